Source: an optimization exercise on an open RTL-to-GDS flow (aim: small area, a short achievable clock period and few clock cycles per item). Production flows keep margins and buffers that such runs may drop.
RTL that was checked went through simulation tests only; none was proved equivalent to the original.
The runs stand in the order in which they began. Some may have run side by side, so a run need not build on the results above it, and the first need not be the original design.
The series may have gaps, and a smaller design here may also do less where the tests do not look.
For runs 2 to 9, 17 to 20, 22, 23 and 25 to 30, only the layout was checked, not whether the RTL still works.
Power and IR drop assume default switching activity.

===== design.v =====
`timescale 1ps / 1ps
module requant
#(
    parameter integer D_W = 8,
    parameter integer D_W_ACC = 32,
    parameter integer OUT_BITS = 8,
    parameter integer CLIP = 0
)
(
    input  wire           clk,
    input  wire           rst,
    input  wire signed [D_W_ACC-1:0] in_A_tdata,
    input  wire                      in_A_tlast,
    input  wire                      in_A_tvalid,
    output wire                      in_A_tready,
    input  wire signed [D_W_ACC-1:0] in_bias_tdata,
    input  wire                      in_bias_tlast,
    input  wire                      in_bias_tvalid,
    output wire                      in_bias_tready,
    input  wire signed [D_W_ACC-1:0] in_m_tdata,
    input  wire                      in_m_tlast,
    input  wire                      in_m_tvalid,
    output wire                      in_m_tready,
    input  wire signed [D_W-1:0]     in_e_tdata,
    input  wire                      in_e_tlast,
    input  wire                      in_e_tvalid,
    output wire                      in_e_tready,
    output wire signed [OUT_BITS-1:0] out_D_tdata,
    output wire                      out_D_tlast,
    output wire                      out_D_tvalid,
    input  wire                      out_D_tready
);
localparam signed [D_W_ACC-1:0] UPPER_BOUND = (1 << (OUT_BITS - 1)) - 1;
localparam signed [D_W_ACC-1:0] LOWER_BOUND = - UPPER_BOUND - 1;
localparam SHAMT_SZ  = $clog2(2*D_W_ACC);
localparam MAX_SHAMT = 1 << SHAMT_SZ;
reg signed [D_W_ACC-1:0]   in_tdata_r0;
reg signed [D_W_ACC-1:0]   in_tdata_bias_r0;
reg signed [D_W_ACC-1:0]   in_tdata_m_r[1:0];
reg signed [D_W-1:0]       in_tdata_e_r[2:0];
reg in_tvalid_r0;
reg in_tvalid_bias_r0;
reg in_tvalid_m_r0;
reg in_tvalid_e_r0;
reg in_tlast_r0;
reg in_tlast_bias_r0;
reg in_tlast_m_r0;
reg in_tlast_e_r0;
reg signed [4:0]           result_tvalid;
reg signed [4:0]           result_tlast;
reg signed [D_W_ACC-1:0]   result_add;
reg signed [2*D_W_ACC-1:0] result_mul;
reg signed [2*D_W_ACC-1:0] result_shift_int;
reg signed [2*D_W_ACC-1:0] result_shift_frac;
reg signed [D_W_ACC-1:0]   result;
wire in_tvalid_s0;
wire in_tlast_s0;
wire in_tready_s0;
wire in_tready_s1;
assign out_D_tvalid = result_tvalid[4];
assign out_D_tlast = result_tlast[4];
assign out_D_tdata = (CLIP && result < LOWER_BOUND) ? LOWER_BOUND :
                   (CLIP && result > UPPER_BOUND) ? UPPER_BOUND : result;
assign in_A_tready = in_tready_s0 | ~in_tvalid_r0;
assign in_bias_tready = in_tready_s0 | ~in_tvalid_bias_r0;
assign in_m_tready = in_tready_s0 | ~in_tvalid_m_r0;
assign in_e_tready = in_tready_s0 | ~in_tvalid_e_r0;
assign in_tvalid_s0 = in_tvalid_r0 & in_tvalid_bias_r0 & in_tvalid_m_r0 & in_tvalid_e_r0;
assign in_tlast_s0 = in_tlast_r0 & in_tlast_bias_r0 & in_tlast_m_r0 & in_tlast_e_r0;
assign in_tready_s0 = in_tready_s1 & in_tvalid_s0;
assign in_tready_s1 = out_D_tready | ~out_D_tvalid;
always @(posedge clk) begin
    if (rst) begin
        in_tdata_r0 <= 0;
        in_tlast_r0 <= 0;
        in_tvalid_r0 <= 0;
        in_tdata_bias_r0 <= 0;
        in_tlast_bias_r0 <= 0;
        in_tvalid_bias_r0 <= 0;
        in_tdata_m_r[0] <= 0;
        in_tlast_m_r0 <= 0;
        in_tvalid_m_r0 <= 0;
        in_tdata_e_r[0] <= 0;
        in_tlast_e_r0 <= 0;
        in_tvalid_e_r0 <= 0;
    end else begin
        if (in_A_tready) begin
            in_tdata_r0 <= in_A_tdata;
            in_tlast_r0 <= in_A_tlast;
            in_tvalid_r0 <= in_A_tvalid;
        end
        if (in_bias_tready) begin
            in_tdata_bias_r0 <= in_bias_tdata;
            in_tlast_bias_r0 <= in_bias_tlast;
            in_tvalid_bias_r0 <= in_bias_tvalid;
        end
        if (in_m_tready) begin
            in_tdata_m_r[0] <= in_m_tdata;
            in_tlast_m_r0 <= in_m_tlast;
            in_tvalid_m_r0 <= in_m_tvalid;
        end
        if (in_e_tready) begin
            in_tdata_e_r[0] <= in_e_tdata;
            in_tlast_e_r0 <= in_e_tlast;
            in_tvalid_e_r0 <= in_e_tvalid;
        end
    end
end
always @(posedge clk) begin
    if (rst) begin
        result_add <= 0;
        in_tdata_m_r[1] <= 0;
        in_tdata_e_r[1] <= 0;
        result_tvalid[1] <= 0;
        result_tlast[1] <= 0;
        result_mul <= 0;
        in_tdata_e_r[2] <= 0;
        result_tvalid[2] <= 0;
        result_tlast[2] <= 0;
        result_shift_int <= 0;
        result_shift_frac <= 0;
        result_tvalid[3] <= 0;
        result_tlast[3] <= 0;
        result <= 0;
        result_tvalid[4] <= 0;
        result_tlast[4] <= 0;
    end else begin
        if (in_tready_s1) begin
            result_add <= in_tdata_r0 + in_tdata_bias_r0;
            in_tdata_m_r[1] <= in_tdata_m_r[0];
            in_tdata_e_r[1] <= in_tdata_e_r[0];
            result_tvalid[1] <= in_tvalid_s0;
            result_tlast[1] <= in_tlast_s0;
            result_mul <= result_add * in_tdata_m_r[1];
            in_tdata_e_r[2] <= in_tdata_e_r[1];
            result_tvalid[2] <= result_tvalid[1];
            result_tlast[2] <= result_tlast[1];
            result_shift_int <= result_mul >>> in_tdata_e_r[2];
            result_shift_frac <= result_mul << (MAX_SHAMT - in_tdata_e_r[2]);
            result_tvalid[3] <= result_tvalid[2];
            result_tlast[3] <= result_tlast[2];
            result <= result_shift_int + result_shift_frac[2*D_W_ACC-1];
            result_tvalid[4] <= result_tvalid[3];
            result_tlast[4] <= result_tlast[3];
        end
    end
end
endmodule
`timescale 1ps / 1ps
module requant_top (
    input  wire        clk,
    input  wire        rst,
    input  wire [31:0] in_A_tdata,
    input  wire        in_A_tlast,
    input  wire        in_A_tvalid,
    output wire        in_A_tready,
    input  wire [31:0] in_bias_tdata,
    input  wire        in_bias_tlast,
    input  wire        in_bias_tvalid,
    output wire        in_bias_tready,
    input  wire [31:0] in_m_tdata,
    input  wire        in_m_tlast,
    input  wire        in_m_tvalid,
    output wire        in_m_tready,
    input  wire [7:0]  in_e_tdata,
    input  wire        in_e_tlast,
    input  wire        in_e_tvalid,
    output wire        in_e_tready,
    output wire [7:0]  out_D_tdata,
    output wire        out_D_tlast,
    output wire        out_D_tvalid,
    input  wire        out_D_tready
);
requant #(
    .D_W      (8),
    .D_W_ACC  (32),
    .OUT_BITS (8),
    .CLIP     (1)
) requant_QKV (
    .clk            (clk),
    .rst            (rst),
    .in_A_tdata     (in_A_tdata),
    .in_A_tlast     (in_A_tlast),
    .in_A_tvalid    (in_A_tvalid),
    .in_A_tready    (in_A_tready),
    .in_bias_tdata  (in_bias_tdata),
    .in_bias_tlast  (in_bias_tlast),
    .in_bias_tvalid (in_bias_tvalid),
    .in_bias_tready (in_bias_tready),
    .in_m_tdata     (in_m_tdata),
    .in_m_tlast     (in_m_tlast),
    .in_m_tvalid    (in_m_tvalid),
    .in_m_tready    (in_m_tready),
    .in_e_tdata     (in_e_tdata),
    .in_e_tlast     (in_e_tlast),
    .in_e_tvalid    (in_e_tvalid),
    .in_e_tready    (in_e_tready),
    .out_D_tdata    (out_D_tdata),
    .out_D_tlast    (out_D_tlast),
    .out_D_tvalid   (out_D_tvalid),
    .out_D_tready   (out_D_tready)
);
endmodule

===== run.sh =====
#!/bin/bash
# synth_recipe.tcl (not shown) runs the flow's synth.tcl, then flattens the netlist and writes it again
# the make line also repeats each setting of config.mk as NAME=value (left out here)
make -C /OpenROAD-flow-scripts/flow DESIGN_CONFIG=/design/flow/config.mk WORK_HOME=/design/flow/orfs CLKGATE_MAP_FILE= SYNTH_SCRIPT=/design/flow/synth_recipe.tcl finish

===== config.mk =====
export PLATFORM = sky130hd
export DESIGN_NAME = requant_top
export DESIGN_NICKNAME = requant_top
export VERILOG_FILES = /design/flow/design.v
export SDC_FILE = /design/flow/constraint.sdc
export NUM_CORES = 4
export LEC_CHECK = 0
export CAP_MARGIN = 20
export CORE_MARGIN = 2
export CORE_UTILIZATION = 40
export SLEW_MARGIN = 20

===== constraint.sdc =====
create_clock -name core_clock -period 9.0 [get_ports {clk}]
set_input_delay 1.8000 -clock core_clock [delete_from_list [all_inputs] [get_ports {clk}]]
set_output_delay 1.8000 -clock core_clock [all_outputs]
set_load 0.01 [all_outputs]

==> flow_summary_export.csv, run 1 <==
group,metric,value,unit
outcome,status,"complete, no violations",
synthesis,ys.warnings.count,3,
worst_setup_path,worstSetupStartpointType,"flip-flop",
worst_setup_path,critical-path-top-delay-family,"adder cells",
min_path,hold_start,"requant_QKV.in_tdata_m_r[0][22]$_SDFFE_PP0P_",
synthesis,async_reset_ff_share,0,%
cts,htree_num_levels,2,
synthesis,seq_area_frac_synth,12.24,%
min_path,hold_depth,2,
routing,dr_total_vias,40770,
timing,worst_slack,0.6048,ns
worst_setup_path,r2r_slack,0.60,ns
worst_setup_path,cp_cell_sequence,"buf_4 > buf_4 > nand2_1 > fa_1 > inv_1 > fa_1 > fa_1 > fa_1 > fa_1 > fa_1 > fa_1 > fa_1 > ha_1 > a21oi_1 > o21ai_0 > a41oi_1 > o21ai_0 > a31oi_1 > o21ai_2 > o21ai_2 > a211oi_1 > or4_1 > a32o_1",
timing,min_period_over_period,93.28,%
floorplanning,die_y,370.8,um
pwr,power.density,128.3,nW/um^2
global_routing,grt_pass1_vias,43570,
cts,cts.path.max_buffers,3,
cts,cts_num_sinks,329,
timing,max-slew-margin-rel,23.56,%
synthesis,netlist_instances,6082,
global_routing,antenna_found_initial,9,
placed_design,port_buffers,128,
synthesis,synth_top_area_share,40.29,%
synthesis,synth-seq-cells,329,
finish,layout-drive-gt1-share,5.929,%
routing,drtIter0Drc,2387,
placed_design,numPlacedInstances,7742,
placed_design,gp_congestion,0.8945,
timing,hold_viol_final,0,
floorplanning,initial_core_util,40.32,%
finish,area_delta_synth_final,8.403,%
cts,cts.repair.resized,0,
routing,viasPerCell,5.223,
cts,clkLatencyLatePin,0.58,ns
worst_setup_path,path_buf_inv,3,
synthesis,ys_types,86,
routing,dr.pass1.iters,5,
timing,finalSetupViolations,0,
pwr,cellLeakagePower,27.09,nW
global_routing,grt_max_degree,101,
global_routing,grt_first_pass_wirelength,243300,um
synthesis,syn_avg_cell_area,8.848,sq um
worst_setup_path,crit_slowest_cell,"dfxtp_1",
finish,nets,7428,
synthesis,synth_edf_count,0,
timing,tightest_slew,1.145,ns
synthesis,synthTopCellsByArea,"fa_1 40%, dfxtp_1 12%, nand2_1 7.3%",
worst_setup_path,r2r_cells,23,
worst_setup_path,critical_path.endpoint_type,"flip-flop",
floorplanning,core-area,133500,sq um
routing,wirelength,150700,um
finish,instances_no_fill,7806,
min_path,worstHoldEndpoint,"requant_QKV.in_tdata_m_r[1][22]$_SDFFE_PP0N_",
floorplanning,row_count,134,
placed_design,postPlaceCellArea,57030,sq um
floorplanning,die_x,370.8,um
timing,maxSlewViolCount,0,
placed_design,detailed_place_hpwl,120300,um
worst_setup_path,startpoint,"requant_QKV.result_add[10]$_SDFFE_PP0N_",
worst_setup_path,critical_path_arrival,8.87,ns
worst_setup_path,r2r_end,"requant_QKV.result_mul[61]$_SDFFE_PP0N_",
cts,post-cts-setup-buffers,0,
cts,cts_root_buf,"clkbuf_16",
placed_design,pre_cts_ws,0.6572,ns
synthesis,syn_nets,7498,
routing,ant_nets,0,
cts,cts-hold-fix-buffers,0,
worst_setup_path,max_stage_delay,0.91,ns
synthesis,yosysTopAreaCell,"fa_1",
finish,final_area,58340,sq um
finish,fillers,13430,
synthesis,syn_area,53810,sq um
worst_setup_path,crit_top_cell,"fa_1",
routing,drc,0,
run,maxCapViolCount,0,
floorplanning,io_pins,129,
worst_setup_path,r2r-start,"requant_QKV.result_add[10]$_SDFFE_PP0N_",
worst_setup_path,worst_ep_required_time,9.47,ns
pwr,ir_drop,133.2,uV
timing,setup_tns,0,ns
cts,clk_pin_slew,0.08,ns
routing,wl_per_cell,19.30,um
worst_setup_path,crit_fanout,16,
min_path,hp-class,"flip-flop to flip-flop",
timing,rsz0062_at_grt,"no",
cts,cts_buffers,36,
floorplanning,dieArea,137500,sq um
timing,finClkSkew,0.02366,ns
timing,holdWs,0.4369,ns
global_routing,groute.usage.overall,22.57,%
finish,antenna_cells,0,
global_routing,grt_overflow,0,
cts,cts_tree,"done",
timing,fin_crit,8.395,ns
timing,clock.fmax,119.1,MHz
synthesis,synth_ff_type,"dfxtp_1",
worst_setup_path,path_class,"flip-flop to flip-flop",
metrics by stage:
stage,total power [mW],util (%)
2_1_floorplan,4.466,-
3_3_place_gp,5.800,42.73
3_5_place_dp,5.816,42.73
4_1_cts,7.535,43.71
5_1_grt,8.052,43.71
6_report,7.485,43.71
logic make-up after synthesis:
logic type	count (synthesis)	synth area share [%]
AND/OR/NAND/NOR	1927	16.61
buffers and inverters	1359	9.523
adder cells (fa/ha/maj)	1301	45.36
AO/OA/AOI/OAI	801	8.998
flip-flops	329	12.24
multiplexers	253	5.450
XOR/XNOR	112	1.823
power breakdown:
| group | total, mW | leakage (nW) | switching, mW | internal (mW) |
|---|---|---|---|---|
| clock | 1.67 | 0.639 | 0.690 | 0.977 |
| sequential | 1.88 | 2.71 | 0.247 | 1.63 |
| combinational | 3.94 | 23.7 | 2.35 | 1.59 |
state kept, by name (all words and copies together), names as in the netlist, 4 cells and up:
signal / cells
requant_QKV.in_tdata_r0: 32
requant_QKV.in_tdata_bias_r0: 32
requant_QKV.in_tdata_e_r: 24
requant_QKV.result_tlast: 4
requant_QKV.result_shift_int: 32
requant_QKV.in_tdata_m_r: 64
requant_QKV.result: 32
requant_QKV.result_mul: 64
requant_QKV.result_tvalid: 4
requant_QKV.result_add: 32
cells in the final DEF (no fill, tap or decap), drive strengths merged, types with 45 or more instances in the layout:
master | synthesis | final
and2 | 512 | 512
mux2 | 90 | 90
nor2 | 179 | 179
mux2i | 140 | 140
xnor2 | 60 | 60
fa | 1083 | 1083
buf | 36 | 144
inv | 976 | 980
xor2 | 52 | 52
o21ai | 195 | 195
ha | 218 | 218
nand3 | 50 | 50
nand2 | 1045 | 1045
clkdlybuf4s50 | 0 | 127
dfxtp | 329 | 329
clkbuf | 343 | 45
a211oi | 47 | 47
a21oi | 345 | 345
synth_stat cells, types with 34 or more instances:
| master | n |
|---|---|
| a211oi_1 | 45 |
| nand2_1 | 1045 |
| dfxtp_1 | 329 |
| a21oi_1 | 344 |
| clkbuf_1 | 343 |
| and2_1 | 511 |
| nor2_1 | 179 |
| mux2_2 | 90 |
| xnor2_1 | 60 |
| o211ai_1 | 37 |
| fa_1 | 1083 |
| nand3_1 | 50 |
| inv_1 | 975 |
| ha_1 | 218 |
| xor2_1 | 52 |
| mux2i_1 | 140 |
| o21ai_0 | 192 |
| a21o_1 | 34 |
worst min-delay path, cell delays in order (launching register included):
cell	delay, ns
dfxtp_1	0.31
nand2_1	0.05
a21oi_1	0.05
layout make-up:
class,count,area (sq um),share of cell area (%)
Sequential cell,329,6601,11.32
Timing Repair Buffer,271,2422,4.152
Clock buffer,45,1005,1.722
Tap cell,1768,2212,3.792
Inverter,980,3679,6.306
Multi-Input combinational cell,4394,42120,72.20
Clock inverter,19,299.0,0.5126
how the worst max path moves through the flow:
| stage | cells after the start | to | slack, ns |
|---|---|---|---|
| after floorplan | 23 | requant_QKV.result_mul[61]$_SDFFE_PP0N_ | 1.45 |
| after global placement | 23 | requant_QKV.result_mul[60]$_SDFFE_PP0N_ | 0.68 |
| after detailed placement | 23 | requant_QKV.result_mul[60]$_SDFFE_PP0N_ | 0.66 |
| after CTS | 23 | requant_QKV.result_mul[60]$_SDFFE_PP0N_ | 0.63 |
| after global routing | 24 | requant_QKV.result_mul[60]$_SDFFE_PP0N_ | 0.24 |
| final | 23 | requant_QKV.result_mul[61]$_SDFFE_PP0N_ | 0.60 |
layer usage:
metal | vias to the layer above | wire (um) | track usage (%) | share of wire (%)
li1 | 18640 | - | - | -
met1 | 20870 | 65480 | 30.09 | 43
met2 | 1008 | 71720 | 38.01 | 48
met3 | 245 | 8128 | 3.004 | 5.4
met4 | 12 | 5286 | 7.124 | 3.5
met5 | - | 79 | 0 | 0.052
Testbench counts, summed over its fixed seeds: cycles 8,040, items 8,000.
--- run 2: outline of the changes from run 1 ---
design.v: 203 -> 3467 lines; modules unchanged: 1
  requant: edited, 147 -> 3411 lines, shown in part
==> module requant, changes in run 2, first 32 of 3536 lines <==
@@ -3,145 +3,3409 @@
     parameter integer D_W = 8,
     parameter integer D_W_ACC = 32,
     parameter integer OUT_BITS = 8,
-    parameter integer CLIP = 0
+    parameter integer CLIP = 1
 )
 (
     input  wire           clk,
     input  wire           rst,
-    input  wire signed [D_W_ACC-1:0] in_A_tdata,
-    input  wire                      in_A_tlast,
-    input  wire                      in_A_tvalid,
-    output wire                      in_A_tready,
-    input  wire signed [D_W_ACC-1:0] in_bias_tdata,
-    input  wire                      in_bias_tlast,
-    input  wire                      in_bias_tvalid,
-    output wire                      in_bias_tready,
-    input  wire signed [D_W_ACC-1:0] in_m_tdata,
-    input  wire                      in_m_tlast,
-    input  wire                      in_m_tvalid,
-    output wire                      in_m_tready,
-    input  wire signed [D_W-1:0]     in_e_tdata,
-    input  wire                      in_e_tlast,
-    input  wire                      in_e_tvalid,
-    output wire                      in_e_tready,
-    output wire signed [OUT_BITS-1:0] out_D_tdata,
-    output wire                      out_D_tlast,
-    output wire                      out_D_tvalid,
-    input  wire                      out_D_tready
+    input  wire [D_W_ACC-1:0] in_A_tdata,
+    input  wire          in_A_tlast,
==> flow_summary_export.csv, run 2 <==
group,metric,value,unit
cts,post-cts-setup-buffers,0,
floorplanning,die_y,333.6,um
global_routing,grt_pass1_vias,36530,
synthesis,synth_top_area_share,19.49,%
synthesis,synth_most_common_cell,"a22oi_1",
cts,cts_num_sinks,434,
routing,ant_nets,0,
cts,cts.repair.resized,0,
finish,mostFrequentLayoutCell,"a22oi_1",
routing,wirelength,147700,um
cts,htree_num_levels,2,
timing,finalSetupViolations,0,
routing,dr_total_vias,35960,
synthesis,synth_ff_type,"dfxtp_1",
synthesis,syn_area,43440,sq um
finish,largest_reg_flops,63,
synthesis,netlist_instances,4597,
timing,setup_tns,0,ns
cts,cts.path.max_buffers,3,
global_routing,groute.usage.overall,26.18,%
worst_setup_path,critical_path.endpoint_type,"flip-flop",
timing,rsz0062_at_grt,"no",
worst_setup_path,crit_fanout,31,
worst_setup_path,worst_ep_required_time,9.38,ns
synthesis,async_reset_ff_share,0,%
timing,tightest_slew,1.104,ns
timing,clock.fmax,194.5,MHz
timing,hold_viol_final,0,
global_routing,grt_overflow,0,
routing,wl_per_cell,24.99,um
routing,drtIter0Drc,3798,
placed_design,postPlaceCellArea,45590,sq um
routing,drc,0,
synthesis,syn_avg_cell_area,9.450,sq um
run,maxCapViolCount,0,
floorplanning,row_count,120,
timing,maxSlewViolCount,0,
synthesis,ys_types,118,
synthesis,synthTopCellsByArea,"fa_1 19%, dfxtp_1 13%, edfxtp_1 11%",
worst_setup_path,path_class,"flip-flop to flip-flop",
finish,area_delta_synth_final,8.701,%
floorplanning,die_x,333.6,um
floorplanning,core-area,107400,sq um
cts,cts_tree,"done",
synthesis,syn_nets,5288,
timing,min_period_over_period,57.13,%
cts,cts-hold-fix-buffers,0,
global_routing,grt_max_degree,66,
finish,multiInputGateArea,30010,sq um
synthesis,yosysTopAreaCell,"fa_1",
synthesis,synth-seq-cells,434,
finish,layout_common_cells,"511 x a22oi_1, 429 x inv_1, 423 x fa_1",
timing,finClkSkew,0.04997,ns
cts,clk_pin_slew,0.06,ns
placed_design,detailed_place_hpwl,100900,um
floorplanning,dieArea,111300,sq um
timing,max-slew-margin-rel,26.42,%
finish,nets,5156,
outcome,status,"complete, no violations",
min_path,hp-class,"flip-flop to flip-flop",
routing,viasPerCell,6.084,
floorplanning,initial_core_util,40.47,%
worst_setup_path,critical_path_arrival,5.53,ns
synthesis,netlist_top_cells_count,"511 x a22oi_1, 429 x inv_1, 423 x fa_1, 377 x xor2_1, 303 x clkbuf_1",
finish,layout-drive-gt1-share,7.346,%
floorplanning,io_pins,129,
finish,seq_area,10280,sq um
global_routing,antenna_found_initial,1,
synthesis,seq_area_frac_synth,23.52,%
global_routing,grt_first_pass_wirelength,224200,um
finish,fillers,10350,
finish,largest_register,"requant_QKV.S2",
worst_setup_path,worstSetupStartpointType,"flip-flop",
cts,clkLatencyLatePin,0.64,ns
cts,cts_root_buf,"clkbuf_16",
finish,final_area,47220,sq um
routing,dr.pass1.iters,6,
synthesis,synth_edf_count,153,
placed_design,port_buffers,128,
synthesis,ys.warnings.count,1,
timing,fin_crit,5.142,ns
cts,cts_buffers,51,
placed_design,gp_congestion,0.9618,
## run 2: changes by cell type after synthesis, moves of 51 or more
cell,delta
inv_1,-546
a22oi_1,+511
nand2_1,-826
and2_1,-488
xnor2_1,+204
a21oi_1,-172
mux2i_1,-89
edfxtp_1,+153
mux2_2,-51
xor2_1,+325
fa_1,-660
ha_1,-65
## run 2: per-layer routing
layer	part of all wire [%]	routed length (um)	track usage (%)	vias up
li1	-	-	-	15770
met1	39	57570	32.90	17630
met2	46	68000	42.42	2068
met3	9.3	13780	5.332	494
met4	5.7	8353	13.78	2
met5	0.0088	13	0	-
## run 2: cell type report
| class | count | share of cell area [%] |
|---|---|---|
| timing repair buffer | 212 | 4.049 |
| clock buffer | 67 | 2.851 |
| antenna | 1 | 0.005299 |
| inverter | 436 | 3.468 |
| multi-input combinational | 3330 | 63.54 |
| sequential | 434 | 21.77 |
| clock inverter | 27 | 0.5962 |
| tap | 1403 | 3.717 |
## run 2: path summary, 6_finish.rpt
path	start	to	slack [ns]	cells past startpoint
setup / recovery	requant_QKV.sh3[6]$_DFF_P_	requant_QKV.od[6]$_DFFE_PP_	3.86	16
hold / removal	requant_QKV.sh1[6]$_DFF_P_	requant_QKV.sh2[6]$_DFF_P_	0.32	0
setup reg to reg	requant_QKV.sh3[6]$_DFF_P_	requant_QKV.od[6]$_DFFE_PP_	3.86	16
hold reg to reg	requant_QKV.sh1[6]$_DFF_P_	requant_QKV.sh2[6]$_DFF_P_	0.32	0
## run 2: kinds of logic after synthesis
| group | share of synthesized area (%) |
|---|---|
| muxes | 3.102 |
| xor gates and xnor gates | 12.92 |
| and+or+nand+nor | 9.095 |
| DFF | 23.52 |
| adders and majority gates | 23.90 |
| AOI/OAI and AO/OA | 20.04 |
| buffers and inverters | 7.419 |
## run 2: critical path, stage by stage (launching register included)
cell and delay (ns):
dfxtp_1 0.30, buf_4 0.29, and2_1 0.58, a21oi_1 0.09, nor2_1 0.13, ha_1 0.29, ha_1 0.27, a21boi_1 0.45
and3_4 0.29, nand2_2 0.07, xor2_1 0.17, or4_1 0.55, nor4_2 0.17, o2111ai_1 0.15, o31a_1 0.44, mux2_4 0.39
mux2_2 0.27
## run 2: per-stage QoR
stage / cells / util, % / hold WS (ns) / setup WS [ns]
after floorplan: 4597 / - / 0.3096 / 4.529
after global placement: 5815 / 42.47 / 0.3121 / 3.987
after detailed placement: 5815 / 42.47 / 0.3135 / 3.919
after CTS: 5909 / 43.99 / 0.3273 / 3.895
after global routing: 5909 / 43.99 / 0.3352 / 3.476
final: 5910 / 43.99 / 0.3231 / 3.858
Power of run 2 is not shown: default switching activity piles up to over one toggle a cycle in this logic, so the estimate is an artifact.
==> inputs of run 3 (changes only) <==
--- a/design.v
+++ b/design.v
@@ -3114,70 +3114,70 @@
 wire        sgn = mul[63];
 wire [64:0] t6 = {mul, 1'b0};
 wire [63:0] t5;
-assign t5[0] = sh2[5] ? t6[32] : t6[0];
-assign t5[1] = sh2[5] ? t6[33] : t6[1];
-assign t5[2] = sh2[5] ? t6[34] : t6[2];
-assign t5[3] = sh2[5] ? t6[35] : t6[3];
-assign t5[4] = sh2[5] ? t6[36] : t6[4];
-assign t5[5] = sh2[5] ? t6[37] : t6[5];
-assign t5[6] = sh2[5] ? t6[38] : t6[6];
-assign t5[7] = sh2[5] ? t6[39] : t6[7];
-assign t5[8] = sh2[5] ? t6[40] : t6[8];
-assign t5[9] = sh2[5] ? t6[41] : t6[9];
-assign t5[10] = sh2[5] ? t6[42] : t6[10];
-assign t5[11] = sh2[5] ? t6[43] : t6[11];
-assign t5[12] = sh2[5] ? t6[44] : t6[12];
-assign t5[13] = sh2[5] ? t6[45] : t6[13];
-assign t5[14] = sh2[5] ? t6[46] : t6[14];
-assign t5[15] = sh2[5] ? t6[47] : t6[15];
-assign t5[16] = sh2[5] ? t6[48] : t6[16];
-assign t5[17] = sh2[5] ? t6[49] : t6[17];
-assign t5[18] = sh2[5] ? t6[50] : t6[18];
-assign t5[19] = sh2[5] ? t6[51] : t6[19];
-assign t5[20] = sh2[5] ? t6[52] : t6[20];
-assign t5[21] = sh2[5] ? t6[53] : t6[21];
-assign t5[22] = sh2[5] ? t6[54] : t6[22];
-assign t5[23] = sh2[5] ? t6[55] : t6[23];
-assign t5[24] = sh2[5] ? t6[56] : t6[24];
-assign t5[25] = sh2[5] ? t6[57] : t6[25];
-assign t5[26] = sh2[5] ? t6[58] : t6[26];
-assign t5[27] = sh2[5] ? t6[59] : t6[27];
-assign t5[28] = sh2[5] ? t6[60] : t6[28];
-assign t5[29] = sh2[5] ? t6[61] : t6[29];
-assign t5[30] = sh2[5] ? t6[62] : t6[30];
-assign t5[31] = sh2[5] ? t6[63] : t6[31];
-assign t5[32] = sh2[5] ? t6[64] : t6[32];
-assign t5[33] = sh2[5] ? sgn : t6[33];
-assign t5[34] = sh2[5] ? sgn : t6[34];
-assign t5[35] = sh2[5] ? sgn : t6[35];
-assign t5[36] = sh2[5] ? sgn : t6[36];
-assign t5[37] = sh2[5] ? sgn : t6[37];
-assign t5[38] = sh2[5] ? sgn : t6[38];
-assign t5[39] = sh2[5] ? sgn : t6[39];
-assign t5[40] = sh2[5] ? sgn : t6[40];
-assign t5[41] = sh2[5] ? sgn : t6[41];
-assign t5[42] = sh2[5] ? sgn : t6[42];
-assign t5[43] = sh2[5] ? sgn : t6[43];
-assign t5[44] = sh2[5] ? sgn : t6[44];
-assign t5[45] = sh2[5] ? sgn : t6[45];
-assign t5[46] = sh2[5] ? sgn : t6[46];
-assign t5[47] = sh2[5] ? sgn : t6[47];
-assign t5[48] = sh2[5] ? sgn : t6[48];
-assign t5[49] = sh2[5] ? sgn : t6[49];
-assign t5[50] = sh2[5] ? sgn : t6[50];
-assign t5[51] = sh2[5] ? sgn : t6[51];
-assign t5[52] = sh2[5] ? sgn : t6[52];
-assign t5[53] = sh2[5] ? sgn : t6[53];
-assign t5[54] = sh2[5] ? sgn : t6[54];
-assign t5[55] = sh2[5] ? sgn : t6[55];
-assign t5[56] = sh2[5] ? sgn : t6[56];
-assign t5[57] = sh2[5] ? sgn : t6[57];
-assign t5[58] = sh2[5] ? sgn : t6[58];
-assign t5[59] = sh2[5] ? sgn : t6[59];
-assign t5[60] = sh2[5] ? sgn : t6[60];
-assign t5[61] = sh2[5] ? sgn : t6[61];
-assign t5[62] = sh2[5] ? sgn : t6[62];
-assign t5[63] = sh2[5] ? sgn : t6[63];
+assign t5[0] = sh2[6] ? sgn : sh2[5] ? t6[32] : t6[0];
+assign t5[1] = sh2[6] ? sgn : sh2[5] ? t6[33] : t6[1];
+assign t5[2] = sh2[6] ? sgn : sh2[5] ? t6[34] : t6[2];
+assign t5[3] = sh2[6] ? sgn : sh2[5] ? t6[35] : t6[3];
+assign t5[4] = sh2[6] ? sgn : sh2[5] ? t6[36] : t6[4];
+assign t5[5] = sh2[6] ? sgn : sh2[5] ? t6[37] : t6[5];
+assign t5[6] = sh2[6] ? sgn : sh2[5] ? t6[38] : t6[6];
+assign t5[7] = sh2[6] ? sgn : sh2[5] ? t6[39] : t6[7];
+assign t5[8] = sh2[6] ? sgn : sh2[5] ? t6[40] : t6[8];
+assign t5[9] = sh2[6] ? sgn : sh2[5] ? t6[41] : t6[9];
+assign t5[10] = sh2[6] ? sgn : sh2[5] ? t6[42] : t6[10];
+assign t5[11] = sh2[6] ? sgn : sh2[5] ? t6[43] : t6[11];
+assign t5[12] = sh2[6] ? sgn : sh2[5] ? t6[44] : t6[12];
+assign t5[13] = sh2[6] ? sgn : sh2[5] ? t6[45] : t6[13];
+assign t5[14] = sh2[6] ? sgn : sh2[5] ? t6[46] : t6[14];
+assign t5[15] = sh2[6] ? sgn : sh2[5] ? t6[47] : t6[15];
+assign t5[16] = sh2[6] ? sgn : sh2[5] ? t6[48] : t6[16];
+assign t5[17] = sh2[6] ? sgn : sh2[5] ? t6[49] : t6[17];
+assign t5[18] = sh2[6] ? sgn : sh2[5] ? t6[50] : t6[18];
+assign t5[19] = sh2[6] ? sgn : sh2[5] ? t6[51] : t6[19];
+assign t5[20] = sh2[6] ? sgn : sh2[5] ? t6[52] : t6[20];
+assign t5[21] = sh2[6] ? sgn : sh2[5] ? t6[53] : t6[21];
+assign t5[22] = sh2[6] ? sgn : sh2[5] ? t6[54] : t6[22];
+assign t5[23] = sh2[6] ? sgn : sh2[5] ? t6[55] : t6[23];
+assign t5[24] = sh2[6] ? sgn : sh2[5] ? t6[56] : t6[24];
+assign t5[25] = sh2[6] ? sgn : sh2[5] ? t6[57] : t6[25];
+assign t5[26] = sh2[6] ? sgn : sh2[5] ? t6[58] : t6[26];
+assign t5[27] = sh2[6] ? sgn : sh2[5] ? t6[59] : t6[27];
+assign t5[28] = sh2[6] ? sgn : sh2[5] ? t6[60] : t6[28];
+assign t5[29] = sh2[6] ? sgn : sh2[5] ? t6[61] : t6[29];
+assign t5[30] = sh2[6] ? sgn : sh2[5] ? t6[62] : t6[30];
+assign t5[31] = sh2[6] ? sgn : sh2[5] ? t6[63] : t6[31];
+assign t5[32] = sh2[6] ? sgn : sh2[5] ? t6[64] : t6[32];
+assign t5[33] = sh2[6] ? sgn : sh2[5] ? sgn : t6[33];
+assign t5[34] = sh2[6] ? sgn : sh2[5] ? sgn : t6[34];
+assign t5[35] = sh2[6] ? sgn : sh2[5] ? sgn : t6[35];
+assign t5[36] = sh2[6] ? sgn : sh2[5] ? sgn : t6[36];
+assign t5[37] = sh2[6] ? sgn : sh2[5] ? sgn : t6[37];
+assign t5[38] = sh2[6] ? sgn : sh2[5] ? sgn : t6[38];
+assign t5[39] = sh2[6] ? sgn : sh2[5] ? sgn : t6[39];
+assign t5[40] = sh2[6] ? sgn : sh2[5] ? sgn : t6[40];
+assign t5[41] = sh2[6] ? sgn : sh2[5] ? sgn : t6[41];
+assign t5[42] = sh2[6] ? sgn : sh2[5] ? sgn : t6[42];
+assign t5[43] = sh2[6] ? sgn : sh2[5] ? sgn : t6[43];
+assign t5[44] = sh2[6] ? sgn : sh2[5] ? sgn : t6[44];
+assign t5[45] = sh2[6] ? sgn : sh2[5] ? sgn : t6[45];
+assign t5[46] = sh2[6] ? sgn : sh2[5] ? sgn : t6[46];
+assign t5[47] = sh2[6] ? sgn : sh2[5] ? sgn : t6[47];
+assign t5[48] = sh2[6] ? sgn : sh2[5] ? sgn : t6[48];
+assign t5[49] = sh2[6] ? sgn : sh2[5] ? sgn : t6[49];
+assign t5[50] = sh2[6] ? sgn : sh2[5] ? sgn : t6[50];
+assign t5[51] = sh2[6] ? sgn : sh2[5] ? sgn : t6[51];
+assign t5[52] = sh2[6] ? sgn : sh2[5] ? sgn : t6[52];
+assign t5[53] = sh2[6] ? sgn : sh2[5] ? sgn : t6[53];
+assign t5[54] = sh2[6] ? sgn : sh2[5] ? sgn : t6[54];
+assign t5[55] = sh2[6] ? sgn : sh2[5] ? sgn : t6[55];
+assign t5[56] = sh2[6] ? sgn : sh2[5] ? sgn : t6[56];
+assign t5[57] = sh2[6] ? sgn : sh2[5] ? sgn : t6[57];
+assign t5[58] = sh2[6] ? sgn : sh2[5] ? sgn : t6[58];
+assign t5[59] = sh2[6] ? sgn : sh2[5] ? sgn : t6[59];
+assign t5[60] = sh2[6] ? sgn : sh2[5] ? sgn : t6[60];
+assign t5[61] = sh2[6] ? sgn : sh2[5] ? sgn : t6[61];
+assign t5[62] = sh2[6] ? sgn : sh2[5] ? sgn : t6[62];
+assign t5[63] = sh2[6] ? sgn : sh2[5] ? sgn : t6[63];
 wire [47:0] t4;
 assign t4[0] = sh2[4] ? t5[16] : t5[0];
 assign t4[1] = sh2[4] ? t5[17] : t5[1];
@@ -3380,11 +3380,15 @@
 always @(posedge clk) begin
     T3 <= t0; sh3 <= sh2; nr3 <= nr2; sg3 <= sgn; l3 <= l2;
 end
-wire [31:0] U  = sh3[6] ? {32{sg3}} : T3[32:1];
-wire        rb = (sh3[6] ? sg3 : T3[0]) & ~nr3;
-wire [31:0] res = U + {31'd0, rb};
-wire        inr = (&res[31:7]) | ~(|res[31:7]);
-wire [7:0]  q = inr ? res[7:0] : (res[31] ? 8'h80 : 8'h7f);
+wire [31:0] U  = T3[32:1];
+wire        rb = T3[0] & ~nr3;
+wire        c7 = rb & (&U[6:0]);
+wire        h1 = &U[31:7];
+wire        h0 = ~(|U[31:7]);
+wire        inr = h1 | (h0 & ~c7);
+wire        neg_res = U[31] ^ (c7 & (&U[30:7]));
+wire [7:0]  r8 = U[7:0] + {7'd0, rb};
+wire [7:0]  q = inr ? r8 : (neg_res ? 8'h80 : 8'h7f);
 reg  [8:0] od;
 reg  [8:0] mem [0:3];
 reg  [1:0] rp, wp;
==> flow_summary_export.csv, run 3 <==
group,metric,value,unit
timing,rsz0062_at_grt,"no",
routing,wirelength,145700,um
cts,cts_num_sinks,432,
worst_setup_path,crit_fanout,23,
floorplanning,io_pins,129,
finish,nets,5013,
finish,layout-drive-gt1-share,6.534,%
timing,setup_tns,0,ns
synthesis,syn_area,42190,sq um
routing,drtIter0Drc,4196,
placed_design,port_buffers,128,
placed_design,detailed_place_hpwl,100000,um
global_routing,grt_pass1_vias,35640,
cts,clkLatencyLatePin,0.66,ns
worst_setup_path,cp_cell_sequence,"buf_4 > o21ai_0 > xnor2_1 > inv_1 > fa_1 > fa_1 > fa_1 > fa_1 > fa_1 > inv_1 > fa_1",
worst_setup_path,path_buf_inv,3,
floorplanning,die_x,328.8,um
finish,fillers,10210,
finish,antenna_cells,0,
cts,cts_root_buf,"clkbuf_16",
routing,wl_per_cell,25.33,um
synthesis,netlist_top_cells_count,"507 x a22oi_1, 423 x fa_1, 418 x inv_1, 372 x xor2_1, 298 x clkbuf_1",
worst_setup_path,crit_slowest_cell,"dfxtp_1",
routing,viasPerCell,6.126,
global_routing,grt_max_degree,49,
worst_setup_path,r2r-start,"requant_QKV.one[0]$_DFF_P_",
worst_setup_path,worst_ep_required_time,9.49,ns
global_routing,groute.usage.overall,26.59,%
cts,cts-hold-fix-buffers,0,
timing,min_period_over_period,57.01,%
routing,dr_total_vias,35240,
timing,max-slew-margin-rel,25.48,%
finish,layout_common_cells,"507 x a22oi_1, 423 x fa_1, 418 x inv_1",
min_path,hold_depth,0,
synthesis,synthTopCellsByArea,"fa_1 20%, dfxtp_1 13%, edfxtp_1 11%",
timing,fin_crit,5.131,ns
synthesis,synth_top_area_share,20.07,%
synthesis,syn_nets,5129,
cts,cts_tree,"done",
worst_setup_path,crit_top_cell,"fa_1",
finish,largest_reg_flops,63,
floorplanning,die_y,328.8,um
worst_setup_path,r2r_cells,11,
finish,seq_area,10220,sq um
worst_setup_path,worstSetupStartpointType,"flip-flop",
min_path,hold_start,"requant_QKV.sh1[2]$_SDFF_PP0_",
routing,ant_nets,0,
cts,htree_num_levels,2,
timing,maxSlewViolCount,0,
floorplanning,row_count,119,
floorplanning,core-area,105000,sq um
worst_setup_path,critical_path_arrival,5.62,ns
timing,finalSetupViolations,0,
min_path,worstHoldEndpoint,"requant_QKV.sh2[2]$_DFF_P_",
run,maxCapViolCount,0,
timing,tightest_slew,1.118,ns
worst_setup_path,path_class,"flip-flop to flip-flop",
routing,dr.pass1.iters,7,
cts,cts_buffers,49,
synthesis,seq_area_frac_synth,24.13,%
synthesis,async_reset_ff_share,0,%
finish,multiInputGateArea,28910,sq um
synthesis,yosysTopAreaCell,"fa_1",
floorplanning,dieArea,108100,sq um
finish,area_delta_synth_final,8.923,%
synthesis,ys_types,101,
finish,mostFrequentLayoutCell,"a22oi_1",
worst_setup_path,critical_path.endpoint_type,"flip-flop",
synthesis,syn_avg_cell_area,9.507,sq um
global_routing,antenna_found_initial,3,
worst_setup_path,critical-path-top-delay-family,"adder cells",
cts,cts.repair.resized,0,
worst_setup_path,max_stage_delay,1.00,ns
worst_setup_path,r2r_end,"requant_QKV.C2[35]$_DFF_P_",
cts,post-cts-setup-buffers,0,
synthesis,synth_ff_type,"dfxtp_1",
synthesis,netlist_instances,4438,
timing,finClkSkew,0.05474,ns
routing,drc,0,
global_routing,grt_overflow,0,
timing,hold_viol_final,0,
worst_setup_path,r2r_slack,3.87,ns
cts,clk_pin_slew,0.06,ns
timing,clock.fmax,194.9,MHz
synthesis,synth_most_common_cell,"a22oi_1",
finish,largest_register,"requant_QKV.S2",
global_routing,grt_first_pass_wirelength,219700,um
outcome,status,"complete, no violations",
cts,cts.path.max_buffers,3,
synthesis,synth_edf_count,153,
placed_design,gp_congestion,1.033,
floorplanning,initial_core_util,40.19,%
synthesis,ys.warnings.count,1,
synthesis,synth-seq-cells,432,
min_path,hp-class,"flip-flop to flip-flop",
[run 3: cell count changes in the layout (fill, tap and decap cells not counted), moves of 12 or more]
cell,before,now
o21ai_1,21,7
a21oi_1,172,157
xnor2_1,264,250
dfxtp_2,48,36
mux2i_1,51,37
nand3_1,76,55
[run 3: cell families (layout without fill, tap and decap cells)]
group / Yosys count / after routing / share of synthesized area [%]
xor+xnor: 622 / 622 / 12.91
mux: 78 / 78 / 2.319
simple gates: 740 / 740 / 8.585
buf+inv: 804 / 728 / 7.399
compound gates: 1186 / 1186 / 20.05
fa+ha+maj: 576 / 576 / 24.61
flops: 432 / 432 / 24.13
[run 3: through the flow]
| stage | cell area [sq um] | hold slack [ns] | utilization [%] | worst slack, ns | std cells |
|---|---|---|---|---|---|
| 2_1_floorplan | 42190 | 0.3096 | - | 4.792 | 4438 |
| 3_3_place_gp | 44390 | 0.3113 | 42.29 | 3.900 | 5662 |
| 3_5_place_dp | 44390 | 0.3121 | 42.29 | 3.892 | 5662 |
| 4_1_cts | 45960 | 0.3248 | 43.78 | 3.829 | 5753 |
| 5_1_grt | 45960 | 0.3284 | 43.78 | 3.584 | 5753 |
| 6_report | 45960 | 0.3243 | 43.78 | 3.869 | 5753 |
[run 3: layer usage]
metal	vias up	global-route usage [%]	share of wire, %
li1	15310	-	-
met1	17190	33.37	39
met2	2159	42.39	45
met3	580	5.813	9.9
met4	4	14.92	6.5
met5	-	0	0.021
[run 3: worst max path at each step]
stage / startpoint / to / depth (start not counted)
after global placement: requant_QKV.one[0]$_DFF_P_ / requant_QKV.C2[34]$_DFF_P_ / 11
after floorplan: requant_QKV.neg[7]$_DFF_P_ / requant_QKV.C2[32]$_DFF_P_ / 10
after global routing: requant_QKV.one[0]$_DFF_P_ / requant_QKV.C2[35]$_DFF_P_ / 11
after CTS: requant_QKV.one[0]$_DFF_P_ / requant_QKV.C2[35]$_DFF_P_ / 11
final: requant_QKV.one[0]$_DFF_P_ / requant_QKV.C2[35]$_DFF_P_ / 11
after detailed placement: requant_QKV.one[0]$_DFF_P_ / requant_QKV.C2[34]$_DFF_P_ / 11
[run 3: layout make-up]
type                            count  share of cell area, %
Multi-Input combinational cell   3202                  62.92
Clock inverter                     23                 0.5037
Sequential cell                   432                  22.25
Timing Repair Buffer              214                  4.193
Tap cell                         1391                  3.787
Clock buffer                       68                  2.897
Inverter                          423                  3.455
Power of run 3 is left out for the same reason.
==> inputs of run 4 (changes only) <==
--- a/config.mk
+++ b/config.mk
@@ -5,7 +5,9 @@
 export SDC_FILE = /design/flow/constraint.sdc
 export NUM_CORES = 4
 export LEC_CHECK = 0
+export ABC_CLOCK_PERIOD_IN_PS = 4000
 export CAP_MARGIN = 20
 export CORE_MARGIN = 2
 export CORE_UTILIZATION = 40
+export SETUP_SLACK_MARGIN = 5
 export SLEW_MARGIN = 20
==> flow_summary_export.csv, run 4 <==
group,metric,value,unit
floorplanning,row_count,119,
finish,final_area,52060,sq um
synthesis,seq_area_frac_synth,24.13,%
routing,dr.pass1.iters,6,
finish,instances_no_fill,5985,
synthesis,syn_area,42190,sq um
worst_setup_path,r2r_end,"requant_QKV.C2[39]$_DFF_P_",
floorplanning,die_x,328.8,um
cts,cts_buffers,48,
synthesis,synth-seq-cells,432,
worst_setup_path,max_stage_delay,0.63,ns
global_routing,groute.usage.overall,29.17,%
worst_setup_path,r2r_slack,4.89,ns
synthesis,ys.warnings.count,1,
global_routing,grt_first_pass_wirelength,237500,um
timing,tightest_slew,1.186,ns
finish,nets,5242,
floorplanning,dieArea,108100,sq um
timing,finClkSkew,0.05167,ns
worst_setup_path,path_class,"flip-flop to flip-flop",
min_path,hold_depth,0,
timing,rsz0062_at_grt,"yes",
worst_setup_path,path_buf_inv,3,
finish,largest_register,"requant_QKV.S2",
finish,area_delta_synth_final,23.40,%
synthesis,synth_edf_count,153,
timing,maxSlewViolCount,0,
synthesis,async_reset_ff_share,0,%
timing,max-slew-margin-rel,20.83,%
routing,drc,0,
global_routing,grt_overflow,0,
min_path,hp-class,"flip-flop to flip-flop",
cts,clk_pin_slew,0.06,ns
timing,min_period_over_period,45.64,%
timing,hold_viol_final,0,
finish,layout_common_cells,"431 x a22oi_1, 397 x inv_1, 363 x fa_1",
global_routing,grt_max_degree,49,
timing,setup_tns,0,ns
finish,mostFrequentLayoutCell,"a22oi_1",
synthesis,netlist_instances,4438,
routing,viasPerCell,6.271,
synthesis,syn_nets,5129,
timing,fin_crit,4.108,ns
cts,cts-hold-fix-buffers,0,
synthesis,synth_top_area_share,20.07,%
worst_setup_path,worstSetupStartpointType,"flip-flop",
worst_setup_path,cp_cell_sequence,"buf_4 > o21ai_2 > xnor2_2 > fa_1 > inv_1 > fa_1 > fa_2 > fa_2 > fa_1 > inv_1 > fa_2",
global_routing,grt_pass1_vias,37590,
cts,htree_num_levels,2,
floorplanning,initial_core_util,40.19,%
worst_setup_path,critical_path_arrival,4.68,ns
routing,dr_total_vias,37530,
cts,cts_num_sinks,432,
timing,finalSetupViolations,0,
worst_setup_path,crit_slowest_cell,"fa_2",
synthesis,ys_types,101,
floorplanning,core-area,105000,sq um
worst_setup_path,critical_path.endpoint_type,"flip-flop",
finish,layout-drive-gt1-share,21.26,%
min_path,worstHoldEndpoint,"requant_QKV.nr2$_DFF_P_",
synthesis,yosysTopAreaCell,"fa_1",
floorplanning,io_pins,129,
finish,utilization,49.60,%
synthesis,synth_most_common_cell,"a22oi_1",
synthesis,syn_avg_cell_area,9.507,sq um
run,maxCapViolCount,0,
routing,wirelength,165200,um
min_path,hold_start,"requant_QKV.nr1$_DFF_P_",
synthesis,synthTopCellsByArea,"fa_1 20%, dfxtp_1 13%, edfxtp_1 11%",
cts,cts_root_buf,"clkbuf_16",
worst_setup_path,r2r-start,"requant_QKV.X[31]$_DFF_P_",
placed_design,postPlaceCellArea,44450,sq um
placed_design,detailed_place_hpwl,100200,um
worst_setup_path,crit_fanout,6,
routing,drtIter0Drc,4526,
cts,cts.path.max_buffers,3,
synthesis,netlist_top_cells_count,"507 x a22oi_1, 423 x fa_1, 418 x inv_1, 372 x xor2_1, 298 x clkbuf_1",
synthesis,synth_ff_type,"dfxtp_1",
cts,cts_tree,"done",
finish,largest_reg_flops,63,
placed_design,numPlacedInstances,5670,
timing,clock.fmax,243.4,MHz
cts,clkLatencyLatePin,0.66,ns
placed_design,port_buffers,128,
outcome,status,"complete, no violations",
routing,wl_per_cell,27.61,um
finish,fillers,9563,
global_routing,antenna_found_initial,7,
worst_setup_path,r2r_cells,11,
routing,ant_nets,0,
worst_setup_path,critical-path-top-delay-family,"adder cells",
placed_design,gp_congestion,1.027,
worst_setup_path,worst_ep_required_time,9.58,ns
floorplanning,die_y,328.8,um
-- run 4: cell counts after synthesis --
Identical to the previous run, type by type.
-- run 4: how the worst max path moves through the flow --
stage,cells past startpoint,slack [ns],end,startpoint
after CTS,10,4.92,requant_QKV.C2[38]$_DFF_P_,requant_QKV.X[23]$_DFF_P_
after floorplan,11,5.00,requant_QKV.C2[29]$_DFF_P_,requant_QKV.neg[4]$_DFF_P_
after global routing,13,4.79,requant_QKV.T3[0]$_DFF_P_,requant_QKV.C2[14]$_DFF_P_
final,11,4.89,requant_QKV.C2[39]$_DFF_P_,requant_QKV.X[31]$_DFF_P_
after global placement,14,4.09,requant_QKV.T3[19]$_DFF_P_,requant_QKV.C2[22]$_DFF_P_
after detailed placement,10,4.13,requant_QKV.C2[38]$_DFF_P_,requant_QKV.neg[4]$_DFF_P_
-- run 4: timing repair --
action | CTS | global route
endpoints found under the setup margin | 92 | 80
cloned | 27 | 10
pin swaps | 82 | 163
resized for setup | 419 | 373
buffers inserted | 92 | 93
-- run 4: kinds of logic after synthesis --
logic type               after synthesis  share of synthesized area, %
AO/OA/AOI/OAI                       1186                         20.05
XOR/XNOR                             622                         12.91
adder cells (fa/ha/maj)              576                         24.61
buffers and inverters                804                         7.399
flip-flops                           432                         24.13
multiplexers                          78                         2.319
AND/OR/NAND/NOR                      740                         8.585
-- run 4: cell type report --
| cell class | count | area (sq um) | share of cell area, % |
|---|---|---|---|
| Sequential cell | 432 | 10350 | 19.89 |
| Clock buffer | 61 | 1333 | 2.559 |
| Timing Repair Buffer | 444 | 5388 | 10.35 |
| Antenna cell | 4 | 10.01 | 0.01923 |
| Tap cell | 1391 | 1740 | 3.343 |
| Multi-Input combinational cell | 3202 | 31340 | 60.20 |
| Clock inverter | 28 | 281.5 | 0.5407 |
| Inverter | 423 | 1614 | 3.100 |
-- run 4: stage by stage --
stage / worst slack [ns] / hold WS [ns]
after CTS: 4.915 / 0.3288
after floorplan: 5.003 / 0.3096
after detailed placement: 4.134 / 0.3138
after global placement: 4.085 / 0.3135
after global routing: 4.791 / 0.3330
final: 4.892 / 0.3258
-- run 4: per-layer routing --
layer / part of all wire (%) / vias up / wire length, um / track usage (%)
met5: 0.031 / - / 51 / 0.04437
met4: 8.1 / 8 / 13320 / 20.04
met3: 12 / 841 / 19220 / 8.611
met2: 44 / 2541 / 72870 / 45.21
met1: 36 / 18380 / 59760 / 34.84
li1: - / 15770 / - / -
Power of run 4 is left out for the same reason.
==> run 5: too many edits to list; what changed since run 4 <==
design.v: 3471 -> 3853 lines; modules unchanged: 1
  requant: edited, 3415 -> 3797 lines, shown in part
==> module requant, changes in run 5, first 33 of 5045 lines <==
@@ -29,50 +29,55 @@
     output wire          out_D_tvalid,
     input  wire          out_D_tready
 );
-localparam integer CAP = 5;    
+localparam integer CAP = 6;    
 reg va, vb, vm, ve;             
+reg ra, rb, rm, re;             
 reg fire;                       
 reg [2:0] cnt;                  
 reg cr;                         
-reg p1, p2, p3;                 
-reg l1, l2, l3;                 
+reg p1, p2, p3, p4;
+reg l1, l2, l3;
 reg la, lb, lm, le;
 reg [31:0] a_r, b_r, m_r;
 reg [7:0]  e_r;
-assign in_A_tready    = ~va | fire;
-assign in_bias_tready = ~vb | fire;
-assign in_m_tready    = ~vm | fire;
-assign in_e_tready    = ~ve | fire;
-wire va_n = (in_A_tvalid & in_A_tready) | (va & ~fire);
-wire vb_n = (in_bias_tvalid & in_bias_tready) | (vb & ~fire);
-wire vm_n = (in_m_tvalid & in_m_tready) | (vm & ~fire);
-wire ve_n = (in_e_tvalid & in_e_tready) | (ve & ~fire);
 reg ov;
-wire pop = ov & out_D_tready;
+assign in_A_tready    = ra;
+assign in_bias_tready = rb;
+assign in_m_tready    = rm;
+assign in_e_tready    = re;
+wire va_n = (in_A_tvalid & ra) | (va & ~fire);
--- a/config.mk
+++ b/config.mk
@@ -5,7 +5,7 @@
 export SDC_FILE = /design/flow/constraint.sdc
 export NUM_CORES = 4
 export LEC_CHECK = 0
-export ABC_CLOCK_PERIOD_IN_PS = 4000
+export ABC_CLOCK_PERIOD_IN_PS = 3500
 export CAP_MARGIN = 20
 export CORE_MARGIN = 2
 export CORE_UTILIZATION = 40
==> flow_summary_export.csv, run 5 <==
group,metric,value,unit
timing,setup_tns,0,ns
floorplanning,core-area,110500,sq um
placed_design,gp_congestion,0.9260,
min_path,hold_depth,0,
synthesis,synthTopCellsByArea,"fa_1 19%, dfxtp_1 18%, edfxtp_1 11%",
floorplanning,row_count,122,
finish,largest_register,"requant_QKV.q2",
synthesis,synth-seq-cells,557,
worst_setup_path,worst_ep_required_time,9.46,ns
floorplanning,initial_core_util,40.22,%
timing,hold_viol_final,0,
finish,layout-drive-gt1-share,8.050,%
synthesis,synth_edf_count,162,
worst_setup_path,critical_path.endpoint_type,"flip-flop",
floorplanning,dieArea,113800,sq um
finish,fillers,10570,
worst_setup_path,r2r_end,"requant_QKV.q2[48]$_DFF_P_",
finish,antenna_cells,0,
timing,rsz0062_at_grt,"yes",
worst_setup_path,r2r_cells,7,
routing,drc,0,
finish,instances_no_fill,5873,
finish,area_delta_synth_final,11.19,%
worst_setup_path,path_class,"flip-flop to flip-flop",
worst_setup_path,r2r_slack,5.15,ns
synthesis,netlist_instances,4418,
synthesis,ys.warnings.count,1,
cts,cts_root_buf,"clkbuf_16",
synthesis,yosysTopAreaCell,"fa_1",
cts,cts_tree,"done",
synthesis,synth_most_common_cell,"inv_1",
placed_design,pre_cts_ws,4.302,ns
worst_setup_path,r2r-start,"requant_QKV.neg[4]$_DFF_P_",
placed_design,postPlaceCellArea,46660,sq um
cts,htree_num_levels,3,
timing,maxSlewViolCount,0,
finish,final_area,49420,sq um
worst_setup_path,critical_path_arrival,4.32,ns
finish,seq_area,12850,sq um
routing,wirelength,132600,um
timing,worst_slack,5.148,ns
timing,clock.fmax,259.6,MHz
finish,layout_common_cells,"548 x inv_1, 503 x a22oi_1, 425 x fa_1",
finish,mostFrequentLayoutCell,"inv_1",
min_path,worstHoldEndpoint,"requant_QKV.sh3[4]$_DFF_P_",
routing,drtIter0Drc,3210,
cts,cts_num_sinks,557,
synthesis,syn_avg_cell_area,10.06,sq um
synthesis,seq_area_frac_synth,28.73,%
outcome,status,"complete, no violations",
routing,viasPerCell,5.675,
cts,clk_pin_slew,0.07,ns
routing,dr.pass1.iters,6,
synthesis,netlist_top_cells_count,"549 x inv_1, 503 x a22oi_1, 426 x fa_1, 395 x dfxtp_1, 390 x xnor2_1",
placed_design,numPlacedInstances,5739,
cts,clkLatencyLatePin,0.64,ns
global_routing,grt_max_degree,55,
placed_design,detailed_place_hpwl,90520,um
worst_setup_path,crit_fanout,27,
global_routing,grt_first_pass_wirelength,205900,um
min_path,hp-class,"flip-flop to flip-flop",
synthesis,synth_top_area_share,19.19,%
global_routing,antenna_found_initial,3,
timing,max-slew-margin-rel,22.28,%
routing,dr_total_vias,33330,
synthesis,syn_area,44450,sq um
floorplanning,die_x,337.4,um
cts,cts.path.max_buffers,3,
cts,cts_buffers,67,
timing,tightest_slew,1.166,ns
timing,min_period_over_period,42.80,%
routing,wl_per_cell,22.58,um
routing,ant_nets,0,
min_path,hold_start,"requant_QKV.sh2[4]$_DFF_P_",
synthesis,syn_nets,5153,
floorplanning,die_y,337.4,um
finish,largest_reg_flops,186,
timing,fin_crit,3.852,ns
timing,finalSetupViolations,0,
synthesis,ys_types,105,
placed_design,port_buffers,128,
global_routing,grt_pass1_vias,34640,
worst_setup_path,worstSetupStartpointType,"flip-flop",
floorplanning,io_pins,129,
global_routing,groute.usage.overall,23.42,%
finish,multiInputGateArea,28590,sq um
run,maxCapViolCount,0,
synthesis,async_reset_ff_share,0,%
finish,nets,5067,
timing,finClkSkew,0.02762,ns
global_routing,grt_overflow,0,
synthesis,synth_ff_type,"dfxtp_1",
## run 5: how the worst max path moves through the flow
stage	from	end	cells past startpoint	slack [ns]
floorplan	requant_QKV.q2[37]$_DFF_P_	requant_QKV.mul[63]$_DFF_P_	16	5.08
global placement	requant_QKV.q2[37]$_DFF_P_	requant_QKV.mul[63]$_DFF_P_	15	4.36
detailed placement	requant_QKV.q2[37]$_DFF_P_	requant_QKV.mul[63]$_DFF_P_	15	4.30
CTS	requant_QKV.q2[35]$_DFF_P_	requant_QKV.mul[63]$_DFF_P_	15	4.96
global route	requant_QKV.q2[41]$_DFF_P_	requant_QKV.mul[63]$_DFF_P_	15	4.95
finish	requant_QKV.neg[4]$_DFF_P_	requant_QKV.q2[48]$_DFF_P_	7	5.15
## run 5: final cells by class
cell class	instances	share of cell area [%]
multi-input combinational	2956	57.85
inverter	554	4.218
sequential	557	25.99
clock inverter	34	0.7746
clock buffer	88	3.716
tap	1488	3.767
timing repair buffer	196	3.686
## run 5: logic make-up after synthesis
group	synth area share (%)
mux	2.556
xor+xnor	12.61
simple gates	6.435
flops	28.73
buf+inv	7.909
compound gates	17.11
fa+ha+maj	24.65
## run 5: metrics by stage
| stage | hold WS [ns] | utilization (%) |
|---|---|---|
| detailed placement | 0.3121 | 42.22 |
| global route | 0.3284 | 44.72 |
| CTS | 0.3259 | 44.42 |
| floorplan | 0.3096 | - |
| finish | 0.3201 | 44.72 |
| global placement | 0.3101 | 42.22 |
## run 5: metal layers
| metal | track usage, % | share of wire [%] |
|---|---|---|
| met2 | 37.94 | 47 |
| met4 | 9.853 | 4.0 |
| met5 | 0 | 0.0060 |
| met3 | 3.688 | 8.1 |
| met1 | 31.14 | 41 |
## run 5: repair_timing
action / in CTS / in global routing
resized for setup: 37 / 57
endpoints found under the setup margin: 42 / 32
pin swaps: 4 / 15
endpoints found under the hold margin: 0 / 0
gates cloned: 0 / 0
buffers inserted: 3 / 9
hold buffers: 0 / 0
## run 5: worst max-delay path, cell delays in order, from the launching register on
cell and delay (ns):
dfxtp_1 0.91, inv_4 0.45, xnor2_1 0.34, fa_1 0.48, fa_1 0.40, inv_1 0.09
fa_1 0.44, fa_1 0.58
Power of run 5 is left out for the same reason.
==> inputs of run 6 (changes only) <==
--- a/config.mk
+++ b/config.mk
@@ -5,9 +5,7 @@
 export SDC_FILE = /design/flow/constraint.sdc
 export NUM_CORES = 4
 export LEC_CHECK = 0
-export ABC_CLOCK_PERIOD_IN_PS = 3500
 export CAP_MARGIN = 20
 export CORE_MARGIN = 2
 export CORE_UTILIZATION = 40
-export SETUP_SLACK_MARGIN = 5
 export SLEW_MARGIN = 20
==> flow_summary_export.csv, run 6 <==
group,metric,value,unit
timing,tightest_slew,1.172,ns
cts,cts-hold-fix-buffers,0,
placed_design,gp_congestion,0.9260,
synthesis,netlist_instances,4418,
worst_setup_path,endpoint,"requant_QKV.mul[63]$_DFF_P_",
synthesis,yosysTopAreaCell,"fa_1",
cts,clk_pin_slew,0.07,ns
global_routing,grtUsageMet3,3.677,%
synthesis,syn_nets,5153,
global_routing,grt_overflow,0,
finish,largest_reg_flops,186,
min_path,hp-class,"flip-flop to flip-flop",
synthesis,synth_edf_count,162,
finish,layout_common_cells,"549 x inv_1, 503 x a22oi_1, 426 x fa_1",
synthesis,ys_types,105,
timing,hold_viol_final,0,
worst_setup_path,crit_fanout,8,
floorplanning,dieArea,113800,sq um
cts,cts.repair.resized,0,
global_routing,grt_busiest_layer,"met2",
cts,htree_num_levels,3,
floorplanning,row_count,122,
timing,fin_crit,4.636,ns
floorplanning,die_y,337.4,um
worst_setup_path,critical_path_arrival,5.19,ns
worst_setup_path,worst_ep_required_time,9.56,ns
worst_setup_path,r2r_cells,15,
worst_setup_path,worstSetupStartpointType,"flip-flop",
routing,wirelength,132500,um
routing,drtIter0Drc,3150,
synthesis,async_reset_ff_share,0,%
floorplanning,initial_core_util,40.22,%
worst_setup_path,r2r-start,"requant_QKV.q2[37]$_DFF_P_",
routing,dr.pass1.iters,6,
finish,area_delta_synth_final,9.984,%
synthesis,synth-seq-cells,557,
worst_setup_path,r2r_end,"requant_QKV.mul[63]$_DFF_P_",
global_routing,grt_use_met2,37.87,%
synthesis,synth_most_common_cell,"inv_1",
outcome,status,"complete, no violations",
global_routing,antenna_found_initial,3,
worst_setup_path,path_class,"flip-flop to flip-flop",
finish,instances_no_fill,5861,
synthesis,syn_area,44450,sq um
cts,clkLatencyLatePin,0.64,ns
placed_design,numPlacedInstances,5739,
cts,cts_root_buf,"clkbuf_16",
finish,layout-drive-gt1-share,6.494,%
finish,utilization,44.24,%
finish,nets,5055,
global_routing,groute.usage.overall,23.37,%
floorplanning,io_pins,129,
synthesis,netlist_top_cells_count,"549 x inv_1, 503 x a22oi_1, 426 x fa_1, 395 x dfxtp_1, 390 x xnor2_1",
routing,ant_nets,0,
synthesis,synth_ff_type,"dfxtp_1",
timing,finalSetupViolations,0,
timing,min_period_over_period,51.51,%
synthesis,synth_top_area_share,19.19,%
global_routing,grt_first_pass_wirelength,205400,um
timing,max-slew-margin-rel,21.88,%
worst_setup_path,critical_path.endpoint_type,"flip-flop",
cts,cts_tree,"done",
worst_setup_path,startpoint,"requant_QKV.q2[37]$_DFF_P_",
finish,largest_register,"requant_QKV.q2",
timing,maxSlewViolCount,0,
min_path,hold_start,"requant_QKV.sh2[4]$_DFF_P_",
finish,antenna_cells,0,
routing,wl_per_cell,22.61,um
worst_setup_path,r2r_slack,4.36,ns
cts,cts_num_sinks,557,
timing,clock.fmax,215.7,MHz
global_routing,met1_usage,31.07,%
timing,finClkSkew,0.02748,ns
synthesis,seq_area_frac_synth,28.73,%
synthesis,syn_avg_cell_area,10.06,sq um
routing,dr_total_vias,33440,
placed_design,port_buffers,128,
floorplanning,die_x,337.4,um
routing,viasPerCell,5.706,
global_routing,grt_max_degree,55,
run,maxCapViolCount,0,
timing,setup_tns,0,ns
floorplanning,core-area,110500,sq um
cts,post-cts-setup-buffers,0,
placed_design,detailed_place_hpwl,90520,um
synthesis,ys.warnings.count,1,
cts,cts_buffers,67,
finish,mostFrequentLayoutCell,"inv_1",
global_routing,grt_pass1_vias,34590,
synthesis,synthTopCellsByArea,"fa_1 19%, dfxtp_1 18%, edfxtp_1 11%",
routing,drc,0,
timing,rsz0062_at_grt,"no",
cts,cts.path.max_buffers,3,
run 6: how the worst min path moves through the flow:
stage | slack, ns | cells after the start | end
2_1_floorplan | 0.31 | 0 | requant_QKV.l2$_DFF_P_
3_3_place_gp | 0.31 | 0 | requant_QKV.l3$_DFF_P_
3_5_place_dp | 0.31 | 0 | requant_QKV.l3$_DFF_P_
4_1_cts | 0.33 | 0 | requant_QKV.sh3[3]$_DFF_P_
5_1_grt | 0.33 | 0 | requant_QKV.l3$_DFF_P_
6_report | 0.32 | 0 | requant_QKV.sh3[4]$_DFF_P_
run 6: cell type report:
type | instances | area [sq um]
clock buffers | 88 | 1837
clock inverters | 34 | 382.9
fillers | 10630 | 61630
inverters | 554 | 2079
multi-input cells | 2956 | 28180
flip-flops and latches | 557 | 12850
well taps | 1488 | 1862
repair buffers | 184 | 1702
run 6: per-stage QoR:
| step | worst slack [ns] | area (sq um) | hold slack [ns] |
|---|---|---|---|
| 2_1_floorplan | 5.084 | 44450 | 0.3096 |
| 3_3_place_gp | 4.358 | 46660 | 0.3101 |
| 6_report | 4.364 | 48890 | 0.3216 |
| 4_1_cts | 4.291 | 48880 | 0.3259 |
| 5_1_grt | 4.001 | 48890 | 0.3284 |
| 3_5_place_dp | 4.302 | 46660 | 0.3121 |
run 6: kinds of logic after synthesis:
family / after synthesis / synth area share, %
compound gates: 1065 / 17.11
xor+xnor: 640 / 12.61
fa+ha+maj: 620 / 24.65
buf+inv: 905 / 7.909
flops: 557 / 28.73
mux: 87 / 2.556
simple gates: 544 / 6.435
run 6: critical path: stages (launching register included):
cell and delay, ns:
dfxtp_1 0.31, inv_1 0.05, fa_1 0.50, fa_1 0.51, inv_1 0.04, ha_1 0.38
nand3_1 0.23, o22ai_1 0.13, a221o_1 0.39, o211a_1 0.23, o311ai_0 0.66, nand2_1 0.19
a31oi_1 0.41, o211ai_1 0.16, a31oi_1 0.21, xor2_1 0.15
run 6: metal layers:
| layer | routed length [um] | vias to the layer above |
|---|---|---|
| li1 | - | 14950 |
| met1 | 55110 | 16540 |
| met2 | 61280 | 1616 |
| met3 | 10840 | 331 |
| met4 | 5261 | 2 |
| met5 | 10 | - |
Power of run 6 is left out for the same reason.
==> inputs of run 7 (changes only) <==
==> flow/run.sh (new file) <==
#!/bin/bash
set -euo pipefail
MARGIN=${MARGIN:-5.8}
sed "s/SETUP_SLACK_MARGIN=[-0-9.]*/SETUP_SLACK_MARGIN=${MARGIN}/" standard.sh > standard_margin.sh
grep -q "SETUP_SLACK_MARGIN=${MARGIN}" standard_margin.sh
bash standard_margin.sh > flow_make.log 2>&1
==> standard.sh (new file) <==
#!/bin/bash
# synth_recipe.tcl (not shown) runs the flow's synth.tcl, then flattens the netlist and writes it again
# the make line also repeats each setting of config.mk as NAME=value (left out here)
make -C /OpenROAD-flow-scripts/flow DESIGN_CONFIG=/design/flow/config.mk WORK_HOME=/design/flow/orfs CLKGATE_MAP_FILE= SYNTH_SCRIPT=/design/flow/synth_recipe.tcl "${@:-finish}"
--- a/config.mk
+++ b/config.mk
@@ -8,4 +8,5 @@
 export CAP_MARGIN = 20
 export CORE_MARGIN = 2
 export CORE_UTILIZATION = 40
+export SETUP_SLACK_MARGIN = 5
 export SLEW_MARGIN = 20
removed: run.sh
==> flow_summary_export.csv, run 7 <==
group,metric,value,unit
routing,drtIter0Drc,3763,
synthesis,seq_area_frac_synth,28.73,%
floorplanning,die_y,337.4,um
synthesis,syn_area,44450,sq um
synthesis,syn_nets,5153,
synthesis,syn_avg_cell_area,10.06,sq um
routing,viasPerCell,5.844,
synthesis,synth_edf_count,162,
synthesis,synth-seq-cells,557,
min_path,hp-class,"flip-flop to flip-flop",
cts,htree_num_levels,3,
routing,drc,0,
synthesis,async_reset_ff_share,0,%
finish,largest_register,"requant_QKV.q2",
worst_setup_path,critical_path.endpoint_type,"flip-flop",
synthesis,yosysTopAreaCell,"fa_1",
cts,cts_num_sinks,557,
cts,cts_buffers,69,
synthesis,synthTopCellsByArea,"fa_1 19%, dfxtp_1 18%, edfxtp_1 11%",
finish,nets,5285,
global_routing,grt_busiest_layer,"met2",
cts,cts_root_buf,"clkbuf_16",
synthesis,ys_types,105,
floorplanning,core-area,110500,sq um
finish,fillers,10020,
global_routing,grtUsageMet3,6.241,%
global_routing,met1_usage,31.69,%
outcome,status,"complete, no violations",
timing,setup_tns,0,ns
global_routing,antenna_found_initial,3,
cts,clk_pin_slew,0.06,ns
global_routing,grt_overflow,0,
timing,maxSlewViolCount,0,
worst_setup_path,worstSetupStartpointType,"flip-flop",
timing,min_period_over_period,42.37,%
timing,finClkSkew,0.03323,ns
routing,dr_total_vias,35610,
routing,ant_nets,0,
finish,largest_reg_flops,186,
timing,rsz0062_at_grt,"yes",
global_routing,grt_pass1_vias,35520,
timing,tightest_slew,0.9718,ns
finish,multiInputGateArea,30050,sq um
synthesis,synth_top_area_share,19.19,%
run,maxCapViolCount,0,
timing,max-slew-margin-rel,35.01,%
worst_setup_path,worst_ep_required_time,9.55,ns
finish,area_delta_synth_final,22.58,%
synthesis,synth_most_common_cell,"inv_1",
routing,dr.pass1.iters,7,
cts,clkLatencyLatePin,0.66,ns
cts,cts_tree,"done",
synthesis,ys.warnings.count,1,
timing,clock.fmax,262.2,MHz
worst_setup_path,r2r_slack,5.19,ns
synthesis,netlist_top_cells_count,"549 x inv_1, 503 x a22oi_1, 426 x fa_1, 395 x dfxtp_1, 390 x xnor2_1",
timing,finalSetupViolations,0,
worst_setup_path,path_class,"flip-flop to flip-flop",
floorplanning,die_x,337.4,um
timing,fin_crit,3.813,ns
placed_design,port_buffers,128,
synthesis,netlist_instances,4418,
global_routing,groute.usage.overall,25.13,%
finish,antenna_cells,0,
worst_setup_path,crit_fanout,6,
floorplanning,row_count,122,
floorplanning,initial_core_util,40.22,%
routing,wl_per_cell,24.89,um
global_routing,grt_max_degree,55,
global_routing,grt_first_pass_wirelength,217600,um
placed_design,detailed_place_hpwl,91800,um
floorplanning,dieArea,113800,sq um
finish,mostFrequentLayoutCell,"inv_1",
floorplanning,io_pins,129,
placed_design,gp_congestion,0.9651,
routing,wirelength,151700,um
cts,cts.path.max_buffers,3,
timing,hold_viol_final,0,
synthesis,synth_ff_type,"dfxtp_1",
finish,seq_area,13010,sq um
finish,layout-drive-gt1-share,18.24,%
worst_setup_path,critical_path_arrival,4.36,ns
global_routing,grt_use_met2,39.84,%
finish,layout_common_cells,"518 x inv_1, 485 x a22oi_1, 408 x fa_1",
run 7: cell counts after synthesis:
No cell type changed its count.
run 7: area by class of cell:
| type | instances | share of cell area, % |
|---|---|---|
| clock inverter | 35 | 0.6384 |
| sequential | 557 | 23.87 |
| multi-input combinational | 2957 | 55.16 |
| timing repair buffer | 411 | 9.484 |
| inverter | 554 | 3.894 |
| clock buffer | 92 | 3.536 |
| tap | 1488 | 3.417 |
run 7: worst max-delay path: stages (launching register included):
cell	delay [ns]
dfxtp_2	0.32
inv_2	0.03
fa_1	0.49
fa_1	0.53
inv_2	0.05
ha_4	0.24
a21oi_4	0.19
nand2_1	0.08
a221o_1	0.34
o211a_1	0.30
o311ai_4	0.30
nand2_2	0.13
a31oi_4	0.20
o211ai_1	0.14
a31oi_1	0.21
xor2_1	0.18
run 7: cells by family after synthesis:
| family | count (synthesis) | share of synthesized area (%) |
|---|---|---|
| AND/OR/NAND/NOR | 544 | 6.435 |
| AO/OA/AOI/OAI | 1065 | 17.11 |
| buffers and inverters | 905 | 7.909 |
| multiplexers | 87 | 2.556 |
| adder cells (fa/ha/maj) | 620 | 24.65 |
| flip-flops | 557 | 28.73 |
| XOR/XNOR | 640 | 12.61 |
run 7: path summary, 6_finish.rpt:
kind                              startpoint                     endpoint  cells after the start
setup / recovery  requant_QKV.q2[41]$_DFF_P_  requant_QKV.mul[63]$_DFF_P_                     15
hold / removal    requant_QKV.sh2[4]$_DFF_P_   requant_QKV.sh3[4]$_DFF_P_                      0
setup reg to reg  requant_QKV.q2[41]$_DFF_P_  requant_QKV.mul[63]$_DFF_P_                     15
hold reg to reg   requant_QKV.sh2[4]$_DFF_P_   requant_QKV.sh3[4]$_DFF_P_                      0
run 7: layer usage:
metal  wire length, um  part of all wire [%]  vias to the layer above
li1                  -                     -                    15430
met1             58070                    38                    17490
met2             68300                    45                     2122
met3             15730                    10                      564
met4              9482                   6.3                        4
met5                70                 0.046                        -
run 7: what timing repair did:
| item | CTS | global route |
|---|---|---|
| hold buffers | 0 | 0 |
| resized for setup | 242 | 324 |
| setup buffers | 58 | 155 |
| cloned | 0 | 17 |
| pin swaps | 64 | 114 |
| setup endpoints to repair | 200 | 148 |
run 7: per-stage QoR:
| stage | instances | hold WS [ns] | utilization, % | instance area (sq um) | setup slack, ns |
|---|---|---|---|---|---|
| finish | 6094 | 0.3217 | 49.30 | 54490 | 5.187 |
| global route | 6094 | 0.3300 | 49.30 | 54490 | 5.088 |
| CTS | 5922 | 0.3248 | 46.12 | 50970 | 5.187 |
| detailed placement | 5737 | 0.3121 | 42.51 | 46980 | 4.731 |
| global placement | 5737 | 0.3113 | 42.51 | 46980 | 4.698 |
| floorplan | 4418 | 0.3096 | - | 44860 | 5.317 |
Power of run 7 is left out for the same reason.
==> inputs of run 8 (changes only) <==
--- a/design.v
+++ b/design.v
@@ -30,70 +30,70 @@
     output wire          out_D_tvalid,
     input  wire          out_D_tready
 );
-localparam integer CAP = 6;    
+localparam integer CAP = 5;    
 reg va, vb, vm, ve;             
 reg ra, rb, rm, re;             
 reg fire;                       
-reg [2:0] cnt;                  
-reg cr;                         
-reg p1, p2, p3, p4;
-reg l1, l2, l3;
+reg [CAP-1:0] th;              
+reg p2, p3, p4;
+reg l2, l3;
 reg la, lb, lm, le;
-reg [31:0] a_r, b_r, m_r;
+reg [31:0] X;                   
+reg [31:0] m_r;
 reg [7:0]  e_r;
 reg ov;
 assign in_A_tready    = ra;
 assign in_bias_tready = rb;
 assign in_m_tready    = rm;
 assign in_e_tready    = re;
-wire va_n = (in_A_tvalid & ra) | (va & ~fire);
-wire vb_n = (in_bias_tvalid & rb) | (vb & ~fire);
+wire acA  = in_A_tvalid & ra;
+wire acB  = in_bias_tvalid & rb;
+wire va_n = acA | (va & ~fire);
+wire vb_n = acB | (vb & ~fire);
 wire vm_n = (in_m_tvalid & rm) | (vm & ~fire);
 wire ve_n = (in_e_tvalid & re) | (ve & ~fire);
 wire pop  = ov & out_D_tready;
-wire [2:0] cnt_n = cnt + {2'd0, fire} - {2'd0, pop};
-wire cr_n = (cnt_n < CAP);
+wire inc  = fire & ~pop;
+wire dec  = pop & ~fire;
+wire [CAP-1:0] th_n = inc ? {th[CAP-2:0], 1'b1} : dec ? {1'b0, th[CAP-1:1]} : th;
+wire cr_n = ~th_n[CAP-1];
 wire fire_n = va_n & vb_n & vm_n & ve_n & cr_n;
 always @(posedge clk) begin
     if (rst) begin
         va <= 1'b0; vb <= 1'b0; vm <= 1'b0; ve <= 1'b0;
         ra <= 1'b1; rb <= 1'b1; rm <= 1'b1; re <= 1'b1;
-        fire <= 1'b0; cnt <= 0; cr <= 1'b1;
-        p1 <= 1'b0; p2 <= 1'b0; p3 <= 1'b0; p4 <= 1'b0;
+        fire <= 1'b0; th <= 0;
+        p2 <= 1'b0; p3 <= 1'b0; p4 <= 1'b0;
     end else begin
         va <= va_n; vb <= vb_n; vm <= vm_n; ve <= ve_n;
         ra <= ~va_n | fire_n; rb <= ~vb_n | fire_n;
         rm <= ~vm_n | fire_n; re <= ~ve_n | fire_n;
         fire <= fire_n;
-        cnt <= cnt_n; cr <= cr_n;
-        p1 <= fire; p2 <= p1; p3 <= p2; p4 <= p3;
+        th <= th_n;
+        p2 <= fire; p3 <= p2; p4 <= p3;
     end
 end
+wire        keep = (va | vb) & ~fire;
+wire [31:0] xp = acA ? in_A_tdata : keep ? X : 32'd0;
+wire [31:0] xq = acB ? in_bias_tdata : (keep & acA) ? X : 32'd0;
 always @(posedge clk) begin
-    if (ra) begin a_r <= in_A_tdata;    la <= in_A_tlast;    end
-    if (rb) begin b_r <= in_bias_tdata; lb <= in_bias_tlast; end
-    if (rm) begin m_r <= in_m_tdata;    lm <= in_m_tlast;    end
-    if (re) begin e_r <= in_e_tdata;    le <= in_e_tlast;    end
+    X <= xp + xq;
+    if (ra) la <= in_A_tlast;
+    if (rb) lb <= in_bias_tlast;
+    if (rm) begin m_r <= in_m_tdata; lm <= in_m_tlast; end
+    if (re) begin e_r <= in_e_tdata; le <= in_e_tlast; end
 end
-reg  [31:0] X;
-reg  [15:0] neg, one, two;
-reg  [6:0]  sh1;
-reg         nr1;
 wire [32:0] mx = {m_r, 1'b0};
-wire [15:0] neg_n, one_n, two_n;
+wire [15:0] neg, one, two;
 genvar gi;
 generate for (gi = 0; gi < 16; gi = gi + 1) begin : benc
-    assign neg_n[gi] = mx[2*gi+2];
-    assign one_n[gi] = mx[2*gi+1] ^ mx[2*gi];
-    assign two_n[gi] = (mx[2*gi+2] & ~mx[2*gi+1] & ~mx[2*gi]) | (~mx[2*gi+2] & mx[2*gi+1] & mx[2*gi]);
+    assign neg[gi] = mx[2*gi+2];
+    assign one[gi] = mx[2*gi+1] ^ mx[2*gi];
+    assign two[gi] = (mx[2*gi+2] & ~mx[2*gi+1] & ~mx[2*gi]) | (~mx[2*gi+2] & mx[2*gi+1] & mx[2*gi]);
 end endgenerate
-always @(posedge clk) begin
-    X   <= a_r + b_r;
-    neg <= neg_n; one <= one_n; two <= two_n;
-    sh1 <= (e_r[7] | e_r[6]) ? 7'd64 : {1'b0, e_r[5:0]};
-    nr1 <= e_r[7] | (e_r[6] & (|e_r[5:0]));
-    l1  <= la & lb & lm & le;
-end
+wire [6:0] sh1 = (e_r[7] | e_r[6]) ? 7'd64 : {1'b0, e_r[5:0]};
+wire       nr1 = e_r[7] | (e_r[6] & (|e_r[5:0]));
+wire       l1  = la & lb & lm & le;
 wire pp0_0;
 wire pp0_1;
 wire pp0_2;
@@ -3772,20 +3772,21 @@
 wire       wv = p4;
 wire [8:0] wd = r4;
 reg  [8:0] od;
-reg  [8:0] mem [0:4];
-reg  [2:0] rp, wp;
-reg  [2:0] ns;                  
+reg  [8:0] mem [0:3];
+reg  [1:0] rp, wp;
+reg  [3:0] nt;                  
 wire take = ~ov | pop;
-wire from_mem = ns != 0;
+wire from_mem = nt[0];
 wire wr = wv & ~(take & ~from_mem);
 always @(posedge clk) begin
     if (rst) begin
-        ov <= 1'b0; rp <= 0; wp <= 0; ns <= 0;
+        ov <= 1'b0; rp <= 0; wp <= 0; nt <= 0;
     end else begin
         if (take) ov <= from_mem | wv;
-        if (take & from_mem) rp <= (rp == 4) ? 0 : rp + 1'b1;
-        if (wr) wp <= (wp == 4) ? 0 : wp + 1'b1;
-        ns <= ns + {2'd0, wr} - {2'd0, take & from_mem};
+        if (take & from_mem) rp <= (rp == 3) ? 0 : rp + 1'b1;
+        if (wr) wp <= (wp == 3) ? 0 : wp + 1'b1;
+        if (wr & ~(take & from_mem)) nt <= {nt[2:0], 1'b1};
+        else if (~wr & take & from_mem) nt <= {1'b0, nt[3:1]};
     end
 end
 always @(posedge clk) begin
==> run.sh (new file) <==
#!/bin/bash
# synth_recipe.tcl (not shown) runs the flow's synth.tcl, then flattens the netlist and writes it again
# the make line also repeats each setting of config.mk as NAME=value (left out here)
make -C /OpenROAD-flow-scripts/flow DESIGN_CONFIG=/design/flow/config.mk WORK_HOME=/design/flow/orfs CLKGATE_MAP_FILE= SYNTH_SCRIPT=/design/flow/synth_recipe.tcl finish
removed: flow/run.sh
removed: standard.sh
==> flow_summary_export.csv, run 8 <==
group,metric,value,unit
outcome,status,"complete, no violations",
synthesis,synth_edf_count,89,
floorplanning,die_y,343.5,um
finish,area_delta_synth_final,13.47,%
timing,fin_crit,4.422,ns
routing,drtIter0Drc,5675,
worst_setup_path,startpoint,"in_bias_tvalid",
placed_design,detailed_place_hpwl,107900,um
synthesis,netlist_instances,5983,
worst_setup_path,r2r_end,"requant_QKV.X[28]$_DFF_P_",
floorplanning,core-area,114300,sq um
cts,cts_tree,"done",
timing,clock.fmax,226.2,MHz
synthesis,synth_compound_area_share,24.93,%
worst_setup_path,crit_fanout,3,
routing,dr_total_vias,44730,
synthesis,ys_types,90,
routing,dr.pass1.iters,9,
global_routing,groute.usage.overall,28.08,%
min_path,hp-class,"flip-flop to flip-flop",
routing,drc,0,
synthesis,synth-xor-area-share,2.944,%
synthesis,syn_nets,6715,
synthesis,synth_ff_type,"dfxtp_1",
timing,rsz0062_at_grt,"yes",
synthesis,ys.warnings.count,1,
finish,mostFrequentLayoutCell,"nand2_1",
timing,setup_tns,0,ns
finish,layout_common_cells,"1049 x nand2_1, 591 x a21oi_1, 540 x inv_1",
timing,min_period_over_period,49.13,%
routing,viasPerCell,6.118,
worst_setup_path,worst_ep_required_time,9.53,ns
synthesis,synth_top_family_by_area,"compound AO/OA/AOI/OAI gates",
finish,largest_register,"requant_QKV.q2",
synthesis,netlist_top_cells_count,"1052 x nand2_1, 605 x a21oi_1, 550 x inv_1, 541 x clkbuf_1, 424 x fa_1",
finish,layout-drive-gt1-share,10.44,%
cts,cts_root_buf,"clkbuf_16",
min_path,hold_depth,0,
synthesis,synthAdderAreaFrac,23.88,%
floorplanning,initial_core_util,40.33,%
synthesis,syn_area,46110,sq um
synthesis,yosys.area_share.simple,15.04,%
global_routing,grt_pass1_vias,41920,
timing,finalSetupViolations,0,
worst_setup_path,critical_path_arrival,4.95,ns
global_routing,antenna_found_initial,4,
worst_setup_path,path_class,"input port to flip-flop",
synthesis,seq_area_frac_synth,20.43,%
cts,cts.path.max_buffers,3,
cts,clk_pin_slew,0.06,ns
floorplanning,die_x,343.5,um
synthesis,synth.area.mux_share,2.911,%
synthesis,synth_top_area_share,18.41,%
timing,maxSlewViolCount,0,
cts,htree_num_levels,2,
cts,cts_num_sinks,426,
timing,hold_viol_final,0,
global_routing,grt_max_degree,65,
worst_setup_path,r2r_slack,4.91,ns
cts,clkLatencyLatePin,0.68,ns
worst_setup_path,endpoint,"requant_QKV.X[28]$_DFF_P_",
floorplanning,dieArea,118000,sq um
timing,finClkSkew,0.04315,ns
timing,max-slew-margin-rel,18.14,%
synthesis,async_reset_ff_share,0,%
routing,wirelength,173500,um
run,maxCapViolCount,0,
synthesis,synth-seq-cells,426,
worst_setup_path,worstSetupStartpointType,"input port",
synthesis,synthTopCellsByArea,"fa_1 18%, dfxtp_1 15%, nand2_1 8.6%",
finish,nets,6487,
worst_setup_path,r2r-start,"requant_QKV.fire$_SDFF_PP0_",
finish,largest_reg_flops,186,
global_routing,grt_first_pass_wirelength,257600,um
floorplanning,io_pins,129,
floorplanning,row_count,124,
synthesis,yosysTopAreaCell,"fa_1",
cts,cts_buffers,51,
routing,ant_nets,0,
worst_setup_path,critical_path.endpoint_type,"flip-flop",
global_routing,grt_overflow,0,
placed_design,port_buffers,128,
routing,wl_per_cell,23.73,um
synthesis,syn_avg_cell_area,7.707,sq um
timing,tightest_slew,1.215,ns
placed_design,gp_congestion,0.9202,
worst_setup_path,r2r_cells,19,
synthesis,synth_most_common_cell,"nand2_1",
-- run 8: cell types whose count changed after synthesis, moves of 73 or more --
cell,before,now
a21oi_1,144,605
clkbuf_1,277,541
o21ai_0,94,402
nand2_1,138,1052
xnor2_1,390,75
a221oi_1,9,188
nor2_1,106,348
a22oi_1,503,295
edfxtp_1,162,89
xor2_1,250,80
-- run 8: area by class of cell --
| cell class | instances | area [sq um] |
|---|---|---|
| repair buffers | 337 | 3665 |
| inverters | 554 | 2085 |
| clock inverters | 29 | 384.1 |
| fillers | 11080 | 62020 |
| well taps | 1512 | 1892 |
| flip-flops and latches | 426 | 9480 |
| multi-input cells | 4385 | 33410 |
| diodes | 2 | 5.005 |
| clock buffers | 66 | 1403 |
-- run 8: critical path: stages --
cell and delay (ns):
buf_12 0.07, and2_4 0.18, nor3_4 0.06, buf_12 0.16, a22o_1 0.21, ha_4 0.18, fa_2 0.37, a211oi_2 0.29
o21ai_1 0.12, a21oi_2 0.24, nor3_2 0.07, o31a_1 0.29, o21ai_2 0.17, o21ai_2 0.09, a211oi_2 0.29, buf_4 0.16
buf_6 0.08, buf_6 0.08, xnor2_2 0.04
-- run 8: how the worst min path moves through the flow --
stage | startpoint | endpoint | slack (ns)
after floorplan | requant_QKV.l2$_DFF_P_ | requant_QKV.l3$_DFF_P_ | 0.31
after global placement | requant_QKV.l3$_DFF_P_ | requant_QKV.r4[8]$_DFF_P_ | 0.31
after detailed placement | requant_QKV.sh2[1]$_SDFF_PP0_ | requant_QKV.sh3[1]$_DFF_P_ | 0.31
after CTS | requant_QKV.l3$_DFF_P_ | requant_QKV.r4[8]$_DFF_P_ | 0.32
after global routing | requant_QKV.l3$_DFF_P_ | requant_QKV.r4[8]$_DFF_P_ | 0.33
final | requant_QKV.l3$_DFF_P_ | requant_QKV.r4[8]$_DFF_P_ | 0.32
-- run 8: cells by family after synthesis --
kind of cell | count (synthesis)
AOI/OAI and AO/OA | 1809
xor gates and xnor gates | 155
adders and majority gates | 628
buffers and inverters | 1192
DFF | 426
muxes | 102
and+or+nand+nor | 1671
-- run 8: repair_timing --
action | CTS | global route
resized for setup | 156 | 199
endpoints found under the setup margin | 172 | 128
pin swaps | 51 | 69
gates cloned | 17 | 11
buffers inserted | 40 | 53
hold buffers | 0 | 0
-- run 8: metal layers --
metal	vias up	part of all wire [%]	GRT usage (%)
li1	19860	-	-
met1	21600	41	38.00
met2	2784	44	43.24
met3	484	12	7.035
met4	4	4.1	10.43
met5	-	0.012	0
-- run 8: metrics by stage --
step | area, sq um | instances | hold slack [ns] | util, % | setup slack (ns)
final | 52330 | 7311 | 0.3201 | 45.76 | 4.578
after CTS | 50890 | 7245 | 0.3247 | 44.50 | 4.658
after global routing | 52320 | 7309 | 0.3285 | 45.76 | 4.507
after detailed placement | 48000 | 7093 | 0.3135 | 41.98 | 2.983
after floorplan | 46380 | 5983 | 0.3096 | - | 4.294
after global placement | 48000 | 7093 | 0.3118 | 41.98 | 3.024
Power of run 8 is left out for the same reason.
==> inputs of run 9 (changes only) <==
--- a/design.v
+++ b/design.v
@@ -39,8 +39,9 @@
 reg l2, l3;
 reg la, lb, lm, le;
 reg [31:0] X;                   
-reg [31:0] m_r;
-reg [7:0]  e_r;
+reg [15:0] neg, one, two;       
+reg [6:0]  sh1;                 
+reg        nr1;                 
 reg ov;
 assign in_A_tready    = ra;
 assign in_bias_tready = rb;
@@ -80,19 +81,19 @@
     X <= xp + xq;
     if (ra) la <= in_A_tlast;
     if (rb) lb <= in_bias_tlast;
-    if (rm) begin m_r <= in_m_tdata; lm <= in_m_tlast; end
-    if (re) begin e_r <= in_e_tdata; le <= in_e_tlast; end
+    if (rm) begin neg <= neg_n; one <= one_n; two <= two_n; lm <= in_m_tlast; end
+    if (re) begin sh1 <= sh_n; nr1 <= nr_n; le <= in_e_tlast; end
 end
-wire [32:0] mx = {m_r, 1'b0};
-wire [15:0] neg, one, two;
+wire [32:0] mx = {in_m_tdata, 1'b0};
+wire [15:0] neg_n, one_n, two_n;
 genvar gi;
 generate for (gi = 0; gi < 16; gi = gi + 1) begin : benc
-    assign neg[gi] = mx[2*gi+2];
-    assign one[gi] = mx[2*gi+1] ^ mx[2*gi];
-    assign two[gi] = (mx[2*gi+2] & ~mx[2*gi+1] & ~mx[2*gi]) | (~mx[2*gi+2] & mx[2*gi+1] & mx[2*gi]);
+    assign neg_n[gi] = mx[2*gi+2];
+    assign one_n[gi] = mx[2*gi+1] ^ mx[2*gi];
+    assign two_n[gi] = (mx[2*gi+2] & ~mx[2*gi+1] & ~mx[2*gi]) | (~mx[2*gi+2] & mx[2*gi+1] & mx[2*gi]);
 end endgenerate
-wire [6:0] sh1 = (e_r[7] | e_r[6]) ? 7'd64 : {1'b0, e_r[5:0]};
-wire       nr1 = e_r[7] | (e_r[6] & (|e_r[5:0]));
+wire [6:0] sh_n = (in_e_tdata[7] | in_e_tdata[6]) ? 7'd64 : {1'b0, in_e_tdata[5:0]};
+wire       nr_n = in_e_tdata[7] | (in_e_tdata[6] & (|in_e_tdata[5:0]));
 wire       l1  = la & lb & lm & le;
 wire pp0_0;
 wire pp0_1;
==> flow_summary_export.csv, run 9 <==
group,metric,value,unit
outcome,status,"complete, no violations",
finish,largest_reg_flops,186,
floorplanning,dieArea,107700,sq um
worst_setup_path,critical_path.endpoint_type,"flip-flop",
run,maxCapViolCount,0,
floorplanning,core-area,103900,sq um
global_routing,grt_first_pass_wirelength,200100,um
finish,layout_common_cells,"517 x inv_1, 506 x a22oi_1, 419 x fa_1",
synthesis,syn_avg_cell_area,9.655,sq um
min_path,hold_depth,0,
floorplanning,row_count,118,
synthesis,seq_area_frac_synth,23.55,%
cts,clk_pin_slew,0.06,ns
routing,wl_per_cell,22.47,um
synthesis,synth_edf_count,105,
worst_setup_path,path_class,"input port to flip-flop",
finish,multiInputGateArea,29210,sq um
timing,fin_crit,4.435,ns
synthesis,ys.warnings.count,1,
timing,rsz0062_at_grt,"yes",
cts,cts_num_sinks,442,
global_routing,grt_max_degree,62,
finish,nets,4997,
synthesis,synth_ff_type,"dfxtp_1",
timing,hold_viol_final,0,
routing,drtIter0Drc,2971,
timing,min_period_over_period,49.28,%
routing,ant_nets,0,
routing,viasPerCell,5.797,
worst_setup_path,worst_ep_required_time,9.54,ns
floorplanning,die_x,328.2,um
worst_setup_path,critical_path_arrival,4.98,ns
global_routing,grt_overflow,0,
placed_design,gp_congestion,0.9073,
cts,cts_root_buf,"clkbuf_16",
routing,dr_total_vias,32990,
worst_setup_path,worstSetupStartpointType,"input port",
finish,mostFrequentLayoutCell,"inv_1",
timing,max-slew-margin-rel,24.79,%
synthesis,async_reset_ff_share,0,%
timing,finClkSkew,0.03015,ns
synthesis,ys_types,93,
synthesis,syn_nets,5086,
placed_design,port_buffers,128,
synthesis,netlist_instances,4354,
finish,fillers,9926,
timing,clock.fmax,225.5,MHz
cts,cts_tree,"done",
placed_design,detailed_place_hpwl,86190,um
finish,seq_area,9915,sq um
timing,setup_tns,0,ns
global_routing,antenna_found_initial,2,
timing,finalSetupViolations,0,
synthesis,syn_area,42040,sq um
timing,maxSlewViolCount,0,
worst_setup_path,crit_fanout,5,
floorplanning,io_pins,129,
cts,cts.path.max_buffers,3,
cts,cts_buffers,55,
routing,dr.pass1.iters,6,
finish,largest_register,"requant_QKV.q2",
global_routing,groute.usage.overall,23.76,%
finish,antenna_cells,0,
cts,htree_num_levels,2,
routing,drc,0,
floorplanning,initial_core_util,40.44,%
global_routing,grt_pass1_vias,33930,
synthesis,synth_top_area_share,20.19,%
synthesis,synthTopCellsByArea,"fa_1 20%, dfxtp_1 16%, a22oi_1 9.0%",
synthesis,netlist_top_cells_count,"531 x inv_1, 506 x a22oi_1, 424 x fa_1, 385 x xnor2_1, 337 x dfxtp_1",
synthesis,synth_most_common_cell,"inv_1",
cts,clkLatencyLatePin,0.68,ns
finish,area_delta_synth_final,12.07,%
finish,layout-drive-gt1-share,10.76,%
synthesis,synth-seq-cells,442,
routing,wirelength,127900,um
synthesis,yosysTopAreaCell,"fa_1",
min_path,hp-class,"flip-flop to flip-flop",
timing,tightest_slew,1.128,ns
floorplanning,die_y,328.2,um
cts,cts-hold-fix-buffers,0,
worst_setup_path,r2r_cells,17,
-- run 9: worst paths after layout --
kind | startpoint | to | slack (ns)
min reg2reg | requant_QKV.sh2[2]$_DFF_P_ | requant_QKV.sh3[2]$_DFF_P_ | 0.32
max | in_A_tvalid | requant_QKV.X[30]$_DFF_P_ | 4.57
max reg2reg | requant_QKV.fire$_SDFF_PP0_ | requant_QKV.X[30]$_DFF_P_ | 4.89
min | requant_QKV.sh2[2]$_DFF_P_ | requant_QKV.sh3[2]$_DFF_P_ | 0.32
-- run 9: area by class of cell --
type                       count  share of cell area (%)
multi-input combinational   2979                   61.99
timing repair buffer         250                   4.967
clock inverter                34                  0.8313
inverter                     537                   4.289
sequential                   442                   21.05
tap                         1380                   3.665
clock buffer                  69                   3.208
-- run 9: kinds of logic (layout without fill, tap and decap cells) --
family | after synthesis | in the layout | share of synthesized area, %
compound gates | 1107 | 1107 | 18.76
buf+inv | 937 | 890 | 8.694
xor+xnor | 634 | 634 | 13.21
fa+ha+maj | 617 | 617 | 25.94
simple gates | 511 | 515 | 6.167
flops | 442 | 442 | 23.55
mux | 106 | 106 | 3.685
-- run 9: repair_timing --
action,in CTS,in global routing
cloned,5,0
endpoints found under the setup margin,43,53
endpoints found under the hold margin,0,0
gates resized for setup,93,71
pin swaps,33,45
setup buffers,28,9
-- run 9: stage by stage --
step / setup WS (ns) / std cells / util [%] / instance area (sq um) / hold slack, ns
finish: 4.565 / 5691 / 45.32 / 47110 / 0.3250
floorplan: 4.280 / 4354 / - / 42230 / 0.3096
global route: 4.503 / 5691 / 45.32 / 47110 / 0.3304
global placement: 2.638 / 5545 / 42.48 / 44150 / 0.3121
detailed placement: 2.811 / 5546 / 42.49 / 44170 / 0.3132
CTS: 4.546 / 5682 / 44.99 / 46760 / 0.3267
-- run 9: critical path: stages --
cell       delay, ns
buf_12          0.08
and2_4          0.17
nor2_4          0.06
buf_12          0.17
a22o_1          0.18
ha_2            0.19
fa_2            0.35
a21o_1          0.19
a21oi_4         0.17
o21ai_4         0.09
a2111oi_4       0.47
o31ai_4         0.12
a21oi_2         0.23
o2111ai_2       0.16
a211o_1         0.34
a21oi_2         0.14
xnor2_1         0.08
-- run 9: routing by layer --
metal | routed length (um) | track usage (%) | vias up
li1 | - | - | 14720
met1 | 53610 | 32.03 | 16480
met2 | 59100 | 38.20 | 1519
met3 | 11070 | 4.487 | 275
met4 | 4102 | 8.239 | 0
met5 | 0 | 0 | -
Power of run 9 is left out for the same reason.
==> inputs of run 10 (changes only) <==
--- a/design.v
+++ b/design.v
@@ -30,27 +30,23 @@
     output wire          out_D_tvalid,
     input  wire          out_D_tready
 );
-localparam integer CAP = 5;    
+localparam integer CAP = 7;    
 reg va, vb, vm, ve;             
 reg ra, rb, rm, re;             
 reg fire;                       
 reg [CAP-1:0] th;              
-reg p2, p3, p4;
-reg l2, l3;
+reg p1, p2, p3, p4, p5;
+reg l1, l2, l3, l4;
 reg la, lb, lm, le;
-reg [31:0] X;                   
-reg [15:0] neg, one, two;       
-reg [6:0]  sh1;                 
-reg        nr1;                 
+reg [31:0] a_r, b_r, m_r;
+reg [7:0]  e_r;
 reg ov;
 assign in_A_tready    = ra;
 assign in_bias_tready = rb;
 assign in_m_tready    = rm;
 assign in_e_tready    = re;
-wire acA  = in_A_tvalid & ra;
-wire acB  = in_bias_tvalid & rb;
-wire va_n = acA | (va & ~fire);
-wire vb_n = acB | (vb & ~fire);
+wire va_n = (in_A_tvalid & ra) | (va & ~fire);
+wire vb_n = (in_bias_tvalid & rb) | (vb & ~fire);
 wire vm_n = (in_m_tvalid & rm) | (vm & ~fire);
 wire ve_n = (in_e_tvalid & re) | (ve & ~fire);
 wire pop  = ov & out_D_tready;
@@ -64,27 +60,27 @@
         va <= 1'b0; vb <= 1'b0; vm <= 1'b0; ve <= 1'b0;
         ra <= 1'b1; rb <= 1'b1; rm <= 1'b1; re <= 1'b1;
         fire <= 1'b0; th <= 0;
-        p2 <= 1'b0; p3 <= 1'b0; p4 <= 1'b0;
+        p1 <= 1'b0; p2 <= 1'b0; p3 <= 1'b0; p4 <= 1'b0; p5 <= 1'b0;
     end else begin
         va <= va_n; vb <= vb_n; vm <= vm_n; ve <= ve_n;
         ra <= ~va_n | fire_n; rb <= ~vb_n | fire_n;
         rm <= ~vm_n | fire_n; re <= ~ve_n | fire_n;
         fire <= fire_n;
         th <= th_n;
-        p2 <= fire; p3 <= p2; p4 <= p3;
+        p1 <= fire; p2 <= p1; p3 <= p2; p4 <= p3; p5 <= p4;
     end
 end
-wire        keep = (va | vb) & ~fire;
-wire [31:0] xp = acA ? in_A_tdata : keep ? X : 32'd0;
-wire [31:0] xq = acB ? in_bias_tdata : (keep & acA) ? X : 32'd0;
 always @(posedge clk) begin
-    X <= xp + xq;
-    if (ra) la <= in_A_tlast;
-    if (rb) lb <= in_bias_tlast;
-    if (rm) begin neg <= neg_n; one <= one_n; two <= two_n; lm <= in_m_tlast; end
-    if (re) begin sh1 <= sh_n; nr1 <= nr_n; le <= in_e_tlast; end
+    if (ra) begin a_r <= in_A_tdata;    la <= in_A_tlast;    end
+    if (rb) begin b_r <= in_bias_tdata; lb <= in_bias_tlast; end
+    if (rm) begin m_r <= in_m_tdata;    lm <= in_m_tlast;    end
+    if (re) begin e_r <= in_e_tdata;    le <= in_e_tlast;    end
 end
-wire [32:0] mx = {in_m_tdata, 1'b0};
+reg  [31:0] X;
+reg  [15:0] neg, one, two;
+reg  [6:0]  sh1;
+reg         nr1;
+wire [32:0] mx = {m_r, 1'b0};
 wire [15:0] neg_n, one_n, two_n;
 genvar gi;
 generate for (gi = 0; gi < 16; gi = gi + 1) begin : benc
@@ -92,9 +88,13 @@
     assign one_n[gi] = mx[2*gi+1] ^ mx[2*gi];
     assign two_n[gi] = (mx[2*gi+2] & ~mx[2*gi+1] & ~mx[2*gi]) | (~mx[2*gi+2] & mx[2*gi+1] & mx[2*gi]);
 end endgenerate
-wire [6:0] sh_n = (in_e_tdata[7] | in_e_tdata[6]) ? 7'd64 : {1'b0, in_e_tdata[5:0]};
-wire       nr_n = in_e_tdata[7] | (in_e_tdata[6] & (|in_e_tdata[5:0]));
-wire       l1  = la & lb & lm & le;
+always @(posedge clk) begin
+    X   <= a_r + b_r;
+    neg <= neg_n; one <= one_n; two <= two_n;
+    sh1 <= (e_r[7] | e_r[6]) ? 7'd64 : {1'b0, e_r[5:0]};
+    nr1 <= e_r[7] | (e_r[6] & (|e_r[5:0]));
+    l1  <= la & lb & lm & le;
+end
 wire pp0_0;
 wire pp0_1;
 wire pp0_2;
@@ -3489,13 +3489,17 @@
 assign tc1056 = q2[184] & q2[185];
 wire [63:0] rs = {tc1056, tc1054, tc1052, tc1050, tc1048, tc1046, tc1044, tc1042, tc1040, tc1038, tc1036, tc1034, tc1032, tc1030, tc1028, tc1026, tc1024, tc1022, tc1020, tc1018, tc1016, tc1014, tc1012, tc1010, tc1008, tc1006, tc1004, tc1002, tc1000, tc998, tc996, tc994, tc992, tc990, tc988, tc986, tc984, tc982, tc980, tc978, tc976, tc974, tc972, tc970, tc968, tc966, tc964, ts963, q2[29], q2[27], q2[25], q2[23], q2[21], q2[19], q2[17], q2[15], q2[13], q2[11], q2[9], q2[7], q2[5], q2[3], q2[2], q2[0]};
 wire [63:0] rc = {1'b1, ts1055, ts1053, ts1051, ts1049, ts1047, ts1045, ts1043, ts1041, ts1039, ts1037, ts1035, ts1033, ts1031, ts1029, ts1027, ts1025, ts1023, ts1021, ts1019, ts1017, ts1015, ts1013, ts1011, ts1009, ts1007, ts1005, ts1003, ts1001, ts999, ts997, ts995, ts993, ts991, ts989, ts987, ts985, ts983, ts981, ts979, ts977, ts975, ts973, ts971, ts969, ts967, ts965, q2[94], q2[30], q2[28], q2[26], q2[24], q2[22], q2[20], q2[18], q2[16], q2[14], q2[12], q2[10], q2[8], q2[6], q2[4], 1'b0, q2[1]};
-reg  [63:0] mul;
+reg  [31:0] lo3, hs3, hc3;
+reg         c3;
 reg  [6:0]  sh3;
 reg         nr3;
 always @(posedge clk) begin
-    mul <= rs + rc;
+    {c3, lo3} <= {1'b0, rs[31:0]} + {1'b0, rc[31:0]};
+    hs3 <= rs[63:32]; hc3 <= rc[63:32];
     sh3 <= sh2; nr3 <= nr2; l3 <= l2;
 end
+wire [31:0] hi4 = hs3 + hc3 + {31'd0, c3};
+wire [63:0] mul = {hi4, lo3};
 wire        sgn = mul[63];
 wire [64:0] t6 = {mul, 1'b0};
 wire [63:0] t5;
@@ -3612,155 +3616,161 @@
 assign t4[45] = sh3[4] ? t5[61] : t5[45];
 assign t4[46] = sh3[4] ? t5[62] : t5[46];
 assign t4[47] = sh3[4] ? t5[63] : t5[47];
+reg  [47:0] t4r;
+reg  [3:0]  sh4;
+reg         nr4;
+always @(posedge clk) begin
+    t4r <= t4; sh4 <= sh3[3:0]; nr4 <= nr3; l4 <= l3;
+end
 wire [39:0] t3;
-assign t3[0] = sh3[3] ? t4[8] : t4[0];
-assign t3[1] = sh3[3] ? t4[9] : t4[1];
-assign t3[2] = sh3[3] ? t4[10] : t4[2];
-assign t3[3] = sh3[3] ? t4[11] : t4[3];
-assign t3[4] = sh3[3] ? t4[12] : t4[4];
-assign t3[5] = sh3[3] ? t4[13] : t4[5];
-assign t3[6] = sh3[3] ? t4[14] : t4[6];
-assign t3[7] = sh3[3] ? t4[15] : t4[7];
-assign t3[8] = sh3[3] ? t4[16] : t4[8];
-assign t3[9] = sh3[3] ? t4[17] : t4[9];
-assign t3[10] = sh3[3] ? t4[18] : t4[10];
-assign t3[11] = sh3[3] ? t4[19] : t4[11];
-assign t3[12] = sh3[3] ? t4[20] : t4[12];
-assign t3[13] = sh3[3] ? t4[21] : t4[13];
-assign t3[14] = sh3[3] ? t4[22] : t4[14];
-assign t3[15] = sh3[3] ? t4[23] : t4[15];
-assign t3[16] = sh3[3] ? t4[24] : t4[16];
-assign t3[17] = sh3[3] ? t4[25] : t4[17];
-assign t3[18] = sh3[3] ? t4[26] : t4[18];
-assign t3[19] = sh3[3] ? t4[27] : t4[19];
-assign t3[20] = sh3[3] ? t4[28] : t4[20];
-assign t3[21] = sh3[3] ? t4[29] : t4[21];
-assign t3[22] = sh3[3] ? t4[30] : t4[22];
-assign t3[23] = sh3[3] ? t4[31] : t4[23];
-assign t3[24] = sh3[3] ? t4[32] : t4[24];
-assign t3[25] = sh3[3] ? t4[33] : t4[25];
-assign t3[26] = sh3[3] ? t4[34] : t4[26];
-assign t3[27] = sh3[3] ? t4[35] : t4[27];
-assign t3[28] = sh3[3] ? t4[36] : t4[28];
-assign t3[29] = sh3[3] ? t4[37] : t4[29];
-assign t3[30] = sh3[3] ? t4[38] : t4[30];
-assign t3[31] = sh3[3] ? t4[39] : t4[31];
-assign t3[32] = sh3[3] ? t4[40] : t4[32];
-assign t3[33] = sh3[3] ? t4[41] : t4[33];
-assign t3[34] = sh3[3] ? t4[42] : t4[34];
-assign t3[35] = sh3[3] ? t4[43] : t4[35];
-assign t3[36] = sh3[3] ? t4[44] : t4[36];
-assign t3[37] = sh3[3] ? t4[45] : t4[37];
-assign t3[38] = sh3[3] ? t4[46] : t4[38];
-assign t3[39] = sh3[3] ? t4[47] : t4[39];
+assign t3[0] = sh4[3] ? t4r[8] : t4r[0];
+assign t3[1] = sh4[3] ? t4r[9] : t4r[1];
+assign t3[2] = sh4[3] ? t4r[10] : t4r[2];
+assign t3[3] = sh4[3] ? t4r[11] : t4r[3];
+assign t3[4] = sh4[3] ? t4r[12] : t4r[4];
+assign t3[5] = sh4[3] ? t4r[13] : t4r[5];
+assign t3[6] = sh4[3] ? t4r[14] : t4r[6];
+assign t3[7] = sh4[3] ? t4r[15] : t4r[7];
+assign t3[8] = sh4[3] ? t4r[16] : t4r[8];
+assign t3[9] = sh4[3] ? t4r[17] : t4r[9];
+assign t3[10] = sh4[3] ? t4r[18] : t4r[10];
+assign t3[11] = sh4[3] ? t4r[19] : t4r[11];
+assign t3[12] = sh4[3] ? t4r[20] : t4r[12];
+assign t3[13] = sh4[3] ? t4r[21] : t4r[13];
+assign t3[14] = sh4[3] ? t4r[22] : t4r[14];
+assign t3[15] = sh4[3] ? t4r[23] : t4r[15];
+assign t3[16] = sh4[3] ? t4r[24] : t4r[16];
+assign t3[17] = sh4[3] ? t4r[25] : t4r[17];
+assign t3[18] = sh4[3] ? t4r[26] : t4r[18];
+assign t3[19] = sh4[3] ? t4r[27] : t4r[19];
+assign t3[20] = sh4[3] ? t4r[28] : t4r[20];
+assign t3[21] = sh4[3] ? t4r[29] : t4r[21];
+assign t3[22] = sh4[3] ? t4r[30] : t4r[22];
+assign t3[23] = sh4[3] ? t4r[31] : t4r[23];
+assign t3[24] = sh4[3] ? t4r[32] : t4r[24];
+assign t3[25] = sh4[3] ? t4r[33] : t4r[25];
+assign t3[26] = sh4[3] ? t4r[34] : t4r[26];
+assign t3[27] = sh4[3] ? t4r[35] : t4r[27];
+assign t3[28] = sh4[3] ? t4r[36] : t4r[28];
+assign t3[29] = sh4[3] ? t4r[37] : t4r[29];
+assign t3[30] = sh4[3] ? t4r[38] : t4r[30];
+assign t3[31] = sh4[3] ? t4r[39] : t4r[31];
+assign t3[32] = sh4[3] ? t4r[40] : t4r[32];
+assign t3[33] = sh4[3] ? t4r[41] : t4r[33];
+assign t3[34] = sh4[3] ? t4r[42] : t4r[34];
+assign t3[35] = sh4[3] ? t4r[43] : t4r[35];
+assign t3[36] = sh4[3] ? t4r[44] : t4r[36];
+assign t3[37] = sh4[3] ? t4r[45] : t4r[37];
+assign t3[38] = sh4[3] ? t4r[46] : t4r[38];
+assign t3[39] = sh4[3] ? t4r[47] : t4r[39];
 wire [35:0] t2;
-assign t2[0] = sh3[2] ? t3[4] : t3[0];
-assign t2[1] = sh3[2] ? t3[5] : t3[1];
-assign t2[2] = sh3[2] ? t3[6] : t3[2];
-assign t2[3] = sh3[2] ? t3[7] : t3[3];
-assign t2[4] = sh3[2] ? t3[8] : t3[4];
-assign t2[5] = sh3[2] ? t3[9] : t3[5];
-assign t2[6] = sh3[2] ? t3[10] : t3[6];
-assign t2[7] = sh3[2] ? t3[11] : t3[7];
-assign t2[8] = sh3[2] ? t3[12] : t3[8];
-assign t2[9] = sh3[2] ? t3[13] : t3[9];
-assign t2[10] = sh3[2] ? t3[14] : t3[10];
-assign t2[11] = sh3[2] ? t3[15] : t3[11];
-assign t2[12] = sh3[2] ? t3[16] : t3[12];
-assign t2[13] = sh3[2] ? t3[17] : t3[13];
-assign t2[14] = sh3[2] ? t3[18] : t3[14];
-assign t2[15] = sh3[2] ? t3[19] : t3[15];
-assign t2[16] = sh3[2] ? t3[20] : t3[16];
-assign t2[17] = sh3[2] ? t3[21] : t3[17];
-assign t2[18] = sh3[2] ? t3[22] : t3[18];
-assign t2[19] = sh3[2] ? t3[23] : t3[19];
-assign t2[20] = sh3[2] ? t3[24] : t3[20];
-assign t2[21] = sh3[2] ? t3[25] : t3[21];
-assign t2[22] = sh3[2] ? t3[26] : t3[22];
-assign t2[23] = sh3[2] ? t3[27] : t3[23];
-assign t2[24] = sh3[2] ? t3[28] : t3[24];
-assign t2[25] = sh3[2] ? t3[29] : t3[25];
-assign t2[26] = sh3[2] ? t3[30] : t3[26];
-assign t2[27] = sh3[2] ? t3[31] : t3[27];
-assign t2[28] = sh3[2] ? t3[32] : t3[28];
-assign t2[29] = sh3[2] ? t3[33] : t3[29];
-assign t2[30] = sh3[2] ? t3[34] : t3[30];
-assign t2[31] = sh3[2] ? t3[35] : t3[31];
-assign t2[32] = sh3[2] ? t3[36] : t3[32];
-assign t2[33] = sh3[2] ? t3[37] : t3[33];
-assign t2[34] = sh3[2] ? t3[38] : t3[34];
-assign t2[35] = sh3[2] ? t3[39] : t3[35];
+assign t2[0] = sh4[2] ? t3[4] : t3[0];
+assign t2[1] = sh4[2] ? t3[5] : t3[1];
+assign t2[2] = sh4[2] ? t3[6] : t3[2];
+assign t2[3] = sh4[2] ? t3[7] : t3[3];
+assign t2[4] = sh4[2] ? t3[8] : t3[4];
+assign t2[5] = sh4[2] ? t3[9] : t3[5];
+assign t2[6] = sh4[2] ? t3[10] : t3[6];
+assign t2[7] = sh4[2] ? t3[11] : t3[7];
+assign t2[8] = sh4[2] ? t3[12] : t3[8];
+assign t2[9] = sh4[2] ? t3[13] : t3[9];
+assign t2[10] = sh4[2] ? t3[14] : t3[10];
+assign t2[11] = sh4[2] ? t3[15] : t3[11];
+assign t2[12] = sh4[2] ? t3[16] : t3[12];
+assign t2[13] = sh4[2] ? t3[17] : t3[13];
+assign t2[14] = sh4[2] ? t3[18] : t3[14];
+assign t2[15] = sh4[2] ? t3[19] : t3[15];
+assign t2[16] = sh4[2] ? t3[20] : t3[16];
+assign t2[17] = sh4[2] ? t3[21] : t3[17];
+assign t2[18] = sh4[2] ? t3[22] : t3[18];
+assign t2[19] = sh4[2] ? t3[23] : t3[19];
+assign t2[20] = sh4[2] ? t3[24] : t3[20];
+assign t2[21] = sh4[2] ? t3[25] : t3[21];
+assign t2[22] = sh4[2] ? t3[26] : t3[22];
+assign t2[23] = sh4[2] ? t3[27] : t3[23];
+assign t2[24] = sh4[2] ? t3[28] : t3[24];
+assign t2[25] = sh4[2] ? t3[29] : t3[25];
+assign t2[26] = sh4[2] ? t3[30] : t3[26];
+assign t2[27] = sh4[2] ? t3[31] : t3[27];
+assign t2[28] = sh4[2] ? t3[32] : t3[28];
+assign t2[29] = sh4[2] ? t3[33] : t3[29];
+assign t2[30] = sh4[2] ? t3[34] : t3[30];
+assign t2[31] = sh4[2] ? t3[35] : t3[31];
+assign t2[32] = sh4[2] ? t3[36] : t3[32];
+assign t2[33] = sh4[2] ? t3[37] : t3[33];
+assign t2[34] = sh4[2] ? t3[38] : t3[34];
+assign t2[35] = sh4[2] ? t3[39] : t3[35];
 wire [33:0] t1;
-assign t1[0] = sh3[1] ? t2[2] : t2[0];
-assign t1[1] = sh3[1] ? t2[3] : t2[1];
-assign t1[2] = sh3[1] ? t2[4] : t2[2];
-assign t1[3] = sh3[1] ? t2[5] : t2[3];
-assign t1[4] = sh3[1] ? t2[6] : t2[4];
-assign t1[5] = sh3[1] ? t2[7] : t2[5];
-assign t1[6] = sh3[1] ? t2[8] : t2[6];
-assign t1[7] = sh3[1] ? t2[9] : t2[7];
-assign t1[8] = sh3[1] ? t2[10] : t2[8];
-assign t1[9] = sh3[1] ? t2[11] : t2[9];
-assign t1[10] = sh3[1] ? t2[12] : t2[10];
-assign t1[11] = sh3[1] ? t2[13] : t2[11];
-assign t1[12] = sh3[1] ? t2[14] : t2[12];
-assign t1[13] = sh3[1] ? t2[15] : t2[13];
-assign t1[14] = sh3[1] ? t2[16] : t2[14];
-assign t1[15] = sh3[1] ? t2[17] : t2[15];
-assign t1[16] = sh3[1] ? t2[18] : t2[16];
-assign t1[17] = sh3[1] ? t2[19] : t2[17];
-assign t1[18] = sh3[1] ? t2[20] : t2[18];
-assign t1[19] = sh3[1] ? t2[21] : t2[19];
-assign t1[20] = sh3[1] ? t2[22] : t2[20];
-assign t1[21] = sh3[1] ? t2[23] : t2[21];
-assign t1[22] = sh3[1] ? t2[24] : t2[22];
-assign t1[23] = sh3[1] ? t2[25] : t2[23];
-assign t1[24] = sh3[1] ? t2[26] : t2[24];
-assign t1[25] = sh3[1] ? t2[27] : t2[25];
-assign t1[26] = sh3[1] ? t2[28] : t2[26];
-assign t1[27] = sh3[1] ? t2[29] : t2[27];
-assign t1[28] = sh3[1] ? t2[30] : t2[28];
-assign t1[29] = sh3[1] ? t2[31] : t2[29];
-assign t1[30] = sh3[1] ? t2[32] : t2[30];
-assign t1[31] = sh3[1] ? t2[33] : t2[31];
-assign t1[32] = sh3[1] ? t2[34] : t2[32];
-assign t1[33] = sh3[1] ? t2[35] : t2[33];
+assign t1[0] = sh4[1] ? t2[2] : t2[0];
+assign t1[1] = sh4[1] ? t2[3] : t2[1];
+assign t1[2] = sh4[1] ? t2[4] : t2[2];
+assign t1[3] = sh4[1] ? t2[5] : t2[3];
+assign t1[4] = sh4[1] ? t2[6] : t2[4];
+assign t1[5] = sh4[1] ? t2[7] : t2[5];
+assign t1[6] = sh4[1] ? t2[8] : t2[6];
+assign t1[7] = sh4[1] ? t2[9] : t2[7];
+assign t1[8] = sh4[1] ? t2[10] : t2[8];
+assign t1[9] = sh4[1] ? t2[11] : t2[9];
+assign t1[10] = sh4[1] ? t2[12] : t2[10];
+assign t1[11] = sh4[1] ? t2[13] : t2[11];
+assign t1[12] = sh4[1] ? t2[14] : t2[12];
+assign t1[13] = sh4[1] ? t2[15] : t2[13];
+assign t1[14] = sh4[1] ? t2[16] : t2[14];
+assign t1[15] = sh4[1] ? t2[17] : t2[15];
+assign t1[16] = sh4[1] ? t2[18] : t2[16];
+assign t1[17] = sh4[1] ? t2[19] : t2[17];
+assign t1[18] = sh4[1] ? t2[20] : t2[18];
+assign t1[19] = sh4[1] ? t2[21] : t2[19];
+assign t1[20] = sh4[1] ? t2[22] : t2[20];
+assign t1[21] = sh4[1] ? t2[23] : t2[21];
+assign t1[22] = sh4[1] ? t2[24] : t2[22];
+assign t1[23] = sh4[1] ? t2[25] : t2[23];
+assign t1[24] = sh4[1] ? t2[26] : t2[24];
+assign t1[25] = sh4[1] ? t2[27] : t2[25];
+assign t1[26] = sh4[1] ? t2[28] : t2[26];
+assign t1[27] = sh4[1] ? t2[29] : t2[27];
+assign t1[28] = sh4[1] ? t2[30] : t2[28];
+assign t1[29] = sh4[1] ? t2[31] : t2[29];
+assign t1[30] = sh4[1] ? t2[32] : t2[30];
+assign t1[31] = sh4[1] ? t2[33] : t2[31];
+assign t1[32] = sh4[1] ? t2[34] : t2[32];
+assign t1[33] = sh4[1] ? t2[35] : t2[33];
 wire [32:0] t0;
-assign t0[0] = sh3[0] ? t1[1] : t1[0];
-assign t0[1] = sh3[0] ? t1[2] : t1[1];
-assign t0[2] = sh3[0] ? t1[3] : t1[2];
-assign t0[3] = sh3[0] ? t1[4] : t1[3];
-assign t0[4] = sh3[0] ? t1[5] : t1[4];
-assign t0[5] = sh3[0] ? t1[6] : t1[5];
-assign t0[6] = sh3[0] ? t1[7] : t1[6];
-assign t0[7] = sh3[0] ? t1[8] : t1[7];
-assign t0[8] = sh3[0] ? t1[9] : t1[8];
-assign t0[9] = sh3[0] ? t1[10] : t1[9];
-assign t0[10] = sh3[0] ? t1[11] : t1[10];
-assign t0[11] = sh3[0] ? t1[12] : t1[11];
-assign t0[12] = sh3[0] ? t1[13] : t1[12];
-assign t0[13] = sh3[0] ? t1[14] : t1[13];
-assign t0[14] = sh3[0] ? t1[15] : t1[14];
-assign t0[15] = sh3[0] ? t1[16] : t1[15];
-assign t0[16] = sh3[0] ? t1[17] : t1[16];
-assign t0[17] = sh3[0] ? t1[18] : t1[17];
-assign t0[18] = sh3[0] ? t1[19] : t1[18];
-assign t0[19] = sh3[0] ? t1[20] : t1[19];
-assign t0[20] = sh3[0] ? t1[21] : t1[20];
-assign t0[21] = sh3[0] ? t1[22] : t1[21];
-assign t0[22] = sh3[0] ? t1[23] : t1[22];
-assign t0[23] = sh3[0] ? t1[24] : t1[23];
-assign t0[24] = sh3[0] ? t1[25] : t1[24];
-assign t0[25] = sh3[0] ? t1[26] : t1[25];
-assign t0[26] = sh3[0] ? t1[27] : t1[26];
-assign t0[27] = sh3[0] ? t1[28] : t1[27];
-assign t0[28] = sh3[0] ? t1[29] : t1[28];
-assign t0[29] = sh3[0] ? t1[30] : t1[29];
-assign t0[30] = sh3[0] ? t1[31] : t1[30];
-assign t0[31] = sh3[0] ? t1[32] : t1[31];
-assign t0[32] = sh3[0] ? t1[33] : t1[32];
+assign t0[0] = sh4[0] ? t1[1] : t1[0];
+assign t0[1] = sh4[0] ? t1[2] : t1[1];
+assign t0[2] = sh4[0] ? t1[3] : t1[2];
+assign t0[3] = sh4[0] ? t1[4] : t1[3];
+assign t0[4] = sh4[0] ? t1[5] : t1[4];
+assign t0[5] = sh4[0] ? t1[6] : t1[5];
+assign t0[6] = sh4[0] ? t1[7] : t1[6];
+assign t0[7] = sh4[0] ? t1[8] : t1[7];
+assign t0[8] = sh4[0] ? t1[9] : t1[8];
+assign t0[9] = sh4[0] ? t1[10] : t1[9];
+assign t0[10] = sh4[0] ? t1[11] : t1[10];
+assign t0[11] = sh4[0] ? t1[12] : t1[11];
+assign t0[12] = sh4[0] ? t1[13] : t1[12];
+assign t0[13] = sh4[0] ? t1[14] : t1[13];
+assign t0[14] = sh4[0] ? t1[15] : t1[14];
+assign t0[15] = sh4[0] ? t1[16] : t1[15];
+assign t0[16] = sh4[0] ? t1[17] : t1[16];
+assign t0[17] = sh4[0] ? t1[18] : t1[17];
+assign t0[18] = sh4[0] ? t1[19] : t1[18];
+assign t0[19] = sh4[0] ? t1[20] : t1[19];
+assign t0[20] = sh4[0] ? t1[21] : t1[20];
+assign t0[21] = sh4[0] ? t1[22] : t1[21];
+assign t0[22] = sh4[0] ? t1[23] : t1[22];
+assign t0[23] = sh4[0] ? t1[24] : t1[23];
+assign t0[24] = sh4[0] ? t1[25] : t1[24];
+assign t0[25] = sh4[0] ? t1[26] : t1[25];
+assign t0[26] = sh4[0] ? t1[27] : t1[26];
+assign t0[27] = sh4[0] ? t1[28] : t1[27];
+assign t0[28] = sh4[0] ? t1[29] : t1[28];
+assign t0[29] = sh4[0] ? t1[30] : t1[29];
+assign t0[30] = sh4[0] ? t1[31] : t1[30];
+assign t0[31] = sh4[0] ? t1[32] : t1[31];
+assign t0[32] = sh4[0] ? t1[33] : t1[32];
 wire [31:0] U  = t0[32:1];
-wire        rnd = t0[0] & ~nr3;
+wire        rnd = t0[0] & ~nr4;
 wire        c7 = rnd & (&U[6:0]);
 wire        h1 = &U[31:7];
 wire        h0 = ~(|U[31:7]);
@@ -3768,14 +3778,14 @@
 wire        neg_res = U[31] ^ (c7 & (&U[30:7]));
 wire [7:0]  r8 = U[7:0] + {7'd0, rnd};
 wire [7:0]  q = inr ? r8 : (neg_res ? 8'h80 : 8'h7f);
-reg  [8:0] r4;
-always @(posedge clk) r4 <= {l3, q};
-wire       wv = p4;
-wire [8:0] wd = r4;
+reg  [8:0] r5;
+always @(posedge clk) r5 <= {l4, q};
+wire       wv = p5;
+wire [8:0] wd = r5;
 reg  [8:0] od;
-reg  [8:0] mem [0:3];
-reg  [1:0] rp, wp;
-reg  [3:0] nt;                  
+reg  [8:0] mem [0:5];
+reg  [2:0] rp, wp;
+reg  [5:0] nt;                  
 wire take = ~ov | pop;
 wire from_mem = nt[0];
 wire wr = wv & ~(take & ~from_mem);
@@ -3784,10 +3794,10 @@
         ov <= 1'b0; rp <= 0; wp <= 0; nt <= 0;
     end else begin
         if (take) ov <= from_mem | wv;
-        if (take & from_mem) rp <= (rp == 3) ? 0 : rp + 1'b1;
-        if (wr) wp <= (wp == 3) ? 0 : wp + 1'b1;
-        if (wr & ~(take & from_mem)) nt <= {nt[2:0], 1'b1};
-        else if (~wr & take & from_mem) nt <= {1'b0, nt[3:1]};
+        if (take & from_mem) rp <= (rp == 5) ? 0 : rp + 1'b1;
+        if (wr) wp <= (wp == 5) ? 0 : wp + 1'b1;
+        if (wr & ~(take & from_mem)) nt <= {nt[4:0], 1'b1};
+        else if (~wr & take & from_mem) nt <= {1'b0, nt[5:1]};
     end
 end
 always @(posedge clk) begin
==> flow_summary_export.csv, run 10 <==
group,metric,value,unit
routing,ant_nets,0,
routing,dr_total_vias,32630,
synthesis,synth-seq-cells,660,
worst_setup_path,crit_slowest_cell,"dfxtp_1",
synthesis,async_reset_ff_share,0,%
synthesis,seq_area_frac_synth,32.28,%
routing,dr.pass1.iters,6,
cts,cts_root_buf,"clkbuf_16",
timing,finClkSkew,0.03307,ns
synthesis,syn_avg_cell_area,10.39,sq um
floorplanning,die_x,344.0,um
worst_setup_path,worst_ep_required_time,9.52,ns
cts,cts.path.max_buffers,3,
worst_setup_path,cp_cell_sequence,"inv_2 > xnor2_1 > fa_1 > fa_1 > fa_1 > inv_1 > fa_1",
worst_setup_path,crit_fanout,26,
timing,rsz0062_at_grt,"no",
cts,cts_num_sinks,660,
synthesis,syn_nets,5178,
timing,setup_tns,0,ns
timing,max-slew-margin-rel,23.71,%
global_routing,grt_max_degree,67,
finish,largest_reg_flops,186,
timing,finalSetupViolations,0,
placed_design,numPlacedInstances,5802,
routing,drc,0,
timing,maxSlewViolCount,0,
cts,cts_tree,"done",
finish,utilization,44.63,%
synthesis,synthTopCellsByArea,"dfxtp_1 21%, fa_1 18%, edfxtp_1 11%",
floorplanning,dieArea,118300,sq um
timing,fin_crit,3.889,ns
placed_design,port_buffers,128,
floorplanning,die_y,344.0,um
run,maxCapViolCount,0,
synthesis,yosysTopAreaCell,"dfxtp_1",
routing,wl_per_cell,21.45,um
finish,layout_common_cells,"685 x inv_1, 504 x a22oi_1, 427 x dfxtp_1",
worst_setup_path,crit_top_cell,"fa_1",
timing,clock.fmax,257.1,MHz
placed_design,detailed_place_hpwl,83270,um
routing,viasPerCell,5.490,
finish,nets,5096,
cts,clkLatencyLatePin,0.67,ns
finish,mostFrequentLayoutCell,"inv_1",
global_routing,antenna_found_initial,2,
synthesis,netlist_instances,4450,
synthesis,synth_edf_count,171,
synthesis,ys_types,89,
timing,tightest_slew,1.144,ns
placed_design,gp_congestion,0.9005,
synthesis,syn_area,46240,sq um
min_path,hp-class,"flip-flop to flip-flop",
worst_setup_path,path_class,"flip-flop to flip-flop",
finish,largest_register,"requant_QKV.q2",
synthesis,netlist_top_cells_count,"684 x inv_1, 504 x a22oi_1, 489 x dfxtp_1, 426 x fa_1, 375 x xnor2_1",
global_routing,grt_overflow,0,
synthesis,synth_ff_type,"dfxtp_1",
cts,htree_num_levels,3,
floorplanning,row_count,124,
worst_setup_path,critical_path_arrival,4.41,ns
global_routing,groute.usage.overall,21.55,%
global_routing,grt_pass1_vias,33660,
placed_design,pre_cts_ws,4.702,ns
timing,min_period_over_period,43.21,%
timing,worst_slack,5.111,ns
floorplanning,io_pins,129,
worst_setup_path,worstSetupStartpointType,"flip-flop",
routing,drtIter0Drc,2954,
finish,area_delta_synth_final,10.53,%
worst_setup_path,critical_path.endpoint_type,"flip-flop",
routing,wirelength,127500,um
synthesis,synth_top_area_share,21.17,%
synthesis,synth_most_common_cell,"inv_1",
finish,instances_no_fill,5944,
global_routing,grt_first_pass_wirelength,197300,um
cts,clk_pin_slew,0.06,ns
outcome,status,"complete, no violations",
worst_setup_path,max_stage_delay,0.78,ns
synthesis,ys.warnings.count,1,
timing,hold_viol_final,0,
floorplanning,core-area,114500,sq um
floorplanning,initial_core_util,40.38,%
finish,layout-drive-gt1-share,7.086,%
cts,cts-hold-fix-buffers,0,
cts,cts_buffers,76,
-- run 10: cell types whose count changed after synthesis, sizes merged, moves of 34 or more --
cell    before  now
dfxtp      337  489
mux2i       19   57
inv        536  689
edfxtp     105  171
mux2        54   20
a22o        64    3
clkbuf     329  274
-- run 10: cell families (layout without fill, tap and decap cells) --
group           after synthesis  count (layout)  share of synthesized area, %
compound gates              932             932                         14.14
xor+xnor                    637             637                         12.12
flops                       660             660                         32.28
other cells                   0               1                             0
simple gates                455             455                         4.866
fa+ha+maj                   613             613                         23.51
buf+inv                    1024            1005                         8.624
mux                         129             129                         4.462
-- run 10: final cells by class --
type,instances,area (sq um)
antenna,1,2.502
clock buffer,98,2090
clock inverter,43,548.0
fill,10710,63390
inverter,690,2592
multi-input combinational,2766,27350
sequential,660,15000
tap,1512,1892
timing repair buffer,174,1630
-- run 10: layer usage --
layer  GRT usage, %  vias to the layer above  part of all wire (%)
li1               -                    14680                     -
met1          28.54                    16100                    42
met2          34.68                     1515                    46
met3          4.646                      329                   8.6
met4          7.908                        4                   3.8
met5              0                        -                 0.018
-- run 10: what timing repair did --
item,4_1_cts,5_1_grt
resized for setup,0,5
buffers inserted,0,0
setup endpoints to repair,0,41
-- run 10: per-stage QoR --
step,instance area [sq um],hold slack (ns)
floorplan,46240,0.3096
global placement,48430,0.3104
global route,51100,0.3305
finish,51110,0.3254
detailed placement,48450,0.3121
CTS,51080,0.3263
-- run 10: worst paths after layout --
check / startpoint / endpoint / slack [ns] / cells after the start
setup / recovery: requant_QKV.neg[12]$_DFF_P_ / requant_QKV.q2[149]$_DFF_P_ / 5.11 / 7
hold / removal: requant_QKV.l1$_DFF_P_ / requant_QKV.l2$_DFF_P_ / 0.33 / 0
setup reg to reg: requant_QKV.neg[12]$_DFF_P_ / requant_QKV.q2[149]$_DFF_P_ / 5.11 / 7
hold reg to reg: requant_QKV.l1$_DFF_P_ / requant_QKV.l2$_DFF_P_ / 0.33 / 0
-- run 10: worst max-delay path: cells and delay by family, from the launching register on --
| kind | cells | cell delay (ns) |
|---|---|---|
| xor+xnor | 1 | 0.41 |
| fa+ha+maj | 4 | 1.91 |
| flops | 1 | 0.78 |
| buf+inv | 2 | 0.64 |
Testbench counts for the RTL of run 10, summed over its fixed seeds: cycles 8,056, items 8,000.
Power of run 10 is left out for the same reason.
==> inputs of run 11 (changes only) <==
==> flow/run.sh (new file) <==
#!/bin/bash
set -euo pipefail
MARGIN=${MARGIN:-5.9}
sed "s/SETUP_SLACK_MARGIN=[-0-9.]*/SETUP_SLACK_MARGIN=${MARGIN}/" standard.sh > standard_margin.sh
grep -q "SETUP_SLACK_MARGIN=${MARGIN}" standard_margin.sh
bash standard_margin.sh > flow_make.log 2>&1
==> standard.sh (new file) <==
#!/bin/bash
# synth_recipe.tcl (not shown) runs the flow's synth.tcl, then flattens the netlist and writes it again
# the make line also repeats each setting of config.mk as NAME=value (left out here)
make -C /OpenROAD-flow-scripts/flow DESIGN_CONFIG=/design/flow/config.mk WORK_HOME=/design/flow/orfs CLKGATE_MAP_FILE= SYNTH_SCRIPT=/design/flow/synth_recipe.tcl "${@:-finish}"
removed: run.sh
==> flow_summary_export.csv, run 11 <==
group,metric,value,unit
worst_setup_path,worst_ep_required_time,9.55,ns
synthesis,synth_ff_type,"dfxtp_1",
placed_design,gp_congestion,0.8951,
outcome,status,"complete, no violations",
synthesis,yosys.area_share.simple,4.866,%
global_routing,groute.usage.overall,25.17,%
synthesis,synth_compound_area_share,14.14,%
placed_design,pre_cts_ws,5.041,ns
cts,cts_tree,"done",
floorplanning,initial_core_util,40.38,%
finish,layout_common_cells,"628 x inv_1, 403 x dfxtp_1, 354 x xnor2_1",
routing,wl_per_cell,25.29,um
routing,dr_total_vias,35270,
global_routing,grt_first_pass_wirelength,223400,um
worst_setup_path,critical_path_arrival,3.88,ns
synthesis,synth_edf_count,171,
floorplanning,die_x,344.0,um
worst_setup_path,worstSetupStartpointType,"flip-flop",
placed_design,port_buffers,128,
floorplanning,core-area,114500,sq um
finish,fillers,9964,
timing,worst_slack,5.674,ns
floorplanning,dieArea,118300,sq um
global_routing,grt_overflow,0,
routing,wirelength,156900,um
synthesis,synth_top_area_share,21.17,%
synthesis,synth_most_common_cell,"inv_1",
timing,finClkSkew,0.05360,ns
finish,area_delta_synth_final,25.26,%
cts,clkLatencyLatePin,0.69,ns
synthesis,seq_area_frac_synth,32.28,%
synthesis,syn_area,46240,sq um
finish,mostFrequentLayoutCell,"inv_1",
synthesis,synthAdderAreaFrac,23.51,%
run,maxCapViolCount,0,
global_routing,grt_pass1_vias,35450,
routing,viasPerCell,5.688,
synthesis,netlist_instances,4450,
floorplanning,die_y,344.0,um
synthesis,syn_avg_cell_area,10.39,sq um
finish,largest_reg_flops,186,
synthesis,async_reset_ff_share,0,%
routing,drc,0,
synthesis,ys_types,89,
placed_design,detailed_place_hpwl,85370,um
cts,cts_buffers,75,
synthesis,synth.area.mux_share,4.462,%
synthesis,synthTopCellsByArea,"dfxtp_1 21%, fa_1 18%, edfxtp_1 11%",
synthesis,yosysTopAreaCell,"dfxtp_1",
global_routing,antenna_found_initial,4,
routing,dr.pass1.iters,6,
timing,fin_crit,3.326,ns
cts,clk_pin_slew,0.07,ns
cts,htree_num_levels,3,
synthesis,synth-xor-area-share,12.12,%
finish,largest_register,"requant_QKV.q2",
floorplanning,io_pins,129,
timing,max-slew-margin-rel,47.03,%
worst_setup_path,crit_fanout,3,
cts,cts_root_buf,"clkbuf_16",
timing,finalSetupViolations,0,
routing,ant_nets,0,
cts,cts_num_sinks,660,
worst_setup_path,path_class,"flip-flop to flip-flop",
min_path,hp-class,"flip-flop to flip-flop",
synthesis,ys.warnings.count,1,
timing,min_period_over_period,36.96,%
finish,utilization,50.58,%
finish,nets,5354,
timing,hold_viol_final,0,
synthesis,synth-seq-cells,660,
timing,maxSlewViolCount,0,
cts,cts-hold-fix-buffers,0,
cts,cts.path.max_buffers,3,
finish,layout-drive-gt1-share,22.22,%
timing,tightest_slew,0.7935,ns
timing,rsz0062_at_grt,"yes",
floorplanning,row_count,124,
timing,clock.fmax,300.6,MHz
worst_setup_path,critical_path.endpoint_type,"flip-flop",
synthesis,netlist_top_cells_count,"684 x inv_1, 504 x a22oi_1, 489 x dfxtp_1, 426 x fa_1, 375 x xnor2_1",
global_routing,grt_max_degree,67,
synthesis,synth_top_family_by_area,"adder cells",
routing,drtIter0Drc,3457,
synthesis,syn_nets,5178,
timing,setup_tns,0,ns
-- run 11: cell counts after synthesis --
No cell type changed its count.
-- run 11: worst max-delay path, cell delays in order (launching register included) --
cell	delay, ns
dfxtp_2	0.32
inv_2	0.04
fa_1	0.51
fa_2	0.61
inv_2	0.06
ha_4	0.28
o211ai_1	0.08
nand2_1	0.12
nand3_2	0.12
a221oi_4	0.34
nand4_1	0.20
a31oi_2	0.23
a31oi_2	0.14
xnor2_1	0.14
-- run 11: worst paths after layout --
path | startpoint | endpoint | slack [ns] | depth (start not counted)
hold reg to reg | requant_QKV.sh1[6]$_DFF_P_ | requant_QKV.sh2[6]$_DFF_P_ | 0.31 | 0
hold / removal | requant_QKV.sh1[6]$_DFF_P_ | requant_QKV.sh2[6]$_DFF_P_ | 0.31 | 0
setup reg to reg | requant_QKV.q2[37]$_DFF_P_ | requant_QKV.lo3[30]$_DFF_P_ | 5.67 | 13
setup / recovery | requant_QKV.q2[37]$_DFF_P_ | requant_QKV.lo3[30]$_DFF_P_ | 5.67 | 13
-- run 11: per-layer routing --
metal  track usage (%)  wire length, um
met1             31.94            59290
met2             39.24            68820
met3             7.077            17980
met5                 0              112
met4             12.80            10660
-- run 11: cell families after synthesis --
group           count (synthesis)
xor+xnor                      637
fa+ha+maj                     613
simple gates                  455
flops                         660
mux                           129
buf+inv                      1024
compound gates                932
-- run 11: layout make-up --
cell class | count | area, sq um | share of cell area, %
multi-input cells | 2766 | 29360 | 50.70
well taps | 1512 | 1892 | 3.267
flip-flops and latches | 660 | 15190 | 26.24
clock buffers | 99 | 2131 | 3.679
diodes | 1 | 2.502 | 0.004321
inverters | 690 | 2633 | 4.545
clock inverters | 41 | 513.0 | 0.8858
repair buffers | 433 | 6188 | 10.69
-- run 11: repair_timing --
action,in CTS,in global routing
buffers inserted,132,83
pin swaps,97,315
hold endpoints to repair,0,0
cloned,19,20
resized for setup,373,398
endpoints found under the setup margin,240,209
-- run 11: through the flow --
stage / std cells / hold slack (ns) / instance area [sq um]
floorplan: 4450 / 0.3096 / 46390
global placement: 5807 / 0.3120 / 48510
detailed placement: 5807 / 0.3120 / 48520
CTS: 6098 / 0.2977 / 55100
global route: 6201 / 0.3030 / 57910
finish: 6202 / 0.3091 / 57920
Power of run 11 is left out for the same reason.
==> inputs of run 12 (changes only) <==
==> flow/run.sh (replaced) <==
#!/bin/bash
set -euo pipefail
MARGIN=${MARGIN:-5.6}
sed "s/SETUP_SLACK_MARGIN=[-0-9.]*/SETUP_SLACK_MARGIN=${MARGIN}/" standard.sh > standard_margin.sh
grep -q "SETUP_SLACK_MARGIN=${MARGIN}" standard_margin.sh
bash standard_margin.sh > flow_make.log 2>&1
==> flow_summary_export.csv, run 12 <==
group,metric,value,unit
routing,wl_per_cell,21.71,um
synthesis,synth-seq-cells,660,
global_routing,grt_busiest_layer,"met2",
global_routing,grt_max_degree,67,
synthesis,seq_area_frac_synth,32.28,%
timing,holdWs,0.3198,ns
timing,fin_crit,3.319,ns
timing,max-slew-margin-rel,36.79,%
finish,area_delta_synth_final,12.21,%
cts,cts_num_sinks,660,
finish,nets,5124,
worst_setup_path,crit_fanout,1,
floorplanning,initial_core_util,40.38,%
synthesis,ys.warnings.count,1,
outcome,status,"complete, no violations",
worst_setup_path,worstSetupStartpointType,"flip-flop",
worst_setup_path,critical_path_arrival,1.52,ns
finish,layout_common_cells,"681 x inv_1, 503 x a22oi_1, 425 x dfxtp_1",
timing,min_period_over_period,36.87,%
routing,drtIter0Drc,3205,
cts,cts_buffers,78,
synthesis,syn_nets,5178,
worst_setup_path,cp_cell_sequence,"clkdlybuf4s50_1",
cts,cts_tree,"done",
floorplanning,dieArea,118300,sq um
finish,fillers,10680,
global_routing,met1_usage,28.25,%
worst_setup_path,max_stage_delay,0.54,ns
routing,ant_nets,0,
worst_setup_path,critical_path.endpoint_type,"output pin",
placed_design,numPlacedInstances,5808,
synthesis,netlist_top_cells_count,"684 x inv_1, 504 x a22oi_1, 489 x dfxtp_1, 426 x fa_1, 375 x xnor2_1",
finish,instances_no_fill,5973,
routing,dr.pass1.iters,8,
synthesis,synth_most_common_cell,"inv_1",
floorplanning,io_pins,129,
timing,clock.fmax,301.3,MHz
finish,largest_register,"requant_QKV.q2",
finish,seq_area,15090,sq um
timing,finalSetupViolations,0,
timing,setup_tns,0,ns
global_routing,grt_first_pass_wirelength,196800,um
min_path,hp-class,"flip-flop to flip-flop",
routing,dr_total_vias,32550,
synthesis,async_reset_ff_share,0,%
synthesis,netlist_instances,4450,
global_routing,antenna_found_initial,0,
worst_setup_path,path_buf_inv,1,
placed_design,port_buffers,128,
timing,maxSlewViolCount,0,
synthesis,synth_edf_count,171,
worst_setup_path,critical-path-top-delay-family,"buffers and inverters",
timing,tightest_slew,0.9481,ns
worst_setup_path,worst_ep_required_time,7.20,ns
synthesis,syn_area,46240,sq um
finish,mostFrequentLayoutCell,"inv_1",
synthesis,synth_top_area_share,21.17,%
global_routing,grtUsageMet3,4.481,%
floorplanning,core-area,114500,sq um
global_routing,groute.usage.overall,21.55,%
placed_design,detailed_place_hpwl,83950,um
floorplanning,die_x,344.0,um
timing,rsz0062_at_grt,"yes",
cts,cts_root_buf,"clkbuf_16",
cts,htree_num_levels,3,
finish,multiInputGateArea,27550,sq um
placed_design,gp_congestion,0.9078,
cts,cts-hold-fix-buffers,0,
worst_setup_path,crit_slowest_cell,"clkdlybuf4s50_1",
cts,cts.path.max_buffers,3,
timing,hold_viol_final,0,
run,maxCapViolCount,0,
global_routing,grt_pass1_vias,33950,
floorplanning,row_count,124,
routing,drc,0,
synthesis,yosysTopAreaCell,"dfxtp_1",
synthesis,synth_ff_type,"dfxtp_1",
synthesis,synthTopCellsByArea,"dfxtp_1 21%, fa_1 18%, edfxtp_1 11%",
routing,wirelength,129700,um
timing,finClkSkew,0.02899,ns
finish,final_area,51880,sq um
worst_setup_path,path_class,"flip-flop to output pin",
routing,viasPerCell,5.449,
global_routing,grt_overflow,0,
synthesis,syn_avg_cell_area,10.39,sq um
cts,clk_pin_slew,0.06,ns
finish,layout-drive-gt1-share,8.386,%
finish,largest_reg_flops,186,
floorplanning,die_y,344.0,um
synthesis,ys_types,89,
placed_design,postPlaceCellArea,48480,sq um
cts,clkLatencyLatePin,0.67,ns
global_routing,grt_use_met2,34.74,%
run 12: changes by cell type in the layout (fill, tap and decap cells not counted), sizes merged, moves of 4 or more:
| cell | before | now |
|---|---|---|
| clkbuf | 121 | 106 |
| dlygate4sd2 | 0 | 4 |
| buf | 289 | 69 |
| inv | 690 | 698 |
| clkinv | 26 | 16 |
| clkdlybuf4s50 | 114 | 121 |
| bufbuf | 8 | 1 |
run 12: final cells by class:
cell class | instances | share of cell area [%]
Multi-Input combinational cell | 2766 | 53.09
Sequential cell | 660 | 29.09
Inverter | 690 | 5.026
Tap cell | 1512 | 3.646
Clock inverter | 41 | 1.039
Clock buffer | 103 | 4.179
Timing Repair Buffer | 200 | 3.919
Antenna cell | 1 | 0.004823
run 12: path summary, 6_finish.rpt:
path / from / endpoint / slack [ns] / cells after the start
max: requant_QKV.od[8]$_DFFE_PN_ / out_D_tlast / 5.68 / 1
min: requant_QKV.sh2[2]$_DFF_P_ / requant_QKV.sh3[2]$_DFF_P_ / 0.32 / 0
max reg2reg: requant_QKV.one[8]$_DFF_P_ / requant_QKV.q2[121]$_DFF_P_ / 5.69 / 9
min reg2reg: requant_QKV.sh2[2]$_DFF_P_ / requant_QKV.sh3[2]$_DFF_P_ / 0.32 / 0
run 12: timing repair:
item,4_1_cts,5_1_grt
gates cloned,1,0
resized for setup,71,53
setup endpoints to repair,156,140
buffers inserted,5,14
pin swaps,6,28
run 12: cell families after synthesis:
kind of cell	after synthesis	share of synthesized area [%]
AO/OA/AOI/OAI	932	14.14
XOR/XNOR	637	12.12
adder cells (fa/ha/maj)	613	23.51
buffers and inverters	1024	8.624
flip-flops	660	32.28
multiplexers	129	4.462
AND/OR/NAND/NOR	455	4.866
run 12: through the flow:
stage	util [%]	setup WS, ns
final	45.31	5.681
after global routing	45.31	5.546
after detailed placement	42.34	4.792
after CTS	44.95	5.504
after global placement	42.34	4.854
after floorplan	-	5.594
run 12: per-layer routing:
metal | wire length (um) | vias to the layer above | part of all wire (%)
met5 | 0 | - | 0
met4 | 5436 | 0 | 4.2
met3 | 10650 | 339 | 8.2
met2 | 59620 | 1521 | 46
met1 | 53970 | 15930 | 42
li1 | - | 14760 | -
Power of run 12 is left out for the same reason.
==> inputs of run 13 (changes only) <==
--- a/design.v
+++ b/design.v
@@ -3787,22 +3787,22 @@
 reg  [2:0] rp, wp;
 reg  [5:0] nt;                  
 wire take = ~ov | pop;
-wire from_mem = nt[0];
-wire wr = wv & ~(take & ~from_mem);
+wire have = nt[0] | wv;
+wire rd   = take & have;
 always @(posedge clk) begin
     if (rst) begin
         ov <= 1'b0; rp <= 0; wp <= 0; nt <= 0;
     end else begin
-        if (take) ov <= from_mem | wv;
-        if (take & from_mem) rp <= (rp == 5) ? 0 : rp + 1'b1;
-        if (wr) wp <= (wp == 5) ? 0 : wp + 1'b1;
-        if (wr & ~(take & from_mem)) nt <= {nt[4:0], 1'b1};
-        else if (~wr & take & from_mem) nt <= {1'b0, nt[5:1]};
+        if (take) ov <= have;
+        if (rd) rp <= (rp == 5) ? 0 : rp + 1'b1;
+        if (wv) wp <= (wp == 5) ? 0 : wp + 1'b1;
+        if (wv & ~rd) nt <= {nt[4:0], 1'b1};
+        else if (~wv & rd) nt <= {1'b0, nt[5:1]};
     end
 end
 always @(posedge clk) begin
-    if (take) od <= from_mem ? mem[rp] : wd;
-    if (wr) mem[wp] <= wd;
+    if (take) od <= nt[0] ? mem[rp] : wd;
+    if (wv) mem[wp] <= wd;
 end
 assign out_D_tvalid = ov;
 assign out_D_tdata  = od[7:0];
==> flow/run.sh (replaced) <==
#!/bin/bash
# The standard layout (standard.sh: same synthesis, SDC and clock period),
# with a few extra ORFS knobs on the make command line:
#  - plain buffers (instead of delay buffers) as the port buffers.
set -euo pipefail
MARGIN=5.6
EXTRA="'BUFFER_PORTS_ARGS=-buffer_cell sky130_fd_sc_hd__buf_2'"
sed -e "s/SETUP_SLACK_MARGIN=[-0-9.]*/SETUP_SLACK_MARGIN=${MARGIN}/" \
    -e "s|\"\${@:-finish}\"|${EXTRA} \"\${@:-finish}\"|" standard.sh > standard_mod.sh
grep -q "SETUP_SLACK_MARGIN=${MARGIN}" standard_mod.sh
grep -q "BUFFER_PORTS_ARGS" standard_mod.sh
bash standard_mod.sh > flow_make.log 2>&1
==> flow_summary_export.csv, run 13 <==
group,metric,value,unit
synthesis,synth_top_area_share,20.99,%
timing,rsz0062_at_grt,"yes",
timing,clock.fmax,294.2,MHz
worst_setup_path,crit_fanout,3,
cts,cts_tree,"done",
global_routing,grt_pass1_vias,35120,
routing,wirelength,134600,um
floorplanning,io_pins,129,
synthesis,synth-seq-cells,660,
timing,hold_viol_final,0,
cts,cts_num_sinks,660,
global_routing,antenna_found_initial,1,
synthesis,yosysTopAreaCell,"dfxtp_1",
global_routing,grt_overflow,0,
timing,maxSlewViolCount,0,
synthesis,synth_most_common_cell,"inv_1",
global_routing,grt_first_pass_wirelength,204700,um
synthesis,syn_nets,5268,
finish,mostFrequentLayoutCell,"inv_1",
outcome,status,"complete, no violations",
timing,tightest_slew,0.9923,ns
worst_setup_path,critical_path.endpoint_type,"flip-flop",
worst_setup_path,critical_path_arrival,3.99,ns
timing,finalSetupViolations,0,
timing,fin_crit,3.399,ns
synthesis,async_reset_ff_share,0,%
routing,wl_per_cell,22.07,um
global_routing,groute.usage.overall,21.84,%
finish,largest_reg_flops,186,
synthesis,ys.warnings.count,1,
placed_design,port_buffers,128,
timing,min_period_over_period,37.76,%
cts,clkLatencyLatePin,0.67,ns
routing,dr_total_vias,33650,
worst_setup_path,worst_ep_required_time,9.59,ns
cts,cts.path.max_buffers,3,
synthesis,synthTopCellsByArea,"dfxtp_1 21%, fa_1 18%, edfxtp_1 11%",
timing,max-slew-margin-rel,33.85,%
cts,cts-hold-fix-buffers,0,
global_routing,grt_max_degree,61,
cts,clk_pin_slew,0.06,ns
routing,drtIter0Drc,2912,
timing,finClkSkew,0.02328,ns
floorplanning,dieArea,119400,sq um
finish,layout_common_cells,"692 x inv_1, 499 x a22oi_1, 436 x dfxtp_1",
synthesis,ys_types,83,
finish,fillers,10900,
synthesis,netlist_instances,4539,
worst_setup_path,cp_cell_sequence,"fa_2 > fa_2 > a211oi_4 > buf_4 > buf_4 > buf_4 > buf_4 > buf_4 > buf_4 > buf_4 > buf_4 > buf_4 > o21bai_1 > a21oi_2 > xnor2_2 > mux2i_2 > mux2_2 > o21ai_1",
finish,area_delta_synth_final,11.66,%
synthesis,synth_edf_count,171,
synthesis,seq_area_frac_synth,32.00,%
floorplanning,die_y,345.5,um
placed_design,detailed_place_hpwl,87050,um
routing,ant_nets,0,
floorplanning,die_x,345.5,um
cts,cts_root_buf,"clkbuf_16",
worst_setup_path,crit_top_cell,"buf_4",
cts,htree_num_levels,3,
floorplanning,core-area,115900,sq um
finish,nets,5237,
synthesis,syn_avg_cell_area,10.28,sq um
synthesis,syn_area,46640,sq um
min_path,hp-class,"flip-flop to flip-flop",
timing,setup_tns,0,ns
placed_design,gp_congestion,0.8733,
cts,cts_buffers,77,
routing,drc,0,
floorplanning,row_count,125,
worst_setup_path,path_class,"flip-flop to flip-flop",
worst_setup_path,crit_slowest_cell,"fa_2",
worst_setup_path,max_stage_delay,0.42,ns
finish,largest_register,"requant_QKV.q2",
synthesis,netlist_top_cells_count,"696 x inv_1, 500 x a22oi_1, 489 x dfxtp_1, 426 x fa_1, 367 x xnor2_1",
finish,layout-drive-gt1-share,12.42,%
routing,dr.pass1.iters,8,
synthesis,synth_ff_type,"dfxtp_1",
floorplanning,initial_core_util,40.25,%
routing,viasPerCell,5.518,
worst_setup_path,worstSetupStartpointType,"flip-flop",
run,maxCapViolCount,0,
## run 13: cell count changes in the layout (fill, tap and decap cells not counted), moves of 11 or more
cell             delta
a21oi_1            +16
buf_2             +128
buf_4              +14
clkdlybuf4s50_1   -121
dfxtp_1            +11
inv_1              +11
mux2i_1            +28
mux4_1             -25
mux4_2             +29
nor2_1             +15
## run 13: kinds of logic (layout without fill, tap and decap cells)
logic type	Yosys count	after routing	synth area share (%)
other	0	2	0
flip-flops	660	660	32.00
AO/OA/AOI/OAI	963	964	14.45
AND/OR/NAND/NOR	479	479	5.038
XOR/XNOR	623	623	11.70
buffers and inverters	1041	1074	8.557
adder cells (fa/ha/maj)	614	614	23.33
multiplexers	159	159	4.936
## run 13: area by class of cell
cell class              count  area [sq um]  area share [%]
flip-flops and latches    660         15060           28.91
diodes                      2         5.005        0.009610
multi-input cells        2839         28060           53.87
repair buffers            226          1672           3.210
inverters                 704          2658           5.103
clock buffers             105          2190           4.204
clock inverters            39         536.8           1.031
well taps                1524          1907           3.661
## run 13: critical path: cells and delay by family, from the launching register on
kind | cells | cell delay, ns
compound gates | 4 | 0.72
xor+xnor | 1 | 0.15
buf+inv | 9 | 0.86
fa+ha+maj | 2 | 0.83
mux | 2 | 0.45
flops | 1 | 0.32
## run 13: stage by stage
step / std cells / hold WS, ns / setup slack (ns) / utilization (%) / instance area [sq um]
CTS: 6071 / 0.3204 / 5.603 / 44.37 / 51420
global placement: 5917 / 0.3134 / 5.227 / 41.76 / 48400
floorplan: 4539 / 0.3096 / 5.636 / - / 46650
finish: 6099 / 0.3204 / 5.601 / 44.94 / 52080
detailed placement: 5917 / 0.3121 / 5.169 / 41.76 / 48400
global route: 6097 / 0.3238 / 5.466 / 44.94 / 52080
## run 13: layer usage
layer  track usage, %  up-vias  part of all wire (%)
li1                 -    15100                     -
met1            28.76    16560                    41
met2            35.14     1639                    46
met3            4.647      350                   9.1
met4            8.485        2                   4.2
met5                0        -                0.0074
## run 13: worst paths after layout
check / slack [ns] / to / startpoint / depth (start not counted)
setup reg to reg: 5.60 / requant_QKV.t4r[7]$_DFF_P_ / requant_QKV.hs3[0]$_DFF_P_ / 18
hold reg to reg: 0.32 / requant_QKV.sh4[0]$_DFF_P_ / requant_QKV.sh3[0]$_DFF_P_ / 0
setup / recovery: 5.60 / requant_QKV.t4r[7]$_DFF_P_ / requant_QKV.hs3[0]$_DFF_P_ / 18
hold / removal: 0.32 / requant_QKV.sh4[0]$_DFF_P_ / requant_QKV.sh3[0]$_DFF_P_ / 0
## run 13: what timing repair did
action / 4_1_cts / 5_1_grt
resized for setup: 63 / 82
pin swaps: 12 / 31
setup buffers: 10 / 25
setup endpoints to repair: 131 / 103
cloned: 0 / 1
Testbench counts for the RTL of run 13, summed over its fixed seeds: cycles 8,056, items 8,000.
Power of run 13 is left out for the same reason.
==> inputs of run 14 (changes only) <==
==> flow/run.sh (replaced) <==
#!/bin/bash
set -euo pipefail
MARGIN=5.6
EXTRA="'BUFFER_PORTS_ARGS=-buffer_cell sky130_fd_sc_hd__buf_2'"
sed -e "s/SETUP_SLACK_MARGIN=[-0-9.]*/SETUP_SLACK_MARGIN=${MARGIN}/" \
    -e "s|\"\${@:-finish}\"|${EXTRA} \"\${@:-finish}\"|" standard.sh > standard_mod.sh
grep -q "SETUP_SLACK_MARGIN=${MARGIN}" standard_mod.sh
grep -q "BUFFER_PORTS_ARGS" standard_mod.sh
bash standard_mod.sh synth > flow_synth.log 2>&1
RES="$PWD/orfs/results/${FLOW_PLATFORM:-sky130hd}/requant_top/base"
cp "$RES/1_synth.odb" "$RES/1_synth_std.odb"
openroad -python -exit flow/fa_polarity.py "$RES/1_synth_std.odb" "$RES/1_synth.odb" > fa_polarity.log 2>&1
touch "$RES/1_synth.sdc"
bash standard_mod.sh > flow_make.log 2>&1
==> flow/fa_polarity.py (new file) <==
# Inverter clean-up around full adders, run on the synthesized netlist
# (1_synth.odb) before floorplanning.
#
# Yosys's full-adder extraction leaves many inverters between full-adder
# cells.  A full adder is self-dual: FA(~a, ~b, ~c) = (~cout, ~sum).  So any
# full adder may be "flipped" (all three inputs and both outputs complemented)
# without changing the logic.  This script removes the plain inverters of the
# netlist, chooses a flip for each full adder that needs few inverters, and
# puts back one inverter per signal whose complement some pin needs.  Only
# combinational cells change; registers and ports are untouched.
import sys
import odb

src, dst = sys.argv[1], sys.argv[2]
db = odb.dbDatabase.create()
odb.read_db(db, src)
blk = db.getChip().getBlock()

INV = 'sky130_fd_sc_hd__inv_1'
inv_master = db.findMaster(INV)

def is_inv(inst):
    n = inst.getMaster().getName()
    return n.startswith('sky130_fd_sc_hd__inv_') or n.startswith('sky130_fd_sc_hd__clkinv_')

def is_fa(inst):
    return inst.getMaster().getName().startswith('sky130_fd_sc_hd__fa_')

def sig_iterms(inst):
    return [it for it in inst.getITerms() if it.getSigType() not in ('POWER', 'GROUND')]

def net_has_port(net):
    return net is not None and len(list(net.getBTerms())) > 0

def driver(net):
    for it in net.getITerms():
        if it.isOutputSignal():
            return it
    return None

# inverters we may remove: input and output nets are plain internal nets
removable = []
for inst in blk.getInsts():
    if not is_inv(inst):
        continue
    a = inst.findITerm('A').getNet()
    y = inst.findITerm('Y').getNet()
    if a is None or y is None or net_has_port(a) or net_has_port(y):
        continue
    if a.getSigType() == 'CLOCK' or y.getSigType() == 'CLOCK':
        continue
    removable.append(inst)
rem_set = set(r.getName() for r in removable)

def root(net):
    """(root net, polarity) after stripping removable inverters."""
    p = 0
    seen = 0
    while True:
        d = driver(net)
        if d is None or d.getInst().getName() not in rem_set:
            return net, p
        net = d.getInst().findITerm('A').getNet()
        p ^= 1
        seen += 1
        if seen > 1000:
            raise RuntimeError('inverter loop')

# every load pin that is not a removable inverter input: its (root, polarity)
loads = []          # [iterm, rootnet, pol, fa_inst_name or None]
for inst in blk.getInsts():
    if inst.getName() in rem_set:
        continue
    for it in sig_iterms(inst):
        if it.isOutputSignal() or it.getNet() is None:
            continue
        if not it.isInputSignal():
            continue
        r, p = root(it.getNet())
        loads.append([it, r, p, inst.getName() if is_fa(inst) else None])
# output ports driven through removable inverters cannot occur (excluded above)

fa_names = [i.getName() for i in blk.getInsts() if is_fa(i)]
flip = {n: 0 for n in fa_names}
# root net -> FA name that drives it (if any)
drv_fa = {}
for inst in blk.getInsts():
    if is_fa(inst):
        for it in sig_iterms(inst):
            if it.isOutputSignal() and it.getNet() is not None:
                drv_fa[it.getNet().getName()] = inst.getName()

by_root = {}
for ld in loads:
    by_root.setdefault(ld[1].getName(), []).append(ld)
fa_roots = {n: set() for n in fa_names}   # roots an FA touches (inputs and outputs)
for ld in loads:
    if ld[3] is not None:
        fa_roots[ld[3]].add(ld[1].getName())
for rn, fn in drv_fa.items():
    fa_roots[fn].add(rn)

def need(ld):
    rn = ld[1].getName()
    f = flip[drv_fa[rn]] if rn in drv_fa else 0
    g = flip[ld[3]] if ld[3] is not None else 0
    return ld[2] ^ f ^ g

def cost_root(rn):
    return 1 if any(need(ld) for ld in by_root.get(rn, [])) else 0

def total():
    return sum(cost_root(rn) for rn in by_root)

before_inv = len(removable)
c0 = total()
improved = True
rounds = 0
while improved and rounds < 50:
    improved = False
    rounds += 1
    for fn in fa_names:
        rs = fa_roots[fn]
        old = sum(cost_root(r) for r in rs)
        flip[fn] ^= 1
        new = sum(cost_root(r) for r in rs)
        if new < old:
            improved = True
        else:
            flip[fn] ^= 1
c1 = total()
print('fa_polarity: %d full adders, %d removable inverters, %d needed before, %d after (%d rounds, %d flipped)'
      % (len(fa_names), before_inv, c0, c1, rounds, sum(flip.values())))

# rebuild: disconnect loads, drop removable inverters, add one inverter per root needing it
inv_net = {}
cnt = [0]
def get_inv(rnet):
    rn = rnet.getName()
    if rn in inv_net:
        return inv_net[rn]
    cnt[0] += 1
    n = odb.dbNet_create(blk, 'fapol_n%d' % cnt[0])
    i = odb.dbInst_create(blk, inv_master, 'fapol_inv%d' % cnt[0])
    i.findITerm('A').connect(rnet)
    i.findITerm('Y').connect(n)
    inv_net[rn] = n
    return n

plan = [(ld[0], ld[1], need(ld)) for ld in loads]
for it, r, p in plan:
    it.disconnect()
old_nets = set()
for inst in removable:
    for it in sig_iterms(inst):
        if it.getNet() is not None:
            old_nets.add(it.getNet().getName())
        it.disconnect()
    odb.dbInst_destroy(inst)
for it, r, p in plan:
    it.connect(get_inv(r) if p else r)
# drop nets left without any connection
for nn in old_nets:
    n = blk.findNet(nn)
    if n is not None and len(list(n.getITerms())) == 0 and len(list(n.getBTerms())) == 0:
        odb.dbNet_destroy(n)
print('fa_polarity: %d inverters in place of %d' % (cnt[0], before_inv))
# a flipped adder's output nets carry the complement of what their names
# (from the RTL) say: give them fresh names
k = 0
for inst in blk.getInsts():
    if is_fa(inst) and flip.get(inst.getName()):
        for it in sig_iterms(inst):
            if it.isOutputSignal() and it.getNet() is not None:
                k += 1
                it.getNet().rename('fapol_x%d' % k)
odb.write_db(db, dst)
==> flow_summary_export.csv, run 14 <==
group,metric,value,unit
outcome,status,"complete, no violations",
cts,cts_buffers,76,
routing,wl_per_cell,22.56,um
finish,layout-drive-gt1-share,13.22,%
finish,layout_common_cells,"499 x a22oi_1, 438 x dfxtp_1, 423 x fa_1",
synthesis,ys.warnings.count,1,
worst_setup_path,worstSetupStartpointType,"flip-flop",
routing,ant_nets,0,
timing,holdWs,0.3211,ns
floorplanning,row_count,123,
global_routing,grt_pass1_vias,33310,
routing,wirelength,127700,um
synthesis,syn_area,45100,sq um
finish,seq_area,15080,sq um
run,maxCapViolCount,0,
placed_design,port_buffers,128,
timing,finalSetupViolations,0,
global_routing,antenna_found_initial,5,
cts,cts.path.max_buffers,3,
cts,clk_pin_slew,0.06,ns
worst_setup_path,critical_path.endpoint_type,"flip-flop",
floorplanning,dieArea,115500,sq um
timing,maxSlewViolCount,0,
synthesis,syn_nets,4857,
global_routing,groute.usage.overall,21.81,%
routing,dr_total_vias,31910,
routing,viasPerCell,5.635,
finish,largest_register,"requant_QKV.q2",
global_routing,grt_overflow,0,
timing,hold_viol_final,0,
min_path,hp-class,"flip-flop to flip-flop",
timing,min_period_over_period,37.50,%
worst_setup_path,crit_fanout,3,
finish,nets,4828,
timing,rsz0062_at_grt,"yes",
worst_setup_path,worst_ep_required_time,9.59,ns
placed_design,detailed_place_hpwl,84250,um
routing,drtIter0Drc,2521,
finish,area_delta_synth_final,11.72,%
timing,setup_tns,0,ns
routing,dr.pass1.iters,5,
finish,multiInputGateArea,28030,sq um
finish,fillers,10460,
finish,largest_reg_flops,186,
floorplanning,io_pins,129,
cts,htree_num_levels,3,
timing,clock.fmax,296.3,MHz
cts,clkLatencyLatePin,0.69,ns
timing,tightest_slew,0.9831,ns
global_routing,grt_first_pass_wirelength,196800,um
timing,max-slew-margin-rel,34.11,%
timing,fin_crit,3.375,ns
cts,cts-hold-fix-buffers,0,
floorplanning,initial_core_util,40.20,%
synthesis,syn_avg_cell_area,10.93,sq um
cts,cts_root_buf,"clkbuf_16",
floorplanning,die_x,339.8,um
global_routing,grt_max_degree,61,
cts,cts_num_sinks,660,
finish,mostFrequentLayoutCell,"a22oi_1",
timing,finClkSkew,0.03739,ns
worst_setup_path,path_class,"flip-flop to flip-flop",
floorplanning,core-area,112200,sq um
routing,drc,0,
worst_setup_path,critical_path_arrival,3.96,ns
synthesis,netlist_instances,4128,
floorplanning,die_y,339.8,um
cts,cts_tree,"done",
placed_design,gp_congestion,0.8942,
==> run 14: cell count changes in the layout (fill, tap and decap cells not counted), moves of 3 or more <==
cell,delta
clkinv_16,+3
buf_4,+12
inv_6,-3
dfxtp_4,+8
inv_2,-8
clkbuf_8,-10
inv_1,-404
clkbuf_1,+7
buf_6,-6
dfxtp_2,-10
==> run 14: worst paths after layout <==
| check | start | endpoint | slack [ns] | cells past startpoint |
|---|---|---|---|---|
| setup / recovery | requant_QKV.q2[35]$_DFF_P_ | requant_QKV.lo3[28]$_DFF_P_ | 5.62 | 13 |
| hold / removal | requant_QKV.sh3[0]$_DFF_P_ | requant_QKV.sh4[0]$_DFF_P_ | 0.32 | 0 |
| setup reg to reg | requant_QKV.q2[35]$_DFF_P_ | requant_QKV.lo3[28]$_DFF_P_ | 5.62 | 13 |
| hold reg to reg | requant_QKV.sh3[0]$_DFF_P_ | requant_QKV.sh4[0]$_DFF_P_ | 0.32 | 0 |
==> run 14: worst max-delay path: stages (launching register included) <==
cell and delay, ns:
dfxtp_1 0.31, fa_1 0.56, fa_1 0.46, ha_4 0.28
buf_4 0.14, nand2_2 0.10, a2111oi_4 0.05, a41oi_2 0.25
o2111ai_1 0.14, o211ai_1 0.18, o21ai_2 0.13, or3_4 0.37
a21oi_4 0.18, xnor2_1 0.13
==> run 14: timing repair <==
item                                    4_1_cts  5_1_grt
gates cloned                                  0        1
buffers inserted                              9       30
endpoints found under the setup margin      144       96
pin swaps                                     9       23
resized for setup                            69       63
==> run 14: area by class of cell <==
cell class / count / area share [%]
repair buffers: 229 / 3.261
well taps: 1500 / 3.725
clock inverters: 37 / 1.045
inverters: 293 / 2.218
multi-input cells: 2839 / 55.64
diodes: 2 / 0.009933
flip-flops and latches: 660 / 29.92
clock buffers: 103 / 4.182
==> run 14: per-stage QoR <==
| step | std cells | cell area [sq um] | utilization, % | setup slack (ns) |
|---|---|---|---|---|
| floorplan | 4128 | 45110 | - | 5.676 |
| global placement | 5480 | 46810 | 41.72 | 5.110 |
| detailed placement | 5480 | 46810 | 41.72 | 4.995 |
| CTS | 5629 | 49750 | 44.35 | 5.595 |
| global route | 5661 | 50380 | 44.90 | 5.468 |
| finish | 5663 | 50380 | 44.91 | 5.625 |
==> run 14: metal layers <==
layer | up-vias | GRT usage [%] | wire length (um)
met5 | - | 0 | 29
met4 | 4 | 8.711 | 5489
met3 | 317 | 5.236 | 10820
met2 | 1434 | 35.43 | 59540
met1 | 15850 | 27.95 | 51860
li1 | 14300 | - | -
Power of run 14 is left out for the same reason.
==> inputs of run 15 (changes only) <==
--- a/config.mk
+++ b/config.mk
@@ -5,8 +5,9 @@
 export SDC_FILE = /design/flow/constraint.sdc
 export NUM_CORES = 4
 export LEC_CHECK = 0
+export ABC_AREA = 1
 export CAP_MARGIN = 20
 export CORE_MARGIN = 2
-export CORE_UTILIZATION = 40
+export CORE_UTILIZATION = 65
 export SETUP_SLACK_MARGIN = 5
 export SLEW_MARGIN = 20
==> flow_summary_export.csv, run 15 <==
group,metric,value,unit
outcome,status,"complete, no violations",
min_path,hold_depth,0,
worst_setup_path,path_buf_inv,3,
finish,largest_register,"requant_QKV.q2",
timing,holdWs,0.3235,ns
synthesis,syn_avg_cell_area,9.375,sq um
worst_setup_path,crit_slowest_cell,"fa_1",
worst_setup_path,crit_fanout,32,
global_routing,grt_overflow,0,
worst_setup_path,r2r-start,"requant_QKV.X[3]$_DFF_P_",
cts,cts_buffers,71,
worst_setup_path,max_stage_delay,0.51,ns
cts,clkLatencyLatePin,0.65,ns
synthesis,ys.warnings.count,1,
cts,cts-hold-fix-buffers,0,
floorplanning,row_count,96,
timing,finalSetupViolations,0,
run,maxCapViolCount,0,
cts,cts_num_sinks,660,
worst_setup_path,r2r_slack,5.61,ns
cts,clk_pin_slew,0.06,ns
min_path,worstHoldEndpoint,"requant_QKV.sh4[3]$_DFF_P_",
timing,tightest_slew,1.039,ns
synthesis,netlist_instances,4820,
global_routing,grt_pass1_vias,35730,
worst_setup_path,crit_top_cell,"fa_1",
cts,cts_root_buf,"clkbuf_16",
cts,cts.path.max_buffers,3,
worst_setup_path,critical-path-top-delay-family,"adder cells",
timing,rsz0062_at_grt,"yes",
routing,wl_per_cell,22.68,um
worst_setup_path,critical_path.endpoint_type,"flip-flop",
worst_setup_path,worst_ep_required_time,9.48,ns
finish,nets,5566,
synthesis,syn_nets,5549,
finish,layout_common_cells,"590 x nand2_1, 583 x xor2_1, 506 x inv_1",
floorplanning,die_y,267.7,um
routing,dr.pass1.iters,7,
global_routing,grt_first_pass_wirelength,202100,um
timing,finClkSkew,0.04116,ns
timing,max-slew-margin-rel,30.01,%
finish,largest_reg_flops,186,
timing,clock.fmax,295.0,MHz
timing,hold_viol_final,0,
finish,area_delta_synth_final,9.472,%
routing,wirelength,132100,um
placed_design,gp_congestion,0.9873,
worst_setup_path,path_class,"flip-flop to flip-flop",
global_routing,groute.usage.overall,37.13,%
routing,drtIter0Drc,3743,
finish,mostFrequentLayoutCell,"nand2_1",
min_path,hp-class,"flip-flop to flip-flop",
floorplanning,die_x,267.7,um
floorplanning,core-area,68710,sq um
timing,maxSlewViolCount,0,
worst_setup_path,r2r_end,"requant_QKV.q2[30]$_DFF_P_",
worst_setup_path,worstSetupStartpointType,"flip-flop",
routing,dr_total_vias,35620,
placed_design,detailed_place_hpwl,91540,um
worst_setup_path,r2r_cells,9,
floorplanning,io_pins,129,
timing,fin_crit,3.389,ns
timing,min_period_over_period,37.66,%
synthesis,syn_area,45190,sq um
placed_design,postPlaceCellArea,46370,sq um
timing,setup_tns,0,ns
floorplanning,initial_core_util,65.77,%
finish,final_area,49470,sq um
global_routing,antenna_found_initial,5,
worst_setup_path,critical_path_arrival,3.87,ns
floorplanning,dieArea,71640,sq um
cts,cts_tree,"done",
routing,drc,0,
min_path,hold_start,"requant_QKV.sh3[3]$_DFF_P_",
global_routing,grt_max_degree,51,
worst_setup_path,cp_cell_sequence,"inv_1 > buf_4 > o22ai_1 > xor2_1 > fa_1 > inv_1 > fa_1 > fa_1 > fa_1",
cts,htree_num_levels,3,
routing,ant_nets,0,
routing,viasPerCell,6.115,
placed_design,port_buffers,128,
finish,layout-drive-gt1-share,10.18,%
[run 15: worst max path at each step]
stage,start,end,slack (ns),cells past startpoint
after floorplan,requant_QKV.neg[11]$_DFF_P_,requant_QKV.q2[139]$_DFF_P_,5.61,9
after global placement,requant_QKV.one[0]$_DFF_P_,requant_QKV.q2[70]$_DFF_P_,5.08,9
after detailed placement,requant_QKV.one[0]$_DFF_P_,requant_QKV.q2[70]$_DFF_P_,5.02,9
after CTS,requant_QKV.neg[0]$_DFF_P_,requant_QKV.q2[70]$_DFF_P_,5.58,9
after global routing,requant_QKV.one[0]$_DFF_P_,requant_QKV.q2[24]$_DFF_P_,5.58,9
final,requant_QKV.X[3]$_DFF_P_,requant_QKV.q2[30]$_DFF_P_,5.61,9
[run 15: area by class of cell]
class / count / area, sq um
clock buffer: 91 / 1942
multi-input combinational: 3326 / 27020
fill: 5338 / 19240
inverter: 527 / 2023
timing repair buffer: 247 / 1778
clock inverter: 38 / 523.0
timing repair inverter: 4 / 30.03
antenna: 1 / 2.502
tap: 931 / 1165
sequential: 660 / 14990
[run 15: what timing repair did]
action,in CTS,in global routing
cloned,4,0
endpoints found under the setup margin,116,79
buffers inserted,17,11
gates resized for setup,46,71
pin swaps,1,8
[run 15: metrics by stage]
| stage | setup slack (ns) | util [%] | std cells |
|---|---|---|---|
| floorplan | 5.608 | - | 4820 |
| global placement | 5.076 | 67.49 | 5663 |
| detailed placement | 5.020 | 67.49 | 5663 |
| CTS | 5.582 | 71.51 | 5813 |
| global route | 5.577 | 72.00 | 5824 |
| finish | 5.611 | 72.00 | 5825 |
[run 15: metal layers]
metal  vias up  part of all wire, %  track usage, %
li1      16050                    -               -
met1     16880                   38           47.02
met2      2168                   44           56.66
met3       516                   12           12.63
met4         6                  5.4           18.99
met5         -                0.033               0
Power of run 15 is left out for the same reason.
==> inputs of run 16 (changes only) <==
--- a/config.mk
+++ b/config.mk
@@ -5,9 +5,10 @@
 export SDC_FILE = /design/flow/constraint.sdc
 export NUM_CORES = 4
 export LEC_CHECK = 0
-export ABC_AREA = 1
 export CAP_MARGIN = 20
 export CORE_MARGIN = 2
 export CORE_UTILIZATION = 65
+export CTS_BUF_LIST = sky130_fd_sc_hd__clkbuf_8
+export CTS_CLUSTER_SIZE = 30
 export SETUP_SLACK_MARGIN = 5
 export SLEW_MARGIN = 20
==> flow_summary_export.csv, run 16 <==
group,metric,value,unit
timing,hold_viol_final,0,
global_routing,grt_overflow,0,
cts,cts_num_sinks,660,
finish,mostFrequentLayoutCell,"a22oi_1",
cts,clk_pin_slew,0.06,ns
timing,holdWs,0.3248,ns
timing,clock.fmax,293.4,MHz
placed_design,detailed_place_hpwl,85940,um
worst_setup_path,r2r_end,"requant_QKV.q2[58]$_DFF_P_",
floorplanning,die_x,267.4,um
timing,setup_tns,0,ns
worst_setup_path,critical_path.endpoint_type,"flip-flop",
outcome,status,"complete, no violations",
floorplanning,core-area,68590,sq um
timing,tightest_slew,0.8625,ns
worst_setup_path,max_stage_delay,0.73,ns
cts,htree_num_levels,3,
worst_setup_path,r2r_cells,7,
routing,viasPerCell,6.528,
cts,cts_buffers,107,
global_routing,antenna_found_initial,4,
global_routing,groute.usage.overall,35.91,%
timing,max-slew-margin-rel,42.25,%
worst_setup_path,r2r-start,"requant_QKV.X[26]$_DFF_P_",
timing,rsz0062_at_grt,"yes",
routing,wirelength,133200,um
routing,drt-met1-wl,47670,um
worst_setup_path,crit_slowest_cell,"dfxtp_4",
routing,dr_total_vias,33650,
cts,cts_tree,"done",
routing,drtIter0Drc,3761,
routing,wl_met3,15360,um
floorplanning,io_pins,129,
finish,layout_common_cells,"499 x a22oi_1, 437 x dfxtp_1, 424 x fa_1",
worst_setup_path,crit_top_cell,"fa_1",
worst_setup_path,cp_cell_sequence,"a22oi_1 > xor2_1 > fa_1 > fa_1 > fa_1 > fa_1 > inv_1",
timing,min_period_over_period,37.86,%
routing,top_layer,"met5",
cts,cts_root_buf,"clkbuf_8",
routing,ant_nets,0,
synthesis,ys.warnings.count,1,
finish,largest_reg_flops,186,
min_path,worstHoldEndpoint,"requant_QKV.sh4[1]$_DFF_P_",
cts,clkLatencyLatePin,0.77,ns
cts,cts.path.max_buffers,3,
worst_setup_path,crit_fanout,32,
worst_setup_path,worstSetupStartpointType,"flip-flop",
routing,met2WireLength,61630,um
global_routing,grt_first_pass_wirelength,196700,um
min_path,hp-class,"flip-flop to flip-flop",
synthesis,syn_area,45100,sq um
worst_setup_path,critical_path_arrival,4.05,ns
finish,layout-drive-gt1-share,13.76,%
placed_design,port_buffers,128,
finish,fillers,4796,
placed_design,gp_congestion,0.9592,
run,maxCapViolCount,0,
finish,nets,4861,
synthesis,netlist_instances,4128,
synthesis,syn_nets,4857,
finish,largest_register,"requant_QKV.q2",
floorplanning,initial_core_util,65.76,%
floorplanning,row_count,96,
global_routing,grt_max_degree,61,
routing,drc,0,
timing,maxSlewViolCount,0,
global_routing,grt_pass1_vias,35060,
floorplanning,die_y,267.4,um
worst_setup_path,path_class,"flip-flop to flip-flop",
worst_setup_path,worst_ep_required_time,9.64,ns
floorplanning,dieArea,71510,sq um
cts,cts-hold-fix-buffers,0,
worst_setup_path,r2r_slack,5.59,ns
timing,fin_crit,3.408,ns
synthesis,syn_avg_cell_area,10.93,sq um
min_path,hold_start,"requant_QKV.sh3[1]$_DFF_P_",
finish,area_delta_synth_final,9.904,%
min_path,hold_depth,0,
timing,finalSetupViolations,0,
routing,wl_per_cell,25.85,um
routing,dr.pass1.iters,7,
timing,finClkSkew,0.04328,ns
run 16: how the worst max path moves through the flow:
stage                                   to  cells after the start                         from
2_1_floorplan  requant_QKV.t4r[15]$_DFF_P_                     11       requant_QKV.c3$_DFF_P_
5_1_grt        requant_QKV.lo3[31]$_DFF_P_                     12   requant_QKV.q2[96]$_DFF_P_
4_1_cts        requant_QKV.t4r[23]$_DFF_P_                     10  requant_QKV.hc3[14]$_DFF_P_
3_5_place_dp    requant_QKV.q2[50]$_DFF_P_                      8   requant_QKV.neg[4]$_DFF_P_
3_3_place_gp   requant_QKV.q2[161]$_DFF_P_                      8  requant_QKV.neg[12]$_DFF_P_
6_report        requant_QKV.q2[58]$_DFF_P_                      7    requant_QKV.X[26]$_DFF_P_
run 16: layer usage:
metal,GRT usage [%],vias to the layer above
li1,-,14360
met1,44.42,16440
met2,57.91,2273
met3,9.562,575
met4,18.90,6
met5,0,-
run 16: critical path, delay by kind of cell (launching register included):
kind | cells | cell delay (ns)
AO/OA/AOI/OAI | 1 | 0.20
XOR/XNOR | 1 | 0.19
adder cells (fa/ha/maj) | 4 | 2.09
buffers and inverters | 1 | 0.04
flip-flops | 1 | 0.73
run 16: layout make-up:
class / instances / area, sq um / share of cell area [%]
clock inverter: 72 / 633.1 / 1.277
antenna: 2 / 5.005 / 0.01010
sequential: 660 / 15090 / 30.44
timing repair buffer: 232 / 1846 / 3.723
tap: 931 / 1165 / 2.350
clock buffer: 127 / 1748 / 3.526
inverter: 293 / 1111 / 2.242
multi-input combinational: 2838 / 27970 / 56.43
run 16: repair_timing:
item	4_1_cts	5_1_grt
buffers inserted	9	26
pin swaps	6	24
setup endpoints to repair	145	101
gates cloned	0	2
resized for setup	77	59
run 16: through the flow:
| stage | instances | instance area [sq um] | utilization [%] | setup slack (ns) |
|---|---|---|---|---|
| 2_1_floorplan | 4128 | 45110 | - | 5.676 |
| 3_3_place_gp | 4917 | 46110 | 67.24 | 5.236 |
| 3_5_place_dp | 4917 | 46120 | 67.25 | 5.129 |
| 4_1_cts | 5125 | 48830 | 71.19 | 5.573 |
| 5_1_grt | 5154 | 49560 | 72.27 | 5.470 |
| 6_report | 5155 | 49570 | 72.27 | 5.592 |
Power of run 16 is left out for the same reason.
==> inputs of run 17 (changes only) <==
--- a/design.v
+++ b/design.v
@@ -3489,16 +3489,16 @@
 assign tc1056 = q2[184] & q2[185];
 wire [63:0] rs = {tc1056, tc1054, tc1052, tc1050, tc1048, tc1046, tc1044, tc1042, tc1040, tc1038, tc1036, tc1034, tc1032, tc1030, tc1028, tc1026, tc1024, tc1022, tc1020, tc1018, tc1016, tc1014, tc1012, tc1010, tc1008, tc1006, tc1004, tc1002, tc1000, tc998, tc996, tc994, tc992, tc990, tc988, tc986, tc984, tc982, tc980, tc978, tc976, tc974, tc972, tc970, tc968, tc966, tc964, ts963, q2[29], q2[27], q2[25], q2[23], q2[21], q2[19], q2[17], q2[15], q2[13], q2[11], q2[9], q2[7], q2[5], q2[3], q2[2], q2[0]};
 wire [63:0] rc = {1'b1, ts1055, ts1053, ts1051, ts1049, ts1047, ts1045, ts1043, ts1041, ts1039, ts1037, ts1035, ts1033, ts1031, ts1029, ts1027, ts1025, ts1023, ts1021, ts1019, ts1017, ts1015, ts1013, ts1011, ts1009, ts1007, ts1005, ts1003, ts1001, ts999, ts997, ts995, ts993, ts991, ts989, ts987, ts985, ts983, ts981, ts979, ts977, ts975, ts973, ts971, ts969, ts967, ts965, q2[94], q2[30], q2[28], q2[26], q2[24], q2[22], q2[20], q2[18], q2[16], q2[14], q2[12], q2[10], q2[8], q2[6], q2[4], 1'b0, q2[1]};
-reg  [31:0] lo3, hs3, hc3;
+reg  [31:0] lo3, hs3;
 reg         c3;
 reg  [6:0]  sh3;
 reg         nr3;
 always @(posedge clk) begin
     {c3, lo3} <= {1'b0, rs[31:0]} + {1'b0, rc[31:0]};
-    hs3 <= rs[63:32]; hc3 <= rc[63:32];
+    hs3 <= rs[63:32] + rc[63:32];
     sh3 <= sh2; nr3 <= nr2; l3 <= l2;
 end
-wire [31:0] hi4 = hs3 + hc3 + {31'd0, c3};
+wire [31:0] hi4 = hs3 + {31'd0, c3};
 wire [63:0] mul = {hi4, lo3};
 wire        sgn = mul[63];
 wire [64:0] t6 = {mul, 1'b0};
@@ -3616,90 +3616,90 @@
 assign t4[45] = sh3[4] ? t5[61] : t5[45];
 assign t4[46] = sh3[4] ? t5[62] : t5[46];
 assign t4[47] = sh3[4] ? t5[63] : t5[47];
-reg  [47:0] t4r;
+wire [39:0] t3;
+assign t3[0] = sh3[3] ? t4[8] : t4[0];
+assign t3[1] = sh3[3] ? t4[9] : t4[1];
+assign t3[2] = sh3[3] ? t4[10] : t4[2];
+assign t3[3] = sh3[3] ? t4[11] : t4[3];
+assign t3[4] = sh3[3] ? t4[12] : t4[4];
+assign t3[5] = sh3[3] ? t4[13] : t4[5];
+assign t3[6] = sh3[3] ? t4[14] : t4[6];
+assign t3[7] = sh3[3] ? t4[15] : t4[7];
+assign t3[8] = sh3[3] ? t4[16] : t4[8];
+assign t3[9] = sh3[3] ? t4[17] : t4[9];
+assign t3[10] = sh3[3] ? t4[18] : t4[10];
+assign t3[11] = sh3[3] ? t4[19] : t4[11];
+assign t3[12] = sh3[3] ? t4[20] : t4[12];
+assign t3[13] = sh3[3] ? t4[21] : t4[13];
+assign t3[14] = sh3[3] ? t4[22] : t4[14];
+assign t3[15] = sh3[3] ? t4[23] : t4[15];
+assign t3[16] = sh3[3] ? t4[24] : t4[16];
+assign t3[17] = sh3[3] ? t4[25] : t4[17];
+assign t3[18] = sh3[3] ? t4[26] : t4[18];
+assign t3[19] = sh3[3] ? t4[27] : t4[19];
+assign t3[20] = sh3[3] ? t4[28] : t4[20];
+assign t3[21] = sh3[3] ? t4[29] : t4[21];
+assign t3[22] = sh3[3] ? t4[30] : t4[22];
+assign t3[23] = sh3[3] ? t4[31] : t4[23];
+assign t3[24] = sh3[3] ? t4[32] : t4[24];
+assign t3[25] = sh3[3] ? t4[33] : t4[25];
+assign t3[26] = sh3[3] ? t4[34] : t4[26];
+assign t3[27] = sh3[3] ? t4[35] : t4[27];
+assign t3[28] = sh3[3] ? t4[36] : t4[28];
+assign t3[29] = sh3[3] ? t4[37] : t4[29];
+assign t3[30] = sh3[3] ? t4[38] : t4[30];
+assign t3[31] = sh3[3] ? t4[39] : t4[31];
+assign t3[32] = sh3[3] ? t4[40] : t4[32];
+assign t3[33] = sh3[3] ? t4[41] : t4[33];
+assign t3[34] = sh3[3] ? t4[42] : t4[34];
+assign t3[35] = sh3[3] ? t4[43] : t4[35];
+assign t3[36] = sh3[3] ? t4[44] : t4[36];
+assign t3[37] = sh3[3] ? t4[45] : t4[37];
+assign t3[38] = sh3[3] ? t4[46] : t4[38];
+assign t3[39] = sh3[3] ? t4[47] : t4[39];
+reg  [39:0] t4r;
 reg  [3:0]  sh4;
 reg         nr4;
 always @(posedge clk) begin
-    t4r <= t4; sh4 <= sh3[3:0]; nr4 <= nr3; l4 <= l3;
+    t4r <= t3; sh4 <= sh3[3:0]; nr4 <= nr3; l4 <= l3;
 end
-wire [39:0] t3;
-assign t3[0] = sh4[3] ? t4r[8] : t4r[0];
-assign t3[1] = sh4[3] ? t4r[9] : t4r[1];
-assign t3[2] = sh4[3] ? t4r[10] : t4r[2];
-assign t3[3] = sh4[3] ? t4r[11] : t4r[3];
-assign t3[4] = sh4[3] ? t4r[12] : t4r[4];
-assign t3[5] = sh4[3] ? t4r[13] : t4r[5];
-assign t3[6] = sh4[3] ? t4r[14] : t4r[6];
-assign t3[7] = sh4[3] ? t4r[15] : t4r[7];
-assign t3[8] = sh4[3] ? t4r[16] : t4r[8];
-assign t3[9] = sh4[3] ? t4r[17] : t4r[9];
-assign t3[10] = sh4[3] ? t4r[18] : t4r[10];
-assign t3[11] = sh4[3] ? t4r[19] : t4r[11];
-assign t3[12] = sh4[3] ? t4r[20] : t4r[12];
-assign t3[13] = sh4[3] ? t4r[21] : t4r[13];
-assign t3[14] = sh4[3] ? t4r[22] : t4r[14];
-assign t3[15] = sh4[3] ? t4r[23] : t4r[15];
-assign t3[16] = sh4[3] ? t4r[24] : t4r[16];
-assign t3[17] = sh4[3] ? t4r[25] : t4r[17];
-assign t3[18] = sh4[3] ? t4r[26] : t4r[18];
-assign t3[19] = sh4[3] ? t4r[27] : t4r[19];
-assign t3[20] = sh4[3] ? t4r[28] : t4r[20];
-assign t3[21] = sh4[3] ? t4r[29] : t4r[21];
-assign t3[22] = sh4[3] ? t4r[30] : t4r[22];
-assign t3[23] = sh4[3] ? t4r[31] : t4r[23];
-assign t3[24] = sh4[3] ? t4r[32] : t4r[24];
-assign t3[25] = sh4[3] ? t4r[33] : t4r[25];
-assign t3[26] = sh4[3] ? t4r[34] : t4r[26];
-assign t3[27] = sh4[3] ? t4r[35] : t4r[27];
-assign t3[28] = sh4[3] ? t4r[36] : t4r[28];
-assign t3[29] = sh4[3] ? t4r[37] : t4r[29];
-assign t3[30] = sh4[3] ? t4r[38] : t4r[30];
-assign t3[31] = sh4[3] ? t4r[39] : t4r[31];
-assign t3[32] = sh4[3] ? t4r[40] : t4r[32];
-assign t3[33] = sh4[3] ? t4r[41] : t4r[33];
-assign t3[34] = sh4[3] ? t4r[42] : t4r[34];
-assign t3[35] = sh4[3] ? t4r[43] : t4r[35];
-assign t3[36] = sh4[3] ? t4r[44] : t4r[36];
-assign t3[37] = sh4[3] ? t4r[45] : t4r[37];
-assign t3[38] = sh4[3] ? t4r[46] : t4r[38];
-assign t3[39] = sh4[3] ? t4r[47] : t4r[39];
 wire [35:0] t2;
-assign t2[0] = sh4[2] ? t3[4] : t3[0];
-assign t2[1] = sh4[2] ? t3[5] : t3[1];
-assign t2[2] = sh4[2] ? t3[6] : t3[2];
-assign t2[3] = sh4[2] ? t3[7] : t3[3];
-assign t2[4] = sh4[2] ? t3[8] : t3[4];
-assign t2[5] = sh4[2] ? t3[9] : t3[5];
-assign t2[6] = sh4[2] ? t3[10] : t3[6];
-assign t2[7] = sh4[2] ? t3[11] : t3[7];
-assign t2[8] = sh4[2] ? t3[12] : t3[8];
-assign t2[9] = sh4[2] ? t3[13] : t3[9];
-assign t2[10] = sh4[2] ? t3[14] : t3[10];
-assign t2[11] = sh4[2] ? t3[15] : t3[11];
-assign t2[12] = sh4[2] ? t3[16] : t3[12];
-assign t2[13] = sh4[2] ? t3[17] : t3[13];
-assign t2[14] = sh4[2] ? t3[18] : t3[14];
-assign t2[15] = sh4[2] ? t3[19] : t3[15];
-assign t2[16] = sh4[2] ? t3[20] : t3[16];
-assign t2[17] = sh4[2] ? t3[21] : t3[17];
-assign t2[18] = sh4[2] ? t3[22] : t3[18];
-assign t2[19] = sh4[2] ? t3[23] : t3[19];
-assign t2[20] = sh4[2] ? t3[24] : t3[20];
-assign t2[21] = sh4[2] ? t3[25] : t3[21];
-assign t2[22] = sh4[2] ? t3[26] : t3[22];
-assign t2[23] = sh4[2] ? t3[27] : t3[23];
-assign t2[24] = sh4[2] ? t3[28] : t3[24];
-assign t2[25] = sh4[2] ? t3[29] : t3[25];
-assign t2[26] = sh4[2] ? t3[30] : t3[26];
-assign t2[27] = sh4[2] ? t3[31] : t3[27];
-assign t2[28] = sh4[2] ? t3[32] : t3[28];
-assign t2[29] = sh4[2] ? t3[33] : t3[29];
-assign t2[30] = sh4[2] ? t3[34] : t3[30];
-assign t2[31] = sh4[2] ? t3[35] : t3[31];
-assign t2[32] = sh4[2] ? t3[36] : t3[32];
-assign t2[33] = sh4[2] ? t3[37] : t3[33];
-assign t2[34] = sh4[2] ? t3[38] : t3[34];
-assign t2[35] = sh4[2] ? t3[39] : t3[35];
+assign t2[0] = sh4[2] ? t4r[4] : t4r[0];
+assign t2[1] = sh4[2] ? t4r[5] : t4r[1];
+assign t2[2] = sh4[2] ? t4r[6] : t4r[2];
+assign t2[3] = sh4[2] ? t4r[7] : t4r[3];
+assign t2[4] = sh4[2] ? t4r[8] : t4r[4];
+assign t2[5] = sh4[2] ? t4r[9] : t4r[5];
+assign t2[6] = sh4[2] ? t4r[10] : t4r[6];
+assign t2[7] = sh4[2] ? t4r[11] : t4r[7];
+assign t2[8] = sh4[2] ? t4r[12] : t4r[8];
+assign t2[9] = sh4[2] ? t4r[13] : t4r[9];
+assign t2[10] = sh4[2] ? t4r[14] : t4r[10];
+assign t2[11] = sh4[2] ? t4r[15] : t4r[11];
+assign t2[12] = sh4[2] ? t4r[16] : t4r[12];
+assign t2[13] = sh4[2] ? t4r[17] : t4r[13];
+assign t2[14] = sh4[2] ? t4r[18] : t4r[14];
+assign t2[15] = sh4[2] ? t4r[19] : t4r[15];
+assign t2[16] = sh4[2] ? t4r[20] : t4r[16];
+assign t2[17] = sh4[2] ? t4r[21] : t4r[17];
+assign t2[18] = sh4[2] ? t4r[22] : t4r[18];
+assign t2[19] = sh4[2] ? t4r[23] : t4r[19];
+assign t2[20] = sh4[2] ? t4r[24] : t4r[20];
+assign t2[21] = sh4[2] ? t4r[25] : t4r[21];
+assign t2[22] = sh4[2] ? t4r[26] : t4r[22];
+assign t2[23] = sh4[2] ? t4r[27] : t4r[23];
+assign t2[24] = sh4[2] ? t4r[28] : t4r[24];
+assign t2[25] = sh4[2] ? t4r[29] : t4r[25];
+assign t2[26] = sh4[2] ? t4r[30] : t4r[26];
+assign t2[27] = sh4[2] ? t4r[31] : t4r[27];
+assign t2[28] = sh4[2] ? t4r[32] : t4r[28];
+assign t2[29] = sh4[2] ? t4r[33] : t4r[29];
+assign t2[30] = sh4[2] ? t4r[34] : t4r[30];
+assign t2[31] = sh4[2] ? t4r[35] : t4r[31];
+assign t2[32] = sh4[2] ? t4r[36] : t4r[32];
+assign t2[33] = sh4[2] ? t4r[37] : t4r[33];
+assign t2[34] = sh4[2] ? t4r[38] : t4r[34];
+assign t2[35] = sh4[2] ? t4r[39] : t4r[35];
 wire [33:0] t1;
 assign t1[0] = sh4[1] ? t2[2] : t2[0];
 assign t1[1] = sh4[1] ? t2[3] : t2[1];
--- a/flow/fa_polarity.py
+++ b/flow/fa_polarity.py
@@ -114,20 +114,48 @@
 
 before_inv = len(removable)
 c0 = total()
-improved = True
-rounds = 0
-while improved and rounds < 50:
-    improved = False
-    rounds += 1
+import random
+
+def greedy():
+    improved = True
+    rounds = 0
+    while improved and rounds < 50:
+        improved = False
+        rounds += 1
+        for fn in fa_names:
+            rs = fa_roots[fn]
+            old = sum(cost_root(r) for r in rs)
+            flip[fn] ^= 1
+            new = sum(cost_root(r) for r in rs)
+            if new < old:
+                improved = True
+            else:
+                flip[fn] ^= 1
+    return rounds
+
+rounds = greedy()
+best = total()
+best_flip = dict(flip)
+# perturb and re-descend (deterministic seed)
+rng = random.Random(1)
+for it in range(int(sys.argv[3]) if len(sys.argv) > 3 else 40):
+    for fn in fa_names:
+        flip[fn] = best_flip[fn]
+    for fn in rng.sample(fa_names, max(1, len(fa_names) // 10)):
+        flip[fn] ^= 1
     for fn in fa_names:
         rs = fa_roots[fn]
         old = sum(cost_root(r) for r in rs)
         flip[fn] ^= 1
-        new = sum(cost_root(r) for r in rs)
-        if new < old:
-            improved = True
-        else:
+        if sum(cost_root(r) for r in rs) > old:
             flip[fn] ^= 1
+    greedy()
+    t = total()
+    if t < best:
+        best = t
+        best_flip = dict(flip)
+for fn in fa_names:
+    flip[fn] = best_flip[fn]
 c1 = total()
 print('fa_polarity: %d full adders, %d removable inverters, %d needed before, %d after (%d rounds, %d flipped)'
       % (len(fa_names), before_inv, c0, c1, rounds, sum(flip.values())))
--- a/config.mk
+++ b/config.mk
@@ -8,7 +8,5 @@
 export CAP_MARGIN = 20
 export CORE_MARGIN = 2
 export CORE_UTILIZATION = 65
-export CTS_BUF_LIST = sky130_fd_sc_hd__clkbuf_8
-export CTS_CLUSTER_SIZE = 30
 export SETUP_SLACK_MARGIN = 5
 export SLEW_MARGIN = 20
==> flow_summary_export.csv, run 17 <==
group,metric,value,unit
worst_setup_path,worstSetupStartpointType,"flip-flop",
cts,cts_tree,"done",
cts,cts.path.max_buffers,3,
timing,max-slew-margin-rel,31.49,%
worst_setup_path,critical_path_arrival,4.10,ns
floorplanning,row_count,95,
synthesis,ys.warnings.count,1,
finish,nets,4827,
finish,utilization,72.51,%
placed_design,port_buffers,128,
worst_setup_path,r2r_slack,5.42,ns
cts,htree_num_levels,3,
timing,rsz0062_at_grt,"yes",
routing,wirelength,129400,um
min_path,hold_start,"requant_QKV.nr1$_DFF_P_",
worst_setup_path,r2r_end,"requant_QKV.hs3[31]$_DFF_P_",
worst_setup_path,r2r_cells,11,
global_routing,groute.usage.overall,35.83,%
timing,clock.fmax,279.5,MHz
floorplanning,core-area,67160,sq um
global_routing,antenna_found_initial,6,
finish,layout_common_cells,"502 x a22oi_1, 422 x fa_1, 399 x dfxtp_1",
placed_design,detailed_place_hpwl,83190,um
min_path,hp-class,"flip-flop to flip-flop",
routing,dr_total_vias,33170,
routing,viasPerCell,6.599,
timing,worst_slack,5.422,ns
routing,drtIter0Drc,3776,
synthesis,syn_nets,4857,
routing,ant_nets,0,
routing,dr.pass1.iters,9,
timing,finClkSkew,0.04138,ns
timing,fin_crit,3.578,ns
floorplanning,io_pins,129,
cts,cts_root_buf,"clkbuf_16",
finish,layout-drive-gt1-share,12.48,%
cts,cts-hold-fix-buffers,0,
worst_setup_path,path_class,"flip-flop to flip-flop",
min_path,hold_depth,0,
timing,setup_tns,0,ns
global_routing,grt_pass1_vias,34690,
worst_setup_path,critical_path.endpoint_type,"flip-flop",
cts,clk_pin_slew,0.06,ns
global_routing,grt_first_pass_wirelength,194500,um
min_path,worstHoldEndpoint,"requant_QKV.nr2$_DFF_P_",
global_routing,grt_overflow,0,
synthesis,netlist_instances,4126,
timing,finalSetupViolations,0,
finish,largest_register,"requant_QKV.q2",
worst_setup_path,r2r-start,"requant_QKV.q2[81]$_DFF_P_",
floorplanning,die_y,264.6,um
cts,cts_buffers,69,
run,maxCapViolCount,0,
finish,fillers,4647,
timing,min_period_over_period,39.76,%
finish,largest_reg_flops,186,
global_routing,grt_max_degree,64,
floorplanning,initial_core_util,65.72,%
cts,cts_num_sinks,620,
placed_design,pre_cts_ws,4.808,ns
routing,wl_per_cell,25.75,um
outcome,status,"complete, no violations",
finish,area_delta_synth_final,10.33,%
worst_setup_path,crit_fanout,7,
finish,mostFrequentLayoutCell,"a22oi_1",
synthesis,syn_area,44130,sq um
synthesis,syn_avg_cell_area,10.70,sq um
routing,drc,0,
timing,tightest_slew,1.024,ns
timing,maxSlewViolCount,0,
placed_design,gp_congestion,0.9462,
floorplanning,dieArea,70000,sq um
worst_setup_path,worst_ep_required_time,9.53,ns
cts,clkLatencyLatePin,0.65,ns
floorplanning,die_x,264.6,um
timing,hold_viol_final,0,
run 17: area by class of cell:
cell class	instances	area, sq um	area share (%)
clock buffer	96	1979	4.065
inverter	281	1066	2.189
sequential	620	14270	29.31
timing repair buffer	236	1899	3.901
antenna	2	5.005	0.01028
clock inverter	31	427.9	0.8788
tap	873	1092	2.243
multi-input combinational	2888	27950	57.41
run 17: layer usage:
layer	GRT usage, %	wire, um	part of all wire, %	vias up
met1	44.97	47070	36	16120
met4	17.37	7975	6.2	6
li1	-	-	-	14270
met2	57.80	59090	46	2205
met5	0.6237	37	0.029	-
met3	9.457	15270	12	565
run 17: metrics by stage:
step	hold WS (ns)	cells	area (sq um)
after global placement	0.3121	4856	45120
after floorplan	0.3096	4126	44160
after detailed placement	0.3121	4856	45120
final	0.3263	5027	48690
after CTS	0.3258	4998	47950
after global routing	0.3312	5025	48690
run 17: critical path, cell delays in order, from the launching register on:
cell	delay (ns)
dfxtp_1	0.33
fa_1	0.56
fa_1	0.42
ha_2	0.42
a21o_1	0.15
a21oi_1	0.11
a21oi_2	0.24
a211oi_2	0.08
or2_4	0.26
or3_1	0.40
and4b_1	0.22
a2111oi_2	0.29
run 17: worst max-delay path by stage:
stage	start	to	slack, ns	cells past startpoint
6_report	requant_QKV.q2[81]$_DFF_P_	requant_QKV.hs3[31]$_DFF_P_	5.42	11
4_1_cts	requant_QKV.q2[63]$_DFF_P_	requant_QKV.hs3[30]$_DFF_P_	5.48	12
3_5_place_dp	requant_QKV.neg[4]$_DFF_P_	requant_QKV.q2[56]$_DFF_P_	4.81	8
3_3_place_gp	requant_QKV.neg[4]$_DFF_P_	requant_QKV.q2[68]$_DFF_P_	4.94	8
5_1_grt	requant_QKV.q2[63]$_DFF_P_	requant_QKV.hs3[30]$_DFF_P_	5.26	12
2_1_floorplan	requant_QKV.q2[63]$_DFF_P_	requant_QKV.hs3[30]$_DFF_P_	5.59	12
run 17: timing repair:
action | 4_1_cts | 5_1_grt
gates cloned | 0 | 3
pin swaps | 13 | 9
endpoints found under the hold margin | 0 | 0
setup buffers | 15 | 24
setup endpoints to repair | 132 | 81
gates resized for setup | 72 | 63
Power of run 17 is left out for the same reason.
==> inputs of run 18 (changes only) <==
--- a/design.v
+++ b/design.v
@@ -3489,16 +3489,17 @@
 assign tc1056 = q2[184] & q2[185];
 wire [63:0] rs = {tc1056, tc1054, tc1052, tc1050, tc1048, tc1046, tc1044, tc1042, tc1040, tc1038, tc1036, tc1034, tc1032, tc1030, tc1028, tc1026, tc1024, tc1022, tc1020, tc1018, tc1016, tc1014, tc1012, tc1010, tc1008, tc1006, tc1004, tc1002, tc1000, tc998, tc996, tc994, tc992, tc990, tc988, tc986, tc984, tc982, tc980, tc978, tc976, tc974, tc972, tc970, tc968, tc966, tc964, ts963, q2[29], q2[27], q2[25], q2[23], q2[21], q2[19], q2[17], q2[15], q2[13], q2[11], q2[9], q2[7], q2[5], q2[3], q2[2], q2[0]};
 wire [63:0] rc = {1'b1, ts1055, ts1053, ts1051, ts1049, ts1047, ts1045, ts1043, ts1041, ts1039, ts1037, ts1035, ts1033, ts1031, ts1029, ts1027, ts1025, ts1023, ts1021, ts1019, ts1017, ts1015, ts1013, ts1011, ts1009, ts1007, ts1005, ts1003, ts1001, ts999, ts997, ts995, ts993, ts991, ts989, ts987, ts985, ts983, ts981, ts979, ts977, ts975, ts973, ts971, ts969, ts967, ts965, q2[94], q2[30], q2[28], q2[26], q2[24], q2[22], q2[20], q2[18], q2[16], q2[14], q2[12], q2[10], q2[8], q2[6], q2[4], 1'b0, q2[1]};
-reg  [31:0] lo3, hs3;
+reg  [39:0] lo3;
+reg  [23:0] hs3;
 reg         c3;
 reg  [6:0]  sh3;
 reg         nr3;
 always @(posedge clk) begin
-    {c3, lo3} <= {1'b0, rs[31:0]} + {1'b0, rc[31:0]};
-    hs3 <= rs[63:32] + rc[63:32];
+    {c3, lo3} <= {1'b0, rs[39:0]} + {1'b0, rc[39:0]};
+    hs3 <= rs[63:40] + rc[63:40];
     sh3 <= sh2; nr3 <= nr2; l3 <= l2;
 end
-wire [31:0] hi4 = hs3 + {31'd0, c3};
+wire [23:0] hi4 = hs3 + {23'd0, c3};
 wire [63:0] mul = {hi4, lo3};
 wire        sgn = mul[63];
 wire [64:0] t6 = {mul, 1'b0};
==> flow_summary_export.csv, run 18 <==
group,metric,value,unit
min_path,hold_start,"requant_QKV.sh2[3]$_DFF_P_",
global_routing,grt_overflow,0,
global_routing,antenna_found_initial,0,
synthesis,syn_area,43550,sq um
floorplanning,core-area,66100,sq um
cts,cts-hold-fix-buffers,0,
timing,rsz0062_at_grt,"yes",
timing,min_period_over_period,38.99,%
finish,layout_common_cells,"499 x a22oi_1, 421 x fa_1, 401 x xnor2_1",
synthesis,netlist_instances,4051,
timing,tightest_slew,1.085,ns
finish,largest_register,"requant_QKV.q2",
global_routing,grt_first_pass_wirelength,192300,um
finish,layout-drive-gt1-share,12.28,%
worst_setup_path,startpoint,"requant_QKV.q2[140]$_DFF_P_",
cts,clkLatencyLatePin,0.63,ns
cts,cts_buffers,68,
routing,drtIter0Drc,3668,
cts,htree_num_levels,3,
timing,clock.fmax,285.0,MHz
floorplanning,die_y,262.8,um
placed_design,numPlacedInstances,4787,
routing,dr_total_vias,32550,
outcome,status,"complete, no violations",
timing,finClkSkew,0.02604,ns
finish,area_delta_synth_final,9.967,%
worst_setup_path,path_class,"flip-flop to flip-flop",
routing,wl_per_cell,25.44,um
synthesis,syn_nets,4782,
timing,fin_crit,3.509,ns
cts,cts_tree,"done",
global_routing,grt_max_degree,62,
worst_setup_path,r2r-start,"requant_QKV.q2[140]$_DFF_P_",
cts,cts_root_buf,"clkbuf_16",
cts,cts_num_sinks,620,
worst_setup_path,worstSetupStartpointType,"flip-flop",
timing,max-slew-margin-rel,25.79,%
placed_design,detailed_place_hpwl,82790,um
timing,setup_tns,0,ns
floorplanning,dieArea,69080,sq um
timing,holdWs,0.3244,ns
routing,wirelength,126000,um
timing,maxSlewViolCount,0,
floorplanning,io_pins,129,
min_path,hp-class,"flip-flop to flip-flop",
finish,antenna_cells,0,
routing,drc,0,
finish,nets,4764,
timing,hold_viol_final,0,
placed_design,port_buffers,128,
cts,clk_pin_slew,0.06,ns
timing,finalSetupViolations,0,
floorplanning,row_count,94,
routing,ant_nets,0,
global_routing,grt_pass1_vias,34530,
floorplanning,initial_core_util,65.88,%
finish,largest_reg_flops,186,
routing,viasPerCell,6.574,
worst_setup_path,worst_ep_required_time,9.55,ns
routing,dr.pass1.iters,7,
worst_setup_path,crit_fanout,4,
cts,cts.path.max_buffers,3,
floorplanning,die_x,262.8,um
synthesis,syn_avg_cell_area,10.75,sq um
worst_setup_path,critical_path_arrival,4.05,ns
global_routing,groute.usage.overall,35.74,%
worst_setup_path,critical_path.endpoint_type,"flip-flop",
synthesis,ys.warnings.count,1,
finish,instances_no_fill,4951,
placed_design,gp_congestion,0.9209,
finish,mostFrequentLayoutCell,"a22oi_1",
run,maxCapViolCount,0,
[run 18: changes by cell type in the layout (fill, tap and decap cells not counted), sizes merged, moves of 14 or more]
cell and delta:
nor2 -26, nand3 -19, mux4 -14, xor2 -21, xnor2 +20
[run 18: cell type report]
class | instances | area (sq um)
Clock buffer | 90 | 1844
Clock inverter | 34 | 382.9
Fill cell | 4637 | 18210
Inverter | 282 | 1070
Multi-Input combinational cell | 2823 | 27430
Sequential cell | 620 | 14270
Tap cell | 864 | 1081
Timing Repair Buffer | 238 | 1810
[run 18: path summary, 6_finish.rpt]
path                                       to  slack (ns)  cells past startpoint
setup / recovery  requant_QKV.hs3[22]$_DFF_P_        5.49                     13
hold / removal     requant_QKV.sh3[3]$_DFF_P_        0.32                      0
setup reg to reg  requant_QKV.hs3[22]$_DFF_P_        5.49                     13
hold reg to reg    requant_QKV.sh3[3]$_DFF_P_        0.32                      0
[run 18: critical path, cell delays in order, from the launching register on]
cell and delay, ns:
dfxtp_2 0.32, fa_1 0.56, fa_1 0.43, ha_2 0.20
fa_2 0.35, a21o_1 0.20, a21oi_4 0.19, o21ai_4 0.08
a21oi_4 0.23, a2111oi_4 0.11, o31ai_2 0.35, o21ai_1 0.12
a21oi_1 0.16, xnor2_1 0.14
[run 18: repair_timing]
item | in CTS | in global routing
pin swaps | 14 | 25
buffers inserted | 14 | 25
resized for setup | 77 | 85
gates cloned | 0 | 1
endpoints found under the setup margin | 138 | 90
[run 18: metal layers]
layer  share of wire [%]  vias up  track usage [%]
met5                   0        -          0.06930
met3                  12      575            9.623
met4                 6.2        0            18.61
li1                    -    13990                -
met1                  37    15830            44.61
met2                  45     2152            57.24
[run 18: through the flow]
stage	setup slack [ns]	area (sq um)	util [%]
after floorplan	5.577	43570	-
after global placement	4.994	44590	67.46
after detailed placement	4.790	44590	67.46
after CTS	5.450	47190	71.39
after global routing	5.324	47890	72.45
final	5.491	47890	72.45
Power of run 18 is left out for the same reason.
==> inputs of run 19 (changes only) <==
--- a/design.v
+++ b/design.v
@@ -3489,17 +3489,17 @@
 assign tc1056 = q2[184] & q2[185];
 wire [63:0] rs = {tc1056, tc1054, tc1052, tc1050, tc1048, tc1046, tc1044, tc1042, tc1040, tc1038, tc1036, tc1034, tc1032, tc1030, tc1028, tc1026, tc1024, tc1022, tc1020, tc1018, tc1016, tc1014, tc1012, tc1010, tc1008, tc1006, tc1004, tc1002, tc1000, tc998, tc996, tc994, tc992, tc990, tc988, tc986, tc984, tc982, tc980, tc978, tc976, tc974, tc972, tc970, tc968, tc966, tc964, ts963, q2[29], q2[27], q2[25], q2[23], q2[21], q2[19], q2[17], q2[15], q2[13], q2[11], q2[9], q2[7], q2[5], q2[3], q2[2], q2[0]};
 wire [63:0] rc = {1'b1, ts1055, ts1053, ts1051, ts1049, ts1047, ts1045, ts1043, ts1041, ts1039, ts1037, ts1035, ts1033, ts1031, ts1029, ts1027, ts1025, ts1023, ts1021, ts1019, ts1017, ts1015, ts1013, ts1011, ts1009, ts1007, ts1005, ts1003, ts1001, ts999, ts997, ts995, ts993, ts991, ts989, ts987, ts985, ts983, ts981, ts979, ts977, ts975, ts973, ts971, ts969, ts967, ts965, q2[94], q2[30], q2[28], q2[26], q2[24], q2[22], q2[20], q2[18], q2[16], q2[14], q2[12], q2[10], q2[8], q2[6], q2[4], 1'b0, q2[1]};
-reg  [39:0] lo3;
-reg  [23:0] hs3;
+reg  [43:0] lo3;
+reg  [19:0] hs3;
 reg         c3;
 reg  [6:0]  sh3;
 reg         nr3;
 always @(posedge clk) begin
-    {c3, lo3} <= {1'b0, rs[39:0]} + {1'b0, rc[39:0]};
-    hs3 <= rs[63:40] + rc[63:40];
+    {c3, lo3} <= {1'b0, rs[43:0]} + {1'b0, rc[43:0]};
+    hs3 <= rs[63:44] + rc[63:44];
     sh3 <= sh2; nr3 <= nr2; l3 <= l2;
 end
-wire [23:0] hi4 = hs3 + {23'd0, c3};
+wire [19:0] hi4 = hs3 + {19'd0, c3};
 wire [63:0] mul = {hi4, lo3};
 wire        sgn = mul[63];
 wire [64:0] t6 = {mul, 1'b0};
==> flow_summary_export.csv, run 19 <==
group,metric,value,unit
finish,area_delta_synth_final,10.95,%
finish,utilization,72.79,%
finish,largest_reg_flops,186,
cts,cts_tree,"done",
placed_design,pre_cts_ws,5.005,ns
run,maxCapViolCount,0,
floorplanning,die_x,264.1,um
cts,clk_pin_slew,0.06,ns
timing,fin_crit,3.684,ns
global_routing,grt_overflow,0,
cts,htree_num_levels,3,
timing,maxSlewViolCount,0,
floorplanning,die_y,264.1,um
floorplanning,initial_core_util,65.60,%
timing,min_period_over_period,40.93,%
floorplanning,core-area,67040,sq um
worst_setup_path,crit_slowest_cell,"fa_1",
synthesis,ys.warnings.count,1,
worst_setup_path,worst_ep_required_time,9.56,ns
worst_setup_path,path_buf_inv,0,
placed_design,numPlacedInstances,4886,
placed_design,detailed_place_hpwl,85140,um
floorplanning,row_count,95,
finish,fillers,4761,
timing,setup_tns,0,ns
routing,drc,0,
worst_setup_path,max_stage_delay,0.56,ns
finish,layout-drive-gt1-share,12.82,%
min_path,hp-class,"flip-flop to flip-flop",
placed_design,port_buffers,128,
timing,clock.fmax,271.5,MHz
synthesis,syn_avg_cell_area,10.57,sq um
floorplanning,dieArea,69760,sq um
timing,max-slew-margin-rel,27.27,%
worst_setup_path,worstSetupStartpointType,"flip-flop",
finish,largest_register,"requant_QKV.q2",
timing,finalSetupViolations,0,
global_routing,grt_max_degree,84,
timing,finClkSkew,0.02053,ns
global_routing,antenna_found_initial,0,
floorplanning,io_pins,129,
routing,ant_nets,0,
routing,dr.pass1.iters,7,
timing,rsz0062_at_grt,"yes",
global_routing,groute.usage.overall,36.53,%
timing,hold_viol_final,0,
routing,drtIter0Drc,4105,
worst_setup_path,critical_path_arrival,4.25,ns
cts,cts_root_buf,"clkbuf_16",
cts,cts_num_sinks,620,
worst_setup_path,crit_fanout,3,
synthesis,netlist_instances,4160,
timing,tightest_slew,1.083,ns
finish,layout_common_cells,"497 x a22oi_1, 422 x fa_1, 402 x xnor2_1",
global_routing,grt_first_pass_wirelength,197600,um
routing,wl_per_cell,26.38,um
cts,cts_buffers,71,
worst_setup_path,cp_cell_sequence,"fa_1 > fa_1 > ha_2 > fa_2 > a21o_1 > a21oi_2 > o21bai_2 > a2111oi_4 > o31ai_2 > o221a_2 > o21ai_2 > nand2b_1 > a21oi_2 > xnor2_1",
finish,antenna_cells,0,
finish,mostFrequentLayoutCell,"a22oi_1",
worst_setup_path,path_class,"flip-flop to flip-flop",
timing,worst_slack,5.316,ns
finish,instances_no_fill,5068,
placed_design,gp_congestion,0.9467,
worst_setup_path,critical-path-top-delay-family,"compound AO/OA/AOI/OAI gates",
global_routing,grt_pass1_vias,35040,
synthesis,syn_area,43980,sq um
routing,dr_total_vias,33690,
finish,nets,4872,
routing,viasPerCell,6.647,
worst_setup_path,critical_path.endpoint_type,"flip-flop",
outcome,status,"complete, no violations",
synthesis,syn_nets,4891,
routing,wirelength,133700,um
cts,clkLatencyLatePin,0.64,ns
cts,cts.path.max_buffers,3,
## run 19: changes by cell type in the layout (fill, tap and decap cells not counted), sizes merged, moves of 14 or more
cell   delta
nand2    +38
nor3     +20
nor2     +14
nand3    +16
mux2i    -19
o21ai    +16
a21o     +24
## run 19: per-layer routing
metal	GRT usage [%]	vias up	share of wire (%)	routed length, um
met4	18.04	0	6.5	8731
met1	46.21	16390	36	47870
met2	58.24	2336	45	60760
met5	0	-	0	0
li1	-	14370	-	-
met3	9.806	593	12	16350
## run 19: cell type report
cell class | count | area (sq um) | area share (%)
Multi-Input combinational cell | 2926 | 27870 | 57.12
Clock buffer | 90 | 1939 | 3.974
Timing Repair Buffer | 246 | 2013 | 4.126
Inverter | 275 | 1040 | 2.131
Timing Repair inverter | 1 | 5.005 | 0.01026
Tap cell | 873 | 1092 | 2.239
Sequential cell | 620 | 14290 | 29.28
Clock inverter | 37 | 545.5 | 1.118
## run 19: what timing repair did
item / 4_1_cts / 5_1_grt
resized for setup: 71 / 86
endpoints found under the setup margin: 140 / 81
setup buffers: 12 / 41
pin swaps: 10 / 34
hold buffers: 0 / 0
cloned: 0 / 2
## run 19: worst paths after layout
| path | from | end | slack (ns) | cells past startpoint |
|---|---|---|---|---|
| hold / removal | requant_QKV.sh2[2]$_DFF_P_ | requant_QKV.sh3[2]$_DFF_P_ | 0.33 | 0 |
| setup reg to reg | requant_QKV.q2[87]$_DFF_P_ | requant_QKV.hs3[16]$_DFF_P_ | 5.32 | 14 |
| hold reg to reg | requant_QKV.sh2[2]$_DFF_P_ | requant_QKV.sh3[2]$_DFF_P_ | 0.33 | 0 |
| setup / recovery | requant_QKV.q2[87]$_DFF_P_ | requant_QKV.hs3[16]$_DFF_P_ | 5.32 | 14 |
## run 19: through the flow
step	hold slack [ns]	instance area, sq um
floorplan	0.3096	44020
global placement	0.3098	44990
detailed placement	0.3138	45000
CTS	0.3279	47810
global route	0.3329	48800
finish	0.3261	48800
Power of run 19 is left out for the same reason.
==> inputs of run 20 (changes only) <==
--- a/design.v
+++ b/design.v
@@ -30,13 +30,13 @@
     output wire          out_D_tvalid,
     input  wire          out_D_tready
 );
-localparam integer CAP = 7;    
+localparam integer CAP = 6;    
 reg va, vb, vm, ve;             
 reg ra, rb, rm, re;             
 reg fire;                       
 reg [CAP-1:0] th;              
-reg p1, p2, p3, p4, p5;
-reg l1, l2, l3, l4;
+reg p1, p2, p3, p4;
+reg l1, l2, l3;
 reg la, lb, lm, le;
 reg [31:0] a_r, b_r, m_r;
 reg [7:0]  e_r;
@@ -60,14 +60,14 @@
         va <= 1'b0; vb <= 1'b0; vm <= 1'b0; ve <= 1'b0;
         ra <= 1'b1; rb <= 1'b1; rm <= 1'b1; re <= 1'b1;
         fire <= 1'b0; th <= 0;
-        p1 <= 1'b0; p2 <= 1'b0; p3 <= 1'b0; p4 <= 1'b0; p5 <= 1'b0;
+        p1 <= 1'b0; p2 <= 1'b0; p3 <= 1'b0; p4 <= 1'b0;
     end else begin
         va <= va_n; vb <= vb_n; vm <= vm_n; ve <= ve_n;
         ra <= ~va_n | fire_n; rb <= ~vb_n | fire_n;
         rm <= ~vm_n | fire_n; re <= ~ve_n | fire_n;
         fire <= fire_n;
         th <= th_n;
-        p1 <= fire; p2 <= p1; p3 <= p2; p4 <= p3; p5 <= p4;
+        p1 <= fire; p2 <= p1; p3 <= p2; p4 <= p3;
     end
 end
 always @(posedge clk) begin
@@ -3489,17 +3489,17 @@
 assign tc1056 = q2[184] & q2[185];
 wire [63:0] rs = {tc1056, tc1054, tc1052, tc1050, tc1048, tc1046, tc1044, tc1042, tc1040, tc1038, tc1036, tc1034, tc1032, tc1030, tc1028, tc1026, tc1024, tc1022, tc1020, tc1018, tc1016, tc1014, tc1012, tc1010, tc1008, tc1006, tc1004, tc1002, tc1000, tc998, tc996, tc994, tc992, tc990, tc988, tc986, tc984, tc982, tc980, tc978, tc976, tc974, tc972, tc970, tc968, tc966, tc964, ts963, q2[29], q2[27], q2[25], q2[23], q2[21], q2[19], q2[17], q2[15], q2[13], q2[11], q2[9], q2[7], q2[5], q2[3], q2[2], q2[0]};
 wire [63:0] rc = {1'b1, ts1055, ts1053, ts1051, ts1049, ts1047, ts1045, ts1043, ts1041, ts1039, ts1037, ts1035, ts1033, ts1031, ts1029, ts1027, ts1025, ts1023, ts1021, ts1019, ts1017, ts1015, ts1013, ts1011, ts1009, ts1007, ts1005, ts1003, ts1001, ts999, ts997, ts995, ts993, ts991, ts989, ts987, ts985, ts983, ts981, ts979, ts977, ts975, ts973, ts971, ts969, ts967, ts965, q2[94], q2[30], q2[28], q2[26], q2[24], q2[22], q2[20], q2[18], q2[16], q2[14], q2[12], q2[10], q2[8], q2[6], q2[4], 1'b0, q2[1]};
-reg  [43:0] lo3;
-reg  [19:0] hs3;
+reg  [39:0] lo3;
+reg  [23:0] hs3;
 reg         c3;
 reg  [6:0]  sh3;
 reg         nr3;
 always @(posedge clk) begin
-    {c3, lo3} <= {1'b0, rs[43:0]} + {1'b0, rc[43:0]};
-    hs3 <= rs[63:44] + rc[63:44];
+    {c3, lo3} <= {1'b0, rs[39:0]} + {1'b0, rc[39:0]};
+    hs3 <= rs[63:40] + rc[63:40];
     sh3 <= sh2; nr3 <= nr2; l3 <= l2;
 end
-wire [19:0] hi4 = hs3 + {19'd0, c3};
+wire [23:0] hi4 = hs3 + {23'd0, c3};
 wire [63:0] mul = {hi4, lo3};
 wire        sgn = mul[63];
 wire [64:0] t6 = {mul, 1'b0};
@@ -3658,118 +3658,114 @@
 assign t3[37] = sh3[3] ? t4[45] : t4[37];
 assign t3[38] = sh3[3] ? t4[46] : t4[38];
 assign t3[39] = sh3[3] ? t4[47] : t4[39];
-reg  [39:0] t4r;
-reg  [3:0]  sh4;
-reg         nr4;
-always @(posedge clk) begin
-    t4r <= t3; sh4 <= sh3[3:0]; nr4 <= nr3; l4 <= l3;
-end
 wire [35:0] t2;
-assign t2[0] = sh4[2] ? t4r[4] : t4r[0];
-assign t2[1] = sh4[2] ? t4r[5] : t4r[1];
-assign t2[2] = sh4[2] ? t4r[6] : t4r[2];
-assign t2[3] = sh4[2] ? t4r[7] : t4r[3];
-assign t2[4] = sh4[2] ? t4r[8] : t4r[4];
-assign t2[5] = sh4[2] ? t4r[9] : t4r[5];
-assign t2[6] = sh4[2] ? t4r[10] : t4r[6];
-assign t2[7] = sh4[2] ? t4r[11] : t4r[7];
-assign t2[8] = sh4[2] ? t4r[12] : t4r[8];
-assign t2[9] = sh4[2] ? t4r[13] : t4r[9];
-assign t2[10] = sh4[2] ? t4r[14] : t4r[10];
-assign t2[11] = sh4[2] ? t4r[15] : t4r[11];
-assign t2[12] = sh4[2] ? t4r[16] : t4r[12];
-assign t2[13] = sh4[2] ? t4r[17] : t4r[13];
-assign t2[14] = sh4[2] ? t4r[18] : t4r[14];
-assign t2[15] = sh4[2] ? t4r[19] : t4r[15];
-assign t2[16] = sh4[2] ? t4r[20] : t4r[16];
-assign t2[17] = sh4[2] ? t4r[21] : t4r[17];
-assign t2[18] = sh4[2] ? t4r[22] : t4r[18];
-assign t2[19] = sh4[2] ? t4r[23] : t4r[19];
-assign t2[20] = sh4[2] ? t4r[24] : t4r[20];
-assign t2[21] = sh4[2] ? t4r[25] : t4r[21];
-assign t2[22] = sh4[2] ? t4r[26] : t4r[22];
-assign t2[23] = sh4[2] ? t4r[27] : t4r[23];
-assign t2[24] = sh4[2] ? t4r[28] : t4r[24];
-assign t2[25] = sh4[2] ? t4r[29] : t4r[25];
-assign t2[26] = sh4[2] ? t4r[30] : t4r[26];
-assign t2[27] = sh4[2] ? t4r[31] : t4r[27];
-assign t2[28] = sh4[2] ? t4r[32] : t4r[28];
-assign t2[29] = sh4[2] ? t4r[33] : t4r[29];
-assign t2[30] = sh4[2] ? t4r[34] : t4r[30];
-assign t2[31] = sh4[2] ? t4r[35] : t4r[31];
-assign t2[32] = sh4[2] ? t4r[36] : t4r[32];
-assign t2[33] = sh4[2] ? t4r[37] : t4r[33];
-assign t2[34] = sh4[2] ? t4r[38] : t4r[34];
-assign t2[35] = sh4[2] ? t4r[39] : t4r[35];
+assign t2[0] = sh3[2] ? t3[4] : t3[0];
+assign t2[1] = sh3[2] ? t3[5] : t3[1];
+assign t2[2] = sh3[2] ? t3[6] : t3[2];
+assign t2[3] = sh3[2] ? t3[7] : t3[3];
+assign t2[4] = sh3[2] ? t3[8] : t3[4];
+assign t2[5] = sh3[2] ? t3[9] : t3[5];
+assign t2[6] = sh3[2] ? t3[10] : t3[6];
+assign t2[7] = sh3[2] ? t3[11] : t3[7];
+assign t2[8] = sh3[2] ? t3[12] : t3[8];
+assign t2[9] = sh3[2] ? t3[13] : t3[9];
+assign t2[10] = sh3[2] ? t3[14] : t3[10];
+assign t2[11] = sh3[2] ? t3[15] : t3[11];
+assign t2[12] = sh3[2] ? t3[16] : t3[12];
+assign t2[13] = sh3[2] ? t3[17] : t3[13];
+assign t2[14] = sh3[2] ? t3[18] : t3[14];
+assign t2[15] = sh3[2] ? t3[19] : t3[15];
+assign t2[16] = sh3[2] ? t3[20] : t3[16];
+assign t2[17] = sh3[2] ? t3[21] : t3[17];
+assign t2[18] = sh3[2] ? t3[22] : t3[18];
+assign t2[19] = sh3[2] ? t3[23] : t3[19];
+assign t2[20] = sh3[2] ? t3[24] : t3[20];
+assign t2[21] = sh3[2] ? t3[25] : t3[21];
+assign t2[22] = sh3[2] ? t3[26] : t3[22];
+assign t2[23] = sh3[2] ? t3[27] : t3[23];
+assign t2[24] = sh3[2] ? t3[28] : t3[24];
+assign t2[25] = sh3[2] ? t3[29] : t3[25];
+assign t2[26] = sh3[2] ? t3[30] : t3[26];
+assign t2[27] = sh3[2] ? t3[31] : t3[27];
+assign t2[28] = sh3[2] ? t3[32] : t3[28];
+assign t2[29] = sh3[2] ? t3[33] : t3[29];
+assign t2[30] = sh3[2] ? t3[34] : t3[30];
+assign t2[31] = sh3[2] ? t3[35] : t3[31];
+assign t2[32] = sh3[2] ? t3[36] : t3[32];
+assign t2[33] = sh3[2] ? t3[37] : t3[33];
+assign t2[34] = sh3[2] ? t3[38] : t3[34];
+assign t2[35] = sh3[2] ? t3[39] : t3[35];
 wire [33:0] t1;
-assign t1[0] = sh4[1] ? t2[2] : t2[0];
-assign t1[1] = sh4[1] ? t2[3] : t2[1];
-assign t1[2] = sh4[1] ? t2[4] : t2[2];
-assign t1[3] = sh4[1] ? t2[5] : t2[3];
-assign t1[4] = sh4[1] ? t2[6] : t2[4];
-assign t1[5] = sh4[1] ? t2[7] : t2[5];
-assign t1[6] = sh4[1] ? t2[8] : t2[6];
-assign t1[7] = sh4[1] ? t2[9] : t2[7];
-assign t1[8] = sh4[1] ? t2[10] : t2[8];
-assign t1[9] = sh4[1] ? t2[11] : t2[9];
-assign t1[10] = sh4[1] ? t2[12] : t2[10];
-assign t1[11] = sh4[1] ? t2[13] : t2[11];
-assign t1[12] = sh4[1] ? t2[14] : t2[12];
-assign t1[13] = sh4[1] ? t2[15] : t2[13];
-assign t1[14] = sh4[1] ? t2[16] : t2[14];
-assign t1[15] = sh4[1] ? t2[17] : t2[15];
-assign t1[16] = sh4[1] ? t2[18] : t2[16];
-assign t1[17] = sh4[1] ? t2[19] : t2[17];
-assign t1[18] = sh4[1] ? t2[20] : t2[18];
-assign t1[19] = sh4[1] ? t2[21] : t2[19];
-assign t1[20] = sh4[1] ? t2[22] : t2[20];
-assign t1[21] = sh4[1] ? t2[23] : t2[21];
-assign t1[22] = sh4[1] ? t2[24] : t2[22];
-assign t1[23] = sh4[1] ? t2[25] : t2[23];
-assign t1[24] = sh4[1] ? t2[26] : t2[24];
-assign t1[25] = sh4[1] ? t2[27] : t2[25];
-assign t1[26] = sh4[1] ? t2[28] : t2[26];
-assign t1[27] = sh4[1] ? t2[29] : t2[27];
-assign t1[28] = sh4[1] ? t2[30] : t2[28];
-assign t1[29] = sh4[1] ? t2[31] : t2[29];
-assign t1[30] = sh4[1] ? t2[32] : t2[30];
-assign t1[31] = sh4[1] ? t2[33] : t2[31];
-assign t1[32] = sh4[1] ? t2[34] : t2[32];
-assign t1[33] = sh4[1] ? t2[35] : t2[33];
+assign t1[0] = sh3[1] ? t2[2] : t2[0];
+assign t1[1] = sh3[1] ? t2[3] : t2[1];
+assign t1[2] = sh3[1] ? t2[4] : t2[2];
+assign t1[3] = sh3[1] ? t2[5] : t2[3];
+assign t1[4] = sh3[1] ? t2[6] : t2[4];
+assign t1[5] = sh3[1] ? t2[7] : t2[5];
+assign t1[6] = sh3[1] ? t2[8] : t2[6];
+assign t1[7] = sh3[1] ? t2[9] : t2[7];
+assign t1[8] = sh3[1] ? t2[10] : t2[8];
+assign t1[9] = sh3[1] ? t2[11] : t2[9];
+assign t1[10] = sh3[1] ? t2[12] : t2[10];
+assign t1[11] = sh3[1] ? t2[13] : t2[11];
+assign t1[12] = sh3[1] ? t2[14] : t2[12];
+assign t1[13] = sh3[1] ? t2[15] : t2[13];
+assign t1[14] = sh3[1] ? t2[16] : t2[14];
+assign t1[15] = sh3[1] ? t2[17] : t2[15];
+assign t1[16] = sh3[1] ? t2[18] : t2[16];
+assign t1[17] = sh3[1] ? t2[19] : t2[17];
+assign t1[18] = sh3[1] ? t2[20] : t2[18];
+assign t1[19] = sh3[1] ? t2[21] : t2[19];
+assign t1[20] = sh3[1] ? t2[22] : t2[20];
+assign t1[21] = sh3[1] ? t2[23] : t2[21];
+assign t1[22] = sh3[1] ? t2[24] : t2[22];
+assign t1[23] = sh3[1] ? t2[25] : t2[23];
+assign t1[24] = sh3[1] ? t2[26] : t2[24];
+assign t1[25] = sh3[1] ? t2[27] : t2[25];
+assign t1[26] = sh3[1] ? t2[28] : t2[26];
+assign t1[27] = sh3[1] ? t2[29] : t2[27];
+assign t1[28] = sh3[1] ? t2[30] : t2[28];
+assign t1[29] = sh3[1] ? t2[31] : t2[29];
+assign t1[30] = sh3[1] ? t2[32] : t2[30];
+assign t1[31] = sh3[1] ? t2[33] : t2[31];
+assign t1[32] = sh3[1] ? t2[34] : t2[32];
+assign t1[33] = sh3[1] ? t2[35] : t2[33];
 wire [32:0] t0;
-assign t0[0] = sh4[0] ? t1[1] : t1[0];
-assign t0[1] = sh4[0] ? t1[2] : t1[1];
-assign t0[2] = sh4[0] ? t1[3] : t1[2];
-assign t0[3] = sh4[0] ? t1[4] : t1[3];
-assign t0[4] = sh4[0] ? t1[5] : t1[4];
-assign t0[5] = sh4[0] ? t1[6] : t1[5];
-assign t0[6] = sh4[0] ? t1[7] : t1[6];
-assign t0[7] = sh4[0] ? t1[8] : t1[7];
-assign t0[8] = sh4[0] ? t1[9] : t1[8];
-assign t0[9] = sh4[0] ? t1[10] : t1[9];
-assign t0[10] = sh4[0] ? t1[11] : t1[10];
-assign t0[11] = sh4[0] ? t1[12] : t1[11];
-assign t0[12] = sh4[0] ? t1[13] : t1[12];
-assign t0[13] = sh4[0] ? t1[14] : t1[13];
-assign t0[14] = sh4[0] ? t1[15] : t1[14];
-assign t0[15] = sh4[0] ? t1[16] : t1[15];
-assign t0[16] = sh4[0] ? t1[17] : t1[16];
-assign t0[17] = sh4[0] ? t1[18] : t1[17];
-assign t0[18] = sh4[0] ? t1[19] : t1[18];
-assign t0[19] = sh4[0] ? t1[20] : t1[19];
-assign t0[20] = sh4[0] ? t1[21] : t1[20];
-assign t0[21] = sh4[0] ? t1[22] : t1[21];
-assign t0[22] = sh4[0] ? t1[23] : t1[22];
-assign t0[23] = sh4[0] ? t1[24] : t1[23];
-assign t0[24] = sh4[0] ? t1[25] : t1[24];
-assign t0[25] = sh4[0] ? t1[26] : t1[25];
-assign t0[26] = sh4[0] ? t1[27] : t1[26];
-assign t0[27] = sh4[0] ? t1[28] : t1[27];
-assign t0[28] = sh4[0] ? t1[29] : t1[28];
-assign t0[29] = sh4[0] ? t1[30] : t1[29];
-assign t0[30] = sh4[0] ? t1[31] : t1[30];
-assign t0[31] = sh4[0] ? t1[32] : t1[31];
-assign t0[32] = sh4[0] ? t1[33] : t1[32];
+assign t0[0] = sh3[0] ? t1[1] : t1[0];
+assign t0[1] = sh3[0] ? t1[2] : t1[1];
+assign t0[2] = sh3[0] ? t1[3] : t1[2];
+assign t0[3] = sh3[0] ? t1[4] : t1[3];
+assign t0[4] = sh3[0] ? t1[5] : t1[4];
+assign t0[5] = sh3[0] ? t1[6] : t1[5];
+assign t0[6] = sh3[0] ? t1[7] : t1[6];
+assign t0[7] = sh3[0] ? t1[8] : t1[7];
+assign t0[8] = sh3[0] ? t1[9] : t1[8];
+assign t0[9] = sh3[0] ? t1[10] : t1[9];
+assign t0[10] = sh3[0] ? t1[11] : t1[10];
+assign t0[11] = sh3[0] ? t1[12] : t1[11];
+assign t0[12] = sh3[0] ? t1[13] : t1[12];
+assign t0[13] = sh3[0] ? t1[14] : t1[13];
+assign t0[14] = sh3[0] ? t1[15] : t1[14];
+assign t0[15] = sh3[0] ? t1[16] : t1[15];
+assign t0[16] = sh3[0] ? t1[17] : t1[16];
+assign t0[17] = sh3[0] ? t1[18] : t1[17];
+assign t0[18] = sh3[0] ? t1[19] : t1[18];
+assign t0[19] = sh3[0] ? t1[20] : t1[19];
+assign t0[20] = sh3[0] ? t1[21] : t1[20];
+assign t0[21] = sh3[0] ? t1[22] : t1[21];
+assign t0[22] = sh3[0] ? t1[23] : t1[22];
+assign t0[23] = sh3[0] ? t1[24] : t1[23];
+assign t0[24] = sh3[0] ? t1[25] : t1[24];
+assign t0[25] = sh3[0] ? t1[26] : t1[25];
+assign t0[26] = sh3[0] ? t1[27] : t1[26];
+assign t0[27] = sh3[0] ? t1[28] : t1[27];
+assign t0[28] = sh3[0] ? t1[29] : t1[28];
+assign t0[29] = sh3[0] ? t1[30] : t1[29];
+assign t0[30] = sh3[0] ? t1[31] : t1[30];
+assign t0[31] = sh3[0] ? t1[32] : t1[31];
+assign t0[32] = sh3[0] ? t1[33] : t1[32];
+wire nr4 = nr3;
+wire l4 = l3;
 wire [31:0] U  = t0[32:1];
 wire        rnd = t0[0] & ~nr4;
 wire        c7 = rnd & (&U[6:0]);
@@ -3781,12 +3777,12 @@
 wire [7:0]  q = inr ? r8 : (neg_res ? 8'h80 : 8'h7f);
 reg  [8:0] r5;
 always @(posedge clk) r5 <= {l4, q};
-wire       wv = p5;
+wire       wv = p4;
 wire [8:0] wd = r5;
 reg  [8:0] od;
-reg  [8:0] mem [0:5];
+reg  [8:0] mem [0:4];
 reg  [2:0] rp, wp;
-reg  [5:0] nt;                  
+reg  [4:0] nt;                  
 wire take = ~ov | pop;
 wire have = nt[0] | wv;
 wire rd   = take & have;
@@ -3795,10 +3791,10 @@
         ov <= 1'b0; rp <= 0; wp <= 0; nt <= 0;
     end else begin
         if (take) ov <= have;
-        if (rd) rp <= (rp == 5) ? 0 : rp + 1'b1;
-        if (wv) wp <= (wp == 5) ? 0 : wp + 1'b1;
-        if (wv & ~rd) nt <= {nt[4:0], 1'b1};
-        else if (~wv & rd) nt <= {1'b0, nt[5:1]};
+        if (rd) rp <= (rp == 4) ? 0 : rp + 1'b1;
+        if (wv) wp <= (wp == 4) ? 0 : wp + 1'b1;
+        if (wv & ~rd) nt <= {nt[3:0], 1'b1};
+        else if (~wv & rd) nt <= {1'b0, nt[4:1]};
     end
 end
 always @(posedge clk) begin
==> flow_summary_export.csv, run 20 <==
group,metric,value,unit
outcome,status,"complete, no violations",
timing,finalSetupViolations,0,
routing,viasPerCell,6.757,
run,maxCapViolCount,0,
placed_design,gp_congestion,1.106,
worst_setup_path,crit_fanout,8,
global_routing,grt_first_pass_wirelength,212200,um
synthesis,netlist_instances,4273,
worst_setup_path,worstSetupStartpointType,"flip-flop",
timing,clock.fmax,230.6,MHz
cts,cts_num_sinks,563,
routing,drtIter0Drc,4535,
floorplanning,row_count,95,
routing,wl_per_cell,27.32,um
cts,cts_tree,"done",
finish,nets,5021,
cts,cts_root_buf,"clkbuf_16",
global_routing,grt_pass1_vias,36040,
synthesis,syn_nets,5009,
synthesis,syn_avg_cell_area,10.27,sq um
timing,finClkSkew,0.02692,ns
synthesis,syn_area,43860,sq um
floorplanning,die_y,263.8,um
routing,dr.pass1.iters,7,
floorplanning,io_pins,129,
cts,clkLatencyLatePin,0.65,ns
finish,multiInputGateArea,29970,sq um
finish,area_delta_synth_final,13.27,%
finish,layout-drive-gt1-share,17.62,%
cts,htree_num_levels,2,
global_routing,grt_overflow,0,
routing,wirelength,142300,um
worst_setup_path,path_class,"flip-flop to flip-flop",
worst_setup_path,critical_path_arrival,4.92,ns
cts,cts.path.max_buffers,3,
timing,max-slew-margin-rel,31.82,%
floorplanning,initial_core_util,65.43,%
timing,min_period_over_period,48.18,%
finish,largest_reg_flops,186,
finish,mostFrequentLayoutCell,"a22oi_1",
finish,seq_area,13110,sq um
finish,layout_common_cells,"504 x a22oi_1, 421 x fa_1, 371 x xnor2_1",
finish,largest_register,"requant_QKV.q2",
min_path,hp-class,"flip-flop to flip-flop",
worst_setup_path,critical_path.endpoint_type,"flip-flop",
timing,maxSlewViolCount,0,
floorplanning,dieArea,69580,sq um
global_routing,grt_max_degree,57,
cts,cts_buffers,59,
finish,fillers,4732,
timing,hold_viol_final,0,
routing,dr_total_vias,35210,
timing,setup_tns,0,ns
timing,rsz0062_at_grt,"yes",
placed_design,detailed_place_hpwl,90190,um
timing,fin_crit,4.336,ns
global_routing,groute.usage.overall,39.66,%
synthesis,ys.warnings.count,1,
placed_design,port_buffers,128,
floorplanning,die_x,263.8,um
timing,tightest_slew,1.023,ns
worst_setup_path,worst_ep_required_time,9.58,ns
routing,drc,0,
cts,clk_pin_slew,0.06,ns
routing,ant_nets,0,
global_routing,antenna_found_initial,3,
floorplanning,core-area,67040,sq um
run 20: cell type report:
type | instances | share of cell area (%)
Antenna cell | 2 | 0.01007
Timing Repair Buffer | 304 | 4.785
Multi-Input combinational cell | 3078 | 60.32
Sequential cell | 563 | 26.39
Clock inverter | 31 | 0.9041
Clock buffer | 81 | 3.226
Tap cell | 873 | 2.198
Inverter | 279 | 2.168
run 20: worst paths after layout:
kind | startpoint | to | slack, ns | cells past startpoint
worst max-delay path | requant_QKV.c3$_DFF_P_ | requant_QKV.r5[6]$_DFF_P_ | 4.66 | 16
worst min-delay path | requant_QKV.sh1[0]$_SDFF_PP0_ | requant_QKV.sh2[0]$_DFF_P_ | 0.32 | 0
worst max register to register | requant_QKV.c3$_DFF_P_ | requant_QKV.r5[6]$_DFF_P_ | 4.66 | 16
worst min register to register | requant_QKV.sh1[0]$_SDFF_PP0_ | requant_QKV.sh2[0]$_DFF_P_ | 0.32 | 0
run 20: repair_timing:
item                       in CTS  in global routing
gates cloned                    0                  1
pin swaps                      99                 72
setup endpoints to repair     152                 88
resized for setup             237                124
buffers inserted               78                 38
hold buffers                    0                  0
run 20: critical path: stages, from the launching register on:
cell	delay, ns
dfxtp_4	0.37
ha_4	0.17
nand3_4	0.09
buf_4	0.18
o31ai_1	0.45
a31oi_1	0.27
nor4_1	0.43
a311oi_2	0.14
a211oi_4	0.30
mux2i_1	0.13
or4_1	0.53
a2111o_1	0.41
nor4_4	0.15
nand4b_1	0.18
buf_4	0.18
o21ai_4	0.10
a31o_1	0.19
run 20: metal layers:
layer  vias to the layer above  part of all wire, %  GRT usage, %
li1                      15040                    -             -
met1                     16980                   36         50.49
met2                      2512                   44         61.59
met3                       676                   12         10.70
met4                         9                  7.5         22.01
met5                         -                 0.11         1.040
run 20: through the flow:
step / utilization, % / cells / instance area (sq um) / setup slack (ns) / hold WS [ns]
global route: 74.11 / 5209 / 49680 / 4.576 / 0.3298
CTS: 72.58 / 5170 / 48660 / 4.755 / 0.3223
detailed placement: 67.12 / 4980 / 45000 / 3.978 / 0.3121
finish: 74.11 / 5211 / 49690 / 4.664 / 0.3224
global placement: 67.12 / 4980 / 45000 / 4.003 / 0.3105
floorplan: - / 4273 / 44110 / 5.057 / 0.3096
Power of run 20 is left out for the same reason.
==> inputs of run 21 (changes only) <==
==> design.v: back to that of run 13 <==
--- a/flow/fa_polarity.py
+++ b/flow/fa_polarity.py
@@ -114,48 +114,20 @@
 
 before_inv = len(removable)
 c0 = total()
-import random
-
-def greedy():
-    improved = True
-    rounds = 0
-    while improved and rounds < 50:
-        improved = False
-        rounds += 1
-        for fn in fa_names:
-            rs = fa_roots[fn]
-            old = sum(cost_root(r) for r in rs)
-            flip[fn] ^= 1
-            new = sum(cost_root(r) for r in rs)
-            if new < old:
-                improved = True
-            else:
-                flip[fn] ^= 1
-    return rounds
-
-rounds = greedy()
-best = total()
-best_flip = dict(flip)
-# perturb and re-descend (deterministic seed)
-rng = random.Random(1)
-for it in range(int(sys.argv[3]) if len(sys.argv) > 3 else 40):
-    for fn in fa_names:
-        flip[fn] = best_flip[fn]
-    for fn in rng.sample(fa_names, max(1, len(fa_names) // 10)):
-        flip[fn] ^= 1
+improved = True
+rounds = 0
+while improved and rounds < 50:
+    improved = False
+    rounds += 1
     for fn in fa_names:
         rs = fa_roots[fn]
         old = sum(cost_root(r) for r in rs)
         flip[fn] ^= 1
-        if sum(cost_root(r) for r in rs) > old:
+        new = sum(cost_root(r) for r in rs)
+        if new < old:
+            improved = True
+        else:
             flip[fn] ^= 1
-    greedy()
-    t = total()
-    if t < best:
-        best = t
-        best_flip = dict(flip)
-for fn in fa_names:
-    flip[fn] = best_flip[fn]
 c1 = total()
 print('fa_polarity: %d full adders, %d removable inverters, %d needed before, %d after (%d rounds, %d flipped)'
       % (len(fa_names), before_inv, c0, c1, rounds, sum(flip.values())))
==> flow_summary_export.csv, run 21 <==
group,metric,value,unit
global_routing,grt_overflow,0,
global_routing,antenna_found_initial,3,
timing,tightest_slew,0.8703,ns
routing,drc,0,
timing,setup_tns,0,ns
worst_setup_path,worstSetupStartpointType,"flip-flop",
timing,finClkSkew,0.03509,ns
timing,max-slew-margin-rel,41.72,%
worst_setup_path,cp_cell_sequence,"a22oi_1 > xor2_1 > fa_1 > fa_1 > fa_1 > fa_1 > inv_1",
global_routing,grt_max_degree,61,
routing,viasPerCell,6.551,
timing,rsz0062_at_grt,"yes",
finish,nets,4819,
timing,clock.fmax,296.4,MHz
routing,dr_total_vias,33280,
placed_design,gp_congestion,0.9592,
timing,finalSetupViolations,0,
cts,cts.path.max_buffers,3,
timing,hold_viol_final,0,
finish,largest_reg_flops,186,
placed_design,port_buffers,128,
worst_setup_path,critical_path.endpoint_type,"flip-flop",
routing,wl_per_cell,25.84,um
routing,ant_nets,0,
synthesis,syn_area,45100,sq um
floorplanning,row_count,96,
synthesis,ys.warnings.count,1,
outcome,status,"complete, no violations",
finish,fillers,4768,
floorplanning,core-area,68590,sq um
worst_setup_path,max_stage_delay,0.70,ns
routing,drtIter0Drc,4010,
finish,area_delta_synth_final,9.779,%
finish,instances_no_fill,5080,
routing,dr.pass1.iters,10,
timing,worst_slack,5.626,ns
worst_setup_path,crit_fanout,32,
worst_setup_path,critical_path_arrival,3.88,ns
global_routing,grt_first_pass_wirelength,196000,um
finish,layout_common_cells,"499 x a22oi_1, 437 x dfxtp_1, 424 x fa_1",
finish,mostFrequentLayoutCell,"a22oi_1",
min_path,hp-class,"flip-flop to flip-flop",
worst_setup_path,worst_ep_required_time,9.51,ns
global_routing,grt_pass1_vias,34880,
floorplanning,initial_core_util,65.76,%
run,maxCapViolCount,0,
cts,cts_num_sinks,660,
timing,min_period_over_period,37.49,%
placed_design,detailed_place_hpwl,85940,um
routing,wirelength,131300,um
worst_setup_path,path_class,"flip-flop to flip-flop",
timing,fin_crit,3.374,ns
cts,clk_pin_slew,0.06,ns
floorplanning,die_x,267.4,um
worst_setup_path,crit_top_cell,"fa_1",
global_routing,groute.usage.overall,35.77,%
cts,cts_buffers,72,
finish,largest_register,"requant_QKV.q2",
floorplanning,io_pins,129,
cts,clkLatencyLatePin,0.64,ns
cts,cts_tree,"done",
cts,htree_num_levels,3,
synthesis,netlist_instances,4128,
placed_design,pre_cts_ws,5.129,ns
worst_setup_path,crit_slowest_cell,"dfxtp_4",
finish,layout-drive-gt1-share,12.70,%
floorplanning,dieArea,71510,sq um
finish,antenna_cells,0,
synthesis,syn_avg_cell_area,10.93,sq um
placed_design,numPlacedInstances,4917,
timing,maxSlewViolCount,0,
cts,cts_root_buf,"clkbuf_16",
floorplanning,die_y,267.4,um
synthesis,syn_nets,4857,
run 21: stage by stage:
stage | util [%] | hold slack (ns) | instance area (sq um)
finish | 72.19 | 0.3244 | 49510
global route | 72.19 | 0.3309 | 49510
CTS | 71.29 | 0.3235 | 48890
detailed placement | 67.25 | 0.3142 | 46120
global placement | 67.24 | 0.3171 | 46110
floorplan | - | 0.3096 | 45110
run 21: path summary, 6_finish.rpt:
check / startpoint / depth (start not counted) / slack, ns / to
worst max-delay path: requant_QKV.X[16]$_DFF_P_ / 7 / 5.63 / requant_QKV.q2[36]$_DFF_P_
worst min-delay path: requant_QKV.sh1[5]$_SDFF_PP0_ / 0 / 0.32 / requant_QKV.sh2[5]$_DFF_P_
worst max register to register: requant_QKV.X[16]$_DFF_P_ / 7 / 5.63 / requant_QKV.q2[36]$_DFF_P_
worst min register to register: requant_QKV.sh1[5]$_SDFF_PP0_ / 0 / 0.32 / requant_QKV.sh2[5]$_DFF_P_
run 21: what timing repair did:
action | 4_1_cts | 5_1_grt
endpoints found under the hold margin | 0 | 0
setup endpoints to repair | 143 | 93
gates resized for setup | 75 | 53
gates cloned | 0 | 0
pin swaps | 6 | 18
buffers inserted | 9 | 21
hold buffers | 0 | 0
run 21: final cells by class:
type                       count  area (sq um)  area share (%)
clock buffer                  94          2021           4.081
clock inverter                39         436.7          0.8820
inverter                     293          1111           2.244
multi-input combinational   2838         27970           56.49
sequential                   660         15080           30.46
tap                          931          1165           2.353
timing repair buffer         225          1727           3.487
run 21: metal layers:
metal	GRT usage (%)	vias up	routed length, um
met5	1.040	-	117
met4	19.84	6	8659
met3	8.404	586	14020
met2	57.87	2180	60750
met1	44.33	16240	47730
li1	-	14260	-
run 21: worst max-delay path: cells and delay by family (launching register included):
kind	cells	cell delay, ns
adders and majority gates	4	2.07
buffers and inverters	1	0.04
DFF	1	0.70
xor gates and xnor gates	1	0.19
AOI/OAI and AO/OA	1	0.21
Testbench counts for the RTL of run 21, summed over its fixed seeds: cycles 8,056, items 8,000.
Power of run 21 is left out for the same reason.
==> inputs of run 22 (changes only) <==
--- a/design.v
+++ b/design.v
@@ -30,12 +30,12 @@
     output wire          out_D_tvalid,
     input  wire          out_D_tready
 );
-localparam integer CAP = 7;    
+localparam integer CAP = 6;    
 reg va, vb, vm, ve;             
 reg ra, rb, rm, re;             
 reg fire;                       
 reg [CAP-1:0] th;              
-reg p1, p2, p3, p4, p5;
+reg p1, p2, p3, p4;
 reg l1, l2, l3, l4;
 reg la, lb, lm, le;
 reg [31:0] a_r, b_r, m_r;
@@ -60,14 +60,14 @@
         va <= 1'b0; vb <= 1'b0; vm <= 1'b0; ve <= 1'b0;
         ra <= 1'b1; rb <= 1'b1; rm <= 1'b1; re <= 1'b1;
         fire <= 1'b0; th <= 0;
-        p1 <= 1'b0; p2 <= 1'b0; p3 <= 1'b0; p4 <= 1'b0; p5 <= 1'b0;
+        p1 <= 1'b0; p2 <= 1'b0; p3 <= 1'b0; p4 <= 1'b0;
     end else begin
         va <= va_n; vb <= vb_n; vm <= vm_n; ve <= ve_n;
         ra <= ~va_n | fire_n; rb <= ~vb_n | fire_n;
         rm <= ~vm_n | fire_n; re <= ~ve_n | fire_n;
         fire <= fire_n;
         th <= th_n;
-        p1 <= fire; p2 <= p1; p3 <= p2; p4 <= p3; p5 <= p4;
+        p1 <= fire; p2 <= p1; p3 <= p2; p4 <= p3;
     end
 end
 always @(posedge clk) begin
@@ -3616,90 +3616,90 @@
 assign t4[45] = sh3[4] ? t5[61] : t5[45];
 assign t4[46] = sh3[4] ? t5[62] : t5[46];
 assign t4[47] = sh3[4] ? t5[63] : t5[47];
-reg  [47:0] t4r;
+wire [39:0] t3;
+assign t3[0] = sh3[3] ? t4[8] : t4[0];
+assign t3[1] = sh3[3] ? t4[9] : t4[1];
+assign t3[2] = sh3[3] ? t4[10] : t4[2];
+assign t3[3] = sh3[3] ? t4[11] : t4[3];
+assign t3[4] = sh3[3] ? t4[12] : t4[4];
+assign t3[5] = sh3[3] ? t4[13] : t4[5];
+assign t3[6] = sh3[3] ? t4[14] : t4[6];
+assign t3[7] = sh3[3] ? t4[15] : t4[7];
+assign t3[8] = sh3[3] ? t4[16] : t4[8];
+assign t3[9] = sh3[3] ? t4[17] : t4[9];
+assign t3[10] = sh3[3] ? t4[18] : t4[10];
+assign t3[11] = sh3[3] ? t4[19] : t4[11];
+assign t3[12] = sh3[3] ? t4[20] : t4[12];
+assign t3[13] = sh3[3] ? t4[21] : t4[13];
+assign t3[14] = sh3[3] ? t4[22] : t4[14];
+assign t3[15] = sh3[3] ? t4[23] : t4[15];
+assign t3[16] = sh3[3] ? t4[24] : t4[16];
+assign t3[17] = sh3[3] ? t4[25] : t4[17];
+assign t3[18] = sh3[3] ? t4[26] : t4[18];
+assign t3[19] = sh3[3] ? t4[27] : t4[19];
+assign t3[20] = sh3[3] ? t4[28] : t4[20];
+assign t3[21] = sh3[3] ? t4[29] : t4[21];
+assign t3[22] = sh3[3] ? t4[30] : t4[22];
+assign t3[23] = sh3[3] ? t4[31] : t4[23];
+assign t3[24] = sh3[3] ? t4[32] : t4[24];
+assign t3[25] = sh3[3] ? t4[33] : t4[25];
+assign t3[26] = sh3[3] ? t4[34] : t4[26];
+assign t3[27] = sh3[3] ? t4[35] : t4[27];
+assign t3[28] = sh3[3] ? t4[36] : t4[28];
+assign t3[29] = sh3[3] ? t4[37] : t4[29];
+assign t3[30] = sh3[3] ? t4[38] : t4[30];
+assign t3[31] = sh3[3] ? t4[39] : t4[31];
+assign t3[32] = sh3[3] ? t4[40] : t4[32];
+assign t3[33] = sh3[3] ? t4[41] : t4[33];
+assign t3[34] = sh3[3] ? t4[42] : t4[34];
+assign t3[35] = sh3[3] ? t4[43] : t4[35];
+assign t3[36] = sh3[3] ? t4[44] : t4[36];
+assign t3[37] = sh3[3] ? t4[45] : t4[37];
+assign t3[38] = sh3[3] ? t4[46] : t4[38];
+assign t3[39] = sh3[3] ? t4[47] : t4[39];
+reg  [39:0] t4r;
 reg  [3:0]  sh4;
 reg         nr4;
 always @(posedge clk) begin
-    t4r <= t4; sh4 <= sh3[3:0]; nr4 <= nr3; l4 <= l3;
+    t4r <= t3; sh4 <= sh3[3:0]; nr4 <= nr3; l4 <= l3;
 end
-wire [39:0] t3;
-assign t3[0] = sh4[3] ? t4r[8] : t4r[0];
-assign t3[1] = sh4[3] ? t4r[9] : t4r[1];
-assign t3[2] = sh4[3] ? t4r[10] : t4r[2];
-assign t3[3] = sh4[3] ? t4r[11] : t4r[3];
-assign t3[4] = sh4[3] ? t4r[12] : t4r[4];
-assign t3[5] = sh4[3] ? t4r[13] : t4r[5];
-assign t3[6] = sh4[3] ? t4r[14] : t4r[6];
-assign t3[7] = sh4[3] ? t4r[15] : t4r[7];
-assign t3[8] = sh4[3] ? t4r[16] : t4r[8];
-assign t3[9] = sh4[3] ? t4r[17] : t4r[9];
-assign t3[10] = sh4[3] ? t4r[18] : t4r[10];
-assign t3[11] = sh4[3] ? t4r[19] : t4r[11];
-assign t3[12] = sh4[3] ? t4r[20] : t4r[12];
-assign t3[13] = sh4[3] ? t4r[21] : t4r[13];
-assign t3[14] = sh4[3] ? t4r[22] : t4r[14];
-assign t3[15] = sh4[3] ? t4r[23] : t4r[15];
-assign t3[16] = sh4[3] ? t4r[24] : t4r[16];
-assign t3[17] = sh4[3] ? t4r[25] : t4r[17];
-assign t3[18] = sh4[3] ? t4r[26] : t4r[18];
-assign t3[19] = sh4[3] ? t4r[27] : t4r[19];
-assign t3[20] = sh4[3] ? t4r[28] : t4r[20];
-assign t3[21] = sh4[3] ? t4r[29] : t4r[21];
-assign t3[22] = sh4[3] ? t4r[30] : t4r[22];
-assign t3[23] = sh4[3] ? t4r[31] : t4r[23];
-assign t3[24] = sh4[3] ? t4r[32] : t4r[24];
-assign t3[25] = sh4[3] ? t4r[33] : t4r[25];
-assign t3[26] = sh4[3] ? t4r[34] : t4r[26];
-assign t3[27] = sh4[3] ? t4r[35] : t4r[27];
-assign t3[28] = sh4[3] ? t4r[36] : t4r[28];
-assign t3[29] = sh4[3] ? t4r[37] : t4r[29];
-assign t3[30] = sh4[3] ? t4r[38] : t4r[30];
-assign t3[31] = sh4[3] ? t4r[39] : t4r[31];
-assign t3[32] = sh4[3] ? t4r[40] : t4r[32];
-assign t3[33] = sh4[3] ? t4r[41] : t4r[33];
-assign t3[34] = sh4[3] ? t4r[42] : t4r[34];
-assign t3[35] = sh4[3] ? t4r[43] : t4r[35];
-assign t3[36] = sh4[3] ? t4r[44] : t4r[36];
-assign t3[37] = sh4[3] ? t4r[45] : t4r[37];
-assign t3[38] = sh4[3] ? t4r[46] : t4r[38];
-assign t3[39] = sh4[3] ? t4r[47] : t4r[39];
 wire [35:0] t2;
-assign t2[0] = sh4[2] ? t3[4] : t3[0];
-assign t2[1] = sh4[2] ? t3[5] : t3[1];
-assign t2[2] = sh4[2] ? t3[6] : t3[2];
-assign t2[3] = sh4[2] ? t3[7] : t3[3];
-assign t2[4] = sh4[2] ? t3[8] : t3[4];
-assign t2[5] = sh4[2] ? t3[9] : t3[5];
-assign t2[6] = sh4[2] ? t3[10] : t3[6];
-assign t2[7] = sh4[2] ? t3[11] : t3[7];
-assign t2[8] = sh4[2] ? t3[12] : t3[8];
-assign t2[9] = sh4[2] ? t3[13] : t3[9];
-assign t2[10] = sh4[2] ? t3[14] : t3[10];
-assign t2[11] = sh4[2] ? t3[15] : t3[11];
-assign t2[12] = sh4[2] ? t3[16] : t3[12];
-assign t2[13] = sh4[2] ? t3[17] : t3[13];
-assign t2[14] = sh4[2] ? t3[18] : t3[14];
-assign t2[15] = sh4[2] ? t3[19] : t3[15];
-assign t2[16] = sh4[2] ? t3[20] : t3[16];
-assign t2[17] = sh4[2] ? t3[21] : t3[17];
-assign t2[18] = sh4[2] ? t3[22] : t3[18];
-assign t2[19] = sh4[2] ? t3[23] : t3[19];
-assign t2[20] = sh4[2] ? t3[24] : t3[20];
-assign t2[21] = sh4[2] ? t3[25] : t3[21];
-assign t2[22] = sh4[2] ? t3[26] : t3[22];
-assign t2[23] = sh4[2] ? t3[27] : t3[23];
-assign t2[24] = sh4[2] ? t3[28] : t3[24];
-assign t2[25] = sh4[2] ? t3[29] : t3[25];
-assign t2[26] = sh4[2] ? t3[30] : t3[26];
-assign t2[27] = sh4[2] ? t3[31] : t3[27];
-assign t2[28] = sh4[2] ? t3[32] : t3[28];
-assign t2[29] = sh4[2] ? t3[33] : t3[29];
-assign t2[30] = sh4[2] ? t3[34] : t3[30];
-assign t2[31] = sh4[2] ? t3[35] : t3[31];
-assign t2[32] = sh4[2] ? t3[36] : t3[32];
-assign t2[33] = sh4[2] ? t3[37] : t3[33];
-assign t2[34] = sh4[2] ? t3[38] : t3[34];
-assign t2[35] = sh4[2] ? t3[39] : t3[35];
+assign t2[0] = sh4[2] ? t4r[4] : t4r[0];
+assign t2[1] = sh4[2] ? t4r[5] : t4r[1];
+assign t2[2] = sh4[2] ? t4r[6] : t4r[2];
+assign t2[3] = sh4[2] ? t4r[7] : t4r[3];
+assign t2[4] = sh4[2] ? t4r[8] : t4r[4];
+assign t2[5] = sh4[2] ? t4r[9] : t4r[5];
+assign t2[6] = sh4[2] ? t4r[10] : t4r[6];
+assign t2[7] = sh4[2] ? t4r[11] : t4r[7];
+assign t2[8] = sh4[2] ? t4r[12] : t4r[8];
+assign t2[9] = sh4[2] ? t4r[13] : t4r[9];
+assign t2[10] = sh4[2] ? t4r[14] : t4r[10];
+assign t2[11] = sh4[2] ? t4r[15] : t4r[11];
+assign t2[12] = sh4[2] ? t4r[16] : t4r[12];
+assign t2[13] = sh4[2] ? t4r[17] : t4r[13];
+assign t2[14] = sh4[2] ? t4r[18] : t4r[14];
+assign t2[15] = sh4[2] ? t4r[19] : t4r[15];
+assign t2[16] = sh4[2] ? t4r[20] : t4r[16];
+assign t2[17] = sh4[2] ? t4r[21] : t4r[17];
+assign t2[18] = sh4[2] ? t4r[22] : t4r[18];
+assign t2[19] = sh4[2] ? t4r[23] : t4r[19];
+assign t2[20] = sh4[2] ? t4r[24] : t4r[20];
+assign t2[21] = sh4[2] ? t4r[25] : t4r[21];
+assign t2[22] = sh4[2] ? t4r[26] : t4r[22];
+assign t2[23] = sh4[2] ? t4r[27] : t4r[23];
+assign t2[24] = sh4[2] ? t4r[28] : t4r[24];
+assign t2[25] = sh4[2] ? t4r[29] : t4r[25];
+assign t2[26] = sh4[2] ? t4r[30] : t4r[26];
+assign t2[27] = sh4[2] ? t4r[31] : t4r[27];
+assign t2[28] = sh4[2] ? t4r[32] : t4r[28];
+assign t2[29] = sh4[2] ? t4r[33] : t4r[29];
+assign t2[30] = sh4[2] ? t4r[34] : t4r[30];
+assign t2[31] = sh4[2] ? t4r[35] : t4r[31];
+assign t2[32] = sh4[2] ? t4r[36] : t4r[32];
+assign t2[33] = sh4[2] ? t4r[37] : t4r[33];
+assign t2[34] = sh4[2] ? t4r[38] : t4r[34];
+assign t2[35] = sh4[2] ? t4r[39] : t4r[35];
 wire [33:0] t1;
 assign t1[0] = sh4[1] ? t2[2] : t2[0];
 assign t1[1] = sh4[1] ? t2[3] : t2[1];
@@ -3778,14 +3778,12 @@
 wire        neg_res = U[31] ^ (c7 & (&U[30:7]));
 wire [7:0]  r8 = U[7:0] + {7'd0, rnd};
 wire [7:0]  q = inr ? r8 : (neg_res ? 8'h80 : 8'h7f);
-reg  [8:0] r5;
-always @(posedge clk) r5 <= {l4, q};
-wire       wv = p5;
-wire [8:0] wd = r5;
+wire       wv = p4;
+wire [8:0] wd = {l4, q};
 reg  [8:0] od;
-reg  [8:0] mem [0:5];
+reg  [8:0] mem [0:4];
 reg  [2:0] rp, wp;
-reg  [5:0] nt;                  
+reg  [4:0] nt;                  
 wire take = ~ov | pop;
 wire have = nt[0] | wv;
 wire rd   = take & have;
@@ -3794,10 +3792,10 @@
         ov <= 1'b0; rp <= 0; wp <= 0; nt <= 0;
     end else begin
         if (take) ov <= have;
-        if (rd) rp <= (rp == 5) ? 0 : rp + 1'b1;
-        if (wv) wp <= (wp == 5) ? 0 : wp + 1'b1;
-        if (wv & ~rd) nt <= {nt[4:0], 1'b1};
-        else if (~wv & rd) nt <= {1'b0, nt[5:1]};
+        if (rd) rp <= (rp == 4) ? 0 : rp + 1'b1;
+        if (wv) wp <= (wp == 4) ? 0 : wp + 1'b1;
+        if (wv & ~rd) nt <= {nt[3:0], 1'b1};
+        else if (~wv & rd) nt <= {1'b0, nt[4:1]};
     end
 end
 always @(posedge clk) begin
--- a/flow/fa_polarity.py
+++ b/flow/fa_polarity.py
@@ -114,20 +114,48 @@
 
 before_inv = len(removable)
 c0 = total()
-improved = True
-rounds = 0
-while improved and rounds < 50:
-    improved = False
-    rounds += 1
+import random
+
+def greedy():
+    improved = True
+    rounds = 0
+    while improved and rounds < 50:
+        improved = False
+        rounds += 1
+        for fn in fa_names:
+            rs = fa_roots[fn]
+            old = sum(cost_root(r) for r in rs)
+            flip[fn] ^= 1
+            new = sum(cost_root(r) for r in rs)
+            if new < old:
+                improved = True
+            else:
+                flip[fn] ^= 1
+    return rounds
+
+rounds = greedy()
+best = total()
+best_flip = dict(flip)
+# perturb and re-descend (deterministic seed)
+rng = random.Random(1)
+for it in range(int(sys.argv[3]) if len(sys.argv) > 3 else 40):
+    for fn in fa_names:
+        flip[fn] = best_flip[fn]
+    for fn in rng.sample(fa_names, max(1, len(fa_names) // 10)):
+        flip[fn] ^= 1
     for fn in fa_names:
         rs = fa_roots[fn]
         old = sum(cost_root(r) for r in rs)
         flip[fn] ^= 1
-        new = sum(cost_root(r) for r in rs)
-        if new < old:
-            improved = True
-        else:
+        if sum(cost_root(r) for r in rs) > old:
             flip[fn] ^= 1
+    greedy()
+    t = total()
+    if t < best:
+        best = t
+        best_flip = dict(flip)
+for fn in fa_names:
+    flip[fn] = best_flip[fn]
 c1 = total()
 print('fa_polarity: %d full adders, %d removable inverters, %d needed before, %d after (%d rounds, %d flipped)'
       % (len(fa_names), before_inv, c0, c1, rounds, sum(flip.values())))
==> flow_summary_export.csv, run 22 <==
group,metric,value,unit
synthesis,syn_avg_cell_area,10.69,sq um
worst_setup_path,startpoint,"requant_QKV.b_r[1]$_DFFE_PP_",
floorplanning,row_count,94,
finish,fillers,4498,
floorplanning,core-area,66100,sq um
worst_setup_path,worst-path-stages,12,
placed_design,gp_congestion,0.9690,
routing,drtIter0Drc,3984,
synthesis,ys.warnings.count,1,
placed_design,port_buffers,128,
worst_setup_path,max_stage_delay,0.48,ns
floorplanning,die_y,263.0,um
finish,utilization,73.79,%
worst_setup_path,worstSetupStartpointType,"flip-flop",
worst_setup_path,critical_path_arrival,3.96,ns
cts,clk_pin_slew,0.06,ns
worst_setup_path,crit_slowest_cell,"a221oi_2",
worst_setup_path,path_buf_inv,0,
timing,setup_tns,0,ns
finish,instances_no_fill,4996,
timing,clock.fmax,289.2,MHz
floorplanning,die_x,263.0,um
global_routing,groute.usage.overall,36.38,%
global_routing,grt_overflow,0,
worst_setup_path,worst_ep_required_time,9.50,ns
outcome,status,"complete, no violations",
timing,rsz0062_at_grt,"yes",
routing,drc,0,
timing,min_period_over_period,38.42,%
finish,area_delta_synth_final,11.84,%
worst_setup_path,cp_cell_sequence,"ha_1 > a21o_1 > a21oi_1 > nor2b_1 > nand4_1 > a31oi_2 > o2111ai_1 > a311o_1 > a221oi_2 > a21o_1 > o221ai_1 > xnor2_1",
routing,dr.pass1.iters,10,
cts,cts_root_buf,"clkbuf_16",
global_routing,grt_first_pass_wirelength,195500,um
worst_setup_path,crit_top_cell,"a21o_1",
cts,cts_buffers,70,
timing,fin_crit,3.457,ns
worst_setup_path,r2r-start,"requant_QKV.b_r[1]$_DFFE_PP_",
timing,tightest_slew,0.9682,ns
finish,nets,4810,
synthesis,netlist_instances,4079,
timing,hold_viol_final,0,
cts,cts_num_sinks,630,
worst_setup_path,r2r_slack,5.54,ns
finish,seq_area,14400,sq um
finish,mostFrequentLayoutCell,"a22oi_1",
floorplanning,dieArea,69180,sq um
timing,max-slew-margin-rel,35.21,%
worst_setup_path,crit_fanout,4,
placed_design,detailed_place_hpwl,83470,um
min_path,hp-class,"flip-flop to flip-flop",
floorplanning,io_pins,129,
placed_design,numPlacedInstances,4799,
global_routing,antenna_found_initial,2,
routing,dr_total_vias,33320,
cts,clkLatencyLatePin,0.64,ns
routing,wl_per_cell,26.87,um
placed_design,pre_cts_ws,5.015,ns
synthesis,syn_area,43610,sq um
worst_setup_path,r2r_cells,12,
timing,worst_slack,5.543,ns
synthesis,syn_nets,4812,
timing,finalSetupViolations,0,
cts,htree_num_levels,3,
finish,multiInputGateArea,27580,sq um
worst_setup_path,critical-path-top-delay-family,"compound AO/OA/AOI/OAI gates",
routing,ant_nets,0,
finish,largest_reg_flops,186,
global_routing,grt_max_degree,64,
finish,layout-drive-gt1-share,13.67,%
routing,wirelength,134300,um
timing,finClkSkew,0.03706,ns
finish,largest_register,"requant_QKV.q2",
floorplanning,initial_core_util,65.98,%
worst_setup_path,endpoint,"requant_QKV.X[31]$_DFF_P_",
cts,cts_tree,"done",
timing,maxSlewViolCount,0,
global_routing,grt_pass1_vias,35110,
cts,cts.path.max_buffers,3,
worst_setup_path,critical_path.endpoint_type,"flip-flop",
run,maxCapViolCount,0,
finish,antenna_cells,0,
finish,layout_common_cells,"502 x a22oi_1, 422 x fa_1, 414 x dfxtp_1",
worst_setup_path,path_class,"flip-flop to flip-flop",
worst_setup_path,r2r_end,"requant_QKV.X[31]$_DFF_P_",
routing,viasPerCell,6.670,
## run 22: worst min path at each step
| stage | depth (start not counted) | start | slack [ns] | to |
|---|---|---|---|---|
| floorplan | 0 | requant_QKV.l1$_DFF_P_ | 0.31 | requant_QKV.l2$_DFF_P_ |
| global placement | 0 | requant_QKV.sh2[5]$_DFF_P_ | 0.31 | requant_QKV.sh3[5]$_DFF_P_ |
| detailed placement | 0 | requant_QKV.sh2[5]$_DFF_P_ | 0.31 | requant_QKV.sh3[5]$_DFF_P_ |
| CTS | 0 | requant_QKV.sh1[0]$_SDFF_PP0_ | 0.32 | requant_QKV.sh2[0]$_DFF_P_ |
| global route | 0 | requant_QKV.sh1[0]$_SDFF_PP0_ | 0.33 | requant_QKV.sh2[0]$_DFF_P_ |
| finish | 0 | requant_QKV.sh1[0]$_SDFF_PP0_ | 0.32 | requant_QKV.sh2[0]$_DFF_P_ |
## run 22: final cells by class
cell class,count,area share [%]
Multi-Input combinational cell,2834,56.55
Sequential cell,630,29.53
Timing Repair Buffer,253,4.474
Clock buffer,101,4.286
Inverter,287,2.216
Tap cell,864,2.216
Clock inverter,26,0.7208
Timing Repair inverter,1,0.01539
## run 22: through the flow
stage / hold slack, ns / instance area, sq um
finish: 0.3210 / 48780
global route: 0.3278 / 48780
CTS: 0.3244 / 47440
detailed placement: 0.3121 / 44570
global placement: 0.3109 / 44570
floorplan: 0.3096 / 43630
## run 22: metal layers
layer / global-route usage (%) / wire [um]
met4: 18.83 / 8793
met5: 0.06930 / 60
met2: 58.94 / 61440
met3: 11.05 / 16380
met1: 44.02 / 47590
## run 22: timing repair
action	in CTS	in global routing
cloned	2	5
buffers inserted	11	52
gates resized for setup	92	117
pin swaps	19	50
endpoints found under the setup margin	208	131
hold buffers	0	0
## run 22: worst register-to-register path: stages (launching register included)
cell and delay [ns]:
edfxtp_1 0.43, ha_1 0.32, a21o_1 0.11, a21oi_1 0.09, nor2b_1 0.21, nand4_1 0.20, a31oi_2 0.29, o2111ai_1 0.22
a311o_1 0.40, a221oi_2 0.48, a21o_1 0.26, o221ai_1 0.16, xnor2_1 0.15
Power of run 22 is left out for the same reason.
==> inputs of run 23 (changes only) <==
--- a/design.v
+++ b/design.v
@@ -30,12 +30,12 @@
     output wire          out_D_tvalid,
     input  wire          out_D_tready
 );
-localparam integer CAP = 6;    
+localparam integer CAP = 7;    
 reg va, vb, vm, ve;             
 reg ra, rb, rm, re;             
 reg fire;                       
 reg [CAP-1:0] th;              
-reg p1, p2, p3, p4;
+reg p1, p2, p3, p4, p5;
 reg l1, l2, l3, l4;
 reg la, lb, lm, le;
 reg [31:0] a_r, b_r, m_r;
@@ -60,21 +60,21 @@
         va <= 1'b0; vb <= 1'b0; vm <= 1'b0; ve <= 1'b0;
         ra <= 1'b1; rb <= 1'b1; rm <= 1'b1; re <= 1'b1;
         fire <= 1'b0; th <= 0;
-        p1 <= 1'b0; p2 <= 1'b0; p3 <= 1'b0; p4 <= 1'b0;
+        p1 <= 1'b0; p2 <= 1'b0; p3 <= 1'b0; p4 <= 1'b0; p5 <= 1'b0;
     end else begin
         va <= va_n; vb <= vb_n; vm <= vm_n; ve <= ve_n;
         ra <= ~va_n | fire_n; rb <= ~vb_n | fire_n;
         rm <= ~vm_n | fire_n; re <= ~ve_n | fire_n;
         fire <= fire_n;
         th <= th_n;
-        p1 <= fire; p2 <= p1; p3 <= p2; p4 <= p3;
+        p1 <= fire; p2 <= p1; p3 <= p2; p4 <= p3; p5 <= p4;
     end
 end
 always @(posedge clk) begin
-    if (ra) begin a_r <= in_A_tdata;    la <= in_A_tlast;    end
-    if (rb) begin b_r <= in_bias_tdata; lb <= in_bias_tlast; end
-    if (rm) begin m_r <= in_m_tdata;    lm <= in_m_tlast;    end
-    if (re) begin e_r <= in_e_tdata;    le <= in_e_tlast;    end
+    if (~va | fire) begin a_r <= in_A_tdata;    la <= in_A_tlast;    end
+    if (~vb | fire) begin b_r <= in_bias_tdata; lb <= in_bias_tlast; end
+    if (~vm | fire) begin m_r <= in_m_tdata;    lm <= in_m_tlast;    end
+    if (~ve | fire) begin e_r <= in_e_tdata;    le <= in_e_tlast;    end
 end
 reg  [31:0] X;
 reg  [15:0] neg, one, two;
@@ -3616,90 +3616,90 @@
 assign t4[45] = sh3[4] ? t5[61] : t5[45];
 assign t4[46] = sh3[4] ? t5[62] : t5[46];
 assign t4[47] = sh3[4] ? t5[63] : t5[47];
-wire [39:0] t3;
-assign t3[0] = sh3[3] ? t4[8] : t4[0];
-assign t3[1] = sh3[3] ? t4[9] : t4[1];
-assign t3[2] = sh3[3] ? t4[10] : t4[2];
-assign t3[3] = sh3[3] ? t4[11] : t4[3];
-assign t3[4] = sh3[3] ? t4[12] : t4[4];
-assign t3[5] = sh3[3] ? t4[13] : t4[5];
-assign t3[6] = sh3[3] ? t4[14] : t4[6];
-assign t3[7] = sh3[3] ? t4[15] : t4[7];
-assign t3[8] = sh3[3] ? t4[16] : t4[8];
-assign t3[9] = sh3[3] ? t4[17] : t4[9];
-assign t3[10] = sh3[3] ? t4[18] : t4[10];
-assign t3[11] = sh3[3] ? t4[19] : t4[11];
-assign t3[12] = sh3[3] ? t4[20] : t4[12];
-assign t3[13] = sh3[3] ? t4[21] : t4[13];
-assign t3[14] = sh3[3] ? t4[22] : t4[14];
-assign t3[15] = sh3[3] ? t4[23] : t4[15];
-assign t3[16] = sh3[3] ? t4[24] : t4[16];
-assign t3[17] = sh3[3] ? t4[25] : t4[17];
-assign t3[18] = sh3[3] ? t4[26] : t4[18];
-assign t3[19] = sh3[3] ? t4[27] : t4[19];
-assign t3[20] = sh3[3] ? t4[28] : t4[20];
-assign t3[21] = sh3[3] ? t4[29] : t4[21];
-assign t3[22] = sh3[3] ? t4[30] : t4[22];
-assign t3[23] = sh3[3] ? t4[31] : t4[23];
-assign t3[24] = sh3[3] ? t4[32] : t4[24];
-assign t3[25] = sh3[3] ? t4[33] : t4[25];
-assign t3[26] = sh3[3] ? t4[34] : t4[26];
-assign t3[27] = sh3[3] ? t4[35] : t4[27];
-assign t3[28] = sh3[3] ? t4[36] : t4[28];
-assign t3[29] = sh3[3] ? t4[37] : t4[29];
-assign t3[30] = sh3[3] ? t4[38] : t4[30];
-assign t3[31] = sh3[3] ? t4[39] : t4[31];
-assign t3[32] = sh3[3] ? t4[40] : t4[32];
-assign t3[33] = sh3[3] ? t4[41] : t4[33];
-assign t3[34] = sh3[3] ? t4[42] : t4[34];
-assign t3[35] = sh3[3] ? t4[43] : t4[35];
-assign t3[36] = sh3[3] ? t4[44] : t4[36];
-assign t3[37] = sh3[3] ? t4[45] : t4[37];
-assign t3[38] = sh3[3] ? t4[46] : t4[38];
-assign t3[39] = sh3[3] ? t4[47] : t4[39];
-reg  [39:0] t4r;
+reg  [47:0] t4r;
 reg  [3:0]  sh4;
 reg         nr4;
 always @(posedge clk) begin
-    t4r <= t3; sh4 <= sh3[3:0]; nr4 <= nr3; l4 <= l3;
+    t4r <= t4; sh4 <= sh3[3:0]; nr4 <= nr3; l4 <= l3;
 end
+wire [39:0] t3;
+assign t3[0] = sh4[3] ? t4r[8] : t4r[0];
+assign t3[1] = sh4[3] ? t4r[9] : t4r[1];
+assign t3[2] = sh4[3] ? t4r[10] : t4r[2];
+assign t3[3] = sh4[3] ? t4r[11] : t4r[3];
+assign t3[4] = sh4[3] ? t4r[12] : t4r[4];
+assign t3[5] = sh4[3] ? t4r[13] : t4r[5];
+assign t3[6] = sh4[3] ? t4r[14] : t4r[6];
+assign t3[7] = sh4[3] ? t4r[15] : t4r[7];
+assign t3[8] = sh4[3] ? t4r[16] : t4r[8];
+assign t3[9] = sh4[3] ? t4r[17] : t4r[9];
+assign t3[10] = sh4[3] ? t4r[18] : t4r[10];
+assign t3[11] = sh4[3] ? t4r[19] : t4r[11];
+assign t3[12] = sh4[3] ? t4r[20] : t4r[12];
+assign t3[13] = sh4[3] ? t4r[21] : t4r[13];
+assign t3[14] = sh4[3] ? t4r[22] : t4r[14];
+assign t3[15] = sh4[3] ? t4r[23] : t4r[15];
+assign t3[16] = sh4[3] ? t4r[24] : t4r[16];
+assign t3[17] = sh4[3] ? t4r[25] : t4r[17];
+assign t3[18] = sh4[3] ? t4r[26] : t4r[18];
+assign t3[19] = sh4[3] ? t4r[27] : t4r[19];
+assign t3[20] = sh4[3] ? t4r[28] : t4r[20];
+assign t3[21] = sh4[3] ? t4r[29] : t4r[21];
+assign t3[22] = sh4[3] ? t4r[30] : t4r[22];
+assign t3[23] = sh4[3] ? t4r[31] : t4r[23];
+assign t3[24] = sh4[3] ? t4r[32] : t4r[24];
+assign t3[25] = sh4[3] ? t4r[33] : t4r[25];
+assign t3[26] = sh4[3] ? t4r[34] : t4r[26];
+assign t3[27] = sh4[3] ? t4r[35] : t4r[27];
+assign t3[28] = sh4[3] ? t4r[36] : t4r[28];
+assign t3[29] = sh4[3] ? t4r[37] : t4r[29];
+assign t3[30] = sh4[3] ? t4r[38] : t4r[30];
+assign t3[31] = sh4[3] ? t4r[39] : t4r[31];
+assign t3[32] = sh4[3] ? t4r[40] : t4r[32];
+assign t3[33] = sh4[3] ? t4r[41] : t4r[33];
+assign t3[34] = sh4[3] ? t4r[42] : t4r[34];
+assign t3[35] = sh4[3] ? t4r[43] : t4r[35];
+assign t3[36] = sh4[3] ? t4r[44] : t4r[36];
+assign t3[37] = sh4[3] ? t4r[45] : t4r[37];
+assign t3[38] = sh4[3] ? t4r[46] : t4r[38];
+assign t3[39] = sh4[3] ? t4r[47] : t4r[39];
 wire [35:0] t2;
-assign t2[0] = sh4[2] ? t4r[4] : t4r[0];
-assign t2[1] = sh4[2] ? t4r[5] : t4r[1];
-assign t2[2] = sh4[2] ? t4r[6] : t4r[2];
-assign t2[3] = sh4[2] ? t4r[7] : t4r[3];
-assign t2[4] = sh4[2] ? t4r[8] : t4r[4];
-assign t2[5] = sh4[2] ? t4r[9] : t4r[5];
-assign t2[6] = sh4[2] ? t4r[10] : t4r[6];
-assign t2[7] = sh4[2] ? t4r[11] : t4r[7];
-assign t2[8] = sh4[2] ? t4r[12] : t4r[8];
-assign t2[9] = sh4[2] ? t4r[13] : t4r[9];
-assign t2[10] = sh4[2] ? t4r[14] : t4r[10];
-assign t2[11] = sh4[2] ? t4r[15] : t4r[11];
-assign t2[12] = sh4[2] ? t4r[16] : t4r[12];
-assign t2[13] = sh4[2] ? t4r[17] : t4r[13];
-assign t2[14] = sh4[2] ? t4r[18] : t4r[14];
-assign t2[15] = sh4[2] ? t4r[19] : t4r[15];
-assign t2[16] = sh4[2] ? t4r[20] : t4r[16];
-assign t2[17] = sh4[2] ? t4r[21] : t4r[17];
-assign t2[18] = sh4[2] ? t4r[22] : t4r[18];
-assign t2[19] = sh4[2] ? t4r[23] : t4r[19];
-assign t2[20] = sh4[2] ? t4r[24] : t4r[20];
-assign t2[21] = sh4[2] ? t4r[25] : t4r[21];
-assign t2[22] = sh4[2] ? t4r[26] : t4r[22];
-assign t2[23] = sh4[2] ? t4r[27] : t4r[23];
-assign t2[24] = sh4[2] ? t4r[28] : t4r[24];
-assign t2[25] = sh4[2] ? t4r[29] : t4r[25];
-assign t2[26] = sh4[2] ? t4r[30] : t4r[26];
-assign t2[27] = sh4[2] ? t4r[31] : t4r[27];
-assign t2[28] = sh4[2] ? t4r[32] : t4r[28];
-assign t2[29] = sh4[2] ? t4r[33] : t4r[29];
-assign t2[30] = sh4[2] ? t4r[34] : t4r[30];
-assign t2[31] = sh4[2] ? t4r[35] : t4r[31];
-assign t2[32] = sh4[2] ? t4r[36] : t4r[32];
-assign t2[33] = sh4[2] ? t4r[37] : t4r[33];
-assign t2[34] = sh4[2] ? t4r[38] : t4r[34];
-assign t2[35] = sh4[2] ? t4r[39] : t4r[35];
+assign t2[0] = sh4[2] ? t3[4] : t3[0];
+assign t2[1] = sh4[2] ? t3[5] : t3[1];
+assign t2[2] = sh4[2] ? t3[6] : t3[2];
+assign t2[3] = sh4[2] ? t3[7] : t3[3];
+assign t2[4] = sh4[2] ? t3[8] : t3[4];
+assign t2[5] = sh4[2] ? t3[9] : t3[5];
+assign t2[6] = sh4[2] ? t3[10] : t3[6];
+assign t2[7] = sh4[2] ? t3[11] : t3[7];
+assign t2[8] = sh4[2] ? t3[12] : t3[8];
+assign t2[9] = sh4[2] ? t3[13] : t3[9];
+assign t2[10] = sh4[2] ? t3[14] : t3[10];
+assign t2[11] = sh4[2] ? t3[15] : t3[11];
+assign t2[12] = sh4[2] ? t3[16] : t3[12];
+assign t2[13] = sh4[2] ? t3[17] : t3[13];
+assign t2[14] = sh4[2] ? t3[18] : t3[14];
+assign t2[15] = sh4[2] ? t3[19] : t3[15];
+assign t2[16] = sh4[2] ? t3[20] : t3[16];
+assign t2[17] = sh4[2] ? t3[21] : t3[17];
+assign t2[18] = sh4[2] ? t3[22] : t3[18];
+assign t2[19] = sh4[2] ? t3[23] : t3[19];
+assign t2[20] = sh4[2] ? t3[24] : t3[20];
+assign t2[21] = sh4[2] ? t3[25] : t3[21];
+assign t2[22] = sh4[2] ? t3[26] : t3[22];
+assign t2[23] = sh4[2] ? t3[27] : t3[23];
+assign t2[24] = sh4[2] ? t3[28] : t3[24];
+assign t2[25] = sh4[2] ? t3[29] : t3[25];
+assign t2[26] = sh4[2] ? t3[30] : t3[26];
+assign t2[27] = sh4[2] ? t3[31] : t3[27];
+assign t2[28] = sh4[2] ? t3[32] : t3[28];
+assign t2[29] = sh4[2] ? t3[33] : t3[29];
+assign t2[30] = sh4[2] ? t3[34] : t3[30];
+assign t2[31] = sh4[2] ? t3[35] : t3[31];
+assign t2[32] = sh4[2] ? t3[36] : t3[32];
+assign t2[33] = sh4[2] ? t3[37] : t3[33];
+assign t2[34] = sh4[2] ? t3[38] : t3[34];
+assign t2[35] = sh4[2] ? t3[39] : t3[35];
 wire [33:0] t1;
 assign t1[0] = sh4[1] ? t2[2] : t2[0];
 assign t1[1] = sh4[1] ? t2[3] : t2[1];
@@ -3778,12 +3778,14 @@
 wire        neg_res = U[31] ^ (c7 & (&U[30:7]));
 wire [7:0]  r8 = U[7:0] + {7'd0, rnd};
 wire [7:0]  q = inr ? r8 : (neg_res ? 8'h80 : 8'h7f);
-wire       wv = p4;
-wire [8:0] wd = {l4, q};
+reg  [8:0] r5;
+always @(posedge clk) r5 <= {l4, q};
+wire       wv = p5;
+wire [8:0] wd = r5;
 reg  [8:0] od;
-reg  [8:0] mem [0:4];
+reg  [8:0] mem [0:5];
 reg  [2:0] rp, wp;
-reg  [4:0] nt;                  
+reg  [5:0] nt;                  
 wire take = ~ov | pop;
 wire have = nt[0] | wv;
 wire rd   = take & have;
@@ -3792,10 +3794,10 @@
         ov <= 1'b0; rp <= 0; wp <= 0; nt <= 0;
     end else begin
         if (take) ov <= have;
-        if (rd) rp <= (rp == 4) ? 0 : rp + 1'b1;
-        if (wv) wp <= (wp == 4) ? 0 : wp + 1'b1;
-        if (wv & ~rd) nt <= {nt[3:0], 1'b1};
-        else if (~wv & rd) nt <= {1'b0, nt[4:1]};
+        if (rd) rp <= (rp == 5) ? 0 : rp + 1'b1;
+        if (wv) wp <= (wp == 5) ? 0 : wp + 1'b1;
+        if (wv & ~rd) nt <= {nt[4:0], 1'b1};
+        else if (~wv & rd) nt <= {1'b0, nt[5:1]};
     end
 end
 always @(posedge clk) begin
--- a/flow/run.sh
+++ b/flow/run.sh
@@ -1,6 +1,6 @@
 #!/bin/bash
 set -euo pipefail
-MARGIN=5.6
+MARGIN=5.75
 EXTRA="'BUFFER_PORTS_ARGS=-buffer_cell sky130_fd_sc_hd__buf_2'"
 sed -e "s/SETUP_SLACK_MARGIN=[-0-9.]*/SETUP_SLACK_MARGIN=${MARGIN}/" \
     -e "s|\"\${@:-finish}\"|${EXTRA} \"\${@:-finish}\"|" standard.sh > standard_mod.sh
==> flow_summary_export.csv, run 23 <==
group,metric,value,unit
cts,clk_pin_slew,0.06,ns
run,maxCapViolCount,0,
finish,largest_reg_flops,186,
global_routing,grt_overflow,0,
cts,htree_num_levels,3,
floorplanning,core-area,68470,sq um
timing,max-slew-margin-rel,34.82,%
timing,tightest_slew,0.9777,ns
global_routing,antenna_found_initial,1,
min_path,hp-class,"flip-flop to flip-flop",
floorplanning,io_pins,129,
worst_setup_path,r2r_end,"requant_QKV.t4r[13]$_DFF_P_",
synthesis,netlist_instances,4089,
timing,fin_crit,3.358,ns
floorplanning,row_count,96,
placed_design,gp_congestion,0.9379,
floorplanning,dieArea,71200,sq um
finish,utilization,74.86,%
min_path,hold_start,"requant_QKV.sh2[6]$_DFF_P_",
placed_design,detailed_place_hpwl,84250,um
finish,mostFrequentLayoutCell,"a22oi_1",
routing,met2WireLength,62540,um
cts,cts_root_buf,"clkbuf_16",
cts,cts.path.max_buffers,3,
worst_setup_path,worstSetupStartpointType,"flip-flop",
routing,drt-met1-wl,48280,um
routing,dr.pass1.iters,9,
cts,cts_buffers,74,
worst_setup_path,crit_fanout,5,
routing,wl_per_cell,26.37,um
global_routing,grt_max_degree,59,
worst_setup_path,r2r_slack,5.64,ns
worst_setup_path,r2r-start,"requant_QKV.hs3[0]$_DFF_P_",
timing,maxSlewViolCount,0,
finish,layout-drive-gt1-share,16.36,%
routing,wl_met3,14410,um
global_routing,grt_first_pass_wirelength,199600,um
timing,finClkSkew,0.04414,ns
min_path,worstHoldEndpoint,"requant_QKV.sh3[6]$_DFF_P_",
finish,seq_area,15040,sq um
finish,nets,4876,
routing,top_layer,"met4",
routing,drtIter0Drc,4053,
worst_setup_path,critical_path.endpoint_type,"flip-flop",
timing,min_period_over_period,37.31,%
finish,area_delta_synth_final,14.14,%
worst_setup_path,worst_ep_required_time,9.51,ns
min_path,hold_depth,0,
cts,cts_num_sinks,660,
routing,dr_total_vias,33910,
timing,finalSetupViolations,0,
floorplanning,initial_core_util,65.58,%
routing,viasPerCell,6.662,
cts,clkLatencyLatePin,0.65,ns
timing,hold_viol_final,0,
synthesis,ys.warnings.count,1,
finish,multiInputGateArea,28300,sq um
timing,setup_tns,0,ns
routing,drc,0,
floorplanning,die_x,266.8,um
finish,largest_register,"requant_QKV.q2",
worst_setup_path,critical_path_arrival,3.87,ns
synthesis,syn_nets,4818,
timing,rsz0062_at_grt,"yes",
routing,ant_nets,0,
cts,cts_tree,"done",
synthesis,syn_area,44900,sq um
placed_design,port_buffers,128,
worst_setup_path,path_class,"flip-flop to flip-flop",
finish,layout_common_cells,"471 x a22oi_1, 451 x dfxtp_1, 415 x fa_1",
timing,clock.fmax,297.8,MHz
worst_setup_path,r2r_cells,11,
floorplanning,die_y,266.8,um
outcome,status,"complete, no violations",
synthesis,syn_avg_cell_area,10.98,sq um
global_routing,grt_pass1_vias,35090,
global_routing,groute.usage.overall,36.61,%
finish,fillers,4493,
routing,wirelength,134300,um
## run 23: how the worst max path moves through the flow
| stage | cells past startpoint | end | start | slack, ns |
|---|---|---|---|---|
| floorplan | 11 | requant_QKV.q2[123]$_DFF_P_ | requant_QKV.neg[11]$_DFF_P_ | 5.70 |
| global placement | 10 | requant_QKV.r5[1]$_DFF_P_ | requant_QKV.sh4[0]$_DFF_P_ | 5.18 |
| detailed placement | 10 | requant_QKV.r5[3]$_DFF_P_ | requant_QKV.sh4[0]$_DFF_P_ | 5.17 |
| CTS | 8 | requant_QKV.q2[137]$_DFF_P_ | requant_QKV.X[14]$_DFF_P_ | 5.75 |
| global route | 11 | requant_QKV.t4r[13]$_DFF_P_ | requant_QKV.hs3[0]$_DFF_P_ | 5.60 |
| finish | 11 | requant_QKV.t4r[13]$_DFF_P_ | requant_QKV.hs3[0]$_DFF_P_ | 5.64 |
## run 23: critical path, stage by stage (launching register included)
cell      delay [ns]
dfxtp_2         0.32
fa_2            0.41
fa_2            0.38
a211oi_2        0.30
o21ai_2         0.09
nand3_1         0.08
o211ai_1        0.16
a31o_2          0.33
a311o_1         0.37
a311oi_2        0.36
nor2_1          0.12
o311ai_1        0.32
## run 23: through the flow
stage	instance area, sq um	hold WS, ns	setup slack (ns)	instances
floorplan	44930	0.3096	5.700	4089
global placement	45950	0.3111	5.184	4840
detailed placement	45950	0.3121	5.167	4840
CTS	49600	0.2950	5.751	5015
global route	51240	0.3225	5.603	5088
finish	51250	0.3045	5.642	5091
## run 23: cell type report
type	count	area share, %
clock buffer	99	4.053
tap	882	2.153
clock inverter	36	0.8618
multi-input combinational	2819	55.22
inverter	278	2.058
sequential	660	29.35
timing repair buffer	314	6.286
antenna	3	0.01465
## run 23: metal layers
metal | GRT usage (%) | up-vias
met3 | 8.866 | 626
met2 | 59.31 | 2265
met5 | 0 | -
met4 | 21.56 | 0
li1 | - | 14360
met1 | 44.68 | 16670
## run 23: what timing repair did
action	CTS	global route
gates cloned	1	8
buffers inserted	39	65
hold buffers	0	0
gates resized for setup	122	197
pin swaps	12	52
hold endpoints to repair	0	0
endpoints found under the setup margin	168	118
Power of run 23 is left out for the same reason.
==> inputs of run 24 (changes only) <==
--- a/design.v
+++ b/design.v
@@ -88,8 +88,204 @@
     assign one_n[gi] = mx[2*gi+1] ^ mx[2*gi];
     assign two_n[gi] = (mx[2*gi+2] & ~mx[2*gi+1] & ~mx[2*gi]) | (~mx[2*gi+2] & mx[2*gi+1] & mx[2*gi]);
 end endgenerate
+wire [31:0] sk1_p = a_r ^ b_r;
+wire [31:0] sk1_g = a_r & b_r;
+wire sk1_G0_1 = sk1_g[1] | (sk1_p[1] & sk1_g[0]);
+wire sk1_P0_1 = sk1_p[1] & sk1_p[0];
+wire sk1_G0_3 = sk1_g[3] | (sk1_p[3] & sk1_g[2]);
+wire sk1_P0_3 = sk1_p[3] & sk1_p[2];
+wire sk1_G0_5 = sk1_g[5] | (sk1_p[5] & sk1_g[4]);
+wire sk1_P0_5 = sk1_p[5] & sk1_p[4];
+wire sk1_G0_7 = sk1_g[7] | (sk1_p[7] & sk1_g[6]);
+wire sk1_P0_7 = sk1_p[7] & sk1_p[6];
+wire sk1_G0_9 = sk1_g[9] | (sk1_p[9] & sk1_g[8]);
+wire sk1_P0_9 = sk1_p[9] & sk1_p[8];
+wire sk1_G0_11 = sk1_g[11] | (sk1_p[11] & sk1_g[10]);
+wire sk1_P0_11 = sk1_p[11] & sk1_p[10];
+wire sk1_G0_13 = sk1_g[13] | (sk1_p[13] & sk1_g[12]);
+wire sk1_P0_13 = sk1_p[13] & sk1_p[12];
+wire sk1_G0_15 = sk1_g[15] | (sk1_p[15] & sk1_g[14]);
+wire sk1_P0_15 = sk1_p[15] & sk1_p[14];
+wire sk1_G0_17 = sk1_g[17] | (sk1_p[17] & sk1_g[16]);
+wire sk1_P0_17 = sk1_p[17] & sk1_p[16];
+wire sk1_G0_19 = sk1_g[19] | (sk1_p[19] & sk1_g[18]);
+wire sk1_P0_19 = sk1_p[19] & sk1_p[18];
+wire sk1_G0_21 = sk1_g[21] | (sk1_p[21] & sk1_g[20]);
+wire sk1_P0_21 = sk1_p[21] & sk1_p[20];
+wire sk1_G0_23 = sk1_g[23] | (sk1_p[23] & sk1_g[22]);
+wire sk1_P0_23 = sk1_p[23] & sk1_p[22];
+wire sk1_G0_25 = sk1_g[25] | (sk1_p[25] & sk1_g[24]);
+wire sk1_P0_25 = sk1_p[25] & sk1_p[24];
+wire sk1_G0_27 = sk1_g[27] | (sk1_p[27] & sk1_g[26]);
+wire sk1_P0_27 = sk1_p[27] & sk1_p[26];
+wire sk1_G0_29 = sk1_g[29] | (sk1_p[29] & sk1_g[28]);
+wire sk1_P0_29 = sk1_p[29] & sk1_p[28];
+wire sk1_G0_31 = sk1_g[31] | (sk1_p[31] & sk1_g[30]);
+wire sk1_P0_31 = sk1_p[31] & sk1_p[30];
+wire sk1_G1_2 = sk1_g[2] | (sk1_p[2] & sk1_G0_1);
+wire sk1_P1_2 = sk1_p[2] & sk1_P0_1;
+wire sk1_G1_3 = sk1_G0_3 | (sk1_P0_3 & sk1_G0_1);
+wire sk1_P1_3 = sk1_P0_3 & sk1_P0_1;
+wire sk1_G1_6 = sk1_g[6] | (sk1_p[6] & sk1_G0_5);
+wire sk1_P1_6 = sk1_p[6] & sk1_P0_5;
+wire sk1_G1_7 = sk1_G0_7 | (sk1_P0_7 & sk1_G0_5);
+wire sk1_P1_7 = sk1_P0_7 & sk1_P0_5;
+wire sk1_G1_10 = sk1_g[10] | (sk1_p[10] & sk1_G0_9);
+wire sk1_P1_10 = sk1_p[10] & sk1_P0_9;
+wire sk1_G1_11 = sk1_G0_11 | (sk1_P0_11 & sk1_G0_9);
+wire sk1_P1_11 = sk1_P0_11 & sk1_P0_9;
+wire sk1_G1_14 = sk1_g[14] | (sk1_p[14] & sk1_G0_13);
+wire sk1_P1_14 = sk1_p[14] & sk1_P0_13;
+wire sk1_G1_15 = sk1_G0_15 | (sk1_P0_15 & sk1_G0_13);
+wire sk1_P1_15 = sk1_P0_15 & sk1_P0_13;
+wire sk1_G1_18 = sk1_g[18] | (sk1_p[18] & sk1_G0_17);
+wire sk1_P1_18 = sk1_p[18] & sk1_P0_17;
+wire sk1_G1_19 = sk1_G0_19 | (sk1_P0_19 & sk1_G0_17);
+wire sk1_P1_19 = sk1_P0_19 & sk1_P0_17;
+wire sk1_G1_22 = sk1_g[22] | (sk1_p[22] & sk1_G0_21);
+wire sk1_P1_22 = sk1_p[22] & sk1_P0_21;
+wire sk1_G1_23 = sk1_G0_23 | (sk1_P0_23 & sk1_G0_21);
+wire sk1_P1_23 = sk1_P0_23 & sk1_P0_21;
+wire sk1_G1_26 = sk1_g[26] | (sk1_p[26] & sk1_G0_25);
+wire sk1_P1_26 = sk1_p[26] & sk1_P0_25;
+wire sk1_G1_27 = sk1_G0_27 | (sk1_P0_27 & sk1_G0_25);
+wire sk1_P1_27 = sk1_P0_27 & sk1_P0_25;
+wire sk1_G1_30 = sk1_g[30] | (sk1_p[30] & sk1_G0_29);
+wire sk1_P1_30 = sk1_p[30] & sk1_P0_29;
+wire sk1_G1_31 = sk1_G0_31 | (sk1_P0_31 & sk1_G0_29);
+wire sk1_P1_31 = sk1_P0_31 & sk1_P0_29;
+wire sk1_G2_4 = sk1_g[4] | (sk1_p[4] & sk1_G1_3);
+wire sk1_P2_4 = sk1_p[4] & sk1_P1_3;
+wire sk1_G2_5 = sk1_G0_5 | (sk1_P0_5 & sk1_G1_3);
+wire sk1_P2_5 = sk1_P0_5 & sk1_P1_3;
+wire sk1_G2_6 = sk1_G1_6 | (sk1_P1_6 & sk1_G1_3);
+wire sk1_P2_6 = sk1_P1_6 & sk1_P1_3;
+wire sk1_G2_7 = sk1_G1_7 | (sk1_P1_7 & sk1_G1_3);
+wire sk1_P2_7 = sk1_P1_7 & sk1_P1_3;
+wire sk1_G2_12 = sk1_g[12] | (sk1_p[12] & sk1_G1_11);
+wire sk1_P2_12 = sk1_p[12] & sk1_P1_11;
+wire sk1_G2_13 = sk1_G0_13 | (sk1_P0_13 & sk1_G1_11);
+wire sk1_P2_13 = sk1_P0_13 & sk1_P1_11;
+wire sk1_G2_14 = sk1_G1_14 | (sk1_P1_14 & sk1_G1_11);
+wire sk1_P2_14 = sk1_P1_14 & sk1_P1_11;
+wire sk1_G2_15 = sk1_G1_15 | (sk1_P1_15 & sk1_G1_11);
+wire sk1_P2_15 = sk1_P1_15 & sk1_P1_11;
+wire sk1_G2_20 = sk1_g[20] | (sk1_p[20] & sk1_G1_19);
+wire sk1_P2_20 = sk1_p[20] & sk1_P1_19;
+wire sk1_G2_21 = sk1_G0_21 | (sk1_P0_21 & sk1_G1_19);
+wire sk1_P2_21 = sk1_P0_21 & sk1_P1_19;
+wire sk1_G2_22 = sk1_G1_22 | (sk1_P1_22 & sk1_G1_19);
+wire sk1_P2_22 = sk1_P1_22 & sk1_P1_19;
+wire sk1_G2_23 = sk1_G1_23 | (sk1_P1_23 & sk1_G1_19);
+wire sk1_P2_23 = sk1_P1_23 & sk1_P1_19;
+wire sk1_G2_28 = sk1_g[28] | (sk1_p[28] & sk1_G1_27);
+wire sk1_P2_28 = sk1_p[28] & sk1_P1_27;
+wire sk1_G2_29 = sk1_G0_29 | (sk1_P0_29 & sk1_G1_27);
+wire sk1_P2_29 = sk1_P0_29 & sk1_P1_27;
+wire sk1_G2_30 = sk1_G1_30 | (sk1_P1_30 & sk1_G1_27);
+wire sk1_P2_30 = sk1_P1_30 & sk1_P1_27;
+wire sk1_G2_31 = sk1_G1_31 | (sk1_P1_31 & sk1_G1_27);
+wire sk1_P2_31 = sk1_P1_31 & sk1_P1_27;
+wire sk1_G3_8 = sk1_g[8] | (sk1_p[8] & sk1_G2_7);
+wire sk1_P3_8 = sk1_p[8] & sk1_P2_7;
+wire sk1_G3_9 = sk1_G0_9 | (sk1_P0_9 & sk1_G2_7);
+wire sk1_P3_9 = sk1_P0_9 & sk1_P2_7;
+wire sk1_G3_10 = sk1_G1_10 | (sk1_P1_10 & sk1_G2_7);
+wire sk1_P3_10 = sk1_P1_10 & sk1_P2_7;
+wire sk1_G3_11 = sk1_G1_11 | (sk1_P1_11 & sk1_G2_7);
+wire sk1_P3_11 = sk1_P1_11 & sk1_P2_7;
+wire sk1_G3_12 = sk1_G2_12 | (sk1_P2_12 & sk1_G2_7);
+wire sk1_P3_12 = sk1_P2_12 & sk1_P2_7;
+wire sk1_G3_13 = sk1_G2_13 | (sk1_P2_13 & sk1_G2_7);
+wire sk1_P3_13 = sk1_P2_13 & sk1_P2_7;
+wire sk1_G3_14 = sk1_G2_14 | (sk1_P2_14 & sk1_G2_7);
+wire sk1_P3_14 = sk1_P2_14 & sk1_P2_7;
+wire sk1_G3_15 = sk1_G2_15 | (sk1_P2_15 & sk1_G2_7);
+wire sk1_P3_15 = sk1_P2_15 & sk1_P2_7;
+wire sk1_G3_24 = sk1_g[24] | (sk1_p[24] & sk1_G2_23);
+wire sk1_P3_24 = sk1_p[24] & sk1_P2_23;
+wire sk1_G3_25 = sk1_G0_25 | (sk1_P0_25 & sk1_G2_23);
+wire sk1_P3_25 = sk1_P0_25 & sk1_P2_23;
+wire sk1_G3_26 = sk1_G1_26 | (sk1_P1_26 & sk1_G2_23);
+wire sk1_P3_26 = sk1_P1_26 & sk1_P2_23;
+wire sk1_G3_27 = sk1_G1_27 | (sk1_P1_27 & sk1_G2_23);
+wire sk1_P3_27 = sk1_P1_27 & sk1_P2_23;
+wire sk1_G3_28 = sk1_G2_28 | (sk1_P2_28 & sk1_G2_23);
+wire sk1_P3_28 = sk1_P2_28 & sk1_P2_23;
+wire sk1_G3_29 = sk1_G2_29 | (sk1_P2_29 & sk1_G2_23);
+wire sk1_P3_29 = sk1_P2_29 & sk1_P2_23;
+wire sk1_G3_30 = sk1_G2_30 | (sk1_P2_30 & sk1_G2_23);
+wire sk1_P3_30 = sk1_P2_30 & sk1_P2_23;
+wire sk1_G3_31 = sk1_G2_31 | (sk1_P2_31 & sk1_G2_23);
+wire sk1_P3_31 = sk1_P2_31 & sk1_P2_23;
+wire sk1_G4_16 = sk1_g[16] | (sk1_p[16] & sk1_G3_15);
+wire sk1_P4_16 = sk1_p[16] & sk1_P3_15;
+wire sk1_G4_17 = sk1_G0_17 | (sk1_P0_17 & sk1_G3_15);
+wire sk1_P4_17 = sk1_P0_17 & sk1_P3_15;
+wire sk1_G4_18 = sk1_G1_18 | (sk1_P1_18 & sk1_G3_15);
+wire sk1_P4_18 = sk1_P1_18 & sk1_P3_15;
+wire sk1_G4_19 = sk1_G1_19 | (sk1_P1_19 & sk1_G3_15);
+wire sk1_P4_19 = sk1_P1_19 & sk1_P3_15;
+wire sk1_G4_20 = sk1_G2_20 | (sk1_P2_20 & sk1_G3_15);
+wire sk1_P4_20 = sk1_P2_20 & sk1_P3_15;
+wire sk1_G4_21 = sk1_G2_21 | (sk1_P2_21 & sk1_G3_15);
+wire sk1_P4_21 = sk1_P2_21 & sk1_P3_15;
+wire sk1_G4_22 = sk1_G2_22 | (sk1_P2_22 & sk1_G3_15);
+wire sk1_P4_22 = sk1_P2_22 & sk1_P3_15;
+wire sk1_G4_23 = sk1_G2_23 | (sk1_P2_23 & sk1_G3_15);
+wire sk1_P4_23 = sk1_P2_23 & sk1_P3_15;
+wire sk1_G4_24 = sk1_G3_24 | (sk1_P3_24 & sk1_G3_15);
+wire sk1_P4_24 = sk1_P3_24 & sk1_P3_15;
+wire sk1_G4_25 = sk1_G3_25 | (sk1_P3_25 & sk1_G3_15);
+wire sk1_P4_25 = sk1_P3_25 & sk1_P3_15;
+wire sk1_G4_26 = sk1_G3_26 | (sk1_P3_26 & sk1_G3_15);
+wire sk1_P4_26 = sk1_P3_26 & sk1_P3_15;
+wire sk1_G4_27 = sk1_G3_27 | (sk1_P3_27 & sk1_G3_15);
+wire sk1_P4_27 = sk1_P3_27 & sk1_P3_15;
+wire sk1_G4_28 = sk1_G3_28 | (sk1_P3_28 & sk1_G3_15);
+wire sk1_P4_28 = sk1_P3_28 & sk1_P3_15;
+wire sk1_G4_29 = sk1_G3_29 | (sk1_P3_29 & sk1_G3_15);
+wire sk1_P4_29 = sk1_P3_29 & sk1_P3_15;
+wire sk1_G4_30 = sk1_G3_30 | (sk1_P3_30 & sk1_G3_15);
+wire sk1_P4_30 = sk1_P3_30 & sk1_P3_15;
+wire sk1_G4_31 = sk1_G3_31 | (sk1_P3_31 & sk1_G3_15);
+wire sk1_P4_31 = sk1_P3_31 & sk1_P3_15;
+wire [32:0] xsum;
+assign xsum[0] = sk1_p[0];
+assign xsum[1] = sk1_p[1] ^ sk1_g[0];
+assign xsum[2] = sk1_p[2] ^ sk1_G0_1;
+assign xsum[3] = sk1_p[3] ^ sk1_G1_2;
+assign xsum[4] = sk1_p[4] ^ sk1_G1_3;
+assign xsum[5] = sk1_p[5] ^ sk1_G2_4;
+assign xsum[6] = sk1_p[6] ^ sk1_G2_5;
+assign xsum[7] = sk1_p[7] ^ sk1_G2_6;
+assign xsum[8] = sk1_p[8] ^ sk1_G2_7;
+assign xsum[9] = sk1_p[9] ^ sk1_G3_8;
+assign xsum[10] = sk1_p[10] ^ sk1_G3_9;
+assign xsum[11] = sk1_p[11] ^ sk1_G3_10;
+assign xsum[12] = sk1_p[12] ^ sk1_G3_11;
+assign xsum[13] = sk1_p[13] ^ sk1_G3_12;
+assign xsum[14] = sk1_p[14] ^ sk1_G3_13;
+assign xsum[15] = sk1_p[15] ^ sk1_G3_14;
+assign xsum[16] = sk1_p[16] ^ sk1_G3_15;
+assign xsum[17] = sk1_p[17] ^ sk1_G4_16;
+assign xsum[18] = sk1_p[18] ^ sk1_G4_17;
+assign xsum[19] = sk1_p[19] ^ sk1_G4_18;
+assign xsum[20] = sk1_p[20] ^ sk1_G4_19;
+assign xsum[21] = sk1_p[21] ^ sk1_G4_20;
+assign xsum[22] = sk1_p[22] ^ sk1_G4_21;
+assign xsum[23] = sk1_p[23] ^ sk1_G4_22;
+assign xsum[24] = sk1_p[24] ^ sk1_G4_23;
+assign xsum[25] = sk1_p[25] ^ sk1_G4_24;
+assign xsum[26] = sk1_p[26] ^ sk1_G4_25;
+assign xsum[27] = sk1_p[27] ^ sk1_G4_26;
+assign xsum[28] = sk1_p[28] ^ sk1_G4_27;
+assign xsum[29] = sk1_p[29] ^ sk1_G4_28;
+assign xsum[30] = sk1_p[30] ^ sk1_G4_29;
+assign xsum[31] = sk1_p[31] ^ sk1_G4_30;
+assign xsum[32] = sk1_G4_31;
 always @(posedge clk) begin
-    X   <= a_r + b_r;
+    X   <= xsum[31:0];
     neg <= neg_n; one <= one_n; two <= two_n;
     sh1 <= (e_r[7] | e_r[6]) ? 7'd64 : {1'b0, e_r[5:0]};
     nr1 <= e_r[7] | (e_r[6] & (|e_r[5:0]));
@@ -3493,12 +3689,407 @@
 reg         c3;
 reg  [6:0]  sh3;
 reg         nr3;
+wire [31:0] sk2_p = rs[31:0] ^ rc[31:0];
+wire [31:0] sk2_g = rs[31:0] & rc[31:0];
+wire sk2_G0_1 = sk2_g[1] | (sk2_p[1] & sk2_g[0]);
+wire sk2_P0_1 = sk2_p[1] & sk2_p[0];
+wire sk2_G0_3 = sk2_g[3] | (sk2_p[3] & sk2_g[2]);
+wire sk2_P0_3 = sk2_p[3] & sk2_p[2];
+wire sk2_G0_5 = sk2_g[5] | (sk2_p[5] & sk2_g[4]);
+wire sk2_P0_5 = sk2_p[5] & sk2_p[4];
+wire sk2_G0_7 = sk2_g[7] | (sk2_p[7] & sk2_g[6]);
+wire sk2_P0_7 = sk2_p[7] & sk2_p[6];
+wire sk2_G0_9 = sk2_g[9] | (sk2_p[9] & sk2_g[8]);
+wire sk2_P0_9 = sk2_p[9] & sk2_p[8];
+wire sk2_G0_11 = sk2_g[11] | (sk2_p[11] & sk2_g[10]);
+wire sk2_P0_11 = sk2_p[11] & sk2_p[10];
+wire sk2_G0_13 = sk2_g[13] | (sk2_p[13] & sk2_g[12]);
+wire sk2_P0_13 = sk2_p[13] & sk2_p[12];
+wire sk2_G0_15 = sk2_g[15] | (sk2_p[15] & sk2_g[14]);
+wire sk2_P0_15 = sk2_p[15] & sk2_p[14];
+wire sk2_G0_17 = sk2_g[17] | (sk2_p[17] & sk2_g[16]);
+wire sk2_P0_17 = sk2_p[17] & sk2_p[16];
+wire sk2_G0_19 = sk2_g[19] | (sk2_p[19] & sk2_g[18]);
+wire sk2_P0_19 = sk2_p[19] & sk2_p[18];
+wire sk2_G0_21 = sk2_g[21] | (sk2_p[21] & sk2_g[20]);
+wire sk2_P0_21 = sk2_p[21] & sk2_p[20];
+wire sk2_G0_23 = sk2_g[23] | (sk2_p[23] & sk2_g[22]);
+wire sk2_P0_23 = sk2_p[23] & sk2_p[22];
+wire sk2_G0_25 = sk2_g[25] | (sk2_p[25] & sk2_g[24]);
+wire sk2_P0_25 = sk2_p[25] & sk2_p[24];
+wire sk2_G0_27 = sk2_g[27] | (sk2_p[27] & sk2_g[26]);
+wire sk2_P0_27 = sk2_p[27] & sk2_p[26];
+wire sk2_G0_29 = sk2_g[29] | (sk2_p[29] & sk2_g[28]);
+wire sk2_P0_29 = sk2_p[29] & sk2_p[28];
+wire sk2_G0_31 = sk2_g[31] | (sk2_p[31] & sk2_g[30]);
+wire sk2_P0_31 = sk2_p[31] & sk2_p[30];
+wire sk2_G1_2 = sk2_g[2] | (sk2_p[2] & sk2_G0_1);
+wire sk2_P1_2 = sk2_p[2] & sk2_P0_1;
+wire sk2_G1_3 = sk2_G0_3 | (sk2_P0_3 & sk2_G0_1);
+wire sk2_P1_3 = sk2_P0_3 & sk2_P0_1;
+wire sk2_G1_6 = sk2_g[6] | (sk2_p[6] & sk2_G0_5);
+wire sk2_P1_6 = sk2_p[6] & sk2_P0_5;
+wire sk2_G1_7 = sk2_G0_7 | (sk2_P0_7 & sk2_G0_5);
+wire sk2_P1_7 = sk2_P0_7 & sk2_P0_5;
+wire sk2_G1_10 = sk2_g[10] | (sk2_p[10] & sk2_G0_9);
+wire sk2_P1_10 = sk2_p[10] & sk2_P0_9;
+wire sk2_G1_11 = sk2_G0_11 | (sk2_P0_11 & sk2_G0_9);
+wire sk2_P1_11 = sk2_P0_11 & sk2_P0_9;
+wire sk2_G1_14 = sk2_g[14] | (sk2_p[14] & sk2_G0_13);
+wire sk2_P1_14 = sk2_p[14] & sk2_P0_13;
+wire sk2_G1_15 = sk2_G0_15 | (sk2_P0_15 & sk2_G0_13);
+wire sk2_P1_15 = sk2_P0_15 & sk2_P0_13;
+wire sk2_G1_18 = sk2_g[18] | (sk2_p[18] & sk2_G0_17);
+wire sk2_P1_18 = sk2_p[18] & sk2_P0_17;
+wire sk2_G1_19 = sk2_G0_19 | (sk2_P0_19 & sk2_G0_17);
+wire sk2_P1_19 = sk2_P0_19 & sk2_P0_17;
+wire sk2_G1_22 = sk2_g[22] | (sk2_p[22] & sk2_G0_21);
+wire sk2_P1_22 = sk2_p[22] & sk2_P0_21;
+wire sk2_G1_23 = sk2_G0_23 | (sk2_P0_23 & sk2_G0_21);
+wire sk2_P1_23 = sk2_P0_23 & sk2_P0_21;
+wire sk2_G1_26 = sk2_g[26] | (sk2_p[26] & sk2_G0_25);
+wire sk2_P1_26 = sk2_p[26] & sk2_P0_25;
+wire sk2_G1_27 = sk2_G0_27 | (sk2_P0_27 & sk2_G0_25);
+wire sk2_P1_27 = sk2_P0_27 & sk2_P0_25;
+wire sk2_G1_30 = sk2_g[30] | (sk2_p[30] & sk2_G0_29);
+wire sk2_P1_30 = sk2_p[30] & sk2_P0_29;
+wire sk2_G1_31 = sk2_G0_31 | (sk2_P0_31 & sk2_G0_29);
+wire sk2_P1_31 = sk2_P0_31 & sk2_P0_29;
+wire sk2_G2_4 = sk2_g[4] | (sk2_p[4] & sk2_G1_3);
+wire sk2_P2_4 = sk2_p[4] & sk2_P1_3;
+wire sk2_G2_5 = sk2_G0_5 | (sk2_P0_5 & sk2_G1_3);
+wire sk2_P2_5 = sk2_P0_5 & sk2_P1_3;
+wire sk2_G2_6 = sk2_G1_6 | (sk2_P1_6 & sk2_G1_3);
+wire sk2_P2_6 = sk2_P1_6 & sk2_P1_3;
+wire sk2_G2_7 = sk2_G1_7 | (sk2_P1_7 & sk2_G1_3);
+wire sk2_P2_7 = sk2_P1_7 & sk2_P1_3;
+wire sk2_G2_12 = sk2_g[12] | (sk2_p[12] & sk2_G1_11);
+wire sk2_P2_12 = sk2_p[12] & sk2_P1_11;
+wire sk2_G2_13 = sk2_G0_13 | (sk2_P0_13 & sk2_G1_11);
+wire sk2_P2_13 = sk2_P0_13 & sk2_P1_11;
+wire sk2_G2_14 = sk2_G1_14 | (sk2_P1_14 & sk2_G1_11);
+wire sk2_P2_14 = sk2_P1_14 & sk2_P1_11;
+wire sk2_G2_15 = sk2_G1_15 | (sk2_P1_15 & sk2_G1_11);
+wire sk2_P2_15 = sk2_P1_15 & sk2_P1_11;
+wire sk2_G2_20 = sk2_g[20] | (sk2_p[20] & sk2_G1_19);
+wire sk2_P2_20 = sk2_p[20] & sk2_P1_19;
+wire sk2_G2_21 = sk2_G0_21 | (sk2_P0_21 & sk2_G1_19);
+wire sk2_P2_21 = sk2_P0_21 & sk2_P1_19;
+wire sk2_G2_22 = sk2_G1_22 | (sk2_P1_22 & sk2_G1_19);
+wire sk2_P2_22 = sk2_P1_22 & sk2_P1_19;
+wire sk2_G2_23 = sk2_G1_23 | (sk2_P1_23 & sk2_G1_19);
+wire sk2_P2_23 = sk2_P1_23 & sk2_P1_19;
+wire sk2_G2_28 = sk2_g[28] | (sk2_p[28] & sk2_G1_27);
+wire sk2_P2_28 = sk2_p[28] & sk2_P1_27;
+wire sk2_G2_29 = sk2_G0_29 | (sk2_P0_29 & sk2_G1_27);
+wire sk2_P2_29 = sk2_P0_29 & sk2_P1_27;
+wire sk2_G2_30 = sk2_G1_30 | (sk2_P1_30 & sk2_G1_27);
+wire sk2_P2_30 = sk2_P1_30 & sk2_P1_27;
+wire sk2_G2_31 = sk2_G1_31 | (sk2_P1_31 & sk2_G1_27);
+wire sk2_P2_31 = sk2_P1_31 & sk2_P1_27;
+wire sk2_G3_8 = sk2_g[8] | (sk2_p[8] & sk2_G2_7);
+wire sk2_P3_8 = sk2_p[8] & sk2_P2_7;
+wire sk2_G3_9 = sk2_G0_9 | (sk2_P0_9 & sk2_G2_7);
+wire sk2_P3_9 = sk2_P0_9 & sk2_P2_7;
+wire sk2_G3_10 = sk2_G1_10 | (sk2_P1_10 & sk2_G2_7);
+wire sk2_P3_10 = sk2_P1_10 & sk2_P2_7;
+wire sk2_G3_11 = sk2_G1_11 | (sk2_P1_11 & sk2_G2_7);
+wire sk2_P3_11 = sk2_P1_11 & sk2_P2_7;
+wire sk2_G3_12 = sk2_G2_12 | (sk2_P2_12 & sk2_G2_7);
+wire sk2_P3_12 = sk2_P2_12 & sk2_P2_7;
+wire sk2_G3_13 = sk2_G2_13 | (sk2_P2_13 & sk2_G2_7);
+wire sk2_P3_13 = sk2_P2_13 & sk2_P2_7;
+wire sk2_G3_14 = sk2_G2_14 | (sk2_P2_14 & sk2_G2_7);
+wire sk2_P3_14 = sk2_P2_14 & sk2_P2_7;
+wire sk2_G3_15 = sk2_G2_15 | (sk2_P2_15 & sk2_G2_7);
+wire sk2_P3_15 = sk2_P2_15 & sk2_P2_7;
+wire sk2_G3_24 = sk2_g[24] | (sk2_p[24] & sk2_G2_23);
+wire sk2_P3_24 = sk2_p[24] & sk2_P2_23;
+wire sk2_G3_25 = sk2_G0_25 | (sk2_P0_25 & sk2_G2_23);
+wire sk2_P3_25 = sk2_P0_25 & sk2_P2_23;
+wire sk2_G3_26 = sk2_G1_26 | (sk2_P1_26 & sk2_G2_23);
+wire sk2_P3_26 = sk2_P1_26 & sk2_P2_23;
+wire sk2_G3_27 = sk2_G1_27 | (sk2_P1_27 & sk2_G2_23);
+wire sk2_P3_27 = sk2_P1_27 & sk2_P2_23;
+wire sk2_G3_28 = sk2_G2_28 | (sk2_P2_28 & sk2_G2_23);
+wire sk2_P3_28 = sk2_P2_28 & sk2_P2_23;
+wire sk2_G3_29 = sk2_G2_29 | (sk2_P2_29 & sk2_G2_23);
+wire sk2_P3_29 = sk2_P2_29 & sk2_P2_23;
+wire sk2_G3_30 = sk2_G2_30 | (sk2_P2_30 & sk2_G2_23);
+wire sk2_P3_30 = sk2_P2_30 & sk2_P2_23;
+wire sk2_G3_31 = sk2_G2_31 | (sk2_P2_31 & sk2_G2_23);
+wire sk2_P3_31 = sk2_P2_31 & sk2_P2_23;
+wire sk2_G4_16 = sk2_g[16] | (sk2_p[16] & sk2_G3_15);
+wire sk2_P4_16 = sk2_p[16] & sk2_P3_15;
+wire sk2_G4_17 = sk2_G0_17 | (sk2_P0_17 & sk2_G3_15);
+wire sk2_P4_17 = sk2_P0_17 & sk2_P3_15;
+wire sk2_G4_18 = sk2_G1_18 | (sk2_P1_18 & sk2_G3_15);
+wire sk2_P4_18 = sk2_P1_18 & sk2_P3_15;
+wire sk2_G4_19 = sk2_G1_19 | (sk2_P1_19 & sk2_G3_15);
+wire sk2_P4_19 = sk2_P1_19 & sk2_P3_15;
+wire sk2_G4_20 = sk2_G2_20 | (sk2_P2_20 & sk2_G3_15);
+wire sk2_P4_20 = sk2_P2_20 & sk2_P3_15;
+wire sk2_G4_21 = sk2_G2_21 | (sk2_P2_21 & sk2_G3_15);
+wire sk2_P4_21 = sk2_P2_21 & sk2_P3_15;
+wire sk2_G4_22 = sk2_G2_22 | (sk2_P2_22 & sk2_G3_15);
+wire sk2_P4_22 = sk2_P2_22 & sk2_P3_15;
+wire sk2_G4_23 = sk2_G2_23 | (sk2_P2_23 & sk2_G3_15);
+wire sk2_P4_23 = sk2_P2_23 & sk2_P3_15;
+wire sk2_G4_24 = sk2_G3_24 | (sk2_P3_24 & sk2_G3_15);
+wire sk2_P4_24 = sk2_P3_24 & sk2_P3_15;
+wire sk2_G4_25 = sk2_G3_25 | (sk2_P3_25 & sk2_G3_15);
+wire sk2_P4_25 = sk2_P3_25 & sk2_P3_15;
+wire sk2_G4_26 = sk2_G3_26 | (sk2_P3_26 & sk2_G3_15);
+wire sk2_P4_26 = sk2_P3_26 & sk2_P3_15;
+wire sk2_G4_27 = sk2_G3_27 | (sk2_P3_27 & sk2_G3_15);
+wire sk2_P4_27 = sk2_P3_27 & sk2_P3_15;
+wire sk2_G4_28 = sk2_G3_28 | (sk2_P3_28 & sk2_G3_15);
+wire sk2_P4_28 = sk2_P3_28 & sk2_P3_15;
+wire sk2_G4_29 = sk2_G3_29 | (sk2_P3_29 & sk2_G3_15);
+wire sk2_P4_29 = sk2_P3_29 & sk2_P3_15;
+wire sk2_G4_30 = sk2_G3_30 | (sk2_P3_30 & sk2_G3_15);
+wire sk2_P4_30 = sk2_P3_30 & sk2_P3_15;
+wire sk2_G4_31 = sk2_G3_31 | (sk2_P3_31 & sk2_G3_15);
+wire sk2_P4_31 = sk2_P3_31 & sk2_P3_15;
+wire [32:0] losum;
+assign losum[0] = sk2_p[0];
+assign losum[1] = sk2_p[1] ^ sk2_g[0];
+assign losum[2] = sk2_p[2] ^ sk2_G0_1;
+assign losum[3] = sk2_p[3] ^ sk2_G1_2;
+assign losum[4] = sk2_p[4] ^ sk2_G1_3;
+assign losum[5] = sk2_p[5] ^ sk2_G2_4;
+assign losum[6] = sk2_p[6] ^ sk2_G2_5;
+assign losum[7] = sk2_p[7] ^ sk2_G2_6;
+assign losum[8] = sk2_p[8] ^ sk2_G2_7;
+assign losum[9] = sk2_p[9] ^ sk2_G3_8;
+assign losum[10] = sk2_p[10] ^ sk2_G3_9;
+assign losum[11] = sk2_p[11] ^ sk2_G3_10;
+assign losum[12] = sk2_p[12] ^ sk2_G3_11;
+assign losum[13] = sk2_p[13] ^ sk2_G3_12;
+assign losum[14] = sk2_p[14] ^ sk2_G3_13;
+assign losum[15] = sk2_p[15] ^ sk2_G3_14;
+assign losum[16] = sk2_p[16] ^ sk2_G3_15;
+assign losum[17] = sk2_p[17] ^ sk2_G4_16;
+assign losum[18] = sk2_p[18] ^ sk2_G4_17;
+assign losum[19] = sk2_p[19] ^ sk2_G4_18;
+assign losum[20] = sk2_p[20] ^ sk2_G4_19;
+assign losum[21] = sk2_p[21] ^ sk2_G4_20;
+assign losum[22] = sk2_p[22] ^ sk2_G4_21;
+assign losum[23] = sk2_p[23] ^ sk2_G4_22;
+assign losum[24] = sk2_p[24] ^ sk2_G4_23;
+assign losum[25] = sk2_p[25] ^ sk2_G4_24;
+assign losum[26] = sk2_p[26] ^ sk2_G4_25;
+assign losum[27] = sk2_p[27] ^ sk2_G4_26;
+assign losum[28] = sk2_p[28] ^ sk2_G4_27;
+assign losum[29] = sk2_p[29] ^ sk2_G4_28;
+assign losum[30] = sk2_p[30] ^ sk2_G4_29;
+assign losum[31] = sk2_p[31] ^ sk2_G4_30;
+assign losum[32] = sk2_G4_31;
 always @(posedge clk) begin
-    {c3, lo3} <= {1'b0, rs[31:0]} + {1'b0, rc[31:0]};
+    {c3, lo3} <= losum;
     hs3 <= rs[63:32]; hc3 <= rc[63:32];
     sh3 <= sh2; nr3 <= nr2; l3 <= l2;
 end
-wire [31:0] hi4 = hs3 + hc3 + {31'd0, c3};
+wire [32:0] sk3_p = {hs3, c3} ^ {hc3, c3};
+wire [32:0] sk3_g = {hs3, c3} & {hc3, c3};
+wire sk3_G0_1 = sk3_g[1] | (sk3_p[1] & sk3_g[0]);
+wire sk3_P0_1 = sk3_p[1] & sk3_p[0];
+wire sk3_G0_3 = sk3_g[3] | (sk3_p[3] & sk3_g[2]);
+wire sk3_P0_3 = sk3_p[3] & sk3_p[2];
+wire sk3_G0_5 = sk3_g[5] | (sk3_p[5] & sk3_g[4]);
+wire sk3_P0_5 = sk3_p[5] & sk3_p[4];
+wire sk3_G0_7 = sk3_g[7] | (sk3_p[7] & sk3_g[6]);
+wire sk3_P0_7 = sk3_p[7] & sk3_p[6];
+wire sk3_G0_9 = sk3_g[9] | (sk3_p[9] & sk3_g[8]);
+wire sk3_P0_9 = sk3_p[9] & sk3_p[8];
+wire sk3_G0_11 = sk3_g[11] | (sk3_p[11] & sk3_g[10]);
+wire sk3_P0_11 = sk3_p[11] & sk3_p[10];
+wire sk3_G0_13 = sk3_g[13] | (sk3_p[13] & sk3_g[12]);
+wire sk3_P0_13 = sk3_p[13] & sk3_p[12];
+wire sk3_G0_15 = sk3_g[15] | (sk3_p[15] & sk3_g[14]);
+wire sk3_P0_15 = sk3_p[15] & sk3_p[14];
+wire sk3_G0_17 = sk3_g[17] | (sk3_p[17] & sk3_g[16]);
+wire sk3_P0_17 = sk3_p[17] & sk3_p[16];
+wire sk3_G0_19 = sk3_g[19] | (sk3_p[19] & sk3_g[18]);
+wire sk3_P0_19 = sk3_p[19] & sk3_p[18];
+wire sk3_G0_21 = sk3_g[21] | (sk3_p[21] & sk3_g[20]);
+wire sk3_P0_21 = sk3_p[21] & sk3_p[20];
+wire sk3_G0_23 = sk3_g[23] | (sk3_p[23] & sk3_g[22]);
+wire sk3_P0_23 = sk3_p[23] & sk3_p[22];
+wire sk3_G0_25 = sk3_g[25] | (sk3_p[25] & sk3_g[24]);
+wire sk3_P0_25 = sk3_p[25] & sk3_p[24];
+wire sk3_G0_27 = sk3_g[27] | (sk3_p[27] & sk3_g[26]);
+wire sk3_P0_27 = sk3_p[27] & sk3_p[26];
+wire sk3_G0_29 = sk3_g[29] | (sk3_p[29] & sk3_g[28]);
+wire sk3_P0_29 = sk3_p[29] & sk3_p[28];
+wire sk3_G0_31 = sk3_g[31] | (sk3_p[31] & sk3_g[30]);
+wire sk3_P0_31 = sk3_p[31] & sk3_p[30];
+wire sk3_G1_2 = sk3_g[2] | (sk3_p[2] & sk3_G0_1);
+wire sk3_P1_2 = sk3_p[2] & sk3_P0_1;
+wire sk3_G1_3 = sk3_G0_3 | (sk3_P0_3 & sk3_G0_1);
+wire sk3_P1_3 = sk3_P0_3 & sk3_P0_1;
+wire sk3_G1_6 = sk3_g[6] | (sk3_p[6] & sk3_G0_5);
+wire sk3_P1_6 = sk3_p[6] & sk3_P0_5;
+wire sk3_G1_7 = sk3_G0_7 | (sk3_P0_7 & sk3_G0_5);
+wire sk3_P1_7 = sk3_P0_7 & sk3_P0_5;
+wire sk3_G1_10 = sk3_g[10] | (sk3_p[10] & sk3_G0_9);
+wire sk3_P1_10 = sk3_p[10] & sk3_P0_9;
+wire sk3_G1_11 = sk3_G0_11 | (sk3_P0_11 & sk3_G0_9);
+wire sk3_P1_11 = sk3_P0_11 & sk3_P0_9;
+wire sk3_G1_14 = sk3_g[14] | (sk3_p[14] & sk3_G0_13);
+wire sk3_P1_14 = sk3_p[14] & sk3_P0_13;
+wire sk3_G1_15 = sk3_G0_15 | (sk3_P0_15 & sk3_G0_13);
+wire sk3_P1_15 = sk3_P0_15 & sk3_P0_13;
+wire sk3_G1_18 = sk3_g[18] | (sk3_p[18] & sk3_G0_17);
+wire sk3_P1_18 = sk3_p[18] & sk3_P0_17;
+wire sk3_G1_19 = sk3_G0_19 | (sk3_P0_19 & sk3_G0_17);
+wire sk3_P1_19 = sk3_P0_19 & sk3_P0_17;
+wire sk3_G1_22 = sk3_g[22] | (sk3_p[22] & sk3_G0_21);
+wire sk3_P1_22 = sk3_p[22] & sk3_P0_21;
+wire sk3_G1_23 = sk3_G0_23 | (sk3_P0_23 & sk3_G0_21);
+wire sk3_P1_23 = sk3_P0_23 & sk3_P0_21;
+wire sk3_G1_26 = sk3_g[26] | (sk3_p[26] & sk3_G0_25);
+wire sk3_P1_26 = sk3_p[26] & sk3_P0_25;
+wire sk3_G1_27 = sk3_G0_27 | (sk3_P0_27 & sk3_G0_25);
+wire sk3_P1_27 = sk3_P0_27 & sk3_P0_25;
+wire sk3_G1_30 = sk3_g[30] | (sk3_p[30] & sk3_G0_29);
+wire sk3_P1_30 = sk3_p[30] & sk3_P0_29;
+wire sk3_G1_31 = sk3_G0_31 | (sk3_P0_31 & sk3_G0_29);
+wire sk3_P1_31 = sk3_P0_31 & sk3_P0_29;
+wire sk3_G2_4 = sk3_g[4] | (sk3_p[4] & sk3_G1_3);
+wire sk3_P2_4 = sk3_p[4] & sk3_P1_3;
+wire sk3_G2_5 = sk3_G0_5 | (sk3_P0_5 & sk3_G1_3);
+wire sk3_P2_5 = sk3_P0_5 & sk3_P1_3;
+wire sk3_G2_6 = sk3_G1_6 | (sk3_P1_6 & sk3_G1_3);
+wire sk3_P2_6 = sk3_P1_6 & sk3_P1_3;
+wire sk3_G2_7 = sk3_G1_7 | (sk3_P1_7 & sk3_G1_3);
+wire sk3_P2_7 = sk3_P1_7 & sk3_P1_3;
+wire sk3_G2_12 = sk3_g[12] | (sk3_p[12] & sk3_G1_11);
+wire sk3_P2_12 = sk3_p[12] & sk3_P1_11;
+wire sk3_G2_13 = sk3_G0_13 | (sk3_P0_13 & sk3_G1_11);
+wire sk3_P2_13 = sk3_P0_13 & sk3_P1_11;
+wire sk3_G2_14 = sk3_G1_14 | (sk3_P1_14 & sk3_G1_11);
+wire sk3_P2_14 = sk3_P1_14 & sk3_P1_11;
+wire sk3_G2_15 = sk3_G1_15 | (sk3_P1_15 & sk3_G1_11);
+wire sk3_P2_15 = sk3_P1_15 & sk3_P1_11;
+wire sk3_G2_20 = sk3_g[20] | (sk3_p[20] & sk3_G1_19);
+wire sk3_P2_20 = sk3_p[20] & sk3_P1_19;
+wire sk3_G2_21 = sk3_G0_21 | (sk3_P0_21 & sk3_G1_19);
+wire sk3_P2_21 = sk3_P0_21 & sk3_P1_19;
+wire sk3_G2_22 = sk3_G1_22 | (sk3_P1_22 & sk3_G1_19);
+wire sk3_P2_22 = sk3_P1_22 & sk3_P1_19;
+wire sk3_G2_23 = sk3_G1_23 | (sk3_P1_23 & sk3_G1_19);
+wire sk3_P2_23 = sk3_P1_23 & sk3_P1_19;
+wire sk3_G2_28 = sk3_g[28] | (sk3_p[28] & sk3_G1_27);
+wire sk3_P2_28 = sk3_p[28] & sk3_P1_27;
+wire sk3_G2_29 = sk3_G0_29 | (sk3_P0_29 & sk3_G1_27);
+wire sk3_P2_29 = sk3_P0_29 & sk3_P1_27;
+wire sk3_G2_30 = sk3_G1_30 | (sk3_P1_30 & sk3_G1_27);
+wire sk3_P2_30 = sk3_P1_30 & sk3_P1_27;
+wire sk3_G2_31 = sk3_G1_31 | (sk3_P1_31 & sk3_G1_27);
+wire sk3_P2_31 = sk3_P1_31 & sk3_P1_27;
+wire sk3_G3_8 = sk3_g[8] | (sk3_p[8] & sk3_G2_7);
+wire sk3_P3_8 = sk3_p[8] & sk3_P2_7;
+wire sk3_G3_9 = sk3_G0_9 | (sk3_P0_9 & sk3_G2_7);
+wire sk3_P3_9 = sk3_P0_9 & sk3_P2_7;
+wire sk3_G3_10 = sk3_G1_10 | (sk3_P1_10 & sk3_G2_7);
+wire sk3_P3_10 = sk3_P1_10 & sk3_P2_7;
+wire sk3_G3_11 = sk3_G1_11 | (sk3_P1_11 & sk3_G2_7);
+wire sk3_P3_11 = sk3_P1_11 & sk3_P2_7;
+wire sk3_G3_12 = sk3_G2_12 | (sk3_P2_12 & sk3_G2_7);
+wire sk3_P3_12 = sk3_P2_12 & sk3_P2_7;
+wire sk3_G3_13 = sk3_G2_13 | (sk3_P2_13 & sk3_G2_7);
+wire sk3_P3_13 = sk3_P2_13 & sk3_P2_7;
+wire sk3_G3_14 = sk3_G2_14 | (sk3_P2_14 & sk3_G2_7);
+wire sk3_P3_14 = sk3_P2_14 & sk3_P2_7;
+wire sk3_G3_15 = sk3_G2_15 | (sk3_P2_15 & sk3_G2_7);
+wire sk3_P3_15 = sk3_P2_15 & sk3_P2_7;
+wire sk3_G3_24 = sk3_g[24] | (sk3_p[24] & sk3_G2_23);
+wire sk3_P3_24 = sk3_p[24] & sk3_P2_23;
+wire sk3_G3_25 = sk3_G0_25 | (sk3_P0_25 & sk3_G2_23);
+wire sk3_P3_25 = sk3_P0_25 & sk3_P2_23;
+wire sk3_G3_26 = sk3_G1_26 | (sk3_P1_26 & sk3_G2_23);
+wire sk3_P3_26 = sk3_P1_26 & sk3_P2_23;
+wire sk3_G3_27 = sk3_G1_27 | (sk3_P1_27 & sk3_G2_23);
+wire sk3_P3_27 = sk3_P1_27 & sk3_P2_23;
+wire sk3_G3_28 = sk3_G2_28 | (sk3_P2_28 & sk3_G2_23);
+wire sk3_P3_28 = sk3_P2_28 & sk3_P2_23;
+wire sk3_G3_29 = sk3_G2_29 | (sk3_P2_29 & sk3_G2_23);
+wire sk3_P3_29 = sk3_P2_29 & sk3_P2_23;
+wire sk3_G3_30 = sk3_G2_30 | (sk3_P2_30 & sk3_G2_23);
+wire sk3_P3_30 = sk3_P2_30 & sk3_P2_23;
+wire sk3_G3_31 = sk3_G2_31 | (sk3_P2_31 & sk3_G2_23);
+wire sk3_P3_31 = sk3_P2_31 & sk3_P2_23;
+wire sk3_G4_16 = sk3_g[16] | (sk3_p[16] & sk3_G3_15);
+wire sk3_P4_16 = sk3_p[16] & sk3_P3_15;
+wire sk3_G4_17 = sk3_G0_17 | (sk3_P0_17 & sk3_G3_15);
+wire sk3_P4_17 = sk3_P0_17 & sk3_P3_15;
+wire sk3_G4_18 = sk3_G1_18 | (sk3_P1_18 & sk3_G3_15);
+wire sk3_P4_18 = sk3_P1_18 & sk3_P3_15;
+wire sk3_G4_19 = sk3_G1_19 | (sk3_P1_19 & sk3_G3_15);
+wire sk3_P4_19 = sk3_P1_19 & sk3_P3_15;
+wire sk3_G4_20 = sk3_G2_20 | (sk3_P2_20 & sk3_G3_15);
+wire sk3_P4_20 = sk3_P2_20 & sk3_P3_15;
+wire sk3_G4_21 = sk3_G2_21 | (sk3_P2_21 & sk3_G3_15);
+wire sk3_P4_21 = sk3_P2_21 & sk3_P3_15;
+wire sk3_G4_22 = sk3_G2_22 | (sk3_P2_22 & sk3_G3_15);
+wire sk3_P4_22 = sk3_P2_22 & sk3_P3_15;
+wire sk3_G4_23 = sk3_G2_23 | (sk3_P2_23 & sk3_G3_15);
+wire sk3_P4_23 = sk3_P2_23 & sk3_P3_15;
+wire sk3_G4_24 = sk3_G3_24 | (sk3_P3_24 & sk3_G3_15);
+wire sk3_P4_24 = sk3_P3_24 & sk3_P3_15;
+wire sk3_G4_25 = sk3_G3_25 | (sk3_P3_25 & sk3_G3_15);
+wire sk3_P4_25 = sk3_P3_25 & sk3_P3_15;
+wire sk3_G4_26 = sk3_G3_26 | (sk3_P3_26 & sk3_G3_15);
+wire sk3_P4_26 = sk3_P3_26 & sk3_P3_15;
+wire sk3_G4_27 = sk3_G3_27 | (sk3_P3_27 & sk3_G3_15);
+wire sk3_P4_27 = sk3_P3_27 & sk3_P3_15;
+wire sk3_G4_28 = sk3_G3_28 | (sk3_P3_28 & sk3_G3_15);
+wire sk3_P4_28 = sk3_P3_28 & sk3_P3_15;
+wire sk3_G4_29 = sk3_G3_29 | (sk3_P3_29 & sk3_G3_15);
+wire sk3_P4_29 = sk3_P3_29 & sk3_P3_15;
+wire sk3_G4_30 = sk3_G3_30 | (sk3_P3_30 & sk3_G3_15);
+wire sk3_P4_30 = sk3_P3_30 & sk3_P3_15;
+wire sk3_G4_31 = sk3_G3_31 | (sk3_P3_31 & sk3_G3_15);
+wire sk3_P4_31 = sk3_P3_31 & sk3_P3_15;
+wire sk3_G5_32 = sk3_g[32] | (sk3_p[32] & sk3_G4_31);
+wire sk3_P5_32 = sk3_p[32] & sk3_P4_31;
+wire [33:0] hisum;
+assign hisum[0] = sk3_p[0];
+assign hisum[1] = sk3_p[1] ^ sk3_g[0];
+assign hisum[2] = sk3_p[2] ^ sk3_G0_1;
+assign hisum[3] = sk3_p[3] ^ sk3_G1_2;
+assign hisum[4] = sk3_p[4] ^ sk3_G1_3;
+assign hisum[5] = sk3_p[5] ^ sk3_G2_4;
+assign hisum[6] = sk3_p[6] ^ sk3_G2_5;
+assign hisum[7] = sk3_p[7] ^ sk3_G2_6;
+assign hisum[8] = sk3_p[8] ^ sk3_G2_7;
+assign hisum[9] = sk3_p[9] ^ sk3_G3_8;
+assign hisum[10] = sk3_p[10] ^ sk3_G3_9;
+assign hisum[11] = sk3_p[11] ^ sk3_G3_10;
+assign hisum[12] = sk3_p[12] ^ sk3_G3_11;
+assign hisum[13] = sk3_p[13] ^ sk3_G3_12;
+assign hisum[14] = sk3_p[14] ^ sk3_G3_13;
+assign hisum[15] = sk3_p[15] ^ sk3_G3_14;
+assign hisum[16] = sk3_p[16] ^ sk3_G3_15;
+assign hisum[17] = sk3_p[17] ^ sk3_G4_16;
+assign hisum[18] = sk3_p[18] ^ sk3_G4_17;
+assign hisum[19] = sk3_p[19] ^ sk3_G4_18;
+assign hisum[20] = sk3_p[20] ^ sk3_G4_19;
+assign hisum[21] = sk3_p[21] ^ sk3_G4_20;
+assign hisum[22] = sk3_p[22] ^ sk3_G4_21;
+assign hisum[23] = sk3_p[23] ^ sk3_G4_22;
+assign hisum[24] = sk3_p[24] ^ sk3_G4_23;
+assign hisum[25] = sk3_p[25] ^ sk3_G4_24;
+assign hisum[26] = sk3_p[26] ^ sk3_G4_25;
+assign hisum[27] = sk3_p[27] ^ sk3_G4_26;
+assign hisum[28] = sk3_p[28] ^ sk3_G4_27;
+assign hisum[29] = sk3_p[29] ^ sk3_G4_28;
+assign hisum[30] = sk3_p[30] ^ sk3_G4_29;
+assign hisum[31] = sk3_p[31] ^ sk3_G4_30;
+assign hisum[32] = sk3_p[32] ^ sk3_G4_31;
+assign hisum[33] = sk3_G5_32;
+wire [31:0] hi4 = hisum[32:1];
 wire [63:0] mul = {hi4, lo3};
 wire        sgn = mul[63];
 wire [64:0] t6 = {mul, 1'b0};
--- a/flow/run.sh
+++ b/flow/run.sh
@@ -1,6 +1,6 @@
 #!/bin/bash
 set -euo pipefail
-MARGIN=5.75
+MARGIN=5.6
 EXTRA="'BUFFER_PORTS_ARGS=-buffer_cell sky130_fd_sc_hd__buf_2'"
 sed -e "s/SETUP_SLACK_MARGIN=[-0-9.]*/SETUP_SLACK_MARGIN=${MARGIN}/" \
     -e "s|\"\${@:-finish}\"|${EXTRA} \"\${@:-finish}\"|" standard.sh > standard_mod.sh
==> flow_summary_export.csv, run 24 <==
group,metric,value,unit
routing,drc,0,
finish,layout_common_cells,"501 x a22oi_1, 446 x dfxtp_1, 436 x fa_1",
finish,fillers,4781,
global_routing,grt_pass1_vias,33360,
timing,min_period_over_period,37.47,%
floorplanning,dieArea,69770,sq um
finish,seq_area,15060,sq um
worst_setup_path,crit_top_cell,"fa_1",
timing,finalSetupViolations,0,
timing,hold_viol_final,0,
timing,finClkSkew,0.03194,ns
placed_design,gp_congestion,0.9240,
finish,largest_reg_flops,186,
cts,cts_buffers,71,
floorplanning,die_x,264.1,um
worst_setup_path,cp_cell_sequence,"buf_12 > a22oi_1 > xor2_1 > fa_1 > fa_1 > fa_1 > fa_1 > inv_1",
routing,viasPerCell,6.506,
synthesis,syn_area,43990,sq um
routing,wl_per_cell,25.83,um
timing,tightest_slew,1.208,ns
worst_setup_path,crit_fanout,17,
floorplanning,row_count,95,
timing,clock.fmax,296.5,MHz
worst_setup_path,path_class,"flip-flop to flip-flop",
worst_setup_path,worstSetupStartpointType,"flip-flop",
cts,clkLatencyLatePin,0.65,ns
min_path,hp-class,"flip-flop to flip-flop",
cts,htree_num_levels,3,
cts,cts_tree,"done",
finish,area_delta_synth_final,9.498,%
global_routing,met1_usage,44.92,%
finish,mostFrequentLayoutCell,"a22oi_1",
worst_setup_path,max_stage_delay,0.63,ns
global_routing,grt_overflow,0,
routing,dr_total_vias,31450,
global_routing,grt_first_pass_wirelength,190000,um
worst_setup_path,critical-path-top-delay-family,"adder cells",
finish,layout-drive-gt1-share,12.65,%
synthesis,ys.warnings.count,1,
synthesis,syn_nets,4673,
outcome,status,"complete, no violations",
cts,cts_root_buf,"clkbuf_16",
global_routing,grtUsageMet3,7.877,%
routing,ant_nets,0,
timing,max-slew-margin-rel,19.49,%
synthesis,netlist_instances,3934,
routing,dr.pass1.iters,8,
routing,drtIter0Drc,3572,
global_routing,antenna_found_initial,0,
global_routing,groute.usage.overall,35.37,%
floorplanning,initial_core_util,65.61,%
cts,clk_pin_slew,0.06,ns
floorplanning,die_y,264.1,um
timing,fin_crit,3.372,ns
worst_setup_path,critical_path_arrival,3.91,ns
floorplanning,core-area,67040,sq um
placed_design,port_buffers,128,
worst_setup_path,worst_ep_required_time,9.53,ns
worst_setup_path,path_buf_inv,2,
timing,rsz0062_at_grt,"yes",
cts,cts.path.max_buffers,3,
synthesis,syn_avg_cell_area,11.18,sq um
timing,maxSlewViolCount,0,
routing,wirelength,124900,um
cts,cts-hold-fix-buffers,0,
finish,multiInputGateArea,26860,sq um
worst_setup_path,crit_slowest_cell,"dfxtp_4",
placed_design,detailed_place_hpwl,82380,um
global_routing,grt_use_met2,57.65,%
timing,setup_tns,0,ns
worst_setup_path,critical_path.endpoint_type,"flip-flop",
global_routing,grt_max_degree,49,
global_routing,grt_busiest_layer,"met2",
run,maxCapViolCount,0,
floorplanning,io_pins,129,
cts,cts_num_sinks,660,
finish,nets,4641,
finish,largest_register,"requant_QKV.q2",
run 24: area by class of cell:
| cell class | instances | area share, % |
|---|---|---|
| diodes | 1 | 0.005195 |
| clock buffers | 93 | 4.027 |
| clock inverters | 38 | 1.130 |
| inverters | 288 | 2.278 |
| multi-input cells | 2662 | 55.77 |
| flip-flops and latches | 660 | 31.27 |
| well taps | 873 | 2.268 |
| repair buffers | 218 | 3.245 |
| repair inverters | 1 | 0.01039 |
run 24: timing repair:
action                                 4_1_cts  5_1_grt
buffers inserted                            12       14
gates cloned                                 1        0
setup endpoints to repair                  143      107
endpoints found under the hold margin        0        0
resized for setup                           51       53
pin swaps                                    3        6
run 24: through the flow:
step	worst slack (ns)	cell area, sq um	cells	utilization, %	hold WS [ns]
global route	5.543	48160	4833	71.84	0.3323
detailed placement	4.916	44980	4675	67.10	0.3143
floorplan	5.600	44000	3934	-	0.3096
global placement	5.093	44980	4675	67.10	0.3115
CTS	5.602	47720	4819	71.19	0.3278
finish	5.628	48160	4834	71.85	0.3273
run 24: final timing paths:
kind                                  start                     endpoint  slack (ns)  depth (start not counted)
hold / removal       requant_QKV.l3$_DFF_P_       requant_QKV.l4$_DFF_P_        0.33                          0
setup reg to reg  requant_QKV.X[14]$_DFF_P_  requant_QKV.q2[133]$_DFF_P_        5.63                          8
setup / recovery  requant_QKV.X[14]$_DFF_P_  requant_QKV.q2[133]$_DFF_P_        5.63                          8
hold reg to reg      requant_QKV.l3$_DFF_P_       requant_QKV.l4$_DFF_P_        0.33                          0
run 24: routing by layer:
layer / part of all wire (%) / wire length, um
met5: 0 / 0
met4: 5.5 / 6808
met3: 10 / 13000
met2: 47 / 58750
met1: 37 / 46290
Testbench counts for the RTL of run 24, summed over its fixed seeds: cycles 8,056, items 8,000.
Power of run 24 is left out for the same reason.
==> inputs of run 25 (changes only) <==
--- a/design.v
+++ b/design.v
@@ -4094,70 +4094,70 @@
 wire        sgn = mul[63];
 wire [64:0] t6 = {mul, 1'b0};
 wire [63:0] t5;
-assign t5[0] = sh3[6] ? sgn : sh3[5] ? t6[32] : t6[0];
-assign t5[1] = sh3[6] ? sgn : sh3[5] ? t6[33] : t6[1];
-assign t5[2] = sh3[6] ? sgn : sh3[5] ? t6[34] : t6[2];
-assign t5[3] = sh3[6] ? sgn : sh3[5] ? t6[35] : t6[3];
-assign t5[4] = sh3[6] ? sgn : sh3[5] ? t6[36] : t6[4];
-assign t5[5] = sh3[6] ? sgn : sh3[5] ? t6[37] : t6[5];
-assign t5[6] = sh3[6] ? sgn : sh3[5] ? t6[38] : t6[6];
-assign t5[7] = sh3[6] ? sgn : sh3[5] ? t6[39] : t6[7];
-assign t5[8] = sh3[6] ? sgn : sh3[5] ? t6[40] : t6[8];
-assign t5[9] = sh3[6] ? sgn : sh3[5] ? t6[41] : t6[9];
-assign t5[10] = sh3[6] ? sgn : sh3[5] ? t6[42] : t6[10];
-assign t5[11] = sh3[6] ? sgn : sh3[5] ? t6[43] : t6[11];
-assign t5[12] = sh3[6] ? sgn : sh3[5] ? t6[44] : t6[12];
-assign t5[13] = sh3[6] ? sgn : sh3[5] ? t6[45] : t6[13];
-assign t5[14] = sh3[6] ? sgn : sh3[5] ? t6[46] : t6[14];
-assign t5[15] = sh3[6] ? sgn : sh3[5] ? t6[47] : t6[15];
-assign t5[16] = sh3[6] ? sgn : sh3[5] ? t6[48] : t6[16];
-assign t5[17] = sh3[6] ? sgn : sh3[5] ? t6[49] : t6[17];
-assign t5[18] = sh3[6] ? sgn : sh3[5] ? t6[50] : t6[18];
-assign t5[19] = sh3[6] ? sgn : sh3[5] ? t6[51] : t6[19];
-assign t5[20] = sh3[6] ? sgn : sh3[5] ? t6[52] : t6[20];
-assign t5[21] = sh3[6] ? sgn : sh3[5] ? t6[53] : t6[21];
-assign t5[22] = sh3[6] ? sgn : sh3[5] ? t6[54] : t6[22];
-assign t5[23] = sh3[6] ? sgn : sh3[5] ? t6[55] : t6[23];
-assign t5[24] = sh3[6] ? sgn : sh3[5] ? t6[56] : t6[24];
-assign t5[25] = sh3[6] ? sgn : sh3[5] ? t6[57] : t6[25];
-assign t5[26] = sh3[6] ? sgn : sh3[5] ? t6[58] : t6[26];
-assign t5[27] = sh3[6] ? sgn : sh3[5] ? t6[59] : t6[27];
-assign t5[28] = sh3[6] ? sgn : sh3[5] ? t6[60] : t6[28];
-assign t5[29] = sh3[6] ? sgn : sh3[5] ? t6[61] : t6[29];
-assign t5[30] = sh3[6] ? sgn : sh3[5] ? t6[62] : t6[30];
-assign t5[31] = sh3[6] ? sgn : sh3[5] ? t6[63] : t6[31];
-assign t5[32] = sh3[6] ? sgn : sh3[5] ? t6[64] : t6[32];
-assign t5[33] = sh3[6] ? sgn : sh3[5] ? sgn : t6[33];
-assign t5[34] = sh3[6] ? sgn : sh3[5] ? sgn : t6[34];
-assign t5[35] = sh3[6] ? sgn : sh3[5] ? sgn : t6[35];
-assign t5[36] = sh3[6] ? sgn : sh3[5] ? sgn : t6[36];
-assign t5[37] = sh3[6] ? sgn : sh3[5] ? sgn : t6[37];
-assign t5[38] = sh3[6] ? sgn : sh3[5] ? sgn : t6[38];
-assign t5[39] = sh3[6] ? sgn : sh3[5] ? sgn : t6[39];
-assign t5[40] = sh3[6] ? sgn : sh3[5] ? sgn : t6[40];
-assign t5[41] = sh3[6] ? sgn : sh3[5] ? sgn : t6[41];
-assign t5[42] = sh3[6] ? sgn : sh3[5] ? sgn : t6[42];
-assign t5[43] = sh3[6] ? sgn : sh3[5] ? sgn : t6[43];
-assign t5[44] = sh3[6] ? sgn : sh3[5] ? sgn : t6[44];
-assign t5[45] = sh3[6] ? sgn : sh3[5] ? sgn : t6[45];
-assign t5[46] = sh3[6] ? sgn : sh3[5] ? sgn : t6[46];
-assign t5[47] = sh3[6] ? sgn : sh3[5] ? sgn : t6[47];
-assign t5[48] = sh3[6] ? sgn : sh3[5] ? sgn : t6[48];
-assign t5[49] = sh3[6] ? sgn : sh3[5] ? sgn : t6[49];
-assign t5[50] = sh3[6] ? sgn : sh3[5] ? sgn : t6[50];
-assign t5[51] = sh3[6] ? sgn : sh3[5] ? sgn : t6[51];
-assign t5[52] = sh3[6] ? sgn : sh3[5] ? sgn : t6[52];
-assign t5[53] = sh3[6] ? sgn : sh3[5] ? sgn : t6[53];
-assign t5[54] = sh3[6] ? sgn : sh3[5] ? sgn : t6[54];
-assign t5[55] = sh3[6] ? sgn : sh3[5] ? sgn : t6[55];
-assign t5[56] = sh3[6] ? sgn : sh3[5] ? sgn : t6[56];
-assign t5[57] = sh3[6] ? sgn : sh3[5] ? sgn : t6[57];
-assign t5[58] = sh3[6] ? sgn : sh3[5] ? sgn : t6[58];
-assign t5[59] = sh3[6] ? sgn : sh3[5] ? sgn : t6[59];
-assign t5[60] = sh3[6] ? sgn : sh3[5] ? sgn : t6[60];
-assign t5[61] = sh3[6] ? sgn : sh3[5] ? sgn : t6[61];
-assign t5[62] = sh3[6] ? sgn : sh3[5] ? sgn : t6[62];
-assign t5[63] = sh3[6] ? sgn : sh3[5] ? sgn : t6[63];
+assign t5[0] = sh3[5] ? t6[32] : t6[0];
+assign t5[1] = sh3[5] ? t6[33] : t6[1];
+assign t5[2] = sh3[5] ? t6[34] : t6[2];
+assign t5[3] = sh3[5] ? t6[35] : t6[3];
+assign t5[4] = sh3[5] ? t6[36] : t6[4];
+assign t5[5] = sh3[5] ? t6[37] : t6[5];
+assign t5[6] = sh3[5] ? t6[38] : t6[6];
+assign t5[7] = sh3[5] ? t6[39] : t6[7];
+assign t5[8] = sh3[5] ? t6[40] : t6[8];
+assign t5[9] = sh3[5] ? t6[41] : t6[9];
+assign t5[10] = sh3[5] ? t6[42] : t6[10];
+assign t5[11] = sh3[5] ? t6[43] : t6[11];
+assign t5[12] = sh3[5] ? t6[44] : t6[12];
+assign t5[13] = sh3[5] ? t6[45] : t6[13];
+assign t5[14] = sh3[5] ? t6[46] : t6[14];
+assign t5[15] = sh3[5] ? t6[47] : t6[15];
+assign t5[16] = sh3[5] ? t6[48] : t6[16];
+assign t5[17] = sh3[5] ? t6[49] : t6[17];
+assign t5[18] = sh3[5] ? t6[50] : t6[18];
+assign t5[19] = sh3[5] ? t6[51] : t6[19];
+assign t5[20] = sh3[5] ? t6[52] : t6[20];
+assign t5[21] = sh3[5] ? t6[53] : t6[21];
+assign t5[22] = sh3[5] ? t6[54] : t6[22];
+assign t5[23] = sh3[5] ? t6[55] : t6[23];
+assign t5[24] = sh3[5] ? t6[56] : t6[24];
+assign t5[25] = sh3[5] ? t6[57] : t6[25];
+assign t5[26] = sh3[5] ? t6[58] : t6[26];
+assign t5[27] = sh3[5] ? t6[59] : t6[27];
+assign t5[28] = sh3[5] ? t6[60] : t6[28];
+assign t5[29] = sh3[5] ? t6[61] : t6[29];
+assign t5[30] = sh3[5] ? t6[62] : t6[30];
+assign t5[31] = sh3[5] ? t6[63] : t6[31];
+assign t5[32] = sh3[5] ? t6[64] : t6[32];
+assign t5[33] = sh3[5] ? sgn : t6[33];
+assign t5[34] = sh3[5] ? sgn : t6[34];
+assign t5[35] = sh3[5] ? sgn : t6[35];
+assign t5[36] = sh3[5] ? sgn : t6[36];
+assign t5[37] = sh3[5] ? sgn : t6[37];
+assign t5[38] = sh3[5] ? sgn : t6[38];
+assign t5[39] = sh3[5] ? sgn : t6[39];
+assign t5[40] = sh3[5] ? sgn : t6[40];
+assign t5[41] = sh3[5] ? sgn : t6[41];
+assign t5[42] = sh3[5] ? sgn : t6[42];
+assign t5[43] = sh3[5] ? sgn : t6[43];
+assign t5[44] = sh3[5] ? sgn : t6[44];
+assign t5[45] = sh3[5] ? sgn : t6[45];
+assign t5[46] = sh3[5] ? sgn : t6[46];
+assign t5[47] = sh3[5] ? sgn : t6[47];
+assign t5[48] = sh3[5] ? sgn : t6[48];
+assign t5[49] = sh3[5] ? sgn : t6[49];
+assign t5[50] = sh3[5] ? sgn : t6[50];
+assign t5[51] = sh3[5] ? sgn : t6[51];
+assign t5[52] = sh3[5] ? sgn : t6[52];
+assign t5[53] = sh3[5] ? sgn : t6[53];
+assign t5[54] = sh3[5] ? sgn : t6[54];
+assign t5[55] = sh3[5] ? sgn : t6[55];
+assign t5[56] = sh3[5] ? sgn : t6[56];
+assign t5[57] = sh3[5] ? sgn : t6[57];
+assign t5[58] = sh3[5] ? sgn : t6[58];
+assign t5[59] = sh3[5] ? sgn : t6[59];
+assign t5[60] = sh3[5] ? sgn : t6[60];
+assign t5[61] = sh3[5] ? sgn : t6[61];
+assign t5[62] = sh3[5] ? sgn : t6[62];
+assign t5[63] = sh3[5] ? sgn : t6[63];
 wire [47:0] t4;
 assign t4[0] = sh3[4] ? t5[16] : t5[0];
 assign t4[1] = sh3[4] ? t5[17] : t5[1];
@@ -4210,8 +4210,10 @@
 reg  [47:0] t4r;
 reg  [3:0]  sh4;
 reg         nr4;
+reg         s64, sg4;           
 always @(posedge clk) begin
     t4r <= t4; sh4 <= sh3[3:0]; nr4 <= nr3; l4 <= l3;
+    s64 <= sh3[6]; sg4 <= sgn;
 end
 wire [39:0] t3;
 assign t3[0] = sh4[3] ? t4r[8] : t4r[0];
@@ -4368,7 +4370,7 @@
 wire        inr = h1 | (h0 & ~c7);
 wire        neg_res = U[31] ^ (c7 & (&U[30:7]));
 wire [7:0]  r8 = U[7:0] + {7'd0, rnd};
-wire [7:0]  q = inr ? r8 : (neg_res ? 8'h80 : 8'h7f);
+wire [7:0]  q = s64 ? {8{sg4 & nr4}} : inr ? r8 : (neg_res ? 8'h80 : 8'h7f);
 reg  [8:0] r5;
 always @(posedge clk) r5 <= {l4, q};
 wire       wv = p5;
==> flow_summary_export.csv, run 25 <==
group,metric,value,unit
timing,fin_crit,3.354,ns
floorplanning,initial_core_util,65.58,%
routing,drc,0,
global_routing,grt_max_degree,76,
placed_design,gp_congestion,0.9089,
synthesis,ys.warnings.count,1,
routing,drtIter0Drc,3256,
finish,final_area,48450,sq um
cts,cts_num_sinks,662,
routing,wl_per_cell,26.02,um
worst_setup_path,path_class,"flip-flop to flip-flop",
finish,nets,4636,
timing,max-slew-margin-rel,33.77,%
min_path,hp-class,"flip-flop to flip-flop",
outcome,status,"complete, no violations",
floorplanning,row_count,95,
run,maxCapViolCount,0,
cts,clkLatencyLatePin,0.64,ns
floorplanning,io_pins,129,
cts,cts_buffers,72,
floorplanning,die_y,264.3,um
finish,layout_common_cells,"503 x a22oi_1, 448 x dfxtp_1, 436 x fa_1",
finish,area_delta_synth_final,10.01,%
timing,clock.fmax,298.2,MHz
synthesis,syn_area,44040,sq um
finish,layout-drive-gt1-share,12.56,%
routing,viasPerCell,6.521,
cts,cts-hold-fix-buffers,0,
worst_setup_path,worstSetupStartpointType,"flip-flop",
routing,ant_nets,0,
floorplanning,core-area,67160,sq um
timing,rsz0062_at_grt,"yes",
worst_setup_path,r2r_end,"requant_QKV.q2[131]$_DFF_P_",
global_routing,grt_first_pass_wirelength,186700,um
placed_design,postPlaceCellArea,45040,sq um
finish,largest_reg_flops,186,
worst_setup_path,r2r_slack,5.65,ns
timing,finalSetupViolations,0,
timing,maxSlewViolCount,0,
floorplanning,dieArea,69850,sq um
global_routing,grt_pass1_vias,33250,
finish,largest_register,"requant_QKV.q2",
timing,min_period_over_period,37.27,%
worst_setup_path,r2r-start,"requant_QKV.X[15]$_DFF_P_",
floorplanning,die_x,264.3,um
timing,hold_viol_final,0,
cts,clk_pin_slew,0.06,ns
worst_setup_path,endpoint,"requant_QKV.q2[131]$_DFF_P_",
cts,cts.path.max_buffers,3,
global_routing,groute.usage.overall,34.60,%
synthesis,syn_avg_cell_area,11.24,sq um
cts,cts_root_buf,"clkbuf_16",
global_routing,antenna_found_initial,4,
min_path,hold_start,"requant_QKV.nr2$_DFF_P_",
placed_design,detailed_place_hpwl,80390,um
routing,dr.pass1.iters,6,
global_routing,grt_overflow,0,
timing,finClkSkew,0.02352,ns
synthesis,netlist_instances,3919,
worst_setup_path,r2r_cells,8,
finish,antenna_cells,0,
timing,setup_tns,0,ns
finish,mostFrequentLayoutCell,"a22oi_1",
cts,htree_num_levels,3,
synthesis,syn_nets,4658,
timing,tightest_slew,0.9935,ns
placed_design,port_buffers,128,
worst_setup_path,critical_path_arrival,3.88,ns
worst_setup_path,worst_ep_required_time,9.52,ns
routing,dr_total_vias,31500,
worst_setup_path,crit_fanout,17,
routing,wirelength,125700,um
placed_design,numPlacedInstances,4657,
cts,cts_tree,"done",
finish,instances_no_fill,4830,
worst_setup_path,startpoint,"requant_QKV.X[15]$_DFF_P_",
worst_setup_path,critical_path.endpoint_type,"flip-flop",
[run 25: area by class of cell]
cell class,instances,area (sq um)
inverters,295,1126
well taps,873,1092
flip-flops and latches,662,15110
multi-input cells,2637,26860
clock buffers,97,1997
clock inverters,37,439.2
repair buffers,229,1833
fillers,4770,18710
[run 25: what timing repair did]
item,in CTS,in global routing
pin swaps,3,14
cloned,0,3
setup endpoints to repair,144,78
resized for setup,57,46
buffers inserted,6,30
[run 25: how the worst min path moves through the flow]
stage	cells after the start	slack, ns	end
floorplan	0	0.31	requant_QKV.l2$_DFF_P_
global placement	0	0.32	requant_QKV.l4$_DFF_P_
detailed placement	0	0.31	requant_QKV.nr3$_DFF_P_
CTS	0	0.32	requant_QKV.nr3$_DFF_P_
global route	0	0.33	requant_QKV.sh4[2]$_DFF_P_
finish	0	0.32	requant_QKV.nr3$_DFF_P_
[run 25: routing by layer]
metal | track usage, % | vias up | routed length, um
met4 | 16.00 | 2 | 6962
met3 | 7.746 | 486 | 13060
met5 | 0 | - | 13
met2 | 57.66 | 1888 | 59650
li1 | - | 13490 | -
met1 | 43.11 | 15630 | 46010
[run 25: worst max-delay path, cell delays in order, from the launching register on]
cell     delay, ns
dfxtp_4       0.63
buf_12        0.25
a22oi_1       0.11
xor2_1        0.19
fa_1          0.53
fa_1          0.47
fa_1          0.50
fa_1          0.52
inv_1         0.04
[run 25: per-stage QoR]
stage / util [%] / setup slack (ns) / hold WS (ns)
finish: 72.14 / 5.646 / 0.3235
global route: 72.14 / 5.544 / 0.3313
CTS: 71.08 / 5.603 / 0.3245
detailed placement: 67.06 / 4.996 / 0.3121
global placement: 67.00 / 5.016 / 0.3154
floorplan: - / 5.600 / 0.3096
Power of run 25 is left out for the same reason.
==> inputs of run 26 (changes only) <==
--- a/flow/run.sh
+++ b/flow/run.sh
@@ -1,6 +1,6 @@
 #!/bin/bash
 set -euo pipefail
-MARGIN=5.6
+MARGIN=5.7
 EXTRA="'BUFFER_PORTS_ARGS=-buffer_cell sky130_fd_sc_hd__buf_2'"
 sed -e "s/SETUP_SLACK_MARGIN=[-0-9.]*/SETUP_SLACK_MARGIN=${MARGIN}/" \
     -e "s|\"\${@:-finish}\"|${EXTRA} \"\${@:-finish}\"|" standard.sh > standard_mod.sh
==> flow_summary_export.csv, run 26 <==
group,metric,value,unit
global_routing,grt_max_degree,76,
routing,drt-met1-wl,48140,um
outcome,status,"complete, no violations",
cts,cts-hold-fix-buffers,0,
routing,dr.pass1.iters,7,
timing,fin_crit,3.383,ns
floorplanning,io_pins,129,
timing,tightest_slew,1.034,ns
worst_setup_path,worstSetupStartpointType,"flip-flop",
synthesis,netlist_instances,3919,
global_routing,groute.usage.overall,36.78,%
synthesis,syn_avg_cell_area,11.24,sq um
floorplanning,row_count,95,
worst_setup_path,worst_ep_required_time,9.51,ns
routing,ant_nets,0,
routing,wl_met3,15020,um
timing,max-slew-margin-rel,31.04,%
synthesis,syn_area,44040,sq um
cts,clkLatencyLatePin,0.63,ns
routing,dr_total_vias,32270,
floorplanning,die_x,264.3,um
routing,viasPerCell,6.604,
timing,min_period_over_period,37.59,%
placed_design,gp_congestion,0.8900,
cts,cts_num_sinks,662,
cts,htree_num_levels,3,
global_routing,antenna_found_initial,2,
timing,rsz0062_at_grt,"yes",
routing,drc,0,
finish,seq_area,15120,sq um
finish,layout-drive-gt1-share,14.61,%
synthesis,ys.warnings.count,1,
worst_setup_path,crit_slowest_cell,"fa_1",
worst_setup_path,critical_path_arrival,3.90,ns
floorplanning,dieArea,69850,sq um
timing,clock.fmax,295.6,MHz
cts,cts_root_buf,"clkbuf_16",
cts,cts_buffers,72,
worst_setup_path,path_class,"flip-flop to flip-flop",
routing,wirelength,132800,um
placed_design,detailed_place_hpwl,80930,um
finish,nets,4692,
worst_setup_path,crit_fanout,33,
routing,met2WireLength,61070,um
global_routing,grt_overflow,0,
finish,multiInputGateArea,27010,sq um
cts,clk_pin_slew,0.06,ns
run,maxCapViolCount,0,
worst_setup_path,max_stage_delay,0.54,ns
finish,area_delta_synth_final,13.05,%
routing,top_layer,"met5",
placed_design,port_buffers,128,
worst_setup_path,cp_cell_sequence,"clkbuf_8 > a22oi_1 > xor2_1 > fa_1 > fa_1 > fa_1 > fa_1 > inv_1",
timing,finalSetupViolations,0,
finish,largest_reg_flops,186,
global_routing,grt_first_pass_wirelength,196400,um
timing,maxSlewViolCount,0,
global_routing,grt_pass1_vias,33680,
cts,cts.path.max_buffers,3,
finish,layout_common_cells,"494 x a22oi_1, 442 x dfxtp_1, 437 x fa_1",
worst_setup_path,critical_path.endpoint_type,"flip-flop",
floorplanning,die_y,264.3,um
synthesis,syn_nets,4658,
routing,wl_per_cell,27.19,um
min_path,hp-class,"flip-flop to flip-flop",
finish,largest_register,"requant_QKV.q2",
worst_setup_path,crit_top_cell,"fa_1",
timing,hold_viol_final,0,
floorplanning,initial_core_util,65.58,%
finish,fillers,4442,
finish,mostFrequentLayoutCell,"a22oi_1",
floorplanning,core-area,67160,sq um
routing,drtIter0Drc,3584,
timing,finClkSkew,0.02796,ns
cts,cts_tree,"done",
timing,setup_tns,0,ns
## run 26: per-layer routing
| metal | track usage [%] | vias up |
|---|---|---|
| met5 | 0 | - |
| met4 | 18.90 | 2 |
| met3 | 10.10 | 586 |
| met2 | 59.57 | 2133 |
| met1 | 45.31 | 15960 |
| li1 | - | 13590 |
## run 26: what timing repair did
item / in CTS / in global routing
setup buffers: 34 / 57
endpoints found under the hold margin: 0 / 0
gates resized for setup: 88 / 85
cloned: 3 / 2
setup endpoints to repair: 171 / 112
pin swaps: 6 / 19
## run 26: stage by stage
stage	cell area, sq um	hold slack [ns]	setup WS, ns	cells	util (%)
after global placement	45000	0.3130	4.893	4655	67.01
after CTS	48480	0.3250	5.668	4825	72.18
after detailed placement	45030	0.3161	4.771	4656	67.05
after floorplan	44050	0.3096	5.708	3919	-
final	49790	0.3188	5.617	4886	74.14
after global routing	49790	0.3279	5.558	4885	74.13
## run 26: critical path: cells and delay by family (launching register included)
| family | cells | cell delay, ns |
|---|---|---|
| AO/OA/AOI/OAI | 1 | 0.36 |
| adder cells (fa/ha/maj) | 4 | 1.99 |
| buffers and inverters | 2 | 0.31 |
| XOR/XNOR | 1 | 0.27 |
| flip-flops | 1 | 0.32 |
## run 26: worst paths after layout
path                            cells after the start                          end  slack (ns)                        from
worst min register to register                      0   requant_QKV.sh3[4]$_DFF_P_        0.32  requant_QKV.sh2[4]$_DFF_P_
worst max-delay path                                8  requant_QKV.q2[139]$_DFF_P_        5.62  requant_QKV.one[8]$_DFF_P_
worst min-delay path                                0   requant_QKV.sh3[4]$_DFF_P_        0.32  requant_QKV.sh2[4]$_DFF_P_
worst max register to register                      8  requant_QKV.q2[139]$_DFF_P_        5.62  requant_QKV.one[8]$_DFF_P_
## run 26: area by class of cell
class	count	area share [%]
flip-flops and latches	662	30.37
well taps	873	2.194
multi-input cells	2637	54.26
inverters	295	2.272
clock buffers	94	3.988
repair buffers	285	5.896
diodes	2	0.01005
clock inverters	38	1.008
Power of run 26 is left out for the same reason.
==> inputs of run 27 (changes only) <==
--- a/design.v
+++ b/design.v
@@ -3685,7 +3685,7 @@
 assign tc1056 = q2[184] & q2[185];
 wire [63:0] rs = {tc1056, tc1054, tc1052, tc1050, tc1048, tc1046, tc1044, tc1042, tc1040, tc1038, tc1036, tc1034, tc1032, tc1030, tc1028, tc1026, tc1024, tc1022, tc1020, tc1018, tc1016, tc1014, tc1012, tc1010, tc1008, tc1006, tc1004, tc1002, tc1000, tc998, tc996, tc994, tc992, tc990, tc988, tc986, tc984, tc982, tc980, tc978, tc976, tc974, tc972, tc970, tc968, tc966, tc964, ts963, q2[29], q2[27], q2[25], q2[23], q2[21], q2[19], q2[17], q2[15], q2[13], q2[11], q2[9], q2[7], q2[5], q2[3], q2[2], q2[0]};
 wire [63:0] rc = {1'b1, ts1055, ts1053, ts1051, ts1049, ts1047, ts1045, ts1043, ts1041, ts1039, ts1037, ts1035, ts1033, ts1031, ts1029, ts1027, ts1025, ts1023, ts1021, ts1019, ts1017, ts1015, ts1013, ts1011, ts1009, ts1007, ts1005, ts1003, ts1001, ts999, ts997, ts995, ts993, ts991, ts989, ts987, ts985, ts983, ts981, ts979, ts977, ts975, ts973, ts971, ts969, ts967, ts965, q2[94], q2[30], q2[28], q2[26], q2[24], q2[22], q2[20], q2[18], q2[16], q2[14], q2[12], q2[10], q2[8], q2[6], q2[4], 1'b0, q2[1]};
-reg  [31:0] lo3, hs3, hc3;
+reg  [31:0] lo3, hs3;
 reg         c3;
 reg  [6:0]  sh3;
 reg         nr3;
@@ -3885,13 +3885,8 @@
 assign losum[30] = sk2_p[30] ^ sk2_G4_29;
 assign losum[31] = sk2_p[31] ^ sk2_G4_30;
 assign losum[32] = sk2_G4_31;
-always @(posedge clk) begin
-    {c3, lo3} <= losum;
-    hs3 <= rs[63:32]; hc3 <= rc[63:32];
-    sh3 <= sh2; nr3 <= nr2; l3 <= l2;
-end
-wire [32:0] sk3_p = {hs3, c3} ^ {hc3, c3};
-wire [32:0] sk3_g = {hs3, c3} & {hc3, c3};
+wire [31:0] sk3_p = rs[63:32] ^ rc[63:32];
+wire [31:0] sk3_g = rs[63:32] & rc[63:32];
 wire sk3_G0_1 = sk3_g[1] | (sk3_p[1] & sk3_g[0]);
 wire sk3_P0_1 = sk3_p[1] & sk3_p[0];
 wire sk3_G0_3 = sk3_g[3] | (sk3_p[3] & sk3_g[2]);
@@ -4052,44 +4047,46 @@
 wire sk3_P4_30 = sk3_P3_30 & sk3_P3_15;
 wire sk3_G4_31 = sk3_G3_31 | (sk3_P3_31 & sk3_G3_15);
 wire sk3_P4_31 = sk3_P3_31 & sk3_P3_15;
-wire sk3_G5_32 = sk3_g[32] | (sk3_p[32] & sk3_G4_31);
-wire sk3_P5_32 = sk3_p[32] & sk3_P4_31;
-wire [33:0] hisum;
-assign hisum[0] = sk3_p[0];
-assign hisum[1] = sk3_p[1] ^ sk3_g[0];
-assign hisum[2] = sk3_p[2] ^ sk3_G0_1;
-assign hisum[3] = sk3_p[3] ^ sk3_G1_2;
-assign hisum[4] = sk3_p[4] ^ sk3_G1_3;
-assign hisum[5] = sk3_p[5] ^ sk3_G2_4;
-assign hisum[6] = sk3_p[6] ^ sk3_G2_5;
-assign hisum[7] = sk3_p[7] ^ sk3_G2_6;
-assign hisum[8] = sk3_p[8] ^ sk3_G2_7;
-assign hisum[9] = sk3_p[9] ^ sk3_G3_8;
-assign hisum[10] = sk3_p[10] ^ sk3_G3_9;
-assign hisum[11] = sk3_p[11] ^ sk3_G3_10;
-assign hisum[12] = sk3_p[12] ^ sk3_G3_11;
-assign hisum[13] = sk3_p[13] ^ sk3_G3_12;
-assign hisum[14] = sk3_p[14] ^ sk3_G3_13;
-assign hisum[15] = sk3_p[15] ^ sk3_G3_14;
-assign hisum[16] = sk3_p[16] ^ sk3_G3_15;
-assign hisum[17] = sk3_p[17] ^ sk3_G4_16;
-assign hisum[18] = sk3_p[18] ^ sk3_G4_17;
-assign hisum[19] = sk3_p[19] ^ sk3_G4_18;
-assign hisum[20] = sk3_p[20] ^ sk3_G4_19;
-assign hisum[21] = sk3_p[21] ^ sk3_G4_20;
-assign hisum[22] = sk3_p[22] ^ sk3_G4_21;
-assign hisum[23] = sk3_p[23] ^ sk3_G4_22;
-assign hisum[24] = sk3_p[24] ^ sk3_G4_23;
-assign hisum[25] = sk3_p[25] ^ sk3_G4_24;
-assign hisum[26] = sk3_p[26] ^ sk3_G4_25;
-assign hisum[27] = sk3_p[27] ^ sk3_G4_26;
-assign hisum[28] = sk3_p[28] ^ sk3_G4_27;
-assign hisum[29] = sk3_p[29] ^ sk3_G4_28;
-assign hisum[30] = sk3_p[30] ^ sk3_G4_29;
-assign hisum[31] = sk3_p[31] ^ sk3_G4_30;
-assign hisum[32] = sk3_p[32] ^ sk3_G4_31;
-assign hisum[33] = sk3_G5_32;
-wire [31:0] hi4 = hisum[32:1];
+wire [32:0] hsum;
+assign hsum[0] = sk3_p[0];
+assign hsum[1] = sk3_p[1] ^ sk3_g[0];
+assign hsum[2] = sk3_p[2] ^ sk3_G0_1;
+assign hsum[3] = sk3_p[3] ^ sk3_G1_2;
+assign hsum[4] = sk3_p[4] ^ sk3_G1_3;
+assign hsum[5] = sk3_p[5] ^ sk3_G2_4;
+assign hsum[6] = sk3_p[6] ^ sk3_G2_5;
+assign hsum[7] = sk3_p[7] ^ sk3_G2_6;
+assign hsum[8] = sk3_p[8] ^ sk3_G2_7;
+assign hsum[9] = sk3_p[9] ^ sk3_G3_8;
+assign hsum[10] = sk3_p[10] ^ sk3_G3_9;
+assign hsum[11] = sk3_p[11] ^ sk3_G3_10;
+assign hsum[12] = sk3_p[12] ^ sk3_G3_11;
+assign hsum[13] = sk3_p[13] ^ sk3_G3_12;
+assign hsum[14] = sk3_p[14] ^ sk3_G3_13;
+assign hsum[15] = sk3_p[15] ^ sk3_G3_14;
+assign hsum[16] = sk3_p[16] ^ sk3_G3_15;
+assign hsum[17] = sk3_p[17] ^ sk3_G4_16;
+assign hsum[18] = sk3_p[18] ^ sk3_G4_17;
+assign hsum[19] = sk3_p[19] ^ sk3_G4_18;
+assign hsum[20] = sk3_p[20] ^ sk3_G4_19;
+assign hsum[21] = sk3_p[21] ^ sk3_G4_20;
+assign hsum[22] = sk3_p[22] ^ sk3_G4_21;
+assign hsum[23] = sk3_p[23] ^ sk3_G4_22;
+assign hsum[24] = sk3_p[24] ^ sk3_G4_23;
+assign hsum[25] = sk3_p[25] ^ sk3_G4_24;
+assign hsum[26] = sk3_p[26] ^ sk3_G4_25;
+assign hsum[27] = sk3_p[27] ^ sk3_G4_26;
+assign hsum[28] = sk3_p[28] ^ sk3_G4_27;
+assign hsum[29] = sk3_p[29] ^ sk3_G4_28;
+assign hsum[30] = sk3_p[30] ^ sk3_G4_29;
+assign hsum[31] = sk3_p[31] ^ sk3_G4_30;
+assign hsum[32] = sk3_G4_31;
+always @(posedge clk) begin
+    {c3, lo3} <= losum;
+    hs3 <= hsum[31:0];
+    sh3 <= sh2; nr3 <= nr2; l3 <= l2;
+end
+wire [31:0] hi4 = hs3 + {31'd0, c3};
 wire [63:0] mul = {hi4, lo3};
 wire        sgn = mul[63];
 wire [64:0] t6 = {mul, 1'b0};
@@ -4207,92 +4204,92 @@
 assign t4[45] = sh3[4] ? t5[61] : t5[45];
 assign t4[46] = sh3[4] ? t5[62] : t5[46];
 assign t4[47] = sh3[4] ? t5[63] : t5[47];
-reg  [47:0] t4r;
+wire [39:0] t3;
+assign t3[0] = sh3[3] ? t4[8] : t4[0];
+assign t3[1] = sh3[3] ? t4[9] : t4[1];
+assign t3[2] = sh3[3] ? t4[10] : t4[2];
+assign t3[3] = sh3[3] ? t4[11] : t4[3];
+assign t3[4] = sh3[3] ? t4[12] : t4[4];
+assign t3[5] = sh3[3] ? t4[13] : t4[5];
+assign t3[6] = sh3[3] ? t4[14] : t4[6];
+assign t3[7] = sh3[3] ? t4[15] : t4[7];
+assign t3[8] = sh3[3] ? t4[16] : t4[8];
+assign t3[9] = sh3[3] ? t4[17] : t4[9];
+assign t3[10] = sh3[3] ? t4[18] : t4[10];
+assign t3[11] = sh3[3] ? t4[19] : t4[11];
+assign t3[12] = sh3[3] ? t4[20] : t4[12];
+assign t3[13] = sh3[3] ? t4[21] : t4[13];
+assign t3[14] = sh3[3] ? t4[22] : t4[14];
+assign t3[15] = sh3[3] ? t4[23] : t4[15];
+assign t3[16] = sh3[3] ? t4[24] : t4[16];
+assign t3[17] = sh3[3] ? t4[25] : t4[17];
+assign t3[18] = sh3[3] ? t4[26] : t4[18];
+assign t3[19] = sh3[3] ? t4[27] : t4[19];
+assign t3[20] = sh3[3] ? t4[28] : t4[20];
+assign t3[21] = sh3[3] ? t4[29] : t4[21];
+assign t3[22] = sh3[3] ? t4[30] : t4[22];
+assign t3[23] = sh3[3] ? t4[31] : t4[23];
+assign t3[24] = sh3[3] ? t4[32] : t4[24];
+assign t3[25] = sh3[3] ? t4[33] : t4[25];
+assign t3[26] = sh3[3] ? t4[34] : t4[26];
+assign t3[27] = sh3[3] ? t4[35] : t4[27];
+assign t3[28] = sh3[3] ? t4[36] : t4[28];
+assign t3[29] = sh3[3] ? t4[37] : t4[29];
+assign t3[30] = sh3[3] ? t4[38] : t4[30];
+assign t3[31] = sh3[3] ? t4[39] : t4[31];
+assign t3[32] = sh3[3] ? t4[40] : t4[32];
+assign t3[33] = sh3[3] ? t4[41] : t4[33];
+assign t3[34] = sh3[3] ? t4[42] : t4[34];
+assign t3[35] = sh3[3] ? t4[43] : t4[35];
+assign t3[36] = sh3[3] ? t4[44] : t4[36];
+assign t3[37] = sh3[3] ? t4[45] : t4[37];
+assign t3[38] = sh3[3] ? t4[46] : t4[38];
+assign t3[39] = sh3[3] ? t4[47] : t4[39];
+reg  [39:0] t4r;
 reg  [3:0]  sh4;
 reg         nr4;
 reg         s64, sg4;           
 always @(posedge clk) begin
-    t4r <= t4; sh4 <= sh3[3:0]; nr4 <= nr3; l4 <= l3;
+    t4r <= t3; sh4 <= sh3[3:0]; nr4 <= nr3; l4 <= l3;
     s64 <= sh3[6]; sg4 <= sgn;
 end
-wire [39:0] t3;
-assign t3[0] = sh4[3] ? t4r[8] : t4r[0];
-assign t3[1] = sh4[3] ? t4r[9] : t4r[1];
-assign t3[2] = sh4[3] ? t4r[10] : t4r[2];
-assign t3[3] = sh4[3] ? t4r[11] : t4r[3];
-assign t3[4] = sh4[3] ? t4r[12] : t4r[4];
-assign t3[5] = sh4[3] ? t4r[13] : t4r[5];
-assign t3[6] = sh4[3] ? t4r[14] : t4r[6];
-assign t3[7] = sh4[3] ? t4r[15] : t4r[7];
-assign t3[8] = sh4[3] ? t4r[16] : t4r[8];
-assign t3[9] = sh4[3] ? t4r[17] : t4r[9];
-assign t3[10] = sh4[3] ? t4r[18] : t4r[10];
-assign t3[11] = sh4[3] ? t4r[19] : t4r[11];
-assign t3[12] = sh4[3] ? t4r[20] : t4r[12];
-assign t3[13] = sh4[3] ? t4r[21] : t4r[13];
-assign t3[14] = sh4[3] ? t4r[22] : t4r[14];
-assign t3[15] = sh4[3] ? t4r[23] : t4r[15];
-assign t3[16] = sh4[3] ? t4r[24] : t4r[16];
-assign t3[17] = sh4[3] ? t4r[25] : t4r[17];
-assign t3[18] = sh4[3] ? t4r[26] : t4r[18];
-assign t3[19] = sh4[3] ? t4r[27] : t4r[19];
-assign t3[20] = sh4[3] ? t4r[28] : t4r[20];
-assign t3[21] = sh4[3] ? t4r[29] : t4r[21];
-assign t3[22] = sh4[3] ? t4r[30] : t4r[22];
-assign t3[23] = sh4[3] ? t4r[31] : t4r[23];
-assign t3[24] = sh4[3] ? t4r[32] : t4r[24];
-assign t3[25] = sh4[3] ? t4r[33] : t4r[25];
-assign t3[26] = sh4[3] ? t4r[34] : t4r[26];
-assign t3[27] = sh4[3] ? t4r[35] : t4r[27];
-assign t3[28] = sh4[3] ? t4r[36] : t4r[28];
-assign t3[29] = sh4[3] ? t4r[37] : t4r[29];
-assign t3[30] = sh4[3] ? t4r[38] : t4r[30];
-assign t3[31] = sh4[3] ? t4r[39] : t4r[31];
-assign t3[32] = sh4[3] ? t4r[40] : t4r[32];
-assign t3[33] = sh4[3] ? t4r[41] : t4r[33];
-assign t3[34] = sh4[3] ? t4r[42] : t4r[34];
-assign t3[35] = sh4[3] ? t4r[43] : t4r[35];
-assign t3[36] = sh4[3] ? t4r[44] : t4r[36];
-assign t3[37] = sh4[3] ? t4r[45] : t4r[37];
-assign t3[38] = sh4[3] ? t4r[46] : t4r[38];
-assign t3[39] = sh4[3] ? t4r[47] : t4r[39];
 wire [35:0] t2;
-assign t2[0] = sh4[2] ? t3[4] : t3[0];
-assign t2[1] = sh4[2] ? t3[5] : t3[1];
-assign t2[2] = sh4[2] ? t3[6] : t3[2];
-assign t2[3] = sh4[2] ? t3[7] : t3[3];
-assign t2[4] = sh4[2] ? t3[8] : t3[4];
-assign t2[5] = sh4[2] ? t3[9] : t3[5];
-assign t2[6] = sh4[2] ? t3[10] : t3[6];
-assign t2[7] = sh4[2] ? t3[11] : t3[7];
-assign t2[8] = sh4[2] ? t3[12] : t3[8];
-assign t2[9] = sh4[2] ? t3[13] : t3[9];
-assign t2[10] = sh4[2] ? t3[14] : t3[10];
-assign t2[11] = sh4[2] ? t3[15] : t3[11];
-assign t2[12] = sh4[2] ? t3[16] : t3[12];
-assign t2[13] = sh4[2] ? t3[17] : t3[13];
-assign t2[14] = sh4[2] ? t3[18] : t3[14];
-assign t2[15] = sh4[2] ? t3[19] : t3[15];
-assign t2[16] = sh4[2] ? t3[20] : t3[16];
-assign t2[17] = sh4[2] ? t3[21] : t3[17];
-assign t2[18] = sh4[2] ? t3[22] : t3[18];
-assign t2[19] = sh4[2] ? t3[23] : t3[19];
-assign t2[20] = sh4[2] ? t3[24] : t3[20];
-assign t2[21] = sh4[2] ? t3[25] : t3[21];
-assign t2[22] = sh4[2] ? t3[26] : t3[22];
-assign t2[23] = sh4[2] ? t3[27] : t3[23];
-assign t2[24] = sh4[2] ? t3[28] : t3[24];
-assign t2[25] = sh4[2] ? t3[29] : t3[25];
-assign t2[26] = sh4[2] ? t3[30] : t3[26];
-assign t2[27] = sh4[2] ? t3[31] : t3[27];
-assign t2[28] = sh4[2] ? t3[32] : t3[28];
-assign t2[29] = sh4[2] ? t3[33] : t3[29];
-assign t2[30] = sh4[2] ? t3[34] : t3[30];
-assign t2[31] = sh4[2] ? t3[35] : t3[31];
-assign t2[32] = sh4[2] ? t3[36] : t3[32];
-assign t2[33] = sh4[2] ? t3[37] : t3[33];
-assign t2[34] = sh4[2] ? t3[38] : t3[34];
-assign t2[35] = sh4[2] ? t3[39] : t3[35];
+assign t2[0] = sh4[2] ? t4r[4] : t4r[0];
+assign t2[1] = sh4[2] ? t4r[5] : t4r[1];
+assign t2[2] = sh4[2] ? t4r[6] : t4r[2];
+assign t2[3] = sh4[2] ? t4r[7] : t4r[3];
+assign t2[4] = sh4[2] ? t4r[8] : t4r[4];
+assign t2[5] = sh4[2] ? t4r[9] : t4r[5];
+assign t2[6] = sh4[2] ? t4r[10] : t4r[6];
+assign t2[7] = sh4[2] ? t4r[11] : t4r[7];
+assign t2[8] = sh4[2] ? t4r[12] : t4r[8];
+assign t2[9] = sh4[2] ? t4r[13] : t4r[9];
+assign t2[10] = sh4[2] ? t4r[14] : t4r[10];
+assign t2[11] = sh4[2] ? t4r[15] : t4r[11];
+assign t2[12] = sh4[2] ? t4r[16] : t4r[12];
+assign t2[13] = sh4[2] ? t4r[17] : t4r[13];
+assign t2[14] = sh4[2] ? t4r[18] : t4r[14];
+assign t2[15] = sh4[2] ? t4r[19] : t4r[15];
+assign t2[16] = sh4[2] ? t4r[20] : t4r[16];
+assign t2[17] = sh4[2] ? t4r[21] : t4r[17];
+assign t2[18] = sh4[2] ? t4r[22] : t4r[18];
+assign t2[19] = sh4[2] ? t4r[23] : t4r[19];
+assign t2[20] = sh4[2] ? t4r[24] : t4r[20];
+assign t2[21] = sh4[2] ? t4r[25] : t4r[21];
+assign t2[22] = sh4[2] ? t4r[26] : t4r[22];
+assign t2[23] = sh4[2] ? t4r[27] : t4r[23];
+assign t2[24] = sh4[2] ? t4r[28] : t4r[24];
+assign t2[25] = sh4[2] ? t4r[29] : t4r[25];
+assign t2[26] = sh4[2] ? t4r[30] : t4r[26];
+assign t2[27] = sh4[2] ? t4r[31] : t4r[27];
+assign t2[28] = sh4[2] ? t4r[32] : t4r[28];
+assign t2[29] = sh4[2] ? t4r[33] : t4r[29];
+assign t2[30] = sh4[2] ? t4r[34] : t4r[30];
+assign t2[31] = sh4[2] ? t4r[35] : t4r[31];
+assign t2[32] = sh4[2] ? t4r[36] : t4r[32];
+assign t2[33] = sh4[2] ? t4r[37] : t4r[33];
+assign t2[34] = sh4[2] ? t4r[38] : t4r[34];
+assign t2[35] = sh4[2] ? t4r[39] : t4r[35];
 wire [33:0] t1;
 assign t1[0] = sh4[1] ? t2[2] : t2[0];
 assign t1[1] = sh4[1] ? t2[3] : t2[1];
--- a/flow/run.sh
+++ b/flow/run.sh
@@ -1,6 +1,6 @@
 #!/bin/bash
 set -euo pipefail
-MARGIN=5.7
+MARGIN=5.6
 EXTRA="'BUFFER_PORTS_ARGS=-buffer_cell sky130_fd_sc_hd__buf_2'"
 sed -e "s/SETUP_SLACK_MARGIN=[-0-9.]*/SETUP_SLACK_MARGIN=${MARGIN}/" \
     -e "s|\"\${@:-finish}\"|${EXTRA} \"\${@:-finish}\"|" standard.sh > standard_mod.sh
==> flow_summary_export.csv, run 27 <==
group,metric,value,unit
global_routing,met1_usage,42.83,%
floorplanning,initial_core_util,65.57,%
finish,mostFrequentLayoutCell,"a22oi_1",
cts,cts_num_sinks,622,
worst_setup_path,path_class,"flip-flop to flip-flop",
timing,max-slew-margin-rel,31.58,%
floorplanning,core-area,65630,sq um
cts,cts_tree,"done",
floorplanning,die_x,261.3,um
floorplanning,row_count,94,
cts,cts-hold-fix-buffers,0,
global_routing,antenna_found_initial,6,
worst_setup_path,worst_ep_required_time,9.51,ns
timing,finalSetupViolations,0,
timing,hold_viol_final,0,
placed_design,gp_congestion,0.8952,
worst_setup_path,crit_fanout,2,
synthesis,syn_avg_cell_area,11.00,sq um
worst_setup_path,worstSetupStartpointType,"flip-flop",
routing,drtIter0Drc,3514,
timing,min_period_over_period,39.32,%
timing,setup_tns,0,ns
global_routing,grt_busiest_layer,"met2",
timing,fin_crit,3.539,ns
routing,ant_nets,0,
worst_setup_path,r2r_cells,15,
finish,nets,4629,
placed_design,port_buffers,128,
synthesis,syn_nets,4654,
worst_setup_path,critical_path_arrival,4.05,ns
global_routing,grt_overflow,0,
cts,cts.path.max_buffers,3,
run,maxCapViolCount,0,
worst_setup_path,critical_path.endpoint_type,"flip-flop",
global_routing,groute.usage.overall,35.29,%
cts,cts_buffers,69,
timing,maxSlewViolCount,0,
floorplanning,dieArea,68280,sq um
global_routing,grt_pass1_vias,32900,
synthesis,syn_area,43030,sq um
cts,cts_root_buf,"clkbuf_16",
floorplanning,io_pins,129,
routing,viasPerCell,6.502,
finish,largest_reg_flops,186,
routing,dr_total_vias,31280,
synthesis,ys.warnings.count,1,
global_routing,grt_first_pass_wirelength,183800,um
cts,htree_num_levels,3,
timing,finClkSkew,0.04180,ns
floorplanning,die_y,261.3,um
timing,rsz0062_at_grt,"yes",
global_routing,grt_use_met2,58.16,%
placed_design,detailed_place_hpwl,80490,um
min_path,hold_depth,0,
routing,drc,0,
routing,wirelength,124300,um
min_path,hp-class,"flip-flop to flip-flop",
timing,clock.fmax,282.6,MHz
finish,layout_common_cells,"500 x a22oi_1, 431 x fa_1, 396 x dfxtp_1",
finish,largest_register,"requant_QKV.q2",
synthesis,netlist_instances,3913,
timing,tightest_slew,1.024,ns
routing,wl_per_cell,25.83,um
global_routing,grtUsageMet3,8.991,%
routing,dr.pass1.iters,8,
global_routing,grt_max_degree,76,
cts,clk_pin_slew,0.06,ns
finish,layout-drive-gt1-share,12.71,%
cts,clkLatencyLatePin,0.62,ns
finish,area_delta_synth_final,10.32,%
outcome,status,"complete, no violations",
## run 27: changes by cell type in the layout (fill, tap and decap cells not counted), sizes merged, moves of 13 or more
cell,before,now
nor2,110,139
mux4,61,33
buf,271,220
nor2b,26,13
inv,297,279
dfxtp,491,451
xnor2,359,394
## run 27: worst paths after layout
check | startpoint | end | slack [ns]
worst max-delay path | requant_QKV.q2[63]$_DFF_P_ | requant_QKV.hs3[9]$_DFF_P_ | 5.46
worst min-delay path | requant_QKV.sh2[3]$_DFF_P_ | requant_QKV.sh3[3]$_DFF_P_ | 0.32
worst max register to register | requant_QKV.q2[63]$_DFF_P_ | requant_QKV.hs3[9]$_DFF_P_ | 5.46
worst min register to register | requant_QKV.sh2[3]$_DFF_P_ | requant_QKV.sh3[3]$_DFF_P_ | 0.32
## run 27: critical path, cell delays in order, from the launching register on
cell	delay, ns
dfxtp_2	0.32
fa_1	0.51
fa_1	0.51
ha_2	0.20
fa_2	0.35
inv_2	0.06
nand2b_4	0.13
a21oi_4	0.06
buf_4	0.14
o21a_1	0.19
o21a_1	0.22
nor2_2	0.11
inv_1	0.07
fa_2	0.35
inv_2	0.10
xnor2_4	0.14
## run 27: per-layer routing
metal / wire (um) / vias to the layer above / part of all wire (%)
li1: - / 13450 / -
met1: 44640 / 15400 / 36
met2: 58460 / 1930 / 47
met3: 13640 / 495 / 11
met4: 7494 / 4 / 6.0
met5: 26 / - / 0.021
## run 27: cell type report
type                            instances  area [sq um]
Multi-Input combinational cell       2695         26910
Fill cell                            4569         18150
Sequential cell                       622         14340
Clock buffer                           91          1983
Timing Repair Buffer                  223          1680
Tap cell                              864          1081
Inverter                              277          1055
Clock inverter                         35         422.9
Antenna cell                            3         7.507
## run 27: per-stage QoR
step | hold slack (ns) | setup WS, ns | std cells | cell area, sq um | util (%)
CTS | 0.3210 | 5.565 | 4782 | 46800 | 71.31
detailed placement | 0.3128 | 4.846 | 4643 | 44050 | 67.12
floorplan | 0.3096 | 5.624 | 3913 | 43040 | -
global route | 0.3239 | 5.377 | 4810 | 47470 | 72.34
finish | 0.3182 | 5.461 | 4810 | 47470 | 72.34
global placement | 0.3123 | 4.882 | 4642 | 44020 | 67.08
## run 27: what timing repair did
| item | CTS | global route |
|---|---|---|
| setup endpoints to repair | 139 | 71 |
| resized for setup | 76 | 64 |
| buffers inserted | 13 | 22 |
| gates cloned | 0 | 3 |
| pin swaps | 12 | 21 |
Power of run 27 is left out for the same reason.
==> inputs of run 28 (changes only) <==
--- a/design.v
+++ b/design.v
@@ -30,12 +30,12 @@
     output wire          out_D_tvalid,
     input  wire          out_D_tready
 );
-localparam integer CAP = 7;    
+localparam integer CAP = 6;    
 reg va, vb, vm, ve;             
 reg ra, rb, rm, re;             
 reg fire;                       
 reg [CAP-1:0] th;              
-reg p1, p2, p3, p4, p5;
+reg p1, p2, p3, p4;
 reg l1, l2, l3, l4;
 reg la, lb, lm, le;
 reg [31:0] a_r, b_r, m_r;
@@ -60,14 +60,14 @@
         va <= 1'b0; vb <= 1'b0; vm <= 1'b0; ve <= 1'b0;
         ra <= 1'b1; rb <= 1'b1; rm <= 1'b1; re <= 1'b1;
         fire <= 1'b0; th <= 0;
-        p1 <= 1'b0; p2 <= 1'b0; p3 <= 1'b0; p4 <= 1'b0; p5 <= 1'b0;
+        p1 <= 1'b0; p2 <= 1'b0; p3 <= 1'b0; p4 <= 1'b0;
     end else begin
         va <= va_n; vb <= vb_n; vm <= vm_n; ve <= ve_n;
         ra <= ~va_n | fire_n; rb <= ~vb_n | fire_n;
         rm <= ~vm_n | fire_n; re <= ~ve_n | fire_n;
         fire <= fire_n;
         th <= th_n;
-        p1 <= fire; p2 <= p1; p3 <= p2; p4 <= p3; p5 <= p4;
+        p1 <= fire; p2 <= p1; p3 <= p2; p4 <= p3;
     end
 end
 always @(posedge clk) begin
@@ -4245,86 +4245,86 @@
 assign t3[37] = sh3[3] ? t4[45] : t4[37];
 assign t3[38] = sh3[3] ? t4[46] : t4[38];
 assign t3[39] = sh3[3] ? t4[47] : t4[39];
-reg  [39:0] t4r;
+wire [35:0] t2;
+assign t2[0] = sh3[2] ? t3[4] : t3[0];
+assign t2[1] = sh3[2] ? t3[5] : t3[1];
+assign t2[2] = sh3[2] ? t3[6] : t3[2];
+assign t2[3] = sh3[2] ? t3[7] : t3[3];
+assign t2[4] = sh3[2] ? t3[8] : t3[4];
+assign t2[5] = sh3[2] ? t3[9] : t3[5];
+assign t2[6] = sh3[2] ? t3[10] : t3[6];
+assign t2[7] = sh3[2] ? t3[11] : t3[7];
+assign t2[8] = sh3[2] ? t3[12] : t3[8];
+assign t2[9] = sh3[2] ? t3[13] : t3[9];
+assign t2[10] = sh3[2] ? t3[14] : t3[10];
+assign t2[11] = sh3[2] ? t3[15] : t3[11];
+assign t2[12] = sh3[2] ? t3[16] : t3[12];
+assign t2[13] = sh3[2] ? t3[17] : t3[13];
+assign t2[14] = sh3[2] ? t3[18] : t3[14];
+assign t2[15] = sh3[2] ? t3[19] : t3[15];
+assign t2[16] = sh3[2] ? t3[20] : t3[16];
+assign t2[17] = sh3[2] ? t3[21] : t3[17];
+assign t2[18] = sh3[2] ? t3[22] : t3[18];
+assign t2[19] = sh3[2] ? t3[23] : t3[19];
+assign t2[20] = sh3[2] ? t3[24] : t3[20];
+assign t2[21] = sh3[2] ? t3[25] : t3[21];
+assign t2[22] = sh3[2] ? t3[26] : t3[22];
+assign t2[23] = sh3[2] ? t3[27] : t3[23];
+assign t2[24] = sh3[2] ? t3[28] : t3[24];
+assign t2[25] = sh3[2] ? t3[29] : t3[25];
+assign t2[26] = sh3[2] ? t3[30] : t3[26];
+assign t2[27] = sh3[2] ? t3[31] : t3[27];
+assign t2[28] = sh3[2] ? t3[32] : t3[28];
+assign t2[29] = sh3[2] ? t3[33] : t3[29];
+assign t2[30] = sh3[2] ? t3[34] : t3[30];
+assign t2[31] = sh3[2] ? t3[35] : t3[31];
+assign t2[32] = sh3[2] ? t3[36] : t3[32];
+assign t2[33] = sh3[2] ? t3[37] : t3[33];
+assign t2[34] = sh3[2] ? t3[38] : t3[34];
+assign t2[35] = sh3[2] ? t3[39] : t3[35];
+reg  [35:0] t4r;
 reg  [3:0]  sh4;
 reg         nr4;
 reg         s64, sg4;           
 always @(posedge clk) begin
-    t4r <= t3; sh4 <= sh3[3:0]; nr4 <= nr3; l4 <= l3;
+    t4r <= t2; sh4 <= sh3[3:0]; nr4 <= nr3; l4 <= l3;
     s64 <= sh3[6]; sg4 <= sgn;
 end
-wire [35:0] t2;
-assign t2[0] = sh4[2] ? t4r[4] : t4r[0];
-assign t2[1] = sh4[2] ? t4r[5] : t4r[1];
-assign t2[2] = sh4[2] ? t4r[6] : t4r[2];
-assign t2[3] = sh4[2] ? t4r[7] : t4r[3];
-assign t2[4] = sh4[2] ? t4r[8] : t4r[4];
-assign t2[5] = sh4[2] ? t4r[9] : t4r[5];
-assign t2[6] = sh4[2] ? t4r[10] : t4r[6];
-assign t2[7] = sh4[2] ? t4r[11] : t4r[7];
-assign t2[8] = sh4[2] ? t4r[12] : t4r[8];
-assign t2[9] = sh4[2] ? t4r[13] : t4r[9];
-assign t2[10] = sh4[2] ? t4r[14] : t4r[10];
-assign t2[11] = sh4[2] ? t4r[15] : t4r[11];
-assign t2[12] = sh4[2] ? t4r[16] : t4r[12];
-assign t2[13] = sh4[2] ? t4r[17] : t4r[13];
-assign t2[14] = sh4[2] ? t4r[18] : t4r[14];
-assign t2[15] = sh4[2] ? t4r[19] : t4r[15];
-assign t2[16] = sh4[2] ? t4r[20] : t4r[16];
-assign t2[17] = sh4[2] ? t4r[21] : t4r[17];
-assign t2[18] = sh4[2] ? t4r[22] : t4r[18];
-assign t2[19] = sh4[2] ? t4r[23] : t4r[19];
-assign t2[20] = sh4[2] ? t4r[24] : t4r[20];
-assign t2[21] = sh4[2] ? t4r[25] : t4r[21];
-assign t2[22] = sh4[2] ? t4r[26] : t4r[22];
-assign t2[23] = sh4[2] ? t4r[27] : t4r[23];
-assign t2[24] = sh4[2] ? t4r[28] : t4r[24];
-assign t2[25] = sh4[2] ? t4r[29] : t4r[25];
-assign t2[26] = sh4[2] ? t4r[30] : t4r[26];
-assign t2[27] = sh4[2] ? t4r[31] : t4r[27];
-assign t2[28] = sh4[2] ? t4r[32] : t4r[28];
-assign t2[29] = sh4[2] ? t4r[33] : t4r[29];
-assign t2[30] = sh4[2] ? t4r[34] : t4r[30];
-assign t2[31] = sh4[2] ? t4r[35] : t4r[31];
-assign t2[32] = sh4[2] ? t4r[36] : t4r[32];
-assign t2[33] = sh4[2] ? t4r[37] : t4r[33];
-assign t2[34] = sh4[2] ? t4r[38] : t4r[34];
-assign t2[35] = sh4[2] ? t4r[39] : t4r[35];
 wire [33:0] t1;
-assign t1[0] = sh4[1] ? t2[2] : t2[0];
-assign t1[1] = sh4[1] ? t2[3] : t2[1];
-assign t1[2] = sh4[1] ? t2[4] : t2[2];
-assign t1[3] = sh4[1] ? t2[5] : t2[3];
-assign t1[4] = sh4[1] ? t2[6] : t2[4];
-assign t1[5] = sh4[1] ? t2[7] : t2[5];
-assign t1[6] = sh4[1] ? t2[8] : t2[6];
-assign t1[7] = sh4[1] ? t2[9] : t2[7];
-assign t1[8] = sh4[1] ? t2[10] : t2[8];
-assign t1[9] = sh4[1] ? t2[11] : t2[9];
-assign t1[10] = sh4[1] ? t2[12] : t2[10];
-assign t1[11] = sh4[1] ? t2[13] : t2[11];
-assign t1[12] = sh4[1] ? t2[14] : t2[12];
-assign t1[13] = sh4[1] ? t2[15] : t2[13];
-assign t1[14] = sh4[1] ? t2[16] : t2[14];
-assign t1[15] = sh4[1] ? t2[17] : t2[15];
-assign t1[16] = sh4[1] ? t2[18] : t2[16];
-assign t1[17] = sh4[1] ? t2[19] : t2[17];
-assign t1[18] = sh4[1] ? t2[20] : t2[18];
-assign t1[19] = sh4[1] ? t2[21] : t2[19];
-assign t1[20] = sh4[1] ? t2[22] : t2[20];
-assign t1[21] = sh4[1] ? t2[23] : t2[21];
-assign t1[22] = sh4[1] ? t2[24] : t2[22];
-assign t1[23] = sh4[1] ? t2[25] : t2[23];
-assign t1[24] = sh4[1] ? t2[26] : t2[24];
-assign t1[25] = sh4[1] ? t2[27] : t2[25];
-assign t1[26] = sh4[1] ? t2[28] : t2[26];
-assign t1[27] = sh4[1] ? t2[29] : t2[27];
-assign t1[28] = sh4[1] ? t2[30] : t2[28];
-assign t1[29] = sh4[1] ? t2[31] : t2[29];
-assign t1[30] = sh4[1] ? t2[32] : t2[30];
-assign t1[31] = sh4[1] ? t2[33] : t2[31];
-assign t1[32] = sh4[1] ? t2[34] : t2[32];
-assign t1[33] = sh4[1] ? t2[35] : t2[33];
+assign t1[0] = sh4[1] ? t4r[2] : t4r[0];
+assign t1[1] = sh4[1] ? t4r[3] : t4r[1];
+assign t1[2] = sh4[1] ? t4r[4] : t4r[2];
+assign t1[3] = sh4[1] ? t4r[5] : t4r[3];
+assign t1[4] = sh4[1] ? t4r[6] : t4r[4];
+assign t1[5] = sh4[1] ? t4r[7] : t4r[5];
+assign t1[6] = sh4[1] ? t4r[8] : t4r[6];
+assign t1[7] = sh4[1] ? t4r[9] : t4r[7];
+assign t1[8] = sh4[1] ? t4r[10] : t4r[8];
+assign t1[9] = sh4[1] ? t4r[11] : t4r[9];
+assign t1[10] = sh4[1] ? t4r[12] : t4r[10];
+assign t1[11] = sh4[1] ? t4r[13] : t4r[11];
+assign t1[12] = sh4[1] ? t4r[14] : t4r[12];
+assign t1[13] = sh4[1] ? t4r[15] : t4r[13];
+assign t1[14] = sh4[1] ? t4r[16] : t4r[14];
+assign t1[15] = sh4[1] ? t4r[17] : t4r[15];
+assign t1[16] = sh4[1] ? t4r[18] : t4r[16];
+assign t1[17] = sh4[1] ? t4r[19] : t4r[17];
+assign t1[18] = sh4[1] ? t4r[20] : t4r[18];
+assign t1[19] = sh4[1] ? t4r[21] : t4r[19];
+assign t1[20] = sh4[1] ? t4r[22] : t4r[20];
+assign t1[21] = sh4[1] ? t4r[23] : t4r[21];
+assign t1[22] = sh4[1] ? t4r[24] : t4r[22];
+assign t1[23] = sh4[1] ? t4r[25] : t4r[23];
+assign t1[24] = sh4[1] ? t4r[26] : t4r[24];
+assign t1[25] = sh4[1] ? t4r[27] : t4r[25];
+assign t1[26] = sh4[1] ? t4r[28] : t4r[26];
+assign t1[27] = sh4[1] ? t4r[29] : t4r[27];
+assign t1[28] = sh4[1] ? t4r[30] : t4r[28];
+assign t1[29] = sh4[1] ? t4r[31] : t4r[29];
+assign t1[30] = sh4[1] ? t4r[32] : t4r[30];
+assign t1[31] = sh4[1] ? t4r[33] : t4r[31];
+assign t1[32] = sh4[1] ? t4r[34] : t4r[32];
+assign t1[33] = sh4[1] ? t4r[35] : t4r[33];
 wire [32:0] t0;
 assign t0[0] = sh4[0] ? t1[1] : t1[0];
 assign t0[1] = sh4[0] ? t1[2] : t1[1];
@@ -4368,14 +4368,12 @@
 wire        neg_res = U[31] ^ (c7 & (&U[30:7]));
 wire [7:0]  r8 = U[7:0] + {7'd0, rnd};
 wire [7:0]  q = s64 ? {8{sg4 & nr4}} : inr ? r8 : (neg_res ? 8'h80 : 8'h7f);
-reg  [8:0] r5;
-always @(posedge clk) r5 <= {l4, q};
-wire       wv = p5;
-wire [8:0] wd = r5;
+wire       wv = p4;
+wire [8:0] wd = {l4, q};
 reg  [8:0] od;
-reg  [8:0] mem [0:5];
+reg  [8:0] mem [0:4];
 reg  [2:0] rp, wp;
-reg  [5:0] nt;                  
+reg  [4:0] nt;                  
 wire take = ~ov | pop;
 wire have = nt[0] | wv;
 wire rd   = take & have;
@@ -4384,10 +4382,10 @@
         ov <= 1'b0; rp <= 0; wp <= 0; nt <= 0;
     end else begin
         if (take) ov <= have;
-        if (rd) rp <= (rp == 5) ? 0 : rp + 1'b1;
-        if (wv) wp <= (wp == 5) ? 0 : wp + 1'b1;
-        if (wv & ~rd) nt <= {nt[4:0], 1'b1};
-        else if (~wv & rd) nt <= {1'b0, nt[5:1]};
+        if (rd) rp <= (rp == 4) ? 0 : rp + 1'b1;
+        if (wv) wp <= (wp == 4) ? 0 : wp + 1'b1;
+        if (wv & ~rd) nt <= {nt[3:0], 1'b1};
+        else if (~wv & rd) nt <= {1'b0, nt[4:1]};
     end
 end
 always @(posedge clk) begin
==> flow_summary_export.csv, run 28 <==
group,metric,value,unit
placed_design,port_buffers,128,
worst_setup_path,path_class,"flip-flop to flip-flop",
global_routing,grt_overflow,0,
timing,setup_tns,0,ns
worst_setup_path,path_buf_inv,1,
worst_setup_path,crit_top_cell,"fa_1",
timing,worst_slack,5.386,ns
floorplanning,row_count,93,
global_routing,antenna_found_initial,0,
placed_design,detailed_place_hpwl,80100,um
min_path,worstHoldEndpoint,"requant_QKV.sh3[1]$_DFF_P_",
worst_setup_path,r2r_slack,5.39,ns
routing,wl_per_cell,25.77,um
worst_setup_path,worstSetupStartpointType,"flip-flop",
timing,finClkSkew,0.02039,ns
cts,cts_tree,"done",
run,maxCapViolCount,0,
synthesis,ys.warnings.count,1,
floorplanning,dieArea,67690,sq um
worst_setup_path,critical_path_arrival,4.19,ns
finish,largest_register,"requant_QKV.q2",
cts,clk_pin_slew,0.06,ns
worst_setup_path,startpoint,"requant_QKV.q2[152]$_DFF_P_",
finish,area_delta_synth_final,10.52,%
synthesis,syn_avg_cell_area,10.89,sq um
timing,rsz0062_at_grt,"yes",
cts,htree_num_levels,2,
finish,largest_reg_flops,186,
timing,clock.fmax,276.7,MHz
global_routing,grt_max_degree,69,
cts,cts_buffers,61,
worst_setup_path,critical-path-top-delay-family,"adder cells",
synthesis,netlist_instances,3918,
min_path,hold_depth,0,
worst_setup_path,crit_slowest_cell,"fa_1",
floorplanning,initial_core_util,65.93,%
floorplanning,io_pins,129,
global_routing,groute.usage.overall,35.55,%
placed_design,gp_congestion,0.9090,
placed_design,pre_cts_ws,4.843,ns
synthesis,syn_area,42660,sq um
timing,fin_crit,3.614,ns
timing,min_period_over_period,40.16,%
finish,antenna_cells,0,
cts,cts-hold-fix-buffers,0,
finish,multiInputGateArea,27330,sq um
cts,cts_root_buf,"clkbuf_16",
finish,seq_area,13700,sq um
cts,cts.path.max_buffers,3,
routing,dr_total_vias,31580,
timing,tightest_slew,0.9860,ns
worst_setup_path,r2r_end,"requant_QKV.hs3[31]$_DFF_P_",
cts,cts_num_sinks,596,
finish,layout-drive-gt1-share,13.85,%
global_routing,grt_first_pass_wirelength,184500,um
worst_setup_path,critical_path.endpoint_type,"flip-flop",
worst_setup_path,r2r-start,"requant_QKV.q2[152]$_DFF_P_",
routing,viasPerCell,6.572,
worst_setup_path,max_stage_delay,0.62,ns
outcome,status,"complete, no violations",
routing,drc,0,
routing,drtIter0Drc,3685,
routing,dr.pass1.iters,6,
synthesis,syn_nets,4663,
routing,wirelength,123800,um
cts,clkLatencyLatePin,0.66,ns
floorplanning,core-area,64700,sq um
worst_setup_path,crit_fanout,5,
floorplanning,die_x,260.2,um
routing,ant_nets,0,
global_routing,grt_pass1_vias,33490,
timing,hold_viol_final,0,
timing,maxSlewViolCount,0,
worst_setup_path,worst_ep_required_time,9.58,ns
min_path,hp-class,"flip-flop to flip-flop",
finish,layout_common_cells,"501 x a22oi_1, 433 x fa_1, 384 x dfxtp_1",
worst_setup_path,r2r_cells,13,
timing,max-slew-margin-rel,34.04,%
min_path,hold_start,"requant_QKV.sh2[1]$_DFF_P_",
finish,mostFrequentLayoutCell,"a22oi_1",
finish,nets,4642,
timing,finalSetupViolations,0,
floorplanning,die_y,260.2,um
worst_setup_path,cp_cell_sequence,"fa_1 > fa_1 > ha_4 > and2_4 > and3_4 > a221oi_4 > buf_6 > a21oi_4 > o211ai_1 > a21boi_2 > o21a_4 > o31ai_4 > xor2_1",
finish,fillers,4541,
-- run 28: per-layer routing --
metal | GRT usage (%) | vias up | part of all wire [%]
li1 | - | 13490 | -
met4 | 17.86 | 0 | 5.9
met5 | 0 | - | 0
met2 | 58.91 | 2013 | 47
met3 | 8.723 | 485 | 11
met1 | 43.42 | 15590 | 36
-- run 28: repair_timing --
| action | in CTS | in global routing |
|---|---|---|
| setup buffers | 22 | 32 |
| setup endpoints to repair | 201 | 110 |
| gates resized for setup | 98 | 84 |
| pin swaps | 23 | 32 |
| gates cloned | 0 | 0 |
| endpoints found under the hold margin | 0 | 0 |
-- run 28: worst max-delay path by stage --
stage / endpoint / slack (ns) / depth (start not counted)
after floorplan: requant_QKV.hs3[31]$_DFF_P_ / 5.62 / 14
after global placement: requant_QKV.q2[163]$_DFF_P_ / 4.92 / 8
after detailed placement: requant_QKV.q2[163]$_DFF_P_ / 4.84 / 8
after CTS: requant_QKV.hs3[22]$_DFF_P_ / 5.49 / 15
after global routing: requant_QKV.hs3[31]$_DFF_P_ / 5.26 / 13
final: requant_QKV.hs3[31]$_DFF_P_ / 5.39 / 13
-- run 28: per-stage QoR --
| stage | instances | cell area, sq um | hold slack [ns] | util [%] |
|---|---|---|---|---|
| finish | 4805 | 47140 | 0.3250 | 72.86 |
| global route | 4805 | 47140 | 0.3295 | 72.86 |
| global placement | 4635 | 43610 | 0.3105 | 67.40 |
| CTS | 4773 | 46320 | 0.3262 | 71.59 |
| detailed placement | 4635 | 43610 | 0.3127 | 67.40 |
| floorplan | 3918 | 42680 | 0.3096 | - |
-- run 28: cell type report --
type                       count  share of cell area [%]
clock buffer                  83                   3.607
inverter                     280                   2.261
sequential                   596                   29.07
clock inverter                33                   1.024
timing repair buffer         240                   3.793
tap                          855                   2.269
multi-input combinational   2718                   57.98
Power of run 28 is left out for the same reason.
==> inputs of run 29 (changes only) <==
--- a/design.v
+++ b/design.v
@@ -3685,12 +3685,13 @@
 assign tc1056 = q2[184] & q2[185];
 wire [63:0] rs = {tc1056, tc1054, tc1052, tc1050, tc1048, tc1046, tc1044, tc1042, tc1040, tc1038, tc1036, tc1034, tc1032, tc1030, tc1028, tc1026, tc1024, tc1022, tc1020, tc1018, tc1016, tc1014, tc1012, tc1010, tc1008, tc1006, tc1004, tc1002, tc1000, tc998, tc996, tc994, tc992, tc990, tc988, tc986, tc984, tc982, tc980, tc978, tc976, tc974, tc972, tc970, tc968, tc966, tc964, ts963, q2[29], q2[27], q2[25], q2[23], q2[21], q2[19], q2[17], q2[15], q2[13], q2[11], q2[9], q2[7], q2[5], q2[3], q2[2], q2[0]};
 wire [63:0] rc = {1'b1, ts1055, ts1053, ts1051, ts1049, ts1047, ts1045, ts1043, ts1041, ts1039, ts1037, ts1035, ts1033, ts1031, ts1029, ts1027, ts1025, ts1023, ts1021, ts1019, ts1017, ts1015, ts1013, ts1011, ts1009, ts1007, ts1005, ts1003, ts1001, ts999, ts997, ts995, ts993, ts991, ts989, ts987, ts985, ts983, ts981, ts979, ts977, ts975, ts973, ts971, ts969, ts967, ts965, q2[94], q2[30], q2[28], q2[26], q2[24], q2[22], q2[20], q2[18], q2[16], q2[14], q2[12], q2[10], q2[8], q2[6], q2[4], 1'b0, q2[1]};
-reg  [31:0] lo3, hs3;
+reg  [39:0] lo3;
+reg  [23:0] hs3;
 reg         c3;
 reg  [6:0]  sh3;
 reg         nr3;
-wire [31:0] sk2_p = rs[31:0] ^ rc[31:0];
-wire [31:0] sk2_g = rs[31:0] & rc[31:0];
+wire [39:0] sk2_p = rs[39:0] ^ rc[39:0];
+wire [39:0] sk2_g = rs[39:0] & rc[39:0];
 wire sk2_G0_1 = sk2_g[1] | (sk2_p[1] & sk2_g[0]);
 wire sk2_P0_1 = sk2_p[1] & sk2_p[0];
 wire sk2_G0_3 = sk2_g[3] | (sk2_p[3] & sk2_g[2]);
@@ -3723,6 +3724,14 @@
 wire sk2_P0_29 = sk2_p[29] & sk2_p[28];
 wire sk2_G0_31 = sk2_g[31] | (sk2_p[31] & sk2_g[30]);
 wire sk2_P0_31 = sk2_p[31] & sk2_p[30];
+wire sk2_G0_33 = sk2_g[33] | (sk2_p[33] & sk2_g[32]);
+wire sk2_P0_33 = sk2_p[33] & sk2_p[32];
+wire sk2_G0_35 = sk2_g[35] | (sk2_p[35] & sk2_g[34]);
+wire sk2_P0_35 = sk2_p[35] & sk2_p[34];
+wire sk2_G0_37 = sk2_g[37] | (sk2_p[37] & sk2_g[36]);
+wire sk2_P0_37 = sk2_p[37] & sk2_p[36];
+wire sk2_G0_39 = sk2_g[39] | (sk2_p[39] & sk2_g[38]);
+wire sk2_P0_39 = sk2_p[39] & sk2_p[38];
 wire sk2_G1_2 = sk2_g[2] | (sk2_p[2] & sk2_G0_1);
 wire sk2_P1_2 = sk2_p[2] & sk2_P0_1;
 wire sk2_G1_3 = sk2_G0_3 | (sk2_P0_3 & sk2_G0_1);
@@ -3755,6 +3764,14 @@
 wire sk2_P1_30 = sk2_p[30] & sk2_P0_29;
 wire sk2_G1_31 = sk2_G0_31 | (sk2_P0_31 & sk2_G0_29);
 wire sk2_P1_31 = sk2_P0_31 & sk2_P0_29;
+wire sk2_G1_34 = sk2_g[34] | (sk2_p[34] & sk2_G0_33);
+wire sk2_P1_34 = sk2_p[34] & sk2_P0_33;
+wire sk2_G1_35 = sk2_G0_35 | (sk2_P0_35 & sk2_G0_33);
+wire sk2_P1_35 = sk2_P0_35 & sk2_P0_33;
+wire sk2_G1_38 = sk2_g[38] | (sk2_p[38] & sk2_G0_37);
+wire sk2_P1_38 = sk2_p[38] & sk2_P0_37;
+wire sk2_G1_39 = sk2_G0_39 | (sk2_P0_39 & sk2_G0_37);
+wire sk2_P1_39 = sk2_P0_39 & sk2_P0_37;
 wire sk2_G2_4 = sk2_g[4] | (sk2_p[4] & sk2_G1_3);
 wire sk2_P2_4 = sk2_p[4] & sk2_P1_3;
 wire sk2_G2_5 = sk2_G0_5 | (sk2_P0_5 & sk2_G1_3);
@@ -3787,6 +3804,14 @@
 wire sk2_P2_30 = sk2_P1_30 & sk2_P1_27;
 wire sk2_G2_31 = sk2_G1_31 | (sk2_P1_31 & sk2_G1_27);
 wire sk2_P2_31 = sk2_P1_31 & sk2_P1_27;
+wire sk2_G2_36 = sk2_g[36] | (sk2_p[36] & sk2_G1_35);
+wire sk2_P2_36 = sk2_p[36] & sk2_P1_35;
+wire sk2_G2_37 = sk2_G0_37 | (sk2_P0_37 & sk2_G1_35);
+wire sk2_P2_37 = sk2_P0_37 & sk2_P1_35;
+wire sk2_G2_38 = sk2_G1_38 | (sk2_P1_38 & sk2_G1_35);
+wire sk2_P2_38 = sk2_P1_38 & sk2_P1_35;
+wire sk2_G2_39 = sk2_G1_39 | (sk2_P1_39 & sk2_G1_35);
+wire sk2_P2_39 = sk2_P1_39 & sk2_P1_35;
 wire sk2_G3_8 = sk2_g[8] | (sk2_p[8] & sk2_G2_7);
 wire sk2_P3_8 = sk2_p[8] & sk2_P2_7;
 wire sk2_G3_9 = sk2_G0_9 | (sk2_P0_9 & sk2_G2_7);
@@ -3851,7 +3876,23 @@
 wire sk2_P4_30 = sk2_P3_30 & sk2_P3_15;
 wire sk2_G4_31 = sk2_G3_31 | (sk2_P3_31 & sk2_G3_15);
 wire sk2_P4_31 = sk2_P3_31 & sk2_P3_15;
-wire [32:0] losum;
+wire sk2_G5_32 = sk2_g[32] | (sk2_p[32] & sk2_G4_31);
+wire sk2_P5_32 = sk2_p[32] & sk2_P4_31;
+wire sk2_G5_33 = sk2_G0_33 | (sk2_P0_33 & sk2_G4_31);
+wire sk2_P5_33 = sk2_P0_33 & sk2_P4_31;
+wire sk2_G5_34 = sk2_G1_34 | (sk2_P1_34 & sk2_G4_31);
+wire sk2_P5_34 = sk2_P1_34 & sk2_P4_31;
+wire sk2_G5_35 = sk2_G1_35 | (sk2_P1_35 & sk2_G4_31);
+wire sk2_P5_35 = sk2_P1_35 & sk2_P4_31;
+wire sk2_G5_36 = sk2_G2_36 | (sk2_P2_36 & sk2_G4_31);
+wire sk2_P5_36 = sk2_P2_36 & sk2_P4_31;
+wire sk2_G5_37 = sk2_G2_37 | (sk2_P2_37 & sk2_G4_31);
+wire sk2_P5_37 = sk2_P2_37 & sk2_P4_31;
+wire sk2_G5_38 = sk2_G2_38 | (sk2_P2_38 & sk2_G4_31);
+wire sk2_P5_38 = sk2_P2_38 & sk2_P4_31;
+wire sk2_G5_39 = sk2_G2_39 | (sk2_P2_39 & sk2_G4_31);
+wire sk2_P5_39 = sk2_P2_39 & sk2_P4_31;
+wire [40:0] losum;
 assign losum[0] = sk2_p[0];
 assign losum[1] = sk2_p[1] ^ sk2_g[0];
 assign losum[2] = sk2_p[2] ^ sk2_G0_1;
@@ -3884,9 +3925,17 @@
 assign losum[29] = sk2_p[29] ^ sk2_G4_28;
 assign losum[30] = sk2_p[30] ^ sk2_G4_29;
 assign losum[31] = sk2_p[31] ^ sk2_G4_30;
-assign losum[32] = sk2_G4_31;
-wire [31:0] sk3_p = rs[63:32] ^ rc[63:32];
-wire [31:0] sk3_g = rs[63:32] & rc[63:32];
+assign losum[32] = sk2_p[32] ^ sk2_G4_31;
+assign losum[33] = sk2_p[33] ^ sk2_G5_32;
+assign losum[34] = sk2_p[34] ^ sk2_G5_33;
+assign losum[35] = sk2_p[35] ^ sk2_G5_34;
+assign losum[36] = sk2_p[36] ^ sk2_G5_35;
+assign losum[37] = sk2_p[37] ^ sk2_G5_36;
+assign losum[38] = sk2_p[38] ^ sk2_G5_37;
+assign losum[39] = sk2_p[39] ^ sk2_G5_38;
+assign losum[40] = sk2_G5_39;
+wire [23:0] sk3_p = rs[63:40] ^ rc[63:40];
+wire [23:0] sk3_g = rs[63:40] & rc[63:40];
 wire sk3_G0_1 = sk3_g[1] | (sk3_p[1] & sk3_g[0]);
 wire sk3_P0_1 = sk3_p[1] & sk3_p[0];
 wire sk3_G0_3 = sk3_g[3] | (sk3_p[3] & sk3_g[2]);
@@ -3911,14 +3960,6 @@
 wire sk3_P0_21 = sk3_p[21] & sk3_p[20];
 wire sk3_G0_23 = sk3_g[23] | (sk3_p[23] & sk3_g[22]);
 wire sk3_P0_23 = sk3_p[23] & sk3_p[22];
-wire sk3_G0_25 = sk3_g[25] | (sk3_p[25] & sk3_g[24]);
-wire sk3_P0_25 = sk3_p[25] & sk3_p[24];
-wire sk3_G0_27 = sk3_g[27] | (sk3_p[27] & sk3_g[26]);
-wire sk3_P0_27 = sk3_p[27] & sk3_p[26];
-wire sk3_G0_29 = sk3_g[29] | (sk3_p[29] & sk3_g[28]);
-wire sk3_P0_29 = sk3_p[29] & sk3_p[28];
-wire sk3_G0_31 = sk3_g[31] | (sk3_p[31] & sk3_g[30]);
-wire sk3_P0_31 = sk3_p[31] & sk3_p[30];
 wire sk3_G1_2 = sk3_g[2] | (sk3_p[2] & sk3_G0_1);
 wire sk3_P1_2 = sk3_p[2] & sk3_P0_1;
 wire sk3_G1_3 = sk3_G0_3 | (sk3_P0_3 & sk3_G0_1);
@@ -3943,14 +3984,6 @@
 wire sk3_P1_22 = sk3_p[22] & sk3_P0_21;
 wire sk3_G1_23 = sk3_G0_23 | (sk3_P0_23 & sk3_G0_21);
 wire sk3_P1_23 = sk3_P0_23 & sk3_P0_21;
-wire sk3_G1_26 = sk3_g[26] | (sk3_p[26] & sk3_G0_25);
-wire sk3_P1_26 = sk3_p[26] & sk3_P0_25;
-wire sk3_G1_27 = sk3_G0_27 | (sk3_P0_27 & sk3_G0_25);
-wire sk3_P1_27 = sk3_P0_27 & sk3_P0_25;
-wire sk3_G1_30 = sk3_g[30] | (sk3_p[30] & sk3_G0_29);
-wire sk3_P1_30 = sk3_p[30] & sk3_P0_29;
-wire sk3_G1_31 = sk3_G0_31 | (sk3_P0_31 & sk3_G0_29);
-wire sk3_P1_31 = sk3_P0_31 & sk3_P0_29;
 wire sk3_G2_4 = sk3_g[4] | (sk3_p[4] & sk3_G1_3);
 wire sk3_P2_4 = sk3_p[4] & sk3_P1_3;
 wire sk3_G2_5 = sk3_G0_5 | (sk3_P0_5 & sk3_G1_3);
@@ -3975,14 +4008,6 @@
 wire sk3_P2_22 = sk3_P1_22 & sk3_P1_19;
 wire sk3_G2_23 = sk3_G1_23 | (sk3_P1_23 & sk3_G1_19);
 wire sk3_P2_23 = sk3_P1_23 & sk3_P1_19;
-wire sk3_G2_28 = sk3_g[28] | (sk3_p[28] & sk3_G1_27);
-wire sk3_P2_28 = sk3_p[28] & sk3_P1_27;
-wire sk3_G2_29 = sk3_G0_29 | (sk3_P0_29 & sk3_G1_27);
-wire sk3_P2_29 = sk3_P0_29 & sk3_P1_27;
-wire sk3_G2_30 = sk3_G1_30 | (sk3_P1_30 & sk3_G1_27);
-wire sk3_P2_30 = sk3_P1_30 & sk3_P1_27;
-wire sk3_G2_31 = sk3_G1_31 | (sk3_P1_31 & sk3_G1_27);
-wire sk3_P2_31 = sk3_P1_31 & sk3_P1_27;
 wire sk3_G3_8 = sk3_g[8] | (sk3_p[8] & sk3_G2_7);
 wire sk3_P3_8 = sk3_p[8] & sk3_P2_7;
 wire sk3_G3_9 = sk3_G0_9 | (sk3_P0_9 & sk3_G2_7);
@@ -3999,22 +4024,6 @@
 wire sk3_P3_14 = sk3_P2_14 & sk3_P2_7;
 wire sk3_G3_15 = sk3_G2_15 | (sk3_P2_15 & sk3_G2_7);
 wire sk3_P3_15 = sk3_P2_15 & sk3_P2_7;
-wire sk3_G3_24 = sk3_g[24] | (sk3_p[24] & sk3_G2_23);
-wire sk3_P3_24 = sk3_p[24] & sk3_P2_23;
-wire sk3_G3_25 = sk3_G0_25 | (sk3_P0_25 & sk3_G2_23);
-wire sk3_P3_25 = sk3_P0_25 & sk3_P2_23;
-wire sk3_G3_26 = sk3_G1_26 | (sk3_P1_26 & sk3_G2_23);
-wire sk3_P3_26 = sk3_P1_26 & sk3_P2_23;
-wire sk3_G3_27 = sk3_G1_27 | (sk3_P1_27 & sk3_G2_23);
-wire sk3_P3_27 = sk3_P1_27 & sk3_P2_23;
-wire sk3_G3_28 = sk3_G2_28 | (sk3_P2_28 & sk3_G2_23);
-wire sk3_P3_28 = sk3_P2_28 & sk3_P2_23;
-wire sk3_G3_29 = sk3_G2_29 | (sk3_P2_29 & sk3_G2_23);
-wire sk3_P3_29 = sk3_P2_29 & sk3_P2_23;
-wire sk3_G3_30 = sk3_G2_30 | (sk3_P2_30 & sk3_G2_23);
-wire sk3_P3_30 = sk3_P2_30 & sk3_P2_23;
-wire sk3_G3_31 = sk3_G2_31 | (sk3_P2_31 & sk3_G2_23);
-wire sk3_P3_31 = sk3_P2_31 & sk3_P2_23;
 wire sk3_G4_16 = sk3_g[16] | (sk3_p[16] & sk3_G3_15);
 wire sk3_P4_16 = sk3_p[16] & sk3_P3_15;
 wire sk3_G4_17 = sk3_G0_17 | (sk3_P0_17 & sk3_G3_15);
@@ -4031,23 +4040,7 @@
 wire sk3_P4_22 = sk3_P2_22 & sk3_P3_15;
 wire sk3_G4_23 = sk3_G2_23 | (sk3_P2_23 & sk3_G3_15);
 wire sk3_P4_23 = sk3_P2_23 & sk3_P3_15;
-wire sk3_G4_24 = sk3_G3_24 | (sk3_P3_24 & sk3_G3_15);
-wire sk3_P4_24 = sk3_P3_24 & sk3_P3_15;
-wire sk3_G4_25 = sk3_G3_25 | (sk3_P3_25 & sk3_G3_15);
-wire sk3_P4_25 = sk3_P3_25 & sk3_P3_15;
-wire sk3_G4_26 = sk3_G3_26 | (sk3_P3_26 & sk3_G3_15);
-wire sk3_P4_26 = sk3_P3_26 & sk3_P3_15;
-wire sk3_G4_27 = sk3_G3_27 | (sk3_P3_27 & sk3_G3_15);
-wire sk3_P4_27 = sk3_P3_27 & sk3_P3_15;
-wire sk3_G4_28 = sk3_G3_28 | (sk3_P3_28 & sk3_G3_15);
-wire sk3_P4_28 = sk3_P3_28 & sk3_P3_15;
-wire sk3_G4_29 = sk3_G3_29 | (sk3_P3_29 & sk3_G3_15);
-wire sk3_P4_29 = sk3_P3_29 & sk3_P3_15;
-wire sk3_G4_30 = sk3_G3_30 | (sk3_P3_30 & sk3_G3_15);
-wire sk3_P4_30 = sk3_P3_30 & sk3_P3_15;
-wire sk3_G4_31 = sk3_G3_31 | (sk3_P3_31 & sk3_G3_15);
-wire sk3_P4_31 = sk3_P3_31 & sk3_P3_15;
-wire [32:0] hsum;
+wire [24:0] hsum;
 assign hsum[0] = sk3_p[0];
 assign hsum[1] = sk3_p[1] ^ sk3_g[0];
 assign hsum[2] = sk3_p[2] ^ sk3_G0_1;
@@ -4072,21 +4065,13 @@
 assign hsum[21] = sk3_p[21] ^ sk3_G4_20;
 assign hsum[22] = sk3_p[22] ^ sk3_G4_21;
 assign hsum[23] = sk3_p[23] ^ sk3_G4_22;
-assign hsum[24] = sk3_p[24] ^ sk3_G4_23;
-assign hsum[25] = sk3_p[25] ^ sk3_G4_24;
-assign hsum[26] = sk3_p[26] ^ sk3_G4_25;
-assign hsum[27] = sk3_p[27] ^ sk3_G4_26;
-assign hsum[28] = sk3_p[28] ^ sk3_G4_27;
-assign hsum[29] = sk3_p[29] ^ sk3_G4_28;
-assign hsum[30] = sk3_p[30] ^ sk3_G4_29;
-assign hsum[31] = sk3_p[31] ^ sk3_G4_30;
-assign hsum[32] = sk3_G4_31;
+assign hsum[24] = sk3_G4_23;
 always @(posedge clk) begin
     {c3, lo3} <= losum;
-    hs3 <= hsum[31:0];
+    hs3 <= hsum[23:0];
     sh3 <= sh2; nr3 <= nr2; l3 <= l2;
 end
-wire [31:0] hi4 = hs3 + {31'd0, c3};
+wire [23:0] hi4 = hs3 + {23'd0, c3};
 wire [63:0] mul = {hi4, lo3};
 wire        sgn = mul[63];
 wire [64:0] t6 = {mul, 1'b0};
==> flow_summary_export.csv, run 29 <==
group,metric,value,unit
outcome,status,"complete, no violations",
cts,cts_tree,"done",
min_path,hold_start,"requant_QKV.sh2[6]$_DFF_P_",
cts,cts.path.max_buffers,3,
min_path,worstHoldEndpoint,"requant_QKV.sh3[6]$_DFF_P_",
timing,fin_crit,4.117,ns
cts,htree_num_levels,3,
global_routing,grt_pass1_vias,32640,
global_routing,grt_first_pass_wirelength,182700,um
finish,nets,4573,
worst_setup_path,r2r_end,"requant_QKV.hs3[22]$_DFF_P_",
worst_setup_path,path_class,"flip-flop to flip-flop",
finish,antenna_cells,0,
finish,final_area,46560,sq um
finish,layout-drive-gt1-share,13.95,%
routing,ant_nets,0,
finish,layout_common_cells,"503 x a22oi_1, 432 x fa_1, 377 x dfxtp_1",
cts,clkLatencyLatePin,0.62,ns
cts,cts-hold-fix-buffers,0,
synthesis,ys.warnings.count,1,
worst_setup_path,r2r_slack,4.88,ns
worst_setup_path,crit_fanout,3,
placed_design,port_buffers,128,
global_routing,groute.usage.overall,35.74,%
placed_design,gp_congestion,0.9701,
routing,dr_total_vias,30460,
finish,largest_reg_flops,186,
cts,cts_root_buf,"clkbuf_16",
synthesis,syn_nets,4584,
cts,cts_num_sinks,596,
timing,min_period_over_period,45.75,%
placed_design,detailed_place_hpwl,76940,um
timing,rsz0062_at_grt,"yes",
finish,fillers,4464,
run,maxCapViolCount,0,
routing,wl_per_cell,25.81,um
routing,wirelength,122200,um
min_path,hold_depth,0,
floorplanning,dieArea,66640,sq um
finish,seq_area,13710,sq um
global_routing,grt_max_degree,71,
synthesis,syn_area,41990,sq um
timing,holdWs,0.3234,ns
worst_setup_path,worst_ep_required_time,9.53,ns
global_routing,antenna_found_initial,1,
worst_setup_path,critical_path_arrival,4.65,ns
timing,finClkSkew,0.02061,ns
routing,viasPerCell,6.436,
floorplanning,die_x,258.2,um
floorplanning,io_pins,129,
routing,drtIter0Drc,3889,
synthesis,syn_avg_cell_area,10.94,sq um
finish,largest_register,"requant_QKV.q2",
finish,mostFrequentLayoutCell,"a22oi_1",
timing,clock.fmax,242.9,MHz
global_routing,grt_overflow,0,
timing,setup_tns,0,ns
cts,clk_pin_slew,0.06,ns
timing,hold_viol_final,0,
worst_setup_path,cp_cell_sequence,"fa_1 > fa_1 > ha_2 > fa_2 > inv_2 > nor2b_2 > o21ai_2 > o21ai_2 > a31o_4 > nor4bb_1 > o21a_1 > o31a_1 > o41a_1 > buf_4 > a21o_1 > a21oi_2 > xnor2_1",
worst_setup_path,crit_slowest_cell,"fa_1",
cts,cts_buffers,67,
worst_setup_path,max_stage_delay,0.54,ns
timing,finalSetupViolations,0,
finish,multiInputGateArea,26550,sq um
min_path,hp-class,"flip-flop to flip-flop",
floorplanning,die_y,258.2,um
worst_setup_path,startpoint,"requant_QKV.q2[140]$_DFF_P_",
worst_setup_path,worstSetupStartpointType,"flip-flop",
worst_setup_path,worst-path-stages,17,
worst_setup_path,r2r-start,"requant_QKV.q2[140]$_DFF_P_",
timing,tightest_slew,1.041,ns
routing,drc,0,
timing,worst_slack,4.883,ns
timing,max-slew-margin-rel,30.58,%
routing,dr.pass1.iters,9,
synthesis,netlist_instances,3838,
floorplanning,initial_core_util,65.49,%
worst_setup_path,path_buf_inv,2,
worst_setup_path,r2r_cells,17,
finish,area_delta_synth_final,10.90,%
floorplanning,row_count,93,
floorplanning,core-area,64120,sq um
placed_design,pre_cts_ws,4.717,ns
worst_setup_path,critical-path-top-delay-family,"compound AO/OA/AOI/OAI gates",
timing,maxSlewViolCount,0,
worst_setup_path,critical_path.endpoint_type,"flip-flop",
placed_design,postPlaceCellArea,43020,sq um
[run 29: cell count changes in the layout (fill, tap and decap cells not counted), sizes merged, moves of 9 or more]
cell	previous run	this run
nor2b	16	30
xnor2	393	381
nand4	24	14
nor2	141	131
nor4	18	8
mux2i	59	68
[run 29: layout make-up]
class / count / area share [%]
clock inverter: 40 / 1.077
timing repair inverter: 1 / 0.01612
timing repair buffer: 242 / 4.130
inverter: 272 / 2.211
tap: 855 / 2.297
clock buffer: 80 / 3.816
multi-input combinational: 2647 / 57.01
sequential: 596 / 29.44
[run 29: per-layer routing]
| metal | up-vias | routed length, um | global-route usage, % |
|---|---|---|---|
| li1 | 13110 | - | - |
| met1 | 14900 | 44040 | 43.48 |
| met2 | 1956 | 56710 | 58.31 |
| met3 | 495 | 14150 | 10.10 |
| met4 | 0 | 7251 | 18.27 |
| met5 | - | 0 | 0.4274 |
[run 29: worst max-delay path by stage]
| stage | endpoint |
|---|---|
| after floorplan | requant_QKV.hs3[23]$_DFF_P_ |
| after global placement | requant_QKV.hs3[23]$_DFF_P_ |
| after detailed placement | requant_QKV.hs3[23]$_DFF_P_ |
| after CTS | requant_QKV.hs3[23]$_DFF_P_ |
| after global routing | requant_QKV.hs3[23]$_DFF_P_ |
| final | requant_QKV.hs3[22]$_DFF_P_ |
[run 29: what timing repair did]
item,4_1_cts,5_1_grt
setup buffers,20,33
pin swaps,35,34
cloned,1,3
gates resized for setup,68,87
endpoints found under the setup margin,184,123
[run 29: through the flow]
stage               util (%)  std cells
floorplan                  -       3838
global placement       67.10       4556
detailed placement     67.10       4556
CTS                    71.20       4697
global route           72.63       4733
finish                 72.63       4733
Power of run 29 is left out for the same reason.
==> inputs of run 30 (changes only) <==
--- a/design.v
+++ b/design.v
@@ -3685,13 +3685,13 @@
 assign tc1056 = q2[184] & q2[185];
 wire [63:0] rs = {tc1056, tc1054, tc1052, tc1050, tc1048, tc1046, tc1044, tc1042, tc1040, tc1038, tc1036, tc1034, tc1032, tc1030, tc1028, tc1026, tc1024, tc1022, tc1020, tc1018, tc1016, tc1014, tc1012, tc1010, tc1008, tc1006, tc1004, tc1002, tc1000, tc998, tc996, tc994, tc992, tc990, tc988, tc986, tc984, tc982, tc980, tc978, tc976, tc974, tc972, tc970, tc968, tc966, tc964, ts963, q2[29], q2[27], q2[25], q2[23], q2[21], q2[19], q2[17], q2[15], q2[13], q2[11], q2[9], q2[7], q2[5], q2[3], q2[2], q2[0]};
 wire [63:0] rc = {1'b1, ts1055, ts1053, ts1051, ts1049, ts1047, ts1045, ts1043, ts1041, ts1039, ts1037, ts1035, ts1033, ts1031, ts1029, ts1027, ts1025, ts1023, ts1021, ts1019, ts1017, ts1015, ts1013, ts1011, ts1009, ts1007, ts1005, ts1003, ts1001, ts999, ts997, ts995, ts993, ts991, ts989, ts987, ts985, ts983, ts981, ts979, ts977, ts975, ts973, ts971, ts969, ts967, ts965, q2[94], q2[30], q2[28], q2[26], q2[24], q2[22], q2[20], q2[18], q2[16], q2[14], q2[12], q2[10], q2[8], q2[6], q2[4], 1'b0, q2[1]};
-reg  [39:0] lo3;
-reg  [23:0] hs3;
+reg  [35:0] lo3;
+reg  [27:0] hs3;
 reg         c3;
 reg  [6:0]  sh3;
 reg         nr3;
-wire [39:0] sk2_p = rs[39:0] ^ rc[39:0];
-wire [39:0] sk2_g = rs[39:0] & rc[39:0];
+wire [35:0] sk2_p = rs[35:0] ^ rc[35:0];
+wire [35:0] sk2_g = rs[35:0] & rc[35:0];
 wire sk2_G0_1 = sk2_g[1] | (sk2_p[1] & sk2_g[0]);
 wire sk2_P0_1 = sk2_p[1] & sk2_p[0];
 wire sk2_G0_3 = sk2_g[3] | (sk2_p[3] & sk2_g[2]);
@@ -3728,10 +3728,6 @@
 wire sk2_P0_33 = sk2_p[33] & sk2_p[32];
 wire sk2_G0_35 = sk2_g[35] | (sk2_p[35] & sk2_g[34]);
 wire sk2_P0_35 = sk2_p[35] & sk2_p[34];
-wire sk2_G0_37 = sk2_g[37] | (sk2_p[37] & sk2_g[36]);
-wire sk2_P0_37 = sk2_p[37] & sk2_p[36];
-wire sk2_G0_39 = sk2_g[39] | (sk2_p[39] & sk2_g[38]);
-wire sk2_P0_39 = sk2_p[39] & sk2_p[38];
 wire sk2_G1_2 = sk2_g[2] | (sk2_p[2] & sk2_G0_1);
 wire sk2_P1_2 = sk2_p[2] & sk2_P0_1;
 wire sk2_G1_3 = sk2_G0_3 | (sk2_P0_3 & sk2_G0_1);
@@ -3768,10 +3764,6 @@
 wire sk2_P1_34 = sk2_p[34] & sk2_P0_33;
 wire sk2_G1_35 = sk2_G0_35 | (sk2_P0_35 & sk2_G0_33);
 wire sk2_P1_35 = sk2_P0_35 & sk2_P0_33;
-wire sk2_G1_38 = sk2_g[38] | (sk2_p[38] & sk2_G0_37);
-wire sk2_P1_38 = sk2_p[38] & sk2_P0_37;
-wire sk2_G1_39 = sk2_G0_39 | (sk2_P0_39 & sk2_G0_37);
-wire sk2_P1_39 = sk2_P0_39 & sk2_P0_37;
 wire sk2_G2_4 = sk2_g[4] | (sk2_p[4] & sk2_G1_3);
 wire sk2_P2_4 = sk2_p[4] & sk2_P1_3;
 wire sk2_G2_5 = sk2_G0_5 | (sk2_P0_5 & sk2_G1_3);
@@ -3804,14 +3796,6 @@
 wire sk2_P2_30 = sk2_P1_30 & sk2_P1_27;
 wire sk2_G2_31 = sk2_G1_31 | (sk2_P1_31 & sk2_G1_27);
 wire sk2_P2_31 = sk2_P1_31 & sk2_P1_27;
-wire sk2_G2_36 = sk2_g[36] | (sk2_p[36] & sk2_G1_35);
-wire sk2_P2_36 = sk2_p[36] & sk2_P1_35;
-wire sk2_G2_37 = sk2_G0_37 | (sk2_P0_37 & sk2_G1_35);
-wire sk2_P2_37 = sk2_P0_37 & sk2_P1_35;
-wire sk2_G2_38 = sk2_G1_38 | (sk2_P1_38 & sk2_G1_35);
-wire sk2_P2_38 = sk2_P1_38 & sk2_P1_35;
-wire sk2_G2_39 = sk2_G1_39 | (sk2_P1_39 & sk2_G1_35);
-wire sk2_P2_39 = sk2_P1_39 & sk2_P1_35;
 wire sk2_G3_8 = sk2_g[8] | (sk2_p[8] & sk2_G2_7);
 wire sk2_P3_8 = sk2_p[8] & sk2_P2_7;
 wire sk2_G3_9 = sk2_G0_9 | (sk2_P0_9 & sk2_G2_7);
@@ -3884,15 +3868,7 @@
 wire sk2_P5_34 = sk2_P1_34 & sk2_P4_31;
 wire sk2_G5_35 = sk2_G1_35 | (sk2_P1_35 & sk2_G4_31);
 wire sk2_P5_35 = sk2_P1_35 & sk2_P4_31;
-wire sk2_G5_36 = sk2_G2_36 | (sk2_P2_36 & sk2_G4_31);
-wire sk2_P5_36 = sk2_P2_36 & sk2_P4_31;
-wire sk2_G5_37 = sk2_G2_37 | (sk2_P2_37 & sk2_G4_31);
-wire sk2_P5_37 = sk2_P2_37 & sk2_P4_31;
-wire sk2_G5_38 = sk2_G2_38 | (sk2_P2_38 & sk2_G4_31);
-wire sk2_P5_38 = sk2_P2_38 & sk2_P4_31;
-wire sk2_G5_39 = sk2_G2_39 | (sk2_P2_39 & sk2_G4_31);
-wire sk2_P5_39 = sk2_P2_39 & sk2_P4_31;
-wire [40:0] losum;
+wire [36:0] losum;
 assign losum[0] = sk2_p[0];
 assign losum[1] = sk2_p[1] ^ sk2_g[0];
 assign losum[2] = sk2_p[2] ^ sk2_G0_1;
@@ -3929,13 +3905,9 @@
 assign losum[33] = sk2_p[33] ^ sk2_G5_32;
 assign losum[34] = sk2_p[34] ^ sk2_G5_33;
 assign losum[35] = sk2_p[35] ^ sk2_G5_34;
-assign losum[36] = sk2_p[36] ^ sk2_G5_35;
-assign losum[37] = sk2_p[37] ^ sk2_G5_36;
-assign losum[38] = sk2_p[38] ^ sk2_G5_37;
-assign losum[39] = sk2_p[39] ^ sk2_G5_38;
-assign losum[40] = sk2_G5_39;
-wire [23:0] sk3_p = rs[63:40] ^ rc[63:40];
-wire [23:0] sk3_g = rs[63:40] & rc[63:40];
+assign losum[36] = sk2_G5_35;
+wire [27:0] sk3_p = rs[63:36] ^ rc[63:36];
+wire [27:0] sk3_g = rs[63:36] & rc[63:36];
 wire sk3_G0_1 = sk3_g[1] | (sk3_p[1] & sk3_g[0]);
 wire sk3_P0_1 = sk3_p[1] & sk3_p[0];
 wire sk3_G0_3 = sk3_g[3] | (sk3_p[3] & sk3_g[2]);
@@ -3960,6 +3932,10 @@
 wire sk3_P0_21 = sk3_p[21] & sk3_p[20];
 wire sk3_G0_23 = sk3_g[23] | (sk3_p[23] & sk3_g[22]);
 wire sk3_P0_23 = sk3_p[23] & sk3_p[22];
+wire sk3_G0_25 = sk3_g[25] | (sk3_p[25] & sk3_g[24]);
+wire sk3_P0_25 = sk3_p[25] & sk3_p[24];
+wire sk3_G0_27 = sk3_g[27] | (sk3_p[27] & sk3_g[26]);
+wire sk3_P0_27 = sk3_p[27] & sk3_p[26];
 wire sk3_G1_2 = sk3_g[2] | (sk3_p[2] & sk3_G0_1);
 wire sk3_P1_2 = sk3_p[2] & sk3_P0_1;
 wire sk3_G1_3 = sk3_G0_3 | (sk3_P0_3 & sk3_G0_1);
@@ -3984,6 +3960,10 @@
 wire sk3_P1_22 = sk3_p[22] & sk3_P0_21;
 wire sk3_G1_23 = sk3_G0_23 | (sk3_P0_23 & sk3_G0_21);
 wire sk3_P1_23 = sk3_P0_23 & sk3_P0_21;
+wire sk3_G1_26 = sk3_g[26] | (sk3_p[26] & sk3_G0_25);
+wire sk3_P1_26 = sk3_p[26] & sk3_P0_25;
+wire sk3_G1_27 = sk3_G0_27 | (sk3_P0_27 & sk3_G0_25);
+wire sk3_P1_27 = sk3_P0_27 & sk3_P0_25;
 wire sk3_G2_4 = sk3_g[4] | (sk3_p[4] & sk3_G1_3);
 wire sk3_P2_4 = sk3_p[4] & sk3_P1_3;
 wire sk3_G2_5 = sk3_G0_5 | (sk3_P0_5 & sk3_G1_3);
@@ -4024,6 +4004,14 @@
 wire sk3_P3_14 = sk3_P2_14 & sk3_P2_7;
 wire sk3_G3_15 = sk3_G2_15 | (sk3_P2_15 & sk3_G2_7);
 wire sk3_P3_15 = sk3_P2_15 & sk3_P2_7;
+wire sk3_G3_24 = sk3_g[24] | (sk3_p[24] & sk3_G2_23);
+wire sk3_P3_24 = sk3_p[24] & sk3_P2_23;
+wire sk3_G3_25 = sk3_G0_25 | (sk3_P0_25 & sk3_G2_23);
+wire sk3_P3_25 = sk3_P0_25 & sk3_P2_23;
+wire sk3_G3_26 = sk3_G1_26 | (sk3_P1_26 & sk3_G2_23);
+wire sk3_P3_26 = sk3_P1_26 & sk3_P2_23;
+wire sk3_G3_27 = sk3_G1_27 | (sk3_P1_27 & sk3_G2_23);
+wire sk3_P3_27 = sk3_P1_27 & sk3_P2_23;
 wire sk3_G4_16 = sk3_g[16] | (sk3_p[16] & sk3_G3_15);
 wire sk3_P4_16 = sk3_p[16] & sk3_P3_15;
 wire sk3_G4_17 = sk3_G0_17 | (sk3_P0_17 & sk3_G3_15);
@@ -4040,7 +4028,15 @@
 wire sk3_P4_22 = sk3_P2_22 & sk3_P3_15;
 wire sk3_G4_23 = sk3_G2_23 | (sk3_P2_23 & sk3_G3_15);
 wire sk3_P4_23 = sk3_P2_23 & sk3_P3_15;
-wire [24:0] hsum;
+wire sk3_G4_24 = sk3_G3_24 | (sk3_P3_24 & sk3_G3_15);
+wire sk3_P4_24 = sk3_P3_24 & sk3_P3_15;
+wire sk3_G4_25 = sk3_G3_25 | (sk3_P3_25 & sk3_G3_15);
+wire sk3_P4_25 = sk3_P3_25 & sk3_P3_15;
+wire sk3_G4_26 = sk3_G3_26 | (sk3_P3_26 & sk3_G3_15);
+wire sk3_P4_26 = sk3_P3_26 & sk3_P3_15;
+wire sk3_G4_27 = sk3_G3_27 | (sk3_P3_27 & sk3_G3_15);
+wire sk3_P4_27 = sk3_P3_27 & sk3_P3_15;
+wire [28:0] hsum;
 assign hsum[0] = sk3_p[0];
 assign hsum[1] = sk3_p[1] ^ sk3_g[0];
 assign hsum[2] = sk3_p[2] ^ sk3_G0_1;
@@ -4065,13 +4061,17 @@
 assign hsum[21] = sk3_p[21] ^ sk3_G4_20;
 assign hsum[22] = sk3_p[22] ^ sk3_G4_21;
 assign hsum[23] = sk3_p[23] ^ sk3_G4_22;
-assign hsum[24] = sk3_G4_23;
+assign hsum[24] = sk3_p[24] ^ sk3_G4_23;
+assign hsum[25] = sk3_p[25] ^ sk3_G4_24;
+assign hsum[26] = sk3_p[26] ^ sk3_G4_25;
+assign hsum[27] = sk3_p[27] ^ sk3_G4_26;
+assign hsum[28] = sk3_G4_27;
 always @(posedge clk) begin
     {c3, lo3} <= losum;
-    hs3 <= hsum[23:0];
+    hs3 <= hsum[27:0];
     sh3 <= sh2; nr3 <= nr2; l3 <= l2;
 end
-wire [23:0] hi4 = hs3 + {23'd0, c3};
+wire [27:0] hi4 = hs3 + {27'd0, c3};
 wire [63:0] mul = {hi4, lo3};
 wire        sgn = mul[63];
 wire [64:0] t6 = {mul, 1'b0};
==> flow_summary_export.csv, run 30 <==
group,metric,value,unit
outcome,status,"complete, no violations",
cts,clk_pin_slew,0.06,ns
floorplanning,row_count,93,
timing,maxSlewViolCount,0,
global_routing,grt_overflow,0,
routing,viasPerCell,6.531,
floorplanning,io_pins,129,
routing,wl_per_cell,26.15,um
worst_setup_path,worstSetupStartpointType,"flip-flop",
finish,area_delta_synth_final,10.49,%
placed_design,detailed_place_hpwl,79080,um
routing,ant_nets,0,
synthesis,syn_nets,4622,
worst_setup_path,critical_path.endpoint_type,"flip-flop",
synthesis,netlist_instances,3876,
timing,min_period_over_period,41.39,%
timing,rsz0062_at_grt,"yes",
global_routing,groute.usage.overall,35.82,%
cts,cts_root_buf,"clkbuf_16",
timing,finalSetupViolations,0,
synthesis,syn_avg_cell_area,10.95,sq um
finish,layout-drive-gt1-share,13.40,%
min_path,hp-class,"flip-flop to flip-flop",
timing,fin_crit,3.725,ns
finish,largest_reg_flops,186,
routing,dr_total_vias,31190,
worst_setup_path,crit_fanout,3,
global_routing,antenna_found_initial,3,
cts,htree_num_levels,3,
synthesis,ys.warnings.count,1,
cts,cts_buffers,67,
global_routing,grt_pass1_vias,32930,
cts,cts_tree,"done",
cts,cts.path.max_buffers,3,
finish,layout_common_cells,"508 x a22oi_1, 431 x fa_1, 387 x xnor2_1",
worst_setup_path,worst_ep_required_time,9.51,ns
floorplanning,initial_core_util,65.82,%
synthesis,syn_area,42430,sq um
floorplanning,die_x,259.5,um
floorplanning,dieArea,67340,sq um
cts,cts_num_sinks,596,
finish,largest_register,"requant_QKV.q2",
timing,tightest_slew,1.187,ns
worst_setup_path,r2r_slack,5.28,ns
routing,wirelength,124900,um
timing,hold_viol_final,0,
placed_design,gp_congestion,0.9323,
finish,nets,4610,
timing,max-slew-margin-rel,20.89,%
cts,cts-hold-fix-buffers,0,
floorplanning,die_y,259.5,um
timing,setup_tns,0,ns
worst_setup_path,critical_path_arrival,4.24,ns
run,maxCapViolCount,0,
worst_setup_path,path_class,"flip-flop to flip-flop",
finish,mostFrequentLayoutCell,"a22oi_1",
floorplanning,core-area,64460,sq um
placed_design,port_buffers,128,
routing,drtIter0Drc,3936,
global_routing,grt_first_pass_wirelength,184900,um
routing,drc,0,
timing,clock.fmax,268.5,MHz
routing,dr.pass1.iters,7,
global_routing,grt_max_degree,72,
cts,clkLatencyLatePin,0.63,ns
timing,finClkSkew,0.02134,ns
-- run 30: changes by cell type in the layout (fill, tap and decap cells not counted), sizes merged, moves of 8 or more --
cell / before / now
a21oi: 112 / 101
clkbuf: 84 / 95
mux2: 27 / 17
mux2i: 68 / 59
o211ai: 18 / 10
xnor2: 381 / 393
xor2: 256 / 247
-- run 30: metrics by stage --
stage / hold WS (ns) / setup WS, ns / cells / cell area (sq um) / util (%)
floorplan: 0.3096 / 5.546 / 3876 / 42520 / -
global route: 0.3338 / 5.188 / 4774 / 46880 / 72.72
detailed placement: 0.3121 / 4.839 / 4594 / 43430 / 67.37
global placement: 0.3109 / 4.916 / 4593 / 43400 / 67.33
CTS: 0.3271 / 5.343 / 4732 / 46010 / 71.37
finish: 0.3253 / 5.275 / 4775 / 46880 / 72.73
-- run 30: worst paths after layout --
check                                start                     endpoint  cells after the start
min reg2reg  requant_QKV.sh1[2]$_SDFF_PP0_   requant_QKV.sh2[2]$_DFF_P_                      0
max             requant_QKV.q2[89]$_DFF_P_  requant_QKV.hs3[24]$_DFF_P_                     13
min          requant_QKV.sh1[2]$_SDFF_PP0_   requant_QKV.sh2[2]$_DFF_P_                      0
max reg2reg     requant_QKV.q2[89]$_DFF_P_  requant_QKV.hs3[24]$_DFF_P_                     13
-- run 30: critical path, stage by stage (launching register included) --
cell and delay (ns):
dfxtp_1 0.32, fa_1 0.55, fa_1 0.46, ha_4 0.27, a21o_1 0.20, a221o_1 0.39
a221oi_2 0.36, a21oi_2 0.13, o221a_2 0.28, buf_4 0.13, buf_6 0.10, a21o_1 0.18
a211oi_2 0.18, nor2_1 0.07
-- run 30: timing repair --
action / 4_1_cts / 5_1_grt
endpoints found under the setup margin: 158 / 110
buffers inserted: 14 / 42
gates resized for setup: 76 / 57
pin swaps: 26 / 14
-- run 30: cell type report --
type / instances / area, sq um
Multi-Input combinational cell: 2684 / 26890
Fill cell: 4492 / 17580
Sequential cell: 596 / 13700
Timing Repair Buffer: 244 / 1954
Clock buffer: 94 / 1943
Tap cell: 855 / 1070
Inverter: 271 / 1028
Clock inverter: 30 / 296.5
Antenna cell: 1 / 2.502
-- run 30: routing by layer --
| metal | global-route usage, % | wire length, um |
|---|---|---|
| met5 | 0 | 13 |
| met4 | 18.82 | 7706 |
| met3 | 9.344 | 14150 |
| met2 | 57.90 | 57550 |
| met1 | 44.31 | 45450 |
Power of run 30 is left out for the same reason.

afterwards: timing with drivers on the ports:
The results above use ideal ports. As a check the final layouts listed here were re-extracted and re-timed, cells and wires unchanged.
Step 1: set_driving_cell puts a clkbuf_16 on clk and a buf_2 on each other input, an assumption about the parent block.
Step 2 adds t to the input delays and takes it off the output delays; t is the mean of the earliest and latest rising clock arrival at the registers after step 1. Input paths then give back, and output paths get back, about the clock's delay inside the block.
Three values: ideal, step 1, step 2; two values: the first two.
run	shift t [ns]	setup WS [ns]	hold WS [ns]
run 1	0.639	0.605 / 0.605 / 0.605	0.437 / 0.437 / 0.437
run 2	0.690	3.858 / 3.858 / 3.858	0.323 / 0.323 / 0.323
run 3	0.698	3.869 / 3.869 / 3.869	0.324 / 0.324 / 0.324
run 4	0.707	4.892 / 4.892 / 4.712	0.326 / 0.326 / 0.326
run 5	0.701	5.148 / 5.148 / 4.610	0.320 / 0.320 / 0.320
run 6	0.703	4.364 / 4.364 / 4.364	0.322 / 0.322 / 0.322
run 7	0.720	5.187 / 5.187 / 5.165	0.322 / 0.322 / 0.322
run 8	0.731	4.578 / 4.587 / 3.856	0.320 / 0.320 / 0.320
run 9	0.734	4.565 / 4.563 / 3.828	0.325 / 0.325 / 0.325
run 10	0.730	5.111 / 5.111 / 4.713	0.325 / 0.325 / 0.325
run 11	0.734	5.674 / 5.674 / 5.360	0.309 / 0.309 / 0.309
run 12	0.734	5.681 / 5.607 / 5.064	0.320 / 0.320 / 0.320
run 13	0.734	5.601 / 5.601 / 5.434	0.320 / 0.320 / 0.320
run 14	0.740	5.625 / 5.625 / 5.477	0.321 / 0.321 / 0.321
run 15	0.706	5.611 / 5.611 / 5.525	0.324 / 0.324 / 0.324
run 16	0.811	5.592 / 5.592 / 5.378	0.325 / 0.325 / 0.325
run 17	0.695	5.422 / 5.422 / 5.272	0.326 / 0.326 / 0.326
run 18	0.688	5.491 / 5.491 / 5.324	0.324 / 0.324 / 0.324
run 19	0.701	5.316 / 5.316 / 5.316	0.326 / 0.326 / 0.326
run 20	0.708	4.664 / 4.664 / 4.664	0.322 / 0.322 / 0.322
run 21	0.691	5.626 / 5.617 / 5.392	0.324 / 0.324 / 0.324
run 22	0.685	5.543 / 5.543 / 5.234	0.321 / 0.321 / 0.321
run 23	0.695	5.642 / 5.642 / 5.527	0.305 / 0.305 / 0.305
run 24	0.704	5.628 / 5.628 / 5.415	0.327 / 0.327 / 0.327
run 25	0.694	5.646 / 5.646 / 5.434	0.323 / 0.323 / 0.323
run 26	0.688	5.617 / 5.617 / 5.364	0.319 / 0.319 / 0.319
run 27	0.667	5.461 / 5.461 / 5.102	0.318 / 0.318 / 0.318
run 28	0.716	5.386 / 5.386 / 5.271	0.325 / 0.325 / 0.325
run 29	0.671	4.883 / 4.883 / 4.883	0.323 / 0.323 / 0.323
run 30	0.690	5.275 / 5.275 / 5.275	0.325 / 0.325 / 0.325
After both steps setup and hold are still met in every run listed. For run 9, which loses most, drivers alone change the setup slack by -0.002 ns; drivers and shift together by -0.737 ns.
